This design comes from an exercise in tuning for small area, a short achievable clock period and few clock cycles on the open sky130 flow, not from production work. Where RTL was checked, it was by simulation tests only, not by an equivalence proof against the original. Order is by start time. A run may have started before the one above it ended, and the first run may already hold edits. Not every run is shown, and edits may drop behaviour that the tests do not exercise. No functional check of the RTL was part of runs 19, 20 and 22.

==> design/flow/design.v <==
module adder(a, b, out);
input [8:0] a;
input [8:0] b;
output [8:0] out;
assign out = a + b;
endmodule
module cntr4(clk, rst, cnt, co);
input clk, rst;
output co;
output reg [1:0] cnt;
always@(posedge clk) begin
	if(rst) cnt <= 2'b0;
	else cnt <= cnt + 1;
end
assign co = &{cnt};
endmodule
module cntr13(clk, rst, cnt_en, cnt, co);
input clk, rst, cnt_en;
output co;
output reg [3:0] cnt;
always@(posedge clk) begin
	if(rst | cnt == 4'b1101) cnt <= 4'b0;
	else if(cnt_en) cnt <= cnt + 1;
end
assign co = (cnt == 4'b1101);
endmodule
module cntr16(clk, rst, cnt, co);
input clk, rst;
output co;
output reg [3:0] cnt;
always@(posedge clk) begin
	if(rst) cnt <= 4'b0;
	else cnt <= cnt + 1;
end
assign co = &{cnt};
endmodule
module buffer16(clk, rst, inp, addr, wen, out);
input clk, rst, wen;
input [31:0] inp;
input [6:0] addr;
output wire [0:127] out;
reg [0:127] buff;
always@(posedge clk) begin
	if(wen) buff[addr +: 32] <= inp;
end
assign out = buff[0:127];
endmodule
module buffer64(clk, rst, meminp, addr, wen, out);
input clk, rst, wen;
input [31:0] meminp;
input [8:0] addr;
output wire [31:0] out;
reg [0:511] buff;
always@(posedge clk) begin
	if(rst) buff <= 512'b0;
	else if(wen) buff[addr +: 32] <= meminp;
end
assign out = buff[addr +: 32];
endmodule
module MAC(rst, macrst, clk, buff16, filter, out);
input rst, macrst, clk;
input [127:0] buff16, filter;
output reg [7:0] out;
reg [3:0] cnt;
wire [15:0] mult16;
wire [11:0] sum_next;
reg [11:0] sum;
assign mult16 = buff16[8*cnt+:8]*filter[8*cnt+:8];
assign sum_next = sum + mult16[15:8];
always@(posedge clk) begin
	if(macrst | rst) cnt <= 0;
	else cnt <= cnt + 1;
end
always@(posedge clk) begin
	if(macrst | rst) sum <= 12'b0;
	else begin
		sum <= sum_next;
		out <= sum_next[11:4];
	end
end
endmodule
module datapath(clk, rst, mw_en, bw_en, w_en, fw_en, macrst, cntrst, cntrst2, cntrst3, cntrst4, 
		cnten3, cnten4, co, co2, co3, co4, sel, sel2, x, y, z, m_addr, m_out, macout);
input clk, rst, mw_en, bw_en, w_en, fw_en, macrst, cntrst, cntrst2, cntrst3, cntrst4, 
      cnten3, cnten4, sel;
input[1:0] sel2;
input [8:0] x, y, z;
output co, co2, co3, co4;
output [8:0] m_addr;
input [31:0] m_out;
output [7:0] macout;
wire [8:0] b64_addr;
wire [31:0] b64_out;
wire [6:0] b16_addr, fltr_addr;
wire[127:0] b16_out, fltr_out;
wire [3:0] cnt1, cnt4, cnt3;
wire [1:0] cnt2;
wire [8:0] adder_out1, adder_out2, adder_out3, adder_out4, adder_out5, adder_out6;
wire [8:0] mult13;
assign mult13 = cnt4 * 4'b1101;
assign m_addr = (sel2 == 2'b00) ? adder_out2 : (sel2 == 2'b01)? adder_out3 : adder_out5;
assign b64_addr = (sel == 0) ? {cnt1, 5'b0} : adder_out4;
assign fltr_addr = {cnt2, 5'b0};
assign b16_addr = {cnt2, 5'b0};
buffer64 Buffer64(clk, rst, m_out, b64_addr, bw_en, b64_out);
buffer16 Buffer16(clk, rst, b64_out, b16_addr, w_en, b16_out);
buffer16 Filter(clk, rst, m_out, fltr_addr, fw_en, fltr_out);
MAC mac(rst, macrst, clk, b16_out, fltr_out, macout);
cntr16 cntr1(clk, rst | cntrst, cnt1, co);
cntr4 cntr2(clk, rst | cntrst2, cnt2, co2);
cntr13 cntr3(clk, rst | cntrst3, cnten3, cnt3, co3);
cntr13 cntr4(clk, rst | cntrst4, cnten4, cnt4, co4);
adder Adder1({5'b0, cnt1}, {3'b0, cnt4, 2'b0}, adder_out1);
adder Adder2({adder_out1, 2'b0}, x, adder_out2);
adder Adder3({5'b0, cnt2, 2'b0}, y, adder_out3);
adder Adder4({2'b0, cnt3, 3'b0}, {cnt2, 7'b0}, adder_out4);
adder Adder5(adder_out6, z, adder_out5);
adder Adder6(mult13, {5'b0, cnt3}, adder_out6);
endmodule
module controller(clk, rst, start, co, co2, co3, co4, mw_en, bw_en, w_en, fw_en, macrst, 
		  cntrst, cntrst2, cntrst3, cntrst4, cnten3, cnten4, sel, sel2, conrst, done);
input clk, rst, start, co, co2, co3, co4;
output reg mw_en, bw_en, w_en, fw_en, macrst, cntrst, cntrst2, cntrst3, cntrst4, cnten3, cnten4, sel, 
       conrst, done;
output reg [1:0] sel2;
reg [3:0] ns, ps;
always@(posedge clk) begin
	if(rst) ps <= 4'b0;
	else ps <= ns;
end
always@(ps, start, co, co2, co3, co4) begin
	ns = 4'b0000;
	case(ps)
		4'b0000:  ns = start? 4'b0001: 4'b0000;
		4'b0001:  ns = start? 4'b0001: 4'b0010;
		4'b0010:  ns = co? 4'b0011: 4'b0010;
		4'b0011:  ns = co2? 4'b0100: 4'b0011;
		4'b0100:  ns = co2? 4'b0101: 4'b0100;
		4'b0101:  ns = co? 4'b0110: 4'b0101;
		4'b0110:  ns = 4'b0111;
		4'b0111:  ns = co3? 4'b1000: 4'b0100;
		4'b1000:  ns = 4'b1001;
		4'b1001:  ns = co4? 4'b1010: 4'b0010;
		4'b1010: ns = 4'b1010;
	endcase
end
always@(ps) begin
	{mw_en, bw_en, w_en, fw_en, macrst, cntrst, cntrst2, cntrst3, cntrst4, cnten3, cnten4, sel, 
        conrst, done, sel2} = 16'b0;
	case(ps)
		4'b0001: conrst = 1'b1;
		4'b0010: begin cntrst2 = 1'b1; bw_en = 1'b1; cntrst3 = 1'b1; end
		4'b0011: begin fw_en = 1'b1; sel2 = 2'b01; end
		4'b0100: begin sel = 1'b1; w_en = 1'b1; macrst = 1'b1; cntrst = 1'b1; end
		4'b0110: begin sel2 = 2'b10; mw_en = 1'b1; cnten3 = 1'b1; end
		4'b0111: cntrst2 = 1'b1;
		4'b1000: cnten4 = 1'b1;
		4'b1001: cntrst = 1'b1;
		4'b1010: done = 1'b1;
	endcase
end
endmodule
module top(clk, rst, start, x, y, z, mem_rdata, mem_addr, mem_wdata, mem_wen, done);
input clk, rst, start;
input [8:0] x, y, z;
input [31:0] mem_rdata;
output [8:0] mem_addr;
output [7:0] mem_wdata;
output mem_wen, done;
wire mw_en, bw_en, w_en, fw_en, macrst, cntrst, cntrst2, cntrst3, cntrst4, 
		cnten3, cnten4, co, co2, co3, co4, sel, conrst;
wire [1:0] sel2;
datapath Datapath(clk, rst | conrst, mw_en, bw_en, w_en, fw_en, macrst, cntrst, cntrst2, cntrst3, cntrst4, 
		cnten3, cnten4, co, co2, co3, co4, sel, sel2, x, y, z, mem_addr, mem_rdata, mem_wdata);
controller Controller(clk, rst, start, co, co2, co3, co4, mw_en, bw_en, w_en, fw_en, macrst, 
		  cntrst, cntrst2, cntrst3, cntrst4, cnten3, cnten4, sel, sel2, conrst, done);
assign mem_wen = mw_en;
endmodule
==> design/flow/run.sh <==
#!/bin/bash
# synth_recipe.tcl (not shown) runs the flow's synth.tcl, then flattens the netlist and writes it again
# the make line also repeats each setting of config.mk as NAME=value (left out here)
make -C /OpenROAD-flow-scripts/flow DESIGN_CONFIG=/design/flow/config.mk WORK_HOME=/design/flow/orfs CLKGATE_MAP_FILE= SYNTH_SCRIPT=/design/flow/synth_recipe.tcl finish
==> design/flow/config.mk <==
export PLATFORM = sky130hd
export DESIGN_NAME = top
export DESIGN_NICKNAME = top
export VERILOG_FILES = /design/flow/design.v
export SDC_FILE = /design/flow/constraint.sdc
export NUM_CORES = 4
export LEC_CHECK = 0
export CAP_MARGIN = 20
export CORE_MARGIN = 2
export CORE_UTILIZATION = 40
export SLEW_MARGIN = 20
==> design/flow/constraint.sdc <==
create_clock -name core_clock -period 10.0 [get_ports {clk}]
set_input_delay 2.0000 -clock core_clock [delete_from_list [all_inputs] [get_ports {clk}]]
set_output_delay 2.0000 -clock core_clock [all_outputs]
set_load 0.01 [all_outputs]
==> reports/results.ini, run 1 <==
[sta]
finalCritPeriodShare_pct=80.3
finalMaxSlewViolations=0
tns_ns=0
skew_ns=0.0484
worstMarginPinSlew_ns=1.37
setup_viol=0
hold_violations=0
rsz0062_at_grt=no
slew-limit-headroom_pct=8.70
fmax_mhz=124
finalWorstPathRequiredPeriod_ns=8.03

[logic_synthesis]
ys_top_cells_by_count=nand2_1 (651), nor2_1 (563), dfxtp_1 (555), mux2i_1 (402), a22oi_1 (341)
yosysSeqAreaShare_pct=34.8
synthCells=5828
async_flop_share_pct=0
synth_edf_count=264
yosysUniqueCellTypes=99
postSynthAreaPerCell_um2=9.40
synthesis.area_mm2=0.0548
synth.most_common_cell=nand2_1
synth_flop_cell=dfxtp_1
synth.top_cells.by_area=dfxtp_1 (20%), edfxtp_1 (14%), mux4_2 (9.6%)
synth_seq_cells=819
synth_area_leader_cell=dfxtp_1
synth_warnings=8
yosysTopAreaCellShare_pct=20.3

[worst_setup_path]
worst_ep_required_time_ns=10.49
crit_fanout=42
timing.rr.end=Datapath.mac.out[7]
rr_worst_depth=26
critPathCaptureType=register
worstSetupPathType=reg2reg
rrSetupSlack_ns=1.97
timing.rr.start=Datapath.mac.cnt[0]
cp_data_arrival_time_ns=8.52
cp.buffers_inverters=3
critPathSlowestCell=dfxtp_4
slowest_delay_ns=0.90
crit_top_cell=a21oi_1
startpoint_type=register
worst_path_dominant_cell_family=adder cells

[outcome]
outcome=finished clean

[hold_path]
holdCritPathClass=reg2reg
whs_endpoint=Datapath.cntr2.cnt[0]
min_from=Datapath.cntrst2
min_path_cells=1

[cts]
numCtsBuffers=96
clock_latency_ns=0.78
cts_max_level=3
postCtsSetupRepairBufs=0
clockBufferDepth=3
root_buffer=clkbuf_16
holdBufCountCts=0
clock-sinks=819
cts_tree=done
cts-resized-gates=0
path_clk_slew_ns=0.06

[placed_design]
place.gp.congestion=1.06
dp_hpwl_um=184000
port_buffers=80
dp_cells=7346

[die]
rows=135
die-width_um=374
core-area_mm2=0.136
die_area_mm2=0.140
die_h_um=374
initial_utilization_pct=40.4
ioPinCount=81

[final_layout]
final_nets=5863
area_growth_pct=10.7
utilization_pct=44.7
drive_gt1_share_pct=13.0
post_layout_nonfiller_instances=7558

[detailed_routing]
drc=0
drtIter0Drc=9629
ant_nets=0
vias=53800
drt_pass1_iterations=12
routed_via_density=7.12
wl_per_cell_um=36.4
totalWireLength_um=275000

[global_route]
grt_pass1_vias=49500
grtUsageTotal_pct=38.0
grt_max_degree=135
antenna_found_initial=25
grt_pass1_wl_um=383000
grt_overflow=0

[flow_run]
max_cap_viol_count=0

## logic make-up (layout without fill, tap and decap cells)
kind of cell,after synthesis,after routing,share of synthesized area (%)
other,0,28,0
DFF,819,819,34.8
and+or+nand+nor,1718,1718,14.1
AOI/OAI and AO/OA,1794,1794,23.7
buffers and inverters,646,567,5.28
xor gates and xnor gates,57,57,1.06
muxes,658,658,17.4
adders and majority gates,136,136,3.72
## area by class of cell
class,instances,area (µm²)
Fill cell,13000,75000
Multi-Input combinational cell,4363,33100
Sequential cell,819,19100
Clock buffer,131,2660
Timing Repair Buffer,279,2440
Tap cell,1781,2230
Clock inverter,51,592
Inverter,106,408
Antenna cell,28,70.1
## worst max path at each step
stage                        start                          to  slack (ns)  depth (start not counted)
2_1_floorplan         Datapath.sel  Datapath.Buffer64.buff[77]        1.20                         24
3_3_place_gp   Datapath.mac.cnt[0]         Datapath.mac.out[6]        1.93                         26
3_5_place_dp   Datapath.mac.cnt[0]         Datapath.mac.out[7]        1.93                         26
4_1_cts        Datapath.mac.cnt[0]         Datapath.mac.out[7]        1.89                         26
5_1_grt        Datapath.mac.cnt[0]        Datapath.mac.sum[11]        1.34                         27
6_report       Datapath.mac.cnt[0]         Datapath.mac.out[7]        1.97                         26
## state kept, by name, summed over array words and instances (netlist names), 2 cells and up
name	cells
Datapath.Buffer64.buff	512
Datapath.Buffer16.buff	128
Datapath.Filter.buff	128
Datapath.mac.sum	12
Datapath.mac.out	8
Controller.ps	4
Datapath.cntr1.cnt	4
Datapath.cntr3.cnt	4
Datapath.cntr4.cnt	4
Datapath.mac.cnt	4
Datapath.cntr2.cnt	2
## layer usage
metal / wire length, µm / track usage [%] / vias up / part of all wire (%)
li1: - / - / 22000 / -
met1: 101000 / 47.4 / 26300 / 37
met2: 110000 / 51.8 / 4424 / 40
met3: 40400 / 16.6 / 1098 / 15
met4: 23400 / 27.6 / 4 / 8.5
met5: 103 / 0.446 / - / 0.037
## metrics by stage
stage	hold slack (ns)	worst slack [ns]	instance area [µm²]
2_1_floorplan	0.399	1.20	54800
3_3_place_gp	0.407	1.93	57100
3_5_place_dp	0.414	1.93	57200
4_1_cts	0.423	1.89	60500
5_1_grt	0.436	1.34	60500
6_report	0.420	1.97	60600
## placed cells by master (no fill, tap or decap), drive strengths merged, types with 127 or more instances in the layout
cell,instances
nand3,132
edfxtp,264
dfxtp,555
o21ai,232
buf,199
nor2,576
a22o,199
clkbuf,131
mux4,233
a22oi,341
a21oi,301
o2bb2ai,127
nand2,654
mux2i,403
Testbench counts, summed over its fixed seeds: cycles 96,144.
Power of run 1 is not shown: the default activity estimate is doubtful for this run.
==> inputs of run 2 (changes only) <==
==> design/flow/design.v (replaced) <==
module top(clk, rst, start, x, y, z, mem_rdata, mem_addr, mem_wdata, mem_wen, done);
input clk, rst, start;
input [8:0] x, y, z;
input [31:0] mem_rdata;
output reg [8:0] mem_addr;
output reg [7:0] mem_wdata;
output reg mem_wen;
output reg done;
reg running;
reg [4:0] s;         
reg [4:0] rho;       
reg [8:0] iaddr, faddr, waddr;
reg [7:0] wcnt;      
reg lastw;
wire s_end = (s == 5'd16);
wire ld_next  = running && ((s_end && rho <= 5'd14) ||
                ((s == 5'd3 || s == 5'd7 || s == 5'd11) && rho <= 5'd15));
wire ld_now   = running && rho <= 5'd15 && (s == 5'd0 || s == 5'd4 || s == 5'd8 || s == 5'd12);
wire fl_next  = running && rho == 5'd0 && (s == 5'd0 || s == 5'd1 || s == 5'd2 || s == 5'd4);
wire win_v = running && (((s >= 5'd5) && rho >= 5'd3 && rho <= 5'd15) ||
                         ((s == 5'd0) && rho >= 5'd4 && rho <= 5'd16));
reg [31:0] P;
reg [7:0] C [0:54];
integer n;
always @(posedge clk) begin
  P <= ld_now ? mem_rdata : {P[23:0], 8'h00};
  C[0] <= P[31:24];
  for (n = 1; n < 55; n = n + 1) C[n] <= C[n-1];
end
reg [31:0] F [0:3];
always @(posedge clk) begin
  if (running && rho == 5'd0 && s == 5'd1) F[0] <= mem_rdata;
  if (running && rho == 5'd0 && s == 5'd2) F[1] <= mem_rdata;
  if (running && rho == 5'd0 && s == 5'd3) F[2] <= mem_rdata;
  if (running && rho == 5'd0 && s == 5'd5) F[3] <= mem_rdata;
end
reg [7:0] pq [0:15];
reg v1;
integer i, j;
reg [15:0] pr;
always @(posedge clk) begin
  for (i = 0; i < 4; i = i + 1)
    for (j = 0; j < 4; j = j + 1) begin
      pr = C[(3-i)*17 + (3-j)] * F[i][(3-j)*8 +: 8];
      pq[i*4+j] <= pr[15:8];
    end
end
reg [11:0] sum;
always @(*) begin
  sum = 12'd0;
  for (i = 0; i < 16; i = i + 1) sum = sum + {4'd0, pq[i]};
end
reg [7:0] fq [0:3];
reg [1:0] wp, rp;
reg [2:0] cnt;
wire wr_next = running && !lastw && !ld_next && !fl_next && (cnt != 3'd0);
always @(posedge clk) begin
  if (v1) fq[wp] <= sum[11:4];
end
always @(posedge clk) begin
  if (rst) begin
    running <= 1'b0; done <= 1'b0; mem_wen <= 1'b0; v1 <= 1'b0;
    wp <= 2'd0; rp <= 2'd0; cnt <= 3'd0; lastw <= 1'b0;
    s <= 5'd0; rho <= 5'd0; wcnt <= 8'd0;
  end else begin
    v1 <= win_v;
    if (!running && !done && start) begin
      running <= 1'b1;
      s <= 5'd0; rho <= 5'd0;
      mem_addr <= x;
      iaddr <= x + 9'd4;
      faddr <= y;
      waddr <= z;
      wcnt <= 8'd0;
      mem_wen <= 1'b0;
    end else if (running) begin
      if (s_end) begin s <= 5'd0; rho <= rho + 5'd1; end
      else s <= s + 5'd1;
      mem_wen <= wr_next;
      if (ld_next) begin
        mem_addr <= iaddr; iaddr <= iaddr + 9'd4;
      end else if (fl_next) begin
        mem_addr <= faddr; faddr <= faddr + 9'd4;
      end else if (wr_next) begin
        mem_addr <= waddr; waddr <= waddr + 9'd1;
        mem_wdata <= fq[rp];
        rp <= rp + 2'd1;
        wcnt <= wcnt + 8'd1;
        if (wcnt == 8'd168) lastw <= 1'b1;
      end
      cnt <= cnt + {2'd0, v1} - {2'd0, wr_next};
      if (v1) wp <= wp + 2'd1;
      if (lastw) begin
        running <= 1'b0; done <= 1'b1;
      end
    end
  end
end
endmodule
==> run 2 against run 1 <==
Highest routed layer unchanged; cell area down 2.0%; area after synthesis down 2.5%; via count down 40%; worst hold slack worse by 0.12 ns; first-iteration DRC count down 80%; critical path type unchanged; non-clock buffer count down 192; count of clock-buffer cells in the layout down 17; global-route usage down 19 points; wire length down 55%; fmax up 50%.
==> reports/results.ini, run 2 <==
[detailed_routing]
routed_via_density=4.76  ; -33%
ant_nets=0  ; unchanged
vias=32500  ; -40%
drc=0  ; unchanged
totalWireLength_um=123000  ; -55%
wl_per_cell_um=18.1  ; -50%
drt_pass1_iterations=6  ; -6
drtIter0Drc=1967  ; -80%

[worst_setup_path]
slowest_delay_ns=0.55  ; -0.35 ns
worstSetupEndpoint=fq[1][7]
crit_top_cell=fa_1
rr_worst_depth=17  ; -35%
startpoint_type=register
timing.rr.start=pq[12][4]
crit_cells=17  ; -35%
cp.buffers_inverters=4  ; +1
worst_ep_required_time_ns=10.48  ; about the same
critPathSlowestCell=fa_1
worst_path_dominant_cell_family=adder cells
critPathCaptureType=register
timing.rr.end=fq[1][7]
crit_fanout=4  ; -90%
cp_cell_sequence=fa_1 -> inv_1 -> fa_1 -> inv_1 -> fa_1 -> inv_1 -> fa_1 -> fa_1 -> fa_1 -> inv_1 -> ha_1 -> a211oi_1 -> o21ai_0 -> and3_1 -> o31a_1 -> nor2_1 -> xnor2_1
worstSetupPathType=reg2reg
cp_data_arrival_time_ns=5.82  ; -2.70 ns
rrSetupSlack_ns=4.66  ; +2.69 ns
crit_start=pq[12][4]

[sta]
finalWorstPathRequiredPeriod_ns=5.34  ; -2.69 ns
finalCritPeriodShare_pct=53.4  ; -27 points
finalMaxSlewViolations=0  ; unchanged
slew-limit-headroom_pct=27.9  ; +19 points
worstMarginPinSlew_ns=1.07  ; -0.297 ns
setup_viol=0  ; unchanged
hold_violations=0  ; unchanged
fmax_mhz=187  ; +50%
tns_ns=0  ; unchanged
skew_ns=0.0402  ; -0.00820 ns
rsz0062_at_grt=no

[die]
rows=134  ; -0.74%
die-width_um=369  ; -1.3%
initial_utilization_pct=40.2  ; -0.22 points
ioPinCount=81  ; unchanged
die_h_um=369  ; -1.3%
core-area_mm2=0.133  ; -2.0%
die_area_mm2=0.136  ; -2.5%

[cts]
cts_tree=done
clock-sinks=834  ; +1.8%
cts_max_level=3  ; unchanged
holdBufCountCts=0  ; unchanged
cts-resized-gates=0  ; unchanged
path_clk_slew_ns=0.06  ; about the same
clock_latency_ns=0.70  ; -0.08 ns
postCtsSetupRepairBufs=0  ; unchanged
root_buffer=clkbuf_16
numCtsBuffers=89  ; -7.3%
clockBufferDepth=3  ; unchanged

[global_route]
grt_max_degree=42  ; -69%
grt_pass1_vias=34200  ; -31%
grt_overflow=0  ; unchanged
grtUsageTotal_pct=18.6  ; -19 points
grt_pass1_wl_um=195000  ; -49%
antenna_found_initial=30  ; +20%

[logic_synthesis]
synth.most_common_cell=inv_1
yosysUniqueCellTypes=73  ; -26%
synth_warnings=4  ; -4
synth.top_cells.by_area=fa_1 (25%), dfxtp_1 (24%), ha_1 (13%)
synth_area_leader_cell=fa_1
synth_flop_cell=dfxtp_1
yosysSeqAreaShare_pct=35.1  ; +0.33 points
postSynthAreaPerCell_um2=11.1  ; +18%
synthCells=4828  ; -17%
yosysTopAreaCellShare_pct=25.1  ; +4.8 points
synth_seq_cells=834  ; +1.8%
async_flop_share_pct=0  ; unchanged
synthesis.area_mm2=0.0534  ; -2.5%
ys_top_cells_by_count=inv_1 (885), fa_1 (668), dfxtp_1 (630), ha_1 (565), and2_1 (537)
synth_edf_count=204  ; -23%

[placed_design]
dp_cells=6647  ; -9.5%
port_buffers=80  ; unchanged
place.gp.congestion=0.857  ; -19%
dp_hpwl_um=96100  ; -48%

[flow_run]
max_cap_viol_count=0  ; unchanged

[outcome]
outcome=finished clean

[hold_path]
holdCritPathClass=reg2reg

[final_layout]
final_common_cell=inv_1
drive_gt1_share_pct=4.18  ; -8.8 points
largestRegisters=C: 440 flops, F: 128 flops, pq: 128 flops
utilization_pct=44.7  ; about the same
final_nets=6265  ; +6.9%
post_layout_nonfiller_instances=6824  ; -9.7%
regMostFlops=C
area_growth_pct=11.2
filler_cell_count=12300  ; -5.3%
largest_reg_flops=440  ; -14%
most-common-layout-cells=inv_1 (885), fa_1 (668), dfxtp_1 (630)

run 2: logic make-up after synthesis:
| kind of cell | count (synthesis) | share of synthesized area [%] |
|---|---|---|
| and+or+nand+nor | 1372 | 13.0 |
| adders and majority gates | 1233 | 38.3 |
| buffers and inverters | 921 | 6.53 |
| DFF | 834 | 35.1 |
| AOI/OAI and AO/OA | 263 | 3.32 |
| xor gates and xnor gates | 155 | 2.54 |
| muxes | 50 | 1.18 |
run 2: worst register-to-register path: cells and delay by family (launching register included):
| family | cells | cell delay, ns |
|---|---|---|
| compound gates | 3 | 0.77 |
| xor+xnor | 1 | 0.21 |
| fa+ha+maj | 7 | 3.25 |
| buf+inv | 4 | 0.20 |
| flops | 1 | 0.32 |
| simple gates | 2 | 0.37 |
run 2: how the worst min path moves through the flow:
stage / startpoint / end / depth (start not counted)
floorplan: P[24] / C[0][0] / 0
global placement: C[44][2] / C[45][2] / 0
detailed placement: P[25] / C[0][1] / 0
CTS: C[11][5] / C[12][5] / 0
global route: C[10][4] / C[11][4] / 0
finish: C[21][3] / C[22][3] / 0
run 2: through the flow:
step	instance area, µm²	worst slack (ns)	hold slack [ns]
after global placement	56300	4.71	0.310
after CTS	59400	4.65	0.295
after floorplan	53400	5.03	0.310
after global routing	59400	4.38	0.308
final	59400	4.66	0.298
after detailed placement	56300	4.68	0.312
run 2: final cells by class:
| type | instances | area [µm²] | area share (%) |
|---|---|---|---|
| multi-input combinational | 3073 | 31200 | 52.5 |
| sequential | 834 | 18700 | 31.6 |
| inverter | 885 | 3320 | 5.59 |
| clock buffer | 114 | 2520 | 4.24 |
| tap | 1768 | 2210 | 3.73 |
| timing repair buffer | 87 | 853 | 1.44 |
| clock inverter | 50 | 510 | 0.860 |
| antenna | 13 | 32.5 | 0.0548 |
run 2: per-layer routing:
layer / GRT usage [%] / vias to the layer above / wire length [µm]
met5: 0 / - / 51
met4: 6.33 / 10 / 3590
met3: 3.89 / 174 / 6830
met2: 30.0 / 629 / 57000
met1: 24.9 / 16300 / 55900
li1: - / 15400 / -
Testbench counts for the RTL of run 2, summed over its fixed seeds: cycles 6,696.
Power of run 2 is not shown: the default activity estimate is doubtful for this run.
==> run 3: too many edits to list; what changed since run 2 <==
design/flow/design.v: 99 -> 5076 lines; modules unchanged: 0
  fa: new, 5 lines
  ha: new, 5 lines
  top: edited, 99 -> 5066 lines, shown in part
==> module fa as of run 3 <==
module fa(a, b, c, s, co);
input a, b, c;
output s, co;
assign {co, s} = {1'b0, a} + {1'b0, b} + {1'b0, c};
endmodule
==> module ha as of run 3 <==
module ha(a, b, s, co);
input a, b;
output s, co;
assign {co, s} = {1'b0, a} + {1'b0, b};
endmodule
==> module top, changes in run 3, first 70 of 5064 lines <==
@@ -8,4 +8,5 @@
 output reg done;
 reg running;
+reg go;              
 reg [4:0] s;         
 reg [4:0] rho;       
@@ -13,4 +14,5 @@
 reg [7:0] wcnt;      
 reg lastw;
+wire idle = !running && !done;
 wire s_end = (s == 5'd16);
 wire ld_next  = running && ((s_end && rho <= 5'd14) ||
@@ -29,26 +31,4989 @@
 end
 reg [31:0] F [0:3];
+reg [3:0] fle;       
 always @(posedge clk) begin
-  if (running && rho == 5'd0 && s == 5'd1) F[0] <= mem_rdata;
-  if (running && rho == 5'd0 && s == 5'd2) F[1] <= mem_rdata;
-  if (running && rho == 5'd0 && s == 5'd3) F[2] <= mem_rdata;
-  if (running && rho == 5'd0 && s == 5'd5) F[3] <= mem_rdata;
+  fle[0] <= running && rho == 5'd0 && s == 5'd0;
+  fle[1] <= running && rho == 5'd0 && s == 5'd1;
+  fle[2] <= running && rho == 5'd0 && s == 5'd2;
+  fle[3] <= running && rho == 5'd0 && s == 5'd4;
+  if (fle[0]) F[0] <= mem_rdata;
+  if (fle[1]) F[1] <= mem_rdata;
+  if (fle[2]) F[2] <= mem_rdata;
+  if (fle[3]) F[3] <= mem_rdata;
 end
-reg [7:0] pq [0:15];
-reg v1;
-integer i, j;
-reg [15:0] pr;
-always @(posedge clk) begin
-  for (i = 0; i < 4; i = i + 1)
-    for (j = 0; j < 4; j = j + 1) begin
-      pr = C[(3-i)*17 + (3-j)] * F[i][(3-j)*8 +: 8];
-      pq[i*4+j] <= pr[15:8];
+wire [127:0] wv, fv;
+wire [7:0] res;
+genvar gi, gj;
+generate
+  for (gi = 0; gi < 4; gi = gi + 1) begin : g_i
+    for (gj = 0; gj < 4; gj = gj + 1) begin : g_j
+      assign wv[(gi*4+gj)*8 +: 8] = C[(3-gi)*17 + (3-gj)];
+      assign fv[(gi*4+gj)*8 +: 8] = F[gi][(3-gj)*8 +: 8];
     end
+  end
+endgenerate
+wire [127:0] w = wv, f = fv;
+wire [7:0] o;
+assign res = o;
+wire pp1;
+wire pp2;
+wire pp3;
+wire pp4;
+wire pp5;
+wire pp6;
+wire pp7;
+wire pp8;
+wire pp9;
+wire pp10;
+wire pp11;
+wire pp12;
+wire pp13;
+wire pp14;
+wire pp15;
+wire pp16;
+wire pp17;
--- a/design/flow/config.mk
+++ b/design/flow/config.mk
@@ -10,2 +10,3 @@
 export CORE_UTILIZATION = 40
 export SLEW_MARGIN = 20
+export SYNTH_HIERARCHICAL = 1
==> run 3 against run 2 <==
Die area down 14%; sequential share of layout area up 2.8 points; non-clock buffer count unchanged; flip-flop and latch count down 37; highest routed layer is now met4; area after synthesis down 14%; synthesized cell count down 31%; register-to-register slack better by 1.1 ns; still clean on timing, DRC and antenna.
==> reports/results.ini, run 3 <==
[outcome]
outcome=finished clean

[sta]
finalCritPeriodShare_pct=42.8  ; -11 points
skew_ns=0.0482  ; +0.00795 ns
finalMaxSlewViolations=0  ; unchanged
slew-limit-headroom_pct=41.5  ; +14 points
fmax_mhz=233  ; +25%
setup_viol=0  ; unchanged
rsz0062_at_grt=no
tns_ns=0  ; unchanged
finalWorstPathRequiredPeriod_ns=4.28  ; -1.06 ns
worstMarginPinSlew_ns=0.875  ; -0.198 ns
hold_violations=0  ; unchanged

[worst_setup_path]
worst_ep_required_time_ns=10.56  ; +0.08 ns
cp_cell_sequence=and2_1 -> fa_1 -> fa_1 -> fa_1 -> fa_1 -> fa_1 -> fa_1 -> ha_1
cp_data_arrival_time_ns=4.85  ; -0.97 ns
timing.rr.start=F[2][28]
crit_fanout=8  ; +4
rrSetupSlack_ns=5.72  ; +1.06 ns
worstSetupEndpoint=r2756
critPathCaptureType=register
cp.buffers_inverters=0  ; -4
crit_start=F[2][28]
worst_path_dominant_cell_family=adder cells
crit_cells=8  ; -9
worstSetupPathType=reg2reg
slowest_delay_ns=0.70  ; +0.15 ns
startpoint_type=register
critPathSlowestCell=fa_1
rr_worst_depth=8  ; -9
crit_top_cell=fa_1
timing.rr.end=r2756

[cts]
clockBufferDepth=3  ; unchanged
numCtsBuffers=86  ; -3.4%
clock_latency_ns=0.68  ; -0.02 ns
clock-sinks=797  ; -4.4%
cts_max_level=3  ; unchanged
path_clk_slew_ns=0.06  ; about the same
cts_tree=done
root_buffer=clkbuf_16
holdBufCountCts=0  ; unchanged
postCtsSetupRepairBufs=0  ; unchanged
cts-resized-gates=0  ; unchanged

[final_layout]
final_common_cell=and2_1
area_growth_pct=12.3
drive_gt1_share_pct=6.40  ; +2.2 points
final_nets=4579  ; -27%
post_layout_nonfiller_instances=5076  ; -26%
regMostFlops=C
largest_reg_flops=440  ; unchanged
largestRegisters=C: 440 flops, F: 128 flops
most-common-layout-cells=and2_1 (995), fa_1 (778), dfxtp_1 (616)

[logic_synthesis]
synthCells=3341  ; -31%
yosysTopAreaCellShare_pct=33.8  ; +8.8 points
postSynthAreaPerCell_um2=13.8  ; +25%
synthesis.area_mm2=0.0461  ; -14%
synth_edf_count=181  ; -11%
yosysUniqueCellTypes=62  ; -15%
synth.most_common_cell=and2_1
ys_top_cells_by_count=and2_1 (995), fa_1 (778), dfxtp_1 (616), ha_1 (248), edfxtp_1 (181)
async_flop_share_pct=0  ; unchanged
synth_flop_cell=dfxtp_1
synth_area_leader_cell=fa_1
synth_warnings=9  ; +5
yosysSeqAreaShare_pct=38.6  ; +3.5 points
synth_seq_cells=797  ; -4.4%
synth.top_cells.by_area=fa_1 (34%), dfxtp_1 (27%), and2_1 (14%)

[hold_path]
min_from=C[8][2]
holdCritPathClass=reg2reg

[detailed_routing]
vias=26100  ; -20%
drc=0  ; unchanged
ant_nets=0  ; unchanged
totalWireLength_um=129000  ; +4.8%
drtIter0Drc=2230  ; +13%
drt_pass1_iterations=6  ; unchanged
routed_via_density=5.13  ; +7.8%
wl_per_cell_um=25.5  ; +41%

[global_route]
grtUsageTotal_pct=22.6  ; +4.0 points
antenna_found_initial=9  ; -70%
grt_pass1_wl_um=192000  ; -1.4%
grt_pass1_vias=28300  ; -17%
grt_overflow=0  ; unchanged
grt_max_degree=33  ; -21%

[flow_run]
max_cap_viol_count=0  ; unchanged

[placed_design]
dp_cells=4915  ; -26%
place.gp.congestion=1.04  ; +21%
port_buffers=80  ; unchanged
dp_hpwl_um=103000  ; +7.2%

[die]
rows=124  ; -7.5%
die_h_um=343  ; -7.0%
ioPinCount=81  ; unchanged
core-area_mm2=0.114  ; -14%
initial_utilization_pct=40.3  ; +0.13 points
die_area_mm2=0.118  ; -14%
die-width_um=343  ; -7.0%

==> run 3: changes by cell type in the layout (fill, tap and decap cells not counted), sizes merged, moves of 38 or more <==
cell,before,now
nand2,523,61
fa,668,778
o21ai,67,29
inv,899,41
xor2,61,7
and2,537,995
nor2,138,57
xnor2,94,12
ha,565,248
==> run 3: area by class of cell <==
cell class | instances | area, µm²
Clock inverter | 46 | 529
Multi-Input combinational cell | 2491 | 28100
Clock buffer | 113 | 2470
Inverter | 28 | 105
Fill cell | 10200 | 62600
Timing Repair Buffer | 87 | 853
Sequential cell | 797 | 17800
Tap cell | 1512 | 1890
Antenna cell | 2 | 5.00
==> run 3: modules after synthesis, one instance, submodules excluded <==
module | cells | area, µm²
top | 2440 | 29000
fa | 1 | 20.0
ha | 1 | 12.5
==> run 3: worst min-delay path by stage <==
| stage | endpoint | slack (ns) | depth (start not counted) |
|---|---|---|---|
| floorplan | C[0][0] | 0.31 | 0 |
| global placement | C[25][3] | 0.31 | 0 |
| detailed placement | C[11][7] | 0.31 | 0 |
| CTS | C[42][3] | 0.32 | 0 |
| global route | C[42][2] | 0.32 | 0 |
| finish | C[9][2] | 0.31 | 0 |
==> run 3: cells by family after synthesis <==
kind of cell | Yosys count | synth area share [%]
simple gates | 1195 | 15.6
fa+ha+maj | 1026 | 40.5
flops | 797 | 38.6
compound gates | 198 | 2.94
buf+inv | 53 | 0.478
mux | 53 | 1.46
xor+xnor | 19 | 0.361
==> run 3: through the flow <==
| step | worst slack (ns) | util (%) | cell area (µm²) | hold WS, ns |
|---|---|---|---|---|
| 3_3_place_gp | 5.56 | 42.6 | 48700 | 0.310 |
| 3_5_place_dp | 5.61 | 42.6 | 48700 | 0.312 |
| 6_report | 5.72 | 45.2 | 51700 | 0.314 |
| 4_1_cts | 5.77 | 45.2 | 51700 | 0.319 |
| 2_1_floorplan | 6.10 | - | 46100 | 0.310 |
| 5_1_grt | 5.64 | 45.2 | 51700 | 0.321 |
==> run 3: per-layer routing <==
| metal | GRT usage (%) | part of all wire, % | vias to the layer above |
|---|---|---|---|
| met5 | 0 | 0 | - |
| met4 | 9.77 | 4.7 | 0 |
| met3 | 4.89 | 8.3 | 241 |
| met2 | 35.1 | 45 | 976 |
| met1 | 30.6 | 42 | 13500 |
| li1 | - | - | 11300 |
Testbench counts for the RTL of run 3, summed over its fixed seeds: cycles 6,720.
Power of run 3 is not shown: the default activity estimate is doubtful for this run.
==> inputs of run 4 (changes only) <==
--- a/design/flow/config.mk
+++ b/design/flow/config.mk
@@ -6,4 +6,5 @@
 export NUM_CORES = 4
 export LEC_CHECK = 0
+export ABC_CLOCK_PERIOD_IN_PS = 3000
 export CAP_MARGIN = 20
 export CORE_MARGIN = 2
==> run 4 against run 3 <==
Fmax unchanged; cell area did not move; register-to-register slack hardly changed; core utilization stayed put; clock skew did not move; synthesized cell count stayed put; critical path depth unchanged; die area unchanged; worst hold slack stayed put; critical path type unchanged.
==> reports/results.ini, run 4 <==
[outcome]
outcome=finished clean

[worst_setup_path]
crit_top_cell=fa_1
critPathSlowestCell=fa_1
worstSetupPathType=reg2reg
crit_fanout=8  ; unchanged
slowest_delay_ns=0.70  ; about the same
worst_ep_required_time_ns=10.56  ; about the same
critPathCaptureType=register
startpoint_type=register
cp_data_arrival_time_ns=4.85  ; about the same
worst_path_dominant_cell_family=adder cells
cp.buffers_inverters=0  ; unchanged
cp_cell_sequence=and2_1 -> fa_1 -> fa_1 -> fa_1 -> fa_1 -> fa_1 -> fa_1 -> ha_1

[detailed_routing]
drt_pass1_iterations=6  ; unchanged
wl_per_cell_um=25.5  ; unchanged
routed_via_density=5.13  ; unchanged
vias=26100  ; unchanged
totalWireLength_um=129000  ; unchanged
ant_nets=0  ; unchanged
drc=0  ; unchanged
drtIter0Drc=2230  ; unchanged

[logic_synthesis]
async_flop_share_pct=0  ; unchanged
yosysUniqueCellTypes=62  ; unchanged
synth-simple-area-share_pct=15.6  ; unchanged
synthAdderAreaFrac_pct=40.5  ; unchanged
synth.most_common_cell=and2_1
synth_warnings=9  ; unchanged
yosysSeqAreaShare_pct=38.6  ; unchanged
synth_flop_cell=dfxtp_1
synth.area.mux_share_pct=1.46  ; unchanged
synth_xor_xnor_area_share_pct=0.361  ; unchanged
synthCells=3341  ; unchanged
synth_top_family_by_area=adder cells
synth_seq_cells=797  ; unchanged
synth.top_cells.by_area=fa_1 (34%), dfxtp_1 (27%), and2_1 (14%)
yosysTopAreaCellShare_pct=33.8  ; unchanged
synth_edf_count=181  ; unchanged
synthesis.area_mm2=0.0461  ; unchanged
ys_top_cells_by_count=and2_1 (995), fa_1 (778), dfxtp_1 (616), ha_1 (248), edfxtp_1 (181)
synth_area_leader_cell=fa_1
postSynthAreaPerCell_um2=13.8  ; unchanged
synth-compound-area-share_pct=2.94  ; unchanged

[placed_design]
port_buffers=80  ; unchanged
dp_hpwl_um=103000  ; unchanged
place.gp.congestion=1.04  ; unchanged
dp_slack_ns=5.61  ; unchanged
placed_cell_area_mm2=0.0487  ; unchanged

[sta]
finalMaxSlewViolations=0  ; unchanged
fmax_mhz=233  ; unchanged
rsz0062_at_grt=no
finalCritPeriodShare_pct=42.8  ; unchanged
skew_ns=0.0482  ; unchanged
tns_ns=0  ; unchanged
setup_viol=0  ; unchanged
setup_slack_ns=5.72  ; unchanged
finalWorstPathRequiredPeriod_ns=4.28  ; unchanged
hold_violations=0  ; unchanged
slew-limit-headroom_pct=41.5  ; unchanged
worstMarginPinSlew_ns=0.875  ; unchanged

[final_layout]
final_common_cell=and2_1
largestRegisters=C: 440 flops, F: 128 flops
drive_gt1_share_pct=6.40  ; unchanged
regMostFlops=C
final_nets=4579  ; unchanged
largest_reg_flops=440  ; unchanged
final_cell_area_mm2=0.0517  ; unchanged
most-common-layout-cells=and2_1 (995), fa_1 (778), dfxtp_1 (616)
area_growth_pct=12.3  ; unchanged

[die]
core-area_mm2=0.114  ; unchanged
die_area_mm2=0.118  ; unchanged
die_h_um=343  ; unchanged
rows=124  ; unchanged
initial_utilization_pct=40.3  ; unchanged
die-width_um=343  ; unchanged
ioPinCount=81  ; unchanged

[flow_run]
max_cap_viol_count=0  ; unchanged

[global_route]
grt_pass1_wl_um=192000  ; unchanged
grt_overflow=0  ; unchanged
grtUsageTotal_pct=22.6  ; unchanged
grt_max_degree=33  ; unchanged
antenna_found_initial=9  ; unchanged
grt_pass1_vias=28300  ; unchanged

[cts]
cts-resized-gates=0  ; unchanged
path_clk_slew_ns=0.06  ; about the same
numCtsBuffers=86  ; unchanged
root_buffer=clkbuf_16
holdBufCountCts=0  ; unchanged
clockBufferDepth=3  ; unchanged
clock_latency_ns=0.68  ; about the same
clock-sinks=797  ; unchanged
cts_max_level=3  ; unchanged
postCtsSetupRepairBufs=0  ; unchanged
cts_tree=done

[hold_path]
holdCritPathClass=reg2reg

run 4: cell counts in the layout (fill, tap and decap cells not counted):
No cell type changed its count.
run 4: path summary, 6_finish.rpt:
check / start / slack, ns / cells after the start / end
worst max-delay path: F[2][28] / 5.72 / 8 / r2756
worst min-delay path: C[8][2] / 0.31 / 0 / C[9][2]
worst min register to register: C[8][2] / 0.31 / 0 / C[9][2]
worst max register to register: F[2][28] / 5.72 / 8 / r2756
run 4: kinds of logic after synthesis:
family                   after synthesis
XOR/XNOR                              19
AO/OA/AOI/OAI                        198
adder cells (fa/ha/maj)             1026
flip-flops                           797
multiplexers                          53
buffers and inverters                 53
AND/OR/NAND/NOR                     1195
run 4: area by class of cell:
class	instances	area, µm²
fill	10200	62600
multi-input combinational	2491	28100
sequential	797	17800
clock buffer	113	2470
tap	1512	1890
timing repair buffer	87	853
clock inverter	46	529
inverter	28	105
antenna	2	5.00
run 4: per-stage QoR:
step / util (%) / hold slack, ns / std cells
2_1_floorplan: - / 0.310 / 3341
3_3_place_gp: 42.6 / 0.310 / 4915
3_5_place_dp: 42.6 / 0.312 / 4915
4_1_cts: 45.2 / 0.319 / 5074
5_1_grt: 45.2 / 0.321 / 5074
6_report: 45.2 / 0.314 / 5076
run 4: per-module statistics from Yosys (local to each module, per instance):
| module | flops+latches | times used | cells inside | cell area, µm² |
|---|---|---|---|---|
| fa | 0 | 777 | 1 | 20.0 |
| ha | 0 | 124 | 1 | 12.5 |
| top | 797 | 1 | 2440 | 29000 |
run 4: worst reg2reg max path: cells and delay by family, from the launching register on:
| kind | cells | cell delay, ns |
|---|---|---|
| simple gates | 1 | 0.24 |
| fa+ha+maj | 7 | 3.37 |
| flops | 1 | 0.56 |
run 4: layer usage:
metal  part of all wire, %  vias up  GRT usage [%]
met5                     0        -              0
met3                   8.3      241           4.89
met1                    42    13500           30.6
li1                      -    11300              -
met2                    45      976           35.1
met4                   4.7        0           9.77
Power of run 4 is not shown: the default activity estimate is doubtful for this run.
==> inputs of run 5 (changes only) <==
--- a/design/flow/design.v
+++ b/design/flow/design.v
@@ -2524,26 +2524,12 @@
 wire s2457;
 wire c2458;
-wire s2459;
-wire c2460;
-wire s2461;
-wire c2462;
-wire s2463;
-wire c2464;
-wire s2465;
-wire c2466;
+wire s2462;
+wire c2463;
 wire s2467;
 wire c2468;
-wire s2469;
-wire c2470;
-wire s2471;
-wire c2472;
-wire s2473;
-wire c2474;
-wire s2475;
-wire c2476;
+wire s2472;
+wire c2473;
 wire s2477;
 wire c2478;
-wire s2479;
-wire c2480;
 wire s2481;
 wire c2482;
@@ -2556,36 +2542,24 @@
 wire s2489;
 wire c2490;
-wire s2491;
-wire c2492;
-wire s2493;
-wire c2494;
-wire s2495;
-wire c2496;
-wire s2497;
-wire c2498;
+wire s2494;
+wire c2495;
 wire s2499;
 wire c2500;
-wire s2501;
-wire c2502;
-wire s2503;
-wire c2504;
-wire s2505;
-wire c2506;
-wire s2507;
-wire c2508;
-wire s2509;
-wire c2510;
-wire s2511;
-wire c2512;
-wire s2513;
-wire c2514;
-wire s2515;
-wire c2516;
-wire s2517;
-wire c2518;
-wire s2519;
-wire c2520;
-wire s2521;
-wire c2522;
+wire s2504;
+wire c2505;
+wire s2506;
+wire c2507;
+wire s2508;
+wire c2509;
+wire s2510;
+wire c2511;
+wire s2512;
+wire c2513;
+wire s2514;
+wire c2515;
+wire s2516;
+wire c2517;
+wire s2518;
+wire c2519;
 wire s2523;
 wire c2524;
@@ -2662,94 +2636,56 @@
 wire s2595;
 wire c2596;
-wire s2597;
-wire c2598;
-wire s2599;
-wire c2600;
-wire s2601;
-wire c2602;
-wire s2603;
-wire c2604;
+wire s2600;
+wire c2601;
 wire s2605;
 wire c2606;
-wire s2607;
-wire c2608;
-wire s2609;
-wire c2610;
-wire s2611;
-wire c2612;
-wire s2613;
-wire c2614;
+wire s2610;
+wire c2611;
 wire s2615;
 wire c2616;
-wire s2617;
-wire c2618;
-wire s2619;
-wire c2620;
-wire s2621;
-wire c2622;
-wire s2623;
-wire c2624;
+wire s2620;
+wire c2621;
 wire s2625;
 wire c2626;
-wire s2627;
-wire c2628;
 wire s2629;
 wire c2630;
 wire s2631;
 wire c2632;
-wire s2633;
-wire c2634;
-wire s2635;
-wire c2636;
-wire s2637;
-wire c2638;
-wire s2639;
-wire c2640;
+wire s2636;
+wire c2637;
 wire s2641;
 wire c2642;
-wire s2643;
-wire c2644;
-wire s2645;
-wire c2646;
-wire s2647;
-wire c2648;
-wire s2649;
-wire c2650;
+wire s2646;
+wire c2647;
 wire s2651;
 wire c2652;
-wire s2653;
-wire c2654;
-wire s2655;
-wire c2656;
-wire s2657;
-wire c2658;
-wire s2659;
-wire c2660;
-wire s2661;
-wire c2662;
-wire s2666;
-wire c2667;
-wire s2668;
-wire c2669;
-wire s2670;
-wire c2671;
-wire s2675;
-wire c2676;
+wire s2656;
+wire c2657;
+wire s2658;
+wire c2659;
+wire s2660;
+wire c2661;
+wire s2662;
+wire c2663;
+wire s2667;
+wire c2668;
+wire s2672;
+wire c2673;
 wire s2677;
 wire c2678;
-wire s2679;
-wire c2680;
-wire s2681;
-wire c2682;
+wire s2682;
+wire c2683;
+wire s2684;
+wire c2685;
 wire s2686;
 wire c2687;
-wire s2691;
-wire c2692;
-wire s2693;
-wire c2694;
+wire s2688;
+wire c2689;
+wire s2690;
+wire c2691;
 wire s2695;
 wire c2696;
-wire s2697;
-wire c2698;
+wire s2700;
+wire c2701;
 wire s2702;
 wire c2703;
@@ -2762,24 +2698,24 @@
 wire s2710;
 wire c2711;
-wire s2712;
-wire c2713;
-wire s2714;
-wire c2715;
-wire s2716;
-wire c2717;
-wire s2718;
-wire c2719;
-wire s2720;
-wire c2721;
-wire s2722;
-wire c2723;
-wire s2724;
-wire c2725;
-wire s2726;
-wire c2727;
-wire s2728;
-wire c2729;
-wire s2730;
-wire c2731;
+wire s2715;
+wire c2716;
+wire s2717;
+wire c2718;
+wire s2719;
+wire c2720;
+wire s2721;
+wire c2722;
+wire s2723;
+wire c2724;
+wire s2725;
+wire c2726;
+wire s2727;
+wire c2728;
+wire s2729;
+wire c2730;
+wire s2731;
+wire c2732;
+wire s2733;
+wire c2734;
 wire s2735;
 wire c2736;
@@ -2788,40 +2724,48 @@
 wire s2744;
 wire c2745;
-wire s2749;
-wire c2750;
+wire s2746;
+wire c2747;
+wire s2748;
+wire c2749;
+wire s2750;
+wire c2751;
+wire s2752;
+wire c2753;
 wire s2754;
 wire c2755;
-wire s2757;
-wire c2758;
+wire s2756;
+wire c2757;
+wire s2758;
+wire c2759;
 wire s2762;
 wire c2763;
-wire s2767;
-wire c2768;
-wire s2769;
-wire c2770;
-wire s2774;
-wire c2775;
-wire s2779;
-wire c2780;
+wire s2764;
+wire c2765;
+wire s2766;
+wire c2767;
+wire s2768;
+wire c2769;
+wire s2773;
+wire c2774;
+wire s2778;
+wire c2779;
 wire s2781;
 wire c2782;
-wire s2786;
-wire c2787;
-wire s2791;
-wire c2792;
-wire s2795;
-wire c2796;
-wire s2797;
-wire c2798;
-wire s2799;
-wire c2800;
-wire s2804;
-wire c2805;
-wire s2806;
-wire c2807;
-wire s2808;
-wire c2809;
-wire s2813;
-wire c2814;
+wire s2783;
+wire c2784;
+wire s2788;
+wire c2789;
+wire s2793;
+wire c2794;
+wire s2798;
+wire c2799;
+wire s2801;
+wire c2802;
+wire s2803;
+wire c2804;
+wire s2805;
+wire c2806;
+wire s2810;
+wire c2811;
 wire s2815;
 wire c2816;
@@ -2830,6 +2774,8 @@
 wire s2819;
 wire c2820;
-wire s2824;
-wire c2825;
+wire s2821;
+wire c2822;
+wire s2826;
+wire c2827;
 wire s2828;
 wire c2829;
@@ -2852,24 +2798,26 @@
 wire s2846;
 wire c2847;
+wire s2848;
+wire c2849;
 wire s2850;
 wire c2851;
 wire s2852;
 wire c2853;
-wire s2857;
-wire c2858;
+wire s2854;
+wire c2855;
+wire s2856;
+wire c2857;
+wire s2858;
+wire c2859;
 wire s2860;
 wire c2861;
-wire s2862;
-wire c2863;
+wire s2864;
+wire c2865;
 wire s2866;
 wire c2867;
 wire s2868;
 wire c2869;
-wire s2872;
-wire c2873;
-wire s2874;
-wire c2875;
-wire s2876;
-wire c2877;
+wire s2873;
+wire c2874;
 wire s2878;
 wire c2879;
@@ -2880,10 +2828,14 @@
 wire s2884;
 wire c2885;
-wire s2886;
-wire c2887;
+wire s2887;
+wire c2888;
 wire s2889;
 wire c2890;
-wire s2894;
-wire c2895;
+wire s2891;
+wire c2892;
+wire s2893;
+wire c2894;
+wire s2895;
+wire c2896;
 wire s2897;
 wire c2898;
@@ -2906,24 +2858,136 @@
 wire s2915;
 wire c2916;
-wire s2918;
-wire c2919;
-reg r2663;
+wire s2917;
+wire c2918;
+wire s2921;
+wire c2922;
+wire s2923;
+wire c2924;
+wire s2927;
+wire c2928;
+wire s2929;
+wire c2930;
+wire s2931;
+wire c2932;
+wire s2933;
+wire c2934;
+wire s2935;
+wire c2936;
+wire s2937;
+wire c2938;
+wire s2939;
+wire c2940;
+wire s2941;
+wire c2942;
+wire s2943;
+wire c2944;
+wire s2945;
+wire c2946;
+wire s2947;
+wire c2948;
+wire s2949;
+wire c2950;
+wire s2951;
+wire c2952;
+wire s2956;
+wire c2957;
+wire s2961;
+wire c2962;
+wire s2966;
+wire c2967;
+wire s2971;
+wire c2972;
+wire s2976;
+wire c2977;
+wire s2981;
+wire c2982;
+wire s2986;
+wire c2987;
+wire s2988;
+wire c2989;
+wire s2990;
+wire c2991;
+reg r2459;
+reg r2460;
+reg r2461;
+reg r2464;
+reg r2465;
+reg r2466;
+reg r2469;
+reg r2470;
+reg r2471;
+reg r2474;
+reg r2475;
+reg r2476;
+reg r2479;
+reg r2480;
+reg r2491;
+reg r2492;
+reg r2493;
+reg r2496;
+reg r2497;
+reg r2498;
+reg r2501;
+reg r2502;
+reg r2503;
+reg r2520;
+reg r2521;
+reg r2522;
+reg r2597;
+reg r2598;
+reg r2599;
+reg r2602;
+reg r2603;
+reg r2604;
+reg r2607;
+reg r2608;
+reg r2609;
+reg r2612;
+reg r2613;
+reg r2614;
+reg r2617;
+reg r2618;
+reg r2619;
+reg r2622;
+reg r2623;
+reg r2624;
+reg r2627;
+reg r2628;
+reg r2633;
+reg r2634;
+reg r2635;
+reg r2638;
+reg r2639;
+reg r2640;
+reg r2643;
+reg r2644;
+reg r2645;
+reg r2648;
+reg r2649;
+reg r2650;
+reg r2653;
+reg r2654;
+reg r2655;
 reg r2664;
 reg r2665;
-reg r2672;
-reg r2673;
+reg r2666;
+reg r2669;
+reg r2670;
+reg r2671;
 reg r2674;
-reg r2683;
-reg r2684;
-reg r2685;
-reg r2688;
-reg r2689;
-reg r2690;
+reg r2675;
+reg r2676;
+reg r2679;
+reg r2680;
+reg r2681;
+reg r2692;
+reg r2693;
+reg r2694;
+reg r2697;
+reg r2698;
 reg r2699;
-reg r2700;
-reg r2701;
-reg r2732;
-reg r2733;
-reg r2734;
+reg r2712;
+reg r2713;
+reg r2714;
 reg r2737;
 reg r2738;
@@ -2931,58 +2995,75 @@
 reg r2742;
 reg r2743;
-reg r2746;
-reg r2747;
-reg r2748;
-reg r2751;
-reg r2752;
-reg r2753;
-reg r2756;
-reg r2759;
 reg r2760;
 reg r2761;
-reg r2764;
-reg r2765;
-reg r2766;
+reg r2770;
 reg r2771;
 reg r2772;
-reg r2773;
+reg r2775;
 reg r2776;
 reg r2777;
-reg r2778;
-reg r2783;
-reg r2784;
+reg r2780;
 reg r2785;
-reg r2788;
-reg r2789;
+reg r2786;
+reg r2787;
 reg r2790;
-reg r2793;
-reg r2794;
-reg r2801;
-reg r2802;
-reg r2803;
-reg r2810;
-reg r2811;
+reg r2791;
+reg r2792;
+reg r2795;
+reg r2796;
+reg r2797;
+reg r2800;
+reg r2807;
+reg r2808;
+reg r2809;
 reg r2812;
-reg r2821;
-reg r2822;
+reg r2813;
+reg r2814;
 reg r2823;
-reg r2826;
-reg r2827;
-reg r2848;
-reg r2849;
-reg r2854;
-reg r2855;
-reg r2856;
-reg r2859;
-reg r2864;
-reg r2865;
+reg r2824;
+reg r2825;
+reg r2862;
+reg r2863;
 reg r2870;
 reg r2871;
-reg r2888;
-reg r2891;
-reg r2892;
-reg r2893;
-reg r2896;
-reg r2917;
+reg r2872;
+reg r2875;
+reg r2876;
+reg r2877;
+reg r2886;
+reg r2919;
+reg r2920;
+reg r2925;
+reg r2926;
+reg r2953;
+reg r2954;
+reg r2955;
+reg r2958;
+reg r2959;
+reg r2960;
+reg r2963;
+reg r2964;
+reg r2965;
+reg r2968;
+reg r2969;
+reg r2970;
+reg r2973;
+reg r2974;
+reg r2975;
+reg r2978;
+reg r2979;
+reg r2980;
+reg r2983;
+reg r2984;
+reg r2985;
+reg r2992;
+reg r2993;
+reg r2994;
+reg r2995;
+reg r2996;
+reg r2997;
+reg r2998;
+reg r2999;
+reg r3000;
 assign pp1 = (w[0] & f[0]);
 assign pp2 = (w[0] & f[1]);
@@ -4750,278 +4831,359 @@
 fa u_s2455(.a(pp1063), .b(pp1174), .c(pp1285), .s(s2455), .co(c2456));
 ha u_s2457(.a(pp1396), .b(pp1507), .s(s2457), .co(c2458));
-fa u_s2459(.a(s2303), .b(s2305), .c(s2307), .s(s2459), .co(c2460));
-fa u_s2461(.a(s2309), .b(s2311), .c(s2313), .s(s2461), .co(c2462));
-fa u_s2463(.a(s2125), .b(s2127), .c(s2129), .s(s2463), .co(c2464));
-fa u_s2465(.a(s2131), .b(s2133), .c(cy111), .s(s2465), .co(c2466));
-ha u_s2467(.a(cy222), .b(cy333), .s(s2467), .co(c2468));
-fa u_s2469(.a(c1775), .b(s2317), .c(s2165), .s(s2469), .co(c2470));
-fa u_s2471(.a(c2304), .b(s2319), .c(s2321), .s(s2471), .co(c2472));
-fa u_s2473(.a(s2323), .b(s2325), .c(s2337), .s(s2473), .co(c2474));
-fa u_s2475(.a(c2136), .b(c1964), .c(s2327), .s(s2475), .co(c2476));
-fa u_s2477(.a(s2329), .b(s2331), .c(s2333), .s(s2477), .co(c2478));
-fa u_s2479(.a(s2335), .b(s2167), .c(c2306), .s(s2479), .co(c2480));
-fa u_s2481(.a(c2308), .b(c2310), .c(c2312), .s(s2481), .co(c2482));
-fa u_s2483(.a(s2339), .b(s2201), .c(s2203), .s(s2483), .co(c2484));
-fa u_s2485(.a(s2341), .b(s2343), .c(s2345), .s(s2485), .co(c2486));
-fa u_s2487(.a(s2363), .b(s2347), .c(s2349), .s(s2487), .co(c2488));
-fa u_s2489(.a(c2318), .b(c2166), .c(s2351), .s(s2489), .co(c2490));
-fa u_s2491(.a(s2353), .b(c2320), .c(c2322), .s(s2491), .co(c2492));
-fa u_s2493(.a(c2324), .b(c2326), .c(s2355), .s(s2493), .co(c2494));
-fa u_s2495(.a(s2357), .b(c2328), .c(c2338), .s(s2495), .co(c2496));
-fa u_s2497(.a(s2359), .b(s2361), .c(c2330), .s(s2497), .co(c2498));
-fa u_s2499(.a(c2340), .b(s2365), .c(s2245), .s(s2499), .co(c2500));
-fa u_s2501(.a(c2342), .b(c2344), .c(c2346), .s(s2501), .co(c2502));
-fa u_s2503(.a(s2367), .b(s2369), .c(s2371), .s(s2503), .co(c2504));
-fa u_s2505(.a(s2373), .b(s2375), .c(s2377), .s(s2505), .co(c2506));
-fa u_s2507(.a(s2379), .b(s2381), .c(s2391), .s(s2507), .co(c2508));
-fa u_s2509(.a(c2364), .b(c2348), .c(c2350), .s(s2509), .co(c2510));
-fa u_s2511(.a(c2352), .b(c2354), .c(s2383), .s(s2511), .co(c2512));
-fa u_s2513(.a(s2385), .b(c2356), .c(c2358), .s(s2513), .co(c2514));
-ha u_s2515(.a(s2387), .b(s2389), .s(s2515), .co(c2516));
-fa u_s2517(.a(s2393), .b(s2395), .c(s2397), .s(s2517), .co(c2518));
-fa u_s2519(.a(s2399), .b(s2401), .c(s2403), .s(s2519), .co(c2520));
-fa u_s2521(.a(c2366), .b(c2368), .c(c2370), .s(s2521), .co(c2522));
-fa u_s2523(.a(c2372), .b(c2374), .c(c2376), .s(s2523), .co(c2524));
-fa u_s2525(.a(c2378), .b(s2405), .c(s2407), .s(s2525), .co(c2526));
-fa u_s2527(.a(c2380), .b(c2382), .c(s2409), .s(s2527), .co(c2528));
-fa u_s2529(.a(s2411), .b(s2413), .c(s2415), .s(s2529), .co(c2530));
-fa u_s2531(.a(s2417), .b(c2392), .c(c2384), .s(s2531), .co(c2532));
-fa u_s2533(.a(c2386), .b(c2388), .c(c2390), .s(s2533), .co(c2534));
-fa u_s2535(.a(s2421), .b(s2423), .c(s2425), .s(s2535), .co(c2536));
-fa u_s2537(.a(s2427), .b(c2394), .c(c2396), .s(s2537), .co(c2538));
-fa u_s2539(.a(c2398), .b(c2400), .c(c2402), .s(s2539), .co(c2540));
-fa u_s2541(.a(s2429), .b(s2431), .c(s2433), .s(s2541), .co(c2542));
-fa u_s2543(.a(s2435), .b(s2437), .c(s2439), .s(s2543), .co(c2544));
-fa u_s2545(.a(s2441), .b(c2404), .c(s2443), .s(s2545), .co(c2546));
-fa u_s2547(.a(c2406), .b(c2408), .c(c2410), .s(s2547), .co(c2548));
-fa u_s2549(.a(c2412), .b(c2414), .c(c2416), .s(s2549), .co(c2550));
-fa u_s2551(.a(c2418), .b(s2445), .c(s2447), .s(s2551), .co(c2552));
-fa u_s2553(.a(pp1618), .b(pp1729), .c(s2457), .s(s2553), .co(c2554));
-fa u_s2555(.a(c2422), .b(c2424), .c(c2426), .s(s2555), .co(c2556));
-fa u_s2557(.a(c2290), .b(c2292), .c(c2294), .s(s2557), .co(c2558));
-fa u_s2559(.a(c2296), .b(c2298), .c(c2300), .s(s2559), .co(c2560));
-fa u_s2561(.a(c2302), .b(s2449), .c(s2451), .s(s2561), .co(c2562));
-fa u_s2563(.a(s2453), .b(s2455), .c(c2428), .s(s2563), .co(c2564));
-fa u_s2565(.a(c2430), .b(c2432), .c(c2434), .s(s2565), .co(c2566));
-fa u_s2567(.a(c2436), .b(c2438), .c(c2440), .s(s2567), .co(c2568));
-fa u_s2569(.a(c2442), .b(c2444), .c(c2446), .s(s2569), .co(c2570));
-fa u_s2571(.a(cy444), .b(cy555), .c(cy666), .s(s2571), .co(c2572));
-fa u_s2573(.a(cy777), .b(cy888), .c(cy999), .s(s2573), .co(c2574));
-fa u_s2575(.a(cy1110), .b(cy1221), .c(cy1332), .s(s2575), .co(c2576));
-fa u_s2577(.a(c2314), .b(c2126), .c(c2128), .s(s2577), .co(c2578));
-fa u_s2579(.a(c2130), .b(c2132), .c(c2134), .s(s2579), .co(c2580));
-fa u_s2581(.a(s2469), .b(s2471), .c(s2473), .s(s2581), .co(c2582));
-fa u_s2583(.a(c2316), .b(s2475), .c(s2477), .s(s2583), .co(c2584));
-ha u_s2585(.a(c2460), .b(c2462), .s(s2585), .co(c2586));
-fa u_s2587(.a(s2483), .b(s2485), .c(c2332), .s(s2587), .co(c2588));
-fa u_s2589(.a(c2334), .b(c2336), .c(c2168), .s(s2589), .co(c2590));
-fa u_s2591(.a(s2487), .b(c2470), .c(s2489), .s(s2591), .co(c2592));
-fa u_s2593(.a(c2472), .b(c2474), .c(s2491), .s(s2593), .co(c2594));
-fa u_s2595(.a(s2493), .b(s2495), .c(c2476), .s(s2595), .co(c2596));
-ha u_s2597(.a(c2478), .b(s2497), .s(s2597), .co(c2598));
-fa u_s2599(.a(c2484), .b(s2499), .c(c2360), .s(s2599), .co(c2600));
-fa u_s2601(.a(c2362), .b(c2486), .c(s2501), .s(s2601), .co(c2602));
-fa u_s2603(.a(s2503), .b(s2505), .c(s2515), .s(s2603), .co(c2604));
-fa u_s2605(.a(s2507), .b(c2488), .c(s2509), .s(s2605), .co(c2606));
-fa u_s2607(.a(c2490), .b(s2511), .c(c2492), .s(s2607), .co(c2608));
-fa u_s2609(.a(c2494), .b(s2513), .c(c2496), .s(s2609), .co(c2610));
-fa u_s2611(.a(s2517), .b(s2519), .c(s2419), .s(s2611), .co(c2612));
-fa u_s2613(.a(c2500), .b(s2521), .c(s2523), .s(s2613), .co(c2614));
-fa u_s2615(.a(c2502), .b(c2504), .c(c2506), .s(s2615), .co(c2616));
-fa u_s2617(.a(s2525), .b(s2527), .c(s2529), .s(s2617), .co(c2618));
-fa u_s2619(.a(c2508), .b(c2516), .c(c2510), .s(s2619), .co(c2620));
-fa u_s2621(.a(c2512), .b(s2531), .c(c2514), .s(s2621), .co(c2622));
-fa u_s2623(.a(s2535), .b(c2518), .c(s2537), .s(s2623), .co(c2624));
-fa u_s2625(.a(s2539), .b(s2541), .c(s2543), .s(s2625), .co(c2626));
-fa u_s2627(.a(c2520), .b(s2545), .c(c2420), .s(s2627), .co(c2628));
-fa u_s2629(.a(c2522), .b(c2524), .c(c2526), .s(s2629), .co(c2630));
-fa u_s2631(.a(s2547), .b(s2549), .c(c2528), .s(s2631), .co(c2632));
-fa u_s2633(.a(c2530), .b(s2551), .c(c2532), .s(s2633), .co(c2634));
-fa u_s2635(.a(s2553), .b(c2536), .c(s2555), .s(s2635), .co(c2636));
-fa u_s2637(.a(s2557), .b(s2559), .c(s2561), .s(s2637), .co(c2638));
-fa u_s2639(.a(s2563), .b(c2448), .c(c2538), .s(s2639), .co(c2640));
-fa u_s2641(.a(c2540), .b(c2542), .c(s2565), .s(s2641), .co(c2642));
-fa u_s2643(.a(c2544), .b(s2567), .c(c2546), .s(s2643), .co(c2644));
-fa u_s2645(.a(c2548), .b(c2550), .c(s2569), .s(s2645), .co(c2646));
-fa u_s2647(.a(c2458), .b(c2450), .c(c2452), .s(s2647), .co(c2648));
-fa u_s2649(.a(c2454), .b(c2456), .c(c2554), .s(s2649), .co(c2650));
-fa u_s2651(.a(c2556), .b(c2558), .c(c2560), .s(s2651), .co(c2652));
-ha u_s2653(.a(c2562), .b(c2564), .s(s2653), .co(c2654));
-fa u_s2655(.a(cy1443), .b(cy1554), .c(cy1665), .s(s2655), .co(c2656));
-fa u_s2657(.a(cy1776), .b(s2315), .c(s2459), .s(s2657), .co(c2658));
-fa u_s2659(.a(s2577), .b(s2579), .c(c2464), .s(s2659), .co(c2660));
-fa u_s2661(.a(s2479), .b(s2481), .c(c2468), .s(s2661), .co(c2662));
-fa u_s2666(.a(r2663), .b(r2664), .c(r2665), .s(s2666), .co(c2667));
-fa u_s2668(.a(s2587), .b(s2589), .c(c2578), .s(s2668), .co(c2669));
-fa u_s2670(.a(c2580), .b(c2480), .c(c2482), .s(s2670), .co(c2671));
-fa u_s2675(.a(r2672), .b(r2673), .c(r2674), .s(s2675), .co(c2676));
-ha u_s2677(.a(s2593), .b(c2586), .s(s2677), .co(c2678));
-fa u_s2679(.a(s2599), .b(s2601), .c(c2588), .s(s2679), .co(c2680));
-fa u_s2681(.a(c2590), .b(c2498), .c(s2603), .s(s2681), .co(c2682));
-fa u_s2686(.a(r2683), .b(r2684), .c(r2685), .s(s2686), .co(c2687));
-fa u_s2691(.a(r2688), .b(r2689), .c(r2690), .s(s2691), .co(c2692));
-fa u_s2693(.a(s2611), .b(s2533), .c(c2600), .s(s2693), .co(c2694));
-fa u_s2695(.a(s2613), .b(c2602), .c(s2615), .s(s2695), .co(c2696));
-fa u_s2697(.a(s2617), .b(c2604), .c(c2606), .s(s2697), .co(c2698));
-fa u_s2702(.a(r2699), .b(r2700), .c(r2701), .s(s2702), .co(c2703));
-fa u_s2704(.a(s2623), .b(s2625), .c(c2612), .s(s2704), .co(c2705));
-fa u_s2706(.a(s2627), .b(c2534), .c(c2614), .s(s2706), .co(c2707));
-fa u_s2708(.a(c2616), .b(s2629), .c(c2618), .s(s2708), .co(c2709));
-fa u_s2710(.a(s2631), .b(c2620), .c(s2633), .s(s2710), .co(c2711));
-fa u_s2712(.a(s2635), .b(s2637), .c(c2552), .s(s2712), .co(c2713));
-fa u_s2714(.a(s2639), .b(c2624), .c(s2641), .s(s2714), .co(c2715));
-fa u_s2716(.a(c2626), .b(c2628), .c(s2643), .s(s2716), .co(c2717));
-fa u_s2718(.a(c2630), .b(s2645), .c(c2632), .s(s2718), .co(c2719));
-fa u_s2720(.a(s2647), .b(s2649), .c(c2566), .s(s2720), .co(c2721));
-fa u_s2722(.a(c2636), .b(c2568), .c(s2651), .s(s2722), .co(c2723));
-fa u_s2724(.a(c2638), .b(s2653), .c(c2570), .s(s2724), .co(c2725));
-fa u_s2726(.a(c2640), .b(c2642), .c(c2644), .s(s2726), .co(c2727));
-fa u_s2728(.a(s2461), .b(s2463), .c(s2467), .s(s2728), .co(c2729));
-ha u_s2730(.a(s2655), .b(s2571), .s(s2730), .co(c2731));
-fa u_s2735(.a(r2732), .b(r2733), .c(r2734), .s(s2735), .co(c2736));
+fa u_s2462(.a(r2459), .b(r2460), .c(r2461), .s(s2462), .co(c2463));
+fa u_s2467(.a(r2464), .b(r2465), .c(r2466), .s(s2467), .co(c2468));
+fa u_s2472(.a(r2469), .b(r2470), .c(r2471), .s(s2472), .co(c2473));
+fa u_s2477(.a(r2474), .b(r2475), .c(r2476), .s(s2477), .co(c2478));
+ha u_s2481(.a(r2479), .b(r2480), .s(s2481), .co(c2482));
+fa u_s2483(.a(c1775), .b(s2317), .c(s2165), .s(s2483), .co(c2484));
+fa u_s2485(.a(c2304), .b(s2319), .c(s2321), .s(s2485), .co(c2486));
+fa u_s2487(.a(s2323), .b(s2325), .c(s2337), .s(s2487), .co(c2488));
+fa u_s2489(.a(c2136), .b(c1964), .c(s2327), .s(s2489), .co(c2490));
+fa u_s2494(.a(r2491), .b(r2492), .c(r2493), .s(s2494), .co(c2495));
+fa u_s2499(.a(r2496), .b(r2497), .c(r2498), .s(s2499), .co(c2500));
+fa u_s2504(.a(r2501), .b(r2502), .c(r2503), .s(s2504), .co(c2505));
+fa u_s2506(.a(s2339), .b(s2201), .c(s2203), .s(s2506), .co(c2507));
+fa u_s2508(.a(s2341), .b(s2343), .c(s2345), .s(s2508), .co(c2509));
+fa u_s2510(.a(s2363), .b(s2347), .c(s2349), .s(s2510), .co(c2511));
+fa u_s2512(.a(c2318), .b(c2166), .c(s2351), .s(s2512), .co(c2513));
+fa u_s2514(.a(s2353), .b(c2320), .c(c2322), .s(s2514), .co(c2515));
+fa u_s2516(.a(c2324), .b(c2326), .c(s2355), .s(s2516), .co(c2517));
+fa u_s2518(.a(s2357), .b(c2328), .c(c2338), .s(s2518), .co(c2519));
+fa u_s2523(.a(r2520), .b(r2521), .c(r2522), .s(s2523), .co(c2524));
+fa u_s2525(.a(c2340), .b(s2365), .c(s2245), .s(s2525), .co(c2526));
+fa u_s2527(.a(c2342), .b(c2344), .c(c2346), .s(s2527), .co(c2528));
+fa u_s2529(.a(s2367), .b(s2369), .c(s2371), .s(s2529), .co(c2530));
+fa u_s2531(.a(s2373), .b(s2375), .c(s2377), .s(s2531), .co(c2532));
+fa u_s2533(.a(s2379), .b(s2381), .c(s2391), .s(s2533), .co(c2534));
+fa u_s2535(.a(c2364), .b(c2348), .c(c2350), .s(s2535), .co(c2536));
+fa u_s2537(.a(c2352), .b(c2354), .c(s2383), .s(s2537), .co(c2538));
+fa u_s2539(.a(s2385), .b(c2356), .c(c2358), .s(s2539), .co(c2540));
+ha u_s2541(.a(s2387), .b(s2389), .s(s2541), .co(c2542));
+fa u_s2543(.a(s2393), .b(s2395), .c(s2397), .s(s2543), .co(c2544));
+fa u_s2545(.a(s2399), .b(s2401), .c(s2403), .s(s2545), .co(c2546));
+fa u_s2547(.a(c2366), .b(c2368), .c(c2370), .s(s2547), .co(c2548));
+fa u_s2549(.a(c2372), .b(c2374), .c(c2376), .s(s2549), .co(c2550));
+fa u_s2551(.a(c2378), .b(s2405), .c(s2407), .s(s2551), .co(c2552));
+fa u_s2553(.a(c2380), .b(c2382), .c(s2409), .s(s2553), .co(c2554));
+fa u_s2555(.a(s2411), .b(s2413), .c(s2415), .s(s2555), .co(c2556));
+fa u_s2557(.a(s2417), .b(c2392), .c(c2384), .s(s2557), .co(c2558));
+fa u_s2559(.a(c2386), .b(c2388), .c(c2390), .s(s2559), .co(c2560));
+fa u_s2561(.a(s2421), .b(s2423), .c(s2425), .s(s2561), .co(c2562));
+fa u_s2563(.a(s2427), .b(c2394), .c(c2396), .s(s2563), .co(c2564));
+fa u_s2565(.a(c2398), .b(c2400), .c(c2402), .s(s2565), .co(c2566));
+fa u_s2567(.a(s2429), .b(s2431), .c(s2433), .s(s2567), .co(c2568));
+fa u_s2569(.a(s2435), .b(s2437), .c(s2439), .s(s2569), .co(c2570));
+fa u_s2571(.a(s2441), .b(c2404), .c(s2443), .s(s2571), .co(c2572));
+fa u_s2573(.a(c2406), .b(c2408), .c(c2410), .s(s2573), .co(c2574));
+fa u_s2575(.a(c2412), .b(c2414), .c(c2416), .s(s2575), .co(c2576));
+fa u_s2577(.a(c2418), .b(s2445), .c(s2447), .s(s2577), .co(c2578));
+fa u_s2579(.a(pp1618), .b(pp1729), .c(s2457), .s(s2579), .co(c2580));
+fa u_s2581(.a(c2422), .b(c2424), .c(c2426), .s(s2581), .co(c2582));
+fa u_s2583(.a(c2290), .b(c2292), .c(c2294), .s(s2583), .co(c2584));
+fa u_s2585(.a(c2296), .b(c2298), .c(c2300), .s(s2585), .co(c2586));
+fa u_s2587(.a(c2302), .b(s2449), .c(s2451), .s(s2587), .co(c2588));
+fa u_s2589(.a(s2453), .b(s2455), .c(c2428), .s(s2589), .co(c2590));
+fa u_s2591(.a(c2430), .b(c2432), .c(c2434), .s(s2591), .co(c2592));
+fa u_s2593(.a(c2436), .b(c2438), .c(c2440), .s(s2593), .co(c2594));
+fa u_s2595(.a(c2442), .b(c2444), .c(c2446), .s(s2595), .co(c2596));
+fa u_s2600(.a(r2597), .b(r2598), .c(r2599), .s(s2600), .co(c2601));
+fa u_s2605(.a(r2602), .b(r2603), .c(r2604), .s(s2605), .co(c2606));
+fa u_s2610(.a(r2607), .b(r2608), .c(r2609), .s(s2610), .co(c2611));
+fa u_s2615(.a(r2612), .b(r2613), .c(r2614), .s(s2615), .co(c2616));
+fa u_s2620(.a(r2617), .b(r2618), .c(r2619), .s(s2620), .co(c2621));
+fa u_s2625(.a(r2622), .b(r2623), .c(r2624), .s(s2625), .co(c2626));
+fa u_s2629(.a(r2627), .b(r2628), .c(c2482), .s(s2629), .co(c2630));
+ha u_s2631(.a(c2463), .b(c2468), .s(s2631), .co(c2632));
+fa u_s2636(.a(r2633), .b(r2634), .c(r2635), .s(s2636), .co(c2637));
+fa u_s2641(.a(r2638), .b(r2639), .c(r2640), .s(s2641), .co(c2642));
+fa u_s2646(.a(r2643), .b(r2644), .c(r2645), .s(s2646), .co(c2647));
+fa u_s2651(.a(r2648), .b(r2649), .c(r2650), .s(s2651), .co(c2652));
+fa u_s2656(.a(r2653), .b(r2654), .c(r2655), .s(s2656), .co(c2657));
+ha u_s2658(.a(c2495), .b(c2500), .s(s2658), .co(c2659));
+fa u_s2660(.a(c2507), .b(s2525), .c(c2360), .s(s2660), .co(c2661));
+fa u_s2662(.a(c2362), .b(c2509), .c(s2527), .s(s2662), .co(c2663));
+fa u_s2667(.a(r2664), .b(r2665), .c(r2666), .s(s2667), .co(c2668));
+fa u_s2672(.a(r2669), .b(r2670), .c(r2671), .s(s2672), .co(c2673));
+fa u_s2677(.a(r2674), .b(r2675), .c(r2676), .s(s2677), .co(c2678));
+fa u_s2682(.a(r2679), .b(r2680), .c(r2681), .s(s2682), .co(c2683));
+fa u_s2684(.a(s2543), .b(s2545), .c(s2419), .s(s2684), .co(c2685));
+fa u_s2686(.a(c2526), .b(s2547), .c(s2549), .s(s2686), .co(c2687));
+fa u_s2688(.a(c2528), .b(c2530), .c(c2532), .s(s2688), .co(c2689));
+fa u_s2690(.a(s2551), .b(s2553), .c(s2555), .s(s2690), .co(c2691));
+fa u_s2695(.a(r2692), .b(r2693), .c(r2694), .s(s2695), .co(c2696));
+fa u_s2700(.a(r2697), .b(r2698), .c(r2699), .s(s2700), .co(c2701));
+fa u_s2702(.a(s2561), .b(c2544), .c(s2563), .s(s2702), .co(c2703));
+fa u_s2704(.a(s2565), .b(s2567), .c(s2569), .s(s2704), .co(c2705));
+fa u_s2706(.a(c2546), .b(s2571), .c(c2420), .s(s2706), .co(c2707));
+fa u_s2708(.a(c2548), .b(c2550), .c(c2552), .s(s2708), .co(c2709));
+fa u_s2710(.a(s2573), .b(s2575), .c(c2554), .s(s2710), .co(c2711));
+fa u_s2715(.a(r2712), .b(r2713), .c(r2714), .s(s2715), .co(c2716));
+fa u_s2717(.a(s2579), .b(c2562), .c(s2581), .s(s2717), .co(c2718));
+fa u_s2719(.a(s2583), .b(s2585), .c(s2587), .s(s2719), .co(c2720));
+fa u_s2721(.a(s2589), .b(c2448), .c(c2564), .s(s2721), .co(c2722));
+fa u_s2723(.a(c2566), .b(c2568), .c(s2591), .s(s2723), .co(c2724));
+fa u_s2725(.a(c2570), .b(s2593), .c(c2572), .s(s2725), .co(c2726));
+fa u_s2727(.a(c2574), .b(c2576), .c(s2595), .s(s2727), .co(c2728));
+fa u_s2729(.a(c2458), .b(c2450), .c(c2452), .s(s2729), .co(c2730));
+fa u_s2731(.a(c2454), .b(c2456), .c(c2580), .s(s2731), .co(c2732));
+fa u_s2733(.a(c2582), .b(c2584), .c(c2586), .s(s2733), .co(c2734));
+ha u_s2735(.a(c2588), .b(c2590), .s(s2735), .co(c2736));
 fa u_s2740(.a(r2737), .b(r2738), .c(r2739), .s(s2740), .co(c2741));
-ha u_s2744(.a(r2742), .b(r2743), .s(s2744), .co(c2745));
-fa u_s2749(.a(r2746), .b(r2747), .c(r2748), .s(s2749), .co(c2750));
-fa u_s2754(.a(r2751), .b(r2752), .c(r2753), .s(s2754), .co(c2755));
-fa u_s2757(.a(r2756), .b(c2667), .c(s2675), .s(s2757), .co(c2758));
-fa u_s2762(.a(r2759), .b(r2760), .c(r2761), .s(s2762), .co(c2763));
-fa u_s2767(.a(r2764), .b(r2765), .c(r2766), .s(s2767), .co(c2768));
-fa u_s2769(.a(c2676), .b(s2686), .c(s2691), .s(s2769), .co(c2770));
-fa u_s2774(.a(r2771), .b(r2772), .c(r2773), .s(s2774), .co(c2775));
-fa u_s2779(.a(r2776), .b(r2777), .c(r2778), .s(s2779), .co(c2780));
-fa u_s2781(.a(c2687), .b(c2692), .c(s2702), .s(s2781), .co(c2782));
-fa u_s2786(.a(r2783), .b(r2784), .c(r2785), .s(s2786), .co(c2787));
-fa u_s2791(.a(r2788), .b(r2789), .c(r2790), .s(s2791), .co(c2792));
-fa u_s2795(.a(r2793), .b(r2794), .c(c2703), .s(s2795), .co(c2796));
-fa u_s2797(.a(s2712), .b(s2714), .c(c2634), .s(s2797), .co(c2798));
-fa u_s2799(.a(c2705), .b(s2716), .c(c2707), .s(s2799), .co(c2800));
-fa u_s2804(.a(r2801), .b(r2802), .c(r2803), .s(s2804), .co(c2805));
-fa u_s2806(.a(s2720), .b(s2722), .c(s2724), .s(s2806), .co(c2807));
-fa u_s2808(.a(c2646), .b(c2713), .c(c2715), .s(s2808), .co(c2809));
-fa u_s2813(.a(r2810), .b(r2811), .c(r2812), .s(s2813), .co(c2814));
-fa u_s2815(.a(c2648), .b(c2650), .c(c2652), .s(s2815), .co(c2816));
-fa u_s2817(.a(c2654), .b(c2721), .c(c2723), .s(s2817), .co(c2818));
-ha u_s2819(.a(c2725), .b(c2727), .s(s2819), .co(c2820));
-fa u_s2824(.a(r2821), .b(r2822), .c(r2823), .s(s2824), .co(c2825));
-fa u_s2828(.a(r2826), .b(r2827), .c(s2744), .s(s2828), .co(c2829));
-ha u_s2830(.a(s2735), .b(s2740), .s(s2830), .co(c2831));
-fa u_s2832(.a(c2745), .b(c2736), .c(c2741), .s(s2832), .co(c2833));
-fa u_s2834(.a(s2749), .b(s2754), .c(s2757), .s(s2834), .co(c2835));
-fa u_s2836(.a(c2750), .b(c2755), .c(s2762), .s(s2836), .co(c2837));
-fa u_s2838(.a(s2767), .b(c2758), .c(s2769), .s(s2838), .co(c2839));
-fa u_s2840(.a(c2763), .b(c2768), .c(s2774), .s(s2840), .co(c2841));
-fa u_s2842(.a(s2779), .b(c2770), .c(s2781), .s(s2842), .co(c2843));
-fa u_s2844(.a(c2775), .b(c2780), .c(s2786), .s(s2844), .co(c2845));
-fa u_s2846(.a(s2791), .b(c2782), .c(s2795), .s(s2846), .co(c2847));
-fa u_s2850(.a(r2848), .b(r2849), .c(c2787), .s(s2850), .co(c2851));
-fa u_s2852(.a(c2792), .b(s2804), .c(c2796), .s(s2852), .co(c2853));
-fa u_s2857(.a(r2854), .b(r2855), .c(r2856), .s(s2857), .co(c2858));
-fa u_s2860(.a(r2859), .b(c2805), .c(s2813), .s(s2860), .co(c2861));
-fa u_s2862(.a(s2815), .b(s2817), .c(c2807), .s(s2862), .co(c2863));
-fa u_s2866(.a(r2864), .b(r2865), .c(c2814), .s(s2866), .co(c2867));
-ha u_s2868(.a(c2816), .b(c2818), .s(s2868), .co(c2869));
-ha u_s2872(.a(r2870), .b(r2871), .s(s2872), .co(c2873));
-fa u_s2874(.a(c2825), .b(s2666), .c(s2828), .s(s2874), .co(c2875));
-fa u_s2876(.a(c2829), .b(c2831), .c(s2832), .s(s2876), .co(c2877));
-fa u_s2878(.a(c2833), .b(s2836), .c(c2835), .s(s2878), .co(c2879));
-fa u_s2880(.a(c2837), .b(s2840), .c(c2839), .s(s2880), .co(c2881));
-fa u_s2882(.a(c2841), .b(s2844), .c(c2843), .s(s2882), .co(c2883));
-fa u_s2884(.a(c2845), .b(s2850), .c(c2847), .s(s2884), .co(c2885));
-fa u_s2886(.a(s2857), .b(c2851), .c(s2860), .s(s2886), .co(c2887));
-fa u_s2889(.a(r2888), .b(c2858), .c(c2861), .s(s2889), .co(c2890));
-fa u_s2894(.a(r2891), .b(r2892), .c(r2893), .s(s2894), .co(c2895));
-ha u_s2897(.a(r2896), .b(s2872), .s(s2897), .co(c2898));
-fa u_s2899(.a(c2873), .b(s2830), .c(s2874), .s(s2899), .co(c2900));
-fa u_s2901(.a(c2875), .b(s2876), .c(s2834), .s(s2901), .co(c2902));
-fa u_s2903(.a(c2877), .b(s2838), .c(s2878), .s(s2903), .co(c2904));
-fa u_s2905(.a(s2842), .b(c2879), .c(s2880), .s(s2905), .co(c2906));
-fa u_s2907(.a(s2846), .b(c2881), .c(s2882), .s(s2907), .co(c2908));
-fa u_s2909(.a(s2852), .b(c2883), .c(s2884), .s(s2909), .co(c2910));
-fa u_s2911(.a(c2853), .b(s2886), .c(c2885), .s(s2911), .co(c2912));
-fa u_s2913(.a(s2866), .b(c2887), .c(s2889), .s(s2913), .co(c2914));
-fa u_s2915(.a(s2894), .b(c2867), .c(c2890), .s(s2915), .co(c2916));
-ha u_s2918(.a(r2917), .b(c2895), .s(s2918), .co(c2919));
-wire [11:0] fsum = {c2919, c2916, c2914, c2912, c2910, c2908, c2906, c2904, c2902, c2900, c2898, s2897} + {1'b0, s2918, s2915, s2913, s2911, s2909, s2907, s2905, s2903, s2901, s2899, s2824};
+fa u_s2744(.a(r2742), .b(r2743), .c(s2481), .s(s2744), .co(c2745));
+fa u_s2746(.a(c2601), .b(c2606), .c(c2611), .s(s2746), .co(c2747));
+fa u_s2748(.a(c2473), .b(c2478), .c(s2615), .s(s2748), .co(c2749));
+fa u_s2750(.a(s2620), .b(s2625), .c(s2494), .s(s2750), .co(c2751));
+fa u_s2752(.a(c2616), .b(c2621), .c(c2626), .s(s2752), .co(c2753));
+fa u_s2754(.a(c2505), .b(s2636), .c(s2641), .s(s2754), .co(c2755));
+fa u_s2756(.a(s2646), .b(s2651), .c(s2656), .s(s2756), .co(c2757));
+ha u_s2758(.a(s2523), .b(c2630), .s(s2758), .co(c2759));
+fa u_s2762(.a(r2760), .b(r2761), .c(c2637), .s(s2762), .co(c2763));
+fa u_s2764(.a(c2642), .b(c2647), .c(c2652), .s(s2764), .co(c2765));
+fa u_s2766(.a(c2657), .b(c2524), .c(s2667), .s(s2766), .co(c2767));
+fa u_s2768(.a(s2672), .b(s2677), .c(s2682), .s(s2768), .co(c2769));
+fa u_s2773(.a(r2770), .b(r2771), .c(r2772), .s(s2773), .co(c2774));
+fa u_s2778(.a(r2775), .b(r2776), .c(r2777), .s(s2778), .co(c2779));
+fa u_s2781(.a(r2780), .b(c2668), .c(c2673), .s(s2781), .co(c2782));
+fa u_s2783(.a(c2678), .b(c2683), .c(s2695), .s(s2783), .co(c2784));
+fa u_s2788(.a(r2785), .b(r2786), .c(r2787), .s(s2788), .co(c2789));
+fa u_s2793(.a(r2790), .b(r2791), .c(r2792), .s(s2793), .co(c2794));
+fa u_s2798(.a(r2795), .b(r2796), .c(r2797), .s(s2798), .co(c2799));
+fa u_s2801(.a(r2800), .b(c2696), .c(c2701), .s(s2801), .co(c2802));
+fa u_s2803(.a(s2717), .b(s2719), .c(c2578), .s(s2803), .co(c2804));
+fa u_s2805(.a(s2721), .b(c2703), .c(s2723), .s(s2805), .co(c2806));
+fa u_s2810(.a(r2807), .b(r2808), .c(r2809), .s(s2810), .co(c2811));
+fa u_s2815(.a(r2812), .b(r2813), .c(r2814), .s(s2815), .co(c2816));
+fa u_s2817(.a(s2729), .b(s2731), .c(c2592), .s(s2817), .co(c2818));
+fa u_s2819(.a(c2718), .b(c2594), .c(s2733), .s(s2819), .co(c2820));
+fa u_s2821(.a(c2720), .b(s2735), .c(c2596), .s(s2821), .co(c2822));
+fa u_s2826(.a(r2823), .b(r2824), .c(r2825), .s(s2826), .co(c2827));
+fa u_s2828(.a(s2740), .b(s2600), .c(s2605), .s(s2828), .co(c2829));
+ha u_s2830(.a(s2610), .b(s2462), .s(s2830), .co(c2831));
+fa u_s2832(.a(c2741), .b(s2499), .c(s2504), .s(s2832), .co(c2833));
+fa u_s2834(.a(c2745), .b(s2631), .c(s2629), .s(s2834), .co(c2835));
+ha u_s2836(.a(s2746), .b(s2748), .s(s2836), .co(c2837));
+fa u_s2838(.a(c2632), .b(s2658), .c(c2747), .s(s2838), .co(c2839));
+fa u_s2840(.a(c2749), .b(c2751), .c(s2752), .s(s2840), .co(c2841));
+fa u_s2842(.a(s2754), .b(s2756), .c(s2758), .s(s2842), .co(c2843));
+fa u_s2844(.a(c2659), .b(c2753), .c(c2755), .s(s2844), .co(c2845));
+fa u_s2846(.a(c2757), .b(s2762), .c(s2764), .s(s2846), .co(c2847));
+fa u_s2848(.a(s2766), .b(s2768), .c(c2759), .s(s2848), .co(c2849));
+fa u_s2850(.a(s2773), .b(s2778), .c(s2700), .s(s2850), .co(c2851));
+fa u_s2852(.a(c2763), .b(c2765), .c(c2767), .s(s2852), .co(c2853));
+fa u_s2854(.a(c2769), .b(s2781), .c(s2783), .s(s2854), .co(c2855));
+fa u_s2856(.a(c2774), .b(c2779), .c(s2788), .s(s2856), .co(c2857));
+fa u_s2858(.a(s2793), .b(s2798), .c(s2715), .s(s2858), .co(c2859));
+fa u_s2860(.a(c2782), .b(c2784), .c(s2801), .s(s2860), .co(c2861));
+fa u_s2864(.a(r2862), .b(r2863), .c(c2789), .s(s2864), .co(c2865));
+fa u_s2866(.a(c2794), .b(c2799), .c(c2716), .s(s2866), .co(c2867));
+fa u_s2868(.a(s2810), .b(s2815), .c(c2802), .s(s2868), .co(c2869));
+fa u_s2873(.a(r2870), .b(r2871), .c(r2872), .s(s2873), .co(c2874));
+fa u_s2878(.a(r2875), .b(r2876), .c(r2877), .s(s2878), .co(c2879));
+fa u_s2880(.a(c2811), .b(c2816), .c(s2826), .s(s2880), .co(c2881));
+fa u_s2882(.a(c2730), .b(c2732), .c(c2734), .s(s2882), .co(c2883));
+fa u_s2884(.a(c2736), .b(c2818), .c(c2820), .s(s2884), .co(c2885));
+ha u_s2887(.a(r2886), .b(c2827), .s(s2887), .co(c2888));
+fa u_s2889(.a(s2467), .b(s2472), .c(s2477), .s(s2889), .co(c2890));
+fa u_s2891(.a(c2831), .b(c2829), .c(s2832), .s(s2891), .co(c2892));
+ha u_s2893(.a(s2750), .b(s2834), .s(s2893), .co(c2894));
+fa u_s2895(.a(c2833), .b(c2835), .c(c2837), .s(s2895), .co(c2896));
+fa u_s2897(.a(s2838), .b(s2840), .c(s2842), .s(s2897), .co(c2898));
+fa u_s2899(.a(c2839), .b(c2841), .c(s2844), .s(s2899), .co(c2900));
+fa u_s2901(.a(s2846), .b(c2843), .c(s2848), .s(s2901), .co(c2902));
+fa u_s2903(.a(s2850), .b(c2845), .c(c2847), .s(s2903), .co(c2904));
+fa u_s2905(.a(s2852), .b(c2849), .c(s2854), .s(s2905), .co(c2906));
+fa u_s2907(.a(c2851), .b(s2856), .c(s2858), .s(s2907), .co(c2908));
+fa u_s2909(.a(c2853), .b(c2855), .c(s2860), .s(s2909), .co(c2910));
+fa u_s2911(.a(c2857), .b(c2859), .c(s2864), .s(s2911), .co(c2912));
+fa u_s2913(.a(s2866), .b(c2861), .c(s2868), .s(s2913), .co(c2914));
+fa u_s2915(.a(s2873), .b(s2878), .c(c2865), .s(s2915), .co(c2916));
+fa u_s2917(.a(c2867), .b(s2880), .c(c2869), .s(s2917), .co(c2918));
+fa u_s2921(.a(r2919), .b(r2920), .c(c2874), .s(s2921), .co(c2922));
+fa u_s2923(.a(c2879), .b(s2887), .c(c2881), .s(s2923), .co(c2924));
+ha u_s2927(.a(r2925), .b(r2926), .s(s2927), .co(c2928));
+ha u_s2929(.a(s2830), .b(s2744), .s(s2929), .co(c2930));
+fa u_s2931(.a(c2890), .b(s2836), .c(s2891), .s(s2931), .co(c2932));
+fa u_s2933(.a(c2892), .b(c2894), .c(s2895), .s(s2933), .co(c2934));
+fa u_s2935(.a(c2896), .b(s2899), .c(c2898), .s(s2935), .co(c2936));
+fa u_s2937(.a(c2900), .b(s2903), .c(c2902), .s(s2937), .co(c2938));
+fa u_s2939(.a(s2907), .b(c2904), .c(c2906), .s(s2939), .co(c2940));
+fa u_s2941(.a(c2908), .b(s2911), .c(c2910), .s(s2941), .co(c2942));
+fa u_s2943(.a(c2912), .b(s2915), .c(c2914), .s(s2943), .co(c2944));
+fa u_s2945(.a(s2921), .b(c2916), .c(s2923), .s(s2945), .co(c2946));
+fa u_s2947(.a(s2927), .b(c2888), .c(c2922), .s(s2947), .co(c2948));
+ha u_s2949(.a(s2889), .b(s2828), .s(s2949), .co(c2950));
+fa u_s2951(.a(c2930), .b(s2893), .c(s2931), .s(s2951), .co(c2952));
+fa u_s2956(.a(r2953), .b(r2954), .c(r2955), .s(s2956), .co(c2957));
+fa u_s2961(.a(r2958), .b(r2959), .c(r2960), .s(s2961), .co(c2962));
+fa u_s2966(.a(r2963), .b(r2964), .c(r2965), .s(s2966), .co(c2967));
+fa u_s2971(.a(r2968), .b(r2969), .c(r2970), .s(s2971), .co(c2972));
+fa u_s2976(.a(r2973), .b(r2974), .c(r2975), .s(s2976), .co(c2977));
+fa u_s2981(.a(r2978), .b(r2979), .c(r2980), .s(s2981), .co(c2982));
+fa u_s2986(.a(r2983), .b(r2984), .c(r2985), .s(s2986), .co(c2987));
+fa u_s2988(.a(s2947), .b(c2924), .c(c2946), .s(s2988), .co(c2989));
+ha u_s2990(.a(c2928), .b(c2948), .s(s2990), .co(c2991));
+wire [11:0] fsum = {r3000, r2998, c2987, c2982, c2977, c2972, c2967, c2962, c2957, r2996, r2994, r2992} + {1'b0, r2999, r2997, s2986, s2981, s2976, s2971, s2966, s2961, s2956, r2995, r2993};
 assign o = fsum[11:4];
 always @(posedge clk) begin
-  r2663 <= c2572;
-  r2664 <= c2574;
-  r2665 <= c2576;
-  r2672 <= s2591;
-  r2673 <= s2597;
-  r2674 <= c2582;
-  r2683 <= s2605;
-  r2684 <= c2592;
-  r2685 <= c2594;
-  r2688 <= s2607;
-  r2689 <= c2598;
-  r2690 <= s2609;
-  r2699 <= s2619;
-  r2700 <= c2608;
-  r2701 <= s2621;
-  r2732 <= c2656;
-  r2733 <= c2466;
-  r2734 <= s2581;
-  r2737 <= s2585;
-  r2738 <= s2583;
-  r2739 <= c2658;
-  r2742 <= s2659;
-  r2743 <= s2661;
-  r2746 <= s2595;
-  r2747 <= c2584;
-  r2748 <= c2660;
-  r2751 <= s2668;
-  r2752 <= s2670;
-  r2753 <= c2662;
-  r2756 <= s2677;
-  r2759 <= c2596;
-  r2760 <= s2679;
-  r2761 <= c2669;
-  r2764 <= c2671;
-  r2765 <= s2681;
-  r2766 <= c2678;
-  r2771 <= s2693;
-  r2772 <= c2610;
-  r2773 <= s2695;
-  r2776 <= c2680;
-  r2777 <= c2682;
-  r2778 <= s2697;
-  r2783 <= c2622;
-  r2784 <= s2704;
-  r2785 <= c2694;
-  r2788 <= s2706;
-  r2789 <= c2696;
-  r2790 <= s2708;
-  r2793 <= c2698;
-  r2794 <= s2710;
-  r2801 <= c2709;
-  r2802 <= s2718;
-  r2803 <= c2711;
-  r2810 <= s2726;
-  r2811 <= c2717;
-  r2812 <= c2719;
-  r2821 <= s2573;
-  r2822 <= s2575;
-  r2823 <= s2465;
-  r2826 <= c2729;
-  r2827 <= c2731;
-  r2848 <= s2797;
-  r2849 <= s2799;
-  r2854 <= s2806;
-  r2855 <= s2808;
-  r2856 <= c2798;
-  r2859 <= c2800;
-  r2864 <= c2809;
-  r2865 <= s2819;
-  r2870 <= s2657;
-  r2871 <= s2728;
-  r2888 <= s2862;
-  r2891 <= s2868;
-  r2892 <= c2820;
-  r2893 <= c2863;
-  r2896 <= s2730;
-  r2917 <= c2869;
+  r2459 <= s2303;
+  r2460 <= s2305;
+  r2461 <= s2307;
+  r2464 <= s2309;
+  r2465 <= s2311;
+  r2466 <= s2313;
+  r2469 <= s2125;
+  r2470 <= s2127;
+  r2471 <= s2129;
+  r2474 <= s2131;
+  r2475 <= s2133;
+  r2476 <= cy111;
+  r2479 <= cy222;
+  r2480 <= cy333;
+  r2491 <= s2329;
+  r2492 <= s2331;
+  r2493 <= s2333;
+  r2496 <= s2335;
+  r2497 <= s2167;
+  r2498 <= c2306;
+  r2501 <= c2308;
+  r2502 <= c2310;
+  r2503 <= c2312;
+  r2520 <= s2359;
+  r2521 <= s2361;
+  r2522 <= c2330;
+  r2597 <= cy444;
+  r2598 <= cy555;
+  r2599 <= cy666;
+  r2602 <= cy777;
+  r2603 <= cy888;
+  r2604 <= cy999;
+  r2607 <= cy1110;
+  r2608 <= cy1221;
+  r2609 <= cy1332;
+  r2612 <= c2314;
+  r2613 <= c2126;
+  r2614 <= c2128;
+  r2617 <= c2130;
+  r2618 <= c2132;
+  r2619 <= c2134;
+  r2622 <= s2483;
+  r2623 <= s2485;
+  r2624 <= s2487;
+  r2627 <= c2316;
+  r2628 <= s2489;
+  r2633 <= s2506;
+  r2634 <= s2508;
+  r2635 <= c2332;
+  r2638 <= c2334;
+  r2639 <= c2336;
+  r2640 <= c2168;
+  r2643 <= s2510;
+  r2644 <= c2484;
+  r2645 <= s2512;
+  r2648 <= c2486;
+  r2649 <= c2488;
+  r2650 <= s2514;
+  r2653 <= s2516;
+  r2654 <= s2518;
+  r2655 <= c2490;
+  r2664 <= s2529;
+  r2665 <= s2531;
+  r2666 <= s2541;
+  r2669 <= s2533;
+  r2670 <= c2511;
+  r2671 <= s2535;
+  r2674 <= c2513;
+  r2675 <= s2537;
+  r2676 <= c2515;
+  r2679 <= c2517;
+  r2680 <= s2539;
+  r2681 <= c2519;
+  r2692 <= c2534;
+  r2693 <= c2542;
+  r2694 <= c2536;
+  r2697 <= c2538;
+  r2698 <= s2557;
+  r2699 <= c2540;
+  r2712 <= c2556;
+  r2713 <= s2577;
+  r2714 <= c2558;
+  r2737 <= cy1443;
+  r2738 <= cy1554;
+  r2739 <= cy1665;
+  r2742 <= cy1776;
+  r2743 <= s2315;
+  r2760 <= s2660;
+  r2761 <= s2662;
+  r2770 <= s2684;
+  r2771 <= s2559;
+  r2772 <= c2661;
+  r2775 <= s2686;
+  r2776 <= c2663;
+  r2777 <= s2688;
+  r2780 <= s2690;
+  r2785 <= s2702;
+  r2786 <= s2704;
+  r2787 <= c2685;
+  r2790 <= s2706;
+  r2791 <= c2560;
+  r2792 <= c2687;
+  r2795 <= c2689;
+  r2796 <= s2708;
+  r2797 <= c2691;
+  r2800 <= s2710;
+  r2807 <= c2705;
+  r2808 <= c2707;
+  r2809 <= s2725;
+  r2812 <= c2709;
+  r2813 <= s2727;
+  r2814 <= c2711;
+  r2823 <= c2722;
+  r2824 <= c2724;
+  r2825 <= c2726;
+  r2862 <= s2803;
+  r2863 <= s2805;
+  r2870 <= s2817;
+  r2871 <= s2819;
+  r2872 <= s2821;
+  r2875 <= c2728;
+  r2876 <= c2804;
+  r2877 <= c2806;
+  r2886 <= c2822;
+  r2919 <= s2882;
+  r2920 <= s2884;
+  r2925 <= c2883;
+  r2926 <= c2885;
+  r2953 <= c2932;
+  r2954 <= s2897;
+  r2955 <= s2933;
+  r2958 <= s2901;
+  r2959 <= c2934;
+  r2960 <= s2935;
+  r2963 <= s2905;
+  r2964 <= c2936;
+  r2965 <= s2937;
+  r2968 <= s2909;
+  r2969 <= c2938;
+  r2970 <= s2939;
+  r2973 <= s2913;
+  r2974 <= c2940;
+  r2975 <= s2941;
+  r2978 <= s2917;
+  r2979 <= s2943;
+  r2980 <= c2942;
+  r2983 <= c2918;
+  r2984 <= s2945;
+  r2985 <= c2944;
+  r2992 <= s2949;
+  r2993 <= s2929;
+  r2994 <= c2950;
+  r2995 <= s2951;
+  r2996 <= c2952;
+  r2997 <= s2988;
+  r2998 <= c2989;
+  r2999 <= s2990;
+  r3000 <= c2991;
 end
-reg v1, v2;
+reg [3:1] vp;     
 reg [7:0] rq;
 always @(posedge clk) rq <= res;
@@ -5031,46 +5193,44 @@
 wire wr_next = running && !lastw && !ld_next && !fl_next && (cnt != 3'd0);
 always @(posedge clk) begin
-  if (v2) fq[wp] <= rq;
+  if (vp[3]) fq[wp] <= rq;
 end
+wire push = vp[3];
 always @(posedge clk) begin
-  if (idle) begin
-    iaddr <= x; faddr <= y; waddr <= z;
-  end
   if (rst) begin
-    running <= 1'b0; done <= 1'b0; mem_wen <= 1'b0; v1 <= 1'b0; v2 <= 1'b0;
+    running <= 1'b0; done <= 1'b0; mem_wen <= 1'b0; vp <= {3{1'b0}};
     wp <= 2'd0; rp <= 2'd0; cnt <= 3'd0; lastw <= 1'b0; go <= 1'b0;
-    s <= 5'd0; rho <= 5'd0; wcnt <= 8'd0;
   end else begin
     go <= idle && start;
-    v1 <= win_v;
-    v2 <= v1;
-    if (go) begin
-      running <= 1'b1;
-      s <= 5'd0; rho <= 5'd0;
-      mem_addr <= iaddr;
-      iaddr <= iaddr + 9'd4;
-      go <= 1'b0;
-    end else if (running) begin
-      if (s_end) begin s <= 5'd0; rho <= rho + 5'd1; end
-      else s <= s + 5'd1;
-      mem_wen <= wr_next;
-      if (ld_next) begin
-        mem_addr <= iaddr; iaddr <= iaddr + 9'd4;
-      end else if (fl_next) begin
-        mem_addr <= faddr; faddr <= faddr + 9'd4;
-      end else if (wr_next) begin
-        mem_addr <= waddr; waddr <= waddr + 9'd1;
-        mem_wdata <= fq[rp];
-        rp <= rp + 2'd1;
-        wcnt <= wcnt + 8'd1;
-        if (wcnt == 8'd168) lastw <= 1'b1;
-      end
-      cnt <= cnt + {2'd0, v2} - {2'd0, wr_next};
-      if (v2) wp <= wp + 2'd1;
-      if (lastw) begin
-        running <= 1'b0; done <= 1'b1;
-      end
+    vp <= {vp, win_v};
+    if (go) running <= 1'b1;
+    if (running) mem_wen <= wr_next;
+    if (wr_next && wcnt == 8'd168) lastw <= 1'b1;
+    if (running && lastw) begin
+      running <= 1'b0; done <= 1'b1;
     end
+    cnt <= cnt + {2'd0, push} - {2'd0, wr_next};
+    if (push) wp <= wp + 2'd1;
+    if (wr_next) rp <= rp + 2'd1;
+  end
+end
+always @(posedge clk) begin
+  if (go) begin
+    s <= 5'd0; rho <= 5'd0;
+  end else if (running) begin
+    if (s_end) begin s <= 5'd0; rho <= rho + 5'd1; end
+    else s <= s + 5'd1;
   end
+  if (go) wcnt <= 8'd0;
+  else if (wr_next) wcnt <= wcnt + 8'd1;
+  if (go || ld_next) iaddr <= iaddr + 9'd4;
+  else if (idle) iaddr <= x;
+  if (idle) faddr <= y;
+  else if (fl_next) faddr <= faddr + 9'd4;
+  if (idle) waddr <= z;
+  else if (wr_next) waddr <= waddr + 9'd1;
+  if (go || ld_next) mem_addr <= iaddr;
+  else if (fl_next) mem_addr <= faddr;
+  else if (wr_next) mem_addr <= waddr;
+  if (wr_next) mem_wdata <= fq[rp];
 end
 endmodule
--- a/design/flow/config.mk
+++ b/design/flow/config.mk
@@ -6,5 +6,4 @@
 export NUM_CORES = 4
 export LEC_CHECK = 0
-export ABC_CLOCK_PERIOD_IN_PS = 3000
 export CAP_MARGIN = 20
 export CORE_MARGIN = 2
==> run 5 against run 4 <==
Sequential share of layout area is 2.3 points higher; register-to-register slack better by 0.05 ns; wire length increased by 2.8%; global-route usage down 0.13 points; synthesized cell count is 0.93% higher; cell area is 3.5% higher; final cell count up 1.7%; area after synthesis rose by 3.1%; setup slack better by 0.045 ns; critical endpoint is now cnt[2]; highest routed layer is now met5.
==> reports/results.ini, run 5 <==
[placed_design]
dp_hpwl_um=103000  ; +0.37%
port_buffers=80  ; unchanged
place.gp.congestion=0.967  ; -6.9%

[hold_path]
holdCritPathClass=reg2reg
min_path_cells=0  ; unchanged
min_from=C[39][6]
whs_endpoint=C[40][6]

[worst_setup_path]
rr_worst_depth=14  ; +6
crit_fanout=18  ; +10
rrSetupSlack_ns=5.76  ; +0.05 ns
timing.rr.end=cnt[2]
worst_ep_required_time_ns=10.54  ; -0.02 ns
critPathCaptureType=register
cp_data_arrival_time_ns=4.78  ; -0.07 ns
worstSetupPathType=reg2reg
startpoint_type=register
timing.rr.start=s[0]

[final_layout]
final_common_cell=and2_1
most-common-layout-cells=and2_1 (995), fa_1 (778), dfxtp_1 (674)
filler_cell_count=10500  ; +3.3%
largest_reg_flops=440  ; unchanged
final_nets=4626  ; +1.0%
regArea_mm2=0.0196  ; +11%
largestRegisters=C: 440 flops, F: 128 flops
regMostFlops=C
multiInputGateArea_mm2=0.0277  ; -1.5%
area_growth_pct=12.7
drive_gt1_share_pct=5.11  ; -1.3 points

[die]
ioPinCount=81  ; unchanged
core-area_mm2=0.118  ; +3.1%
die_h_um=349  ; +1.5%
die_area_mm2=0.121  ; +3.1%
die-width_um=349  ; +1.5%
initial_utilization_pct=40.3  ; about the same
rows=126  ; +1.6%

[logic_synthesis]
synth_warnings=9  ; unchanged
yosysSeqAreaShare_pct=41.4  ; +2.8 points
synth_flop_cell=dfxtp_1
postSynthAreaPerCell_um2=14.1  ; +2.1%
yosysTopAreaCellShare_pct=32.8  ; -1.0 points
ys_top_cells_by_count=and2_1 (995), fa_1 (778), dfxtp_1 (675), ha_1 (249), edfxtp_1 (204)
synthesis.area_mm2=0.0475  ; +3.1%
synth.top_cells.by_area=fa_1 (33%), dfxtp_1 (28%), and2_1 (13%)
synth_area_leader_cell=fa_1
synth_edf_count=204  ; +13%
synth_seq_cells=879  ; +10%
async_flop_share_pct=0  ; unchanged
yosysUniqueCellTypes=54  ; -13%
synth.most_common_cell=and2_1
synthCells=3372  ; +0.93%

[sta]
finalCritPeriodShare_pct=42.4  ; -0.45 points
finalWorstPathRequiredPeriod_ns=4.24  ; -0.0454 ns
finalMaxSlewViolations=0  ; unchanged
fmax_mhz=236  ; +1.1%
rsz0062_at_grt=no
hold_violations=0  ; unchanged
slew-limit-headroom_pct=31.8  ; -9.7 points
skew_ns=0.0349  ; -0.0133 ns
worstMarginPinSlew_ns=1.02  ; +0.144 ns
setup_viol=0  ; unchanged
tns_ns=0  ; unchanged

[detailed_routing]
wl_per_cell_um=25.7  ; +1.0%
top_layer=met5
drc=0  ; unchanged
drt_pass1_iterations=6  ; unchanged
vias=26200  ; +0.68%
wl_met3_um=12200  ; +15%
wl_met2_um=59200  ; +1.8%
drtIter0Drc=2190  ; -1.8%
drt-met1-wl_um=55400  ; +1.9%
totalWireLength_um=133000  ; +2.8%
routed_via_density=5.08  ; -1.0%
ant_nets=0  ; unchanged

[cts]
cts-resized-gates=0  ; unchanged
root_buffer=clkbuf_16
clock-sinks=879  ; +10%
postCtsSetupRepairBufs=0  ; unchanged
numCtsBuffers=95  ; +10%
cts_tree=done
clockBufferDepth=3  ; unchanged
holdBufCountCts=0  ; unchanged
clock_latency_ns=0.69  ; about the same
cts_max_level=3  ; unchanged
path_clk_slew_ns=0.06  ; about the same

[global_route]
antenna_found_initial=14  ; +5
grtUsageTotal_pct=22.5  ; -0.13 points
grt_pass1_wl_um=195000  ; +1.6%
grt_max_degree=34  ; +3.0%
grt_overflow=0  ; unchanged
grt_pass1_vias=28300  ; -0.014%

[flow_run]
max_cap_viol_count=0  ; unchanged

[outcome]
outcome=finished clean

## run 5: changes by cell type after synthesis, sizes merged, moves of 6 or more
cell | before | now
o21ai | 29 | 46
o32ai | 6 | 0
o21a | 2 | 16
a21o | 18 | 2
a211oi | 8 | 2
dfxtp | 616 | 675
nor2 | 57 | 40
a31o | 18 | 0
a31oi | 6 | 0
xor2 | 7 | 13
nand2 | 61 | 77
and3 | 13 | 5
xnor2 | 12 | 21
edfxtp | 181 | 204
## run 5: metal layers
metal | GRT usage [%] | vias to the layer above
met5 | 0 | -
met4 | 8.77 | 4
met3 | 6.95 | 220
met2 | 34.7 | 976
met1 | 29.6 | 13700
li1 | - | 11400
## run 5: kinds of logic after synthesis
kind of cell | Yosys count | synth area share (%)
multiplexers | 48 | 1.29
AO/OA/AOI/OAI | 168 | 2.18
AND/OR/NAND/NOR | 1170 | 14.8
adder cells (fa/ha/maj) | 1027 | 39.4
buffers and inverters | 46 | 0.393
flip-flops | 879 | 41.4
XOR/XNOR | 34 | 0.627
## run 5: worst max-delay path by stage
stage	depth (start not counted)	slack [ns]	startpoint	endpoint
after global routing	14	5.31	s[0]	cnt[2]
final	14	5.76	s[0]	cnt[2]
after global placement	14	5.81	s[0]	cnt[2]
after CTS	14	5.74	s[0]	cnt[2]
after detailed placement	14	5.75	s[0]	cnt[2]
after floorplan	6	6.83	F[1][6]	r2624
## run 5: per-module statistics from Yosys, one instance, submodules excluded
module | cell area [µm²] | flops+latches
ha | 12.5 | 0
fa | 20.0 | 0
top | 30400 | 879
## run 5: layout make-up
type,count,area share (%)
repair buffers,90,1.65
multi-input cells,2447,51.7
clock inverters,47,0.963
diodes,7,0.0327
inverters,24,0.168
flip-flops and latches,879,36.7
clock buffers,132,5.18
well taps,1536,3.59
## run 5: per-stage QoR
step	instances	instance area (µm²)	hold slack, ns	setup slack (ns)	util (%)
2_1_floorplan	3372	47500	0.310	6.83	-
3_3_place_gp	4975	50200	0.310	5.81	42.6
3_5_place_dp	4975	50200	0.312	5.75	42.6
4_1_cts	5154	53500	0.315	5.74	45.4
5_1_grt	5157	53500	0.322	5.31	45.4
6_report	5162	53500	0.309	5.76	45.4
## run 5: worst max-delay path, cell delays in order, from the launching register on
cell and delay, ns:
dfxtp_1 0.43, inv_1 0.10, ha_1 0.22, o21ba_2 0.22, o2111ai_2 0.65, nand4bb_1 0.74, inv_2 0.49, ha_1 0.30
inv_1 0.06, ha_1 0.13, inv_1 0.05, fa_1 0.37, xor2_1 0.16, xnor2_1 0.15, nor2_1 0.05
Testbench counts for the RTL of run 5, summed over its fixed seeds: cycles 6,744.
Power of run 5 is not shown: the default activity estimate is doubtful for this run.
==> inputs of run 6 (changes only) <==
--- a/design/flow/config.mk
+++ b/design/flow/config.mk
@@ -9,4 +9,6 @@
 export CORE_MARGIN = 2
 export CORE_UTILIZATION = 40
+export CTS_CLUSTER_DIAMETER = 80
+export CTS_CLUSTER_SIZE = 30
 export SLEW_MARGIN = 20
 export SYNTH_HIERARCHICAL = 1
==> run 6 against run 5 <==
Core utilization shrank 1.4 points; die area did not move; sequential share of layout area rose by 1.1 points; first-iteration DRC count fell by 12%; critical path type unchanged; highest routed layer is now met4.
==> reports/results.ini, run 6 <==
[outcome]
outcome=finished clean

[sta]
skew_ns=0.0416  ; +0.00673 ns
setup_viol=0  ; unchanged
finalWorstPathRequiredPeriod_ns=4.24  ; -0.00126 ns
hold_violations=0  ; unchanged
tns_ns=0  ; unchanged
finalCritPeriodShare_pct=42.4  ; about the same
rsz0062_at_grt=no
finalMaxSlewViolations=0  ; unchanged
slew-limit-headroom_pct=25.3  ; -6.5 points
worstMarginPinSlew_ns=1.12  ; +0.0973 ns
fmax_mhz=236  ; about the same

[detailed_routing]
wl_per_cell_um=25.9  ; +0.70%
vias=25600  ; -2.3%
drt_pass1_iterations=5  ; -1
totalWireLength_um=131000  ; -1.2%
drc=0  ; unchanged
drtIter0Drc=1918  ; -12%
routed_via_density=5.06  ; -0.37%
ant_nets=0  ; unchanged

[logic_synthesis]
yosysSeqAreaShare_pct=41.4  ; unchanged
async_flop_share_pct=0  ; unchanged
yosysUniqueCellTypes=54  ; unchanged
synth_seq_cells=879  ; unchanged
synth.top_cells.by_area=fa_1 (33%), dfxtp_1 (28%), and2_1 (13%)
synthCells=3372  ; unchanged
synth_flop_cell=dfxtp_1
yosysTopAreaCellShare_pct=32.8  ; unchanged
synth_warnings=9  ; unchanged
postSynthAreaPerCell_um2=14.1  ; unchanged
synth_area_leader_cell=fa_1
ys_top_cells_by_count=and2_1 (995), fa_1 (778), dfxtp_1 (675), ha_1 (249), edfxtp_1 (204)
synth_edf_count=204  ; unchanged
synthesis.area_mm2=0.0475  ; unchanged
synth.most_common_cell=and2_1

[die]
initial_utilization_pct=40.3  ; unchanged
rows=126  ; unchanged
die_h_um=349  ; unchanged
core-area_mm2=0.118  ; unchanged
ioPinCount=81  ; unchanged
die-width_um=349  ; unchanged
die_area_mm2=0.121  ; unchanged

[final_layout]
drive_gt1_share_pct=2.93  ; -2.2 points
most-common-layout-cells=and2_1 (995), fa_1 (778), dfxtp_1 (674)
largestRegisters=C: 440 flops, F: 128 flops
final_nets=4576  ; -1.1%
largest_reg_flops=440  ; unchanged
multiInputGateArea_mm2=0.0277  ; unchanged
regArea_mm2=0.0196  ; unchanged
filler_cell_count=10600  ; +1.1%
area_growth_pct=9.26
final_common_cell=and2_1
regMostFlops=C

[global_route]
grt_pass1_wl_um=192000  ; -1.6%
grt_max_degree=34  ; unchanged
grtUsageTotal_pct=22.1  ; -0.32 points
antenna_found_initial=7  ; -7
grt_pass1_vias=27700  ; -2.1%
grt_overflow=0  ; unchanged

[worst_setup_path]
cp_data_arrival_time_ns=4.79  ; about the same
worstSetupPathType=reg2reg
slowest_delay_ns=0.73  ; about the same
cp.buffers_inverters=4  ; unchanged
critPathSlowestCell=nand4bb_1
worst_path_dominant_cell_family=adder cells
critPathCaptureType=register
worst_ep_required_time_ns=10.55  ; about the same
startpoint_type=register
cp_cell_sequence=inv_1 -> ha_1 -> o21ba_2 -> o2111ai_2 -> nand4bb_1 -> inv_2 -> ha_1 -> inv_1 -> ha_1 -> inv_1 -> fa_1 -> xor2_1 -> xnor2_1 -> nor2_1
crit_fanout=18  ; unchanged

[cts]
cts-resized-gates=0  ; unchanged
root_buffer=clkbuf_16
postCtsSetupRepairBufs=0  ; unchanged
cts_tree=done
clockBufferDepth=3  ; unchanged
cts_max_level=2  ; -1
holdBufCountCts=0  ; unchanged
clock_latency_ns=0.69  ; about the same
numCtsBuffers=46  ; -52%
path_clk_slew_ns=0.11  ; +0.05 ns
clock-sinks=879  ; unchanged

[placed_design]
dp_hpwl_um=103000  ; unchanged
port_buffers=80  ; unchanged
place.gp.congestion=0.967  ; unchanged

[flow_run]
max_cap_viol_count=0  ; unchanged

[hold_path]
holdCritPathClass=reg2reg

[run 6: cell counts after synthesis]
No cell type changed its count.
[run 6: per-module statistics from Yosys (local to each module, per instance)]
module	area, µm²	flops+latches	times used
fa	20.0	0	777
ha	12.5	0	124
top	30400	879	1
[run 6: layout make-up]
| class | instances | area share, % |
|---|---|---|
| diodes | 6 | 0.0289 |
| clock buffers | 51 | 2.31 |
| clock inverters | 31 | 0.931 |
| inverters | 24 | 0.174 |
| multi-input cells | 2447 | 53.3 |
| flip-flops and latches | 879 | 37.8 |
| well taps | 1536 | 3.70 |
| repair buffers | 89 | 1.67 |
[run 6: path summary, 6_finish.rpt]
kind | startpoint | endpoint | slack [ns] | cells after the start
min reg2reg | C[45][0] | C[46][0] | 0.32 | 0
max reg2reg | s[0] | cnt[2] | 5.76 | 14
min | C[45][0] | C[46][0] | 0.32 | 0
max | s[0] | cnt[2] | 5.76 | 14
[run 6: cells by family after synthesis]
logic type	after synthesis	share of synthesized area, %
compound gates	168	2.18
flops	879	41.4
xor+xnor	34	0.627
simple gates	1170	14.8
fa+ha+maj	1027	39.4
mux	48	1.29
buf+inv	46	0.393
[run 6: routing by layer]
layer / vias to the layer above / track usage, % / routed length (µm)
li1: 11200 / - / -
met1: 13400 / 29.0 / 54800
met2: 890 / 34.6 / 59200
met3: 160 / 7.13 / 12300
met4: 0 / 7.90 / 4970
met5: - / 0 / 0
[run 6: per-stage QoR]
stage	instances	utilization, %	hold WS (ns)	area, µm²	setup slack (ns)
after floorplan	3372	-	0.310	47500	6.83
after global placement	4975	42.6	0.310	50200	5.81
after detailed placement	4975	42.6	0.312	50200	5.75
after CTS	5057	44.0	0.322	51900	5.74
after global routing	5059	44.0	0.326	51900	5.31
final	5063	44.0	0.318	51900	5.76
Power of run 6 is not shown: the default activity estimate is doubtful for this run.
==> run 7: too many edits to list; what changed since run 6 <==
design/flow/design.v: 5236 -> 5246 lines; modules unchanged: 2
  hn: new, 6 lines
  nd: new, 5 lines
  an: new, 5 lines
  top: edited, 5226 -> 5220 lines, shown in part
==> module hn as of run 7 <==
module hn(a, b, s, co);
input a, b;
output s, co;
assign s = ~(a ^ b);
assign co = a | b;
endmodule
==> module nd as of run 7 <==
module nd(a, b, y);
input a, b;
output y;
assign y = ~(a & b);
endmodule
==> module an as of run 7 <==
module an(a, b, y);
input a, b;
output y;
assign y = a & b;
endmodule
==> module top, changes in run 7, first 69 of 4771 lines <==
@@ -16,8 +16,18 @@
 wire idle = !running && !done;
 wire s_end = (s == 5'd16);
-wire ld_next  = running && ((s_end && rho <= 5'd14) ||
-                ((s == 5'd3 || s == 5'd7 || s == 5'd11) && rho <= 5'd15));
-wire ld_now   = running && rho <= 5'd15 && (s == 5'd0 || s == 5'd4 || s == 5'd8 || s == 5'd12);
-wire fl_next  = running && rho == 5'd0 && (s == 5'd0 || s == 5'd1 || s == 5'd2 || s == 5'd4);
+wire [4:0] sn = go ? 5'd0 : (s_end ? 5'd0 : s + 5'd1);
+wire [4:0] rn = go ? 5'd0 : (s_end ? rho + 5'd1 : rho);
+wire act = go || running;
+reg ld_now, ld_next, fl_next;
+always @(posedge clk) begin
+  if (rst) begin
+    ld_now <= 1'b0; ld_next <= 1'b0; fl_next <= 1'b0;
+  end else begin
+    ld_now  <= act && rn <= 5'd15 && (sn == 5'd0 || sn == 5'd4 || sn == 5'd8 || sn == 5'd12);
+    ld_next <= act && ((sn == 5'd16 && rn <= 5'd14) ||
+                       ((sn == 5'd3 || sn == 5'd7 || sn == 5'd11) && rn <= 5'd15));
+    fl_next <= act && rn == 5'd0 && (sn == 5'd0 || sn == 5'd1 || sn == 5'd2 || sn == 5'd4);
+  end
+end
 wire win_v = running && (((s >= 5'd5) && rho >= 5'd3 && rho <= 5'd15) ||
                          ((s == 5'd0) && rho >= 5'd4 && rho <= 5'd16));
@@ -2370,176 +2380,170 @@
 wire s2313;
 wire c2314;
-wire s2315;
-wire c2316;
-wire s2317;
-wire c2318;
-wire s2319;
-wire c2320;
-wire s2321;
-wire c2322;
-wire s2323;
-wire c2324;
-wire s2325;
-wire c2326;
-wire s2327;
-wire c2328;
-wire s2329;
-wire c2330;
-wire s2331;
-wire c2332;
-wire s2333;
-wire c2334;
-wire s2335;
-wire c2336;
-wire s2337;
-wire c2338;
-wire s2339;
-wire c2340;
-wire s2341;
-wire c2342;
-wire s2343;
-wire c2344;
-wire s2345;
-wire c2346;
-wire s2347;
-wire c2348;
-wire s2349;
-wire c2350;
-wire s2351;
-wire c2352;
-wire s2353;
-wire c2354;
-wire s2355;
-wire c2356;
-wire s2357;
==> run 7 against run 6 <==
Sequential share of layout area increased by 1.2 points; highest routed layer is now met5; synthesized cell count grew 0.59%; critical path depth is 13 lower; final cell count grew 2.2%; cell area is 2.8% lower; flip-flop and latch count up 3; area after synthesis down 3.7%; setup slack gained 0.42 ns; worst hold slack worse by 0.0061 ns; critical endpoint is now done.
==> reports/results.ini, run 7 <==
[global_route]
grt_pass1_wl_um=190000  ; -1.0%
grt_overflow=0  ; unchanged
grt_max_degree=36  ; +5.9%
antenna_found_initial=14  ; +7
grtUsageTotal_pct=22.4  ; +0.25 points
grt_pass1_vias=28400  ; +2.4%

[final_layout]
filler_cell_count=10400  ; -2.1%
most-common-layout-cells=nand2_1 (1050), fa_1 (902), dfxtp_1 (677)
largestRegisters=C: 440 flops, F: 128 flops
final_common_cell=nand2_1
regMostFlops=C
drive_gt1_share_pct=4.37  ; +1.4 points
area_growth_pct=10.3
largest_reg_flops=440  ; unchanged
final_nets=4616  ; +0.87%

[sta]
finalWorstPathRequiredPeriod_ns=3.82  ; -0.419 ns
setup_slack_ns=6.18  ; +0.419 ns
finalMaxSlewViolations=0  ; unchanged
setup_viol=0  ; unchanged
worstMarginPinSlew_ns=1.02  ; -0.0992 ns
finalCritPeriodShare_pct=38.2  ; -4.2 points
hold_violations=0  ; unchanged
skew_ns=0.0412  ; -0.000379 ns
fmax_mhz=262  ; +11%
tns_ns=0  ; unchanged
slew-limit-headroom_pct=31.4  ; +6.1 points
rsz0062_at_grt=no

[logic_synthesis]
synth_area_leader_cell=fa_1
synthCells=3392  ; +0.59%
ys_top_cells_by_count=nand2_1 (1050), fa_1 (902), dfxtp_1 (678), edfxtp_1 (204), nor2_1 (69)
synthesis.area_mm2=0.0457  ; -3.7%
synth_edf_count=204  ; unchanged
yosysSeqAreaShare_pct=43.1  ; +1.7 points
synth_warnings=9  ; unchanged
postSynthAreaPerCell_um2=13.5  ; -4.2%
yosysUniqueCellTypes=65  ; +20%
async_flop_share_pct=0  ; unchanged
synth.most_common_cell=nand2_1
synth_seq_cells=882  ; +0.34%
synth.top_cells.by_area=fa_1 (39%), dfxtp_1 (30%), edfxtp_1 (13%)
yosysTopAreaCellShare_pct=39.5  ; +6.7 points
synth_flop_cell=dfxtp_1

[cts]
holdBufCountCts=0  ; unchanged
cts-resized-gates=0  ; unchanged
clock_latency_ns=0.67  ; -0.02 ns
path_clk_slew_ns=0.11  ; about the same
clockBufferDepth=3  ; unchanged
cts_tree=done
numCtsBuffers=45  ; -2.2%
root_buffer=clkbuf_16
cts_max_level=2  ; unchanged
postCtsSetupRepairBufs=0  ; unchanged
clock-sinks=882  ; +0.34%

[placed_design]
dp_hpwl_um=102000  ; -1.1%
dp_slack_ns=6.32  ; +0.567 ns
port_buffers=80  ; unchanged
place.gp.congestion=0.968  ; +0.10%

[worst_setup_path]
rrSetupSlack_ns=6.33  ; +0.57 ns
timing.rr.end=r2658
startpoint_type=register
cp.buffers_inverters=1  ; -3
timing.rr.start=F[0][9]
slowest_delay_ns=0.65  ; -0.08 ns
critPathSlowestCell=clkdlybuf4s50_1
cp_data_arrival_time_ns=1.82  ; -2.97 ns
worst_ep_required_time_ns=8.00  ; -2.55 ns
crit_fanout=7  ; -11
rr_worst_depth=6  ; -8
cp_cell_sequence=clkdlybuf4s50_1
worst_path_dominant_cell_family=buffers and inverters
worstSetupPathType=reg2out
critPathCaptureType=output port

[die]
ioPinCount=81  ; unchanged
die-width_um=342  ; -1.8%
initial_utilization_pct=40.2  ; -0.10 points
rows=124  ; -1.6%
core-area_mm2=0.114  ; -3.4%
die_area_mm2=0.117  ; -3.6%
die_h_um=342  ; -1.8%

[hold_path]
whs_endpoint=C[13][6]
holdCritPathClass=reg2reg
min_path_cells=0  ; unchanged
min_from=C[12][6]

[detailed_routing]
drt_pass1_iterations=6  ; +1
vias=26800  ; +4.6%
drtIter0Drc=2717  ; +42%
ant_nets=0  ; unchanged
totalWireLength_um=128000  ; -2.1%
routed_via_density=5.18  ; +2.3%
drc=0  ; unchanged
wl_per_cell_um=24.8  ; -4.2%

[outcome]
outcome=finished clean

[flow_run]
max_cap_viol_count=0  ; unchanged

[run 7: changes by cell type after synthesis, sizes merged, moves of 28 or more]
cell / previous run / this run
and2: 995 / 20
nand2: 77 / 1050
ha: 249 / 28
fa: 778 / 902
a21oi: 70 / 40
nor2: 40 / 69
maj3: 0 / 28
[run 7: layer usage]
metal	GRT usage, %	part of all wire [%]	up-vias
met1	31.2	42	14100
met3	3.73	7.7	231
li1	-	-	11200
met4	9.68	4.9	10
met2	34.8	46	1189
met5	0	0.054	-
[run 7: through the flow]
stage / hold WS [ns] / util [%] / instance area, µm² / instances
after floorplan: 0.310 / - / 46200 / 3515
after global placement: 0.309 / 42.9 / 48800 / 5089
after detailed placement: 0.312 / 42.9 / 48800 / 5089
after CTS: 0.314 / 44.3 / 50400 / 5170
after global routing: 0.313 / 44.3 / 50400 / 5171
final: 0.312 / 44.3 / 50500 / 5173
[run 7: final cells by class]
type,count,area [µm²],share of cell area (%)
clock buffer,51,1200,2.38
timing repair buffer,89,868,1.72
clock inverter,30,390,0.774
multi-input combinational,2569,26300,52.0
antenna,3,7.51,0.0149
sequential,882,19700,39.0
inverter,37,140,0.278
tap,1512,1890,3.75
[run 7: per-module statistics from Yosys (local to each module, per instance)]
module	cells	copies in the design	area (µm²)	flip-flops and latches
top	1483	1	23900	882
fa	1	901	20.0	0
nd	1	1008	3.75	0
[run 7: worst max path at each step]
stage                        from  endpoint  slack [ns]  depth (start not counted)
final                        done      done        6.18                          1
after global routing         done      done        6.06                          1
after CTS                    done      done        6.11                          1
after detailed placement  F[0][9]     r2658        6.32                          6
after global placement    F[0][9]     r2658        6.34                          6
after floorplan           F[0][5]     r2603        6.82                          9
[run 7: cell families after synthesis]
kind of cell               after synthesis  share of synthesized area, %
DFF                                    882                          43.1
AOI/OAI and AO/OA                      177                          2.72
and+or+nand+nor                       1222                          10.6
other                                    1                       0.00820
adders and majority gates              958                          40.9
muxes                                   47                          1.32
xor gates and xnor gates                41                         0.785
buffers and inverters                   64                         0.580
[run 7: worst reg2reg max path, stage by stage, from the launching register on]
cell and delay, ns:
edfxtp_1 0.75, nand2_1 0.16, fa_1 0.52, fa_1 0.55, fa_1 0.45, fa_1 0.60, fa_1 0.50
Testbench counts for the RTL of run 7, summed over its fixed seeds: cycles 6,744.
Power of run 7 is not shown: the default activity estimate is doubtful for this run.
--- run 8: outline of the changes from run 7 ---
design/flow/design.v: 5246 -> 5246 lines; modules unchanged: 5
  top: edited, 5220 -> 5220 lines, shown in part
==> module top as of run 8, first 52 of 5220 lines <==
module top(clk, rst, start, x, y, z, mem_rdata, mem_addr, mem_wdata, mem_wen, done);
input clk, rst, start;
input [8:0] x, y, z;
input [31:0] mem_rdata;
output reg [8:0] mem_addr;
output reg [7:0] mem_wdata;
output reg mem_wen;
output reg done;
reg running;
reg go;              
reg [4:0] s;         
reg [4:0] rho;       
reg [8:0] iaddr, faddr, waddr;
reg [7:0] wcnt;      
reg lastw;
wire idle = !running && !done;
wire s_end = (s == 5'd16);
wire [4:0] sn = go ? 5'd0 : (s_end ? 5'd0 : s + 5'd1);
wire [4:0] rn = go ? 5'd0 : (s_end ? rho + 5'd1 : rho);
wire act = go || running;
reg ld_now, ld_next, fl_next;
always @(posedge clk) begin
  if (rst) begin
    ld_now <= 1'b0; ld_next <= 1'b0; fl_next <= 1'b0;
  end else begin
    ld_now  <= act && rn <= 5'd15 && (sn == 5'd0 || sn == 5'd4 || sn == 5'd8 || sn == 5'd12);
    ld_next <= act && ((sn == 5'd16 && rn <= 5'd14) ||
                       ((sn == 5'd3 || sn == 5'd7 || sn == 5'd11) && rn <= 5'd15));
    fl_next <= act && rn == 5'd0 && (sn == 5'd0 || sn == 5'd1 || sn == 5'd2 || sn == 5'd4);
  end
end
wire win_v = running && (((s >= 5'd5) && rho >= 5'd3 && rho <= 5'd15) ||
                         ((s == 5'd0) && rho >= 5'd4 && rho <= 5'd16));
reg [31:0] P;
reg [7:0] C [0:54];
integer n;
always @(posedge clk) begin
  P <= ld_now ? mem_rdata : {P[23:0], 8'h00};
  C[0] <= P[31:24];
  for (n = 1; n < 55; n = n + 1) C[n] <= C[n-1];
end
reg [31:0] F [0:3];
reg [3:0] fle;       
always @(posedge clk) begin
  fle[0] <= running && rho == 5'd0 && s == 5'd0;
  fle[1] <= running && rho == 5'd0 && s == 5'd1;
  fle[2] <= running && rho == 5'd0 && s == 5'd2;
  fle[3] <= running && rho == 5'd0 && s == 5'd4;
  if (fle[0]) F[0] <= mem_rdata;
  if (fle[1]) F[1] <= mem_rdata;
  if (fle[2]) F[2] <= mem_rdata;
  if (fle[3]) F[3] <= mem_rdata;
==> run 8 against run 7 <==
Sequential share of layout area shrank 0.81 points; global-route usage fell by 0.43 points; critical path depth did not move; die area increased by 2.7%; worst hold slack about the same; final cell count shrank 2.3%; core utilization hardly changed; wire length increased by 0.54%; setup slack better by 0.11 ns; register-to-register slack better by 0.03 ns; area after synthesis increased by 2.7%; critical path type unchanged.
==> reports/results.ini, run 8 <==
[die]
initial_utilization_pct=40.4  ; +0.20 points
rows=125  ; +0.81%
die_area_mm2=0.120  ; +2.7%
ioPinCount=81  ; unchanged
die-width_um=347  ; +1.3%
die_h_um=347  ; +1.3%
core-area_mm2=0.116  ; +2.2%

[global_route]
grt_max_degree=37  ; +2.8%
grt_pass1_vias=27800  ; -1.9%
busiest_layer=met2
met3_usage_pct=5.12  ; +1.4 points
grt_pass1_wl_um=192000  ; +0.96%
grt_use_met1_pct=30.5  ; -0.68 points
antenna_found_initial=9  ; -5
globalRouteMet2Util_pct=33.3  ; -1.5 points
grtUsageTotal_pct=22.0  ; -0.43 points
grt_overflow=0  ; unchanged

[hold_path]
holdCritPathClass=reg2reg

[final_layout]
regArea_mm2=0.0197  ; unchanged
most-common-layout-cells=and2_1 (977), fa_1 (778), dfxtp_1 (677)
area_growth_pct=9.67
largestRegisters=C: 440 flops, F: 128 flops
multiInputGateArea_mm2=0.0271  ; +3.1%
final_common_cell=and2_1
filler_cell_count=10500  ; +1.1%
drive_gt1_share_pct=4.35  ; -0.029 points
final_nets=4478  ; -3.0%
largest_reg_flops=440  ; unchanged
post_layout_nonfiller_instances=5053  ; -2.3%
regMostFlops=C
utilization_pct=44.3  ; about the same

[worst_setup_path]
critPathCaptureType=output port
cp.buffers_inverters=1  ; unchanged
worstSetupPathType=reg2out
slowest_delay_ns=0.59  ; -0.06 ns
worst_ep_required_time_ns=8.00  ; about the same
critPathSlowestCell=clkdlybuf4s50_1
cp_data_arrival_time_ns=1.71  ; -0.11 ns
worst_path_dominant_cell_family=buffers and inverters
cp_cell_sequence=clkdlybuf4s50_1
crit_fanout=6  ; -1
startpoint_type=register

[detailed_routing]
drt_pass1_iterations=5  ; -1
drc=0  ; unchanged
ant_nets=0  ; unchanged
vias=25900  ; -3.4%
routed_via_density=5.12  ; -1.1%
drtIter0Drc=2245  ; -17%
wl_per_cell_um=25.6  ; +2.9%
totalWireLength_um=129000  ; +0.54%

[logic_synthesis]
postSynthAreaPerCell_um2=13.9  ; +3.4%
yosysUniqueCellTypes=58  ; -11%
synth.most_common_cell=and2_1
synth_top_family_by_area=adder cells
synth-compound-area-share_pct=2.66  ; -0.063 points
synth.top_cells.by_area=fa_1 (33%), dfxtp_1 (29%), edfxtp_1 (13%)
synth_warnings=9  ; unchanged
synth_flop_cell=dfxtp_1
ys_top_cells_by_count=and2_1 (977), fa_1 (778), dfxtp_1 (678), edfxtp_1 (204), ha_1 (152)
synth_edf_count=204  ; unchanged
synth_xor_xnor_area_share_pct=0.820  ; +0.035 points
synthesis.area_mm2=0.0470  ; +2.7%
async_flop_share_pct=0  ; unchanged
synth-simple-area-share_pct=15.3  ; +4.7 points
synth.area.mux_share_pct=1.33  ; +0.011 points
synthCells=3368  ; -0.71%
synth_seq_cells=882  ; unchanged
yosysTopAreaCellShare_pct=33.2  ; -6.3 points
synthAdderAreaFrac_pct=37.4  ; -3.5 points
synth_area_leader_cell=fa_1
yosysSeqAreaShare_pct=41.9  ; -1.1 points

[sta]
hold_violations=0  ; unchanged
finalMaxSlewViolations=0  ; unchanged
finalCritPeriodShare_pct=37.1  ; -1.1 points
setup_viol=0  ; unchanged
finalWorstPathRequiredPeriod_ns=3.71  ; -0.105 ns
fmax_mhz=269  ; +2.8%
worstMarginPinSlew_ns=1.05  ; +0.0322 ns
whs_ns=0.313  ; +0.000435 ns
skew_ns=0.0680  ; +0.0268 ns
tns_ns=0  ; unchanged
rsz0062_at_grt=no
slew-limit-headroom_pct=29.8  ; -1.6 points

[cts]
holdBufCountCts=0  ; unchanged
cts-resized-gates=0  ; unchanged
postCtsSetupRepairBufs=0  ; unchanged
path_clk_slew_ns=0.10  ; about the same
cts_max_level=2  ; unchanged
clock_latency_ns=0.70  ; +0.03 ns
cts_tree=done
clock-sinks=882  ; unchanged
numCtsBuffers=50  ; +11%
root_buffer=clkbuf_16
clockBufferDepth=3  ; unchanged

[placed_design]
dp_hpwl_um=102000  ; -0.19%
place.gp.congestion=0.975  ; +0.69%
port_buffers=80  ; unchanged
dp_cells=4958  ; -2.6%

[outcome]
outcome=finished clean

[flow_run]
max_cap_viol_count=0  ; unchanged

-- run 8: cell types whose count changed in the layout (fill, tap and decap cells not counted), moves of 12 or more --
cell | previous run | this run
conb_1 | 124 | 0
a211o_1 | 15 | 1
a31oi_1 | 4 | 21
o21ai_0 | 31 | 47
and2_1 | 20 | 977
maj3_2 | 23 | 0
ha_1 | 28 | 152
fa_1 | 902 | 778
o22a_1 | 14 | 0
nand2_1 | 1050 | 75
a22o_1 | 13 | 1
a211oi_1 | 14 | 2
-- run 8: metrics by stage --
| stage | worst slack, ns | area, µm² |
|---|---|---|
| after CTS | 6.20 | 51500 |
| after floorplan | 6.84 | 47000 |
| after detailed placement | 6.44 | 49700 |
| final | 6.29 | 51500 |
| after global routing | 6.19 | 51500 |
| after global placement | 6.44 | 49700 |
-- run 8: per-module statistics from Yosys, one instance, submodules excluded --
module | times used | cells inside | cell area (µm²) | flip-flops and latches
fa | 777 | 1 | 20.0 | 0
ha | 124 | 1 | 12.5 | 0
top | 1 | 2467 | 29900 | 882
-- run 8: worst paths after layout --
kind | slack (ns) | cells after the start | start | to
worst max-delay path | 6.29 | 1 | done | done
worst min-delay path | 0.31 | 0 | C[48][1] | C[49][1]
worst min register to register | 0.31 | 0 | C[48][1] | C[49][1]
worst max register to register | 6.36 | 6 | F[0][10] | r2624
-- run 8: cell families (layout without fill, tap and decap cells) --
group | count (synthesis) | in the layout
simple gates | 1205 | 1205
fa+ha+maj | 941 | 941
flops | 882 | 882
compound gates | 191 | 191
buf+inv | 56 | 209
mux | 49 | 49
xor+xnor | 44 | 44
other cells | 0 | 8
-- run 8: cell type report --
type,instances,share of cell area [%]
Sequential cell,882,38.2
Antenna cell,8,0.0389
Clock inverter,33,1.00
Inverter,31,0.226
Multi-Input combinational cell,2430,52.5
Timing Repair Buffer,91,1.71
Tap cell,1524,3.70
Clock buffer,54,2.54
-- run 8: worst register-to-register path: stages, from the launching register on --
cell and delay, ns:
edfxtp_1 0.66, and2_1 0.28, fa_1 0.41, fa_1 0.70
fa_1 0.49, fa_1 0.53, fa_1 0.42
-- run 8: routing by layer --
metal | routed length (µm) | share of wire [%]
met1 | 56000 | 43
met2 | 56800 | 44
met3 | 10200 | 7.9
met4 | 6030 | 4.7
met5 | 22 | 0.017
Testbench counts for the RTL of run 8, summed over its fixed seeds: cycles 6,744.
Power of run 8 is not shown: the default activity estimate is doubtful for this run.
--- run 9: outline of the changes from run 8 ---
design/flow/design.v: 5246 -> 5256 lines; modules unchanged: 5
  top: edited, 5220 -> 5230 lines, shown in part
==> module top as of run 9, first 51 of 5230 lines <==
module top(clk, rst, start, x, y, z, mem_rdata, mem_addr, mem_wdata, mem_wen, done);
input clk, rst, start;
input [8:0] x, y, z;
input [31:0] mem_rdata;
output reg [8:0] mem_addr;
output reg [7:0] mem_wdata;
output reg mem_wen;
output reg done;
reg running;
reg go;              
reg [4:0] s;         
reg [4:0] rho;       
reg [8:0] iaddr, faddr, waddr;
reg [7:0] wcnt;      
reg lastw;
wire idle = !running && !lastw;
wire s_end = (s == 5'd16);
wire [4:0] sn = go ? 5'd0 : (s_end ? 5'd0 : s + 5'd1);
wire [4:0] rn = go ? 5'd0 : (s_end ? rho + 5'd1 : rho);
wire act = go || running;
reg ld_now, ld_next, fl_next;
always @(posedge clk) begin
  if (rst) begin
    ld_now <= 1'b0; ld_next <= 1'b0; fl_next <= 1'b0;
  end else begin
    ld_now  <= act && rn <= 5'd15 && (sn == 5'd0 || sn == 5'd4 || sn == 5'd8 || sn == 5'd12);
    ld_next <= act && ((sn == 5'd16 && rn <= 5'd14) ||
                       ((sn == 5'd3 || sn == 5'd7 || sn == 5'd11) && rn <= 5'd15));
    fl_next <= act && rn == 5'd0 && (sn == 5'd0 || sn == 5'd1 || sn == 5'd2 || sn == 5'd4);
  end
end
wire win_v = running && (((s >= 5'd5) && rho >= 5'd3 && rho <= 5'd15) ||
                         ((s == 5'd0) && rho >= 5'd4 && rho <= 5'd16));
reg [31:0] P;
reg [7:0] C [0:54];
integer n;
always @(posedge clk) begin
  P <= ld_now ? mem_rdata : {P[23:0], 8'h00};
  C[0] <= P[31:24];
  for (n = 1; n < 55; n = n + 1) C[n] <= C[n-1];
end
reg [31:0] F [0:3];
reg [3:0] fle;       
always @(posedge clk) begin
  fle[0] <= running && rho == 5'd0 && s == 5'd0;
  fle[1] <= running && rho == 5'd0 && s == 5'd1;
  fle[2] <= running && rho == 5'd0 && s == 5'd2;
  fle[3] <= running && rho == 5'd0 && s == 5'd4;
  if (fle[0]) F[0] <= mem_rdata;
  if (fle[1]) F[1] <= mem_rdata;
  if (fle[2]) F[2] <= mem_rdata;
==> run 9 against run 8 <==
Still clean on timing, DRC and antenna; area after synthesis shrank 2.5%; non-clock buffer count shrank 3; count of clock-buffer cells in the layout shrank 3.
==> reports/results.ini, run 9 <==
[logic_synthesis]
yosysTopAreaCellShare_pct=39.4  ; +6.3 points
synth.most_common_cell=nand2_1
synth_seq_cells=887  ; +0.57%
yosysSeqAreaShare_pct=43.2  ; +1.3 points
synth_edf_count=204  ; unchanged
synth.top_cells.by_area=fa_1 (39%), dfxtp_1 (30%), edfxtp_1 (13%)
yosysUniqueCellTypes=62  ; +6.9%
synth_area_leader_cell=fa_1
synth_flop_cell=dfxtp_1
synth_warnings=9  ; unchanged
synthesis.area_mm2=0.0458  ; -2.5%
postSynthAreaPerCell_um2=13.5  ; -3.1%
async_flop_share_pct=0  ; unchanged
ys_top_cells_by_count=nand2_1 (1051), fa_1 (902), dfxtp_1 (683), edfxtp_1 (204), nor2_1 (64)
synthCells=3387  ; +0.56%

[hold_path]
holdCritPathClass=reg2reg
min_path_cells=0  ; unchanged
min_from=C[28][4]
whs_endpoint=C[29][4]

[sta]
slew-limit-headroom_pct=35.7  ; +5.9 points
tns_ns=0  ; unchanged
finalMaxSlewViolations=0  ; unchanged
hold_violations=0  ; unchanged
fmax_mhz=263  ; -2.2%
finalCritPeriodShare_pct=38.0  ; +0.85 points
worstMarginPinSlew_ns=0.962  ; -0.0883 ns
setup_viol=0  ; unchanged
setup_slack_ns=6.20  ; -0.0847 ns
rsz0062_at_grt=no
finalWorstPathRequiredPeriod_ns=3.80  ; +0.0847 ns
skew_ns=0.0588  ; -0.00923 ns

[placed_design]
place.gp.congestion=1.01  ; +3.3%
port_buffers=80  ; unchanged
dp_hpwl_um=97400  ; -4.7%
dp_slack_ns=6.30  ; -0.147 ns

[worst_setup_path]
cp_data_arrival_time_ns=4.33  ; +2.62 ns
startpoint_type=register
rr_worst_depth=9  ; +3
rrSetupSlack_ns=6.20  ; -0.16 ns
timing.rr.end=r2605
worst_ep_required_time_ns=10.54  ; +2.54 ns
crit_fanout=8  ; +2
timing.rr.start=F[1][21]
worstSetupPathType=reg2reg
critPathCaptureType=register

[final_layout]
final_common_cell=nand2_1
largestRegisters=C: 440 flops, F: 128 flops
filler_cell_count=10400  ; -1.1%
regMostFlops=C
largest_reg_flops=440  ; unchanged
most-common-layout-cells=nand2_1 (1051), fa_1 (902), dfxtp_1 (683)
final_nets=4613  ; +3.0%
drive_gt1_share_pct=3.75  ; -0.60 points
area_growth_pct=10.5

[detailed_routing]
top_layer=met5
drt-met1-wl_um=50100  ; -11%
ant_nets=0  ; unchanged
routed_via_density=5.16  ; +0.79%
vias=26700  ; +3.3%
drt_pass1_iterations=8  ; +3
wl_per_cell_um=23.9  ; -6.6%
wl_met2_um=56100  ; -1.1%
drtIter0Drc=2313  ; +3.0%
drc=0  ; unchanged
wl_met3_um=12100  ; +18%
totalWireLength_um=124000  ; -4.2%

[cts]
numCtsBuffers=46  ; -8.0%
clock-sinks=887  ; +0.57%
clockBufferDepth=3  ; unchanged
cts-resized-gates=0  ; unchanged
root_buffer=clkbuf_16
clock_latency_ns=0.71  ; about the same
cts_max_level=2  ; unchanged
postCtsSetupRepairBufs=0  ; unchanged
path_clk_slew_ns=0.12  ; +0.02 ns
holdBufCountCts=0  ; unchanged
cts_tree=done

[global_route]
grt_pass1_vias=28100  ; +0.85%
grt_max_degree=36  ; -2.7%
grt_overflow=0  ; unchanged
antenna_found_initial=11  ; +2
grtUsageTotal_pct=21.6  ; -0.37 points
grt_pass1_wl_um=184000  ; -3.8%

[flow_run]
max_cap_viol_count=0  ; unchanged

[die]
die_area_mm2=0.117  ; -2.5%
initial_utilization_pct=40.2  ; -0.17 points
rows=124  ; -0.80%
die_h_um=342  ; -1.3%
ioPinCount=81  ; unchanged
die-width_um=342  ; -1.3%
core-area_mm2=0.114  ; -2.1%

[outcome]
outcome=finished clean

## run 9: cell types whose count changed after synthesis, moves of 16 or more
cell / previous run / this run
nand2_1: 75 / 1051
ha_1: 152 / 28
o22a_1: 0 / 16
a31oi_1: 21 / 4
fa_1: 778 / 902
maj3_1: 11 / 32
and2_1: 977 / 21
## run 9: cell families (layout without fill, tap and decap cells)
group	count (synthesis)	after routing	synth area share (%)
AOI/OAI and AO/OA	162	162	2.45
buffers and inverters	62	210	0.558
adders and majority gates	963	963	40.9
and+or+nand+nor	1221	1221	10.6
muxes	51	51	1.41
DFF	887	887	43.2
xor gates and xnor gates	40	40	0.765
other	1	134	0.00819
## run 9: per-stage QoR
| stage | hold slack (ns) | instances | instance area, µm² | util (%) |
|---|---|---|---|---|
| after floorplan | 0.310 | 3510 | 46200 | - |
| after CTS | 0.309 | 5170 | 50600 | 44.4 |
| final | 0.308 | 5180 | 50600 | 44.4 |
| after global placement | 0.310 | 5085 | 48900 | 42.9 |
| after detailed placement | 0.312 | 5085 | 48900 | 42.9 |
| after global routing | 0.308 | 5172 | 50600 | 44.4 |
## run 9: layout make-up
class | count | area (µm²) | area share, %
antenna | 10 | 25.0 | 0.0495
clock buffer | 51 | 1180 | 2.33
clock inverter | 34 | 485 | 0.960
inverter | 37 | 140 | 0.277
multi-input combinational | 2561 | 26200 | 51.8
sequential | 887 | 19800 | 39.1
tap | 1512 | 1890 | 3.74
timing repair buffer | 88 | 861 | 1.70
## run 9: per-layer routing
metal  GRT usage [%]  vias up
met2            33.1     1214
met5               0        -
met1            29.1    14100
met4            8.88        6
li1                -    11200
met3            5.90      217
## run 9: how the worst max path moves through the flow
stage               slack [ns]  cells after the start     start     to
floorplan                 6.74                      9  F[0][29]  r2479
global placement          6.37                      9  F[1][21]  r2605
detailed placement        6.30                      9  F[1][21]  r2605
CTS                       6.23                      9  F[1][21]  r2605
global route              6.05                      9   F[0][5]  r2603
finish                    6.20                      9  F[1][21]  r2605
## run 9: modules after synthesis, one instance, submodules excluded
| module | cells inside | times used |
|---|---|---|
| fa | 1 | 901 |
| top | 1478 | 1 |
| nd | 1 | 1008 |
## run 9: critical path, stage by stage, from the launching register on
cell,delay (ns)
edfxtp_1,0.69
nand2_1,0.17
fa_1,0.58
fa_1,0.43
fa_1,0.49
a22o_1,0.22
a221oi_1,0.22
nor3_1,0.09
maj3_1,0.36
maj3_1,0.36
Testbench counts for the RTL of run 9, summed over its fixed seeds: cycles 6,744.
Power of run 9 is not shown: the default activity estimate is doubtful for this run.
==> run 10: too many edits to list; what changed since run 9 <==
design/flow/design.v: 5256 -> 5266 lines; modules unchanged: 5
  top: edited, 5230 -> 5240 lines, shown in part
==> module top, changes in run 10, first 136 of 4681 lines <==
@@ -2536,20 +2536,14 @@
 wire s2486;
 wire c2487;
-wire s2488;
-wire c2489;
-wire s2490;
-wire c2491;
-wire s2495;
-wire c2496;
-wire s2500;
-wire c2501;
-wire s2505;
-wire c2506;
-wire s2510;
-wire c2511;
-wire s2512;
-wire c2513;
-wire s2514;
-wire c2515;
+wire s2491;
+wire c2492;
+wire s2496;
+wire c2497;
+wire s2501;
+wire c2502;
+wire s2506;
+wire c2507;
+wire s2511;
+wire c2512;
 wire s2516;
 wire c2517;
@@ -2562,104 +2556,106 @@
 wire s2524;
 wire c2525;
-wire s2529;
-wire c2530;
-wire s2531;
-wire c2532;
+wire s2526;
+wire c2527;
+wire s2528;
+wire c2529;
 wire s2533;
 wire c2534;
-wire s2535;
-wire c2536;
-wire s2537;
-wire c2538;
-wire s2539;
-wire c2540;
-wire s2541;
-wire c2542;
-wire s2543;
-wire c2544;
-wire s2545;
-wire c2546;
-wire s2547;
-wire c2548;
-wire s2549;
-wire c2550;
-wire s2551;
-wire c2552;
-wire s2553;
-wire c2554;
-wire s2555;
-wire c2556;
-wire s2557;
-wire c2558;
-wire s2559;
-wire c2560;
-wire s2561;
-wire c2562;
-wire s2563;
-wire c2564;
-wire s2565;
-wire c2566;
-wire s2567;
-wire c2568;
-wire s2569;
-wire c2570;
-wire s2571;
-wire c2572;
-wire s2573;
-wire c2574;
-wire s2575;
-wire c2576;
-wire s2577;
-wire c2578;
-wire s2579;
-wire c2580;
-wire s2581;
-wire c2582;
-wire s2583;
-wire c2584;
-wire s2585;
-wire c2586;
-wire s2587;
-wire c2588;
-wire s2589;
-wire c2590;
-wire s2591;
-wire c2592;
-wire s2593;
-wire c2594;
-wire s2595;
-wire c2596;
-wire s2597;
-wire c2598;
-wire s2599;
-wire c2600;
-wire s2601;
-wire c2602;
+wire s2538;
+wire c2539;
+wire s2540;
+wire c2541;
+wire s2542;
+wire c2543;
+wire s2544;
+wire c2545;
+wire s2546;
+wire c2547;
+wire s2548;
+wire c2549;
+wire s2550;
+wire c2551;
+wire s2552;
+wire c2553;
+wire s2554;
+wire c2555;
+wire s2556;
+wire c2557;
+wire s2558;
+wire c2559;
+wire s2560;
+wire c2561;
==> run 10 against run 9 <==
Critical path depth decreased by 8; largest cell class unchanged; synthesized cell count down 0.27%; fmax increased by 5.4%; global-route usage decreased by 0.33 points; core utilization is 0.22 points lower; flip-flop and latch count increased by 5; still clean; count of clock-buffer cells in the layout is 6 higher; highest routed layer is now met4; first-iteration DRC count fell by 0.91%.
==> reports/results.ini, run 10 <==
[outcome]
outcome=finished clean

[logic_synthesis]
synthAdderAreaFrac_pct=37.3  ; -3.7 points
synth_warnings=9  ; unchanged
synth.top_cells.by_area=fa_1 (33%), dfxtp_1 (29%), edfxtp_1 (13%)
synth.area.mux_share_pct=1.33  ; -0.087 points
yosysUniqueCellTypes=59  ; -4.8%
synthesis.area_mm2=0.0472  ; +3.0%
postSynthAreaPerCell_um2=14.0  ; +3.3%
synth-compound-area-share_pct=2.65  ; +0.20 points
async_flop_share_pct=0  ; unchanged
synthCells=3378  ; -0.27%
synth-simple-area-share_pct=15.3  ; +4.6 points
ys_top_cells_by_count=and2_1 (977), fa_1 (778), dfxtp_1 (688), edfxtp_1 (204), ha_1 (152)
synth_edf_count=204  ; unchanged
synth_area_leader_cell=fa_1
synth_seq_cells=892  ; +0.56%
synth_xor_xnor_area_share_pct=0.817  ; +0.052 points
synth_top_family_by_area=adder cells
yosysTopAreaCellShare_pct=33.0  ; -6.4 points
synth.most_common_cell=and2_1
yosysSeqAreaShare_pct=42.2  ; -1.1 points
synth_flop_cell=dfxtp_1

[worst_setup_path]
crit_start=mem_addr[0]
startpoint_type=register
worstSetupEndpoint=mem_addr[0]
crit_fanout=1  ; -7
timing.rr.end=r2659
cp_data_arrival_time_ns=1.60  ; -2.73 ns
rr_worst_depth=6  ; -3
worst_ep_required_time_ns=8.00  ; -2.54 ns
slowest_delay_ns=0.55  ; -0.14 ns
rrSetupSlack_ns=6.46  ; +0.26 ns
worst_path_dominant_cell_family=buffers and inverters
crit_cells=1  ; -8
timing.rr.start=F[0][25]
cp_cell_sequence=clkdlybuf4s50_1
critPathSlowestCell=clkdlybuf4s50_1
critPathCaptureType=output port
worstSetupPathType=reg2out
cp.buffers_inverters=1  ; +1

[placed_design]
dp_hpwl_um=99700  ; +2.4%
port_buffers=80  ; unchanged
dp_cells=4968  ; -2.3%
place.gp.congestion=0.926  ; -8.0%

[global_route]
grt_overflow=0  ; unchanged
grt_max_degree=37  ; +2.8%
grtUsageTotal_pct=21.3  ; -0.33 points
grt_pass1_wl_um=187000  ; +1.3%
antenna_found_initial=5  ; -6
grt_pass1_vias=28100  ; -0.021%

[sta]
worstMarginPinSlew_ns=0.899  ; -0.0631 ns
fmax_mhz=278  ; +5.4%
finalWorstPathRequiredPeriod_ns=3.60  ; -0.194 ns
rsz0062_at_grt=no
setup_viol=0  ; unchanged
tns_ns=0  ; unchanged
skew_ns=0.0408  ; -0.0179 ns
finalCritPeriodShare_pct=36.0  ; -1.9 points
slew-limit-headroom_pct=39.9  ; +4.2 points
finalMaxSlewViolations=0  ; unchanged
hold_violations=0  ; unchanged

[die]
die-width_um=347  ; +1.5%
core-area_mm2=0.117  ; +2.3%
initial_utilization_pct=40.5  ; +0.28 points
die_h_um=347  ; +1.5%
rows=125  ; +0.81%
ioPinCount=81  ; unchanged
die_area_mm2=0.121  ; +3.0%

[detailed_routing]
ant_nets=0  ; unchanged
drtIter0Drc=2292  ; -0.91%
wl_per_cell_um=24.9  ; +4.3%
routed_via_density=5.18  ; +0.26%
drc=0  ; unchanged
totalWireLength_um=126000  ; +1.8%
vias=26200  ; -2.2%
drt_pass1_iterations=5  ; -3

[cts]
holdBufCountCts=0  ; unchanged
cts-resized-gates=0  ; unchanged
numCtsBuffers=45  ; -2.2%
clockBufferDepth=3  ; unchanged
path_clk_slew_ns=0.12  ; about the same
root_buffer=clkbuf_16
cts_tree=done
clock_latency_ns=0.68  ; -0.03 ns
clock-sinks=892  ; +0.56%
cts_max_level=2  ; unchanged
postCtsSetupRepairBufs=0  ; unchanged

[final_layout]
post_layout_nonfiller_instances=5053  ; -2.5%
largest_reg_flops=440  ; unchanged
drive_gt1_share_pct=3.94  ; +0.20 points
largestRegisters=C: 440 flops, F: 128 flops
final_common_cell=and2_1
most-common-layout-cells=and2_1 (977), fa_1 (778), dfxtp_1 (688)
final_nets=4483  ; -2.8%
regMostFlops=C
area_growth_pct=9.16

[hold_path]
holdCritPathClass=reg2reg

[flow_run]
max_cap_viol_count=0  ; unchanged

run 10: cell types whose count changed after synthesis, sizes merged, moves of 16 or more:
cell   previous run  this run
nand2          1051        75
maj3             33        11
ha               28       152
fa              902       778
and2             21       977
o22a             16         0
a31oi             4        21
run 10: kinds of logic (layout without fill, tap and decap cells):
kind of cell,count (synthesis),count (layout)
AOI/OAI and AO/OA,191,191
xor gates and xnor gates,44,44
adders and majority gates,941,941
buffers and inverters,56,203
DFF,892,892
muxes,49,49
other,0,4
and+or+nand+nor,1205,1205
run 10: final cells by class:
| class | instances | area (µm²) |
|---|---|---|
| Antenna cell | 4 | 10.0 |
| Clock buffer | 57 | 1230 |
| Clock inverter | 24 | 382 |
| Fill cell | 10600 | 65000 |
| Inverter | 31 | 116 |
| Multi-Input combinational cell | 2430 | 27100 |
| Sequential cell | 892 | 19900 |
| Tap cell | 1524 | 1910 |
| Timing Repair Buffer | 91 | 883 |
run 10: metal layers:
metal | global-route usage (%) | up-vias | routed length (µm)
met3 | 3.86 | 185 | 8890
li1 | - | 11300 | -
met2 | 33.2 | 888 | 56600
met5 | 0 | - | 0
met1 | 29.3 | 13800 | 54600
met4 | 9.00 | 0 | 5750
run 10: metrics by stage:
stage	instance area (µm²)	setup WS (ns)	utilization (%)	hold slack, ns
2_1_floorplan	47200	6.90	-	0.310
3_3_place_gp	49900	6.49	42.8	0.310
3_5_place_dp	49900	6.45	42.8	0.312
4_1_cts	51500	6.31	44.2	0.317
5_1_grt	51500	6.33	44.2	0.322
6_report	51500	6.40	44.2	0.315
run 10: per-module statistics from Yosys (local to each module, per instance):
module	flip-flops and latches	copies in the design	area, µm²
fa	0	777	20.0
ha	0	124	12.5
top	892	1	30100
run 10: worst min path at each step:
| stage | depth (start not counted) | end | startpoint | slack, ns |
|---|---|---|---|---|
| after floorplan | 0 | C[0][0] | P[24] | 0.31 |
| after global placement | 0 | C[39][0] | C[38][0] | 0.31 |
| after detailed placement | 0 | C[51][3] | C[50][3] | 0.31 |
| after CTS | 0 | C[0][3] | P[27] | 0.32 |
| after global routing | 0 | C[11][4] | C[10][4] | 0.32 |
| final | 0 | C[0][3] | P[27] | 0.31 |
Testbench counts for the RTL of run 10, summed over its fixed seeds: cycles 6,744.
Power of run 10 is not shown: the default activity estimate is doubtful for this run.
==> inputs of run 11 (changes only) <==
--- a/design/flow/design.v
+++ b/design/flow/design.v
@@ -5215,7 +5215,5 @@
   r3010 <= c3001;
 end
-reg [3:1] vp;     
-reg [7:0] rq;
-always @(posedge clk) rq <= res;
+reg [2:1] vp;     
 reg [7:0] fq [0:3];
 reg [1:0] wp, rp;
@@ -5223,10 +5221,10 @@
 wire wr_next = running && !lastw && !ld_next && !fl_next && (cnt != 3'd0);
 always @(posedge clk) begin
-  if (vp[3]) fq[wp] <= rq;
+  if (vp[2]) fq[wp] <= res;
 end
-wire push = vp[3];
+wire push = vp[2];
 always @(posedge clk) begin
   if (rst) begin
-    running <= 1'b0; done <= 1'b0; mem_wen <= 1'b0; vp <= {3{1'b0}};
+    running <= 1'b0; done <= 1'b0; mem_wen <= 1'b0; vp <= {2{1'b0}};
     wp <= 2'd0; rp <= 2'd0; cnt <= 3'd0; lastw <= 1'b0; go <= 1'b0;
   end else begin
@@ -5259,8 +5257,6 @@
   if (idle) waddr <= z;
   else if (wr_next) waddr <= waddr + 9'd1;
-  if (go || ld_next) mem_addr <= iaddr;
-  else if (fl_next) mem_addr <= faddr;
-  else if (wr_next) mem_addr <= waddr;
-  if (wr_next) mem_wdata <= fq[rp];
+  mem_addr <= (go || ld_next) ? iaddr : (fl_next ? faddr : waddr);
+  mem_wdata <= fq[rp];
 end
 endmodule
==> run 11 against run 10 <==
Critical path depth grew 5; global-route usage rose by 0.51 points; clock skew decreased by 0.0016 ns; count of clock-buffer cells in the layout decreased by 4; core utilization fell by 0.12 points; setup slack better by 0.013 ns; non-clock buffer count fell by 6; final cell count is 0.38% lower; critical path type is now reg2reg.
==> reports/results.ini, run 11 <==
[sta]
tns_ns=0  ; unchanged
setup_viol=0  ; unchanged
finalWorstPathRequiredPeriod_ns=3.59  ; -0.0128 ns
setup_slack_ns=6.41  ; +0.0128 ns
worstMarginPinSlew_ns=0.997  ; +0.0980 ns
finalMaxSlewViolations=0  ; unchanged
slew-limit-headroom_pct=32.9  ; -7.1 points
finalCritPeriodShare_pct=35.9  ; -0.13 points
hold_violations=0  ; unchanged
rsz0062_at_grt=no
skew_ns=0.0393  ; -0.00155 ns
fmax_mhz=279  ; +0.36%

[placed_design]
placed_cell_area_mm2=0.0495  ; -0.73%
dp_hpwl_um=101000  ; +1.7%
place.gp.congestion=0.978  ; +5.6%
port_buffers=80  ; unchanged
dp_slack_ns=6.46  ; +0.00872 ns

[global_route]
grt_pass1_vias=27400  ; -2.2%
grt_max_degree=37  ; unchanged
grtUsageTotal_pct=21.8  ; +0.51 points
grt_overflow=0  ; unchanged
antenna_found_initial=13  ; +8
grt_pass1_wl_um=189000  ; +1.4%

[detailed_routing]
ant_nets=0  ; unchanged
drtIter0Drc=2367  ; +3.3%
wl_per_cell_um=25.6  ; +2.7%
vias=25900  ; -1.0%
routed_via_density=5.14  ; -0.67%
drt_pass1_iterations=5  ; unchanged
drc=0  ; unchanged
totalWireLength_um=129000  ; +2.3%

[die]
die_h_um=346  ; -0.31%
ioPinCount=81  ; unchanged
rows=125  ; unchanged
initial_utilization_pct=40.3  ; -0.15 points
die_area_mm2=0.120  ; -0.62%
core-area_mm2=0.116  ; -0.27%
die-width_um=346  ; -0.31%

[final_layout]
most-common-layout-cells=and2_1 (965), fa_1 (778), dfxtp_1 (694)
drive_gt1_share_pct=4.36  ; +0.42 points
largest_reg_flops=440  ; unchanged
final_common_cell=and2_1
final_cell_area_mm2=0.0512  ; -0.54%
regMostFlops=C
area_growth_pct=9.25  ; about the same
largestRegisters=C: 440 flops, F: 128 flops
final_nets=4465  ; -0.40%

[logic_synthesis]
postSynthAreaPerCell_um2=13.9  ; -0.24%
synth.top_cells.by_area=fa_1 (33%), dfxtp_1 (30%), and2_1 (13%)
synth_area_leader_cell=fa_1
synthesis.area_mm2=0.0469  ; -0.63%
synthCells=3365  ; -0.38%
async_flop_share_pct=0  ; unchanged
synth_flop_cell=dfxtp_1
synth_seq_cells=883  ; -1.0%
yosysTopAreaCellShare_pct=33.2  ; +0.21 points
yosysSeqAreaShare_pct=41.7  ; -0.48 points
synth_edf_count=187  ; -8.3%
synth.most_common_cell=and2_1
synth_warnings=9  ; unchanged
yosysUniqueCellTypes=67  ; +14%
ys_top_cells_by_count=and2_1 (965), fa_1 (778), dfxtp_1 (696), edfxtp_1 (187), ha_1 (152)

[cts]
numCtsBuffers=46  ; +2.2%
cts-resized-gates=0  ; unchanged
root_buffer=clkbuf_16
clock-sinks=883  ; -1.0%
clockBufferDepth=3  ; unchanged
postCtsSetupRepairBufs=0  ; unchanged
path_clk_slew_ns=0.11  ; about the same
holdBufCountCts=0  ; unchanged
cts_max_level=2  ; unchanged
cts_tree=done
clock_latency_ns=0.68  ; about the same

[worst_setup_path]
startpoint_type=register
worstSetupPathType=reg2reg
cp_data_arrival_time_ns=4.13  ; +2.53 ns
worst_ep_required_time_ns=10.54  ; +2.54 ns
critPathCaptureType=register
crit_fanout=8  ; +7

[hold_path]
holdCritPathClass=reg2reg

[flow_run]
max_cap_viol_count=0  ; unchanged

[outcome]
outcome=finished clean

## run 11: final cells by class
cell class	instances	area [µm²]
repair buffers	85	838
well taps	1524	1910
clock buffers	53	1220
diodes	3	7.51
multi-input cells	2436	27100
flip-flops and latches	883	19600
fillers	10500	65000
clock inverters	29	473
inverters	21	78.8
## run 11: path summary, 6_finish.rpt
kind / startpoint / to / slack [ns] / depth (start not counted)
worst max register to register: F[2][25] / r2656 / 6.41 / 6
worst min register to register: C[42][7] / C[43][7] / 0.31 / 0
worst max-delay path: F[2][25] / r2656 / 6.41 / 6
worst min-delay path: C[42][7] / C[43][7] / 0.31 / 0
## run 11: layer usage
layer / wire (µm) / global-route usage, % / part of all wire [%]
met5: 0 / 0 / 0
met4: 5070 / 7.69 / 3.9
met3: 9340 / 3.81 / 7.2
met2: 57600 / 33.6 / 45
met1: 56800 / 31.0 / 44
## run 11: stage by stage
stage                     hold slack (ns)  instances  utilization (%)
after global placement              0.310       4949             42.6
after detailed placement            0.312       4949             42.6
after CTS                           0.315       5031             44.1
after global routing                0.318       5032             44.1
final                               0.307       5034             44.1
after floorplan                     0.310       3365                -
## run 11: Yosys stat by module, one instance, submodules excluded
module	cell area (µm²)	copies in the design	cells
top	29800	1	2464
ha	12.5	124	1
fa	20.0	777	1
## run 11: critical path, cell delays in order (launching register included)
cell and delay, ns:
edfxtp_1 0.66, and2_1 0.27, fa_1 0.43, fa_1 0.56, fa_1 0.52, fa_1 0.59, fa_1 0.42
## run 11: cell families (layout without fill, tap and decap cells)
group | after synthesis | in the layout | synth area share, %
AND/OR/NAND/NOR | 1227 | 1227 | 15.6
adder cells (fa/ha/maj) | 946 | 946 | 37.6
flip-flops | 883 | 883 | 41.7
AO/OA/AOI/OAI | 173 | 173 | 2.52
multiplexers | 50 | 50 | 1.36
buffers and inverters | 46 | 188 | 0.448
XOR/XNOR | 40 | 40 | 0.747
other | 0 | 3 | 0
Testbench counts for the RTL of run 11, summed over its fixed seeds: cycles 6,720.
Power of run 11 is not shown: the default activity estimate is doubtful for this run.
==> inputs of run 12 (changes only) <==
==> design/flow/flow/run.sh (new file) <==
#!/bin/bash
set -euo pipefail
export BUFFER_PORTS_ARGS="-buffer_cell sky130_fd_sc_hd__buf_4"
bash standard.sh > standard.log 2>&1
==> design/flow/standard.sh (new file) <==
#!/bin/bash
# synth_recipe.tcl (not shown) runs the flow's synth.tcl, then flattens the netlist and writes it again
# the make line also repeats each setting of config.mk as NAME=value (left out here)
make -C /OpenROAD-flow-scripts/flow DESIGN_CONFIG=/design/flow/config.mk WORK_HOME=/design/flow/orfs CLKGATE_MAP_FILE= SYNTH_SCRIPT=/design/flow/synth_recipe.tcl "${@:-finish}"
removed: design/flow/run.sh
==> run 12 against run 11 <==
Non-clock buffer count increased by 2; wire length increased by 0.30%; core utilization decreased by 0.068 points; fmax increased by 2.1%; via count increased by 0.46%; setup slack improved by 0.072 ns; count of clock-buffer cells in the layout unchanged; synthesized cell count unchanged; clock skew increased by 0.0027 ns; first-iteration DRC count decreased by 14%; global-route usage increased by 0.14 points; worst hold slack improved by 0.0088 ns; critical endpoint is now r2927.
==> reports/results.ini, run 12 <==
[global_route]
grt_max_degree=37  ; unchanged
globalRouteMet2Util_pct=33.7  ; +0.15 points
met3_usage_pct=4.63  ; +0.82 points
grt_overflow=0  ; unchanged
grt_use_met1_pct=30.5  ; -0.46 points
busiest_layer=met2
grt_pass1_wl_um=190000  ; +0.42%
antenna_found_initial=11  ; -2
grt_pass1_vias=27400  ; -0.066%
grtUsageTotal_pct=21.9  ; +0.14 points

[die]
die_h_um=346  ; unchanged
core-area_mm2=0.116  ; unchanged
die_area_mm2=0.120  ; unchanged
rows=125  ; unchanged
die-width_um=346  ; unchanged
initial_utilization_pct=40.3  ; unchanged
ioPinCount=81  ; unchanged

[logic_synthesis]
synth_seq_cells=883  ; unchanged
synth_flop_cell=dfxtp_1
synth_xor_xnor_area_share_pct=0.747  ; unchanged
synth_warnings=9  ; unchanged
synth_area_leader_cell=fa_1
synthCells=3365  ; unchanged
yosysTopAreaCellShare_pct=33.2  ; unchanged
synthesis.area_mm2=0.0469  ; unchanged
synth-simple-area-share_pct=15.6  ; unchanged
synth_top_family_by_area=adder cells
synth.most_common_cell=and2_1
async_flop_share_pct=0  ; unchanged
synthAdderAreaFrac_pct=37.6  ; unchanged
postSynthAreaPerCell_um2=13.9  ; unchanged
ys_top_cells_by_count=and2_1 (965), fa_1 (778), dfxtp_1 (696), edfxtp_1 (187), ha_1 (152)
synth-compound-area-share_pct=2.52  ; unchanged
synth.area.mux_share_pct=1.36  ; unchanged
yosysUniqueCellTypes=67  ; unchanged
synth.top_cells.by_area=fa_1 (33%), dfxtp_1 (30%), and2_1 (13%)
yosysSeqAreaShare_pct=41.7  ; unchanged
synth_edf_count=187  ; unchanged

[cts]
clockBufferDepth=3  ; unchanged
numCtsBuffers=49  ; +6.5%
path_clk_slew_ns=0.10  ; about the same
clock-sinks=883  ; unchanged
cts_tree=done
holdBufCountCts=0  ; unchanged
clock_latency_ns=0.71  ; +0.03 ns
postCtsSetupRepairBufs=0  ; unchanged
cts_max_level=2  ; unchanged
cts-resized-gates=0  ; unchanged
root_buffer=clkbuf_16

[flow_run]
max_cap_viol_count=0  ; unchanged

[sta]
finalMaxSlewViolations=0  ; unchanged
finalCritPeriodShare_pct=35.2  ; -0.72 points
fmax_mhz=284  ; +2.1%
skew_ns=0.0420  ; +0.00267 ns
rsz0062_at_grt=no
tns_ns=0  ; unchanged
worstMarginPinSlew_ns=1.09  ; +0.0958 ns
setup_viol=0  ; unchanged
slew-limit-headroom_pct=27.2  ; -5.7 points
hold_violations=0  ; unchanged
finalWorstPathRequiredPeriod_ns=3.52  ; -0.0723 ns

[final_layout]
largest_reg_flops=440  ; unchanged
regMostFlops=C
drive_gt1_share_pct=6.86  ; +2.5 points
final_nets=4470  ; +0.11%
most-common-layout-cells=and2_1 (965), fa_1 (778), dfxtp_1 (694)
area_growth_pct=9.08
final_common_cell=and2_1
largestRegisters=C: 440 flops, F: 128 flops

[detailed_routing]
vias=26000  ; +0.46%
drc=0  ; unchanged
drtIter0Drc=2043  ; -14%
routed_via_density=5.16  ; +0.30%
wl_per_cell_um=25.6  ; +0.14%
ant_nets=0  ; unchanged
drt_pass1_iterations=5  ; unchanged
totalWireLength_um=129000  ; +0.30%

[placed_design]
dp_hpwl_um=101000  ; -0.61%
port_buffers=80  ; unchanged
place.gp.congestion=1.01  ; +3.2%

[worst_setup_path]
crit_fanout=8  ; unchanged
worst_ep_required_time_ns=10.55  ; about the same
critPathCaptureType=register
startpoint_type=register
cp_data_arrival_time_ns=4.07  ; -0.06 ns
worstSetupPathType=reg2reg

[hold_path]
holdCritPathClass=reg2reg

[outcome]
outcome=finished clean

==> run 12: cell counts after synthesis <==
Identical to the previous run, type by type.
==> run 12: logic make-up (layout without fill, tap and decap cells) <==
kind of cell | Yosys count | count (layout)
simple gates | 1227 | 1227
fa+ha+maj | 946 | 946
flops | 883 | 883
compound gates | 173 | 173
mux | 50 | 50
buf+inv | 46 | 195
xor+xnor | 40 | 40
other cells | 0 | 4
==> run 12: final timing paths <==
| path | start | to | slack, ns | cells after the start |
|---|---|---|---|---|
| max | F[2][14] | r2927 | 6.48 | 6 |
| min | C[29][5] | C[30][5] | 0.32 | 0 |
| max reg2reg | F[2][14] | r2927 | 6.48 | 6 |
| min reg2reg | C[29][5] | C[30][5] | 0.32 | 0 |
==> run 12: routing by layer <==
| layer | up-vias | share of wire, % |
|---|---|---|
| met1 | 13700 | 43 |
| met5 | - | 0.010 |
| met4 | 2 | 4.1 |
| li1 | 11200 | - |
| met2 | 946 | 45 |
| met3 | 181 | 7.9 |
==> run 12: metrics by stage <==
stage	std cells	setup slack, ns	cell area (µm²)	hold slack [ns]	utilization (%)
global route	5038	6.43	51100	0.329	44.0
CTS	5038	6.51	51100	0.330	44.0
detailed placement	4951	6.51	49300	0.312	42.4
floorplan	3365	6.90	46900	0.310	-
global placement	4951	6.52	49300	0.310	42.4
finish	5042	6.48	51100	0.316	44.0
==> run 12: layout make-up <==
cell class              instances  area, µm²
repair buffers                 87        653
multi-input cells            2436      27100
well taps                    1524       1910
fillers                     10500      65100
diodes                          4       10.0
clock inverters                34        569
flip-flops and latches        883      19600
clock buffers                  53       1240
inverters                      21       78.8
==> run 12: critical path, cell delays in order (launching register included) <==
cell,delay (ns)
edfxtp_1,0.57
and2_1,0.23
fa_1,0.51
fa_1,0.54
fa_1,0.55
fa_1,0.45
fa_1,0.53
==> run 12: modules after synthesis (local to each module, per instance) <==
module,flip-flops and latches,cell area [µm²],cells,times used
fa,0,20.0,1,777
ha,0,12.5,1,124
top,883,29800,2464,1
Power of run 12 is not shown: the default activity estimate is doubtful for this run.
## Run 13: large edit since run 12, in outline
design/flow/design.v: 5262 -> 5470 lines; modules unchanged: 5
  top: edited, 5236 -> 5444 lines, shown in part
==> module top, changes in run 13, first 39 of 8018 lines <==
@@ -9,4 +9,6 @@
 reg running;
 reg go;              
+reg fill;            
+reg [3:0] fc;        
 reg [4:0] s;         
 reg [4:0] rho;       
@@ -16,20 +18,33 @@
 wire idle = !running && !lastw;
 wire s_end = (s == 5'd16);
-wire [4:0] sn = go ? 5'd0 : (s_end ? 5'd0 : s + 5'd1);
-wire [4:0] rn = go ? 5'd0 : (s_end ? rho + 5'd1 : rho);
+wire fill_end = (fc == 4'd13);
+wire nfill = go || (fill && !fill_end);
+wire [3:0] nfc = go ? 4'd0 : fc + 4'd1;
+wire [4:0] ns = (fill || s_end) ? 5'd0 : s + 5'd1;
+wire [4:0] nrho = fill ? 5'd3 : (s_end ? rho + 5'd1 : rho);
 wire act = go || running;
-reg ld_now, ld_next, fl_next;
+reg fast, ld_now, ld_next, fl_next;
+reg [3:0] fle;       
 always @(posedge clk) begin
   if (rst) begin
-    ld_now <= 1'b0; ld_next <= 1'b0; fl_next <= 1'b0;
+    fast <= 1'b0; ld_now <= 1'b0; ld_next <= 1'b0; fl_next <= 1'b0; fle <= 4'd0;
   end else begin
-    ld_now  <= act && rn <= 5'd15 && (sn == 5'd0 || sn == 5'd4 || sn == 5'd8 || sn == 5'd12);
-    ld_next <= act && ((sn == 5'd16 && rn <= 5'd14) ||
-                       ((sn == 5'd3 || sn == 5'd7 || sn == 5'd11) && rn <= 5'd15));
-    fl_next <= act && rn == 5'd0 && (sn == 5'd0 || sn == 5'd1 || sn == 5'd2 || sn == 5'd4);
+    fast    <= act && nfill && nfc != 4'd4 && nfc != 4'd9;
+    ld_now  <= act && !nfill && nrho <= 5'd15 &&
+               (ns == 5'd0 || ns == 5'd4 || ns == 5'd8 || ns == 5'd12);
+    ld_next <= act && (nfill ? (nfc != 4'd3 && nfc != 4'd8) :
+               ((ns == 5'd16 && nrho <= 5'd14) ||
+                ((ns == 5'd3 || ns == 5'd7 || ns == 5'd11) && nrho <= 5'd15)));
+    fl_next <= act && (nfill ? (nfc == 4'd3 || nfc == 4'd8) :
+               (nrho == 5'd3 && (ns == 5'd0 || ns == 5'd1)));
+    fle[0]  <= act && nfill && nfc == 4'd4;
removed: design/flow/flow/run.sh
removed: design/flow/standard.sh
==> design/flow/run.sh (new file) <==
#!/bin/bash
# synth_recipe.tcl (not shown) runs the flow's synth.tcl, then flattens the netlist and writes it again
# the make line also repeats each setting of config.mk as NAME=value (left out here)
make -C /OpenROAD-flow-scripts/flow DESIGN_CONFIG=/design/flow/config.mk WORK_HOME=/design/flow/orfs CLKGATE_MAP_FILE= SYNTH_SCRIPT=/design/flow/synth_recipe.tcl finish
==> run 13 against run 12 <==
Setup slack lost 0.066 ns; via count up 14%; final cell count rose by 13%; die area increased by 10%; first-iteration DRC count is 25% higher; global-route usage rose by 0.74 points; core utilization shrank 0.080 points; wire length increased by 14%; critical path type unchanged; highest routed layer is now met4.
==> reports/results.ini, run 13 <==
[worst_setup_path]
startpoint_type=register
timing.rr.start=F[3][18]
rr_worst_depth=6  ; unchanged
timing.rr.end=r2851
worst_ep_required_time_ns=10.66  ; +0.11 ns
rrSetupSlack_ns=6.42  ; -0.07 ns
critPathCaptureType=register
worstSetupPathType=reg2reg
crit_fanout=8  ; unchanged
cp_data_arrival_time_ns=4.25  ; +0.18 ns
crit_start=F[3][18]

[global_route]
grt_pass1_wl_um=217000  ; +14%
grtUsageTotal_pct=22.6  ; +0.74 points
grt_max_degree=163  ; +340%
grt_overflow=0  ; unchanged
grt_pass1_vias=31500  ; +15%
antenna_found_initial=14  ; +3

[outcome]
outcome=finished clean

[logic_synthesis]
yosysSeqAreaShare_pct=38.2  ; -3.5 points
synth_area_leader_cell=fa_1
synthCells=3816  ; +13%
ys_top_cells_by_count=and2_1 (973), fa_1 (778), dfxtp_1 (687), mux2_2 (435), edfxtp_1 (202)
synth_edf_count=202  ; +8.0%
yosysTopAreaCellShare_pct=30.0  ; -3.2 points
synth.most_common_cell=and2_1
yosysUniqueCellTypes=57  ; -15%
postSynthAreaPerCell_um2=13.6  ; -2.5%
synth_warnings=9  ; unchanged
async_flop_share_pct=0  ; unchanged
synthesis.area_mm2=0.0518  ; +11%
synth_flop_cell=dfxtp_1
synth_seq_cells=889  ; +0.68%
synth.top_cells.by_area=fa_1 (30%), dfxtp_1 (27%), and2_1 (12%)

[flow_run]
max_cap_viol_count=0  ; unchanged

[cts]
clock-sinks=889  ; +0.68%
path_clk_slew_ns=0.12  ; +0.02 ns
holdBufCountCts=0  ; unchanged
clockBufferDepth=3  ; unchanged
postCtsSetupRepairBufs=0  ; unchanged
cts_tree=done
cts-resized-gates=0  ; unchanged
root_buffer=clkbuf_16
numCtsBuffers=51  ; +4.1%
cts_max_level=2  ; unchanged
clock_latency_ns=0.71  ; about the same

[placed_design]
dp_slack_ns=6.35  ; -0.165 ns
dp_hpwl_um=115000  ; +14%
place.gp.congestion=0.998  ; -1.1%
dp_cells=5578  ; +13%
port_buffers=80  ; unchanged

[detailed_routing]
routed_via_density=5.24  ; +1.6%
ant_nets=0  ; unchanged
drc=0  ; unchanged
drtIter0Drc=2562  ; +25%
totalWireLength_um=147000  ; +14%
wl_per_cell_um=25.9  ; +1.1%
drt_pass1_iterations=5  ; unchanged
vias=29800  ; +14%

[sta]
fmax_mhz=279  ; -1.8%
setup_slack_ns=6.42  ; -0.0658 ns
rsz0062_at_grt=no
finalMaxSlewViolations=0  ; unchanged
finalCritPeriodShare_pct=35.8  ; +0.66 points
finalWorstPathRequiredPeriod_ns=3.58  ; +0.0658 ns
worstMarginPinSlew_ns=1.04  ; -0.0550 ns
setup_viol=0  ; unchanged
slew-limit-headroom_pct=30.8  ; +3.7 points
skew_ns=0.0623  ; +0.0204 ns
tns_ns=0  ; unchanged
hold_violations=0  ; unchanged

[hold_path]
whs_endpoint=C[51][4]
min_path_cells=0  ; unchanged
min_from=C[50][4]
holdCritPathClass=reg2reg

[die]
initial_utilization_pct=40.2  ; -0.15 points
ioPinCount=81  ; unchanged
rows=132  ; +5.6%
die-width_um=364  ; +5.1%
die_area_mm2=0.132  ; +10%
core-area_mm2=0.129  ; +11%
die_h_um=364  ; +5.1%

[final_layout]
largestRegisters=C: 440 flops, F: 128 flops
final_nets=4882  ; +9.2%
final_common_cell=and2_1
largest_reg_flops=440  ; unchanged
post_layout_nonfiller_instances=5680  ; +13%
most-common-layout-cells=and2_1 (973), fa_1 (778), dfxtp_1 (686)
area_growth_pct=9.30
regMostFlops=C
drive_gt1_share_pct=14.3  ; +7.4 points

-- run 13: layout make-up --
| class | count | area [µm²] |
|---|---|---|
| Fill cell | 11800 | 72300 |
| Sequential cell | 889 | 19800 |
| Inverter | 23 | 86.3 |
| Tap cell | 1742 | 2180 |
| Multi-Input combinational cell | 2832 | 31700 |
| Antenna cell | 8 | 20.0 |
| Clock buffer | 61 | 1360 |
| Timing Repair Buffer | 92 | 903 |
| Clock inverter | 33 | 614 |
-- run 13: per-module statistics from Yosys (local to each module, per instance) --
module	flip-flops and latches	area, µm²	copies in the design	cells inside
top	889	34700	1	2915
fa	0	20.0	777	1
ha	0	12.5	124	1
-- run 13: per-stage QoR --
| stage | instance area, µm² | hold slack, ns | utilization, % |
|---|---|---|---|
| 6_report | 56700 | 0.336 | 43.9 |
| 5_1_grt | 56600 | 0.348 | 43.9 |
| 4_1_cts | 56600 | 0.341 | 43.9 |
| 3_5_place_dp | 54700 | 0.318 | 42.4 |
| 3_3_place_gp | 54700 | 0.313 | 42.4 |
| 2_1_floorplan | 51800 | 0.310 | - |
-- run 13: kinds of logic (layout without fill, tap and decap cells) --
| family | Yosys count | count (layout) | synth area share (%) |
|---|---|---|---|
| AOI/OAI and AO/OA | 190 | 190 | 2.30 |
| xor gates and xnor gates | 43 | 43 | 0.727 |
| adders and majority gates | 957 | 957 | 34.3 |
| buffers and inverters | 95 | 209 | 0.695 |
| DFF | 889 | 889 | 38.2 |
| muxes | 455 | 455 | 10.0 |
| other | 0 | 8 | 0 |
| and+or+nand+nor | 1187 | 1187 | 13.8 |
-- run 13: worst max-delay path by stage --
stage	to
5_1_grt	fq[3][7]
4_1_cts	mem_wdata[6]
3_5_place_dp	fle[2]
6_report	r2851
3_3_place_gp	fle[2]
2_1_floorplan	fq[0][7]
-- run 13: critical path: stages, from the launching register on --
cell      delay [ns]
edfxtp_1        0.55
and2_1          0.24
fa_1            0.58
fa_1            0.60
fa_1            0.48
fa_1            0.54
fa_1            0.55
-- run 13: layer usage --
| layer | GRT usage, % | up-vias | wire (µm) |
|---|---|---|---|
| met5 | 0 | - | 0 |
| met4 | 7.62 | 0 | 5040 |
| met3 | 3.79 | 187 | 9800 |
| met2 | 36.3 | 965 | 68700 |
| met1 | 31.2 | 15700 | 63600 |
| li1 | - | 12900 | - |
Testbench counts for the RTL of run 13, summed over its fixed seeds: cycles 5,832.
Power of run 13 is not shown: the default activity estimate is doubtful for this run.
==> inputs of run 14 (changes only) <==
==> design/flow/design.v: back to that of run 11 <==
--- a/design/flow/config.mk
+++ b/design/flow/config.mk
@@ -8,5 +8,5 @@
 export CAP_MARGIN = 20
 export CORE_MARGIN = 2
-export CORE_UTILIZATION = 40
+export CORE_UTILIZATION = 65
 export CTS_CLUSTER_DIAMETER = 80
 export CTS_CLUSTER_SIZE = 30
==> run 14 against run 13 <==
Critical path type unchanged; global-route usage up 13 points; first-iteration DRC count is 9.6% higher; area after synthesis decreased by 9.6%; still clean; critical endpoint is now r2637; largest cell class unchanged.
==> reports/results.ini, run 14 <==
[placed_design]
place.gp.congestion=1.05  ; +4.8%
port_buffers=80  ; unchanged
dp_hpwl_um=103000  ; -10%

[cts]
holdBufCountCts=0  ; unchanged
clock_latency_ns=0.65  ; -0.06 ns
root_buffer=clkbuf_16
postCtsSetupRepairBufs=0  ; unchanged
clockBufferDepth=3  ; unchanged
numCtsBuffers=45  ; -12%
cts_max_level=2  ; unchanged
cts-resized-gates=0  ; unchanged
cts_tree=done
clock-sinks=883  ; -0.67%
path_clk_slew_ns=0.11  ; about the same

[detailed_routing]
drt_pass1_iterations=5  ; unchanged
wl_per_cell_um=28.9  ; +12%
ant_nets=0  ; unchanged
vias=27100  ; -9.1%
routed_via_density=6.07  ; +16%
drc=0  ; unchanged
totalWireLength_um=129000  ; -12%
drtIter0Drc=2809  ; +9.6%

[logic_synthesis]
yosysUniqueCellTypes=67  ; +18%
synthesis.area_mm2=0.0469  ; -9.6%
synth_area_leader_cell=fa_1
async_flop_share_pct=0  ; unchanged
synth_edf_count=187  ; -7.4%
synth.top_cells.by_area=fa_1 (33%), dfxtp_1 (30%), and2_1 (13%)
synth_seq_cells=883  ; -0.67%
yosysTopAreaCellShare_pct=33.2  ; +3.2 points
ys_top_cells_by_count=and2_1 (965), fa_1 (778), dfxtp_1 (696), edfxtp_1 (187), ha_1 (152)
yosysSeqAreaShare_pct=41.7  ; +3.5 points
postSynthAreaPerCell_um2=13.9  ; +2.6%
synth_flop_cell=dfxtp_1
synthCells=3365  ; -12%
synth.most_common_cell=and2_1
synth_warnings=9  ; unchanged

[worst_setup_path]
worst_path_dominant_cell_family=adder cells
cp.buffers_inverters=0  ; unchanged
worstSetupPathType=reg2reg
slowest_delay_ns=0.69  ; +0.09 ns
startpoint_type=register
critPathCaptureType=register
critPathSlowestCell=edfxtp_1
crit_fanout=8  ; unchanged
cp_data_arrival_time_ns=4.23  ; -0.02 ns
crit_top_cell=fa_1
cp_cell_sequence=and2_1 -> fa_1 -> fa_1 -> fa_1 -> fa_1 -> fa_1
worst_ep_required_time_ns=10.53  ; -0.13 ns
rrSetupSlack_ns=6.30  ; -0.12 ns

[global_route]
globalRouteMet2Util_pct=56.9  ; +21 points
busiest_layer=met2
antenna_found_initial=7  ; -7
grtUsageTotal_pct=35.9  ; +13 points
grt_use_met1_pct=48.3  ; +17 points
grt_pass1_wl_um=191000  ; -12%
grt_max_degree=37  ; -77%
grt_pass1_vias=29400  ; -6.6%
grt_overflow=0  ; unchanged
met3_usage_pct=7.07  ; +3.3 points

[final_layout]
most-common-layout-cells=and2_1 (965), fa_1 (778), dfxtp_1 (696)
area_growth_pct=7.63
largestRegisters=C: 440 flops, F: 128 flops
regMostFlops=C
filler_cell_count=4813  ; -59%
final_nets=4466  ; -8.5%
largest_reg_flops=440  ; unchanged
drive_gt1_share_pct=4.28  ; -10 points
final_common_cell=and2_1

[sta]
finalCritPeriodShare_pct=37.0  ; +1.2 points
finalWorstPathRequiredPeriod_ns=3.70  ; +0.120 ns
finalMaxSlewViolations=0  ; unchanged
skew_ns=0.0286  ; -0.0337 ns
tns_ns=0  ; unchanged
hold_violations=0  ; unchanged
slew-limit-headroom_pct=35.4  ; +4.6 points
rsz0062_at_grt=no
worstMarginPinSlew_ns=0.959  ; -0.0787 ns
fmax_mhz=270  ; -3.2%
setup_viol=0  ; unchanged

[die]
die_area_mm2=0.0743  ; -44%
die_h_um=273  ; -25%
initial_utilization_pct=65.6  ; +25 points
die-width_um=273  ; -25%
rows=98  ; -26%
core-area_mm2=0.0715  ; -45%
ioPinCount=81  ; unchanged

[outcome]
outcome=finished clean

[hold_path]
holdCritPathClass=reg2reg

[flow_run]
max_cap_viol_count=0  ; unchanged

[run 14: changes by cell type in the layout (fill, tap and decap cells not counted), moves of 13 or more]
cell	previous run	this run
nand2_1	50	85
nand3_1	18	31
mux2_2	435	27
edfxtp_1	202	187
a21oi_1	54	30
a31oi_1	28	10
[run 14: cell families after synthesis]
| kind of cell | count (synthesis) | synth area share [%] |
|---|---|---|
| buf+inv | 46 | 0.448 |
| fa+ha+maj | 946 | 37.6 |
| simple gates | 1227 | 15.6 |
| flops | 883 | 41.7 |
| compound gates | 173 | 2.52 |
| mux | 50 | 1.36 |
| xor+xnor | 40 | 0.747 |
[run 14: modules after synthesis, one instance, submodules excluded]
module	cell area, µm²	cells inside	times used	flip-flops and latches
ha	12.5	1	124	0
top	29800	2464	1	883
fa	20.0	1	777	0
[run 14: path summary, 6_finish.rpt]
| path | start | endpoint | cells past startpoint |
|---|---|---|---|
| max reg2reg | F[0][1] | r2637 | 6 |
| max | F[0][1] | r2637 | 6 |
| min reg2reg | C[40][6] | C[41][6] | 0 |
| min | C[40][6] | C[41][6] | 0 |
[run 14: stage by stage]
step | hold WS (ns) | worst slack, ns | utilization (%) | instance area, µm² | cells
2_1_floorplan | 0.310 | 6.90 | - | 46900 | 3365
3_3_place_gp | 0.310 | 6.42 | 68.3 | 48800 | 4377
3_5_place_dp | 0.312 | 6.39 | 68.3 | 48800 | 4377
4_1_cts | 0.324 | 6.37 | 70.6 | 50400 | 4456
5_1_grt | 0.325 | 6.31 | 70.6 | 50400 | 4456
6_report | 0.323 | 6.30 | 70.6 | 50500 | 4458
[run 14: cell type report]
class                      count  area [µm²]  share of cell area [%]
antenna                        2        5.00                 0.00992
clock buffer                  55        1250                    2.48
clock inverter                24         400                   0.794
inverter                      21        78.8                   0.156
multi-input combinational   2436       27100                    53.8
sequential                   883       19500                    38.7
tap                          950        1190                    2.36
timing repair buffer          87         853                    1.69
[run 14: per-layer routing]
metal	share of wire, %	up-vias
met4	5.7	2
met1	39	14200
li1	-	11200
met3	8.7	282
met2	47	1343
met5	0.018	-
Testbench counts for the RTL of run 14, summed over its fixed seeds: cycles 6,720.
Power of run 14 is not shown: the default activity estimate is doubtful for this run.
==> inputs of run 15 (changes only) <==
==> design/flow/design.v: back to that of run 13 <==
==> design/flow/flow/run.sh (new file) <==
#!/bin/bash
set -euo pipefail
export BUFFER_PORTS_ARGS="-buffer_cell sky130_fd_sc_hd__buf_4"
bash standard.sh > standard.log 2>&1
==> design/flow/standard.sh (new file) <==
#!/bin/bash
# synth_recipe.tcl (not shown) runs the flow's synth.tcl, then flattens the netlist and writes it again
# the make line also repeats each setting of config.mk as NAME=value (left out here)
make -C /OpenROAD-flow-scripts/flow DESIGN_CONFIG=/design/flow/config.mk WORK_HOME=/design/flow/orfs CLKGATE_MAP_FILE= SYNTH_SCRIPT=/design/flow/synth_recipe.tcl "${@:-finish}"
--- a/design/flow/config.mk
+++ b/design/flow/config.mk
@@ -8,6 +8,6 @@
 export CAP_MARGIN = 20
 export CORE_MARGIN = 2
-export CORE_UTILIZATION = 65
-export CTS_CLUSTER_DIAMETER = 80
+export CORE_UTILIZATION = 40
+export CTS_CLUSTER_DIAMETER = 60
 export CTS_CLUSTER_SIZE = 30
 export SLEW_MARGIN = 20
removed: design/flow/run.sh
==> run 15 against run 14 <==
Fmax is 1.7% higher; critical endpoint is now r2963; first-iteration DRC count is 16% lower; setup slack better by 0.061 ns; critical path type unchanged; largest cell class unchanged; area after synthesis is 11% higher; via count is 11% higher; synthesized cell count is 13% higher; final cell count is 29% higher; sequential share of layout area is 4.4 points lower; critical path depth stayed put; highest routed layer unchanged; register-to-register slack better by 0.06 ns; worst hold slack better by 0.0046 ns; wire length is 16% higher.
==> reports/results.ini, run 15 <==
[sta]
finalMaxSlewViolations=0  ; unchanged
finalWorstPathRequiredPeriod_ns=3.64  ; -0.0610 ns
whs_ns=0.328  ; +0.00459 ns
rsz0062_at_grt=no
slew-limit-headroom_pct=35.2  ; -0.20 points
fmax_mhz=274  ; +1.7%
worstMarginPinSlew_ns=0.972  ; +0.0131 ns
finalCritPeriodShare_pct=36.4  ; -0.61 points
hold_violations=0  ; unchanged
setup_viol=0  ; unchanged
tns_ns=0  ; unchanged
skew_ns=0.0395  ; +0.0109 ns

[die]
initial_utilization_pct=40.2  ; -25 points
rows=132  ; +35%
die_area_mm2=0.132  ; +78%
die-width_um=364  ; +34%
core-area_mm2=0.129  ; +80%
ioPinCount=81  ; unchanged
die_h_um=364  ; +34%

[logic_synthesis]
yosysTopAreaCellShare_pct=30.0  ; -3.2 points
postSynthAreaPerCell_um2=13.6  ; -2.5%
synth.most_common_cell=and2_1
synth.top_cells.by_area=fa_1 (30%), dfxtp_1 (27%), and2_1 (12%)
synthesis.area_mm2=0.0518  ; +11%
synth_area_leader_cell=fa_1
synth_warnings=9  ; unchanged
yosysSeqAreaShare_pct=38.2  ; -3.5 points
synth_flop_cell=dfxtp_1
ys_top_cells_by_count=and2_1 (973), fa_1 (778), dfxtp_1 (687), mux2_2 (435), edfxtp_1 (202)
synth_seq_cells=889  ; +0.68%
async_flop_share_pct=0  ; unchanged
synth_edf_count=202  ; +8.0%
yosysUniqueCellTypes=57  ; -15%
synthCells=3816  ; +13%

[global_route]
antenna_found_initial=22  ; +15
grt_pass1_vias=32000  ; +8.6%
grt_pass1_wl_um=220000  ; +15%
grt_max_degree=165  ; +350%
grt_overflow=0  ; unchanged
grtUsageTotal_pct=23.0  ; -13 points

[final_layout]
largest_reg_flops=440  ; unchanged
drive_gt1_share_pct=18.0  ; +14 points
area_growth_pct=11.4
final_nets=4920  ; +10%
final_common_cell=and2_1
multiInputGateArea_mm2=0.0317  ; +17%
largestRegisters=C: 440 flops, F: 128 flops
filler_cell_count=11600  ; +140%
regMostFlops=C
final_cell_area_mm2=0.0577  ; +14%
regArea_mm2=0.0198  ; +1.4%
most-common-layout-cells=and2_1 (973), fa_1 (778), dfxtp_1 (686)

[worst_setup_path]
worstSetupPathType=reg2reg
worst_ep_required_time_ns=10.58  ; +0.05 ns
cp_data_arrival_time_ns=4.22  ; about the same
critPathCaptureType=register
startpoint_type=register
crit_fanout=8  ; unchanged

[cts]
holdBufCountCts=0  ; unchanged
cts-resized-gates=0  ; unchanged
postCtsSetupRepairBufs=0  ; unchanged
cts_tree=done
clock_latency_ns=0.72  ; +0.07 ns
cts_max_level=3  ; +1
path_clk_slew_ns=0.07  ; -0.04 ns
clockBufferDepth=3  ; unchanged
root_buffer=clkbuf_16
numCtsBuffers=90  ; +100%
clock-sinks=889  ; +0.68%

[detailed_routing]
vias=30000  ; +11%
routed_via_density=5.20  ; -14%
wl_per_cell_um=25.9  ; -10%
drtIter0Drc=2366  ; -16%
totalWireLength_um=149000  ; +16%
ant_nets=0  ; unchanged
drc=0  ; unchanged
drt_pass1_iterations=5  ; unchanged

[placed_design]
place.gp.congestion=0.984  ; -6.0%
placed_cell_area_mm2=0.0545  ; +12%
port_buffers=80  ; unchanged
dp_hpwl_um=114000  ; +11%

[hold_path]
holdCritPathClass=reg2reg

[flow_run]
max_cap_viol_count=0  ; unchanged

[outcome]
outcome=finished clean

run 15: cell types whose count changed in the layout (fill, tap and decap cells not counted), sizes merged, moves of 13 or more:
cell	previous run	this run
clkdlybuf4s50	80	0
a21oi	30	54
mux2	28	435
clkbuf	55	95
diode	2	15
nand3	31	18
buf	7	91
nand2	85	50
clkinv	9	25
edfxtp	187	202
a31oi	10	28
inv	34	66
run 15: Yosys stat by module (local to each module, per instance):
module	cells inside	times used
ha	1	124
top	2915	1
fa	1	777
run 15: worst max-delay path, stage by stage (launching register included):
cell and delay [ns]:
edfxtp_1 0.55, and2_1 0.25, fa_1 0.48, fa_1 0.51, fa_1 0.58, fa_1 0.67, fa_1 0.45
run 15: path summary, 6_finish.rpt:
kind                  from       end  slack [ns]  depth (start not counted)
setup / recovery  F[1][12]     r2963        6.36                          6
hold / removal    C[50][4]  C[51][4]        0.33                          0
setup reg to reg  F[1][12]     r2963        6.36                          6
hold reg to reg   C[50][4]  C[51][4]        0.33                          0
run 15: layout make-up:
type / count / share of cell area [%]
multi-input cells: 2832 / 54.9
flip-flops and latches: 889 / 34.3
clock buffers: 95 / 3.97
well taps: 1742 / 3.78
clock inverters: 73 / 1.63
repair buffers: 91 / 1.23
inverters: 23 / 0.150
diodes: 15 / 0.0650
run 15: metal layers:
metal  track usage [%]  wire [µm]
met3              5.29      11500
met2              36.3      68700
met4              9.51       6300
met5                 0         51
met1              30.5      62600
run 15: per-stage QoR:
step / util, % / std cells / setup slack [ns]
6_report: 44.8 / 5760 / 6.36
5_1_grt: 44.7 / 5746 / 6.29
4_1_cts: 44.7 / 5745 / 6.37
3_5_place_dp: 42.2 / 5577 / 6.39
3_3_place_gp: 42.2 / 5577 / 6.39
2_1_floorplan: - / 3816 / 6.88
run 15: cell families (layout without fill, tap and decap cells):
kind of cell | count (synthesis) | count (layout) | synth area share, %
muxes | 455 | 455 | 10.0
other | 0 | 15 | 0
AOI/OAI and AO/OA | 190 | 190 | 2.30
xor gates and xnor gates | 43 | 43 | 0.727
DFF | 889 | 889 | 38.2
buffers and inverters | 95 | 282 | 0.695
and+or+nand+nor | 1187 | 1187 | 13.8
adders and majority gates | 957 | 957 | 34.3
Testbench counts for the RTL of run 15, summed over its fixed seeds: cycles 5,832.
Power of run 15 is not shown: the default activity estimate is doubtful for this run.
==> inputs of run 16 (changes only) <==
==> design/flow/run.sh (new file) <==
#!/bin/bash
# synth_recipe.tcl (not shown) runs the flow's synth.tcl, then flattens the netlist and writes it again
# the make line also repeats each setting of config.mk as NAME=value (left out here)
make -C /OpenROAD-flow-scripts/flow DESIGN_CONFIG=/design/flow/config.mk WORK_HOME=/design/flow/orfs CLKGATE_MAP_FILE= SYNTH_SCRIPT=/design/flow/synth_recipe.tcl finish
removed: design/flow/flow/run.sh
removed: design/flow/standard.sh
==> run 16 against run 15 <==
Largest cell class unchanged; still clean; cell area increased by 0.15%; first-iteration DRC count increased by 9.0%; fmax increased by 0.87%; die area unchanged; sequential share of layout area decreased by 0.051 points; global-route usage decreased by 0.16 points.
==> reports/results.ini, run 16 <==
[die]
core-area_mm2=0.129  ; unchanged
rows=132  ; unchanged
ioPinCount=81  ; unchanged
die_h_um=364  ; unchanged
die-width_um=364  ; unchanged
die_area_mm2=0.132  ; unchanged
initial_utilization_pct=40.2  ; unchanged

[global_route]
grt_overflow=0  ; unchanged
antenna_found_initial=13  ; -41%
grt_max_degree=163  ; -1.2%
grt_pass1_vias=31900  ; -0.28%
grtUsageTotal_pct=22.8  ; -0.16 points
grt_pass1_wl_um=219000  ; -0.67%

[detailed_routing]
ant_nets=0  ; unchanged
drc=0  ; unchanged
wl_per_cell_um=25.8  ; -0.55%
routed_via_density=5.23  ; +0.48%
drt_pass1_iterations=5  ; unchanged
totalWireLength_um=148000  ; -0.97%
vias=30000  ; +0.057%
drtIter0Drc=2578  ; +9.0%

[final_layout]
final_nets=4912  ; -0.16%
final_common_cell=and2_1
final_cell_area_mm2=0.0578  ; +0.15%
utilization_pct=44.8  ; +0.066 points
post_layout_nonfiller_instances=5736  ; -0.42%
largestRegisters=C: 440 flops, F: 128 flops
filler_cell_count=11700  ; +0.41%
drive_gt1_share_pct=15.6  ; -2.3 points
area_growth_pct=11.5
largest_reg_flops=440  ; unchanged
regMostFlops=C
most-common-layout-cells=and2_1 (973), fa_1 (778), dfxtp_1 (686)

[outcome]
outcome=finished clean

[worst_setup_path]
cp_cell_sequence=and2_1 -> fa_1 -> fa_1 -> fa_1 -> fa_1 -> fa_1
cp_data_arrival_time_ns=4.17  ; -0.05 ns
critPathSlowestCell=fa_1
worst_path_dominant_cell_family=adder cells
crit_top_cell=fa_1
worst_ep_required_time_ns=10.56  ; -0.02 ns
slowest_delay_ns=0.61  ; -0.06 ns
worstSetupPathType=reg2reg
critPathCaptureType=register
cp.buffers_inverters=0  ; unchanged
crit_fanout=8  ; unchanged
startpoint_type=register

[flow_run]
max_cap_viol_count=0  ; unchanged

[sta]
finalMaxSlewViolations=0  ; unchanged
worstMarginPinSlew_ns=1.07  ; +0.0933 ns
slew-limit-headroom_pct=29.0  ; -6.2 points
skew_ns=0.0600  ; +0.0205 ns
finalWorstPathRequiredPeriod_ns=3.61  ; -0.0315 ns
fmax_mhz=277  ; +0.87%
rsz0062_at_grt=no
hold_violations=0  ; unchanged
setup_viol=0  ; unchanged
finalCritPeriodShare_pct=36.1  ; -0.31 points
tns_ns=0  ; unchanged

[cts]
path_clk_slew_ns=0.10  ; +0.03 ns
holdBufCountCts=0  ; unchanged
numCtsBuffers=81  ; -10%
cts_max_level=3  ; unchanged
root_buffer=clkbuf_16
cts-resized-gates=0  ; unchanged
cts_tree=done
clockBufferDepth=3  ; unchanged
clock-sinks=889  ; unchanged
clock_latency_ns=0.71  ; about the same
postCtsSetupRepairBufs=0  ; unchanged

[logic_synthesis]
synth_flop_cell=dfxtp_1
synth.most_common_cell=and2_1
synthCells=3816  ; unchanged
synthesis.area_mm2=0.0518  ; unchanged
yosysSeqAreaShare_pct=38.2  ; unchanged
synth_seq_cells=889  ; unchanged
async_flop_share_pct=0  ; unchanged
synth_edf_count=202  ; unchanged
yosysTopAreaCellShare_pct=30.0  ; unchanged
ys_top_cells_by_count=and2_1 (973), fa_1 (778), dfxtp_1 (687), mux2_2 (435), edfxtp_1 (202)
synth_warnings=9  ; unchanged
yosysUniqueCellTypes=57  ; unchanged
synth.top_cells.by_area=fa_1 (30%), dfxtp_1 (27%), and2_1 (12%)
synth_area_leader_cell=fa_1
postSynthAreaPerCell_um2=13.6  ; unchanged

[placed_design]
dp_cells=5578  ; +0.018%
placed_cell_area_mm2=0.0547  ; +0.36%
dp_hpwl_um=115000  ; +0.24%
place.gp.congestion=0.998  ; +1.5%
port_buffers=80  ; unchanged

[hold_path]
holdCritPathClass=reg2reg

[run 16: cell counts after synthesis]
No cell type changed its count.
[run 16: layer usage]
layer	up-vias	share of wire, %	routed length, µm	track usage (%)
met4	0	4.0	5890	8.40
met1	15800	43	63100	31.0
met2	976	46	68200	36.2
met3	214	7.2	10600	4.56
li1	13000	-	-	-
met5	-	0	0	0
[run 16: cell type report]
cell class | count | area (µm²) | area share (%)
multi-input combinational | 2832 | 31700 | 54.8
sequential | 889 | 19800 | 34.3
tap | 1742 | 2180 | 3.77
clock buffer | 84 | 2080 | 3.60
clock inverter | 67 | 1060 | 1.83
timing repair buffer | 92 | 903 | 1.56
inverter | 23 | 86.3 | 0.149
antenna | 7 | 17.5 | 0.0303
[run 16: logic make-up after synthesis]
| logic type | after synthesis | share of synthesized area (%) |
|---|---|---|
| compound gates | 190 | 2.30 |
| mux | 455 | 10.0 |
| buf+inv | 95 | 0.695 |
| flops | 889 | 38.2 |
| simple gates | 1187 | 13.8 |
| xor+xnor | 43 | 0.727 |
| fa+ha+maj | 957 | 34.3 |
[run 16: final timing paths]
kind / slack (ns) / endpoint / cells after the start / start
worst max-delay path: 6.39 / r2851 / 6 / F[3][18]
worst min-delay path: 0.33 / C[51][4] / 0 / C[50][4]
worst max register to register: 6.39 / r2851 / 6 / F[3][18]
worst min register to register: 0.33 / C[51][4] / 0 / C[50][4]
[run 16: modules after synthesis, one instance, submodules excluded]
module | times used | area [µm²] | cells | flip-flops and latches
top | 1 | 34700 | 2915 | 889
fa | 777 | 20.0 | 1 | 0
ha | 124 | 12.5 | 1 | 0
[run 16: worst reg2reg max path, delay by kind of cell (launching register included)]
| family | cells | cell delay [ns] |
|---|---|---|
| adder cells (fa/ha/maj) | 5 | 2.67 |
| flip-flops | 1 | 0.54 |
| AND/OR/NAND/NOR | 1 | 0.24 |
[run 16: stage by stage]
step	hold WS, ns	worst slack [ns]
after floorplan	0.310	6.88
after global placement	0.313	6.30
after detailed placement	0.318	6.35
after CTS	0.334	6.38
after global routing	0.340	6.28
final	0.327	6.39
Power of run 16 is not shown: the default activity estimate is doubtful for this run.
==> inputs of run 17 (changes only) <==
--- a/design/flow/design.v
+++ b/design/flow/design.v
@@ -34,5 +34,4 @@
 output reg done;
 reg running;
-reg go;              
 reg fill;            
 reg [3:0] fc;        
@@ -43,11 +42,12 @@
 reg lastw;
 wire idle = !running && !lastw;
+wire st = idle && start;    
 wire s_end = (s == 5'd16);
 wire fill_end = (fc == 4'd13);
-wire nfill = go || (fill && !fill_end);
-wire [3:0] nfc = go ? 4'd0 : fc + 4'd1;
+wire nfill = st || (fill && !fill_end);
+wire [3:0] nfc = st ? 4'd0 : fc + 4'd1;
 wire [4:0] ns = (fill || s_end) ? 5'd0 : s + 5'd1;
 wire [4:0] nrho = fill ? 5'd3 : (s_end ? rho + 5'd1 : rho);
-wire act = go || running;
+wire act = st || running;
 reg fast, ld_now, ld_next, fl_next;
 reg [3:0] fle;       
@@ -5438,9 +5438,8 @@
   if (rst) begin
     running <= 1'b0; done <= 1'b0; mem_wen <= 1'b0; vp <= {2{1'b0}};
-    wp <= 2'd0; rp <= 2'd0; cnt <= 3'd0; lastw <= 1'b0; go <= 1'b0;
+    wp <= 2'd0; rp <= 2'd0; cnt <= 3'd0; lastw <= 1'b0;
   end else begin
-    go <= idle && start;
     vp <= {vp, win_v};
-    if (go) running <= 1'b1;
+    if (st) running <= 1'b1;
     if (running) mem_wen <= wr_next;
     if (wr_next && wcnt == 8'd168) lastw <= 1'b1;
@@ -5457,7 +5456,8 @@
     fill <= nfill; fc <= nfc; s <= ns; rho <= nrho;
   end
-  if (go) wcnt <= 8'd0;
+  if (st) wcnt <= 8'd0;
   else if (wr_next) wcnt <= wcnt + 8'd1;
-  if (go || ld_next) iaddr <= iaddr + 9'd4;
+  if (st) iaddr <= x + 9'd4;
+  else if (ld_next) iaddr <= iaddr + 9'd4;
   else if (idle) iaddr <= x;
   if (idle) faddr <= y;
@@ -5465,5 +5465,5 @@
   if (idle) waddr <= z;
   else if (wr_next) waddr <= waddr + 9'd1;
-  mem_addr <= (go || ld_next) ? iaddr : (fl_next ? faddr : waddr);
+  mem_addr <= st ? x : (ld_next ? iaddr : (fl_next ? faddr : waddr));
   mem_wdata <= fq[rp];
 end
--- a/design/flow/config.mk
+++ b/design/flow/config.mk
@@ -9,5 +9,5 @@
 export CORE_MARGIN = 2
 export CORE_UTILIZATION = 40
-export CTS_CLUSTER_DIAMETER = 60
+export CTS_CLUSTER_DIAMETER = 70
 export CTS_CLUSTER_SIZE = 30
 export SLEW_MARGIN = 20
==> run 17 against run 16 <==
Synthesized cell count rose by 1.4%; sequential share of layout area hardly changed; core utilization fell by 0.26 points; global-route usage down 0.30 points; clock skew is 0.0050 ns lower; setup slack got worse by 0.11 ns; wire length down 0.52%; via count shrank 0.17%; worst hold slack better by 0.0015 ns; area after synthesis increased by 0.73%; count of clock-buffer cells in the layout down 10; critical path depth is 4 higher; critical endpoint is now r2674; largest cell class unchanged; highest routed layer is now met5.
==> reports/results.ini, run 17 <==
[cts]
cts_max_level=3  ; unchanged
postCtsSetupRepairBufs=0  ; unchanged
holdBufCountCts=0  ; unchanged
cts-resized-gates=0  ; unchanged
clockBufferDepth=3  ; unchanged
cts_tree=done
root_buffer=clkbuf_16
clock_latency_ns=0.69  ; -0.02 ns
clock-sinks=888  ; -0.11%
numCtsBuffers=68  ; -16%
path_clk_slew_ns=0.10  ; about the same

[worst_setup_path]
crit_start=F[0][22]
timing.rr.start=F[0][22]
cp_data_arrival_time_ns=4.29  ; +0.12 ns
crit_fanout=8  ; unchanged
startpoint_type=register
worstSetupPathType=reg2reg
critPathCaptureType=register
worst_ep_required_time_ns=10.56  ; about the same

[logic_synthesis]
synthesis.area_mm2=0.0522  ; +0.73%
synth_area_leader_cell=fa_1
synth_seq_cells=888  ; -0.11%
synth_warnings=9  ; unchanged
synth.top_cells.by_area=fa_1 (30%), dfxtp_1 (26%), edfxtp_1 (12%)
synth_edf_count=202  ; unchanged
yosysTopAreaCellShare_pct=29.8  ; -0.22 points
ys_top_cells_by_count=and2_1 (952), fa_1 (778), dfxtp_1 (686), mux2_2 (432), edfxtp_1 (202)
synthCells=3870  ; +1.4%
synth_flop_cell=dfxtp_1
postSynthAreaPerCell_um2=13.5  ; -0.68%
async_flop_share_pct=0  ; unchanged
synth.most_common_cell=and2_1
yosysUniqueCellTypes=61  ; +7.0%
yosysSeqAreaShare_pct=37.9  ; -0.32 points

[die]
rows=132  ; unchanged
initial_utilization_pct=40.3  ; +0.14 points
die-width_um=365  ; +0.36%
ioPinCount=81  ; unchanged
die_area_mm2=0.133  ; +0.72%
core-area_mm2=0.129  ; +0.38%
die_h_um=365  ; +0.36%

[placed_design]
dp_hpwl_um=114000  ; -0.33%
port_buffers=80  ; unchanged
place.gp.congestion=0.985  ; -1.3%
placed_cell_area_mm2=0.0550  ; +0.66%

[final_layout]
final_common_cell=and2_1
final_cell_area_mm2=0.0577  ; -0.20%
final_nets=4948  ; +0.73%
largestRegisters=C: 440 flops, F: 128 flops
regMostFlops=C
area_growth_pct=10.5
most-common-layout-cells=and2_1 (952), fa_1 (778), dfxtp_1 (685)
drive_gt1_share_pct=16.0  ; +0.39 points
largest_reg_flops=440  ; unchanged

[global_route]
grt_pass1_vias=32100  ; +0.83%
grtUsageTotal_pct=22.5  ; -0.30 points
grt_pass1_wl_um=218000  ; -0.39%
antenna_found_initial=11  ; -2
grt_overflow=0  ; unchanged
grt_max_degree=136  ; -17%

[sta]
worstMarginPinSlew_ns=1.05  ; -0.0118 ns
finalCritPeriodShare_pct=37.3  ; +1.1 points
tns_ns=0  ; unchanged
finalWorstPathRequiredPeriod_ns=3.73  ; +0.115 ns
rsz0062_at_grt=no
setup_viol=0  ; unchanged
hold_violations=0  ; unchanged
slew-limit-headroom_pct=29.8  ; +0.79 points
skew_ns=0.0550  ; -0.00501 ns
whs_ns=0.329  ; +0.00150 ns
finalMaxSlewViolations=0  ; unchanged
fmax_mhz=268  ; -3.1%

[detailed_routing]
routed_via_density=5.20  ; -0.62%
totalWireLength_um=147000  ; -0.52%
drt_pass1_iterations=5  ; unchanged
drc=0  ; unchanged
vias=29900  ; -0.17%
ant_nets=0  ; unchanged
drtIter0Drc=2237  ; -13%
wl_per_cell_um=25.5  ; -0.96%

[hold_path]
min_from=C[50][3]
holdCritPathClass=reg2reg

[flow_run]
max_cap_viol_count=0  ; unchanged

[outcome]
outcome=finished clean

## run 17: kinds of logic after synthesis
logic type / count (synthesis) / share of synthesized area [%]
xor+xnor: 45 / 0.755
simple gates: 1219 / 13.9
flops: 888 / 37.9
mux: 453 / 9.91
compound gates: 190 / 2.48
fa+ha+maj: 968 / 34.2
buf+inv: 107 / 0.776
## run 17: modules after synthesis, one instance, submodules excluded
module / area (µm²) / times used / flops+latches
top: 35100 / 1 / 888
ha: 12.5 / 124 / 0
fa: 20.0 / 777 / 0
## run 17: worst paths after layout
check / end / slack [ns] / cells after the start
max: r2674 / 6.27 / 10
min reg2reg: C[51][3] / 0.33 / 0
max reg2reg: r2674 / 6.27 / 10
min: C[51][3] / 0.33 / 0
## run 17: per-stage QoR
stage	worst slack, ns	utilization [%]	cells
floorplan	6.53	-	3870
global placement	6.16	42.5	5626
detailed placement	6.18	42.5	5626
CTS	6.29	44.5	5751
global route	6.17	44.5	5752
finish	6.27	44.6	5762
## run 17: worst max-delay path, cell delays in order (launching register included)
cell and delay [ns]:
edfxtp_1 0.50, and2_1 0.21, ha_1 0.30, fa_1 0.40
fa_1 0.52, fa_1 0.44, o22a_1 0.25, a32oi_1 0.20
nand2_1 0.08, maj3_1 0.36, maj3_1 0.36
## run 17: cell type report
cell class / instances / area, µm²
fillers: 11800 / 71800
multi-input cells: 2875 / 32000
flip-flops and latches: 888 / 19800
well taps: 1742 / 2180
clock buffers: 74 / 1790
repair buffers: 93 / 911
clock inverters: 51 / 868
inverters: 28 / 105
diodes: 11 / 27.5
## run 17: per-layer routing
metal | share of wire (%) | global-route usage (%) | vias to the layer above
met4 | 4.9 | 9.88 | 8
met1 | 42 | 30.0 | 15600
li1 | - | - | 13100
met2 | 46 | 35.7 | 927
met5 | 0.037 | 0 | -
met3 | 6.9 | 4.47 | 251
Testbench counts for the RTL of run 17, summed over its fixed seeds: cycles 5,808.
Power of run 17 is not shown: the default activity estimate is doubtful for this run.
==> inputs of run 18 (changes only) <==
--- a/design/flow/config.mk
+++ b/design/flow/config.mk
@@ -9,5 +9,5 @@
 export CORE_MARGIN = 2
 export CORE_UTILIZATION = 40
-export CTS_CLUSTER_DIAMETER = 70
+export CTS_CLUSTER_DIAMETER = 80
 export CTS_CLUSTER_SIZE = 30
 export SLEW_MARGIN = 20
==> run 18 against run 17 <==
Highest routed layer unchanged; area after synthesis unchanged; first-iteration DRC count is 0.40% higher; critical endpoint is now r2804; via count barely moved; critical path type unchanged; count of clock-buffer cells in the layout decreased by 15; largest cell class unchanged.
==> reports/results.ini, run 18 <==
[cts]
numCtsBuffers=51  ; -25%
root_buffer=clkbuf_16
holdBufCountCts=0  ; unchanged
cts_tree=done
clock_latency_ns=0.76  ; +0.07 ns
clockBufferDepth=3  ; unchanged
cts_max_level=2  ; -1
path_clk_slew_ns=0.12  ; +0.02 ns
clock-sinks=888  ; unchanged
postCtsSetupRepairBufs=0  ; unchanged
cts-resized-gates=0  ; unchanged

[worst_setup_path]
rr_worst_depth=10  ; unchanged
cp.buffers_inverters=0  ; unchanged
worst_ep_required_time_ns=10.55  ; about the same
rrSetupSlack_ns=6.25  ; -0.02 ns
worst_path_dominant_cell_family=adder cells
critPathCaptureType=register
crit_cells=10  ; unchanged
cp_data_arrival_time_ns=4.30  ; about the same
timing.rr.end=r2804
crit_top_cell=fa_1
cp_cell_sequence=and2_1 -> ha_1 -> fa_1 -> fa_1 -> fa_1 -> or2_2 -> o2111a_1 -> a31oi_1 -> nand2_1 -> a221o_1
crit_fanout=8  ; unchanged
startpoint_type=register
critPathSlowestCell=edfxtp_1
worstSetupPathType=reg2reg
slowest_delay_ns=0.55  ; +0.03 ns
timing.rr.start=F[0][6]

[detailed_routing]
totalWireLength_um=146000  ; -0.38%
routed_via_density=5.23  ; +0.62%
drt_pass1_iterations=5  ; unchanged
vias=29900  ; +0.040%
drtIter0Drc=2246  ; +0.40%
wl_per_cell_um=25.6  ; +0.19%
drc=0  ; unchanged
ant_nets=0  ; unchanged

[global_route]
grtUsageTotal_pct=22.4  ; -0.13 points
antenna_found_initial=12  ; +1
grt_max_degree=136  ; unchanged
grt_overflow=0  ; unchanged
grt_pass1_vias=31900  ; -0.83%
grt_pass1_wl_um=217000  ; -0.49%

[flow_run]
max_cap_viol_count=0  ; unchanged

[logic_synthesis]
postSynthAreaPerCell_um2=13.5  ; unchanged
synth.top_cells.by_area=fa_1 (30%), dfxtp_1 (26%), edfxtp_1 (12%)
synthCells=3870  ; unchanged
yosysTopAreaCellShare_pct=29.8  ; unchanged
synth_flop_cell=dfxtp_1
yosysSeqAreaShare_pct=37.9  ; unchanged
synth_top_family_by_area=adder cells
synth_edf_count=202  ; unchanged
synth-simple-area-share_pct=13.9  ; unchanged
synth_seq_cells=888  ; unchanged
synth_area_leader_cell=fa_1
synth-compound-area-share_pct=2.48  ; unchanged
synthesis.area_mm2=0.0522  ; unchanged
ys_top_cells_by_count=and2_1 (952), fa_1 (778), dfxtp_1 (686), mux2_2 (432), edfxtp_1 (202)
async_flop_share_pct=0  ; unchanged
synth.most_common_cell=and2_1
yosysUniqueCellTypes=61  ; unchanged
synth_warnings=9  ; unchanged
synth.area.mux_share_pct=9.91  ; unchanged
synthAdderAreaFrac_pct=34.2  ; unchanged
synth_xor_xnor_area_share_pct=0.755  ; unchanged

[die]
ioPinCount=81  ; unchanged
core-area_mm2=0.129  ; unchanged
initial_utilization_pct=40.3  ; unchanged
die-width_um=365  ; unchanged
die_h_um=365  ; unchanged
die_area_mm2=0.133  ; unchanged
rows=132  ; unchanged

[final_layout]
utilization_pct=44.1  ; -0.49 points
final_nets=4931  ; -0.34%
largestRegisters=C: 440 flops, F: 128 flops
drive_gt1_share_pct=15.4  ; -0.66 points
regMostFlops=C
most-common-layout-cells=and2_1 (952), fa_1 (778), dfxtp_1 (685)
largest_reg_flops=440  ; unchanged
area_growth_pct=9.29
final_common_cell=and2_1

[outcome]
outcome=finished clean

[hold_path]
whs_endpoint=C[51][3]
holdCritPathClass=reg2reg
min_from=C[50][3]
min_path_cells=0  ; unchanged

[sta]
slew-limit-headroom_pct=29.0  ; -0.76 points
fmax_mhz=267  ; -0.63%
hold_violations=0  ; unchanged
rsz0062_at_grt=no
tns_ns=0  ; unchanged
finalCritPeriodShare_pct=37.5  ; +0.24 points
finalMaxSlewViolations=0  ; unchanged
setup_viol=0  ; unchanged
worstMarginPinSlew_ns=1.06  ; +0.0114 ns
finalWorstPathRequiredPeriod_ns=3.75  ; +0.0238 ns
skew_ns=0.107  ; +0.0521 ns

[placed_design]
port_buffers=80  ; unchanged
dp_hpwl_um=114000  ; unchanged
place.gp.congestion=0.985  ; unchanged

## run 18: how the worst max path moves through the flow
stage,startpoint,slack (ns),endpoint
global route,F[0][6],6.12,r2804
detailed placement,start,6.18,fl_next
floorplan,F[0][22],6.53,r2674
finish,F[0][6],6.25,r2804
global placement,start,6.16,iaddr[5]
CTS,F[2][9],6.27,r2815
## run 18: final cells by class
cell class / count / area [µm²]
Clock inverter: 36 / 666
Inverter: 28 / 105
Timing Repair Buffer: 93 / 911
Antenna cell: 8 / 20.0
Multi-Input combinational cell: 2875 / 32000
Tap cell: 1742 / 2180
Sequential cell: 888 / 19800
Clock buffer: 59 / 1360
Fill cell: 11900 / 72400
## run 18: worst register-to-register path, cell delays in order (launching register included)
cell and delay, ns:
edfxtp_1 0.55, and2_1 0.23, ha_1 0.31, fa_1 0.40, fa_1 0.51, fa_1 0.43
or2_2 0.34, o2111a_1 0.13, a31oi_1 0.20, nand2_1 0.09, a221o_1 0.36
## run 18: stage by stage
step | hold WS, ns | std cells | cell area (µm²) | setup slack [ns]
after floorplan | 0.310 | 3870 | 52200 | 6.53
after global placement | 0.314 | 5626 | 55000 | 6.16
after detailed placement | 0.315 | 5626 | 55000 | 6.18
after CTS | 0.343 | 5721 | 57000 | 6.27
after global routing | 0.349 | 5721 | 57000 | 6.12
final | 0.337 | 5729 | 57100 | 6.25
## run 18: layer usage
metal	part of all wire [%]	wire length (µm)	track usage, %	vias up
met5	0.016	23	0	-
met4	4.5	6600	9.10	4
met3	6.6	9630	4.55	239
met2	46	67700	35.6	922
met1	43	62400	30.0	15700
li1	-	-	-	13100
## run 18: logic make-up after synthesis
logic type | count (synthesis)
XOR/XNOR | 45
AO/OA/AOI/OAI | 190
adder cells (fa/ha/maj) | 968
flip-flops | 888
multiplexers | 453
AND/OR/NAND/NOR | 1219
buffers and inverters | 107
## run 18: Yosys stat by module (local to each module, per instance)
module | flip-flops and latches | times used | cells
fa | 0 | 777 | 1
ha | 0 | 124 | 1
top | 888 | 1 | 2969
Power of run 18 is not shown: the default activity estimate is doubtful for this run.
==> inputs of run 19 (changes only) <==
--- a/design/flow/design.v
+++ b/design/flow/design.v
@@ -25,4 +25,15 @@
 assign y = a & b;
 endmodule
+module gpc(gh, ph, gl, pl, g, p);
+input gh, ph, gl, pl;
+output g, p;
+assign g = gh | (ph & gl);
+assign p = ph & pl;
+endmodule
+module gc(gh, ph, gl, g);
+input gh, ph, gl;
+output g;
+assign g = gh | (ph & gl);
+endmodule
 module top(clk, rst, start, x, y, z, mem_rdata, mem_addr, mem_wdata, mem_wen, done);
 input clk, rst, start;
@@ -2579,28 +2590,22 @@
 wire s2676;
 wire c2677;
-wire s2678;
-wire c2679;
-wire s2683;
-wire c2684;
-wire s2688;
-wire c2689;
-wire s2693;
-wire c2694;
-wire s2698;
-wire c2699;
-wire s2703;
-wire c2704;
-wire s2708;
-wire c2709;
-wire s2710;
-wire c2711;
-wire s2712;
-wire c2713;
-wire s2714;
-wire c2715;
-wire s2716;
-wire c2717;
-wire s2718;
-wire c2719;
+wire s2681;
+wire c2682;
+wire s2686;
+wire c2687;
+wire s2691;
+wire c2692;
+wire s2696;
+wire c2697;
+wire s2701;
+wire c2702;
+wire s2706;
+wire c2707;
+wire s2711;
+wire c2712;
+wire s2713;
+wire c2714;
+wire s2715;
+wire c2716;
 wire s2720;
 wire c2721;
@@ -2609,62 +2614,44 @@
 wire s2730;
 wire c2731;
-wire s2732;
-wire c2733;
-wire s2734;
-wire c2735;
-wire s2736;
-wire c2737;
-wire s2738;
-wire c2739;
+wire s2735;
+wire c2736;
 wire s2740;
 wire c2741;
-wire s2742;
-wire c2743;
-wire s2744;
-wire c2745;
-wire s2746;
-wire c2747;
-wire s2748;
-wire c2749;
-wire s2750;
-wire c2751;
-wire s2752;
-wire c2753;
-wire s2754;
-wire c2755;
-wire s2756;
-wire c2757;
-wire s2758;
-wire c2759;
-wire s2760;
-wire c2761;
+wire s2745;
+wire c2746;
+wire s2747;
+wire c2748;
+wire s2749;
+wire c2750;
+wire s2751;
+wire c2752;
+wire s2753;
+wire c2754;
+wire s2755;
+wire c2756;
+wire s2757;
+wire c2758;
 wire s2762;
 wire c2763;
-wire s2764;
-wire c2765;
-wire s2766;
-wire c2767;
-wire s2768;
-wire c2769;
-wire s2770;
-wire c2771;
-wire s2772;
-wire c2773;
-wire s2774;
-wire c2775;
-wire s2776;
-wire c2777;
-wire s2778;
-wire c2779;
-wire s2780;
-wire c2781;
-wire s2782;
-wire c2783;
-wire s2784;
-wire c2785;
-wire s2786;
-wire c2787;
-wire s2788;
-wire c2789;
+wire s2767;
+wire c2768;
+wire s2769;
+wire c2770;
+wire s2771;
+wire c2772;
+wire s2773;
+wire c2774;
+wire s2775;
+wire c2776;
+wire s2777;
+wire c2778;
+wire s2779;
+wire c2780;
+wire s2781;
+wire c2782;
+wire s2783;
+wire c2784;
+wire s2785;
+wire c2786;
 wire s2790;
 wire c2791;
@@ -2681,26 +2668,38 @@
 wire s2802;
 wire c2803;
-wire s2807;
-wire c2808;
+wire s2804;
+wire c2805;
+wire s2806;
+wire c2807;
+wire s2808;
+wire c2809;
+wire s2810;
+wire c2811;
 wire s2812;
 wire c2813;
-wire s2817;
-wire c2818;
+wire s2814;
+wire c2815;
+wire s2816;
+wire c2817;
+wire s2818;
+wire c2819;
+wire s2820;
+wire c2821;
 wire s2822;
 wire c2823;
-wire s2827;
-wire c2828;
-wire s2830;
-wire c2831;
-wire s2832;
-wire c2833;
-wire s2834;
-wire c2835;
-wire s2839;
-wire c2840;
-wire s2844;
-wire c2845;
-wire s2849;
-wire c2850;
+wire s2824;
+wire c2825;
+wire s2826;
+wire c2827;
+wire s2831;
+wire c2832;
+wire s2836;
+wire c2837;
+wire s2841;
+wire c2842;
+wire s2846;
+wire c2847;
+wire s2851;
+wire c2852;
 wire s2853;
 wire c2854;
@@ -2709,62 +2708,50 @@
 wire s2857;
 wire c2858;
-wire s2859;
-wire c2860;
-wire s2864;
-wire c2865;
+wire s2862;
+wire c2863;
+wire s2867;
+wire c2868;
 wire s2869;
 wire c2870;
-wire s2874;
-wire c2875;
-wire s2879;
-wire c2880;
-wire s2883;
-wire c2884;
+wire s2871;
+wire c2872;
+wire s2873;
+wire c2874;
+wire s2875;
+wire c2876;
+wire s2880;
+wire c2881;
 wire s2885;
 wire c2886;
-wire s2887;
-wire c2888;
-wire s2889;
-wire c2890;
+wire s2890;
+wire c2891;
 wire s2894;
 wire c2895;
-wire s2899;
-wire c2900;
-wire s2904;
-wire c2905;
-wire s2906;
-wire c2907;
+wire s2896;
+wire c2897;
+wire s2898;
+wire c2899;
+wire s2903;
+wire c2904;
 wire s2908;
 wire c2909;
-wire s2910;
-wire c2911;
-wire s2912;
-wire c2913;
-wire s2914;
-wire c2915;
-wire s2919;
-wire c2920;
-wire s2921;
-wire c2922;
+wire s2913;
+wire c2914;
+wire s2918;
+wire c2919;
 wire s2923;
 wire c2924;
-wire s2925;
-wire c2926;
-wire s2927;
-wire c2928;
-wire s2929;
-wire c2930;
-wire s2931;
-wire c2932;
-wire s2933;
-wire c2934;
-wire s2935;
-wire c2936;
+wire s2926;
+wire c2927;
+wire s2928;
+wire c2929;
+wire s2930;
+wire c2931;
+wire s2932;
+wire c2933;
 wire s2937;
 wire c2938;
-wire s2939;
-wire c2940;
-wire s2944;
-wire c2945;
+wire s2942;
+wire c2943;
 wire s2947;
 wire c2948;
@@ -2779,8 +2766,6 @@
 wire s2957;
 wire c2958;
-wire s2959;
-wire c2960;
-wire s2961;
-wire c2962;
+wire s2962;
+wire c2963;
 wire s2964;
 wire c2965;
@@ -2793,14 +2778,24 @@
 wire s2975;
 wire c2976;
-wire s2979;
-wire c2980;
-wire s2981;
-wire c2982;
-wire s2983;
-wire c2984;
+wire s2978;
+wire c2979;
+wire s2980;
+wire c2981;
+wire s2982;
+wire c2983;
+wire s2984;
+wire c2985;
+wire s2986;
+wire c2987;
 wire s2988;
 wire c2989;
-wire s2993;
-wire c2994;
+wire s2990;
+wire c2991;
+wire s2992;
+wire c2993;
+wire s2994;
+wire c2995;
+wire s2996;
+wire c2997;
 wire s2998;
 wire c2999;
@@ -2811,36 +2806,30 @@
 wire s3004;
 wire c3005;
-wire s3009;
-wire c3010;
-wire s3014;
-wire c3015;
-wire s3016;
-wire c3017;
-wire s3018;
-wire c3019;
-wire s3020;
-wire c3021;
-wire s3025;
-wire c3026;
-wire s3027;
-wire c3028;
+wire s3006;
+wire c3007;
+wire s3008;
+wire c3009;
+wire s3013;
+wire c3014;
+wire s3015;
+wire c3016;
+wire s3017;
+wire c3018;
+wire s3019;
+wire c3020;
+wire s3024;
+wire c3025;
 wire s3029;
 wire c3030;
-wire s3031;
-wire c3032;
-wire s3033;
-wire c3034;
-wire s3035;
-wire c3036;
-wire s3037;
-wire c3038;
-wire s3039;
-wire c3040;
-wire s3041;
-wire c3042;
-wire s3043;
-wire c3044;
-wire s3045;
-wire c3046;
+wire s3034;
+wire c3035;
+wire s3036;
+wire c3037;
+wire s3038;
+wire c3039;
+wire s3040;
+wire c3041;
+wire s3042;
+wire c3043;
 wire s3047;
 wire c3048;
@@ -2857,4 +2846,6 @@
 wire s3059;
 wire c3060;
+wire s3061;
+wire c3062;
 wire s3063;
 wire c3064;
@@ -2863,6 +2854,12 @@
 wire s3067;
 wire c3068;
-wire s3072;
-wire c3073;
+wire s3069;
+wire c3070;
+wire s3071;
+wire c3072;
+wire s3073;
+wire c3074;
+wire s3075;
+wire c3076;
 wire s3077;
 wire c3078;
@@ -2873,10 +2870,8 @@
 wire s3083;
 wire c3084;
-wire s3086;
-wire c3087;
-wire s3088;
-wire c3089;
-wire s3090;
-wire c3091;
+wire s3085;
+wire c3086;
+wire s3087;
+wire c3088;
 wire s3092;
 wire c3093;
@@ -2887,10 +2882,6 @@
 wire s3098;
 wire c3099;
-wire s3100;
-wire c3101;
-wire s3102;
-wire c3103;
-wire s3104;
-wire c3105;
+wire s3103;
+wire c3104;
 wire s3106;
 wire c3107;
@@ -2905,8 +2896,12 @@
 wire s3116;
 wire c3117;
+wire s3118;
+wire c3119;
 wire s3120;
 wire c3121;
 wire s3122;
 wire c3123;
+wire s3124;
+wire c3125;
 wire s3126;
 wire c3127;
@@ -2917,40 +2912,56 @@
 wire s3132;
 wire c3133;
-wire s3137;
-wire c3138;
-wire s3142;
-wire c3143;
-wire s3147;
-wire c3148;
-wire s3149;
-wire c3150;
-wire s3151;
-wire c3152;
-wire s3153;
-wire c3154;
+wire s3134;
+wire c3135;
+wire s3136;
+wire c3137;
+wire s3139;
+wire c3140;
+wire s3141;
+wire c3142;
+wire s3144;
+wire c3145;
+wire s3146;
+wire c3147;
+wire s3148;
+wire c3149;
+wire s3150;
+wire c3151;
 wire s3155;
 wire c3156;
-wire s3157;
-wire c3158;
-wire s3159;
-wire c3160;
-wire s3164;
-wire c3165;
-wire s3168;
-wire c3169;
-wire s3171;
-wire c3172;
+wire s3160;
+wire c3161;
+wire s3165;
+wire c3166;
+wire s3170;
+wire c3171;
+wire s3172;
+wire c3173;
 wire s3174;
 wire c3175;
+wire s3176;
+wire c3177;
 wire s3178;
 wire c3179;
-wire s3183;
-wire c3184;
-wire s3188;
-wire c3189;
-wire s3190;
-wire c3191;
+wire s3180;
+wire c3181;
+wire s3185;
+wire c3186;
+wire s3189;
+wire c3190;
 wire s3192;
 wire c3193;
+wire s3195;
+wire c3196;
+wire s3198;
+wire c3199;
+wire s3202;
+wire c3203;
+wire s3207;
+wire c3208;
+wire s3212;
+wire c3213;
+wire s3214;
+wire c3215;
 reg r2507;
 reg r2508;
@@ -2970,22 +2981,28 @@
 reg r2674;
 reg r2675;
+reg r2678;
+reg r2679;
 reg r2680;
-reg r2681;
-reg r2682;
+reg r2683;
+reg r2684;
 reg r2685;
-reg r2686;
-reg r2687;
+reg r2688;
+reg r2689;
 reg r2690;
-reg r2691;
-reg r2692;
+reg r2693;
+reg r2694;
 reg r2695;
-reg r2696;
-reg r2697;
+reg r2698;
+reg r2699;
 reg r2700;
-reg r2701;
-reg r2702;
+reg r2703;
+reg r2704;
 reg r2705;
-reg r2706;
-reg r2707;
+reg r2708;
+reg r2709;
+reg r2710;
+reg r2717;
+reg r2718;
+reg r2719;
 reg r2722;
 reg r2723;
@@ -2994,131 +3011,145 @@
 reg r2728;
 reg r2729;
-reg r2804;
-reg r2805;
-reg r2806;
-reg r2809;
-reg r2810;
-reg r2811;
-reg r2814;
-reg r2815;
-reg r2816;
-reg r2819;
-reg r2820;
-reg r2821;
-reg r2824;
-reg r2825;
-reg r2826;
+reg r2732;
+reg r2733;
+reg r2734;
+reg r2737;
+reg r2738;
+reg r2739;
+reg r2742;
+reg r2743;
+reg r2744;
+reg r2759;
+reg r2760;
+reg r2761;
+reg r2764;
+reg r2765;
+reg r2766;
+reg r2787;
+reg r2788;
+reg r2789;
+reg r2828;
 reg r2829;
-reg r2836;
-reg r2837;
+reg r2830;
+reg r2833;
+reg r2834;
+reg r2835;
 reg r2838;
-reg r2841;
-reg r2842;
+reg r2839;
+reg r2840;
 reg r2843;
-reg r2846;
-reg r2847;
+reg r2844;
+reg r2845;
 reg r2848;
-reg r2851;
-reg r2852;
+reg r2849;
+reg r2850;
+reg r2859;
+reg r2860;
 reg r2861;
-reg r2862;
-reg r2863;
+reg r2864;
+reg r2865;
 reg r2866;
-reg r2867;
-reg r2868;
-reg r2871;
-reg r2872;
-reg r2873;
-reg r2876;
 reg r2877;
 reg r2878;
-reg r2881;
+reg r2879;
 reg r2882;
-reg r2891;
+reg r2883;
+reg r2884;
+reg r2887;
+reg r2888;
+reg r2889;
 reg r2892;
 reg r2893;
-reg r2896;
-reg r2897;
-reg r2898;
+reg r2900;
 reg r2901;
 reg r2902;
-reg r2903;
+reg r2905;
+reg r2906;
+reg r2907;
+reg r2910;
+reg r2911;
+reg r2912;
+reg r2915;
 reg r2916;
 reg r2917;
-reg r2918;
+reg r2920;
+reg r2921;
+reg r2922;
+reg r2925;
+reg r2934;
+reg r2935;
+reg r2936;
+reg r2939;
+reg r2940;
 reg r2941;
-reg r2942;
-reg r2943;
+reg r2944;
+reg r2945;
 reg r2946;
-reg r2963;
+reg r2959;
+reg r2960;
+reg r2961;
 reg r2972;
 reg r2973;
 reg r2974;
 reg r2977;
-reg r2978;
-reg r2985;
-reg r2986;
-reg r2987;
-reg r2990;
-reg r2991;
-reg r2992;
-reg r2995;
-reg r2996;
-reg r2997;
-reg r3006;
-reg r3007;
-reg r3008;
+reg r3010;
 reg r3011;
 reg r3012;
-reg r3013;
+reg r3021;
 reg r3022;
 reg r3023;
-reg r3024;
-reg r3061;
-reg r3062;
-reg r3069;
-reg r3070;
-reg r3071;
-reg r3074;
-reg r3075;
-reg r3076;
-reg r3085;
-reg r3118;
-reg r3119;
-reg r3124;
-reg r3125;
-reg r3134;
-reg r3135;
-reg r3136;
-reg r3139;
-reg r3140;
-reg r3141;
-reg r3144;
-reg r3145;
-reg r3146;
-reg r3161;
+reg r3026;
+reg r3027;
+reg r3028;
+reg r3031;
+reg r3032;
+reg r3033;
+reg r3044;
+reg r3045;
+reg r3046;
+reg r3089;
+reg r3090;
+reg r3091;
+reg r3100;
+reg r3101;
+reg r3102;
+reg r3105;
+reg r3138;
+reg r3143;
+reg r3152;
+reg r3153;
+reg r3154;
+reg r3157;
+reg r3158;
+reg r3159;
 reg r3162;
 reg r3163;
-reg r3166;
+reg r3164;
 reg r3167;
-reg r3170;
-reg r3173;
-reg r3176;
-reg r3177;
-reg r3180;
-reg r3181;
+reg r3168;
+reg r3169;
 reg r3182;
-reg r3185;
-reg r3186;
+reg r3183;
+reg r3184;
 reg r3187;
+reg r3188;
+reg r3191;
 reg r3194;
-reg r3195;
-reg r3196;
 reg r3197;
-reg r3198;
-reg r3199;
 reg r3200;
 reg r3201;
-reg r3202;
+reg r3204;
+reg r3205;
+reg r3206;
+reg r3209;
+reg r3210;
+reg r3211;
+reg r3216;
+reg r3217;
+reg r3218;
+reg r3219;
+reg r3220;
+reg r3221;
+reg r3222;
 assign pp1 = (w[0] & f[0]);
 assign pp2 = (w[0] & f[1]);
@@ -3208,16 +3239,16 @@
 fa u_s107(.a(c92), .b(s83), .c(s93), .s(s107), .co(c108));
 fa u_s109(.a(s95), .b(c84), .c(c94), .s(s109), .co(c110));
-wire g112 = (s97 & pp17) | ((s97 | pp17) & (pp2 & pp9));
-wire p113 = (s97 | pp17) & (pp2 | pp9);
-wire g114 = (c100 & s101) | ((c100 | s101) & (c98 & s99));
-wire p115 = (c100 | s101) & (c98 | s99);
-wire g116 = (c104 & s105) | ((c104 | s105) & (c102 & s103));
-wire p117 = (c104 | s105) & (c102 | s103);
-wire g118 = g114 | (p115 & g112);
-wire p119 = p115 & p113;
-wire g120 = (c106 & s107) | ((c106 | s107) & g116);
-wire p121 = (c106 | s107) & p117;
-wire g122 = g120 | (p121 & g118);
-wire p123 = p121 & p119;
+wire g112, p113;
+gpc u_g112(.gh((s97 & pp17)), .ph((s97 | pp17)), .gl((pp2 & pp9)), .pl((pp2 | pp9)), .g(g112), .p(p113));
+wire g114, p115;
+gpc u_g114(.gh((c100 & s101)), .ph((c100 | s101)), .gl((c98 & s99)), .pl((c98 | s99)), .g(g114), .p(p115));
+wire g116, p117;
+gpc u_g116(.gh((c104 & s105)), .ph((c104 | s105)), .gl((c102 & s103)), .pl((c102 | s103)), .g(g116), .p(p117));
+wire g118, p119;
+gpc u_g118(.gh(g114), .ph(p115), .gl(g112), .pl(p113), .g(g118), .p(p119));
+wire g120, p121;
+gpc u_g120(.gh((c106 & s107)), .ph((c106 | s107)), .gl(g116), .pl(p117), .g(g120), .p(p121));
+wire g122, p123;
+gc u_g122(.gh(g120), .ph(p121), .gl(g118), .g(g122));
 assign cy111 = g122;
 assign pp124 = (w[8] & f[8]);
@@ -3308,16 +3339,16 @@
 fa u_s230(.a(c215), .b(s206), .c(s216), .s(s230), .co(c231));
 fa u_s232(.a(s218), .b(c207), .c(c217), .s(s232), .co(c233));
-wire g235 = (s220 & pp140) | ((s220 | pp140) & (pp125 & pp132));
-wire p236 = (s220 | pp140) & (pp125 | pp132);
-wire g237 = (c223 & s224) | ((c223 | s224) & (c221 & s222));
-wire p238 = (c223 | s224) & (c221 | s222);
-wire g239 = (c227 & s228) | ((c227 | s228) & (c225 & s226));
-wire p240 = (c227 | s228) & (c225 | s226);
-wire g241 = g237 | (p238 & g235);
-wire p242 = p238 & p236;
-wire g243 = (c229 & s230) | ((c229 | s230) & g239);
-wire p244 = (c229 | s230) & p240;
-wire g245 = g243 | (p244 & g241);
-wire p246 = p244 & p242;
+wire g235, p236;
+gpc u_g235(.gh((s220 & pp140)), .ph((s220 | pp140)), .gl((pp125 & pp132)), .pl((pp125 | pp132)), .g(g235), .p(p236));
+wire g237, p238;
+gpc u_g237(.gh((c223 & s224)), .ph((c223 | s224)), .gl((c221 & s222)), .pl((c221 | s222)), .g(g237), .p(p238));
+wire g239, p240;
+gpc u_g239(.gh((c227 & s228)), .ph((c227 | s228)), .gl((c225 & s226)), .pl((c225 | s226)), .g(g239), .p(p240));
+wire g241, p242;
+gpc u_g241(.gh(g237), .ph(p238), .gl(g235), .pl(p236), .g(g241), .p(p242));
+wire g243, p244;
+gpc u_g243(.gh((c229 & s230)), .ph((c229 | s230)), .gl(g239), .pl(p240), .g(g243), .p(p244));
+wire g245, p246;
+gc u_g245(.gh(g243), .ph(p244), .gl(g241), .g(g245));
 assign cy234 = g245;
 assign pp247 = (w[16] & f[16]);
@@ -3408,16 +3439,16 @@
 fa u_s353(.a(c338), .b(s329), .c(s339), .s(s353), .co(c354));
 fa u_s355(.a(s341), .b(c330), .c(c340), .s(s355), .co(c356));
-wire g358 = (s343 & pp263) | ((s343 | pp263) & (pp248 & pp255));
-wire p359 = (s343 | pp263) & (pp248 | pp255);
-wire g360 = (c346 & s347) | ((c346 | s347) & (c344 & s345));
-wire p361 = (c346 | s347) & (c344 | s345);
-wire g362 = (c350 & s351) | ((c350 | s351) & (c348 & s349));
-wire p363 = (c350 | s351) & (c348 | s349);
-wire g364 = g360 | (p361 & g358);
-wire p365 = p361 & p359;
-wire g366 = (c352 & s353) | ((c352 | s353) & g362);
-wire p367 = (c352 | s353) & p363;
-wire g368 = g366 | (p367 & g364);
-wire p369 = p367 & p365;
+wire g358, p359;
+gpc u_g358(.gh((s343 & pp263)), .ph((s343 | pp263)), .gl((pp248 & pp255)), .pl((pp248 | pp255)), .g(g358), .p(p359));
+wire g360, p361;
+gpc u_g360(.gh((c346 & s347)), .ph((c346 | s347)), .gl((c344 & s345)), .pl((c344 | s345)), .g(g360), .p(p361));
+wire g362, p363;
+gpc u_g362(.gh((c350 & s351)), .ph((c350 | s351)), .gl((c348 & s349)), .pl((c348 | s349)), .g(g362), .p(p363));
+wire g364, p365;
+gpc u_g364(.gh(g360), .ph(p361), .gl(g358), .pl(p359), .g(g364), .p(p365));
+wire g366, p367;
+gpc u_g366(.gh((c352 & s353)), .ph((c352 | s353)), .gl(g362), .pl(p363), .g(g366), .p(p367));
+wire g368, p369;
+gc u_g368(.gh(g366), .ph(p367), .gl(g364), .g(g368));
 assign cy357 = g368;
 assign pp370 = (w[24] & f[24]);
@@ -3508,16 +3539,16 @@
 fa u_s476(.a(c461), .b(s452), .c(s462), .s(s476), .co(c477));
 fa u_s478(.a(s464), .b(c453), .c(c463), .s(s478), .co(c479));
-wire g481 = (s466 & pp386) | ((s466 | pp386) & (pp371 & pp378));
-wire p482 = (s466 | pp386) & (pp371 | pp378);
-wire g483 = (c469 & s470) | ((c469 | s470) & (c467 & s468));
-wire p484 = (c469 | s470) & (c467 | s468);
-wire g485 = (c473 & s474) | ((c473 | s474) & (c471 & s472));
-wire p486 = (c473 | s474) & (c471 | s472);
-wire g487 = g483 | (p484 & g481);
-wire p488 = p484 & p482;
-wire g489 = (c475 & s476) | ((c475 | s476) & g485);
-wire p490 = (c475 | s476) & p486;
-wire g491 = g489 | (p490 & g487);
-wire p492 = p490 & p488;
+wire g481, p482;
+gpc u_g481(.gh((s466 & pp386)), .ph((s466 | pp386)), .gl((pp371 & pp378)), .pl((pp371 | pp378)), .g(g481), .p(p482));
+wire g483, p484;
+gpc u_g483(.gh((c469 & s470)), .ph((c469 | s470)), .gl((c467 & s468)), .pl((c467 | s468)), .g(g483), .p(p484));
+wire g485, p486;
+gpc u_g485(.gh((c473 & s474)), .ph((c473 | s474)), .gl((c471 & s472)), .pl((c471 | s472)), .g(g485), .p(p486));
+wire g487, p488;
+gpc u_g487(.gh(g483), .ph(p484), .gl(g481), .pl(p482), .g(g487), .p(p488));
+wire g489, p490;
+gpc u_g489(.gh((c475 & s476)), .ph((c475 | s476)), .gl(g485), .pl(p486), .g(g489), .p(p490));
+wire g491, p492;
+gc u_g491(.gh(g489), .ph(p490), .gl(g487), .g(g491));
 assign cy480 = g491;
 assign pp493 = (w[32] & f[32]);
@@ -3608,16 +3639,16 @@
 fa u_s599(.a(c584), .b(s575), .c(s585), .s(s599), .co(c600));
 fa u_s601(.a(s587), .b(c576), .c(c586), .s(s601), .co(c602));
-wire g604 = (s589 & pp509) | ((s589 | pp509) & (pp494 & pp501));
-wire p605 = (s589 | pp509) & (pp494 | pp501);
-wire g606 = (c592 & s593) | ((c592 | s593) & (c590 & s591));
-wire p607 = (c592 | s593) & (c590 | s591);
-wire g608 = (c596 & s597) | ((c596 | s597) & (c594 & s595));
-wire p609 = (c596 | s597) & (c594 | s595);
-wire g610 = g606 | (p607 & g604);
-wire p611 = p607 & p605;
-wire g612 = (c598 & s599) | ((c598 | s599) & g608);
-wire p613 = (c598 | s599) & p609;
-wire g614 = g612 | (p613 & g610);
-wire p615 = p613 & p611;
+wire g604, p605;
+gpc u_g604(.gh((s589 & pp509)), .ph((s589 | pp509)), .gl((pp494 & pp501)), .pl((pp494 | pp501)), .g(g604), .p(p605));
+wire g606, p607;
+gpc u_g606(.gh((c592 & s593)), .ph((c592 | s593)), .gl((c590 & s591)), .pl((c590 | s591)), .g(g606), .p(p607));
+wire g608, p609;
+gpc u_g608(.gh((c596 & s597)), .ph((c596 | s597)), .gl((c594 & s595)), .pl((c594 | s595)), .g(g608), .p(p609));
+wire g610, p611;
+gpc u_g610(.gh(g606), .ph(p607), .gl(g604), .pl(p605), .g(g610), .p(p611));
+wire g612, p613;
+gpc u_g612(.gh((c598 & s599)), .ph((c598 | s599)), .gl(g608), .pl(p609), .g(g612), .p(p613));
+wire g614, p615;
+gc u_g614(.gh(g612), .ph(p613), .gl(g610), .g(g614));
 assign cy603 = g614;
 assign pp616 = (w[40] & f[40]);
@@ -3708,16 +3739,16 @@
 fa u_s722(.a(c707), .b(s698), .c(s708), .s(s722), .co(c723));
 fa u_s724(.a(s710), .b(c699), .c(c709), .s(s724), .co(c725));
-wire g727 = (s712 & pp632) | ((s712 | pp632) & (pp617 & pp624));
-wire p728 = (s712 | pp632) & (pp617 | pp624);
-wire g729 = (c715 & s716) | ((c715 | s716) & (c713 & s714));
-wire p730 = (c715 | s716) & (c713 | s714);
-wire g731 = (c719 & s720) | ((c719 | s720) & (c717 & s718));
-wire p732 = (c719 | s720) & (c717 | s718);
-wire g733 = g729 | (p730 & g727);
-wire p734 = p730 & p728;
-wire g735 = (c721 & s722) | ((c721 | s722) & g731);
-wire p736 = (c721 | s722) & p732;
-wire g737 = g735 | (p736 & g733);
-wire p738 = p736 & p734;
+wire g727, p728;
+gpc u_g727(.gh((s712 & pp632)), .ph((s712 | pp632)), .gl((pp617 & pp624)), .pl((pp617 | pp624)), .g(g727), .p(p728));
+wire g729, p730;
+gpc u_g729(.gh((c715 & s716)), .ph((c715 | s716)), .gl((c713 & s714)), .pl((c713 | s714)), .g(g729), .p(p730));
+wire g731, p732;
+gpc u_g731(.gh((c719 & s720)), .ph((c719 | s720)), .gl((c717 & s718)), .pl((c717 | s718)), .g(g731), .p(p732));
+wire g733, p734;
+gpc u_g733(.gh(g729), .ph(p730), .gl(g727), .pl(p728), .g(g733), .p(p734));
+wire g735, p736;
+gpc u_g735(.gh((c721 & s722)), .ph((c721 | s722)), .gl(g731), .pl(p732), .g(g735), .p(p736));
+wire g737, p738;
+gc u_g737(.gh(g735), .ph(p736), .gl(g733), .g(g737));
 assign cy726 = g737;
 assign pp739 = (w[48] & f[48]);
@@ -3808,16 +3839,16 @@
 fa u_s845(.a(c830), .b(s821), .c(s831), .s(s845), .co(c846));
 fa u_s847(.a(s833), .b(c822), .c(c832), .s(s847), .co(c848));
-wire g850 = (s835 & pp755) | ((s835 | pp755) & (pp740 & pp747));
-wire p851 = (s835 | pp755) & (pp740 | pp747);
-wire g852 = (c838 & s839) | ((c838 | s839) & (c836 & s837));
-wire p853 = (c838 | s839) & (c836 | s837);
-wire g854 = (c842 & s843) | ((c842 | s843) & (c840 & s841));
-wire p855 = (c842 | s843) & (c840 | s841);
-wire g856 = g852 | (p853 & g850);
-wire p857 = p853 & p851;
-wire g858 = (c844 & s845) | ((c844 | s845) & g854);
-wire p859 = (c844 | s845) & p855;
-wire g860 = g858 | (p859 & g856);
-wire p861 = p859 & p857;
+wire g850, p851;
+gpc u_g850(.gh((s835 & pp755)), .ph((s835 | pp755)), .gl((pp740 & pp747)), .pl((pp740 | pp747)), .g(g850), .p(p851));
+wire g852, p853;
+gpc u_g852(.gh((c838 & s839)), .ph((c838 | s839)), .gl((c836 & s837)), .pl((c836 | s837)), .g(g852), .p(p853));
+wire g854, p855;
+gpc u_g854(.gh((c842 & s843)), .ph((c842 | s843)), .gl((c840 & s841)), .pl((c840 | s841)), .g(g854), .p(p855));
+wire g856, p857;
+gpc u_g856(.gh(g852), .ph(p853), .gl(g850), .pl(p851), .g(g856), .p(p857));
+wire g858, p859;
+gpc u_g858(.gh((c844 & s845)), .ph((c844 | s845)), .gl(g854), .pl(p855), .g(g858), .p(p859));
+wire g860, p861;
+gc u_g860(.gh(g858), .ph(p859), .gl(g856), .g(g860));
 assign cy849 = g860;
 assign pp862 = (w[56] & f[56]);
@@ -3908,16 +3939,16 @@
 fa u_s968(.a(c953), .b(s944), .c(s954), .s(s968), .co(c969));
 fa u_s970(.a(s956), .b(c945), .c(c955), .s(s970), .co(c971));
-wire g973 = (s958 & pp878) | ((s958 | pp878) & (pp863 & pp870));
-wire p974 = (s958 | pp878) & (pp863 | pp870);
-wire g975 = (c961 & s962) | ((c961 | s962) & (c959 & s960));
-wire p976 = (c961 | s962) & (c959 | s960);
-wire g977 = (c965 & s966) | ((c965 | s966) & (c963 & s964));
-wire p978 = (c965 | s966) & (c963 | s964);
-wire g979 = g975 | (p976 & g973);
-wire p980 = p976 & p974;
-wire g981 = (c967 & s968) | ((c967 | s968) & g977);
-wire p982 = (c967 | s968) & p978;
-wire g983 = g981 | (p982 & g979);
-wire p984 = p982 & p980;
+wire g973, p974;
+gpc u_g973(.gh((s958 & pp878)), .ph((s958 | pp878)), .gl((pp863 & pp870)), .pl((pp863 | pp870)), .g(g973), .p(p974));
+wire g975, p976;
+gpc u_g975(.gh((c961 & s962)), .ph((c961 | s962)), .gl((c959 & s960)), .pl((c959 | s960)), .g(g975), .p(p976));
+wire g977, p978;
+gpc u_g977(.gh((c965 & s966)), .ph((c965 | s966)), .gl((c963 & s964)), .pl((c963 | s964)), .g(g977), .p(p978));
+wire g979, p980;
+gpc u_g979(.gh(g975), .ph(p976), .gl(g973), .pl(p974), .g(g979), .p(p980));
+wire g981, p982;
+gpc u_g981(.gh((c967 & s968)), .ph((c967 | s968)), .gl(g977), .pl(p978), .g(g981), .p(p982));
+wire g983, p984;
+gc u_g983(.gh(g981), .ph(p982), .gl(g979), .g(g983));
 assign cy972 = g983;
 assign pp985 = (w[64] & f[64]);
@@ -4008,16 +4039,16 @@
 fa u_s1091(.a(c1076), .b(s1067), .c(s1077), .s(s1091), .co(c1092));
 fa u_s1093(.a(s1079), .b(c1068), .c(c1078), .s(s1093), .co(c1094));
-wire g1096 = (s1081 & pp1001) | ((s1081 | pp1001) & (pp986 & pp993));
-wire p1097 = (s1081 | pp1001) & (pp986 | pp993);
-wire g1098 = (c1084 & s1085) | ((c1084 | s1085) & (c1082 & s1083));
-wire p1099 = (c1084 | s1085) & (c1082 | s1083);
-wire g1100 = (c1088 & s1089) | ((c1088 | s1089) & (c1086 & s1087));
-wire p1101 = (c1088 | s1089) & (c1086 | s1087);
-wire g1102 = g1098 | (p1099 & g1096);
-wire p1103 = p1099 & p1097;
-wire g1104 = (c1090 & s1091) | ((c1090 | s1091) & g1100);
-wire p1105 = (c1090 | s1091) & p1101;
-wire g1106 = g1104 | (p1105 & g1102);
-wire p1107 = p1105 & p1103;
+wire g1096, p1097;
+gpc u_g1096(.gh((s1081 & pp1001)), .ph((s1081 | pp1001)), .gl((pp986 & pp993)), .pl((pp986 | pp993)), .g(g1096), .p(p1097));
+wire g1098, p1099;
+gpc u_g1098(.gh((c1084 & s1085)), .ph((c1084 | s1085)), .gl((c1082 & s1083)), .pl((c1082 | s1083)), .g(g1098), .p(p1099));
+wire g1100, p1101;
+gpc u_g1100(.gh((c1088 & s1089)), .ph((c1088 | s1089)), .gl((c1086 & s1087)), .pl((c1086 | s1087)), .g(g1100), .p(p1101));
+wire g1102, p1103;
+gpc u_g1102(.gh(g1098), .ph(p1099), .gl(g1096), .pl(p1097), .g(g1102), .p(p1103));
+wire g1104, p1105;
+gpc u_g1104(.gh((c1090 & s1091)), .ph((c1090 | s1091)), .gl(g1100), .pl(p1101), .g(g1104), .p(p1105));
+wire g1106, p1107;
+gc u_g1106(.gh(g1104), .ph(p1105), .gl(g1102), .g(g1106));
 assign cy1095 = g1106;
 assign pp1108 = (w[72] & f[72]);
@@ -4108,16 +4139,16 @@
 fa u_s1214(.a(c1199), .b(s1190), .c(s1200), .s(s1214), .co(c1215));
 fa u_s1216(.a(s1202), .b(c1191), .c(c1201), .s(s1216), .co(c1217));
-wire g1219 = (s1204 & pp1124) | ((s1204 | pp1124) & (pp1109 & pp1116));
-wire p1220 = (s1204 | pp1124) & (pp1109 | pp1116);
-wire g1221 = (c1207 & s1208) | ((c1207 | s1208) & (c1205 & s1206));
-wire p1222 = (c1207 | s1208) & (c1205 | s1206);
-wire g1223 = (c1211 & s1212) | ((c1211 | s1212) & (c1209 & s1210));
-wire p1224 = (c1211 | s1212) & (c1209 | s1210);
-wire g1225 = g1221 | (p1222 & g1219);
-wire p1226 = p1222 & p1220;
-wire g1227 = (c1213 & s1214) | ((c1213 | s1214) & g1223);
-wire p1228 = (c1213 | s1214) & p1224;
-wire g1229 = g1227 | (p1228 & g1225);
-wire p1230 = p1228 & p1226;
+wire g1219, p1220;
+gpc u_g1219(.gh((s1204 & pp1124)), .ph((s1204 | pp1124)), .gl((pp1109 & pp1116)), .pl((pp1109 | pp1116)), .g(g1219), .p(p1220));
+wire g1221, p1222;
+gpc u_g1221(.gh((c1207 & s1208)), .ph((c1207 | s1208)), .gl((c1205 & s1206)), .pl((c1205 | s1206)), .g(g1221), .p(p1222));
+wire g1223, p1224;
+gpc u_g1223(.gh((c1211 & s1212)), .ph((c1211 | s1212)), .gl((c1209 & s1210)), .pl((c1209 | s1210)), .g(g1223), .p(p1224));
+wire g1225, p1226;
+gpc u_g1225(.gh(g1221), .ph(p1222), .gl(g1219), .pl(p1220), .g(g1225), .p(p1226));
+wire g1227, p1228;
+gpc u_g1227(.gh((c1213 & s1214)), .ph((c1213 | s1214)), .gl(g1223), .pl(p1224), .g(g1227), .p(p1228));
+wire g1229, p1230;
+gc u_g1229(.gh(g1227), .ph(p1228), .gl(g1225), .g(g1229));
 assign cy1218 = g1229;
 assign pp1231 = (w[80] & f[80]);
@@ -4208,16 +4239,16 @@
 fa u_s1337(.a(c1322), .b(s1313), .c(s1323), .s(s1337), .co(c1338));
 fa u_s1339(.a(s1325), .b(c1314), .c(c1324), .s(s1339), .co(c1340));
-wire g1342 = (s1327 & pp1247) | ((s1327 | pp1247) & (pp1232 & pp1239));
-wire p1343 = (s1327 | pp1247) & (pp1232 | pp1239);
-wire g1344 = (c1330 & s1331) | ((c1330 | s1331) & (c1328 & s1329));
-wire p1345 = (c1330 | s1331) & (c1328 | s1329);
-wire g1346 = (c1334 & s1335) | ((c1334 | s1335) & (c1332 & s1333));
-wire p1347 = (c1334 | s1335) & (c1332 | s1333);
-wire g1348 = g1344 | (p1345 & g1342);
-wire p1349 = p1345 & p1343;
-wire g1350 = (c1336 & s1337) | ((c1336 | s1337) & g1346);
-wire p1351 = (c1336 | s1337) & p1347;
-wire g1352 = g1350 | (p1351 & g1348);
-wire p1353 = p1351 & p1349;
+wire g1342, p1343;
+gpc u_g1342(.gh((s1327 & pp1247)), .ph((s1327 | pp1247)), .gl((pp1232 & pp1239)), .pl((pp1232 | pp1239)), .g(g1342), .p(p1343));
+wire g1344, p1345;
+gpc u_g1344(.gh((c1330 & s1331)), .ph((c1330 | s1331)), .gl((c1328 & s1329)), .pl((c1328 | s1329)), .g(g1344), .p(p1345));
+wire g1346, p1347;
+gpc u_g1346(.gh((c1334 & s1335)), .ph((c1334 | s1335)), .gl((c1332 & s1333)), .pl((c1332 | s1333)), .g(g1346), .p(p1347));
+wire g1348, p1349;
+gpc u_g1348(.gh(g1344), .ph(p1345), .gl(g1342), .pl(p1343), .g(g1348), .p(p1349));
+wire g1350, p1351;
+gpc u_g1350(.gh((c1336 & s1337)), .ph((c1336 | s1337)), .gl(g1346), .pl(p1347), .g(g1350), .p(p1351));
+wire g1352, p1353;
+gc u_g1352(.gh(g1350), .ph(p1351), .gl(g1348), .g(g1352));
 assign cy1341 = g1352;
 assign pp1354 = (w[88] & f[88]);
@@ -4308,16 +4339,16 @@
 fa u_s1460(.a(c1445), .b(s1436), .c(s1446), .s(s1460), .co(c1461));
 fa u_s1462(.a(s1448), .b(c1437), .c(c1447), .s(s1462), .co(c1463));
-wire g1465 = (s1450 & pp1370) | ((s1450 | pp1370) & (pp1355 & pp1362));
-wire p1466 = (s1450 | pp1370) & (pp1355 | pp1362);
-wire g1467 = (c1453 & s1454) | ((c1453 | s1454) & (c1451 & s1452));
-wire p1468 = (c1453 | s1454) & (c1451 | s1452);
-wire g1469 = (c1457 & s1458) | ((c1457 | s1458) & (c1455 & s1456));
-wire p1470 = (c1457 | s1458) & (c1455 | s1456);
-wire g1471 = g1467 | (p1468 & g1465);
-wire p1472 = p1468 & p1466;
-wire g1473 = (c1459 & s1460) | ((c1459 | s1460) & g1469);
-wire p1474 = (c1459 | s1460) & p1470;
-wire g1475 = g1473 | (p1474 & g1471);
-wire p1476 = p1474 & p1472;
+wire g1465, p1466;
+gpc u_g1465(.gh((s1450 & pp1370)), .ph((s1450 | pp1370)), .gl((pp1355 & pp1362)), .pl((pp1355 | pp1362)), .g(g1465), .p(p1466));
+wire g1467, p1468;
+gpc u_g1467(.gh((c1453 & s1454)), .ph((c1453 | s1454)), .gl((c1451 & s1452)), .pl((c1451 | s1452)), .g(g1467), .p(p1468));
+wire g1469, p1470;
+gpc u_g1469(.gh((c1457 & s1458)), .ph((c1457 | s1458)), .gl((c1455 & s1456)), .pl((c1455 | s1456)), .g(g1469), .p(p1470));
+wire g1471, p1472;
+gpc u_g1471(.gh(g1467), .ph(p1468), .gl(g1465), .pl(p1466), .g(g1471), .p(p1472));
+wire g1473, p1474;
+gpc u_g1473(.gh((c1459 & s1460)), .ph((c1459 | s1460)), .gl(g1469), .pl(p1470), .g(g1473), .p(p1474));
+wire g1475, p1476;
+gc u_g1475(.gh(g1473), .ph(p1474), .gl(g1471), .g(g1475));
 assign cy1464 = g1475;
 assign pp1477 = (w[96] & f[96]);
@@ -4408,16 +4439,16 @@
 fa u_s1583(.a(c1568), .b(s1559), .c(s1569), .s(s1583), .co(c1584));
 fa u_s1585(.a(s1571), .b(c1560), .c(c1570), .s(s1585), .co(c1586));
-wire g1588 = (s1573 & pp1493) | ((s1573 | pp1493) & (pp1478 & pp1485));
-wire p1589 = (s1573 | pp1493) & (pp1478 | pp1485);
-wire g1590 = (c1576 & s1577) | ((c1576 | s1577) & (c1574 & s1575));
-wire p1591 = (c1576 | s1577) & (c1574 | s1575);
-wire g1592 = (c1580 & s1581) | ((c1580 | s1581) & (c1578 & s1579));
-wire p1593 = (c1580 | s1581) & (c1578 | s1579);
-wire g1594 = g1590 | (p1591 & g1588);
-wire p1595 = p1591 & p1589;
-wire g1596 = (c1582 & s1583) | ((c1582 | s1583) & g1592);
-wire p1597 = (c1582 | s1583) & p1593;
-wire g1598 = g1596 | (p1597 & g1594);
-wire p1599 = p1597 & p1595;
+wire g1588, p1589;
+gpc u_g1588(.gh((s1573 & pp1493)), .ph((s1573 | pp1493)), .gl((pp1478 & pp1485)), .pl((pp1478 | pp1485)), .g(g1588), .p(p1589));
+wire g1590, p1591;
+gpc u_g1590(.gh((c1576 & s1577)), .ph((c1576 | s1577)), .gl((c1574 & s1575)), .pl((c1574 | s1575)), .g(g1590), .p(p1591));
+wire g1592, p1593;
+gpc u_g1592(.gh((c1580 & s1581)), .ph((c1580 | s1581)), .gl((c1578 & s1579)), .pl((c1578 | s1579)), .g(g1592), .p(p1593));
+wire g1594, p1595;
+gpc u_g1594(.gh(g1590), .ph(p1591), .gl(g1588), .pl(p1589), .g(g1594), .p(p1595));
+wire g1596, p1597;
+gpc u_g1596(.gh((c1582 & s1583)), .ph((c1582 | s1583)), .gl(g1592), .pl(p1593), .g(g1596), .p(p1597));
+wire g1598, p1599;
+gc u_g1598(.gh(g1596), .ph(p1597), .gl(g1594), .g(g1598));
 assign cy1587 = g1598;
 assign pp1600 = (w[104] & f[104]);
@@ -4508,16 +4539,16 @@
 fa u_s1706(.a(c1691), .b(s1682), .c(s1692), .s(s1706), .co(c1707));
 fa u_s1708(.a(s1694), .b(c1683), .c(c1693), .s(s1708), .co(c1709));
-wire g1711 = (s1696 & pp1616) | ((s1696 | pp1616) & (pp1601 & pp1608));
-wire p1712 = (s1696 | pp1616) & (pp1601 | pp1608);
-wire g1713 = (c1699 & s1700) | ((c1699 | s1700) & (c1697 & s1698));
-wire p1714 = (c1699 | s1700) & (c1697 | s1698);
-wire g1715 = (c1703 & s1704) | ((c1703 | s1704) & (c1701 & s1702));
-wire p1716 = (c1703 | s1704) & (c1701 | s1702);
-wire g1717 = g1713 | (p1714 & g1711);
-wire p1718 = p1714 & p1712;
-wire g1719 = (c1705 & s1706) | ((c1705 | s1706) & g1715);
-wire p1720 = (c1705 | s1706) & p1716;
-wire g1721 = g1719 | (p1720 & g1717);
-wire p1722 = p1720 & p1718;
+wire g1711, p1712;
+gpc u_g1711(.gh((s1696 & pp1616)), .ph((s1696 | pp1616)), .gl((pp1601 & pp1608)), .pl((pp1601 | pp1608)), .g(g1711), .p(p1712));
+wire g1713, p1714;
+gpc u_g1713(.gh((c1699 & s1700)), .ph((c1699 | s1700)), .gl((c1697 & s1698)), .pl((c1697 | s1698)), .g(g1713), .p(p1714));
+wire g1715, p1716;
+gpc u_g1715(.gh((c1703 & s1704)), .ph((c1703 | s1704)), .gl((c1701 & s1702)), .pl((c1701 | s1702)), .g(g1715), .p(p1716));
+wire g1717, p1718;
+gpc u_g1717(.gh(g1713), .ph(p1714), .gl(g1711), .pl(p1712), .g(g1717), .p(p1718));
+wire g1719, p1720;
+gpc u_g1719(.gh((c1705 & s1706)), .ph((c1705 | s1706)), .gl(g1715), .pl(p1716), .g(g1719), .p(p1720));
+wire g1721, p1722;
+gc u_g1721(.gh(g1719), .ph(p1720), .gl(g1717), .g(g1721));
 assign cy1710 = g1721;
 assign pp1723 = (w[112] & f[112]);
@@ -4608,16 +4639,16 @@
 fa u_s1829(.a(c1814), .b(s1805), .c(s1815), .s(s1829), .co(c1830));
 fa u_s1831(.a(s1817), .b(c1806), .c(c1816), .s(s1831), .co(c1832));
-wire g1834 = (s1819 & pp1739) | ((s1819 | pp1739) & (pp1724 & pp1731));
-wire p1835 = (s1819 | pp1739) & (pp1724 | pp1731);
-wire g1836 = (c1822 & s1823) | ((c1822 | s1823) & (c1820 & s1821));
-wire p1837 = (c1822 | s1823) & (c1820 | s1821);
-wire g1838 = (c1826 & s1827) | ((c1826 | s1827) & (c1824 & s1825));
-wire p1839 = (c1826 | s1827) & (c1824 | s1825);
-wire g1840 = g1836 | (p1837 & g1834);
-wire p1841 = p1837 & p1835;
-wire g1842 = (c1828 & s1829) | ((c1828 | s1829) & g1838);
-wire p1843 = (c1828 | s1829) & p1839;
-wire g1844 = g1842 | (p1843 & g1840);
-wire p1845 = p1843 & p1841;
+wire g1834, p1835;
+gpc u_g1834(.gh((s1819 & pp1739)), .ph((s1819 | pp1739)), .gl((pp1724 & pp1731)), .pl((pp1724 | pp1731)), .g(g1834), .p(p1835));
+wire g1836, p1837;
+gpc u_g1836(.gh((c1822 & s1823)), .ph((c1822 | s1823)), .gl((c1820 & s1821)), .pl((c1820 | s1821)), .g(g1836), .p(p1837));
+wire g1838, p1839;
+gpc u_g1838(.gh((c1826 & s1827)), .ph((c1826 | s1827)), .gl((c1824 & s1825)), .pl((c1824 | s1825)), .g(g1838), .p(p1839));
+wire g1840, p1841;
+gpc u_g1840(.gh(g1836), .ph(p1837), .gl(g1834), .pl(p1835), .g(g1840), .p(p1841));
+wire g1842, p1843;
+gpc u_g1842(.gh((c1828 & s1829)), .ph((c1828 | s1829)), .gl(g1838), .pl(p1839), .g(g1842), .p(p1843));
+wire g1844, p1845;
+gc u_g1844(.gh(g1842), .ph(p1843), .gl(g1840), .g(g1844));
 assign cy1833 = g1844;
 assign pp1846 = (w[120] & f[120]);
@@ -4708,16 +4739,16 @@
 fa u_s1952(.a(c1937), .b(s1928), .c(s1938), .s(s1952), .co(c1953));
 fa u_s1954(.a(s1940), .b(c1929), .c(c1939), .s(s1954), .co(c1955));
-wire g1957 = (s1942 & pp1862) | ((s1942 | pp1862) & (pp1847 & pp1854));
-wire p1958 = (s1942 | pp1862) & (pp1847 | pp1854);
-wire g1959 = (c1945 & s1946) | ((c1945 | s1946) & (c1943 & s1944));
-wire p1960 = (c1945 | s1946) & (c1943 | s1944);
-wire g1961 = (c1949 & s1950) | ((c1949 | s1950) & (c1947 & s1948));
-wire p1962 = (c1949 | s1950) & (c1947 | s1948);
-wire g1963 = g1959 | (p1960 & g1957);
-wire p1964 = p1960 & p1958;
-wire g1965 = (c1951 & s1952) | ((c1951 | s1952) & g1961);
-wire p1966 = (c1951 | s1952) & p1962;
-wire g1967 = g1965 | (p1966 & g1963);
-wire p1968 = p1966 & p1964;
+wire g1957, p1958;
+gpc u_g1957(.gh((s1942 & pp1862)), .ph((s1942 | pp1862)), .gl((pp1847 & pp1854)), .pl((pp1847 | pp1854)), .g(g1957), .p(p1958));
+wire g1959, p1960;
+gpc u_g1959(.gh((c1945 & s1946)), .ph((c1945 | s1946)), .gl((c1943 & s1944)), .pl((c1943 | s1944)), .g(g1959), .p(p1960));
+wire g1961, p1962;
+gpc u_g1961(.gh((c1949 & s1950)), .ph((c1949 | s1950)), .gl((c1947 & s1948)), .pl((c1947 | s1948)), .g(g1961), .p(p1962));
+wire g1963, p1964;
+gpc u_g1963(.gh(g1959), .ph(p1960), .gl(g1957), .pl(p1958), .g(g1963), .p(p1964));
+wire g1965, p1966;
+gpc u_g1965(.gh((c1951 & s1952)), .ph((c1951 | s1952)), .gl(g1961), .pl(p1962), .g(g1965), .p(p1966));
+wire g1967, p1968;
+gc u_g1967(.gh(g1965), .ph(p1966), .gl(g1963), .g(g1967));
 assign cy1956 = g1967;
 fa u_s1969(.a(pp16), .b(pp23), .c(pp30), .s(s1969), .co(c1970));
@@ -5067,192 +5098,192 @@
 fa u_s2672(.a(r2669), .b(r2670), .c(r2671), .s(s2672), .co(c2673));
 ha u_s2676(.a(r2674), .b(r2675), .s(s2676), .co(c2677));
-fa u_s2678(.a(c1955), .b(s2512), .c(s2357), .s(s2678), .co(c2679));
-fa u_s2683(.a(r2680), .b(r2681), .c(r2682), .s(s2683), .co(c2684));
-fa u_s2688(.a(r2685), .b(r2686), .c(r2687), .s(s2688), .co(c2689));
-fa u_s2693(.a(r2690), .b(r2691), .c(r2692), .s(s2693), .co(c2694));
-fa u_s2698(.a(r2695), .b(r2696), .c(r2697), .s(s2698), .co(c2699));
-fa u_s2703(.a(r2700), .b(r2701), .c(r2702), .s(s2703), .co(c2704));
-fa u_s2708(.a(r2705), .b(r2706), .c(r2707), .s(s2708), .co(c2709));
-fa u_s2710(.a(s2534), .b(s2393), .c(s2395), .s(s2710), .co(c2711));
-fa u_s2712(.a(s2536), .b(s2538), .c(s2540), .s(s2712), .co(c2713));
-fa u_s2714(.a(s2558), .b(s2542), .c(s2544), .s(s2714), .co(c2715));
-fa u_s2716(.a(c2513), .b(c2358), .c(s2546), .s(s2716), .co(c2717));
-fa u_s2718(.a(s2548), .b(c2515), .c(c2517), .s(s2718), .co(c2719));
-fa u_s2720(.a(c2519), .b(c2521), .c(s2550), .s(s2720), .co(c2721));
+fa u_s2681(.a(r2678), .b(r2679), .c(r2680), .s(s2681), .co(c2682));
+fa u_s2686(.a(r2683), .b(r2684), .c(r2685), .s(s2686), .co(c2687));
+fa u_s2691(.a(r2688), .b(r2689), .c(r2690), .s(s2691), .co(c2692));
+fa u_s2696(.a(r2693), .b(r2694), .c(r2695), .s(s2696), .co(c2697));
+fa u_s2701(.a(r2698), .b(r2699), .c(r2700), .s(s2701), .co(c2702));
+fa u_s2706(.a(r2703), .b(r2704), .c(r2705), .s(s2706), .co(c2707));
+fa u_s2711(.a(r2708), .b(r2709), .c(r2710), .s(s2711), .co(c2712));
+fa u_s2713(.a(s2534), .b(s2393), .c(s2395), .s(s2713), .co(c2714));
+fa u_s2715(.a(s2536), .b(s2538), .c(s2540), .s(s2715), .co(c2716));
+fa u_s2720(.a(r2717), .b(r2718), .c(r2719), .s(s2720), .co(c2721));
 fa u_s2725(.a(r2722), .b(r2723), .c(r2724), .s(s2725), .co(c2726));
 fa u_s2730(.a(r2727), .b(r2728), .c(r2729), .s(s2730), .co(c2731));
-fa u_s2732(.a(c2535), .b(s2560), .c(s2437), .s(s2732), .co(c2733));
-fa u_s2734(.a(c2537), .b(c2539), .c(c2541), .s(s2734), .co(c2735));
-fa u_s2736(.a(s2562), .b(s2564), .c(s2566), .s(s2736), .co(c2737));
-fa u_s2738(.a(s2568), .b(s2570), .c(s2572), .s(s2738), .co(c2739));
-fa u_s2740(.a(s2574), .b(s2576), .c(s2586), .s(s2740), .co(c2741));
-fa u_s2742(.a(c2559), .b(c2543), .c(c2545), .s(s2742), .co(c2743));
-fa u_s2744(.a(c2547), .b(c2549), .c(s2578), .s(s2744), .co(c2745));
-fa u_s2746(.a(s2580), .b(c2551), .c(c2553), .s(s2746), .co(c2747));
-ha u_s2748(.a(s2582), .b(s2584), .s(s2748), .co(c2749));
-fa u_s2750(.a(s2588), .b(s2590), .c(s2592), .s(s2750), .co(c2751));
-fa u_s2752(.a(s2594), .b(s2596), .c(s2598), .s(s2752), .co(c2753));
-fa u_s2754(.a(c2561), .b(c2563), .c(c2565), .s(s2754), .co(c2755));
-fa u_s2756(.a(c2567), .b(c2569), .c(c2571), .s(s2756), .co(c2757));
-fa u_s2758(.a(c2573), .b(s2600), .c(s2602), .s(s2758), .co(c2759));
-fa u_s2760(.a(c2575), .b(c2577), .c(s2604), .s(s2760), .co(c2761));
-fa u_s2762(.a(s2606), .b(s2608), .c(s2610), .s(s2762), .co(c2763));
-fa u_s2764(.a(s2612), .b(c2587), .c(c2579), .s(s2764), .co(c2765));
-fa u_s2766(.a(c2581), .b(c2583), .c(c2585), .s(s2766), .co(c2767));
-fa u_s2768(.a(s2616), .b(s2618), .c(s2620), .s(s2768), .co(c2769));
-fa u_s2770(.a(s2622), .b(c2589), .c(c2591), .s(s2770), .co(c2771));
-fa u_s2772(.a(c2593), .b(c2595), .c(c2597), .s(s2772), .co(c2773));
-fa u_s2774(.a(s2624), .b(s2626), .c(s2628), .s(s2774), .co(c2775));
-fa u_s2776(.a(s2630), .b(s2632), .c(s2634), .s(s2776), .co(c2777));
-fa u_s2778(.a(s2636), .b(c2599), .c(s2638), .s(s2778), .co(c2779));
-fa u_s2780(.a(c2601), .b(c2603), .c(c2605), .s(s2780), .co(c2781));
-fa u_s2782(.a(c2607), .b(c2609), .c(c2611), .s(s2782), .co(c2783));
-fa u_s2784(.a(c2613), .b(s2640), .c(s2642), .s(s2784), .co(c2785));
-fa u_s2786(.a(pp1786), .b(pp1909), .c(s2652), .s(s2786), .co(c2787));
-fa u_s2788(.a(c2617), .b(c2619), .c(c2621), .s(s2788), .co(c2789));
-fa u_s2790(.a(c2482), .b(c2484), .c(c2486), .s(s2790), .co(c2791));
-fa u_s2792(.a(c2488), .b(c2490), .c(c2492), .s(s2792), .co(c2793));
-fa u_s2794(.a(c2494), .b(s2644), .c(s2646), .s(s2794), .co(c2795));
-fa u_s2796(.a(s2648), .b(s2650), .c(c2623), .s(s2796), .co(c2797));
-fa u_s2798(.a(c2625), .b(c2627), .c(c2629), .s(s2798), .co(c2799));
-fa u_s2800(.a(c2631), .b(c2633), .c(c2635), .s(s2800), .co(c2801));
-fa u_s2802(.a(c2637), .b(c2639), .c(c2641), .s(s2802), .co(c2803));
-fa u_s2807(.a(r2804), .b(r2805), .c(r2806), .s(s2807), .co(c2808));
-fa u_s2812(.a(r2809), .b(r2810), .c(r2811), .s(s2812), .co(c2813));
-fa u_s2817(.a(r2814), .b(r2815), .c(r2816), .s(s2817), .co(c2818));
-fa u_s2822(.a(r2819), .b(r2820), .c(r2821), .s(s2822), .co(c2823));
-fa u_s2827(.a(r2824), .b(r2825), .c(r2826), .s(s2827), .co(c2828));
-fa u_s2830(.a(r2829), .b(c2677), .c(c2658), .s(s2830), .co(c2831));
-fa u_s2832(.a(c2663), .b(c2668), .c(c2673), .s(s2832), .co(c2833));
-ha u_s2834(.a(c2511), .b(s2683), .s(s2834), .co(c2835));
-fa u_s2839(.a(r2836), .b(r2837), .c(r2838), .s(s2839), .co(c2840));
-fa u_s2844(.a(r2841), .b(r2842), .c(r2843), .s(s2844), .co(c2845));
-fa u_s2849(.a(r2846), .b(r2847), .c(r2848), .s(s2849), .co(c2850));
-fa u_s2853(.a(r2851), .b(r2852), .c(c2684), .s(s2853), .co(c2854));
-fa u_s2855(.a(c2689), .b(c2694), .c(c2699), .s(s2855), .co(c2856));
-ha u_s2857(.a(c2704), .b(c2709), .s(s2857), .co(c2858));
-fa u_s2859(.a(c2711), .b(s2732), .c(c2555), .s(s2859), .co(c2860));
-fa u_s2864(.a(r2861), .b(r2862), .c(r2863), .s(s2864), .co(c2865));
-fa u_s2869(.a(r2866), .b(r2867), .c(r2868), .s(s2869), .co(c2870));
-fa u_s2874(.a(r2871), .b(r2872), .c(r2873), .s(s2874), .co(c2875));
-fa u_s2879(.a(r2876), .b(r2877), .c(r2878), .s(s2879), .co(c2880));
-fa u_s2883(.a(r2881), .b(r2882), .c(c2726), .s(s2883), .co(c2884));
-fa u_s2885(.a(s2750), .b(s2752), .c(s2614), .s(s2885), .co(c2886));
-fa u_s2887(.a(c2733), .b(s2754), .c(s2756), .s(s2887), .co(c2888));
-fa u_s2889(.a(c2735), .b(c2737), .c(c2739), .s(s2889), .co(c2890));
-fa u_s2894(.a(r2891), .b(r2892), .c(r2893), .s(s2894), .co(c2895));
-fa u_s2899(.a(r2896), .b(r2897), .c(r2898), .s(s2899), .co(c2900));
-fa u_s2904(.a(r2901), .b(r2902), .c(r2903), .s(s2904), .co(c2905));
-fa u_s2906(.a(s2768), .b(c2751), .c(s2770), .s(s2906), .co(c2907));
-fa u_s2908(.a(s2772), .b(s2774), .c(s2776), .s(s2908), .co(c2909));
-fa u_s2910(.a(c2753), .b(s2778), .c(c2615), .s(s2910), .co(c2911));
-fa u_s2912(.a(c2755), .b(c2757), .c(c2759), .s(s2912), .co(c2913));
-fa u_s2914(.a(s2780), .b(s2782), .c(c2761), .s(s2914), .co(c2915));
-fa u_s2919(.a(r2916), .b(r2917), .c(r2918), .s(s2919), .co(c2920));
-fa u_s2921(.a(s2786), .b(c2769), .c(s2788), .s(s2921), .co(c2922));
-fa u_s2923(.a(s2790), .b(s2792), .c(s2794), .s(s2923), .co(c2924));
-fa u_s2925(.a(s2796), .b(c2643), .c(c2771), .s(s2925), .co(c2926));
-fa u_s2927(.a(c2773), .b(c2775), .c(s2798), .s(s2927), .co(c2928));
-fa u_s2929(.a(c2777), .b(s2800), .c(c2779), .s(s2929), .co(c2930));
-fa u_s2931(.a(c2781), .b(c2783), .c(s2802), .s(s2931), .co(c2932));
-fa u_s2933(.a(c2653), .b(c2645), .c(c2647), .s(s2933), .co(c2934));
-fa u_s2935(.a(c2649), .b(c2651), .c(c2787), .s(s2935), .co(c2936));
-fa u_s2937(.a(c2789), .b(c2791), .c(c2793), .s(s2937), .co(c2938));
-ha u_s2939(.a(c2795), .b(c2797), .s(s2939), .co(c2940));
-fa u_s2944(.a(r2941), .b(r2942), .c(r2943), .s(s2944), .co(c2945));
-fa u_s2947(.a(r2946), .b(s2676), .c(s2807), .s(s2947), .co(c2948));
-fa u_s2949(.a(c2808), .b(c2813), .c(c2818), .s(s2949), .co(c2950));
-fa u_s2951(.a(s2822), .b(s2827), .c(s2688), .s(s2951), .co(c2952));
-fa u_s2953(.a(s2693), .b(s2698), .c(s2703), .s(s2953), .co(c2954));
-fa u_s2955(.a(c2823), .b(c2828), .c(s2839), .s(s2955), .co(c2956));
-fa u_s2957(.a(s2844), .b(s2849), .c(s2725), .s(s2957), .co(c2958));
-fa u_s2959(.a(s2730), .b(s2857), .c(c2835), .s(s2959), .co(c2960));
-ha u_s2961(.a(c2831), .b(c2833), .s(s2961), .co(c2962));
-fa u_s2964(.a(r2963), .b(c2840), .c(c2845), .s(s2964), .co(c2965));
-fa u_s2966(.a(c2850), .b(c2731), .c(s2864), .s(s2966), .co(c2967));
-fa u_s2968(.a(s2869), .b(s2874), .c(s2879), .s(s2968), .co(c2969));
-fa u_s2970(.a(c2858), .b(c2854), .c(c2856), .s(s2970), .co(c2971));
+fa u_s2735(.a(r2732), .b(r2733), .c(r2734), .s(s2735), .co(c2736));
+fa u_s2740(.a(r2737), .b(r2738), .c(r2739), .s(s2740), .co(c2741));
+fa u_s2745(.a(r2742), .b(r2743), .c(r2744), .s(s2745), .co(c2746));
+fa u_s2747(.a(c2535), .b(s2560), .c(s2437), .s(s2747), .co(c2748));
+fa u_s2749(.a(c2537), .b(c2539), .c(c2541), .s(s2749), .co(c2750));
+fa u_s2751(.a(s2562), .b(s2564), .c(s2566), .s(s2751), .co(c2752));
+fa u_s2753(.a(s2568), .b(s2570), .c(s2572), .s(s2753), .co(c2754));
+fa u_s2755(.a(s2574), .b(s2576), .c(s2586), .s(s2755), .co(c2756));
+fa u_s2757(.a(c2559), .b(c2543), .c(c2545), .s(s2757), .co(c2758));
+fa u_s2762(.a(r2759), .b(r2760), .c(r2761), .s(s2762), .co(c2763));
+fa u_s2767(.a(r2764), .b(r2765), .c(r2766), .s(s2767), .co(c2768));
+ha u_s2769(.a(s2582), .b(s2584), .s(s2769), .co(c2770));
+fa u_s2771(.a(s2588), .b(s2590), .c(s2592), .s(s2771), .co(c2772));
+fa u_s2773(.a(s2594), .b(s2596), .c(s2598), .s(s2773), .co(c2774));
+fa u_s2775(.a(c2561), .b(c2563), .c(c2565), .s(s2775), .co(c2776));
+fa u_s2777(.a(c2567), .b(c2569), .c(c2571), .s(s2777), .co(c2778));
+fa u_s2779(.a(c2573), .b(s2600), .c(s2602), .s(s2779), .co(c2780));
+fa u_s2781(.a(c2575), .b(c2577), .c(s2604), .s(s2781), .co(c2782));
+fa u_s2783(.a(s2606), .b(s2608), .c(s2610), .s(s2783), .co(c2784));
+fa u_s2785(.a(s2612), .b(c2587), .c(c2579), .s(s2785), .co(c2786));
+fa u_s2790(.a(r2787), .b(r2788), .c(r2789), .s(s2790), .co(c2791));
+fa u_s2792(.a(s2616), .b(s2618), .c(s2620), .s(s2792), .co(c2793));
+fa u_s2794(.a(s2622), .b(c2589), .c(c2591), .s(s2794), .co(c2795));
+fa u_s2796(.a(c2593), .b(c2595), .c(c2597), .s(s2796), .co(c2797));
+fa u_s2798(.a(s2624), .b(s2626), .c(s2628), .s(s2798), .co(c2799));
+fa u_s2800(.a(s2630), .b(s2632), .c(s2634), .s(s2800), .co(c2801));
+fa u_s2802(.a(s2636), .b(c2599), .c(s2638), .s(s2802), .co(c2803));
+fa u_s2804(.a(c2601), .b(c2603), .c(c2605), .s(s2804), .co(c2805));
+fa u_s2806(.a(c2607), .b(c2609), .c(c2611), .s(s2806), .co(c2807));
+fa u_s2808(.a(c2613), .b(s2640), .c(s2642), .s(s2808), .co(c2809));
+fa u_s2810(.a(pp1786), .b(pp1909), .c(s2652), .s(s2810), .co(c2811));
+fa u_s2812(.a(c2617), .b(c2619), .c(c2621), .s(s2812), .co(c2813));
+fa u_s2814(.a(c2482), .b(c2484), .c(c2486), .s(s2814), .co(c2815));
+fa u_s2816(.a(c2488), .b(c2490), .c(c2492), .s(s2816), .co(c2817));
+fa u_s2818(.a(c2494), .b(s2644), .c(s2646), .s(s2818), .co(c2819));
+fa u_s2820(.a(s2648), .b(s2650), .c(c2623), .s(s2820), .co(c2821));
+fa u_s2822(.a(c2625), .b(c2627), .c(c2629), .s(s2822), .co(c2823));
+fa u_s2824(.a(c2631), .b(c2633), .c(c2635), .s(s2824), .co(c2825));
+fa u_s2826(.a(c2637), .b(c2639), .c(c2641), .s(s2826), .co(c2827));
+fa u_s2831(.a(r2828), .b(r2829), .c(r2830), .s(s2831), .co(c2832));
+fa u_s2836(.a(r2833), .b(r2834), .c(r2835), .s(s2836), .co(c2837));
+fa u_s2841(.a(r2838), .b(r2839), .c(r2840), .s(s2841), .co(c2842));
+fa u_s2846(.a(r2843), .b(r2844), .c(r2845), .s(s2846), .co(c2847));
+fa u_s2851(.a(r2848), .b(r2849), .c(r2850), .s(s2851), .co(c2852));
+fa u_s2853(.a(c2677), .b(c2658), .c(c2663), .s(s2853), .co(c2854));
+fa u_s2855(.a(c2668), .b(c2673), .c(c2511), .s(s2855), .co(c2856));
+ha u_s2857(.a(s2681), .b(s2686), .s(s2857), .co(c2858));
+fa u_s2862(.a(r2859), .b(r2860), .c(r2861), .s(s2862), .co(c2863));
+fa u_s2867(.a(r2864), .b(r2865), .c(r2866), .s(s2867), .co(c2868));
+fa u_s2869(.a(c2682), .b(c2687), .c(c2692), .s(s2869), .co(c2870));
+fa u_s2871(.a(c2697), .b(c2702), .c(c2707), .s(s2871), .co(c2872));
+fa u_s2873(.a(c2712), .b(s2720), .c(s2725), .s(s2873), .co(c2874));
+ha u_s2875(.a(s2730), .b(s2735), .s(s2875), .co(c2876));
+fa u_s2880(.a(r2877), .b(r2878), .c(r2879), .s(s2880), .co(c2881));
+fa u_s2885(.a(r2882), .b(r2883), .c(r2884), .s(s2885), .co(c2886));
+fa u_s2890(.a(r2887), .b(r2888), .c(r2889), .s(s2890), .co(c2891));
+fa u_s2894(.a(r2892), .b(r2893), .c(c2721), .s(s2894), .co(c2895));
+fa u_s2896(.a(c2726), .b(c2731), .c(c2736), .s(s2896), .co(c2897));
+fa u_s2898(.a(c2741), .b(c2746), .c(s2762), .s(s2898), .co(c2899));
+fa u_s2903(.a(r2900), .b(r2901), .c(r2902), .s(s2903), .co(c2904));
+fa u_s2908(.a(r2905), .b(r2906), .c(r2907), .s(s2908), .co(c2909));
+fa u_s2913(.a(r2910), .b(r2911), .c(r2912), .s(s2913), .co(c2914));
+fa u_s2918(.a(r2915), .b(r2916), .c(r2917), .s(s2918), .co(c2919));
+fa u_s2923(.a(r2920), .b(r2921), .c(r2922), .s(s2923), .co(c2924));
+fa u_s2926(.a(r2925), .b(c2763), .c(c2768), .s(s2926), .co(c2927));
+fa u_s2928(.a(s2792), .b(c2772), .c(s2794), .s(s2928), .co(c2929));
+fa u_s2930(.a(s2796), .b(s2798), .c(s2800), .s(s2930), .co(c2931));
+fa u_s2932(.a(c2774), .b(s2802), .c(c2615), .s(s2932), .co(c2933));
+fa u_s2937(.a(r2934), .b(r2935), .c(r2936), .s(s2937), .co(c2938));
+fa u_s2942(.a(r2939), .b(r2940), .c(r2941), .s(s2942), .co(c2943));
+fa u_s2947(.a(r2944), .b(r2945), .c(r2946), .s(s2947), .co(c2948));
+fa u_s2949(.a(s2810), .b(c2793), .c(s2812), .s(s2949), .co(c2950));
+fa u_s2951(.a(s2814), .b(s2816), .c(s2818), .s(s2951), .co(c2952));
+fa u_s2953(.a(s2820), .b(c2643), .c(c2795), .s(s2953), .co(c2954));
+fa u_s2955(.a(c2797), .b(c2799), .c(s2822), .s(s2955), .co(c2956));
+fa u_s2957(.a(c2801), .b(s2824), .c(c2803), .s(s2957), .co(c2958));
+fa u_s2962(.a(r2959), .b(r2960), .c(r2961), .s(s2962), .co(c2963));
+fa u_s2964(.a(c2653), .b(c2645), .c(c2647), .s(s2964), .co(c2965));
+fa u_s2966(.a(c2649), .b(c2651), .c(c2811), .s(s2966), .co(c2967));
+fa u_s2968(.a(c2813), .b(c2815), .c(c2817), .s(s2968), .co(c2969));
+ha u_s2970(.a(c2819), .b(c2821), .s(s2970), .co(c2971));
 fa u_s2975(.a(r2972), .b(r2973), .c(r2974), .s(s2975), .co(c2976));
-fa u_s2979(.a(r2977), .b(r2978), .c(c2865), .s(s2979), .co(c2980));
-fa u_s2981(.a(c2870), .b(c2875), .c(c2880), .s(s2981), .co(c2982));
-fa u_s2983(.a(s2894), .b(s2899), .c(s2904), .s(s2983), .co(c2984));
-fa u_s2988(.a(r2985), .b(r2986), .c(r2987), .s(s2988), .co(c2989));
-fa u_s2993(.a(r2990), .b(r2991), .c(r2992), .s(s2993), .co(c2994));
-fa u_s2998(.a(r2995), .b(r2996), .c(r2997), .s(s2998), .co(c2999));
-fa u_s3000(.a(c2895), .b(c2900), .c(c2905), .s(s3000), .co(c3001));
-fa u_s3002(.a(s2921), .b(s2923), .c(c2785), .s(s3002), .co(c3003));
-fa u_s3004(.a(s2925), .b(c2907), .c(s2927), .s(s3004), .co(c3005));
-fa u_s3009(.a(r3006), .b(r3007), .c(r3008), .s(s3009), .co(c3010));
-fa u_s3014(.a(r3011), .b(r3012), .c(r3013), .s(s3014), .co(c3015));
-fa u_s3016(.a(s2933), .b(s2935), .c(c2799), .s(s3016), .co(c3017));
-fa u_s3018(.a(c2922), .b(c2801), .c(s2937), .s(s3018), .co(c3019));
-fa u_s3020(.a(c2924), .b(s2939), .c(c2803), .s(s3020), .co(c3021));
-fa u_s3025(.a(r3022), .b(r3023), .c(r3024), .s(s3025), .co(c3026));
-fa u_s3027(.a(s2944), .b(s2812), .c(s2817), .s(s3027), .co(c3028));
-ha u_s3029(.a(s2657), .b(s2662), .s(s3029), .co(c3030));
-fa u_s3031(.a(c2945), .b(s2708), .c(s2834), .s(s3031), .co(c3032));
-fa u_s3033(.a(c2948), .b(s2949), .c(s2830), .s(s3033), .co(c3034));
-ha u_s3035(.a(s2832), .b(s2951), .s(s3035), .co(c3036));
-fa u_s3037(.a(c2950), .b(c2952), .c(c2954), .s(s3037), .co(c3038));
-fa u_s3039(.a(s2853), .b(s2855), .c(s2955), .s(s3039), .co(c3040));
-fa u_s3041(.a(s2957), .b(s2961), .c(s2959), .s(s3041), .co(c3042));
-fa u_s3043(.a(c2956), .b(c2958), .c(s2964), .s(s3043), .co(c3044));
-fa u_s3045(.a(s2883), .b(s2966), .c(s2968), .s(s3045), .co(c3046));
-fa u_s3047(.a(c2962), .b(c2960), .c(s2970), .s(s3047), .co(c3048));
-fa u_s3049(.a(s2975), .b(c2965), .c(c2884), .s(s3049), .co(c3050));
-fa u_s3051(.a(c2967), .b(c2969), .c(s2979), .s(s3051), .co(c3052));
-fa u_s3053(.a(s2981), .b(s2983), .c(c2971), .s(s3053), .co(c3054));
-fa u_s3055(.a(c2976), .b(s2988), .c(s2993), .s(s3055), .co(c3056));
-fa u_s3057(.a(s2998), .b(s2919), .c(c2980), .s(s3057), .co(c3058));
-fa u_s3059(.a(c2982), .b(c2984), .c(s3000), .s(s3059), .co(c3060));
-fa u_s3063(.a(r3061), .b(r3062), .c(c2989), .s(s3063), .co(c3064));
-fa u_s3065(.a(c2994), .b(c2999), .c(c2920), .s(s3065), .co(c3066));
-fa u_s3067(.a(s3009), .b(s3014), .c(c3001), .s(s3067), .co(c3068));
-fa u_s3072(.a(r3069), .b(r3070), .c(r3071), .s(s3072), .co(c3073));
-fa u_s3077(.a(r3074), .b(r3075), .c(r3076), .s(s3077), .co(c3078));
-fa u_s3079(.a(c3010), .b(c3015), .c(s3025), .s(s3079), .co(c3080));
-fa u_s3081(.a(c2934), .b(c2936), .c(c2938), .s(s3081), .co(c3082));
-fa u_s3083(.a(c2940), .b(c3017), .c(c3019), .s(s3083), .co(c3084));
-ha u_s3086(.a(r3085), .b(c3026), .s(s3086), .co(c3087));
-fa u_s3088(.a(s2667), .b(s2672), .c(s2510), .s(s3088), .co(c3089));
-fa u_s3090(.a(c3030), .b(c3028), .c(s2953), .s(s3090), .co(c3091));
-ha u_s3092(.a(s3031), .b(s3035), .s(s3092), .co(c3093));
-fa u_s3094(.a(c3032), .b(c3036), .c(c3034), .s(s3094), .co(c3095));
-fa u_s3096(.a(s3037), .b(s3039), .c(s3041), .s(s3096), .co(c3097));
-fa u_s3098(.a(c3038), .b(c3040), .c(s3043), .s(s3098), .co(c3099));
-fa u_s3100(.a(s3045), .b(c3042), .c(s3047), .s(s3100), .co(c3101));
-fa u_s3102(.a(c3044), .b(s3049), .c(c3046), .s(s3102), .co(c3103));
-fa u_s3104(.a(s3051), .b(c3048), .c(s3053), .s(s3104), .co(c3105));
-fa u_s3106(.a(s3055), .b(c3050), .c(c3052), .s(s3106), .co(c3107));
-fa u_s3108(.a(s3057), .b(s3059), .c(c3054), .s(s3108), .co(c3109));
-fa u_s3110(.a(c3056), .b(s3063), .c(s3065), .s(s3110), .co(c3111));
-fa u_s3112(.a(c3058), .b(c3060), .c(s3067), .s(s3112), .co(c3113));
-fa u_s3114(.a(s3072), .b(s3077), .c(c3064), .s(s3114), .co(c3115));
-fa u_s3116(.a(c3066), .b(s3079), .c(c3068), .s(s3116), .co(c3117));
-fa u_s3120(.a(r3118), .b(r3119), .c(c3073), .s(s3120), .co(c3121));
-fa u_s3122(.a(c3078), .b(s3086), .c(c3080), .s(s3122), .co(c3123));
-ha u_s3126(.a(r3124), .b(r3125), .s(s3126), .co(c3127));
-ha u_s3128(.a(s3029), .b(s3088), .s(s3128), .co(c3129));
-fa u_s3130(.a(c3089), .b(s3033), .c(s3090), .s(s3130), .co(c3131));
-fa u_s3132(.a(c3091), .b(c3093), .c(s3094), .s(s3132), .co(c3133));
-fa u_s3137(.a(r3134), .b(r3135), .c(r3136), .s(s3137), .co(c3138));
-fa u_s3142(.a(r3139), .b(r3140), .c(r3141), .s(s3142), .co(c3143));
-fa u_s3147(.a(r3144), .b(r3145), .c(r3146), .s(s3147), .co(c3148));
-fa u_s3149(.a(s3110), .b(c3107), .c(s3112), .s(s3149), .co(c3150));
-fa u_s3151(.a(c3111), .b(s3114), .c(c3113), .s(s3151), .co(c3152));
-fa u_s3153(.a(s3120), .b(c3115), .c(s3122), .s(s3153), .co(c3154));
-fa u_s3155(.a(s3126), .b(c3087), .c(c3121), .s(s3155), .co(c3156));
-ha u_s3157(.a(s3027), .b(s2947), .s(s3157), .co(c3158));
-fa u_s3159(.a(c3129), .b(s3092), .c(s3130), .s(s3159), .co(c3160));
-fa u_s3164(.a(r3161), .b(r3162), .c(r3163), .s(s3164), .co(c3165));
-fa u_s3168(.a(r3166), .b(r3167), .c(s3137), .s(s3168), .co(c3169));
-fa u_s3171(.a(r3170), .b(c3138), .c(s3142), .s(s3171), .co(c3172));
-fa u_s3174(.a(r3173), .b(c3143), .c(s3147), .s(s3174), .co(c3175));
-fa u_s3178(.a(r3176), .b(r3177), .c(c3148), .s(s3178), .co(c3179));
-fa u_s3183(.a(r3180), .b(r3181), .c(r3182), .s(s3183), .co(c3184));
-fa u_s3188(.a(r3185), .b(r3186), .c(r3187), .s(s3188), .co(c3189));
-fa u_s3190(.a(s3155), .b(c3123), .c(c3154), .s(s3190), .co(c3191));
-ha u_s3192(.a(c3127), .b(c3156), .s(s3192), .co(c3193));
-wire [11:0] fsum = {r3202, r3200, c3189, c3184, c3179, c3175, c3172, c3169, c3165, r3198, r3196, r3194} + {1'b0, r3201, r3199, s3188, s3183, s3178, s3174, s3171, s3168, s3164, r3197, r3195};
+fa u_s2978(.a(r2977), .b(s2676), .c(s2831), .s(s2978), .co(c2979));
+fa u_s2980(.a(c2832), .b(c2837), .c(c2842), .s(s2980), .co(c2981));
+fa u_s2982(.a(s2846), .b(s2851), .c(s2691), .s(s2982), .co(c2983));
+fa u_s2984(.a(s2696), .b(s2701), .c(s2706), .s(s2984), .co(c2985));
+fa u_s2986(.a(c2847), .b(c2852), .c(s2862), .s(s2986), .co(c2987));
+fa u_s2988(.a(s2867), .b(s2740), .c(s2745), .s(s2988), .co(c2989));
+fa u_s2990(.a(c2858), .b(s2875), .c(c2854), .s(s2990), .co(c2991));
+ha u_s2992(.a(c2856), .b(s2869), .s(s2992), .co(c2993));
+fa u_s2994(.a(c2863), .b(c2868), .c(s2880), .s(s2994), .co(c2995));
+fa u_s2996(.a(s2885), .b(s2890), .c(s2767), .s(s2996), .co(c2997));
+fa u_s2998(.a(c2876), .b(c2870), .c(c2872), .s(s2998), .co(c2999));
+fa u_s3000(.a(c2874), .b(s2894), .c(s2896), .s(s3000), .co(c3001));
+fa u_s3002(.a(c2881), .b(c2886), .c(c2891), .s(s3002), .co(c3003));
+fa u_s3004(.a(s2903), .b(s2908), .c(s2913), .s(s3004), .co(c3005));
+fa u_s3006(.a(s2918), .b(s2923), .c(s2790), .s(s3006), .co(c3007));
+fa u_s3008(.a(c2895), .b(c2897), .c(c2899), .s(s3008), .co(c3009));
+fa u_s3013(.a(r3010), .b(r3011), .c(r3012), .s(s3013), .co(c3014));
+fa u_s3015(.a(c2904), .b(c2909), .c(c2914), .s(s3015), .co(c3016));
+fa u_s3017(.a(c2919), .b(c2924), .c(c2791), .s(s3017), .co(c3018));
+fa u_s3019(.a(s2937), .b(s2942), .c(s2947), .s(s3019), .co(c3020));
+fa u_s3024(.a(r3021), .b(r3022), .c(r3023), .s(s3024), .co(c3025));
+fa u_s3029(.a(r3026), .b(r3027), .c(r3028), .s(s3029), .co(c3030));
+fa u_s3034(.a(r3031), .b(r3032), .c(r3033), .s(s3034), .co(c3035));
+fa u_s3036(.a(c2938), .b(c2943), .c(c2948), .s(s3036), .co(c3037));
+fa u_s3038(.a(s2964), .b(s2966), .c(c2823), .s(s3038), .co(c3039));
+fa u_s3040(.a(c2950), .b(c2825), .c(s2968), .s(s3040), .co(c3041));
+fa u_s3042(.a(c2952), .b(s2970), .c(c2827), .s(s3042), .co(c3043));
+fa u_s3047(.a(r3044), .b(r3045), .c(r3046), .s(s3047), .co(c3048));
+fa u_s3049(.a(s2975), .b(s2836), .c(s2841), .s(s3049), .co(c3050));
+ha u_s3051(.a(s2657), .b(s2662), .s(s3051), .co(c3052));
+fa u_s3053(.a(c2976), .b(s2711), .c(s2857), .s(s3053), .co(c3054));
+fa u_s3055(.a(c2979), .b(s2980), .c(s2853), .s(s3055), .co(c3056));
+ha u_s3057(.a(s2855), .b(s2982), .s(s3057), .co(c3058));
+fa u_s3059(.a(c2981), .b(c2983), .c(c2985), .s(s3059), .co(c3060));
+fa u_s3061(.a(s2871), .b(s2986), .c(s2988), .s(s3061), .co(c3062));
+fa u_s3063(.a(s2873), .b(s2992), .c(s2990), .s(s3063), .co(c3064));
+fa u_s3065(.a(c2987), .b(c2989), .c(s2994), .s(s3065), .co(c3066));
+fa u_s3067(.a(s2996), .b(s2898), .c(c2993), .s(s3067), .co(c3068));
+fa u_s3069(.a(c2991), .b(s2998), .c(s3000), .s(s3069), .co(c3070));
+fa u_s3071(.a(c2995), .b(c2997), .c(s3002), .s(s3071), .co(c3072));
+fa u_s3073(.a(s2926), .b(s3004), .c(s3006), .s(s3073), .co(c3074));
+fa u_s3075(.a(c2999), .b(c3001), .c(s3008), .s(s3075), .co(c3076));
+fa u_s3077(.a(s3013), .b(c3003), .c(c2927), .s(s3077), .co(c3078));
+fa u_s3079(.a(c3005), .b(c3007), .c(s3015), .s(s3079), .co(c3080));
+fa u_s3081(.a(s3017), .b(s3019), .c(c3009), .s(s3081), .co(c3082));
+fa u_s3083(.a(c3014), .b(s3024), .c(s3029), .s(s3083), .co(c3084));
+fa u_s3085(.a(s3034), .b(s2962), .c(c3016), .s(s3085), .co(c3086));
+fa u_s3087(.a(c3018), .b(c3020), .c(s3036), .s(s3087), .co(c3088));
+fa u_s3092(.a(r3089), .b(r3090), .c(r3091), .s(s3092), .co(c3093));
+fa u_s3094(.a(c3025), .b(c3030), .c(c3035), .s(s3094), .co(c3095));
+fa u_s3096(.a(c2963), .b(s3047), .c(c3037), .s(s3096), .co(c3097));
+fa u_s3098(.a(c2965), .b(c2967), .c(c2969), .s(s3098), .co(c3099));
+fa u_s3103(.a(r3100), .b(r3101), .c(r3102), .s(s3103), .co(c3104));
+ha u_s3106(.a(r3105), .b(c3048), .s(s3106), .co(c3107));
+fa u_s3108(.a(s2667), .b(s2672), .c(s2510), .s(s3108), .co(c3109));
+fa u_s3110(.a(c3052), .b(c3050), .c(s2984), .s(s3110), .co(c3111));
+ha u_s3112(.a(s3053), .b(s3057), .s(s3112), .co(c3113));
+fa u_s3114(.a(c3054), .b(c3058), .c(c3056), .s(s3114), .co(c3115));
+fa u_s3116(.a(s3059), .b(s3061), .c(s3063), .s(s3116), .co(c3117));
+fa u_s3118(.a(c3060), .b(c3062), .c(s3065), .s(s3118), .co(c3119));
+fa u_s3120(.a(s3067), .b(c3064), .c(s3069), .s(s3120), .co(c3121));
+fa u_s3122(.a(c3066), .b(s3071), .c(s3073), .s(s3122), .co(c3123));
+fa u_s3124(.a(c3068), .b(c3070), .c(s3075), .s(s3124), .co(c3125));
+fa u_s3126(.a(c3072), .b(s3077), .c(c3074), .s(s3126), .co(c3127));
+fa u_s3128(.a(s3079), .b(c3076), .c(s3081), .s(s3128), .co(c3129));
+fa u_s3130(.a(s3083), .b(c3078), .c(c3080), .s(s3130), .co(c3131));
+fa u_s3132(.a(s3085), .b(s3087), .c(c3082), .s(s3132), .co(c3133));
+fa u_s3134(.a(s3092), .b(c3084), .c(s3094), .s(s3134), .co(c3135));
+fa u_s3136(.a(c3086), .b(c3088), .c(s3096), .s(s3136), .co(c3137));
+fa u_s3139(.a(r3138), .b(c3093), .c(s3103), .s(s3139), .co(c3140));
+fa u_s3141(.a(s3106), .b(c3095), .c(c3097), .s(s3141), .co(c3142));
+ha u_s3144(.a(r3143), .b(c3104), .s(s3144), .co(c3145));
+ha u_s3146(.a(s3051), .b(s3108), .s(s3146), .co(c3147));
+fa u_s3148(.a(c3109), .b(s3055), .c(s3110), .s(s3148), .co(c3149));
+fa u_s3150(.a(c3111), .b(c3113), .c(s3114), .s(s3150), .co(c3151));
+fa u_s3155(.a(r3152), .b(r3153), .c(r3154), .s(s3155), .co(c3156));
+fa u_s3160(.a(r3157), .b(r3158), .c(r3159), .s(s3160), .co(c3161));
+fa u_s3165(.a(r3162), .b(r3163), .c(r3164), .s(s3165), .co(c3166));
+fa u_s3170(.a(r3167), .b(r3168), .c(r3169), .s(s3170), .co(c3171));
+fa u_s3172(.a(s3134), .b(c3131), .c(s3136), .s(s3172), .co(c3173));
+fa u_s3174(.a(s3139), .b(c3135), .c(c3137), .s(s3174), .co(c3175));
+fa u_s3176(.a(s3144), .b(c3107), .c(c3140), .s(s3176), .co(c3177));
+ha u_s3178(.a(s3049), .b(s2978), .s(s3178), .co(c3179));
+fa u_s3180(.a(c3147), .b(s3112), .c(s3148), .s(s3180), .co(c3181));
+fa u_s3185(.a(r3182), .b(r3183), .c(r3184), .s(s3185), .co(c3186));
+fa u_s3189(.a(r3187), .b(r3188), .c(s3155), .s(s3189), .co(c3190));
+fa u_s3192(.a(r3191), .b(c3156), .c(s3160), .s(s3192), .co(c3193));
+fa u_s3195(.a(r3194), .b(c3161), .c(s3165), .s(s3195), .co(c3196));
+fa u_s3198(.a(r3197), .b(c3166), .c(s3170), .s(s3198), .co(c3199));
+fa u_s3202(.a(r3200), .b(r3201), .c(c3171), .s(s3202), .co(c3203));
+fa u_s3207(.a(r3204), .b(r3205), .c(r3206), .s(s3207), .co(c3208));
+fa u_s3212(.a(r3209), .b(r3210), .c(r3211), .s(s3212), .co(c3213));
+ha u_s3214(.a(c3145), .b(c3177), .s(s3214), .co(c3215));
+wire [11:0] fsum = {r3222, c3213, c3208, c3203, c3199, c3196, c3193, c3190, c3186, r3220, r3218, r3216} + {1'b0, r3221, s3212, s3207, s3202, s3198, s3195, s3192, s3189, s3185, r3219, r3217};
 assign o = fsum[11:4];
 always @(posedge clk) begin
@@ -5274,155 +5305,175 @@
   r2674 <= cy234;
   r2675 <= cy357;
-  r2680 <= c2496;
-  r2681 <= s2514;
-  r2682 <= s2516;
-  r2685 <= s2518;
-  r2686 <= s2520;
-  r2687 <= s2532;
-  r2690 <= c2328;
-  r2691 <= c2156;
-  r2692 <= s2522;
-  r2695 <= s2524;
-  r2696 <= s2526;
-  r2697 <= s2528;
-  r2700 <= s2530;
-  r2701 <= s2359;
-  r2702 <= c2498;
-  r2705 <= c2500;
-  r2706 <= c2502;
-  r2707 <= c2504;
-  r2722 <= s2552;
-  r2723 <= c2523;
-  r2724 <= c2533;
-  r2727 <= s2554;
-  r2728 <= s2556;
-  r2729 <= c2525;
-  r2804 <= cy480;
-  r2805 <= cy603;
-  r2806 <= cy726;
-  r2809 <= cy849;
-  r2810 <= cy972;
-  r2811 <= cy1095;
-  r2814 <= cy1218;
-  r2815 <= cy1341;
-  r2816 <= cy1464;
-  r2819 <= c2506;
-  r2820 <= c2318;
-  r2821 <= c2320;
-  r2824 <= c2322;
-  r2825 <= c2324;
-  r2826 <= c2326;
-  r2829 <= s2678;
-  r2836 <= s2710;
-  r2837 <= s2712;
-  r2838 <= c2527;
-  r2841 <= c2529;
-  r2842 <= c2531;
-  r2843 <= c2360;
-  r2846 <= s2714;
-  r2847 <= c2679;
-  r2848 <= s2716;
-  r2851 <= s2718;
-  r2852 <= s2720;
-  r2861 <= c2557;
-  r2862 <= c2713;
-  r2863 <= s2734;
-  r2866 <= s2736;
-  r2867 <= s2738;
-  r2868 <= s2748;
-  r2871 <= s2740;
-  r2872 <= c2715;
-  r2873 <= s2742;
-  r2876 <= c2717;
-  r2877 <= s2744;
-  r2878 <= c2719;
-  r2881 <= c2721;
-  r2882 <= s2746;
-  r2891 <= s2758;
-  r2892 <= s2760;
-  r2893 <= s2762;
-  r2896 <= c2741;
-  r2897 <= c2749;
-  r2898 <= c2743;
-  r2901 <= c2745;
-  r2902 <= s2764;
-  r2903 <= c2747;
-  r2916 <= c2763;
-  r2917 <= s2784;
-  r2918 <= c2765;
-  r2941 <= cy1587;
-  r2942 <= cy1710;
-  r2943 <= cy1833;
-  r2946 <= cy1956;
-  r2963 <= s2859;
-  r2972 <= s2885;
-  r2973 <= s2766;
-  r2974 <= c2860;
-  r2977 <= s2887;
-  r2978 <= s2889;
-  r2985 <= s2906;
-  r2986 <= s2908;
-  r2987 <= c2886;
-  r2990 <= s2910;
-  r2991 <= c2767;
-  r2992 <= c2888;
-  r2995 <= c2890;
-  r2996 <= s2912;
-  r2997 <= s2914;
-  r3006 <= c2909;
-  r3007 <= c2911;
-  r3008 <= s2929;
-  r3011 <= c2913;
-  r3012 <= s2931;
-  r3013 <= c2915;
-  r3022 <= c2926;
-  r3023 <= c2928;
-  r3024 <= c2930;
-  r3061 <= s3002;
-  r3062 <= s3004;
-  r3069 <= s3016;
-  r3070 <= s3018;
-  r3071 <= s3020;
-  r3074 <= c2932;
-  r3075 <= c3003;
-  r3076 <= c3005;
-  r3085 <= c3021;
-  r3118 <= s3081;
-  r3119 <= s3083;
-  r3124 <= c3082;
-  r3125 <= c3084;
-  r3134 <= c3095;
-  r3135 <= s3098;
-  r3136 <= c3097;
-  r3139 <= c3099;
-  r3140 <= s3102;
-  r3141 <= c3101;
-  r3144 <= c3103;
-  r3145 <= s3106;
-  r3146 <= s3108;
-  r3161 <= c3131;
-  r3162 <= s3096;
-  r3163 <= s3132;
-  r3166 <= c3133;
-  r3167 <= s3100;
-  r3170 <= s3104;
-  r3173 <= c3105;
-  r3176 <= c3109;
-  r3177 <= s3149;
-  r3180 <= s3116;
-  r3181 <= s3151;
-  r3182 <= c3150;
-  r3185 <= c3117;
-  r3186 <= s3153;
-  r3187 <= c3152;
-  r3194 <= s3157;
-  r3195 <= s3128;
-  r3196 <= c3158;
-  r3197 <= s3159;
-  r3198 <= c3160;
-  r3199 <= s3190;
-  r3200 <= c3191;
-  r3201 <= s3192;
-  r3202 <= c3193;
+  r2678 <= c1955;
+  r2679 <= s2512;
+  r2680 <= s2357;
+  r2683 <= c2496;
+  r2684 <= s2514;
+  r2685 <= s2516;
+  r2688 <= s2518;
+  r2689 <= s2520;
+  r2690 <= s2532;
+  r2693 <= c2328;
+  r2694 <= c2156;
+  r2695 <= s2522;
+  r2698 <= s2524;
+  r2699 <= s2526;
+  r2700 <= s2528;
+  r2703 <= s2530;
+  r2704 <= s2359;
+  r2705 <= c2498;
+  r2708 <= c2500;
+  r2709 <= c2502;
+  r2710 <= c2504;
+  r2717 <= s2558;
+  r2718 <= s2542;
+  r2719 <= s2544;
+  r2722 <= c2513;
+  r2723 <= c2358;
+  r2724 <= s2546;
+  r2727 <= s2548;
+  r2728 <= c2515;
+  r2729 <= c2517;
+  r2732 <= c2519;
+  r2733 <= c2521;
+  r2734 <= s2550;
+  r2737 <= s2552;
+  r2738 <= c2523;
+  r2739 <= c2533;
+  r2742 <= s2554;
+  r2743 <= s2556;
+  r2744 <= c2525;
+  r2759 <= c2547;
+  r2760 <= c2549;
+  r2761 <= s2578;
+  r2764 <= s2580;
+  r2765 <= c2551;
+  r2766 <= c2553;
+  r2787 <= c2581;
+  r2788 <= c2583;
+  r2789 <= c2585;
+  r2828 <= cy480;
+  r2829 <= cy603;
+  r2830 <= cy726;
+  r2833 <= cy849;
+  r2834 <= cy972;
+  r2835 <= cy1095;
+  r2838 <= cy1218;
+  r2839 <= cy1341;
+  r2840 <= cy1464;
+  r2843 <= c2506;
+  r2844 <= c2318;
+  r2845 <= c2320;
+  r2848 <= c2322;
+  r2849 <= c2324;
+  r2850 <= c2326;
+  r2859 <= s2713;
+  r2860 <= s2715;
+  r2861 <= c2527;
+  r2864 <= c2529;
+  r2865 <= c2531;
+  r2866 <= c2360;
+  r2877 <= c2714;
+  r2878 <= s2747;
+  r2879 <= c2555;
+  r2882 <= c2557;
+  r2883 <= c2716;
+  r2884 <= s2749;
+  r2887 <= s2751;
+  r2888 <= s2753;
+  r2889 <= s2769;
+  r2892 <= s2755;
+  r2893 <= s2757;
+  r2900 <= s2771;
+  r2901 <= s2773;
+  r2902 <= s2614;
+  r2905 <= c2748;
+  r2906 <= s2775;
+  r2907 <= s2777;
+  r2910 <= c2750;
+  r2911 <= c2752;
+  r2912 <= c2754;
+  r2915 <= s2779;
+  r2916 <= s2781;
+  r2917 <= s2783;
+  r2920 <= c2756;
+  r2921 <= c2770;
+  r2922 <= c2758;
+  r2925 <= s2785;
+  r2934 <= c2776;
+  r2935 <= c2778;
+  r2936 <= c2780;
+  r2939 <= s2804;
+  r2940 <= s2806;
+  r2941 <= c2782;
+  r2944 <= c2784;
+  r2945 <= s2808;
+  r2946 <= c2786;
+  r2959 <= c2805;
+  r2960 <= c2807;
+  r2961 <= s2826;
+  r2972 <= cy1587;
+  r2973 <= cy1710;
+  r2974 <= cy1833;
+  r2977 <= cy1956;
+  r3010 <= s2928;
+  r3011 <= s2930;
+  r3012 <= s2932;
+  r3021 <= s2949;
+  r3022 <= s2951;
+  r3023 <= c2809;
+  r3026 <= s2953;
+  r3027 <= c2929;
+  r3028 <= s2955;
+  r3031 <= c2931;
+  r3032 <= c2933;
+  r3033 <= s2957;
+  r3044 <= c2954;
+  r3045 <= c2956;
+  r3046 <= c2958;
+  r3089 <= s3038;
+  r3090 <= s3040;
+  r3091 <= s3042;
+  r3100 <= c2971;
+  r3101 <= c3039;
+  r3102 <= c3041;
+  r3105 <= c3043;
+  r3138 <= s3098;
+  r3143 <= c3099;
+  r3152 <= c3115;
+  r3153 <= s3118;
+  r3154 <= c3117;
+  r3157 <= c3119;
+  r3158 <= s3122;
+  r3159 <= c3121;
+  r3162 <= c3123;
+  r3163 <= s3126;
+  r3164 <= c3125;
+  r3167 <= c3127;
+  r3168 <= s3130;
+  r3169 <= s3132;
+  r3182 <= c3149;
+  r3183 <= s3150;
+  r3184 <= s3116;
+  r3187 <= c3151;
+  r3188 <= s3120;
+  r3191 <= s3124;
+  r3194 <= s3128;
+  r3197 <= c3129;
+  r3200 <= c3133;
+  r3201 <= s3172;
+  r3204 <= s3141;
+  r3205 <= s3174;
+  r3206 <= c3173;
+  r3209 <= s3176;
+  r3210 <= c3142;
+  r3211 <= c3175;
+  r3216 <= s3178;
+  r3217 <= s3146;
+  r3218 <= c3179;
+  r3219 <= s3180;
+  r3220 <= c3181;
+  r3221 <= s3214;
+  r3222 <= c3215;
 end
 reg [2:1] vp;     
@@ -5453,11 +5504,8 @@
 end
 always @(posedge clk) begin
-  if (act) begin
-    fill <= nfill; fc <= nfc; s <= ns; rho <= nrho;
-  end
+  fill <= nfill; fc <= nfc; s <= ns; rho <= nrho;
   if (st) wcnt <= 8'd0;
   else if (wr_next) wcnt <= wcnt + 8'd1;
-  if (st) iaddr <= x + 9'd4;
-  else if (ld_next) iaddr <= iaddr + 9'd4;
+  if (ld_next) iaddr <= iaddr + 9'd4;
   else if (idle) iaddr <= x;
   if (idle) faddr <= y;
@@ -5465,5 +5513,5 @@
   if (idle) waddr <= z;
   else if (wr_next) waddr <= waddr + 9'd1;
-  mem_addr <= st ? x : (ld_next ? iaddr : (fl_next ? faddr : waddr));
+  mem_addr <= st ? x : (ld_next ? iaddr + 9'd4 : (fl_next ? faddr : waddr));
   mem_wdata <= fq[rp];
 end
==> design/flow/flow/run.sh (new file) <==
#!/bin/bash
set -euo pipefail
export BUFFER_PORTS_ARGS="-buffer_cell sky130_fd_sc_hd__buf_4"
bash standard.sh > standard.log 2>&1
==> design/flow/standard.sh (new file) <==
#!/bin/bash
# synth_recipe.tcl (not shown) runs the flow's synth.tcl, then flattens the netlist and writes it again
# the make line also repeats each setting of config.mk as NAME=value (left out here)
make -C /OpenROAD-flow-scripts/flow DESIGN_CONFIG=/design/flow/config.mk WORK_HOME=/design/flow/orfs CLKGATE_MAP_FILE= SYNTH_SCRIPT=/design/flow/synth_recipe.tcl "${@:-finish}"
--- a/design/flow/config.mk
+++ b/design/flow/config.mk
@@ -9,5 +9,5 @@
 export CORE_MARGIN = 2
 export CORE_UTILIZATION = 40
-export CTS_CLUSTER_DIAMETER = 80
+export CTS_CLUSTER_DIAMETER = 70
 export CTS_CLUSTER_SIZE = 30
 export SLEW_MARGIN = 20
removed: design/flow/run.sh
==> run 19 against run 18 <==
Still clean on timing, DRC and antenna; cell area up 2.6%; flip-flop and latch count up 20; first-iteration DRC count up 21%.
==> reports/results.ini, run 19 <==
[worst_setup_path]
worst_path_dominant_cell_family=adder cells
cp_cell_sequence=and2_1 -> fa_1 -> fa_1 -> fa_1 -> fa_1 -> ha_1
crit_fanout=11  ; +3
critPathCaptureType=register
critPathSlowestCell=dfxtp_1
timing.rr.start=C[3][2]
worstSetupPathType=reg2reg
cp.buffers_inverters=0  ; unchanged
crit_top_cell=fa_1
cp_data_arrival_time_ns=4.02  ; -0.28 ns
worst_ep_required_time_ns=10.60  ; +0.05 ns
slowest_delay_ns=0.80  ; +0.25 ns
crit_start=C[3][2]
startpoint_type=register

[cts]
clockBufferDepth=3  ; unchanged
postCtsSetupRepairBufs=0  ; unchanged
path_clk_slew_ns=0.11  ; about the same
clock-sinks=908  ; +2.3%
root_buffer=clkbuf_16
numCtsBuffers=66  ; +29%
cts_max_level=3  ; +1
cts_tree=done
holdBufCountCts=0  ; unchanged
clock_latency_ns=0.70  ; -0.06 ns
cts-resized-gates=0  ; unchanged

[final_layout]
most-common-layout-cells=and2_1 (1103), fa_1 (778), dfxtp_1 (720)
final_common_cell=and2_1
drive_gt1_share_pct=18.2  ; +2.8 points
largest_reg_flops=440  ; unchanged
largestRegisters=C: 440 flops, F: 128 flops
area_growth_pct=9.64
final_nets=5103  ; +3.5%
regMostFlops=C

[global_route]
grt_max_degree=183  ; +35%
grt_pass1_vias=32100  ; +0.87%
grt_pass1_wl_um=223000  ; +2.9%
grt_overflow=0  ; unchanged
antenna_found_initial=34  ; +22
grtUsageTotal_pct=22.8  ; +0.40 points

[detailed_routing]
drt_pass1_iterations=5  ; unchanged
drc=0  ; unchanged
drtIter0Drc=2728  ; +21%
routed_via_density=5.21  ; -0.29%
vias=30900  ; +3.3%
wl_per_cell_um=25.9  ; +1.4%
ant_nets=0  ; unchanged
totalWireLength_um=154000  ; +5.1%

[die]
initial_utilization_pct=40.2  ; -0.16 points
die-width_um=369  ; +1.1%
rows=134  ; +1.5%
core-area_mm2=0.133  ; +2.7%
die_h_um=369  ; +1.1%
ioPinCount=81  ; unchanged
die_area_mm2=0.136  ; +2.2%

[sta]
finalCritPeriodShare_pct=34.2  ; -3.3 points
skew_ns=0.0502  ; -0.0569 ns
worstMarginPinSlew_ns=1.19  ; +0.122 ns
finalMaxSlewViolations=0  ; unchanged
fmax_mhz=292  ; +9.7%
setup_viol=0  ; unchanged
tns_ns=0  ; unchanged
rsz0062_at_grt=no
hold_violations=0  ; unchanged
slew-limit-headroom_pct=20.9  ; -8.1 points
finalWorstPathRequiredPeriod_ns=3.42  ; -0.330 ns

[hold_path]
holdCritPathClass=reg2reg
min_from=C[50][2]

[logic_synthesis]
postSynthAreaPerCell_um2=13.3  ; -1.8%
synth_warnings=9  ; unchanged
synthesis.area_mm2=0.0534  ; +2.3%
synthCells=4029  ; +4.1%

[placed_design]
place.gp.congestion=0.980  ; -0.59%
port_buffers=80  ; unchanged
dp_hpwl_um=120000  ; +5.4%

[outcome]
outcome=finished clean

[flow_run]
max_cap_viol_count=0  ; unchanged

run 19: final cells by class:
type	count	area, µm²
clock inverter	45	714
sequential	908	20100
multi-input combinational	3014	32900
fill	12200	74400
antenna	6	15.0
timing repair buffer	96	733
inverter	24	90.1
clock buffer	75	1810
tap	1768	2210
run 19: layer usage:
layer / part of all wire, % / global-route usage (%)
met5: 0.062 / 0
met4: 3.5 / 8.23
met1: 43 / 31.9
met2: 45 / 35.4
met3: 7.8 / 4.14
run 19: stage by stage:
stage               util [%]  area [µm²]  cells  worst slack (ns)  hold WS, ns
floorplan                  -       53400   4029              6.93        0.310
global placement        42.1       56000   5810              6.62        0.312
detailed placement      42.1       56000   5810              6.62        0.312
CTS                     44.0       58500   5930              6.60        0.338
global route            44.0       58500   5930              6.51        0.344
finish                  44.0       58500   5936              6.58        0.337
run 19: worst paths after layout:
check	depth (start not counted)	slack (ns)	to
setup / recovery	6	6.58	r2889
hold reg to reg	0	0.34	C[51][2]
setup reg to reg	6	6.58	r2889
hold / removal	0	0.34	C[51][2]
Power of run 19 is not shown: the default activity estimate is doubtful for this run.
==> inputs of run 20 (changes only) <==
--- a/design/flow/config.mk
+++ b/design/flow/config.mk
@@ -11,4 +11,4 @@
 export CTS_CLUSTER_DIAMETER = 70
 export CTS_CLUSTER_SIZE = 30
-export SLEW_MARGIN = 20
+export SLEW_MARGIN = 50
 export SYNTH_HIERARCHICAL = 1
==> run 20 against run 19 <==
Still clean; flip-flop and latch count unchanged; final cell count unchanged; global-route usage down 0.13 points; critical path depth unchanged; critical endpoint unchanged.
==> reports/results.ini, run 20 <==
[cts]
clock_latency_ns=0.72  ; +0.02 ns
cts-resized-gates=0  ; unchanged
clock-sinks=908  ; unchanged
postCtsSetupRepairBufs=0  ; unchanged
numCtsBuffers=60  ; -9.1%
root_buffer=clkbuf_16
path_clk_slew_ns=0.11  ; about the same
cts_max_level=2  ; -1
clockBufferDepth=3  ; unchanged
holdBufCountCts=0  ; unchanged
cts_tree=done

[die]
die_h_um=369  ; unchanged
initial_utilization_pct=40.2  ; unchanged
rows=134  ; unchanged
core-area_mm2=0.133  ; unchanged
die-width_um=369  ; unchanged
ioPinCount=81  ; unchanged
die_area_mm2=0.136  ; unchanged

[hold_path]
min_from=C[50][2]
holdCritPathClass=reg2reg

[final_layout]
regMostFlops=C
largest_reg_flops=440  ; unchanged
largestRegisters=C: 440 flops, F: 128 flops
final_common_cell=and2_1
post_layout_nonfiller_instances=5936  ; unchanged
final_nets=5100  ; -0.059%
most-common-layout-cells=and2_1 (1103), fa_1 (778), dfxtp_1 (718)
drive_gt1_share_pct=18.1  ; -0.085 points
area_growth_pct=9.57  ; about the same

[sta]
slew-limit-headroom_pct=48.9  ; +28 points
worstMarginPinSlew_ns=0.766  ; -0.421 ns
setup_viol=0  ; unchanged
skew_ns=0.0538  ; +0.00361 ns
tns_ns=0  ; unchanged
finalWorstPathRequiredPeriod_ns=3.48  ; +0.0585 ns
finalCritPeriodShare_pct=34.8  ; +0.58 points
finalMaxSlewViolations=0  ; unchanged
rsz0062_at_grt=no
fmax_mhz=287  ; -1.7%
hold_violations=0  ; unchanged

[worst_setup_path]
critPathCaptureType=register
startpoint_type=register
worst_path_dominant_cell_family=adder cells
cp_cell_sequence=and2_1 -> fa_1 -> fa_1 -> fa_1 -> fa_1 -> ha_1
critPathSlowestCell=dfxtp_1
cp.buffers_inverters=0  ; unchanged
crit_fanout=11  ; unchanged
timing.rr.start=C[3][2]
slowest_delay_ns=0.83  ; +0.03 ns
cp_data_arrival_time_ns=4.08  ; +0.06 ns
crit_top_cell=fa_1
crit_start=C[3][2]
worst_ep_required_time_ns=10.60  ; about the same
worstSetupPathType=reg2reg

[logic_synthesis]
postSynthAreaPerCell_um2=13.3  ; unchanged
synthesis.area_mm2=0.0534  ; unchanged
synth_warnings=9  ; unchanged
synthCells=4029  ; unchanged

[outcome]
outcome=finished clean

[detailed_routing]
ant_nets=0  ; unchanged
totalWireLength_um=153000  ; -0.44%
drtIter0Drc=2570  ; -5.8%
wl_per_cell_um=25.8  ; -0.44%
drt_pass1_iterations=5  ; unchanged
routed_via_density=5.20  ; -0.26%
vias=30900  ; -0.26%
drc=0  ; unchanged

[placed_design]
dp_hpwl_um=121000  ; +0.24%
port_buffers=80  ; unchanged
dp_cells=5813  ; +0.052%
place.gp.congestion=0.980  ; unchanged

[global_route]
antenna_found_initial=33  ; -2.9%
grt_pass1_wl_um=223000  ; about the same
grt_overflow=0  ; unchanged
grt_pass1_vias=32100  ; -0.025%
grtUsageTotal_pct=22.7  ; -0.13 points
grt_max_degree=98  ; -46%

[flow_run]
max_cap_viol_count=0  ; unchanged

-- run 20: area by class of cell --
cell class / count / area (µm²)
fillers: 12200 / 74500
multi-input cells: 3014 / 32900
flip-flops and latches: 908 / 20100
well taps: 1768 / 2210
clock buffers: 63 / 1530
clock inverters: 46 / 857
repair buffers: 99 / 808
inverters: 24 / 90.1
diodes: 14 / 35.0
-- run 20: path summary, 6_finish.rpt --
kind	endpoint	slack, ns	cells past startpoint
max	r2889	6.52	6
min	C[51][2]	0.34	0
max reg2reg	r2889	6.52	6
min reg2reg	C[51][2]	0.34	0
-- run 20: metal layers --
metal	track usage [%]	wire [µm]	part of all wire, %	up-vias
met4	7.03	4810	3.1	4
li1	-	-	-	13500
met5	0	22	0.014	-
met2	35.4	70300	46	1005
met3	4.14	11500	7.5	168
met1	32.0	66500	43	16200
-- run 20: per-stage QoR --
| step | instance area (µm²) | worst slack (ns) | hold slack, ns | util [%] |
|---|---|---|---|---|
| floorplan | 53400 | 6.93 | 0.310 | - |
| global placement | 56000 | 6.62 | 0.312 | 42.1 |
| detailed placement | 56100 | 6.61 | 0.312 | 42.2 |
| CTS | 58500 | 6.58 | 0.339 | 44.0 |
| global route | 58500 | 6.48 | 0.345 | 44.0 |
| finish | 58500 | 6.52 | 0.337 | 44.0 |
Power of run 20 is not shown: the default activity estimate is doubtful for this run.
==> inputs of run 21 (changes only) <==
--- a/design/flow/design.v
+++ b/design/flow/design.v
@@ -56,27 +56,28 @@
 wire s_end = (s == 5'd16);
 wire fill_end = (fc == 4'd13);
-wire nfill = st || (fill && !fill_end);
-wire [3:0] nfc = st ? 4'd0 : fc + 4'd1;
+wire rfill = fill && !fill_end;
+wire [3:0] rfc = fc + 4'd1;
 wire [4:0] ns = (fill || s_end) ? 5'd0 : s + 5'd1;
 wire [4:0] nrho = fill ? 5'd3 : (s_end ? rho + 5'd1 : rho);
-wire act = st || running;
-reg fast, ld_now, ld_next, fl_next;
+reg fast, fast1, fast2, ld_now, ld_next, fl_next;
 reg [3:0] fle;       
 always @(posedge clk) begin
   if (rst) begin
-    fast <= 1'b0; ld_now <= 1'b0; ld_next <= 1'b0; fl_next <= 1'b0; fle <= 4'd0;
+    fast <= 1'b0; fast1 <= 1'b0; fast2 <= 1'b0; ld_now <= 1'b0; ld_next <= 1'b0; fl_next <= 1'b0; fle <= 4'd0;
   end else begin
-    fast    <= act && nfill && nfc != 4'd4 && nfc != 4'd9;
-    ld_now  <= act && !nfill && nrho <= 5'd15 &&
+    fast    <= st || (running && rfill && rfc != 4'd4 && rfc != 4'd9);
+    fast1   <= running && rfill && rfc != 4'd4 && rfc != 4'd9 && rfc >= 4'd5;
+    fast2   <= running && rfill && rfc != 4'd9 && rfc >= 4'd10;
+    ld_now  <= running && !rfill && nrho <= 5'd15 &&
                (ns == 5'd0 || ns == 5'd4 || ns == 5'd8 || ns == 5'd12);
-    ld_next <= act && (nfill ? (nfc != 4'd3 && nfc != 4'd8) :
+    ld_next <= st || (running && (rfill ? (rfc != 4'd3 && rfc != 4'd8) :
                ((ns == 5'd16 && nrho <= 5'd14) ||
-                ((ns == 5'd3 || ns == 5'd7 || ns == 5'd11) && nrho <= 5'd15)));
-    fl_next <= act && (nfill ? (nfc == 4'd3 || nfc == 4'd8) :
+                ((ns == 5'd3 || ns == 5'd7 || ns == 5'd11) && nrho <= 5'd15))));
+    fl_next <= running && (rfill ? (rfc == 4'd3 || rfc == 4'd8) :
                (nrho == 5'd3 && (ns == 5'd0 || ns == 5'd1)));
-    fle[0]  <= act && nfill && nfc == 4'd4;
-    fle[1]  <= act && nfill && nfc == 4'd9;
-    fle[2]  <= act && !nfill && nrho == 5'd3 && ns == 5'd1;
-    fle[3]  <= act && !nfill && nrho == 5'd3 && ns == 5'd2;
+    fle[0]  <= running && rfill && rfc == 4'd4;
+    fle[1]  <= running && rfill && rfc == 4'd9;
+    fle[2]  <= running && !rfill && nrho == 5'd3 && ns == 5'd1;
+    fle[3]  <= running && !rfill && nrho == 5'd3 && ns == 5'd2;
   end
 end
@@ -94,9 +95,11 @@
     C[2] <= mem_rdata[23:16];
     C[3] <= mem_rdata[31:24];
-    for (n = 4; n < 51; n = n + 1) C[n] <= C[n-4];
+    for (n = 4; n < 17; n = n + 1) C[n] <= C[n-4];
   end else begin
     C[0] <= P[31:24];
-    for (n = 1; n < 51; n = n + 1) C[n] <= C[n-1];
+    for (n = 1; n < 17; n = n + 1) C[n] <= C[n-1];
   end
+  for (n = 17; n < 34; n = n + 1) C[n] <= fast1 ? C[n-4] : C[n-1];
+  for (n = 34; n < 51; n = n + 1) C[n] <= fast2 ? C[n-4] : C[n-1];
   for (n = 51; n < 55; n = n + 1) C[n] <= C[n-1];
 end
@@ -5504,5 +5507,5 @@
 end
 always @(posedge clk) begin
-  fill <= nfill; fc <= nfc; s <= ns; rho <= nrho;
+  fill <= st || rfill; fc <= st ? 4'd0 : rfc; s <= ns; rho <= nrho;
   if (st) wcnt <= 8'd0;
   else if (wr_next) wcnt <= wcnt + 8'd1;
--- a/design/flow/config.mk
+++ b/design/flow/config.mk
@@ -11,4 +11,4 @@
 export CTS_CLUSTER_DIAMETER = 70
 export CTS_CLUSTER_SIZE = 30
-export SLEW_MARGIN = 50
+export SLEW_MARGIN = 20
 export SYNTH_HIERARCHICAL = 1
==> run 21 against run 20 <==
Wire length is 0.16% higher; die area up 0.32%; synthesized cell count rose by 0.82%; final cell count increased by 0.76%; count of clock-buffer cells in the layout grew 19; flip-flop and latch count increased by 2; critical path depth down 1; area after synthesis rose by 0.33%; worst hold slack better by 0.0033 ns; sequential share of layout area down 0.10 points; via count about the same.
==> reports/results.ini, run 21 <==
[outcome]
outcome=finished clean

[sta]
skew_ns=0.0563  ; +0.00253 ns
slew-limit-headroom_pct=20.7  ; -28 points
finalMaxSlewViolations=0  ; unchanged
worstMarginPinSlew_ns=1.19  ; +0.424 ns
rsz0062_at_grt=no
hold_violations=0  ; unchanged
whs_ns=0.340  ; +0.00329 ns
setup_viol=0  ; unchanged
tns_ns=0  ; unchanged
fmax_mhz=294  ; +2.4%
finalCritPeriodShare_pct=34.0  ; -0.83 points
finalWorstPathRequiredPeriod_ns=3.40  ; -0.0831 ns

[hold_path]
holdCritPathClass=reg2reg

[detailed_routing]
totalWireLength_um=153000  ; +0.16%
drtIter0Drc=2347  ; -8.7%
routed_via_density=5.16  ; -0.71%
drt_pass1_iterations=7  ; +2
ant_nets=0  ; unchanged
vias=30900  ; +0.045%
drc=0  ; unchanged
wl_per_cell_um=25.6  ; -0.59%

[worst_setup_path]
worst_ep_required_time_ns=10.52  ; -0.08 ns
worstSetupPathType=reg2reg
cp_data_arrival_time_ns=3.91  ; -0.17 ns
startpoint_type=register
crit_fanout=10  ; -1
critPathCaptureType=register
rrSetupSlack_ns=6.60  ; +0.08 ns

[flow_run]
max_cap_viol_count=0  ; unchanged

[final_layout]
regMostFlops=C
largest_reg_flops=440  ; unchanged
final_common_cell=and2_1
area_growth_pct=9.80
final_nets=5135  ; +0.69%
final_cell_area_mm2=0.0588  ; +0.54%
most-common-layout-cells=and2_1 (1106), fa_1 (778), dfxtp_1 (718)
largestRegisters=C: 440 flops, F: 128 flops
filler_cell_count=12200  ; -0.033%
drive_gt1_share_pct=18.1  ; -0.023 points

[logic_synthesis]
postSynthAreaPerCell_um2=13.2  ; -0.49%
synth_warnings=9  ; unchanged
synthCells=4062  ; +0.82%
synthesis.area_mm2=0.0536  ; +0.33%

[global_route]
grtUsageTotal_pct=22.7  ; +0.065 points
grt_max_degree=74  ; -24%
grt_overflow=0  ; unchanged
antenna_found_initial=18  ; -45%
grt_pass1_vias=32500  ; +1.0%
grt_pass1_wl_um=225000  ; +1.1%

[placed_design]
dp_hpwl_um=119000  ; -1.7%
port_buffers=80  ; unchanged
placed_cell_area_mm2=0.0561  ; about the same
place.gp.congestion=1.01  ; +3.2%

[die]
core-area_mm2=0.133  ; +0.13%
die-width_um=370  ; +0.16%
initial_utilization_pct=40.2  ; +0.081 points
die_h_um=370  ; +0.16%
ioPinCount=81  ; unchanged
die_area_mm2=0.137  ; +0.32%
rows=134  ; unchanged

[cts]
cts_max_level=3  ; +1
path_clk_slew_ns=0.11  ; about the same
clock-sinks=910  ; +0.22%
clock_latency_ns=0.71  ; about the same
cts_tree=done
clockBufferDepth=3  ; unchanged
root_buffer=clkbuf_16
cts-resized-gates=0  ; unchanged
numCtsBuffers=71  ; +18%
postCtsSetupRepairBufs=0  ; unchanged
holdBufCountCts=0  ; unchanged

[run 21: final timing paths]
kind             from  endpoint  depth (start not counted)
max          C[37][3]     r2883                          5
max reg2reg  C[37][3]     r2883                          5
min          C[50][0]  C[51][0]                          0
min reg2reg  C[50][0]  C[51][0]                          0
[run 21: layer usage]
layer | track usage [%] | vias up | routed length, µm
met2 | 36.6 | 900 | 72600
met5 | 0 | - | 27
met3 | 4.12 | 205 | 9230
li1 | - | 13600 | -
met4 | 8.68 | 4 | 5600
met1 | 30.5 | 16200 | 66000
[run 21: critical path, stage by stage (launching register included)]
cell     delay (ns)
dfxtp_1        0.77
and2_1         0.24
fa_1           0.44
fa_1           0.68
fa_1           0.56
fa_1           0.53
[run 21: final cells by class]
| class | instances | area (µm²) | share of cell area, % |
|---|---|---|---|
| diodes | 15 | 37.5 | 0.0638 |
| clock buffers | 82 | 1920 | 3.27 |
| clock inverters | 50 | 739 | 1.26 |
| inverters | 24 | 90.1 | 0.153 |
| multi-input cells | 3041 | 33000 | 56.2 |
| flip-flops and latches | 910 | 20100 | 34.2 |
| well taps | 1768 | 2210 | 3.76 |
| repair buffers | 91 | 683 | 1.16 |
[run 21: stage by stage]
step	setup WS (ns)	util, %	std cells
final	6.60	44.2	5981
after global routing	6.45	44.2	5970
after CTS	6.60	44.2	5966
after detailed placement	6.63	42.2	5834
after global placement	6.65	42.2	5834
after floorplan	7.00	-	4062
Testbench counts for the RTL of run 21, summed over its fixed seeds: cycles 5,808.
Power of run 21 is not shown: the default activity estimate is doubtful for this run.
==> inputs of run 22 (changes only) <==
--- a/design/flow/design.v
+++ b/design/flow/design.v
@@ -2633,34 +2633,28 @@
 wire s2755;
 wire c2756;
-wire s2757;
-wire c2758;
-wire s2762;
-wire c2763;
-wire s2767;
-wire c2768;
-wire s2769;
-wire c2770;
-wire s2771;
-wire c2772;
-wire s2773;
-wire c2774;
-wire s2775;
-wire c2776;
-wire s2777;
-wire c2778;
-wire s2779;
-wire c2780;
-wire s2781;
-wire c2782;
-wire s2783;
-wire c2784;
-wire s2785;
-wire c2786;
-wire s2790;
-wire c2791;
-wire s2792;
-wire c2793;
-wire s2794;
-wire c2795;
+wire s2760;
+wire c2761;
+wire s2765;
+wire c2766;
+wire s2770;
+wire c2771;
+wire s2772;
+wire c2773;
+wire s2774;
+wire c2775;
+wire s2776;
+wire c2777;
+wire s2778;
+wire c2779;
+wire s2780;
+wire c2781;
+wire s2782;
+wire c2783;
+wire s2784;
+wire c2785;
+wire s2786;
+wire c2787;
+wire s2791;
+wire c2792;
 wire s2796;
 wire c2797;
@@ -2695,44 +2689,48 @@
 wire s2826;
 wire c2827;
-wire s2831;
-wire c2832;
-wire s2836;
-wire c2837;
-wire s2841;
-wire c2842;
-wire s2846;
-wire c2847;
-wire s2851;
-wire c2852;
-wire s2853;
-wire c2854;
-wire s2855;
-wire c2856;
+wire s2828;
+wire c2829;
+wire s2830;
+wire c2831;
+wire s2832;
+wire c2833;
+wire s2837;
+wire c2838;
+wire s2842;
+wire c2843;
+wire s2847;
+wire c2848;
+wire s2852;
+wire c2853;
 wire s2857;
 wire c2858;
-wire s2862;
-wire c2863;
-wire s2867;
-wire c2868;
-wire s2869;
-wire c2870;
-wire s2871;
-wire c2872;
+wire s2859;
+wire c2860;
+wire s2861;
+wire c2862;
+wire s2863;
+wire c2864;
+wire s2868;
+wire c2869;
 wire s2873;
 wire c2874;
 wire s2875;
 wire c2876;
-wire s2880;
-wire c2881;
-wire s2885;
-wire c2886;
-wire s2890;
-wire c2891;
-wire s2894;
-wire c2895;
+wire s2877;
+wire c2878;
+wire s2879;
+wire c2880;
+wire s2881;
+wire c2882;
+wire s2886;
+wire c2887;
+wire s2891;
+wire c2892;
 wire s2896;
 wire c2897;
-wire s2898;
-wire c2899;
+wire s2899;
+wire c2900;
+wire s2901;
+wire c2902;
 wire s2903;
 wire c2904;
@@ -2745,100 +2743,96 @@
 wire s2923;
 wire c2924;
-wire s2926;
-wire c2927;
-wire s2928;
-wire c2929;
-wire s2930;
-wire c2931;
-wire s2932;
-wire c2933;
-wire s2937;
-wire c2938;
-wire s2942;
-wire c2943;
-wire s2947;
-wire c2948;
-wire s2949;
-wire c2950;
-wire s2951;
-wire c2952;
-wire s2953;
-wire c2954;
-wire s2955;
-wire c2956;
-wire s2957;
-wire c2958;
+wire s2927;
+wire c2928;
+wire s2929;
+wire c2930;
+wire s2931;
+wire c2932;
+wire s2933;
+wire c2934;
+wire s2938;
+wire c2939;
+wire s2943;
+wire c2944;
+wire s2948;
+wire c2949;
+wire s2952;
+wire c2953;
+wire s2954;
+wire c2955;
+wire s2956;
+wire c2957;
+wire s2958;
+wire c2959;
+wire s2960;
+wire c2961;
 wire s2962;
 wire c2963;
-wire s2964;
-wire c2965;
-wire s2966;
-wire c2967;
-wire s2968;
-wire c2969;
-wire s2970;
-wire c2971;
+wire s2967;
+wire c2968;
+wire s2969;
+wire c2970;
+wire s2971;
+wire c2972;
+wire s2973;
+wire c2974;
 wire s2975;
 wire c2976;
-wire s2978;
-wire c2979;
 wire s2980;
 wire c2981;
-wire s2982;
-wire c2983;
-wire s2984;
-wire c2985;
-wire s2986;
-wire c2987;
-wire s2988;
-wire c2989;
-wire s2990;
-wire c2991;
-wire s2992;
-wire c2993;
-wire s2994;
-wire c2995;
-wire s2996;
-wire c2997;
-wire s2998;
-wire c2999;
-wire s3000;
-wire c3001;
-wire s3002;
-wire c3003;
-wire s3004;
-wire c3005;
-wire s3006;
-wire c3007;
-wire s3008;
-wire c3009;
+wire s2983;
+wire c2984;
+wire s2985;
+wire c2986;
+wire s2987;
+wire c2988;
+wire s2989;
+wire c2990;
+wire s2991;
+wire c2992;
+wire s2993;
+wire c2994;
+wire s2995;
+wire c2996;
+wire s2997;
+wire c2998;
+wire s2999;
+wire c3000;
+wire s3001;
+wire c3002;
+wire s3003;
+wire c3004;
+wire s3005;
+wire c3006;
+wire s3007;
+wire c3008;
+wire s3009;
+wire c3010;
+wire s3011;
+wire c3012;
 wire s3013;
 wire c3014;
-wire s3015;
-wire c3016;
 wire s3017;
 wire c3018;
 wire s3019;
 wire c3020;
-wire s3024;
-wire c3025;
-wire s3029;
-wire c3030;
-wire s3034;
-wire c3035;
-wire s3036;
-wire c3037;
-wire s3038;
-wire c3039;
-wire s3040;
-wire c3041;
-wire s3042;
-wire c3043;
-wire s3047;
-wire c3048;
-wire s3049;
-wire c3050;
-wire s3051;
-wire c3052;
+wire s3021;
+wire c3022;
+wire s3023;
+wire c3024;
+wire s3028;
+wire c3029;
+wire s3033;
+wire c3034;
+wire s3037;
+wire c3038;
+wire s3039;
+wire c3040;
+wire s3041;
+wire c3042;
+wire s3043;
+wire c3044;
+wire s3048;
+wire c3049;
 wire s3053;
 wire c3054;
@@ -2877,16 +2871,18 @@
 wire s3087;
 wire c3088;
-wire s3092;
-wire c3093;
-wire s3094;
-wire c3095;
-wire s3096;
-wire c3097;
-wire s3098;
-wire c3099;
+wire s3089;
+wire c3090;
+wire s3091;
+wire c3092;
+wire s3093;
+wire c3094;
+wire s3097;
+wire c3098;
+wire s3099;
+wire c3100;
+wire s3101;
+wire c3102;
 wire s3103;
 wire c3104;
-wire s3106;
-wire c3107;
 wire s3108;
 wire c3109;
@@ -2919,52 +2915,56 @@
 wire s3136;
 wire c3137;
-wire s3139;
-wire c3140;
-wire s3141;
-wire c3142;
-wire s3144;
-wire c3145;
-wire s3146;
-wire c3147;
+wire s3138;
+wire c3139;
+wire s3140;
+wire c3141;
+wire s3143;
+wire c3144;
+wire s3145;
+wire c3146;
 wire s3148;
 wire c3149;
 wire s3150;
 wire c3151;
-wire s3155;
-wire c3156;
-wire s3160;
-wire c3161;
-wire s3165;
-wire c3166;
-wire s3170;
-wire c3171;
-wire s3172;
-wire c3173;
+wire s3152;
+wire c3153;
+wire s3154;
+wire c3155;
+wire s3159;
+wire c3160;
+wire s3164;
+wire c3165;
+wire s3169;
+wire c3170;
 wire s3174;
 wire c3175;
-wire s3176;
-wire c3177;
-wire s3178;
-wire c3179;
-wire s3180;
-wire c3181;
+wire s3179;
+wire c3180;
+wire s3181;
+wire c3182;
+wire s3183;
+wire c3184;
 wire s3185;
 wire c3186;
-wire s3189;
-wire c3190;
-wire s3192;
-wire c3193;
+wire s3190;
+wire c3191;
 wire s3195;
 wire c3196;
-wire s3198;
-wire c3199;
+wire s3199;
+wire c3200;
 wire s3202;
 wire c3203;
-wire s3207;
-wire c3208;
-wire s3212;
-wire c3213;
-wire s3214;
-wire c3215;
+wire s3205;
+wire c3206;
+wire s3208;
+wire c3209;
+wire s3211;
+wire c3212;
+wire s3215;
+wire c3216;
+wire s3220;
+wire c3221;
+wire s3222;
+wire c3223;
 reg r2507;
 reg r2508;
@@ -3023,48 +3023,50 @@
 reg r2743;
 reg r2744;
+reg r2757;
+reg r2758;
 reg r2759;
-reg r2760;
-reg r2761;
+reg r2762;
+reg r2763;
 reg r2764;
-reg r2765;
-reg r2766;
-reg r2787;
+reg r2767;
+reg r2768;
+reg r2769;
 reg r2788;
 reg r2789;
-reg r2828;
-reg r2829;
-reg r2830;
-reg r2833;
+reg r2790;
+reg r2793;
+reg r2794;
+reg r2795;
 reg r2834;
 reg r2835;
-reg r2838;
+reg r2836;
 reg r2839;
 reg r2840;
-reg r2843;
+reg r2841;
 reg r2844;
 reg r2845;
-reg r2848;
+reg r2846;
 reg r2849;
 reg r2850;
-reg r2859;
-reg r2860;
-reg r2861;
-reg r2864;
+reg r2851;
+reg r2854;
+reg r2855;
+reg r2856;
 reg r2865;
 reg r2866;
-reg r2877;
-reg r2878;
-reg r2879;
-reg r2882;
+reg r2867;
+reg r2870;
+reg r2871;
+reg r2872;
 reg r2883;
 reg r2884;
-reg r2887;
+reg r2885;
 reg r2888;
 reg r2889;
-reg r2892;
+reg r2890;
 reg r2893;
-reg r2900;
-reg r2901;
-reg r2902;
+reg r2894;
+reg r2895;
+reg r2898;
 reg r2905;
 reg r2906;
@@ -3080,79 +3082,83 @@
 reg r2922;
 reg r2925;
-reg r2934;
+reg r2926;
 reg r2935;
 reg r2936;
-reg r2939;
+reg r2937;
 reg r2940;
 reg r2941;
-reg r2944;
+reg r2942;
 reg r2945;
 reg r2946;
-reg r2959;
-reg r2960;
-reg r2961;
-reg r2972;
-reg r2973;
-reg r2974;
+reg r2947;
+reg r2950;
+reg r2951;
+reg r2964;
+reg r2965;
+reg r2966;
 reg r2977;
-reg r3010;
-reg r3011;
-reg r3012;
-reg r3021;
-reg r3022;
-reg r3023;
+reg r2978;
+reg r2979;
+reg r2982;
+reg r3015;
+reg r3016;
+reg r3025;
 reg r3026;
 reg r3027;
-reg r3028;
+reg r3030;
 reg r3031;
 reg r3032;
-reg r3033;
-reg r3044;
+reg r3035;
+reg r3036;
 reg r3045;
 reg r3046;
-reg r3089;
-reg r3090;
-reg r3091;
-reg r3100;
-reg r3101;
-reg r3102;
+reg r3047;
+reg r3050;
+reg r3051;
+reg r3052;
+reg r3095;
+reg r3096;
 reg r3105;
-reg r3138;
-reg r3143;
-reg r3152;
-reg r3153;
-reg r3154;
+reg r3106;
+reg r3107;
+reg r3142;
+reg r3147;
+reg r3156;
 reg r3157;
 reg r3158;
-reg r3159;
+reg r3161;
 reg r3162;
 reg r3163;
-reg r3164;
+reg r3166;
 reg r3167;
 reg r3168;
-reg r3169;
-reg r3182;
-reg r3183;
-reg r3184;
+reg r3171;
+reg r3172;
+reg r3173;
+reg r3176;
+reg r3177;
+reg r3178;
 reg r3187;
 reg r3188;
-reg r3191;
+reg r3189;
+reg r3192;
+reg r3193;
 reg r3194;
 reg r3197;
-reg r3200;
+reg r3198;
 reg r3201;
 reg r3204;
-reg r3205;
-reg r3206;
-reg r3209;
+reg r3207;
 reg r3210;
-reg r3211;
-reg r3216;
+reg r3213;
+reg r3214;
 reg r3217;
 reg r3218;
 reg r3219;
-reg r3220;
-reg r3221;
-reg r3222;
+reg r3224;
+reg r3225;
+reg r3226;
+reg r3227;
+reg r3228;
 assign pp1 = (w[0] & f[0]);
 assign pp2 = (w[0] & f[1]);
@@ -5121,172 +5127,172 @@
 fa u_s2753(.a(s2568), .b(s2570), .c(s2572), .s(s2753), .co(c2754));
 fa u_s2755(.a(s2574), .b(s2576), .c(s2586), .s(s2755), .co(c2756));
-fa u_s2757(.a(c2559), .b(c2543), .c(c2545), .s(s2757), .co(c2758));
-fa u_s2762(.a(r2759), .b(r2760), .c(r2761), .s(s2762), .co(c2763));
-fa u_s2767(.a(r2764), .b(r2765), .c(r2766), .s(s2767), .co(c2768));
-ha u_s2769(.a(s2582), .b(s2584), .s(s2769), .co(c2770));
-fa u_s2771(.a(s2588), .b(s2590), .c(s2592), .s(s2771), .co(c2772));
-fa u_s2773(.a(s2594), .b(s2596), .c(s2598), .s(s2773), .co(c2774));
-fa u_s2775(.a(c2561), .b(c2563), .c(c2565), .s(s2775), .co(c2776));
-fa u_s2777(.a(c2567), .b(c2569), .c(c2571), .s(s2777), .co(c2778));
-fa u_s2779(.a(c2573), .b(s2600), .c(s2602), .s(s2779), .co(c2780));
-fa u_s2781(.a(c2575), .b(c2577), .c(s2604), .s(s2781), .co(c2782));
-fa u_s2783(.a(s2606), .b(s2608), .c(s2610), .s(s2783), .co(c2784));
-fa u_s2785(.a(s2612), .b(c2587), .c(c2579), .s(s2785), .co(c2786));
-fa u_s2790(.a(r2787), .b(r2788), .c(r2789), .s(s2790), .co(c2791));
-fa u_s2792(.a(s2616), .b(s2618), .c(s2620), .s(s2792), .co(c2793));
-fa u_s2794(.a(s2622), .b(c2589), .c(c2591), .s(s2794), .co(c2795));
-fa u_s2796(.a(c2593), .b(c2595), .c(c2597), .s(s2796), .co(c2797));
-fa u_s2798(.a(s2624), .b(s2626), .c(s2628), .s(s2798), .co(c2799));
-fa u_s2800(.a(s2630), .b(s2632), .c(s2634), .s(s2800), .co(c2801));
-fa u_s2802(.a(s2636), .b(c2599), .c(s2638), .s(s2802), .co(c2803));
-fa u_s2804(.a(c2601), .b(c2603), .c(c2605), .s(s2804), .co(c2805));
-fa u_s2806(.a(c2607), .b(c2609), .c(c2611), .s(s2806), .co(c2807));
-fa u_s2808(.a(c2613), .b(s2640), .c(s2642), .s(s2808), .co(c2809));
-fa u_s2810(.a(pp1786), .b(pp1909), .c(s2652), .s(s2810), .co(c2811));
-fa u_s2812(.a(c2617), .b(c2619), .c(c2621), .s(s2812), .co(c2813));
-fa u_s2814(.a(c2482), .b(c2484), .c(c2486), .s(s2814), .co(c2815));
-fa u_s2816(.a(c2488), .b(c2490), .c(c2492), .s(s2816), .co(c2817));
-fa u_s2818(.a(c2494), .b(s2644), .c(s2646), .s(s2818), .co(c2819));
-fa u_s2820(.a(s2648), .b(s2650), .c(c2623), .s(s2820), .co(c2821));
-fa u_s2822(.a(c2625), .b(c2627), .c(c2629), .s(s2822), .co(c2823));
-fa u_s2824(.a(c2631), .b(c2633), .c(c2635), .s(s2824), .co(c2825));
-fa u_s2826(.a(c2637), .b(c2639), .c(c2641), .s(s2826), .co(c2827));
-fa u_s2831(.a(r2828), .b(r2829), .c(r2830), .s(s2831), .co(c2832));
-fa u_s2836(.a(r2833), .b(r2834), .c(r2835), .s(s2836), .co(c2837));
-fa u_s2841(.a(r2838), .b(r2839), .c(r2840), .s(s2841), .co(c2842));
-fa u_s2846(.a(r2843), .b(r2844), .c(r2845), .s(s2846), .co(c2847));
-fa u_s2851(.a(r2848), .b(r2849), .c(r2850), .s(s2851), .co(c2852));
-fa u_s2853(.a(c2677), .b(c2658), .c(c2663), .s(s2853), .co(c2854));
-fa u_s2855(.a(c2668), .b(c2673), .c(c2511), .s(s2855), .co(c2856));
-ha u_s2857(.a(s2681), .b(s2686), .s(s2857), .co(c2858));
-fa u_s2862(.a(r2859), .b(r2860), .c(r2861), .s(s2862), .co(c2863));
-fa u_s2867(.a(r2864), .b(r2865), .c(r2866), .s(s2867), .co(c2868));
-fa u_s2869(.a(c2682), .b(c2687), .c(c2692), .s(s2869), .co(c2870));
-fa u_s2871(.a(c2697), .b(c2702), .c(c2707), .s(s2871), .co(c2872));
-fa u_s2873(.a(c2712), .b(s2720), .c(s2725), .s(s2873), .co(c2874));
-ha u_s2875(.a(s2730), .b(s2735), .s(s2875), .co(c2876));
-fa u_s2880(.a(r2877), .b(r2878), .c(r2879), .s(s2880), .co(c2881));
-fa u_s2885(.a(r2882), .b(r2883), .c(r2884), .s(s2885), .co(c2886));
-fa u_s2890(.a(r2887), .b(r2888), .c(r2889), .s(s2890), .co(c2891));
-fa u_s2894(.a(r2892), .b(r2893), .c(c2721), .s(s2894), .co(c2895));
-fa u_s2896(.a(c2726), .b(c2731), .c(c2736), .s(s2896), .co(c2897));
-fa u_s2898(.a(c2741), .b(c2746), .c(s2762), .s(s2898), .co(c2899));
-fa u_s2903(.a(r2900), .b(r2901), .c(r2902), .s(s2903), .co(c2904));
+fa u_s2760(.a(r2757), .b(r2758), .c(r2759), .s(s2760), .co(c2761));
+fa u_s2765(.a(r2762), .b(r2763), .c(r2764), .s(s2765), .co(c2766));
+fa u_s2770(.a(r2767), .b(r2768), .c(r2769), .s(s2770), .co(c2771));
+ha u_s2772(.a(s2582), .b(s2584), .s(s2772), .co(c2773));
+fa u_s2774(.a(s2588), .b(s2590), .c(s2592), .s(s2774), .co(c2775));
+fa u_s2776(.a(s2594), .b(s2596), .c(s2598), .s(s2776), .co(c2777));
+fa u_s2778(.a(c2561), .b(c2563), .c(c2565), .s(s2778), .co(c2779));
+fa u_s2780(.a(c2567), .b(c2569), .c(c2571), .s(s2780), .co(c2781));
+fa u_s2782(.a(c2573), .b(s2600), .c(s2602), .s(s2782), .co(c2783));
+fa u_s2784(.a(c2575), .b(c2577), .c(s2604), .s(s2784), .co(c2785));
+fa u_s2786(.a(s2606), .b(s2608), .c(s2610), .s(s2786), .co(c2787));
+fa u_s2791(.a(r2788), .b(r2789), .c(r2790), .s(s2791), .co(c2792));
+fa u_s2796(.a(r2793), .b(r2794), .c(r2795), .s(s2796), .co(c2797));
+fa u_s2798(.a(s2616), .b(s2618), .c(s2620), .s(s2798), .co(c2799));
+fa u_s2800(.a(s2622), .b(c2589), .c(c2591), .s(s2800), .co(c2801));
+fa u_s2802(.a(c2593), .b(c2595), .c(c2597), .s(s2802), .co(c2803));
+fa u_s2804(.a(s2624), .b(s2626), .c(s2628), .s(s2804), .co(c2805));
+fa u_s2806(.a(s2630), .b(s2632), .c(s2634), .s(s2806), .co(c2807));
+fa u_s2808(.a(s2636), .b(c2599), .c(s2638), .s(s2808), .co(c2809));
+fa u_s2810(.a(c2601), .b(c2603), .c(c2605), .s(s2810), .co(c2811));
+fa u_s2812(.a(c2607), .b(c2609), .c(c2611), .s(s2812), .co(c2813));
+fa u_s2814(.a(c2613), .b(s2640), .c(s2642), .s(s2814), .co(c2815));
+fa u_s2816(.a(pp1786), .b(pp1909), .c(s2652), .s(s2816), .co(c2817));
+fa u_s2818(.a(c2617), .b(c2619), .c(c2621), .s(s2818), .co(c2819));
+fa u_s2820(.a(c2482), .b(c2484), .c(c2486), .s(s2820), .co(c2821));
+fa u_s2822(.a(c2488), .b(c2490), .c(c2492), .s(s2822), .co(c2823));
+fa u_s2824(.a(c2494), .b(s2644), .c(s2646), .s(s2824), .co(c2825));
+fa u_s2826(.a(s2648), .b(s2650), .c(c2623), .s(s2826), .co(c2827));
+fa u_s2828(.a(c2625), .b(c2627), .c(c2629), .s(s2828), .co(c2829));
+fa u_s2830(.a(c2631), .b(c2633), .c(c2635), .s(s2830), .co(c2831));
+fa u_s2832(.a(c2637), .b(c2639), .c(c2641), .s(s2832), .co(c2833));
+fa u_s2837(.a(r2834), .b(r2835), .c(r2836), .s(s2837), .co(c2838));
+fa u_s2842(.a(r2839), .b(r2840), .c(r2841), .s(s2842), .co(c2843));
+fa u_s2847(.a(r2844), .b(r2845), .c(r2846), .s(s2847), .co(c2848));
+fa u_s2852(.a(r2849), .b(r2850), .c(r2851), .s(s2852), .co(c2853));
+fa u_s2857(.a(r2854), .b(r2855), .c(r2856), .s(s2857), .co(c2858));
+fa u_s2859(.a(c2677), .b(c2658), .c(c2663), .s(s2859), .co(c2860));
+fa u_s2861(.a(c2668), .b(c2673), .c(c2511), .s(s2861), .co(c2862));
+ha u_s2863(.a(s2681), .b(s2686), .s(s2863), .co(c2864));
+fa u_s2868(.a(r2865), .b(r2866), .c(r2867), .s(s2868), .co(c2869));
+fa u_s2873(.a(r2870), .b(r2871), .c(r2872), .s(s2873), .co(c2874));
+fa u_s2875(.a(c2682), .b(c2687), .c(c2692), .s(s2875), .co(c2876));
+fa u_s2877(.a(c2697), .b(c2702), .c(c2707), .s(s2877), .co(c2878));
+fa u_s2879(.a(c2712), .b(s2720), .c(s2725), .s(s2879), .co(c2880));
+ha u_s2881(.a(s2730), .b(s2735), .s(s2881), .co(c2882));
+fa u_s2886(.a(r2883), .b(r2884), .c(r2885), .s(s2886), .co(c2887));
+fa u_s2891(.a(r2888), .b(r2889), .c(r2890), .s(s2891), .co(c2892));
+fa u_s2896(.a(r2893), .b(r2894), .c(r2895), .s(s2896), .co(c2897));
+fa u_s2899(.a(r2898), .b(c2721), .c(c2726), .s(s2899), .co(c2900));
+fa u_s2901(.a(c2731), .b(c2736), .c(c2741), .s(s2901), .co(c2902));
+fa u_s2903(.a(c2746), .b(s2760), .c(s2765), .s(s2903), .co(c2904));
 fa u_s2908(.a(r2905), .b(r2906), .c(r2907), .s(s2908), .co(c2909));
 fa u_s2913(.a(r2910), .b(r2911), .c(r2912), .s(s2913), .co(c2914));
 fa u_s2918(.a(r2915), .b(r2916), .c(r2917), .s(s2918), .co(c2919));
 fa u_s2923(.a(r2920), .b(r2921), .c(r2922), .s(s2923), .co(c2924));
-fa u_s2926(.a(r2925), .b(c2763), .c(c2768), .s(s2926), .co(c2927));
-fa u_s2928(.a(s2792), .b(c2772), .c(s2794), .s(s2928), .co(c2929));
-fa u_s2930(.a(s2796), .b(s2798), .c(s2800), .s(s2930), .co(c2931));
-fa u_s2932(.a(c2774), .b(s2802), .c(c2615), .s(s2932), .co(c2933));
-fa u_s2937(.a(r2934), .b(r2935), .c(r2936), .s(s2937), .co(c2938));
-fa u_s2942(.a(r2939), .b(r2940), .c(r2941), .s(s2942), .co(c2943));
-fa u_s2947(.a(r2944), .b(r2945), .c(r2946), .s(s2947), .co(c2948));
-fa u_s2949(.a(s2810), .b(c2793), .c(s2812), .s(s2949), .co(c2950));
-fa u_s2951(.a(s2814), .b(s2816), .c(s2818), .s(s2951), .co(c2952));
-fa u_s2953(.a(s2820), .b(c2643), .c(c2795), .s(s2953), .co(c2954));
-fa u_s2955(.a(c2797), .b(c2799), .c(s2822), .s(s2955), .co(c2956));
-fa u_s2957(.a(c2801), .b(s2824), .c(c2803), .s(s2957), .co(c2958));
-fa u_s2962(.a(r2959), .b(r2960), .c(r2961), .s(s2962), .co(c2963));
-fa u_s2964(.a(c2653), .b(c2645), .c(c2647), .s(s2964), .co(c2965));
-fa u_s2966(.a(c2649), .b(c2651), .c(c2811), .s(s2966), .co(c2967));
-fa u_s2968(.a(c2813), .b(c2815), .c(c2817), .s(s2968), .co(c2969));
-ha u_s2970(.a(c2819), .b(c2821), .s(s2970), .co(c2971));
-fa u_s2975(.a(r2972), .b(r2973), .c(r2974), .s(s2975), .co(c2976));
-fa u_s2978(.a(r2977), .b(s2676), .c(s2831), .s(s2978), .co(c2979));
-fa u_s2980(.a(c2832), .b(c2837), .c(c2842), .s(s2980), .co(c2981));
-fa u_s2982(.a(s2846), .b(s2851), .c(s2691), .s(s2982), .co(c2983));
-fa u_s2984(.a(s2696), .b(s2701), .c(s2706), .s(s2984), .co(c2985));
-fa u_s2986(.a(c2847), .b(c2852), .c(s2862), .s(s2986), .co(c2987));
-fa u_s2988(.a(s2867), .b(s2740), .c(s2745), .s(s2988), .co(c2989));
-fa u_s2990(.a(c2858), .b(s2875), .c(c2854), .s(s2990), .co(c2991));
-ha u_s2992(.a(c2856), .b(s2869), .s(s2992), .co(c2993));
-fa u_s2994(.a(c2863), .b(c2868), .c(s2880), .s(s2994), .co(c2995));
-fa u_s2996(.a(s2885), .b(s2890), .c(s2767), .s(s2996), .co(c2997));
-fa u_s2998(.a(c2876), .b(c2870), .c(c2872), .s(s2998), .co(c2999));
-fa u_s3000(.a(c2874), .b(s2894), .c(s2896), .s(s3000), .co(c3001));
-fa u_s3002(.a(c2881), .b(c2886), .c(c2891), .s(s3002), .co(c3003));
-fa u_s3004(.a(s2903), .b(s2908), .c(s2913), .s(s3004), .co(c3005));
-fa u_s3006(.a(s2918), .b(s2923), .c(s2790), .s(s3006), .co(c3007));
-fa u_s3008(.a(c2895), .b(c2897), .c(c2899), .s(s3008), .co(c3009));
-fa u_s3013(.a(r3010), .b(r3011), .c(r3012), .s(s3013), .co(c3014));
-fa u_s3015(.a(c2904), .b(c2909), .c(c2914), .s(s3015), .co(c3016));
-fa u_s3017(.a(c2919), .b(c2924), .c(c2791), .s(s3017), .co(c3018));
-fa u_s3019(.a(s2937), .b(s2942), .c(s2947), .s(s3019), .co(c3020));
-fa u_s3024(.a(r3021), .b(r3022), .c(r3023), .s(s3024), .co(c3025));
-fa u_s3029(.a(r3026), .b(r3027), .c(r3028), .s(s3029), .co(c3030));
-fa u_s3034(.a(r3031), .b(r3032), .c(r3033), .s(s3034), .co(c3035));
-fa u_s3036(.a(c2938), .b(c2943), .c(c2948), .s(s3036), .co(c3037));
-fa u_s3038(.a(s2964), .b(s2966), .c(c2823), .s(s3038), .co(c3039));
-fa u_s3040(.a(c2950), .b(c2825), .c(s2968), .s(s3040), .co(c3041));
-fa u_s3042(.a(c2952), .b(s2970), .c(c2827), .s(s3042), .co(c3043));
-fa u_s3047(.a(r3044), .b(r3045), .c(r3046), .s(s3047), .co(c3048));
-fa u_s3049(.a(s2975), .b(s2836), .c(s2841), .s(s3049), .co(c3050));
-ha u_s3051(.a(s2657), .b(s2662), .s(s3051), .co(c3052));
-fa u_s3053(.a(c2976), .b(s2711), .c(s2857), .s(s3053), .co(c3054));
-fa u_s3055(.a(c2979), .b(s2980), .c(s2853), .s(s3055), .co(c3056));
-ha u_s3057(.a(s2855), .b(s2982), .s(s3057), .co(c3058));
-fa u_s3059(.a(c2981), .b(c2983), .c(c2985), .s(s3059), .co(c3060));
-fa u_s3061(.a(s2871), .b(s2986), .c(s2988), .s(s3061), .co(c3062));
-fa u_s3063(.a(s2873), .b(s2992), .c(s2990), .s(s3063), .co(c3064));
-fa u_s3065(.a(c2987), .b(c2989), .c(s2994), .s(s3065), .co(c3066));
-fa u_s3067(.a(s2996), .b(s2898), .c(c2993), .s(s3067), .co(c3068));
-fa u_s3069(.a(c2991), .b(s2998), .c(s3000), .s(s3069), .co(c3070));
-fa u_s3071(.a(c2995), .b(c2997), .c(s3002), .s(s3071), .co(c3072));
-fa u_s3073(.a(s2926), .b(s3004), .c(s3006), .s(s3073), .co(c3074));
-fa u_s3075(.a(c2999), .b(c3001), .c(s3008), .s(s3075), .co(c3076));
-fa u_s3077(.a(s3013), .b(c3003), .c(c2927), .s(s3077), .co(c3078));
-fa u_s3079(.a(c3005), .b(c3007), .c(s3015), .s(s3079), .co(c3080));
-fa u_s3081(.a(s3017), .b(s3019), .c(c3009), .s(s3081), .co(c3082));
-fa u_s3083(.a(c3014), .b(s3024), .c(s3029), .s(s3083), .co(c3084));
-fa u_s3085(.a(s3034), .b(s2962), .c(c3016), .s(s3085), .co(c3086));
-fa u_s3087(.a(c3018), .b(c3020), .c(s3036), .s(s3087), .co(c3088));
-fa u_s3092(.a(r3089), .b(r3090), .c(r3091), .s(s3092), .co(c3093));
-fa u_s3094(.a(c3025), .b(c3030), .c(c3035), .s(s3094), .co(c3095));
-fa u_s3096(.a(c2963), .b(s3047), .c(c3037), .s(s3096), .co(c3097));
-fa u_s3098(.a(c2965), .b(c2967), .c(c2969), .s(s3098), .co(c3099));
-fa u_s3103(.a(r3100), .b(r3101), .c(r3102), .s(s3103), .co(c3104));
-ha u_s3106(.a(r3105), .b(c3048), .s(s3106), .co(c3107));
-fa u_s3108(.a(s2667), .b(s2672), .c(s2510), .s(s3108), .co(c3109));
-fa u_s3110(.a(c3052), .b(c3050), .c(s2984), .s(s3110), .co(c3111));
-ha u_s3112(.a(s3053), .b(s3057), .s(s3112), .co(c3113));
-fa u_s3114(.a(c3054), .b(c3058), .c(c3056), .s(s3114), .co(c3115));
-fa u_s3116(.a(s3059), .b(s3061), .c(s3063), .s(s3116), .co(c3117));
-fa u_s3118(.a(c3060), .b(c3062), .c(s3065), .s(s3118), .co(c3119));
-fa u_s3120(.a(s3067), .b(c3064), .c(s3069), .s(s3120), .co(c3121));
-fa u_s3122(.a(c3066), .b(s3071), .c(s3073), .s(s3122), .co(c3123));
-fa u_s3124(.a(c3068), .b(c3070), .c(s3075), .s(s3124), .co(c3125));
+fa u_s2927(.a(r2925), .b(r2926), .c(c2761), .s(s2927), .co(c2928));
+fa u_s2929(.a(c2766), .b(c2771), .c(s2791), .s(s2929), .co(c2930));
+fa u_s2931(.a(s2798), .b(c2775), .c(s2800), .s(s2931), .co(c2932));
+fa u_s2933(.a(s2802), .b(s2804), .c(s2806), .s(s2933), .co(c2934));
+fa u_s2938(.a(r2935), .b(r2936), .c(r2937), .s(s2938), .co(c2939));
+fa u_s2943(.a(r2940), .b(r2941), .c(r2942), .s(s2943), .co(c2944));
+fa u_s2948(.a(r2945), .b(r2946), .c(r2947), .s(s2948), .co(c2949));
+fa u_s2952(.a(r2950), .b(r2951), .c(c2792), .s(s2952), .co(c2953));
+fa u_s2954(.a(s2816), .b(c2799), .c(s2818), .s(s2954), .co(c2955));
+fa u_s2956(.a(s2820), .b(s2822), .c(s2824), .s(s2956), .co(c2957));
+fa u_s2958(.a(s2826), .b(c2643), .c(c2801), .s(s2958), .co(c2959));
+fa u_s2960(.a(c2803), .b(c2805), .c(s2828), .s(s2960), .co(c2961));
+fa u_s2962(.a(c2807), .b(s2830), .c(c2809), .s(s2962), .co(c2963));
+fa u_s2967(.a(r2964), .b(r2965), .c(r2966), .s(s2967), .co(c2968));
+fa u_s2969(.a(c2653), .b(c2645), .c(c2647), .s(s2969), .co(c2970));
+fa u_s2971(.a(c2649), .b(c2651), .c(c2817), .s(s2971), .co(c2972));
+fa u_s2973(.a(c2819), .b(c2821), .c(c2823), .s(s2973), .co(c2974));
+ha u_s2975(.a(c2825), .b(c2827), .s(s2975), .co(c2976));
+fa u_s2980(.a(r2977), .b(r2978), .c(r2979), .s(s2980), .co(c2981));
+fa u_s2983(.a(r2982), .b(s2676), .c(s2837), .s(s2983), .co(c2984));
+fa u_s2985(.a(c2838), .b(c2843), .c(c2848), .s(s2985), .co(c2986));
+fa u_s2987(.a(s2852), .b(s2857), .c(s2691), .s(s2987), .co(c2988));
+fa u_s2989(.a(s2696), .b(s2701), .c(s2706), .s(s2989), .co(c2990));
+fa u_s2991(.a(c2853), .b(c2858), .c(s2868), .s(s2991), .co(c2992));
+fa u_s2993(.a(s2873), .b(s2740), .c(s2745), .s(s2993), .co(c2994));
+fa u_s2995(.a(c2864), .b(s2881), .c(c2860), .s(s2995), .co(c2996));
+ha u_s2997(.a(c2862), .b(s2875), .s(s2997), .co(c2998));
+fa u_s2999(.a(c2869), .b(c2874), .c(s2886), .s(s2999), .co(c3000));
+fa u_s3001(.a(s2891), .b(s2896), .c(s2770), .s(s3001), .co(c3002));
+fa u_s3003(.a(c2882), .b(c2876), .c(c2878), .s(s3003), .co(c3004));
+fa u_s3005(.a(c2880), .b(s2899), .c(s2901), .s(s3005), .co(c3006));
+fa u_s3007(.a(c2887), .b(c2892), .c(c2897), .s(s3007), .co(c3008));
+fa u_s3009(.a(s2908), .b(s2913), .c(s2918), .s(s3009), .co(c3010));
+fa u_s3011(.a(s2923), .b(s2796), .c(c2900), .s(s3011), .co(c3012));
+fa u_s3013(.a(c2902), .b(c2904), .c(s2927), .s(s3013), .co(c3014));
+fa u_s3017(.a(r3015), .b(r3016), .c(c2909), .s(s3017), .co(c3018));
+fa u_s3019(.a(c2914), .b(c2919), .c(c2924), .s(s3019), .co(c3020));
+fa u_s3021(.a(c2797), .b(s2938), .c(s2943), .s(s3021), .co(c3022));
+fa u_s3023(.a(s2948), .b(c2928), .c(c2930), .s(s3023), .co(c3024));
+fa u_s3028(.a(r3025), .b(r3026), .c(r3027), .s(s3028), .co(c3029));
+fa u_s3033(.a(r3030), .b(r3031), .c(r3032), .s(s3033), .co(c3034));
+fa u_s3037(.a(r3035), .b(r3036), .c(c2939), .s(s3037), .co(c3038));
+fa u_s3039(.a(c2944), .b(c2949), .c(s2967), .s(s3039), .co(c3040));
+fa u_s3041(.a(s2969), .b(s2971), .c(c2829), .s(s3041), .co(c3042));
+fa u_s3043(.a(c2955), .b(c2831), .c(s2973), .s(s3043), .co(c3044));
+fa u_s3048(.a(r3045), .b(r3046), .c(r3047), .s(s3048), .co(c3049));
+fa u_s3053(.a(r3050), .b(r3051), .c(r3052), .s(s3053), .co(c3054));
+fa u_s3055(.a(s2980), .b(s2842), .c(s2847), .s(s3055), .co(c3056));
+ha u_s3057(.a(s2657), .b(s2662), .s(s3057), .co(c3058));
+fa u_s3059(.a(c2981), .b(s2711), .c(s2863), .s(s3059), .co(c3060));
+fa u_s3061(.a(c2984), .b(s2985), .c(s2859), .s(s3061), .co(c3062));
+ha u_s3063(.a(s2861), .b(s2987), .s(s3063), .co(c3064));
+fa u_s3065(.a(c2986), .b(c2988), .c(c2990), .s(s3065), .co(c3066));
+fa u_s3067(.a(s2877), .b(s2991), .c(s2993), .s(s3067), .co(c3068));
+fa u_s3069(.a(s2879), .b(s2997), .c(s2995), .s(s3069), .co(c3070));
+fa u_s3071(.a(c2992), .b(c2994), .c(s2999), .s(s3071), .co(c3072));
+fa u_s3073(.a(s3001), .b(s2903), .c(c2998), .s(s3073), .co(c3074));
+fa u_s3075(.a(c2996), .b(s3003), .c(s3005), .s(s3075), .co(c3076));
+fa u_s3077(.a(c3000), .b(c3002), .c(s3007), .s(s3077), .co(c3078));
+fa u_s3079(.a(s3009), .b(s2929), .c(c3004), .s(s3079), .co(c3080));
+fa u_s3081(.a(c3006), .b(s3011), .c(s3013), .s(s3081), .co(c3082));
+fa u_s3083(.a(c3008), .b(c3010), .c(s3017), .s(s3083), .co(c3084));
+fa u_s3085(.a(s3019), .b(s2952), .c(s3021), .s(s3085), .co(c3086));
+fa u_s3087(.a(c3012), .b(c3014), .c(s3023), .s(s3087), .co(c3088));
+fa u_s3089(.a(s3028), .b(s3033), .c(c3018), .s(s3089), .co(c3090));
+fa u_s3091(.a(c3020), .b(c2953), .c(c3022), .s(s3091), .co(c3092));
+fa u_s3093(.a(s3037), .b(s3039), .c(c3024), .s(s3093), .co(c3094));
+fa u_s3097(.a(r3095), .b(r3096), .c(c3029), .s(s3097), .co(c3098));
+fa u_s3099(.a(c3034), .b(c2968), .c(s3048), .s(s3099), .co(c3100));
+fa u_s3101(.a(s3053), .b(c3038), .c(c3040), .s(s3101), .co(c3102));
+fa u_s3103(.a(c2970), .b(c2972), .c(c2974), .s(s3103), .co(c3104));
+fa u_s3108(.a(r3105), .b(r3106), .c(r3107), .s(s3108), .co(c3109));
+ha u_s3110(.a(c3049), .b(c3054), .s(s3110), .co(c3111));
+fa u_s3112(.a(s2667), .b(s2672), .c(s2510), .s(s3112), .co(c3113));
+fa u_s3114(.a(c3058), .b(c3056), .c(s2989), .s(s3114), .co(c3115));
+ha u_s3116(.a(s3059), .b(s3063), .s(s3116), .co(c3117));
+fa u_s3118(.a(c3060), .b(c3064), .c(c3062), .s(s3118), .co(c3119));
+fa u_s3120(.a(s3065), .b(s3067), .c(s3069), .s(s3120), .co(c3121));
+fa u_s3122(.a(c3066), .b(c3068), .c(s3071), .s(s3122), .co(c3123));
+fa u_s3124(.a(s3073), .b(c3070), .c(s3075), .s(s3124), .co(c3125));
 fa u_s3126(.a(c3072), .b(s3077), .c(c3074), .s(s3126), .co(c3127));
 fa u_s3128(.a(s3079), .b(c3076), .c(s3081), .s(s3128), .co(c3129));
-fa u_s3130(.a(s3083), .b(c3078), .c(c3080), .s(s3130), .co(c3131));
-fa u_s3132(.a(s3085), .b(s3087), .c(c3082), .s(s3132), .co(c3133));
-fa u_s3134(.a(s3092), .b(c3084), .c(s3094), .s(s3134), .co(c3135));
-fa u_s3136(.a(c3086), .b(c3088), .c(s3096), .s(s3136), .co(c3137));
-fa u_s3139(.a(r3138), .b(c3093), .c(s3103), .s(s3139), .co(c3140));
-fa u_s3141(.a(s3106), .b(c3095), .c(c3097), .s(s3141), .co(c3142));
-ha u_s3144(.a(r3143), .b(c3104), .s(s3144), .co(c3145));
-ha u_s3146(.a(s3051), .b(s3108), .s(s3146), .co(c3147));
-fa u_s3148(.a(c3109), .b(s3055), .c(s3110), .s(s3148), .co(c3149));
-fa u_s3150(.a(c3111), .b(c3113), .c(s3114), .s(s3150), .co(c3151));
-fa u_s3155(.a(r3152), .b(r3153), .c(r3154), .s(s3155), .co(c3156));
-fa u_s3160(.a(r3157), .b(r3158), .c(r3159), .s(s3160), .co(c3161));
-fa u_s3165(.a(r3162), .b(r3163), .c(r3164), .s(s3165), .co(c3166));
-fa u_s3170(.a(r3167), .b(r3168), .c(r3169), .s(s3170), .co(c3171));
-fa u_s3172(.a(s3134), .b(c3131), .c(s3136), .s(s3172), .co(c3173));
-fa u_s3174(.a(s3139), .b(c3135), .c(c3137), .s(s3174), .co(c3175));
-fa u_s3176(.a(s3144), .b(c3107), .c(c3140), .s(s3176), .co(c3177));
-ha u_s3178(.a(s3049), .b(s2978), .s(s3178), .co(c3179));
-fa u_s3180(.a(c3147), .b(s3112), .c(s3148), .s(s3180), .co(c3181));
-fa u_s3185(.a(r3182), .b(r3183), .c(r3184), .s(s3185), .co(c3186));
-fa u_s3189(.a(r3187), .b(r3188), .c(s3155), .s(s3189), .co(c3190));
-fa u_s3192(.a(r3191), .b(c3156), .c(s3160), .s(s3192), .co(c3193));
-fa u_s3195(.a(r3194), .b(c3161), .c(s3165), .s(s3195), .co(c3196));
-fa u_s3198(.a(r3197), .b(c3166), .c(s3170), .s(s3198), .co(c3199));
-fa u_s3202(.a(r3200), .b(r3201), .c(c3171), .s(s3202), .co(c3203));
-fa u_s3207(.a(r3204), .b(r3205), .c(r3206), .s(s3207), .co(c3208));
-fa u_s3212(.a(r3209), .b(r3210), .c(r3211), .s(s3212), .co(c3213));
-ha u_s3214(.a(c3145), .b(c3177), .s(s3214), .co(c3215));
-wire [11:0] fsum = {r3222, c3213, c3208, c3203, c3199, c3196, c3193, c3190, c3186, r3220, r3218, r3216} + {1'b0, r3221, s3212, s3207, s3202, s3198, s3195, s3192, s3189, s3185, r3219, r3217};
+fa u_s3130(.a(c3078), .b(s3083), .c(s3085), .s(s3130), .co(c3131));
+fa u_s3132(.a(c3080), .b(c3082), .c(s3087), .s(s3132), .co(c3133));
+fa u_s3134(.a(c3084), .b(s3089), .c(c3086), .s(s3134), .co(c3135));
+fa u_s3136(.a(s3091), .b(c3088), .c(s3093), .s(s3136), .co(c3137));
+fa u_s3138(.a(s3097), .b(s3099), .c(c3090), .s(s3138), .co(c3139));
+fa u_s3140(.a(c3092), .b(s3101), .c(c3094), .s(s3140), .co(c3141));
+fa u_s3143(.a(r3142), .b(s3108), .c(s3110), .s(s3143), .co(c3144));
+fa u_s3145(.a(c3098), .b(c3100), .c(c3102), .s(s3145), .co(c3146));
+ha u_s3148(.a(r3147), .b(c3109), .s(s3148), .co(c3149));
+ha u_s3150(.a(s3057), .b(s3112), .s(s3150), .co(c3151));
+fa u_s3152(.a(c3113), .b(s3061), .c(s3114), .s(s3152), .co(c3153));
+fa u_s3154(.a(c3115), .b(c3117), .c(s3118), .s(s3154), .co(c3155));
+fa u_s3159(.a(r3156), .b(r3157), .c(r3158), .s(s3159), .co(c3160));
+fa u_s3164(.a(r3161), .b(r3162), .c(r3163), .s(s3164), .co(c3165));
+fa u_s3169(.a(r3166), .b(r3167), .c(r3168), .s(s3169), .co(c3170));
+fa u_s3174(.a(r3171), .b(r3172), .c(r3173), .s(s3174), .co(c3175));
+fa u_s3179(.a(r3176), .b(r3177), .c(r3178), .s(s3179), .co(c3180));
+fa u_s3181(.a(s3143), .b(c3139), .c(s3145), .s(s3181), .co(c3182));
+fa u_s3183(.a(s3148), .b(c3111), .c(c3144), .s(s3183), .co(c3184));
+ha u_s3185(.a(s3055), .b(s2983), .s(s3185), .co(c3186));
+fa u_s3190(.a(r3187), .b(r3188), .c(r3189), .s(s3190), .co(c3191));
+fa u_s3195(.a(r3192), .b(r3193), .c(r3194), .s(s3195), .co(c3196));
+fa u_s3199(.a(r3197), .b(r3198), .c(s3159), .s(s3199), .co(c3200));
+fa u_s3202(.a(r3201), .b(c3160), .c(s3164), .s(s3202), .co(c3203));
+fa u_s3205(.a(r3204), .b(c3165), .c(s3169), .s(s3205), .co(c3206));
+fa u_s3208(.a(r3207), .b(c3170), .c(s3174), .s(s3208), .co(c3209));
+fa u_s3211(.a(r3210), .b(c3175), .c(s3179), .s(s3211), .co(c3212));
+fa u_s3215(.a(r3213), .b(r3214), .c(c3180), .s(s3215), .co(c3216));
+fa u_s3220(.a(r3217), .b(r3218), .c(r3219), .s(s3220), .co(c3221));
+ha u_s3222(.a(c3149), .b(c3184), .s(s3222), .co(c3223));
+wire [11:0] fsum = {r3228, c3221, c3216, c3212, c3209, c3206, c3203, c3200, c3196, c3191, r3226, r3224} + {1'b0, r3227, s3220, s3215, s3211, s3208, s3205, s3202, s3199, s3195, s3190, r3225};
 assign o = fsum[11:4];
 always @(posedge clk) begin
@@ -5295,17 +5301,17 @@
   r2509 <= s2155;
   r2654 <= s2495;
-  r2655 <= s2497;
-  r2656 <= s2499;
-  r2659 <= s2501;
-  r2660 <= s2503;
-  r2661 <= s2505;
-  r2664 <= s2317;
-  r2665 <= s2319;
-  r2666 <= s2321;
-  r2669 <= s2323;
-  r2670 <= s2325;
-  r2671 <= cy111;
-  r2674 <= cy234;
-  r2675 <= cy357;
+  r2655 <= cy111;
+  r2656 <= cy234;
+  r2659 <= cy357;
+  r2660 <= cy480;
+  r2661 <= cy603;
+  r2664 <= cy726;
+  r2665 <= cy849;
+  r2666 <= cy972;
+  r2669 <= cy1095;
+  r2670 <= cy1218;
+  r2671 <= cy1341;
+  r2674 <= cy1464;
+  r2675 <= cy1587;
   r2678 <= c1955;
   r2679 <= s2512;
@@ -5347,136 +5353,142 @@
   r2743 <= s2556;
   r2744 <= c2525;
-  r2759 <= c2547;
-  r2760 <= c2549;
-  r2761 <= s2578;
-  r2764 <= s2580;
-  r2765 <= c2551;
-  r2766 <= c2553;
-  r2787 <= c2581;
-  r2788 <= c2583;
-  r2789 <= c2585;
-  r2828 <= cy480;
-  r2829 <= cy603;
-  r2830 <= cy726;
-  r2833 <= cy849;
-  r2834 <= cy972;
-  r2835 <= cy1095;
-  r2838 <= cy1218;
-  r2839 <= cy1341;
-  r2840 <= cy1464;
-  r2843 <= c2506;
-  r2844 <= c2318;
-  r2845 <= c2320;
-  r2848 <= c2322;
-  r2849 <= c2324;
-  r2850 <= c2326;
-  r2859 <= s2713;
-  r2860 <= s2715;
-  r2861 <= c2527;
-  r2864 <= c2529;
-  r2865 <= c2531;
-  r2866 <= c2360;
-  r2877 <= c2714;
-  r2878 <= s2747;
-  r2879 <= c2555;
-  r2882 <= c2557;
-  r2883 <= c2716;
-  r2884 <= s2749;
-  r2887 <= s2751;
-  r2888 <= s2753;
-  r2889 <= s2769;
-  r2892 <= s2755;
-  r2893 <= s2757;
-  r2900 <= s2771;
-  r2901 <= s2773;
-  r2902 <= s2614;
-  r2905 <= c2748;
-  r2906 <= s2775;
-  r2907 <= s2777;
-  r2910 <= c2750;
-  r2911 <= c2752;
-  r2912 <= c2754;
-  r2915 <= s2779;
-  r2916 <= s2781;
-  r2917 <= s2783;
-  r2920 <= c2756;
-  r2921 <= c2770;
-  r2922 <= c2758;
-  r2925 <= s2785;
-  r2934 <= c2776;
-  r2935 <= c2778;
-  r2936 <= c2780;
-  r2939 <= s2804;
-  r2940 <= s2806;
-  r2941 <= c2782;
-  r2944 <= c2784;
-  r2945 <= s2808;
-  r2946 <= c2786;
-  r2959 <= c2805;
-  r2960 <= c2807;
-  r2961 <= s2826;
-  r2972 <= cy1587;
-  r2973 <= cy1710;
-  r2974 <= cy1833;
-  r2977 <= cy1956;
-  r3010 <= s2928;
-  r3011 <= s2930;
-  r3012 <= s2932;
-  r3021 <= s2949;
-  r3022 <= s2951;
-  r3023 <= c2809;
-  r3026 <= s2953;
-  r3027 <= c2929;
-  r3028 <= s2955;
-  r3031 <= c2931;
-  r3032 <= c2933;
-  r3033 <= s2957;
-  r3044 <= c2954;
-  r3045 <= c2956;
-  r3046 <= c2958;
-  r3089 <= s3038;
-  r3090 <= s3040;
-  r3091 <= s3042;
-  r3100 <= c2971;
-  r3101 <= c3039;
-  r3102 <= c3041;
-  r3105 <= c3043;
-  r3138 <= s3098;
-  r3143 <= c3099;
-  r3152 <= c3115;
-  r3153 <= s3118;
-  r3154 <= c3117;
-  r3157 <= c3119;
-  r3158 <= s3122;
-  r3159 <= c3121;
-  r3162 <= c3123;
-  r3163 <= s3126;
-  r3164 <= c3125;
+  r2757 <= c2559;
+  r2758 <= c2543;
+  r2759 <= c2545;
+  r2762 <= c2547;
+  r2763 <= c2549;
+  r2764 <= s2578;
+  r2767 <= s2580;
+  r2768 <= c2551;
+  r2769 <= c2553;
+  r2788 <= s2612;
+  r2789 <= c2587;
+  r2790 <= c2579;
+  r2793 <= c2581;
+  r2794 <= c2583;
+  r2795 <= c2585;
+  r2834 <= cy1710;
+  r2835 <= cy1833;
+  r2836 <= cy1956;
+  r2839 <= s2497;
+  r2840 <= s2499;
+  r2841 <= s2501;
+  r2844 <= s2503;
+  r2845 <= s2505;
+  r2846 <= s2317;
+  r2849 <= c2506;
+  r2850 <= c2318;
+  r2851 <= c2320;
+  r2854 <= c2322;
+  r2855 <= c2324;
+  r2856 <= c2326;
+  r2865 <= s2713;
+  r2866 <= s2715;
+  r2867 <= c2527;
+  r2870 <= c2529;
+  r2871 <= c2531;
+  r2872 <= c2360;
+  r2883 <= c2714;
+  r2884 <= s2747;
+  r2885 <= c2555;
+  r2888 <= c2557;
+  r2889 <= c2716;
+  r2890 <= s2749;
+  r2893 <= s2751;
+  r2894 <= s2753;
+  r2895 <= s2772;
+  r2898 <= s2755;
+  r2905 <= s2774;
+  r2906 <= s2776;
+  r2907 <= s2614;
+  r2910 <= c2748;
+  r2911 <= s2778;
+  r2912 <= s2780;
+  r2915 <= c2750;
+  r2916 <= c2752;
+  r2917 <= c2754;
+  r2920 <= s2782;
+  r2921 <= s2784;
+  r2922 <= s2786;
+  r2925 <= c2756;
+  r2926 <= c2773;
+  r2935 <= c2777;
+  r2936 <= s2808;
+  r2937 <= c2615;
+  r2940 <= c2779;
+  r2941 <= c2781;
+  r2942 <= c2783;
+  r2945 <= s2810;
+  r2946 <= s2812;
+  r2947 <= c2785;
+  r2950 <= c2787;
+  r2951 <= s2814;
+  r2964 <= c2811;
+  r2965 <= c2813;
+  r2966 <= s2832;
+  r2977 <= s2319;
+  r2978 <= s2321;
+  r2979 <= s2323;
+  r2982 <= s2325;
+  r3015 <= s2931;
+  r3016 <= s2933;
+  r3025 <= s2954;
+  r3026 <= s2956;
+  r3027 <= c2815;
+  r3030 <= s2958;
+  r3031 <= c2932;
+  r3032 <= s2960;
+  r3035 <= c2934;
+  r3036 <= s2962;
+  r3045 <= c2957;
+  r3046 <= s2975;
+  r3047 <= c2833;
+  r3050 <= c2959;
+  r3051 <= c2961;
+  r3052 <= c2963;
+  r3095 <= s3041;
+  r3096 <= s3043;
+  r3105 <= c2976;
+  r3106 <= c3042;
+  r3107 <= c3044;
+  r3142 <= s3103;
+  r3147 <= c3104;
+  r3156 <= c3119;
+  r3157 <= s3122;
+  r3158 <= c3121;
+  r3161 <= c3123;
+  r3162 <= s3126;
+  r3163 <= c3125;
+  r3166 <= s3130;
   r3167 <= c3127;
-  r3168 <= s3130;
-  r3169 <= s3132;
-  r3182 <= c3149;
-  r3183 <= s3150;
-  r3184 <= s3116;
+  r3168 <= c3129;
+  r3171 <= c3131;
+  r3172 <= s3134;
+  r3173 <= c3133;
+  r3176 <= s3138;
+  r3177 <= c3135;
+  r3178 <= s3140;
   r3187 <= c3151;
-  r3188 <= s3120;
-  r3191 <= s3124;
-  r3194 <= s3128;
-  r3197 <= c3129;
-  r3200 <= c3133;
-  r3201 <= s3172;
-  r3204 <= s3141;
-  r3205 <= s3174;
-  r3206 <= c3173;
-  r3209 <= s3176;
-  r3210 <= c3142;
-  r3211 <= c3175;
-  r3216 <= s3178;
-  r3217 <= s3146;
-  r3218 <= c3179;
-  r3219 <= s3180;
-  r3220 <= c3181;
-  r3221 <= s3214;
-  r3222 <= c3215;
+  r3188 <= s3116;
+  r3189 <= s3152;
+  r3192 <= c3153;
+  r3193 <= s3154;
+  r3194 <= s3120;
+  r3197 <= c3155;
+  r3198 <= s3124;
+  r3201 <= s3128;
+  r3204 <= s3132;
+  r3207 <= s3136;
+  r3210 <= c3137;
+  r3213 <= c3141;
+  r3214 <= s3181;
+  r3217 <= s3183;
+  r3218 <= c3146;
+  r3219 <= c3182;
+  r3224 <= s3185;
+  r3225 <= s3150;
+  r3226 <= c3186;
+  r3227 <= s3222;
+  r3228 <= c3223;
 end
 reg [2:1] vp;     
==> run 22 against run 21 <==
Non-clock buffer count grew 1; sequential share of layout area grew 0.074 points; count of clock-buffer cells in the layout shrank 4; die area grew 0.22%; fmax grew 1.1%; global-route usage shrank 0.13 points; first-iteration DRC count grew 6.5%; clock skew shrank 0.0085 ns.
==> reports/results.ini, run 22 <==
[outcome]
outcome=finished clean

[die]
initial_utilization_pct=40.3  ; about the same
ioPinCount=81  ; unchanged
die-width_um=370  ; +0.11%
die_h_um=370  ; +0.11%
core-area_mm2=0.133  ; +0.13%
die_area_mm2=0.137  ; +0.22%
rows=134  ; unchanged

[global_route]
grt_pass1_wl_um=226000  ; about the same
grtUsageTotal_pct=22.6  ; -0.13 points
grt_max_degree=87  ; +18%
grt_overflow=0  ; unchanged
grt_pass1_vias=32900  ; +1.2%
antenna_found_initial=11  ; -7

[placed_design]
port_buffers=80  ; unchanged
place.gp.congestion=1.01  ; about the same
dp_cells=5841  ; +0.12%
dp_hpwl_um=117000  ; -1.2%

[sta]
rsz0062_at_grt=no
worstMarginPinSlew_ns=1.08  ; -0.113 ns
finalMaxSlewViolations=0  ; unchanged
hold_violations=0  ; unchanged
setup_viol=0  ; unchanged
skew_ns=0.0478  ; -0.00853 ns
finalWorstPathRequiredPeriod_ns=3.36  ; -0.0376 ns
finalCritPeriodShare_pct=33.6  ; -0.38 points
slew-limit-headroom_pct=28.3  ; +7.6 points
fmax_mhz=298  ; +1.1%
tns_ns=0  ; unchanged

[cts]
clock-sinks=916  ; +0.66%
holdBufCountCts=0  ; unchanged
path_clk_slew_ns=0.08  ; -0.03 ns
cts_tree=done
cts-resized-gates=0  ; unchanged
clockBufferDepth=3  ; unchanged
root_buffer=clkbuf_16
cts_max_level=3  ; unchanged
clock_latency_ns=0.69  ; -0.02 ns
postCtsSetupRepairBufs=0  ; unchanged
numCtsBuffers=74  ; +4.2%

[worst_setup_path]
cp_data_arrival_time_ns=3.81  ; -0.10 ns
crit_start=r3166
rr_worst_depth=8  ; +3
worstSetupPathType=reg2reg
crit_fanout=4  ; -6
startpoint_type=register
critPathCaptureType=register
timing.rr.start=r3166
worst_ep_required_time_ns=10.46  ; -0.06 ns

[final_layout]
area_growth_pct=9.99
filler_cell_count=12200  ; -0.21%
post_layout_nonfiller_instances=5983  ; +0.033%
largestRegisters=C: 440 flops, F: 128 flops
most-common-layout-cells=and2_1 (1106), fa_1 (778), dfxtp_1 (724)
final_nets=5145  ; +0.19%
regMostFlops=C
multiInputGateArea_mm2=0.0330  ; about the same
largest_reg_flops=440  ; unchanged
final_common_cell=and2_1
regArea_mm2=0.0202  ; +0.61%
drive_gt1_share_pct=18.2  ; +0.095 points

[detailed_routing]
ant_nets=0  ; unchanged
totalWireLength_um=152000  ; -0.81%
vias=30900  ; +0.13%
drt_pass1_iterations=5  ; -2
routed_via_density=5.17  ; about the same
wl_per_cell_um=25.4  ; -0.84%
drc=0  ; unchanged
drtIter0Drc=2499  ; +6.5%

[hold_path]
min_from=C[50][2]
holdCritPathClass=reg2reg
min_path_cells=0  ; unchanged

[logic_synthesis]
postSynthAreaPerCell_um2=13.2  ; about the same
synth_warnings=9  ; unchanged
synthCells=4068  ; +0.15%
synthesis.area_mm2=0.0537  ; +0.22%

[flow_run]
max_cap_viol_count=0  ; unchanged

## run 22: layer usage
layer | part of all wire, % | vias to the layer above | global-route usage (%)
li1 | - | 13600 | -
met1 | 43 | 16200 | 30.7
met2 | 46 | 900 | 35.7
met3 | 6.2 | 218 | 4.04
met4 | 4.8 | 6 | 9.50
met5 | 0.027 | - | 0
## run 22: critical path, cell delays in order, from the launching register on
cell and delay [ns]:
dfxtp_1 0.32, fa_1 0.55, fa_1 0.42, ha_1 0.36, nand3_1 0.10, a2111oi_0 0.76, nor3_1 0.18, o21bai_1 0.20
xor2_1 0.27
## run 22: final timing paths
kind,end,slack [ns]
setup / recovery,fq[1][7],6.64
hold / removal,C[51][2],0.33
setup reg to reg,fq[1][7],6.64
hold reg to reg,C[51][2],0.33
## run 22: area by class of cell
| type | count | share of cell area [%] |
|---|---|---|
| antenna | 6 | 0.0254 |
| clock buffer | 78 | 3.20 |
| clock inverter | 58 | 1.52 |
| inverter | 24 | 0.153 |
| multi-input combinational | 3041 | 55.9 |
| sequential | 916 | 34.2 |
| tap | 1768 | 3.75 |
| timing repair buffer | 92 | 1.17 |
## run 22: per-stage QoR
stage	worst slack [ns]	area, µm²	util, %	hold slack (ns)
2_1_floorplan	7.00	53700	-	0.310
3_3_place_gp	6.69	56200	42.2	0.311
3_5_place_dp	6.67	56200	42.2	0.314
4_1_cts	6.64	59000	44.3	0.335
5_1_grt	6.36	59000	44.3	0.340
6_report	6.64	59100	44.3	0.332
Power of run 22 is not shown: the default activity estimate is doubtful for this run.
==> inputs of run 23 (changes only) <==
--- a/design/flow/design.v
+++ b/design/flow/design.v
@@ -5494,9 +5494,10 @@
 reg [2:1] vp;     
 reg [7:0] fq [0:3];
-reg [1:0] wp, rp;
 reg [2:0] cnt;
 wire wr_next = running && !lastw && !ld_next && !fl_next && (cnt != 3'd0);
 always @(posedge clk) begin
-  if (vp[2]) fq[wp] <= res;
+  if (vp[2]) begin
+    fq[0] <= res; fq[1] <= fq[0]; fq[2] <= fq[1]; fq[3] <= fq[2];
+  end
 end
 wire push = vp[2];
@@ -5504,5 +5505,5 @@
   if (rst) begin
     running <= 1'b0; done <= 1'b0; mem_wen <= 1'b0; vp <= {2{1'b0}};
-    wp <= 2'd0; rp <= 2'd0; cnt <= 3'd0; lastw <= 1'b0;
+    cnt <= 3'd0; lastw <= 1'b0;
   end else begin
     vp <= {vp, win_v};
@@ -5514,6 +5515,4 @@
     end
     cnt <= cnt + {2'd0, push} - {2'd0, wr_next};
-    if (push) wp <= wp + 2'd1;
-    if (wr_next) rp <= rp + 2'd1;
   end
 end
@@ -5529,5 +5528,5 @@
   else if (wr_next) waddr <= waddr + 9'd1;
   mem_addr <= st ? x : (ld_next ? iaddr + 9'd4 : (fl_next ? faddr : waddr));
-  mem_wdata <= fq[rp];
+  mem_wdata <= fq[cnt[1:0] - 2'd1];
 end
 endmodule
==> run 23 against run 22 <==
Still clean on timing, DRC and antenna; die area is 0.23% lower; global-route usage is 0.18 points lower; count of clock-buffer cells in the layout is 11 lower; clock skew is 0.022 ns higher; register-to-register slack worse by 0.02 ns; final cell count is 0.62% lower; synthesized cell count is 0.59% lower; critical path depth is 2 lower; setup slack worse by 0.019 ns; non-clock buffer count stayed put; sequential share of layout area is 0.20 points higher; critical path type unchanged; highest routed layer unchanged.
==> reports/results.ini, run 23 <==
[outcome]
outcome=finished clean

[logic_synthesis]
synthesis.area_mm2=0.0536  ; -0.23%
synthCells=4044  ; -0.59%
postSynthAreaPerCell_um2=13.2  ; +0.36%
synth_warnings=10  ; +1

[final_layout]
most-common-layout-cells=and2_1 (1100), fa_1 (778), dfxtp_1 (721)
largestRegisters=C: 440 flops, F: 128 flops
largest_reg_flops=440  ; unchanged
regMostFlops=C
final_nets=5103  ; -0.82%
final_common_cell=and2_1
area_growth_pct=9.16
drive_gt1_share_pct=18.0  ; -0.18 points
filler_cell_count=12200  ; -0.40%

[worst_setup_path]
worst_ep_required_time_ns=10.62  ; +0.16 ns
crit_top_cell=fa_1
slowest_delay_ns=0.73  ; -0.03 ns
crit_fanout=10  ; +6
critPathSlowestCell=dfxtp_1
startpoint_type=register
cp_data_arrival_time_ns=4.00  ; +0.19 ns
timing.rr.end=r2895
worst_path_dominant_cell_family=adder cells
worstSetupPathType=reg2reg
cp_cell_sequence=and2_1 -> fa_1 -> fa_1 -> fa_1 -> fa_1 -> ha_1
rrSetupSlack_ns=6.62  ; -0.02 ns
timing.rr.start=C[3][4]
cp.buffers_inverters=0  ; unchanged
critPathCaptureType=register
rr_worst_depth=6  ; -2

[cts]
clockBufferDepth=3  ; unchanged
holdBufCountCts=0  ; unchanged
clock-sinks=912  ; -0.44%
cts_max_level=2  ; -1
root_buffer=clkbuf_16
numCtsBuffers=60  ; -19%
postCtsSetupRepairBufs=0  ; unchanged
path_clk_slew_ns=0.10  ; +0.02 ns
cts-resized-gates=0  ; unchanged
cts_tree=done
clock_latency_ns=0.75  ; +0.06 ns

[detailed_routing]
totalWireLength_um=151000  ; -0.67%
ant_nets=0  ; unchanged
drc=0  ; unchanged
wl_per_cell_um=25.4  ; about the same
vias=30500  ; -1.3%
drtIter0Drc=2230  ; -11%
drt_pass1_iterations=6  ; +1
routed_via_density=5.13  ; -0.68%

[die]
ioPinCount=81  ; unchanged
rows=134  ; unchanged
die_area_mm2=0.137  ; -0.23%
die_h_um=370  ; -0.11%
core-area_mm2=0.133  ; -0.13%
initial_utilization_pct=40.2  ; -0.043 points
die-width_um=370  ; -0.11%

[hold_path]
holdCritPathClass=reg2reg
min_from=C[50][3]
whs_endpoint=C[51][3]
min_path_cells=0  ; unchanged

[global_route]
grt_pass1_wl_um=223000  ; -1.2%
grt_overflow=0  ; unchanged
grtUsageTotal_pct=22.4  ; -0.18 points
grt_pass1_vias=32500  ; -1.1%
antenna_found_initial=14  ; +3
grt_max_degree=88  ; +1.1%

[placed_design]
dp_hpwl_um=118000  ; +0.26%
port_buffers=80  ; unchanged
place.gp.congestion=0.971  ; -4.0%

[flow_run]
max_cap_viol_count=0  ; unchanged

[sta]
slew-limit-headroom_pct=25.0  ; -3.2 points
setup_viol=0  ; unchanged
finalMaxSlewViolations=0  ; unchanged
fmax_mhz=296  ; -0.56%
skew_ns=0.0697  ; +0.0219 ns
rsz0062_at_grt=no
hold_violations=0  ; unchanged
finalWorstPathRequiredPeriod_ns=3.38  ; +0.0190 ns
tns_ns=0  ; unchanged
finalCritPeriodShare_pct=33.8  ; +0.19 points
whs_ns=0.332  ; +0.000290 ns
worstMarginPinSlew_ns=1.12  ; +0.0484 ns

run 23: cell type report:
cell class / count / area (µm²) / area share (%)
repair buffers: 92 / 694 / 1.19
clock inverters: 47 / 701 / 1.20
clock buffers: 67 / 1620 / 2.77
flip-flops and latches: 912 / 20100 / 34.4
multi-input cells: 3029 / 33000 / 56.4
diodes: 15 / 37.5 / 0.0642
well taps: 1768 / 2210 / 3.78
inverters: 16 / 60.1 / 0.103
run 23: metal layers:
layer / share of wire, % / global-route usage [%]
met2: 45 / 34.7
met1: 44 / 30.6
met3: 6.6 / 4.48
met5: 0.017 / 0
met4: 4.2 / 9.90
run 23: worst register-to-register path: stages (launching register included):
cell and delay (ns):
dfxtp_1 0.73, and2_1 0.24, fa_1 0.46, fa_1 0.51, fa_1 0.52, fa_1 0.57
ha_1 0.23
run 23: how the worst max path moves through the flow:
| stage | from | endpoint | slack, ns | cells past startpoint |
|---|---|---|---|---|
| 3_5_place_dp | C[3][3] | r2895 | 6.71 | 6 |
| 6_report | C[3][4] | r2895 | 6.62 | 6 |
| 4_1_cts | C[3][3] | r2895 | 6.67 | 6 |
| 3_3_place_gp | F[1][7] | r2895 | 6.68 | 6 |
| 5_1_grt | C[34][6] | r2895 | 6.59 | 6 |
| 2_1_floorplan | start | mem_addr[8] | 7.04 | 4 |
run 23: metrics by stage:
stage	cells	cell area, µm²	worst slack [ns]	util, %
CTS	5931	58400	6.67	43.9
global placement	5817	56100	6.68	42.1
finish	5946	58500	6.62	43.9
detailed placement	5817	56100	6.71	42.1
floorplan	4044	53600	7.04	-
global route	5933	58400	6.59	43.9
Testbench counts for the RTL of run 23, summed over its fixed seeds: cycles 5,808.
Power of run 23 is not shown: the default activity estimate is doubtful for this run.
## Run 24: large edit since run 23, in outline
design/flow/design.v: 5532 -> 5537 lines; modules unchanged: 7
  top: edited, 5495 -> 5500 lines, shown in part
==> module top, changes in run 24, first 107 of 4759 lines <==
@@ -74,5 +74,5 @@
   if (fle[3]) F[3] <= mem_rdata;
 end
-wire [127:0] wv, fv;
+wire [127:0] wv, fv, wnv;
 wire [7:0] res;
 genvar gi, gj;
@@ -81,9 +81,14 @@
     for (gj = 0; gj < 4; gj = gj + 1) begin : g_j
       assign wv[(gi*4+gj)*8 +: 8] = C[(3-gi)*17 + (3-gj)];
+      if (gi == 3 && gj == 3) begin : g_head
+        assign wnv[(gi*4+gj)*8 +: 8] = P[31:24];
+      end else begin : g_prev
+        assign wnv[(gi*4+gj)*8 +: 8] = C[(3-gi)*17 + (3-gj) - 1];
+      end
       assign fv[(gi*4+gj)*8 +: 8] = F[gi][(3-gj)*8 +: 8];
     end
   end
 endgenerate
-wire [127:0] w = wv, f = fv;
+wire [127:0] w = wv, f = fv, wn = wnv;
 wire [7:0] o;
 assign res = o;
@@ -1886,46 +1891,20 @@
 wire s1989;
 wire c1990;
-wire s1991;
-wire c1992;
-wire s1993;
-wire c1994;
-wire s1995;
-wire c1996;
-wire s1997;
-wire c1998;
+wire s1994;
+wire c1995;
 wire s1999;
 wire c2000;
-wire s2001;
-wire c2002;
-wire s2003;
-wire c2004;
-wire s2005;
-wire c2006;
-wire s2007;
-wire c2008;
+wire s2004;
+wire c2005;
 wire s2009;
 wire c2010;
-wire s2011;
-wire c2012;
-wire s2013;
-wire c2014;
-wire s2015;
-wire c2016;
-wire s2017;
-wire c2018;
+wire s2014;
+wire c2015;
 wire s2019;
 wire c2020;
-wire s2021;
-wire c2022;
-wire s2023;
-wire c2024;
-wire s2025;
-wire c2026;
-wire s2027;
-wire c2028;
+wire s2024;
+wire c2025;
 wire s2029;
 wire c2030;
-wire s2031;
-wire c2032;
 wire s2033;
 wire c2034;
@@ -1978,22 +1957,10 @@
 wire s2081;
 wire c2082;
-wire s2083;
-wire c2084;
-wire s2085;
-wire c2086;
-wire s2087;
-wire c2088;
-wire s2089;
-wire c2090;
+wire s2086;
+wire c2087;
 wire s2091;
 wire c2092;
-wire s2093;
-wire c2094;
-wire s2095;
-wire c2096;
-wire s2097;
-wire c2098;
-wire s2099;
-wire c2100;
+wire s2096;
+wire c2097;
 wire s2101;
 wire c2102;
@@ -2058,106 +2025,90 @@
 wire s2161;
==> run 24 against run 23 <==
Synthesized cell count decreased by 0.54%; sequential share of layout area decreased by 0.17 points; global-route usage about the same; critical endpoint is now r3116; critical path depth unchanged; area after synthesis decreased by 0.37%; setup slack got worse by 0.027 ns; largest cell class unchanged; still clean; register-to-register slack got worse by 0.03 ns; non-clock buffer count decreased by 2.
==> reports/results.ini, run 24 <==
[outcome]
outcome=finished clean

[worst_setup_path]
crit_fanout=11  ; +1
worstSetupPathType=reg2reg
cp_data_arrival_time_ns=4.00  ; about the same
worst_ep_required_time_ns=10.60  ; -0.02 ns
rrSetupSlack_ns=6.60  ; -0.03 ns
cp_cell_sequence=and2_1 -> fa_1 -> fa_1 -> fa_1 -> fa_1 -> ha_1
critPathSlowestCell=fa_1
crit_top_cell=fa_1
startpoint_type=register
slowest_delay_ns=0.66  ; -0.07 ns
rr_worst_depth=6  ; unchanged
critPathCaptureType=register

[detailed_routing]
top_layer=met5
drt_pass1_iterations=5  ; -1
vias=30600  ; +0.17%
drt-met1-wl_um=65500  ; -0.95%
ant_nets=0  ; unchanged
drc=0  ; unchanged
wl_met3_um=10800  ; +9.1%
wl_per_cell_um=25.2  ; -0.77%
drtIter0Drc=2285  ; +2.5%
routed_via_density=5.14  ; +0.14%
totalWireLength_um=150000  ; -0.74%
wl_met2_um=67800  ; -1.3%

[final_layout]
most-common-layout-cells=and2_1 (1101), fa_1 (778), dfxtp_1 (719)
largest_reg_flops=439  ; -0.23%
final_nets=5094  ; -0.18%
final_common_cell=and2_1
largestRegisters=C: 439 flops, F: 128 flops
area_growth_pct=10.0
final_cell_area_mm2=0.0587  ; +0.42%
regMostFlops=C
post_layout_nonfiller_instances=5948  ; +0.034%
drive_gt1_share_pct=18.2  ; +0.21 points

[die]
core-area_mm2=0.133  ; -0.13%
die_h_um=369  ; -0.19%
die-width_um=369  ; -0.19%
ioPinCount=81  ; unchanged
initial_utilization_pct=40.1  ; -0.10 points
rows=134  ; unchanged
die_area_mm2=0.136  ; -0.37%

[placed_design]
dp_cells=5799  ; -0.31%
port_buffers=80  ; unchanged
dp_slack_ns=6.63  ; -0.0842 ns
dp_hpwl_um=115000  ; -1.8%
place.gp.congestion=0.974  ; +0.33%
placed_cell_area_mm2=0.0559  ; -0.31%

[sta]
finalCritPeriodShare_pct=34.0  ; +0.27 points
setup_slack_ns=6.60  ; -0.0274 ns
setup_viol=0  ; unchanged
fmax_mhz=294  ; -0.81%
tns_ns=0  ; unchanged
hold_violations=0  ; unchanged
finalWorstPathRequiredPeriod_ns=3.40  ; +0.0274 ns
finalMaxSlewViolations=0  ; unchanged
rsz0062_at_grt=no
worstMarginPinSlew_ns=1.10  ; -0.0195 ns
skew_ns=0.0381  ; -0.0316 ns
slew-limit-headroom_pct=26.3  ; +1.3 points

[cts]
root_buffer=clkbuf_16
cts_tree=done
holdBufCountCts=0  ; unchanged
clock_latency_ns=0.71  ; -0.04 ns
numCtsBuffers=69  ; +15%
cts_max_level=3  ; +1
cts-resized-gates=0  ; unchanged
path_clk_slew_ns=0.10  ; about the same
clockBufferDepth=3  ; unchanged
clock-sinks=911  ; -0.11%
postCtsSetupRepairBufs=0  ; unchanged

[hold_path]
holdCritPathClass=reg2reg
min_path_cells=0  ; unchanged

[global_route]
grt_max_degree=89  ; +1.1%
grt_overflow=0  ; unchanged
grt_pass1_wl_um=221000  ; -0.76%
grtUsageTotal_pct=22.4  ; -0.040 points
antenna_found_initial=17  ; +3
grt_pass1_vias=32000  ; -1.5%

[flow_run]
max_cap_viol_count=0  ; unchanged

[logic_synthesis]
synthesis.area_mm2=0.0534  ; -0.37%
synth_warnings=10  ; unchanged
synthCells=4022  ; -0.54%
postSynthAreaPerCell_um2=13.3  ; +0.17%

## run 24: cell type report
class	instances	area, µm²
clock buffers	77	1910
diodes	22	55.1
well taps	1768	2210
multi-input cells	3010	32800
repair buffers	90	676
clock inverters	50	822
fillers	12200	74200
inverters	20	75.1
flip-flops and latches	911	20100
## run 24: worst max-delay path, delay by kind of cell, from the launching register on
kind | cells | cell delay (ns)
flip-flops | 1 | 0.64
AND/OR/NAND/NOR | 1 | 0.23
adder cells (fa/ha/maj) | 5 | 2.42
## run 24: metal layers
metal,vias to the layer above,track usage (%)
met3,207,5.10
li1,13500,-
met1,15900,30.6
met5,-,0
met4,12,8.96
met2,933,34.4
## run 24: path summary, 6_finish.rpt
| path | startpoint | end |
|---|---|---|
| worst max-delay path | C[2][2] | r3116 |
| worst min-delay path | r3215 | r3216 |
| worst max register to register | C[2][2] | r3116 |
| worst min register to register | r3215 | r3216 |
## run 24: stage by stage
| step | utilization (%) | hold slack [ns] |
|---|---|---|
| 6_report | 44.2 | 0.329 |
| 5_1_grt | 44.1 | 0.334 |
| 4_1_cts | 44.1 | 0.330 |
| 3_5_place_dp | 42.1 | 0.313 |
| 3_3_place_gp | 42.1 | 0.313 |
| 2_1_floorplan | - | 0.310 |
Testbench counts for the RTL of run 24, summed over its fixed seeds: cycles 5,808.
Power of run 24 is not shown: the default activity estimate is doubtful for this run.

## afterwards: timing with drivers on the ports
The flow's constraints put no driver on any port. The routed layouts listed below were extracted and timed again, unchanged, in two steps. Step 1 (the two cells are an assumption about what drives the block):
set clk [get_ports {clk}]
set_driving_cell -lib_cell sky130_fd_sc_hd__clkbuf_16 $clk
set_driving_cell -lib_cell sky130_fd_sc_hd__buf_2 [delete_from_list [all_inputs] $clk]
Step 2, shift: input delay + t, output delay - t, t = (earliest + latest rising clock arrival at the registers) / 2. This alone moves slack from input paths to output paths. Three values: ideal, step 1, step 2; two values: the first two.
| run | t (ns) | setup WS [ns] | worst setup path after step 2 | cell pins on the clock port's net |
|---|---|---|---|---|
| run 1 | 0.828 | 1.966 / 1.966 / 1.966 | register to register | 1 |
| run 2 | 0.758 | 4.656 / 4.656 / 4.656 | register to register | 1 |
| run 3 | 0.731 | 5.716 / 5.716 / 5.601 | input to register | 1 |
| run 4 | 0.731 | 5.716 / 5.716 / 5.601 | input to register | 1 |
| run 5 | 0.748 | 5.762 / 5.762 / 5.762 | register to register | 1 |
| run 6 | 0.742 | 5.763 / 5.763 / 5.763 | register to register | 1 |
| run 7 | 0.716 | 6.182 / 6.109 / 6.327 | register to register | 1 |
| run 8 | 0.734 | 6.287 / 6.217 / 6.358 | register to register | 1 |
| run 9 | 0.739 | 6.202 / 6.202 / 6.202 | register to register | 1 |
| run 10 | 0.731 | 6.397 / 6.323 / 6.457 | register to register | 1 |
| run 11 | 0.732 | 6.409 / 6.358 / 6.409 | register to register | 1 |
| run 12 | 0.749 | 6.482 / 6.482 / 6.482 | register to register | 1 |
| run 13 | 0.754 | 6.416 / 6.341 / 6.392 | input to register | 1 |
| run 14 | 0.696 | 6.296 / 6.296 / 6.296 | register to register | 1 |
| run 15 | 0.778 | 6.357 / 6.357 / 6.357 | register to register | 1 |
| run 16 | 0.756 | 6.388 / 6.363 / 6.352 | input to register | 1 |
| run 17 | 0.736 | 6.273 / 6.273 / 6.196 | input to register | 1 |
| run 18 | 0.777 | 6.249 / 6.249 / 6.186 | input to register | 1 |
| run 19 | 0.756 | 6.580 / 6.580 / 6.580 | register to register | 1 |
| run 20 | 0.778 | 6.521 / 6.521 / 6.521 | register to register | 1 |
| run 21 | 0.748 | 6.604 / 6.604 / 6.558 | input to register | 1 |
| run 22 | 0.750 | 6.642 / 6.642 / 6.642 | register to register | 1 |
| run 23 | 0.796 | 6.623 / 6.623 / 6.623 | register to register | 1 |
| run 24 | 0.770 | 6.595 / 6.595 / 6.595 | register to register | 1 |
After both steps setup and hold are still met in every run listed.
